Context: an optimization exercise on an open-source flow, tuned for small area, a short achievable clock period and few clock cycles per item. The choices shown serve that exercise and are no tape-out recipe. At most, simulation tests tie the RTL to the original design; equivalence was not proved. The runs stand in the order in which they began. Some may have run side by side, so a run need not build on the results above it, and the first need not be the original design. Some runs may be left out. An edit can pass the tests and still lose a function that they never use. The RTL of runs 2 to 5, 21, 25, 27, 30, 31, 38, 39, 43, 46, 48, 49, 52 and 53 was laid out without a check of its function. In runs 21 to 55 the design's own scripts or RTL, not TritonCTS, make the clock network. No driver is modelled on the clock port, so clock power and skew are understated where the tree is cut down; a real chip needs a root buffer or a tree.

**flow/design.v**
```verilog
`timescale 1ns/10ps
module LBP ( 
	input  clk,
	input  reset,
	output     [13:0] gray_addr,
	output reg        gray_req,
	input  		  gray_ready,
	input      [7:0]  gray_data,
	output reg        lbp_valid,
	output reg [13:0] lbp_addr,
	output reg [7:0]  lbp_data,
	output reg        finish
);
	localparam frame_width = 3;
	integer i;
	reg [7:0] gray_temp [0:8];
	reg [7:0] valid_pixel;
	reg [7:0] valid_value [7:0];
	reg [6:0] gray_x;
	reg [6:0] gray_y;
	reg [6:0] gray_xb;
	reg [6:0] gray_xb_temp;
	assign gray_addr = {gray_x+gray_xb, gray_y};
	reg gray_done;
	reg gray_valid;
	reg [1:0] shift_con;
	always@(posedge clk, posedge reset)begin
		if(reset)begin
			gray_req  <= 0;
			gray_done <= 0;
			gray_x    <= 0;
			gray_y    <= 0;
			gray_xb   <= 0;
		end else begin
			if(gray_ready & ~gray_done)gray_req <= 1; else gray_req <= 0;
			if(gray_xb==7'd125 && gray_x==7'd1 && gray_y==7'd127)gray_done <= 1;
			if(gray_req)begin
				if(gray_x==2)begin
					gray_x <= 0; 
					gray_y <= gray_y + 1;
					if(gray_y==127)gray_xb <= gray_xb + 1;
				end else begin
					gray_x <= gray_x + 1;
				end
			end
		end
	end
	always@(posedge clk, posedge reset)begin
		if(reset)begin
			for(i=0;i<9;i=i+1)gray_temp[i] <= 0;
			shift_con <= 0;
		end else begin
			if(gray_req)begin
				if(shift_con==2)shift_con <= 0; else shift_con <= shift_con + 1;
				if(shift_con==0)gray_temp[2] <= gray_data;
				if(shift_con==1)gray_temp[5] <= gray_data;
				if(shift_con==2)gray_temp[8] <= gray_data;
				if(shift_con==0)begin
					gray_temp[1] <= gray_temp[2];
					gray_temp[4] <= gray_temp[5];
					gray_temp[7] <= gray_temp[8];
					gray_temp[0] <= gray_temp[1];
					gray_temp[3] <= gray_temp[4];
					gray_temp[6] <= gray_temp[7];
				end
			end
		end
	end
	always@(*)begin
		for(i=0;i<4;i=i+1)if(gray_temp[i] >= gray_temp[4])valid_pixel[i] = 1; else valid_pixel[i] = 0; 
		for(i=5;i<9;i=i+1)if(gray_temp[i] >= gray_temp[4])valid_pixel[i-1] = 1; else valid_pixel[i-1] = 0; 
		for(i=0;i<8;i=i+1)if(valid_pixel[i])valid_value[i] = 8'd1 << i; else valid_value[i] = 0;
	end
	always@(posedge clk, posedge reset)begin
		if(reset)begin
			lbp_data <= 0;
		end else begin
			lbp_data <= valid_value[0] + valid_value[1] + valid_value[2] + valid_value[3] + valid_value[4] + valid_value[5] + valid_value[6] + valid_value[7];
		end
	end
	always@(posedge clk, posedge reset)begin
		if(reset)begin
			lbp_valid <= 0;
			lbp_addr  <= 14'd129;
			gray_xb_temp <= 0;
		end else begin
			if(lbp_valid)begin
				if(lbp_addr[6:0]==7'd126)begin
					lbp_addr[13:7] <= lbp_addr[13:7] + 1;
					lbp_addr[6:0]  <= 1;
				end	else begin
					lbp_addr[6:0] <= lbp_addr[6:0] + 1;
				end
			end
			if(gray_x==0 && gray_y>=3 || gray_xb_temp!=gray_xb)lbp_valid <= 1; else lbp_valid <= 0;
			if(gray_xb_temp!=gray_xb)gray_xb_temp <= gray_xb;
		end
	end
	always@(posedge clk, posedge reset)begin
		if(reset)begin
			finish <= 0;
		end else begin
			if(lbp_addr[13:7]==7'd127 && lbp_addr[6:0]==7'd1)finish <= 1;
		end
	end
endmodule
```
**flow/run.sh**
```bash
#!/bin/bash
# synth_recipe.tcl (not shown) runs the flow's synth.tcl, then flattens the netlist and writes it again
# the make line also repeats each setting of config.mk as NAME=value (left out here)
make -C /OpenROAD-flow-scripts/flow DESIGN_CONFIG=/design/flow/config.mk WORK_HOME=/design/flow/orfs CLKGATE_MAP_FILE= SYNTH_SCRIPT=/design/flow/synth_recipe.tcl finish
```
**flow/constraint.sdc**
```tcl
create_clock -name core_clock -period 4.0 [get_ports {clk}]
set_input_delay 0.8000 -clock core_clock [delete_from_list [all_inputs] [get_ports {clk}]]
set_output_delay 0.8000 -clock core_clock [all_outputs]
set_load 0.01 [all_outputs]
```
**flow/config.mk**
```make
export PLATFORM = sky130hd
export DESIGN_NAME = LBP
export DESIGN_NICKNAME = LBP
export VERILOG_FILES = /design/flow/design.v
export SDC_FILE = /design/flow/constraint.sdc
export NUM_CORES = 4
export LEC_CHECK = 0
export CAP_MARGIN = 20
export CORE_MARGIN = 2
export CORE_UTILIZATION = 40
export SLEW_MARGIN = 20
```
==> flow_summary_export.csv, run 1 <==
group,metric,value,unit
critical_path,crit_start,"gray_xb[0]$_DFFE_PP0P_",
routing,antenna_left,0,
routing,drc_errors,0,
critical_path,required,3.20,ns
run_status,status,"complete, no violations",
grt,gr-total-overflow,0,
critical_path,critical_path.top_delay_family,"simple AND/OR/NAND/NOR gates",
logic_synthesis,synthesis.nets,663,
sta,skew,0.00776,ns
routing,num_vias,4365,
placement,portBuffers,49,
clocking,cts.htree.levels,4,
sta,setup_viol,0,
finish,instances_no_fill,852,
clocking,ctsRootBufferMaster,"clkbuf_16",
logic_synthesis,async_flop_share,100,%
placement,dpl.hpwl,9010,um
critical_path,worst_path_largest_cell_delay,0.48,ns
sta,fin_crit,3.63,ns
routing,drt_iter0_drc,117,
clocking,cts.repair.resized,0,
critical_path,start_kind,"flop",
floorplan,rows,47,
clocking,clkSinkCount,128,
critical_path,path_class,"reg2out",
clocking,cts_hold_buf,0,
clocking,clkLatencyLatePin,0.42,ns
logic_synthesis,syn_inst,570,
logic_synthesis,synth.distinct_cells,42,
grt,grt_first_pass_wirelength,21600,um
sta,timing.fmax,275,MHz
sta,slew_viol_final,0,
critical_path,arrival,2.83,ns
critical_path,crit_cells,8,
floorplan,die_h,133,um
logic_synthesis,ys.flop_type,"dfrtp_1",
critical_path,r2r-start,"gray_req$_DFF_PP0_",
logic_synthesis,synth_area,6660,um2
sta,finalCritPeriodShare,90.9,%
logic_synthesis,avgSynthCellArea,11.7,um2
sta,hold_ws,0.429,ns
finish,diodes,0,
clocking,clockBufferDepth,2,
floorplan,initial_core_util,40.6,%
critical_path,r2r-end,"gray_temp[0][7]$_DFFE_PP0P_",
routing,dr.pass1.iters,4,
routing,routedWlPerCell,15.0,um
floorplan,core,16400,um2
critical_path,crit_end,"gray_addr[13]",
floorplan,die_w,133,um
finish,final_cell_mix,"dfrtp_1, ha_1, mux2_2",
clocking,numCtsBuffers,17,
logic_synthesis,synth_warnings,3,
grt,grt_pass1_vias,4569,
routing,avgViaCountPerCell,5.12,
grt,antenna_found_initial,0,
finish,nets,714,
critical_path,slowest_stage,"dfrtp_1",
routing,finalWirelength,12800,um
clocking,clk_pin_slew,0.06,ns
clocking,cts_tree,"done",
grt,grt_max_degree,129,
sta,setup_tns,0,ns
critical_path,worstSetupEndpointType,"primary output",
placement,dpl_cell_area,7380,um2
floorplan,dieArea,17700,um2
critical_path,reg2reg_depth,4,
grt,grt.total_usage,15.3,%
finish,syn2layout_area_growth,19.8,%
logic_synthesis,synth-seq-area-share,48.1,%
job,maxCapViolCount,0,
clocking,cts_setup_buffers,0,
placement,gp_congestion,0.817,
critical_path,regToRegSetupSlack,1.83,ns
logic_synthesis,synth-seq-cells,128,
sta,slew_headroom,44.6,%
floorplan,boundaryPins,50,
min_path,hp-class,"reg2reg",
sta,final_hold_viol_count,0,
finish,final_common_cell,"dfrtp_1",
placement,place_inst,822,
sta,worst_pin_slew,0.831,ns
critical_path,cp_num_buf_inv,2,
critical_path,critPathMaxFanout,8,
sta,rsz0062_at_grt,"no",
finish,design_area,7980,um2
critical_path,path_cells,"ha_1 -> inv_1 -> fa_1 -> nor2b_1 -> o31a_1 -> or4_1 -> and3_1 -> clkdlybuf4s50_1",
finish,drive_above_1_share,15.8,%
logic_synthesis,synth_enable_flop_cells,0,
-- through the flow --
stage / util, % / worst slack (ns)
floorplan: - / 1.42
global placement: 45.0 / 0.894
detailed placement: 45.0 / 0.830
CTS: 48.6 / 0.360
global route: 48.6 / 0.289
finish: 48.6 / 0.366
-- kinds of logic after synthesis --
logic type      after synthesis  share of synthesized area [%]
simple gates                130                           10.2
fa+ha+maj                    82                           15.5
mux                          60                           10.1
compound gates               90                           8.91
xor+xnor                     33                           4.34
flops                       128                           48.1
buf+inv                      47                           2.76
-- layout make-up --
| class | count | area (um2) |
|---|---|---|
| Inverter | 28 | 109 |
| Fill cell | 1458 | 8430 |
| Sequential cell | 128 | 3210 |
| Multi-Input combinational cell | 395 | 3270 |
| Timing Repair Buffer | 51 | 518 |
| Clock buffer | 24 | 492 |
| Tap cell | 220 | 275 |
| Clock inverter | 6 | 105 |
-- worst min-delay path by stage --
stage               depth (start not counted)  slack (ns)                  to                  start
floorplan                                   1        0.40  gray_req$_DFF_PP0_  gray_done$_DFFE_PP0P_
detailed placement                          1        0.43  gray_req$_DFF_PP0_  gray_done$_DFFE_PP0P_
finish                                      1        0.43  gray_req$_DFF_PP0_  gray_done$_DFFE_PP0P_
CTS                                         1        0.43  gray_req$_DFF_PP0_  gray_done$_DFFE_PP0P_
global route                                1        0.44  gray_req$_DFF_PP0_  gray_done$_DFFE_PP0P_
global placement                            1        0.41  gray_req$_DFF_PP0_  gray_done$_DFFE_PP0P_
-- per-layer routing --
metal  part of all wire (%)  track usage, %  vias to the layer above
li1                       -               -                     2135
met1                     47            19.1                     2163
met2                     49            25.6                       53
met3                    3.0            4.71                       14
met4                    1.0            4.96                        0
met5                      0               0                        -
-- worst reg2reg max path, delay by kind of cell (launching register included) --
family / cells / cell delay, ns
simple gates: 1 / 0.14
mux: 1 / 0.47
flops: 1 / 0.59
buf+inv: 2 / 0.85
-- synth_stat cells, types with 2 or more instances --
cell type  instances  area, um2
xor2_1            16        140
xnor2_1           17        149
o211ai_1           2       15.0
or3_1              2       12.5
a21oi_1           15       75.1
a21o_1            28        210
nor4_1             2       12.5
nor2_1            25       93.8
o2bb2ai_1          2       17.5
inv_1             28        105
dfstp_2            2       52.6
nor3_1            10       50.1
mux2_2            60        676
nand3_1           14       70.1
nand4_1           19        119
clkbuf_1          18       67.6
and3_1             4       25.0
dfrtp_1          126       3150
nand2_1           32        120
nand2b_1           9       56.3
o22ai_1            2       12.5
ha_1              81       1010
o21ai_0           20        100
a211oi_1           8       60.1
o31ai_1            9       67.6
nor2b_1            3       18.8
-- registers in the layout, summed over array words and instances, names as in the netlist --
name	flops
finish	1
gray_temp	72
gray_xb_temp	7
gray_xb	7
lbp_addr	14
gray_y	7
shift_con	2
gray_x	7
gray_req	1
lbp_valid	1
lbp_data	8
gray_done	1
Testbench counts, summed over its fixed seeds: cycles 774,208, images 16.
Power of run 1 is not shown: the default activity estimate is doubtful for this run.
==> inputs of run 2 (changes only) <==
==> flow/design.v (replaced) <==
`timescale 1ns/10ps
module LBP (
	input  clk,
	input  reset,
	output reg [13:0] gray_addr,
	output reg        gray_req,
	input             gray_ready,
	input      [7:0]  gray_data,
	output reg        lbp_valid,
	output reg [13:0] lbp_addr,
	output reg [7:0]  lbp_data,
	output reg        finish
);
	localparam H = 8;            
	wire [6:0] row = gray_addr[13:7];
	wire [6:0] col = gray_addr[6:0];
	reg  [2:0] s;                
	wire       endc = &s;        
	wire       endr = &col;      
	wire [6:0] row_step = {{4{endc}}, {2{endc & endr}}, 1'b1};
	always @(posedge clk) begin
		if (reset) begin
			gray_req  <= 1'b0;
			gray_addr <= 14'd0;
			s         <= 3'd0;
			lbp_valid <= 1'b0;
			finish    <= 1'b0;
		end else begin
			gray_req  <= gray_ready & ~finish & ~(gray_req & endc & endr & (row == 7'd127));
			lbp_valid <= gray_req & (s >= 3'd2) & (col >= 7'd2);
			if (gray_req & endc & endr & (row == 7'd127)) finish <= 1'b1;
			if (gray_req) begin
				{gray_addr[6:0], s} <= {col, s} + 10'd1;
				gray_addr[13:7] <= row + row_step;
			end
		end
	end
	reg [7:0] d [0:H];
	integer i;
	always @(posedge clk) begin
		d[0] <= gray_data;
		for (i = 1; i <= H; i = i + 1) d[i] <= d[i-1];
	end
	function [1:0] tcmp;
		input [7:0] a, b;
		reg [7:0] g, e;
		reg [3:0] g2, e2;
		reg [1:0] g4, e4;
		integer k;
		begin
			g = a & ~b; e = ~(a ^ b);
			for (k = 0; k < 4; k = k + 1) begin
				g2[k] = g[2*k+1] | (e[2*k+1] & g[2*k]);
				e2[k] = e[2*k+1] & e[2*k];
			end
			for (k = 0; k < 2; k = k + 1) begin
				g4[k] = g2[2*k+1] | (e2[2*k+1] & g2[2*k]);
				e4[k] = e2[2*k+1] & e2[2*k];
			end
			tcmp = {g4[1] | (e4[1] & g4[0]), e4[1] & e4[0]};
		end
	endfunction
	wire [7:0] c = d[H];
	wire [1:0] r_dg = tcmp(gray_data, c), r_hz = tcmp(d[0], c);
	wire [1:0] r_ad = tcmp(d[1], c),      r_vt = tcmp(d[H-1], c);
	wire ge_dg = r_dg[1] | r_dg[0],  le_dg = ~r_dg[1];
	wire ge_hz = r_hz[1] | r_hz[0],  le_hz = ~r_hz[1];
	wire ge_ad = r_ad[1] | r_ad[0],  le_ad = ~r_ad[1];
	wire ge_vt = r_vt[1] | r_vt[0],  le_vt = ~r_vt[1];
	reg [H:0]   q_dg;    
	reg [H-1:0] q_hz;
	reg [H-2:0] q_ad;
	reg         q_vt;
	always @(posedge clk) begin
		q_dg <= {q_dg[H-1:0], le_dg};
		q_hz <= {q_hz[H-2:0], le_hz};
		q_ad <= {q_ad[H-3:0], le_ad};
		q_vt <= le_vt;
	end
	always @(posedge clk) begin
		lbp_addr <= {row - 7'd1, col - 7'd1};
		lbp_data <= {ge_dg, ge_vt, q_ad[H-2], ge_hz, q_hz[H-1], ge_ad, q_vt, q_dg[H]};
	end
endmodule
--- a/flow/config.mk
+++ b/flow/config.mk
@@ -10,2 +10,3 @@
 export CORE_UTILIZATION = 40
+export SETUP_SLACK_MARGIN = 0
 export SLEW_MARGIN = 20
==> flow_summary_export.csv, run 2 <==
group,metric,value,unit
clocking,ctsRootBufferMaster,"clkbuf_8",
logic_synthesis,synth-seq-cells,139,
clocking,clkLatencyLatePin,0.51,ns
critical_path,critPathMaxFanout,7,
floorplan,core,10700,um2
floorplan,die_h,108,um
clocking,cts_setup_buffers,0,
clocking,numCtsBuffers,17,
routing,drc_errors,0,
floorplan,rows,38,
routing,drt_iter0_drc,62,
run_status,status,"complete, no violations",
finish,largest_reg_flops,72,
sta,fin_crit,2.67,ns
critical_path,required,4.37,ns
floorplan,initial_core_util,40.6,%
finish,largest-register,"d",
critical_path,arrival,3.04,ns
logic_synthesis,avgSynthCellArea,12.4,um2
sta,setup_tns,0,ns
min_path,hp-class,"reg2reg",
placement,gp_congestion,0.770,
sta,final_hold_viol_count,0,
sta,timing.fmax,374,MHz
clocking,cts_hold_buf,0,
clocking,clockBufferDepth,2,
finish,reg_top3,"d x72, gray_addr x14, lbp_addr x14",
floorplan,dieArea,11800,um2
clocking,cts.htree.levels,4,
finish,num-fill-cells,976,
sta,worst_pin_slew,0.714,ns
critical_path,start_kind,"flop",
placement,portBuffers,49,
finish,design_area,5550,um2
job,maxCapViolCount,0,
logic_synthesis,synth_common_cells,"dfxtp_1, ha_1, nor2_1",
placement,dpl_cell_area,4990,um2
routing,avgViaCountPerCell,4.58,
sta,slew_viol_final,0,
logic_synthesis,synthesis.nets,407,
clocking,cts.repair.resized,0,
routing,dr.pass1.iters,4,
logic_synthesis,async_flop_share,0,%
logic_synthesis,syn_inst,352,
finish,final_common_cell,"dfxtp_1",
logic_synthesis,synth.distinct_cells,33,
clocking,clkSinkCount,139,
logic_synthesis,synth_warnings,2,
sta,finalCritPeriodShare,66.8,%
clocking,cts_tree,"done",
finish,nets,467,
sta,skew,0.00721,ns
grt,gr-total-overflow,0,
logic_synthesis,yosysMostFrequentCell,"dfxtp_1",
finish,syn2layout_area_growth,27.3,%
placement,pre_cts_ws,1.37,ns
logic_synthesis,synth-seq-area-share,63.8,%
grt,grt.total_usage,12.7,%
routing,antenna_left,0,
floorplan,die_w,108,um
routing,routedWlPerCell,11.9,um
critical_path,path_class,"reg2reg",
logic_synthesis,synth_enable_flop_cells,0,
routing,num_vias,2585,
finish,drive_above_1_share,7.55,%
logic_synthesis,synth.area.top_cells,"dfxtp_1, ha_1, a21o_1",
grt,grt_pass1_vias,2502,
sta,setup_viol,0,
logic_synthesis,yosysTopAreaCell,"dfxtp_1",
placement,dpl.hpwl,4670,um
logic_synthesis,synth_area,4360,um2
finish,final_cell_mix,"dfxtp_1, clkdlybuf4s50_1, ha_1",
grt,grt_first_pass_wirelength,11100,um
logic_synthesis,ys.flop_type,"dfxtp_1",
sta,setup_ws,1.33,ns
sta,slew_headroom,52.3,%
routing,finalWirelength,6700,um
floorplan,boundaryPins,50,
grt,grt_max_degree,20,
critical_path,worstSetupEndpointType,"flop",
grt,antenna_found_initial,0,
sta,rsz0062_at_grt,"no",
clocking,clk_pin_slew,0.06,ns
finish,diodes,0,
logic_synthesis,synth_top_area_share,63.8,%
[run 2: worst paths after layout]
check,slack (ns),end,depth (start not counted),startpoint
setup reg to reg,1.33,gray_addr[13]$_SDFFE_PP0P_,11,s[0]$_SDFFE_PP0P_
hold reg to reg,0.32,q_dg[4]$_DFF_P_,0,q_dg[3]$_DFF_P_
setup / recovery,1.33,gray_addr[13]$_SDFFE_PP0P_,11,s[0]$_SDFFE_PP0P_
hold / removal,0.32,q_dg[4]$_DFF_P_,0,q_dg[3]$_DFF_P_
[run 2: through the flow]
stage / instances / hold slack, ns / util [%]
final: 564 / 0.321 / 51.7
after global routing: 564 / 0.331 / 51.7
after CTS: 564 / 0.325 / 51.7
after detailed placement: 533 / 0.312 / 46.4
after global placement: 533 / 0.310 / 46.4
after floorplan: 352 / 0.310 / -
[run 2: critical path, stage by stage (launching register included)]
cell and delay, ns:
dfxtp_1 0.39, ha_1 0.20, ha_1 0.29, nand3_1 0.25, nor2_1 0.23, xnor2_1 0.15
ha_1 0.24, o31ai_1 0.08, o31a_1 0.29, o2111ai_2 0.21, xor2_1 0.16, nor2_1 0.05
[run 2: cell type report]
class | instances | area (um2) | share of cell area (%)
inverters | 17 | 63.8 | 1.15
well taps | 140 | 175 | 3.15
repair buffers | 50 | 498 | 8.97
multi-input cells | 187 | 1470 | 26.5
flip-flops and latches | 139 | 2780 | 50.1
clock inverters | 12 | 141 | 2.55
clock buffers | 19 | 422 | 7.59
[run 2: logic make-up after synthesis]
kind of cell / count (synthesis) / share of synthesized area [%]
and+or+nand+nor: 64 / 7.40
AOI/OAI and AO/OA: 52 / 8.17
adders and majority gates: 44 / 12.6
DFF: 139 / 63.8
xor gates and xnor gates: 24 / 4.82
muxes: 3 / 0.688
buffers and inverters: 26 / 2.52
[run 2: layer usage]
metal	vias up	GRT usage, %	share of wire (%)
met5	-	0	0
met4	0	6.50	1.6
li1	1342	-	-
met2	61	18.8	45
met3	11	6.27	5.8
met1	1171	15.1	48
Power of run 2 is not shown: the default activity estimate is doubtful for this run.
==> inputs of run 3 (changes only) <==
--- a/flow/config.mk
+++ b/flow/config.mk
@@ -10,3 +10,3 @@
 export CORE_UTILIZATION = 40
-export SETUP_SLACK_MARGIN = 0
+export SETUP_SLACK_MARGIN = 2.2
 export SLEW_MARGIN = 20
==> flow_summary_export.csv, run 3 <==
group,metric,value,unit
logic_synthesis,avgSynthCellArea,12.4,um2
job,maxCapViolCount,0,
clocking,clk_pin_slew,0.06,ns
logic_synthesis,synthMuxAreaShare,0.688,%
logic_synthesis,synthSimpleGateAreaFrac,7.40,%
floorplan,core,10700,um2
logic_synthesis,synthAdderAreaFrac,12.6,%
critical_path,r2r-start,"s[0]$_SDFFE_PP0P_",
logic_synthesis,async_flop_share,0,%
finish,syn2layout_area_growth,35.6,%
sta,timing.fmax,476,MHz
clocking,cts_tree,"done",
logic_synthesis,synth-compound-area-share,8.17,%
routing,num_vias,2768,
grt,grt_pass1_vias,2678,
routing,avgViaCountPerCell,4.68,
routing,routedWlPerCell,12.8,um
finish,final_common_cell,"dfxtp_1",
finish,largest_reg_flops,72,
logic_synthesis,ys.flop_type,"dfxtp_1",
clocking,ctsRootBufferMaster,"clkbuf_8",
clocking,numCtsBuffers,17,
sta,setup_tns,0,ns
clocking,cts_hold_buf,0,
logic_synthesis,synth_area,4360,um2
sta,slew_headroom,52.6,%
floorplan,boundaryPins,50,
critical_path,regToRegSetupSlack,1.90,ns
clocking,clkSinkCount,139,
routing,drc_errors,0,
clocking,cts.htree.levels,4,
critical_path,r2r-end,"gray_addr[13]$_SDFFE_PP0P_",
sta,slew_viol_final,0,
min_path,min_to,"lbp_data[1]$_DFF_P_",
grt,antenna_found_initial,0,
grt,gr-total-overflow,0,
logic_synthesis,yosysMostFrequentCell,"dfxtp_1",
logic_synthesis,synth_top_area_share,63.8,%
finish,diodes,0,
clocking,clockBufferDepth,2,
floorplan,initial_core_util,40.6,%
logic_synthesis,synth-xor-area-share,4.82,%
floorplan,rows,38,
min_path,whs_path_depth,0,
placement,portBuffers,49,
critical_path,critPathMaxFanout,3,
routing,drt_iter0_drc,51,
sta,skew,0.00599,ns
logic_synthesis,yosysTopAreaCell,"dfxtp_1",
sta,rsz0062_at_grt,"yes",
critical_path,worstSetupEndpointType,"flop",
logic_synthesis,synth_common_cells,"dfxtp_1, ha_1, nor2_1",
placement,gp_congestion,0.768,
logic_synthesis,synth_enable_flop_cells,0,
logic_synthesis,synth_warnings,2,
sta,fin_crit,2.10,ns
clocking,clkLatencyLatePin,0.51,ns
floorplan,dieArea,11800,um2
critical_path,arrival,2.47,ns
finish,reg_top3,"d x72, gray_addr x14, lbp_addr x14",
placement,dpl.hpwl,4780,um
routing,antenna_left,0,
run_status,status,"complete, no violations",
logic_synthesis,synth-seq-area-share,63.8,%
routing,finalWirelength,7570,um
logic_synthesis,synth_top_family_by_area,"adder cells",
logic_synthesis,synth.area.top_cells,"dfxtp_1, ha_1, a21o_1",
logic_synthesis,synthesis.nets,407,
sta,setup_viol,0,
critical_path,required,4.37,ns
floorplan,die_h,108,um
logic_synthesis,syn_inst,352,
logic_synthesis,synth.distinct_cells,33,
grt,grt.total_usage,14.1,%
min_path,hp-class,"reg2reg",
sta,worst_pin_slew,0.709,ns
floorplan,die_w,108,um
critical_path,start_kind,"flop",
routing,dr.pass1.iters,4,
critical_path,path_class,"reg2reg",
finish,drive_above_1_share,32.2,%
finish,largest-register,"d",
sta,final_hold_viol_count,0,
critical_path,reg2reg_depth,11,
finish,nets,494,
logic_synthesis,synth-seq-cells,139,
grt,grt_max_degree,20,
min_path,hp-start,"q_vt$_DFF_P_",
sta,finalCritPeriodShare,52.5,%
finish,final_cell_mix,"dfxtp_1, ha_1, buf_4",
grt,grt_first_pass_wirelength,12300,um
-- run 3: cell counts after synthesis --
Identical to the previous run, type by type.
-- run 3: final cells by class --
| cell class | count | area, um2 |
|---|---|---|
| tap | 140 | 175 |
| timing repair buffer | 77 | 641 |
| clock inverter | 13 | 141 |
| multi-input combinational | 187 | 1620 |
| sequential | 139 | 2850 |
| clock buffer | 18 | 428 |
| inverter | 17 | 63.8 |
| fill | 935 | 4830 |
-- run 3: stage by stage --
step           hold WS (ns)  std cells  util, %  instance area [um2]  setup WS, ns
6_report              0.322        591     55.1                 5920          1.90
4_1_cts               0.323        586     53.8                 5780          1.92
3_3_place_gp          0.310        533     47.1                 5060          1.68
3_5_place_dp          0.312        533     47.1                 5060          1.63
2_1_floorplan         0.310        352        -                 4430          1.92
5_1_grt               0.326        591     55.1                 5920          1.80
-- run 3: timing repair --
action / in CTS / in global routing
setup buffers: 22 / 5
setup endpoints to repair: 44 / 34
pin swaps: 11 / 3
resized for setup: 197 / 28
-- run 3: critical path, cell delays in order, from the launching register on --
cell and delay (ns):
dfxtp_4 0.35, ha_4 0.14, ha_4 0.14, nand3_4 0.08
nor2_4 0.12, xnor2_2 0.13, ha_2 0.24, a31oi_2 0.12
o21ai_0 0.27, o2111ai_2 0.16, xor2_1 0.16, nor2_1 0.05
-- run 3: how the worst max path moves through the flow --
stage / startpoint / endpoint / slack [ns] / cells past startpoint
global route: s[1]$_SDFFE_PP0P_ / gray_addr[13]$_SDFFE_PP0P_ / 1.80 / 9
global placement: gray_data[1] / lbp_data[7]$_DFF_P_ / 1.68 / 7
detailed placement: gray_data[5] / lbp_data[7]$_DFF_P_ / 1.63 / 7
finish: s[0]$_SDFFE_PP0P_ / gray_addr[13]$_SDFFE_PP0P_ / 1.90 / 11
floorplan: s[1]$_SDFFE_PP0P_ / gray_addr[13]$_SDFFE_PP0P_ / 1.92 / 11
CTS: s[0]$_SDFFE_PP0P_ / gray_addr[13]$_SDFFE_PP0P_ / 1.92 / 11
-- run 3: per-layer routing --
metal,vias up,global-route usage (%),share of wire (%)
met4,0,7.05,2.0
met3,16,5.79,5.8
met5,-,0,0
met1,1283,16.3,44
li1,1396,-,-
met2,73,22.5,48
Power of run 3 is not shown: the default activity estimate is doubtful for this run.
==> inputs of run 4 (changes only) <==
--- a/flow/design.v
+++ b/flow/design.v
@@ -17,5 +17,6 @@
 	reg  [2:0] s;                
-	wire       endc = &s;        
-	wire       endr = &col;      
-	wire [6:0] row_step = {{4{endc}}, {2{endc & endr}}, 1'b1};
+	reg        endc;             
+	reg        ends;             
+	reg        last;             
+	wire [6:0] row_step = {{4{endc}}, {2{ends}}, 1'b1};
 	always @(posedge clk) begin
@@ -25,2 +26,5 @@
 			s         <= 3'd0;
+			endc      <= 1'b0;
+			ends      <= 1'b0;
+			last      <= 1'b0;
 			lbp_valid <= 1'b0;
@@ -28,5 +32,5 @@
 		end else begin
-			gray_req  <= gray_ready & ~finish & ~(gray_req & endc & endr & (row == 7'd127));
+			gray_req  <= gray_ready & ~finish & ~(gray_req & last);
 			lbp_valid <= gray_req & (s >= 3'd2) & (col >= 7'd2);
-			if (gray_req & endc & endr & (row == 7'd127)) finish <= 1'b1;
+			if (gray_req & last) finish <= 1'b1;
 			if (gray_req) begin
@@ -34,2 +38,5 @@
 				gray_addr[13:7] <= row + row_step;
+				endc <= (s == 3'd6);
+				ends <= (s == 3'd6) & (col == 7'd127);
+				last <= (s == 3'd6) & (col == 7'd127) & (row == 7'd126);
 			end
==> flow_summary_export.csv, run 4 <==
group,metric,value,unit
finish,largest-register,"d",
sta,slew_viol_final,0,
clocking,ctsRootBufferMaster,"clkbuf_16",
critical_path,slowest_stage,"dfxtp_4",
finish,syn2layout_area_growth,30.8,%
critical_path,arrival,0.97,ns
floorplan,dieArea,12200,um2
finish,nets,525,
logic_synthesis,async_flop_share,0,%
critical_path,critPathMaxFanout,11,
logic_synthesis,synth.distinct_cells,38,
clocking,clk_pin_slew,0.06,ns
clocking,cts_hold_buf,0,
run_status,status,"complete, no violations",
sta,slew_headroom,63.4,%
logic_synthesis,synth-seq-cells,142,
finish,final_common_cell,"dfxtp_1",
logic_synthesis,synth_top_area_share,62.9,%
critical_path,worst_path_largest_cell_delay,0.41,ns
finish,final_util,54.1,%
finish,num-fill-cells,952,
sta,fin_crit,1.77,ns
finish,diodes,0,
routing,dr.pass1.iters,4,
finish,reg_top3,"d x72, gray_addr x14, lbp_addr x14",
grt,grtUsageMet1,17.2,%
logic_synthesis,avgSynthCellArea,11.6,um2
logic_synthesis,synth_common_cells,"dfxtp_1, ha_1, nor2_1",
placement,dpl.hpwl,4970,um
floorplan,boundaryPins,50,
clocking,clkLatencyLatePin,0.41,ns
logic_synthesis,yosysTopAreaCell,"dfxtp_1",
critical_path,required,3.20,ns
sta,rsz0062_at_grt,"yes",
sta,finalCritPeriodShare,44.3,%
finish,multi_input_area,1600,um2
routing,finalWirelength,7510,um
floorplan,core,10900,um2
logic_synthesis,synth_enable_flop_cells,0,
placement,portBuffers,49,
sta,worst_pin_slew,0.548,ns
grt,grt_max_degree,29,
clocking,cts_tree,"done",
sta,timing.fmax,565,MHz
placement,gp_congestion,0.745,
logic_synthesis,yosysMostFrequentCell,"dfxtp_1",
clocking,clockBufferDepth,2,
sta,final_hold_viol_count,0,
floorplan,rows,38,
clocking,cts.htree.levels,4,
logic_synthesis,synth.area.top_cells,"dfxtp_1, ha_1, a21oi_1",
floorplan,initial_core_util,41.3,%
critical_path,start_kind,"flop",
placement,dpl_cell_area,5150,um2
grt,grt_util_met2,20.4,%
finish,largest_reg_flops,72,
critical_path,path_cells,"clkbuf_2",
logic_synthesis,synth_area,4520,um2
grt,grt_first_pass_wirelength,12400,um
finish,regArea,2900,um2
grt,met3_usage,6.06,%
grt,gr-max-usage-layer,"met2",
finish,final_cell_mix,"dfxtp_1, ha_1, nor2_1",
logic_synthesis,ys.flop_type,"dfxtp_1",
routing,avgViaCountPerCell,4.65,
floorplan,die_w,110,um
logic_synthesis,syn_inst,390,
routing,drt_iter0_drc,78,
routing,drc_errors,0,
floorplan,die_h,110,um
sta,setup_viol,0,
routing,antenna_left,0,
logic_synthesis,synth_warnings,2,
clocking,clkSinkCount,142,
grt,grt.total_usage,13.8,%
grt,antenna_found_initial,0,
finish,drive_above_1_share,21.0,%
grt,gr-total-overflow,0,
logic_synthesis,synthesis.nets,446,
grt,grt_pass1_vias,2720,
routing,num_vias,2891,
critical_path,worstSetupEndpointType,"primary output",
min_path,hp-class,"reg2reg",
clocking,numCtsBuffers,17,
finish,design_area,5910,um2
logic_synthesis,synth-seq-area-share,62.9,%
sta,setup_tns,0,ns
critical_path,path_class,"reg2out",
sta,skew,0.00468,ns
critical_path,critical_path.top_delay_family,"flip-flops",
job,maxCapViolCount,0,
routing,routedWlPerCell,12.1,um
critical_path,cp_num_buf_inv,1,
## run 4: changes by cell type after synthesis, sizes merged, moves of 6 or more
cell | previous run | this run
a21o | 17 | 1
a21oi | 11 | 27
nand2 | 10 | 25
nand4 | 13 | 5
nor2 | 24 | 32
nor3 | 7 | 13
o21ai | 8 | 16
## run 4: final timing paths
path | from | to | slack [ns] | cells past startpoint
worst max register to register | gray_addr[7]$_SDFFE_PP0P_ | gray_addr[11]$_SDFFE_PP0P_ | 2.30 | 6
worst min register to register | q_hz[2]$_DFF_P_ | q_hz[3]$_DFF_P_ | 0.32 | 0
worst min-delay path | q_hz[2]$_DFF_P_ | q_hz[3]$_DFF_P_ | 0.32 | 0
worst max-delay path | gray_addr[2]$_SDFFE_PP0P_ | gray_addr[2] | 2.23 | 1
## run 4: per-stage QoR
step,hold WS [ns],instances,setup slack (ns)
final,0.323,622,2.23
after global placement,0.310,572,1.47
after CTS,0.321,622,2.07
after detailed placement,0.312,572,1.44
after global routing,0.325,622,2.18
after floorplan,0.310,390,2.22
## run 4: repair_timing
item	4_1_cts	5_1_grt
cloned	1	0
pin swaps	1	2
endpoints found under the setup margin	48	37
setup buffers	17	0
resized for setup	110	44
## run 4: cell type report
cell class	count	share of cell area, %
Sequential cell	142	49.0
Tap cell	140	2.96
Inverter	17	1.08
Clock inverter	14	3.05
Multi-Input combinational cell	223	27.0
Clock buffer	18	7.26
Timing Repair Buffer	68	9.69
## run 4: logic make-up after synthesis
kind of cell | after synthesis | share of synthesized area (%)
flops | 142 | 62.9
simple gates | 97 | 10.1
compound gates | 59 | 7.89
fa+ha+maj | 45 | 12.6
buf+inv | 25 | 2.27
xor+xnor | 22 | 4.26
## run 4: per-layer routing
layer / up-vias / wire length, um
met5: - / 0
met4: 0 / 163
met3: 17 / 443
met2: 64 / 3410
met1: 1308 / 3500
li1: 1502 / -
Power of run 4 is not shown: the default activity estimate is doubtful for this run.
==> inputs of run 5 (changes only) <==
--- a/flow/config.mk
+++ b/flow/config.mk
@@ -10,3 +10,3 @@
 export CORE_UTILIZATION = 40
-export SETUP_SLACK_MARGIN = 2.2
+export SETUP_SLACK_MARGIN = 2.5
 export SLEW_MARGIN = 20
==> flow_summary_export.csv, run 5 <==
group,metric,value,unit
sta,slew_viol_final,0,
floorplan,rows,38,
critical_path,r2r-end,"gray_addr[11]$_SDFFE_PP0P_",
sta,rsz0062_at_grt,"yes",
routing,finalWirelength,7900,um
critical_path,worstSetupEndpointType,"primary output",
grt,grt_max_degree,17,
floorplan,boundaryPins,50,
logic_synthesis,yosysTopAreaCell,"dfxtp_1",
floorplan,initial_core_util,41.3,%
finish,largest_reg_flops,72,
sta,slew_headroom,78.4,%
sta,timing.fmax,598,MHz
sta,final_hold_viol_count,0,
logic_synthesis,avgSynthCellArea,11.6,um2
finish,regArea,2920,um2
grt,antenna_found_initial,0,
sta,setup_viol,0,
finish,final_cell_mix,"dfxtp_1, ha_1, buf_6",
finish,num-fill-cells,919,
min_path,whs_path_depth,0,
finish,nets,528,
placement,gp_congestion,0.724,
logic_synthesis,synth_top_area_share,62.9,%
finish,final_util,56.2,%
floorplan,die_w,110,um
critical_path,required,3.20,ns
logic_synthesis,synth.distinct_cells,38,
logic_synthesis,yosysMostFrequentCell,"dfxtp_1",
critical_path,slowest_stage,"dfxtp_4",
finish,drive_above_1_share,33.2,%
grt,grt.total_usage,14.1,%
placement,dpl.hpwl,5040,um
critical_path,critical_path.top_delay_family,"flip-flops",
floorplan,die_h,110,um
clocking,numCtsBuffers,17,
logic_synthesis,synth_area,4520,um2
critical_path,worst_path_largest_cell_delay,0.36,ns
min_path,hp-class,"reg2reg",
clocking,clk_pin_slew,0.06,ns
routing,routedWlPerCell,12.6,um
placement,portBuffers,49,
logic_synthesis,synth-seq-cells,142,
logic_synthesis,synth-seq-area-share,62.9,%
clocking,cts.htree.levels,4,
clocking,clkLatencyLatePin,0.41,ns
routing,drt_iter0_drc,82,
critical_path,arrival,0.87,ns
routing,num_vias,2951,
logic_synthesis,async_flop_share,0,%
critical_path,r2r-start,"ends$_SDFFE_PP0P_",
logic_synthesis,synth_enable_flop_cells,0,
finish,reg_top3,"d x72, gray_addr x14, lbp_addr x14",
sta,skew,0.0102,ns
run_status,status,"complete, no violations",
grt,gr-total-overflow,0,
logic_synthesis,ys.flop_type,"dfxtp_1",
grt,grt_first_pass_wirelength,13000,um
logic_synthesis,synthesis.nets,446,
floorplan,core,10900,um2
finish,final_common_cell,"dfxtp_1",
clocking,clockBufferDepth,2,
sta,worst_pin_slew,0.320,ns
critical_path,start_kind,"flop",
logic_synthesis,synth_warnings,2,
critical_path,reg2reg_depth,6,
sta,fin_crit,1.67,ns
critical_path,cp_num_buf_inv,1,
finish,multi_input_area,1790,um2
finish,syn2layout_area_growth,36.0,%
min_path,min_to,"d[7][4]$_DFF_P_",
logic_synthesis,syn_inst,390,
clocking,ctsRootBufferMaster,"clkbuf_16",
sta,finalCritPeriodShare,41.8,%
critical_path,regToRegSetupSlack,2.35,ns
finish,largest-register,"d",
sta,setup_tns,0,ns
finish,diodes,0,
floorplan,dieArea,12200,um2
logic_synthesis,synth.area.top_cells,"dfxtp_1, ha_1, a21oi_1",
min_path,hp-start,"d[6][4]$_DFF_P_",
routing,drc_errors,0,
clocking,cts_tree,"done",
grt,grt_pass1_vias,2908,
critical_path,path_cells,"buf_6",
logic_synthesis,synth_common_cells,"dfxtp_1, ha_1, nor2_1",
job,maxCapViolCount,0,
clocking,clkSinkCount,142,
routing,antenna_left,0,
critical_path,critPathMaxFanout,2,
routing,dr.pass1.iters,4,
routing,avgViaCountPerCell,4.72,
critical_path,path_class,"reg2out",
[run 5: cell counts after synthesis]
No cell type changed its count.
[run 5: cell type report]
cell class | count | area share, %
Sequential cell | 142 | 47.5
Inverter | 17 | 1.10
Tap cell | 140 | 2.85
Clock buffer | 18 | 6.98
Multi-Input combinational cell | 223 | 29.1
Timing Repair Buffer | 71 | 10.5
Clock inverter | 14 | 2.02
[run 5: cells by family after synthesis]
kind of cell    synth area share [%]
buf+inv                         2.27
flops                           62.9
xor+xnor                        4.26
fa+ha+maj                       12.6
simple gates                    10.1
compound gates                  7.89
[run 5: what timing repair did]
item | in CTS | in global routing
buffers inserted | 17 | 4
setup endpoints to repair | 62 | 47
resized for setup | 227 | 38
pin swaps | 12 | 10
hold buffers | 0 | 0
[run 5: worst max-delay path by stage]
stage | startpoint | to | slack (ns) | cells after the start
after floorplan | gray_data[1] | lbp_data[7]$_DFF_P_ | 2.48 | 4
after global placement | reset | last$_SDFFE_PP0P_ | 1.63 | 5
after detailed placement | reset | last$_SDFFE_PP0P_ | 1.57 | 5
after CTS | gray_addr[10]$_SDFFE_PP0P_ | gray_addr[10] | 2.30 | 1
after global routing | ends$_SDFFE_PP0P_ | gray_addr[11]$_SDFFE_PP0P_ | 2.28 | 6
final | gray_addr[10]$_SDFFE_PP0P_ | gray_addr[10] | 2.33 | 1
[run 5: layer usage]
metal / up-vias / track usage (%) / wire, um
met4: 0 / 6.70 / 101
met5: - / 0 / 0
met2: 62 / 22.1 / 3720
li1: 1505 / - / -
met3: 9 / 4.64 / 384
met1: 1375 / 17.5 / 3700
[run 5: stage by stage]
stage               setup slack (ns)  cells  hold WS, ns  cell area (um2)
floorplan                       2.48    390        0.310             4620
global placement                1.63    572        0.310             5250
detailed placement              1.57    572        0.312             5250
CTS                             2.30    621        0.324             5980
global route                    2.28    625        0.329             6150
finish                          2.33    625        0.323             6150
Power of run 5 is not shown: the default activity estimate is doubtful for this run.
==> inputs of run 6 (changes only) <==
--- a/flow/design.v
+++ b/flow/design.v
@@ -26,5 +26,2 @@
 			s         <= 3'd0;
-			endc      <= 1'b0;
-			ends      <= 1'b0;
-			last      <= 1'b0;
 			lbp_valid <= 1'b0;
@@ -38,7 +35,9 @@
 				gray_addr[13:7] <= row + row_step;
-				endc <= (s == 3'd6);
-				ends <= (s == 3'd6) & (col == 7'd127);
-				last <= (s == 3'd6) & (col == 7'd127) & (row == 7'd126);
 			end
 		end
+	end
+	always @(posedge clk) begin
+		endc <= (s == 3'd6);
+		ends <= (s == 3'd6) & (col == 7'd127);
+		last <= (s == 3'd6) & (col == 7'd127) & (row == 7'd126);
 	end
--- a/flow/config.mk
+++ b/flow/config.mk
@@ -10,2 +10,4 @@
 export CORE_UTILIZATION = 40
+export CTS_BUF_LIST = sky130_fd_sc_hd__clkbuf_4 sky130_fd_sc_hd__clkbuf_8
+export CTS_CLUSTER_SIZE = 30
 export SETUP_SLACK_MARGIN = 2.5
==> flow_summary_export.csv, run 6 <==
group,metric,value,unit
sta,timing.fmax,585,MHz
logic_synthesis,synth-seq-area-share,63.8,%
floorplan,die_h,110,um
logic_synthesis,async_flop_share,0,%
finish,final_cell_mix,"dfxtp_1, ha_1, nor2_1",
routing,routedWlPerCell,12.2,um
sta,fin_crit,1.71,ns
finish,final_common_cell,"dfxtp_1",
routing,dr_wl_met3,434,um
logic_synthesis,synth_top_area_share,63.8,%
floorplan,boundaryPins,50,
critical_path,arrival,0.91,ns
finish,nets,520,
floorplan,core,10800,um2
routing,num_vias,2831,
routing,dr.pass1.iters,4,
sta,rsz0062_at_grt,"yes",
logic_synthesis,syn_inst,378,
critical_path,worstSetupEndpointType,"primary output",
routing,wl_met1,3520,um
clocking,clkSinkCount,142,
grt,grt_first_pass_wirelength,12300,um
routing,highest_layer,"met4",
logic_synthesis,synth_warnings,2,
sta,setup_viol,0,
finish,largest_reg_flops,72,
grt,gr-total-overflow,0,
critical_path,required,3.20,ns
placement,gp_congestion,0.720,
grt,antenna_found_initial,0,
finish,num-fill-cells,937,
placement,portBuffers,49,
sta,slew_viol_final,0,
routing,finalWirelength,7550,um
clocking,cts_tree,"done",
finish,reg_top3,"d x72, gray_addr x14, lbp_addr x14",
clocking,cts.htree.levels,4,
critical_path,path_cells,"buf_6",
logic_synthesis,synth_area,4460,um2
min_path,hp-class,"reg2reg",
floorplan,initial_core_util,41.1,%
logic_synthesis,synthesis.nets,434,
critical_path,critPathMaxFanout,2,
sta,slew_headroom,66.6,%
finish,drive_above_1_share,32.1,%
routing,wl_met2,3440,um
run_status,status,"complete, no violations",
logic_synthesis,synth-seq-cells,142,
clocking,clk_pin_slew,0.09,ns
finish,diodes,0,
grt,grt_max_degree,25,
finish,syn2layout_area_growth,31.6,%
critical_path,path_class,"reg2out",
sta,finalCritPeriodShare,42.8,%
clocking,clockBufferDepth,2,
logic_synthesis,synth_common_cells,"dfxtp_1, ha_1, nor2_1",
routing,drt_iter0_drc,84,
clocking,clkLatencyLatePin,0.44,ns
routing,antenna_left,0,
job,maxCapViolCount,0,
logic_synthesis,yosysTopAreaCell,"dfxtp_1",
sta,hold_ws,0.328,ns
logic_synthesis,synth_enable_flop_cells,0,
placement,dpl.hpwl,4910,um
logic_synthesis,ys.flop_type,"dfxtp_1",
critical_path,cp_num_buf_inv,1,
logic_synthesis,synth.distinct_cells,34,
critical_path,start_kind,"flop",
floorplan,dieArea,12000,um2
clocking,numCtsBuffers,17,
logic_synthesis,yosysMostFrequentCell,"dfxtp_1",
clocking,cts_hold_buf,0,
sta,skew,0.0105,ns
routing,avgViaCountPerCell,4.59,
critical_path,slowest_stage,"dfxtp_4",
logic_synthesis,synth.area.top_cells,"dfxtp_1, ha_1, xor2_1",
finish,final_util,54.1,%
logic_synthesis,avgSynthCellArea,11.8,um2
critical_path,worst_path_largest_cell_delay,0.36,ns
finish,largest-register,"d",
routing,drc_errors,0,
floorplan,die_w,110,um
finish,design_area,5870,um2
sta,setup_tns,0,ns
sta,final_hold_viol_count,0,
placement,dpl_cell_area,5190,um2
sta,worst_pin_slew,0.501,ns
critical_path,critical_path.top_delay_family,"flip-flops",
grt,grt_pass1_vias,2731,
grt,grt.total_usage,13.7,%
floorplan,rows,38,
clocking,ctsRootBufferMaster,"clkbuf_8",
==> run 6: cell count changes in the layout (fill, tap and decap cells not counted), sizes merged, moves of 3 or more <==
cell   delta
xnor2     -3
nor3      -3
nand2     -3
xor2      +4
a21oi     -3
==> run 6: cell families after synthesis <==
| logic type | after synthesis | share of synthesized area (%) |
|---|---|---|
| flops | 142 | 63.8 |
| simple gates | 91 | 9.54 |
| compound gates | 54 | 7.33 |
| fa+ha+maj | 45 | 12.8 |
| xor+xnor | 23 | 4.52 |
| buf+inv | 23 | 2.05 |
==> run 6: path summary, 6_finish.rpt <==
kind	cells past startpoint	to	slack [ns]	start
max reg2reg	7	gray_addr[11]$_SDFFE_PP0P_	2.36	gray_addr[8]$_SDFFE_PP0P_
max	1	gray_addr[1]	2.29	gray_addr[1]$_SDFFE_PP0P_
min reg2reg	0	q_dg[3]$_DFF_P_	0.33	q_dg[2]$_DFF_P_
min	0	q_dg[3]$_DFF_P_	0.33	q_dg[2]$_DFF_P_
==> run 6: area by class of cell <==
cell class              instances  area (um2)  share of cell area, %
flip-flops and latches        142        2910                   49.6
multi-input cells             213        1720                   29.4
repair buffers                 73         614                   10.5
clock buffers                  19         255                   4.35
well taps                     140         175                   2.99
clock inverters                13         116                   1.98
inverters                      17        68.8                   1.17
==> run 6: timing repair <==
item | in CTS | in global routing
resized for setup | 231 | 16
cloned | 0 | 0
endpoints found under the hold margin | 0 | 0
pin swaps | 15 | 6
setup buffers | 22 | 2
endpoints found under the setup margin | 62 | 49
==> run 6: layer usage <==
metal  track usage [%]  up-vias
li1                  -     1473
met1              16.4     1286
met2              21.9       58
met3              4.86       14
met4              6.69        0
met5                 0        -
==> run 6: per-stage QoR <==
stage / instances / worst slack (ns)
CTS: 615 / 2.26
finish: 617 / 2.29
global route: 617 / 2.25
global placement: 561 / 1.58
detailed placement: 561 / 1.51
floorplan: 378 / 2.48
Testbench counts for the RTL of run 6, summed over its fixed seeds: cycles 344,080, images 16.
Power of run 6 is not shown: the default activity estimate is doubtful for this run.
==> inputs of run 7 (changes only) <==
--- a/flow/config.mk
+++ b/flow/config.mk
@@ -10,4 +10,5 @@
 export CORE_UTILIZATION = 40
-export CTS_BUF_LIST = sky130_fd_sc_hd__clkbuf_4 sky130_fd_sc_hd__clkbuf_8
-export CTS_CLUSTER_SIZE = 30
+export CTS_BUF_LIST = sky130_fd_sc_hd__clkbuf_8
+export CTS_CLUSTER_DIAMETER = 100
+export CTS_CLUSTER_SIZE = 50
 export SETUP_SLACK_MARGIN = 2.5
==> flow_summary_export.csv, run 7 <==
group,metric,value,unit
run_status,status,"complete, no violations",
logic_synthesis,synth.area.top_cells,"dfxtp_1, ha_1, xor2_1",
clocking,clkLatencyLatePin,0.44,ns
routing,drc_errors,0,
logic_synthesis,synth_warnings,2,
logic_synthesis,avgSynthCellArea,11.8,um2
critical_path,regToRegSetupSlack,2.36,ns
routing,num_vias,2831,
grt,grt_max_degree,25,
logic_synthesis,synthesis.nets,434,
routing,finalWirelength,7550,um
sta,finalCritPeriodShare,42.8,%
critical_path,critical_path.top_delay_family,"flip-flops",
clocking,clk_pin_slew,0.09,ns
floorplan,rows,38,
logic_synthesis,yosysTopAreaCell,"dfxtp_1",
critical_path,required,3.20,ns
critical_path,cp_num_buf_inv,1,
clocking,numCtsBuffers,17,
sta,setup_tns,0,ns
logic_synthesis,synth_common_cells,"dfxtp_1, ha_1, nor2_1",
finish,drive_above_1_share,31.9,%
grt,grt.total_usage,13.7,%
floorplan,dieArea,12000,um2
job,maxCapViolCount,0,
critical_path,start_kind,"flop",
critical_path,worstSetupEndpointType,"primary output",
placement,gp_congestion,0.720,
sta,setup_viol,0,
grt,antenna_found_initial,0,
clocking,clkSinkCount,142,
sta,slew_viol_final,0,
grt,grt_first_pass_wirelength,12300,um
logic_synthesis,synth-seq-cells,142,
clocking,cts.htree.levels,4,
routing,avgViaCountPerCell,4.59,
sta,skew,0.0105,ns
routing,antenna_left,0,
critical_path,path_class,"reg2out",
critical_path,path_cells,"buf_6",
finish,diodes,0,
logic_synthesis,yosysMostFrequentCell,"dfxtp_1",
logic_synthesis,async_flop_share,0,%
routing,dr.pass1.iters,4,
placement,dpl.hpwl,4910,um
finish,nets,520,
floorplan,initial_core_util,41.1,%
sta,final_hold_viol_count,0,
logic_synthesis,synth_area,4460,um2
logic_synthesis,synth_enable_flop_cells,0,
logic_synthesis,synth_top_area_share,63.8,%
critical_path,worst_path_largest_cell_delay,0.36,ns
floorplan,die_h,110,um
finish,final_cell_mix,"dfxtp_1, ha_1, nor2_1",
floorplan,boundaryPins,50,
finish,largest_reg_flops,72,
floorplan,core,10800,um2
floorplan,die_w,110,um
critical_path,arrival,0.91,ns
sta,rsz0062_at_grt,"yes",
min_path,hp-class,"reg2reg",
finish,syn2layout_area_growth,31.5,%
logic_synthesis,synth-seq-area-share,63.8,%
finish,largest-register,"d",
sta,timing.fmax,585,MHz
placement,portBuffers,49,
logic_synthesis,ys.flop_type,"dfxtp_1",
clocking,ctsRootBufferMaster,"clkbuf_8",
grt,grt_pass1_vias,2731,
grt,gr-total-overflow,0,
logic_synthesis,syn_inst,378,
sta,worst_pin_slew,0.501,ns
sta,fin_crit,1.71,ns
routing,routedWlPerCell,12.2,um
sta,slew_headroom,66.6,%
clocking,clockBufferDepth,2,
critical_path,critPathMaxFanout,2,
clocking,cts_tree,"done",
routing,drt_iter0_drc,84,
critical_path,slowest_stage,"dfxtp_4",
finish,reg_top3,"d x72, gray_addr x14, lbp_addr x14",
clocking,cts_hold_buf,0,
sta,hold_ws,0.328,ns
logic_synthesis,synth.distinct_cells,34,
finish,final_common_cell,"dfxtp_1",
-- run 7: cell counts after synthesis --
No cell type changed its count.
-- run 7: through the flow --
stage | cell area, um2 | worst slack (ns) | cells | util, %
3_3_place_gp | 5190 | 1.58 | 561 | 47.9
3_5_place_dp | 5190 | 1.51 | 561 | 47.9
2_1_floorplan | 4550 | 2.48 | 378 | -
4_1_cts | 5800 | 2.26 | 615 | 53.5
6_report | 5860 | 2.29 | 617 | 54.1
5_1_grt | 5860 | 2.25 | 617 | 54.1
-- run 7: layer usage --
layer / vias to the layer above / part of all wire [%] / wire [um] / track usage, %
met4: 0 / 1.9 / 144 / 6.69
met3: 14 / 5.8 / 434 / 4.86
met5: - / 0 / 0 / 0
li1: 1473 / - / - / -
met1: 1286 / 47 / 3520 / 16.4
met2: 58 / 46 / 3440 / 21.9
-- run 7: final timing paths --
path	start	end	cells after the start
min	q_dg[2]$_DFF_P_	q_dg[3]$_DFF_P_	0
max reg2reg	gray_addr[8]$_SDFFE_PP0P_	gray_addr[11]$_SDFFE_PP0P_	7
min reg2reg	q_dg[2]$_DFF_P_	q_dg[3]$_DFF_P_	0
max	gray_addr[1]$_SDFFE_PP0P_	gray_addr[1]	1
-- run 7: cell type report --
type	count	area (um2)
inverter	17	68.8
clock buffer	18	248
multi-input combinational	213	1720
tap	140	175
timing repair buffer	73	614
sequential	142	2910
clock inverter	14	120
fill	939	4980
-- run 7: timing repair --
item	in CTS	in global routing
endpoints found under the hold margin	0	0
buffers inserted	22	2
endpoints found under the setup margin	62	49
gates cloned	0	0
pin swaps	15	6
resized for setup	231	16
-- run 7: cell families (layout without fill, tap and decap cells) --
family                     after synthesis  in the layout  share of synthesized area, %
AOI/OAI and AO/OA                       54             54                          7.33
and+or+nand+nor                         91             91                          9.54
buffers and inverters                   23            122                          2.05
adders and majority gates               45             45                          12.8
xor gates and xnor gates                23             23                          4.52
DFF                                    142            142                          63.8
Power of run 7 is not shown: the default activity estimate is doubtful for this run.
==> inputs of run 8 (changes only) <==
--- a/flow/design.v
+++ b/flow/design.v
@@ -24,4 +24,2 @@
 			gray_req  <= 1'b0;
-			gray_addr <= 14'd0;
-			s         <= 3'd0;
 			lbp_valid <= 1'b0;
@@ -32,6 +30,10 @@
 			if (gray_req & last) finish <= 1'b1;
-			if (gray_req) begin
-				{gray_addr[6:0], s} <= {col, s} + 10'd1;
-				gray_addr[13:7] <= row + row_step;
-			end
+		end
+	end
+	always @(posedge clk) begin
+		if (gray_req) begin
+			{gray_addr[6:0], s} <= {col, s} + 10'd1;
+			gray_addr[13:7] <= row + row_step;
+		end else begin
+			{gray_addr, s} <= 17'd0;
 		end
--- a/flow/config.mk
+++ b/flow/config.mk
@@ -11,4 +11,2 @@
 export CTS_BUF_LIST = sky130_fd_sc_hd__clkbuf_8
-export CTS_CLUSTER_DIAMETER = 100
-export CTS_CLUSTER_SIZE = 50
 export SETUP_SLACK_MARGIN = 2.5
==> flow_summary_export.csv, run 8 <==
group,metric,value,unit
sta,rsz0062_at_grt,"yes",
logic_synthesis,synth-seq-cells,142,
logic_synthesis,synthMuxAreaShare,0,%
floorplan,die_h,109,um
finish,reg_top3,"d x72, gray_addr x14, lbp_addr x14",
critical_path,arrival,0.97,ns
run_status,status,"complete, no violations",
sta,slew_viol_final,0,
floorplan,dieArea,11900,um2
routing,drc_errors,0,
critical_path,start_kind,"flop",
sta,fin_crit,1.77,ns
sta,finalCritPeriodShare,44.3,%
placement,dpl.hpwl,4890,um
critical_path,critPathMaxFanout,2,
finish,largest-register,"d",
floorplan,die_w,109,um
clocking,cts.htree.levels,4,
routing,finalWirelength,7120,um
critical_path,required,3.20,ns
logic_synthesis,async_flop_share,0,%
logic_synthesis,yosysTopAreaCell,"dfxtp_1",
clocking,clk_pin_slew,0.07,ns
critical_path,worstSetupEndpointType,"primary output",
finish,diodes,0,
critical_path,critical_path.top_delay_family,"flip-flops",
grt,gr-total-overflow,0,
logic_synthesis,synth_enable_flop_cells,0,
clocking,clockBufferDepth,2,
floorplan,initial_core_util,41.0,%
routing,avgViaCountPerCell,4.53,
sta,final_hold_viol_count,0,
sta,skew,0.00897,ns
logic_synthesis,synth_top_family_by_area,"adder cells",
job,maxCapViolCount,0,
placement,gp_congestion,0.726,
finish,drive_above_1_share,30.7,%
finish,final_cell_mix,"dfxtp_1, ha_1, buf_6",
min_path,hp-class,"reg2reg",
logic_synthesis,synth-seq-area-share,64.3,%
logic_synthesis,synth_warnings,2,
logic_synthesis,synth-compound-area-share,7.50,%
routing,antenna_left,0,
sta,setup_tns,0,ns
logic_synthesis,synth.area.top_cells,"dfxtp_1, ha_1, a21oi_1",
logic_synthesis,synth_area,4420,um2
routing,dr.pass1.iters,4,
grt,antenna_found_initial,0,
clocking,clkLatencyLatePin,0.42,ns
sta,slew_headroom,71.7,%
routing,drt_iter0_drc,86,
floorplan,core,10800,um2
finish,largest_reg_flops,72,
routing,num_vias,2702,
grt,grt_first_pass_wirelength,11700,um
critical_path,cp_num_buf_inv,2,
sta,timing.fmax,564,MHz
logic_synthesis,ys.flop_type,"dfxtp_1",
grt,grt_max_degree,17,
finish,syn2layout_area_growth,32.2,%
logic_synthesis,synth.distinct_cells,41,
logic_synthesis,synthSimpleGateAreaFrac,9.59,%
logic_synthesis,synthesis.nets,416,
finish,nets,499,
critical_path,slowest_stage,"dfxtp_2",
clocking,ctsRootBufferMaster,"clkbuf_8",
logic_synthesis,yosysMostFrequentCell,"dfxtp_1",
logic_synthesis,avgSynthCellArea,12.3,um2
critical_path,path_class,"reg2out",
finish,regArea,2910,um2
floorplan,rows,38,
placement,portBuffers,49,
sta,worst_pin_slew,0.419,ns
clocking,cts_tree,"done",
critical_path,worst_path_largest_cell_delay,0.33,ns
finish,multi_input_area,1660,um2
finish,num-fill-cells,919,
clocking,clkSinkCount,142,
finish,final_common_cell,"dfxtp_1",
critical_path,path_cells,"buf_8 -> buf_6",
floorplan,boundaryPins,50,
logic_synthesis,synthAdderAreaFrac,12.9,%
routing,routedWlPerCell,11.9,um
logic_synthesis,synth-xor-area-share,3.57,%
logic_synthesis,synth_top_area_share,64.3,%
grt,grt_pass1_vias,2611,
sta,setup_viol,0,
grt,grt.total_usage,13.3,%
logic_synthesis,syn_inst,360,
logic_synthesis,synth_common_cells,"dfxtp_1, ha_1, a21oi_1",
clocking,numCtsBuffers,17,
-- run 8: cell types whose count changed after synthesis, moves of 4 or more --
cell,previous run,this run
nor2_1,32,12
and2_1,1,8
nand2_1,22,15
xor2_1,14,9
a211oi_1,5,1
buf_2,4,0
nor2b_1,0,4
-- run 8: stage by stage --
step | hold slack (ns) | setup slack (ns) | instances | util (%) | area, um2
global route | 0.333 | 2.16 | 596 | 54.2 | 5850
finish | 0.325 | 2.23 | 596 | 54.2 | 5850
global placement | 0.310 | 1.92 | 546 | 47.7 | 5150
floorplan | 0.310 | 2.48 | 360 | - | 4500
CTS | 0.327 | 2.19 | 595 | 53.6 | 5790
detailed placement | 0.312 | 1.89 | 546 | 47.7 | 5150
-- run 8: area by class of cell --
type	count	area share (%)
Clock buffer	19	4.47
Clock inverter	13	2.80
Inverter	19	1.26
Multi-Input combinational cell	195	28.4
Sequential cell	142	49.7
Tap cell	140	3.00
Timing Repair Buffer	68	10.4
-- run 8: path summary, 6_finish.rpt --
path	start	end	slack, ns	cells after the start
worst max-delay path	gray_req$_SDFF_PP0_	gray_req	2.23	2
worst min-delay path	d[6][4]$_DFF_P_	d[7][4]$_DFF_P_	0.33	0
worst max register to register	gray_addr[7]$_SDFF_PN0_	gray_addr[13]$_SDFF_PN0_	2.46	7
worst min register to register	d[6][4]$_DFF_P_	d[7][4]$_DFF_P_	0.33	0
-- run 8: layer usage --
layer,track usage (%),wire length (um),up-vias
li1,-,-,1401
met1,15.1,3140,1239
met2,21.4,3480,55
met3,5.80,414,7
met4,6.04,91,0
met5,0,0,-
-- run 8: worst register-to-register path, cell delays in order, from the launching register on --
cell and delay [ns]:
dfxtp_4 0.36, buf_6 0.12, inv_4 0.05, fa_2 0.35
nand2b_4 0.17, a21oi_4 0.16, o21ai_1 0.08, and3b_1 0.16
-- run 8: what timing repair did --
item / in CTS / in global routing
endpoints found under the setup margin: 44 / 46
gates resized for setup: 226 / 18
pin swaps: 9 / 9
cloned: 1 / 0
setup buffers: 16 / 1
endpoints found under the hold margin: 0 / 0
hold buffers: 0 / 0
Testbench counts for the RTL of run 8, summed over its fixed seeds: cycles 344,080, images 16.
Power of run 8 is not shown: the default activity estimate is doubtful for this run.
==> inputs of run 9 (changes only) <==
--- a/flow/config.mk
+++ b/flow/config.mk
@@ -9,3 +9,3 @@
 export CORE_MARGIN = 2
-export CORE_UTILIZATION = 40
+export CORE_UTILIZATION = 60
 export CTS_BUF_LIST = sky130_fd_sc_hd__clkbuf_8
==> flow_summary_export.csv, run 9 <==
group,metric,value,unit
critical_path,slowest_stage,"dfxtp_4",
grt,grtUsageMet1,21.4,%
routing,finalWirelength,8350,um
logic_synthesis,avgSynthCellArea,12.3,um2
logic_synthesis,yosysMostFrequentCell,"dfxtp_1",
critical_path,worst_path_largest_cell_delay,0.36,ns
critical_path,path_class,"reg2out",
min_path,min_to,"d[6][0]$_DFF_P_",
logic_synthesis,synth_area,4420,um2
finish,num-fill-cells,415,
finish,final_cell_mix,"dfxtp_1, ha_1, buf_6",
logic_synthesis,synth_common_cells,"dfxtp_1, ha_1, a21oi_1",
critical_path,start_kind,"flop",
routing,drt_iter0_drc,51,
logic_synthesis,ys.flop_type,"dfxtp_1",
placement,dpl.hpwl,4660,um
routing,antenna_left,0,
finish,drive_above_1_share,32.5,%
clocking,numCtsBuffers,17,
clocking,clkSinkCount,142,
logic_synthesis,async_flop_share,0,%
sta,skew,0.00774,ns
finish,reg_top3,"d x72, gray_addr x14, lbp_addr x14",
logic_synthesis,synth.area.top_cells,"dfxtp_1, ha_1, a21oi_1",
floorplan,initial_core_util,61.6,%
logic_synthesis,synth-seq-cells,142,
routing,drc_errors,0,
logic_synthesis,synth_warnings,2,
job,maxCapViolCount,0,
sta,timing.fmax,589,MHz
grt,gr-total-overflow,0,
grt,grt.total_usage,20.4,%
logic_synthesis,synth_top_area_share,64.3,%
finish,largest_reg_flops,72,
run_status,status,"complete, no violations",
placement,gp_congestion,0.765,
grt,grt_util_met2,36.0,%
floorplan,die_w,89.8,um
sta,slew_viol_final,0,
placement,portBuffers,49,
floorplan,core,7180,um2
grt,gr-max-usage-layer,"met2",
critical_path,r2r-end,"gray_addr[10]$_SDFF_PN0_",
critical_path,regToRegSetupSlack,2.38,ns
min_path,hp-start,"d[5][0]$_DFF_P_",
critical_path,worstSetupEndpointType,"primary output",
critical_path,arrival,0.90,ns
min_path,hp-class,"reg2reg",
sta,setup_viol,0,
floorplan,die_h,89.8,um
grt,grt_max_degree,17,
logic_synthesis,syn_inst,360,
finish,nets,502,
sta,final_hold_viol_count,0,
finish,final_util,81.1,%
finish,syn2layout_area_growth,31.6,%
routing,num_vias,2889,
finish,diodes,0,
critical_path,critical_path.top_delay_family,"flip-flops",
grt,grt_pass1_vias,2848,
floorplan,dieArea,8070,um2
critical_path,reg2reg_depth,7,
logic_synthesis,synth.distinct_cells,41,
sta,rsz0062_at_grt,"yes",
grt,antenna_found_initial,0,
clocking,clockBufferDepth,2,
grt,met3_usage,6.29,%
grt,grt_first_pass_wirelength,12800,um
sta,finalCritPeriodShare,42.4,%
sta,worst_pin_slew,0.402,ns
critical_path,cp_num_buf_inv,1,
floorplan,boundaryPins,50,
clocking,ctsRootBufferMaster,"clkbuf_8",
logic_synthesis,synthesis.nets,416,
logic_synthesis,synth-seq-area-share,64.3,%
clocking,clkLatencyLatePin,0.42,ns
critical_path,required,3.20,ns
logic_synthesis,synth_enable_flop_cells,0,
critical_path,path_cells,"buf_6",
clocking,clk_pin_slew,0.08,ns
sta,setup_tns,0,ns
min_path,whs_path_depth,0,
finish,largest-register,"d",
finish,final_common_cell,"dfxtp_1",
sta,fin_crit,1.70,ns
routing,routedWlPerCell,15.0,um
critical_path,critPathMaxFanout,2,
floorplan,rows,31,
routing,avgViaCountPerCell,5.18,
clocking,cts.htree.levels,4,
clocking,cts_tree,"done",
routing,dr.pass1.iters,4,
critical_path,r2r-start,"gray_addr[8]$_SDFF_PN0_",
logic_synthesis,yosysTopAreaCell,"dfxtp_1",
sta,slew_headroom,72.8,%
[run 9: metal layers]
metal  vias up  part of all wire, %
li1       1414                    -
met5         -                    0
met2        77                   52
met1      1367                   40
met3        31                  4.4
met4         0                  4.0
[run 9: through the flow]
stage          cells  hold slack (ns)  worst slack [ns]  area, um2
3_3_place_gp     504            0.310              1.81       5090
4_1_cts          552            0.328              2.29       5640
2_1_floorplan    360            0.310              2.48       4500
3_5_place_dp     504            0.312              1.80       5090
6_report         558            0.327              2.30       5820
5_1_grt          558            0.327              2.26       5820
[run 9: worst max path at each step]
| stage | from | to | cells after the start |
|---|---|---|---|
| global route | gray_addr[6]$_SDFF_PN0_ | gray_addr[6] | 1 |
| finish | gray_addr[5]$_SDFF_PN0_ | gray_addr[5] | 1 |
| CTS | gray_addr[9]$_SDFF_PN0_ | gray_addr[9] | 1 |
| detailed placement | gray_req$_SDFF_PP0_ | gray_req | 1 |
| floorplan | gray_data[1] | lbp_data[7]$_DFF_P_ | 4 |
| global placement | gray_req$_SDFF_PP0_ | gray_req | 1 |
[run 9: repair_timing]
item | in CTS | in global routing
setup buffers | 16 | 6
gates resized for setup | 217 | 38
endpoints found under the setup margin | 44 | 47
hold buffers | 0 | 0
pin swaps | 10 | 14
[run 9: cell type report]
cell class	instances	area (um2)	share of cell area, %
clock inverters	14	168	2.88
flip-flops and latches	142	2910	50.0
inverters	19	76.3	1.31
clock buffers	18	248	4.26
well taps	99	124	2.13
multi-input cells	195	1660	28.6
repair buffers	71	633	10.9
[run 9: kinds of logic after synthesis]
| group | synth area share [%] |
|---|---|
| AOI/OAI and AO/OA | 7.50 |
| buffers and inverters | 2.15 |
| adders and majority gates | 12.9 |
| DFF | 64.3 |
| and+or+nand+nor | 9.59 |
| xor gates and xnor gates | 3.57 |
Power of run 9 is not shown: the default activity estimate is doubtful for this run.
==> inputs of run 10 (changes only) <==
==> flow/flow/run.sh (new file) <==
#!/bin/bash
# Standard layout with custom clock tree synthesis arguments.
set -euo pipefail
bash standard.sh finish "CTS_ARGS=-sink_clustering_enable -repair_clock_nets -root_buf sky130_fd_sc_hd__clkbuf_16 -buf_list sky130_fd_sc_hd__clkbuf_16 -sink_clustering_size 40 -sink_clustering_max_diameter 200 -dont_use_dummy_load" > standard_flow.log 2>&1
==> flow/standard.sh (new file) <==
#!/bin/bash
# synth_recipe.tcl (not shown) runs the flow's synth.tcl, then flattens the netlist and writes it again
# the make line also repeats each setting of config.mk as NAME=value (left out here)
make -C /OpenROAD-flow-scripts/flow DESIGN_CONFIG=/design/flow/config.mk WORK_HOME=/design/flow/orfs CLKGATE_MAP_FILE= SYNTH_SCRIPT=/design/flow/synth_recipe.tcl "${@:-finish}"
--- a/flow/config.mk
+++ b/flow/config.mk
@@ -10,3 +10,2 @@
 export CORE_UTILIZATION = 60
-export CTS_BUF_LIST = sky130_fd_sc_hd__clkbuf_8
 export SETUP_SLACK_MARGIN = 2.5
removed: flow/run.sh
==> flow_summary_export.csv, run 10 <==
group,metric,value,unit
grt,grt_first_pass_wirelength,12400,um
critical_path,path_class,"reg2out",
floorplan,boundaryPins,50,
min_path,whs_path_depth,0,
finish,design_area,5820,um2
sta,slew_viol_final,0,
sta,setup_ws,2.34,ns
routing,drc_errors,0,
critical_path,path_cells,"buf_6",
grt,grt_max_degree,17,
placement,gp_congestion,0.765,
critical_path,cp_num_buf_inv,1,
finish,largest_reg_flops,72,
logic_synthesis,avgSynthCellArea,12.3,um2
critical_path,worst_path_largest_cell_delay,0.35,ns
critical_path,arrival,0.86,ns
job,maxCapViolCount,0,
sta,rsz0062_at_grt,"yes",
critical_path,r2r-end,"gray_addr[12]$_SDFF_PN0_",
routing,drt_iter0_drc,57,
min_path,hp-class,"reg2reg",
sta,slew_headroom,74.1,%
critical_path,crit_end,"gray_addr[9]",
finish,nets,502,
critical_path,crit_cells,1,
sta,final_hold_viol_count,0,
floorplan,initial_core_util,61.6,%
routing,dr.pass1.iters,4,
clocking,clockBufferDepth,2,
sta,skew,0.0164,ns
clocking,cts.htree.levels,4,
sta,timing.fmax,604,MHz
logic_synthesis,syn_inst,360,
finish,diodes,0,
finish,syn2layout_area_growth,31.6,%
routing,num_vias,2828,
placement,pre_cts_ws,1.80,ns
floorplan,rows,31,
logic_synthesis,async_flop_share,0,%
grt,grt.total_usage,19.5,%
min_path,hp-start,"d[5][0]$_DFF_P_",
logic_synthesis,synth-seq-cells,142,
floorplan,core,7180,um2
finish,final_common_cell,"dfxtp_1",
routing,finalWirelength,7800,um
critical_path,r2r-start,"gray_addr[8]$_SDFF_PN0_",
logic_synthesis,synth_common_cells,"dfxtp_1, ha_1, a21oi_1",
clocking,cts_tree,"done",
run_status,status,"complete, no violations",
placement,dpl.hpwl,4660,um
critical_path,critical_path.top_delay_family,"flip-flops",
placement,portBuffers,49,
clocking,clkLatencyLatePin,0.40,ns
routing,avgViaCountPerCell,5.21,
clocking,numCtsBuffers,17,
logic_synthesis,ys.flop_type,"dfxtp_1",
finish,drive_above_1_share,30.4,%
logic_synthesis,synth_area,4420,um2
logic_synthesis,yosysMostFrequentCell,"dfxtp_1",
logic_synthesis,synth.area.top_cells,"dfxtp_1, ha_1, a21oi_1",
critical_path,reg2reg_depth,7,
logic_synthesis,synthesis.nets,416,
finish,largest-register,"d",
critical_path,crit_start,"gray_addr[9]$_SDFF_PN0_",
sta,setup_viol,0,
clocking,cts_hold_buf,0,
critical_path,slowest_stage,"dfxtp_4",
critical_path,required,3.20,ns
logic_synthesis,synth_warnings,2,
critical_path,worstSetupEndpointType,"primary output",
clocking,clkSinkCount,142,
clocking,ctsRootBufferMaster,"clkbuf_16",
placement,dpl_cell_area,5090,um2
floorplan,die_h,89.8,um
sta,worst_pin_slew,0.384,ns
routing,antenna_left,0,
grt,antenna_found_initial,0,
finish,final_util,81.1,%
logic_synthesis,synth_top_area_share,64.3,%
sta,setup_tns,0,ns
critical_path,critPathMaxFanout,2,
grt,gr-total-overflow,0,
finish,final_cell_mix,"dfxtp_1, ha_1, buf_6",
sta,fin_crit,1.66,ns
logic_synthesis,yosysTopAreaCell,"dfxtp_1",
grt,grt_pass1_vias,2784,
critical_path,regToRegSetupSlack,2.47,ns
finish,reg_top3,"d x72, gray_addr x14, lbp_addr x14",
clocking,clk_pin_slew,0.05,ns
logic_synthesis,synth-seq-area-share,64.3,%
floorplan,die_w,89.8,um
logic_synthesis,synth_enable_flop_cells,0,
sta,finalCritPeriodShare,41.4,%
logic_synthesis,synth.distinct_cells,41,
routing,routedWlPerCell,14.4,um
critical_path,start_kind,"flop",
floorplan,dieArea,8070,um2
[run 10: worst min-delay path by stage]
stage	to	slack [ns]
finish	d[6][0]$_DFF_P_	0.31
global route	d[6][0]$_DFF_P_	0.31
CTS	d[6][0]$_DFF_P_	0.32
detailed placement	q_dg[7]$_DFF_P_	0.31
global placement	q_hz[6]$_DFF_P_	0.31
floorplan	d[3][0]$_DFF_P_	0.31
[run 10: routing by layer]
| metal | global-route usage (%) | part of all wire [%] |
|---|---|---|
| met2 | 33.8 | 53 |
| met5 | 0 | 0 |
| met4 | 8.97 | 1.4 |
| met1 | 21.2 | 42 |
| met3 | 7.21 | 3.8 |
[run 10: kinds of logic after synthesis]
| group | Yosys count | synth area share, % |
|---|---|---|
| DFF | 142 | 64.3 |
| and+or+nand+nor | 76 | 9.59 |
| AOI/OAI and AO/OA | 56 | 7.50 |
| adders and majority gates | 45 | 12.9 |
| buffers and inverters | 23 | 2.15 |
| xor gates and xnor gates | 18 | 3.57 |
[run 10: metrics by stage]
| step | hold WS, ns | instances |
|---|---|---|
| final | 0.314 | 543 |
| after global placement | 0.310 | 504 |
| after floorplan | 0.310 | 360 |
| after CTS | 0.315 | 538 |
| after global routing | 0.315 | 543 |
| after detailed placement | 0.312 | 504 |
[run 10: cell type report]
cell class              instances  area, um2
flip-flops and latches        142       2910
multi-input cells             195       1680
fillers                       410       1360
repair buffers                 71        613
clock buffers                  17        425
well taps                      99        124
inverters                      19       73.8
[run 10: what timing repair did]
action	CTS	global route
gates resized for setup	222	27
endpoints found under the hold margin	0	0
pin swaps	15	14
setup endpoints to repair	44	48
setup buffers	17	5
Power of run 10 is not shown: the default activity estimate is doubtful for this run.
==> inputs of run 11 (changes only) <==
==> flow/flow/run.sh (replaced) <==
#!/bin/bash
# Standard layout with custom clock tree synthesis arguments.
set -euo pipefail
bash standard.sh finish "CTS_ARGS=-sink_clustering_enable -repair_clock_nets -root_buf sky130_fd_sc_hd__clkbuf_16 -buf_list sky130_fd_sc_hd__clkbuf_8 -sink_clustering_size 30 -sink_clustering_levels 1 -dont_use_dummy_load" > standard_flow.log 2>&1
==> flow_summary_export.csv, run 11 <==
group,metric,value,unit
logic_synthesis,synth_enable_flop_cells,0,
logic_synthesis,yosysMostFrequentCell,"dfxtp_1",
clocking,ctsRootBufferMaster,"clkbuf_16",
logic_synthesis,synth.area.top_cells,"dfxtp_1, ha_1, a21oi_1",
logic_synthesis,synth_common_cells,"dfxtp_1, ha_1, a21oi_1",
clocking,cts.htree.levels,4,
routing,drc_errors,0,
critical_path,reg2reg_depth,7,
sta,rsz0062_at_grt,"yes",
critical_path,r2r-start,"gray_addr[8]$_SDFF_PN0_",
floorplan,die_w,89.8,um
job,maxCapViolCount,0,
sta,slew_viol_final,0,
critical_path,critical_path.top_delay_family,"flip-flops",
critical_path,required,3.20,ns
logic_synthesis,avgSynthCellArea,12.3,um2
critical_path,slowest_stage,"dfxtp_1",
logic_synthesis,async_flop_share,0,%
logic_synthesis,synth-seq-cells,142,
run_status,status,"complete, no violations",
finish,largest-register,"d",
placement,place_inst,504,
clocking,numCtsBuffers,17,
critical_path,r2r-end,"gray_addr[13]$_SDFF_PN0_",
critical_path,critPathMaxFanout,1,
logic_synthesis,yosysTopAreaCell,"dfxtp_1",
floorplan,die_h,89.8,um
sta,slew_headroom,74.4,%
sta,setup_tns,0,ns
routing,num_vias,2768,
routing,antenna_left,0,
finish,drive_above_1_share,31.0,%
critical_path,worstSetupEndpointType,"primary output",
logic_synthesis,ys.flop_type,"dfxtp_1",
placement,dpl.hpwl,4660,um
critical_path,path_cells,"buf_2",
floorplan,boundaryPins,50,
finish,final_cell_mix,"dfxtp_1, ha_1, buf_6",
floorplan,initial_core_util,61.6,%
critical_path,worst_path_largest_cell_delay,0.34,ns
placement,portBuffers,49,
floorplan,dieArea,8070,um2
finish,syn2layout_area_growth,27.4,%
sta,skew,0.0279,ns
routing,finalWirelength,7700,um
critical_path,cp_num_buf_inv,1,
min_path,whs_path_depth,0,
grt,grt_max_degree,17,
min_path,hp-class,"reg2reg",
floorplan,rows,31,
finish,instances_no_fill,541,
sta,hold_ws,0.309,ns
critical_path,arrival,0.83,ns
grt,grt_pass1_vias,2790,
logic_synthesis,synth.distinct_cells,41,
grt,gr-total-overflow,0,
critical_path,path_class,"reg2out",
clocking,clk_pin_slew,0.07,ns
sta,worst_pin_slew,0.379,ns
placement,gp_congestion,0.765,
critical_path,regToRegSetupSlack,2.49,ns
min_path,min_to,"d[6][0]$_DFF_P_",
grt,antenna_found_initial,0,
sta,fin_crit,1.63,ns
clocking,clkLatencyLatePin,0.35,ns
logic_synthesis,synth_top_area_share,64.3,%
sta,timing.fmax,615,MHz
critical_path,start_kind,"flop",
finish,nets,500,
clocking,clockBufferDepth,2,
clocking,clkSinkCount,142,
finish,num-fill-cells,438,
min_path,hp-start,"d[5][0]$_DFF_P_",
routing,dr.pass1.iters,4,
finish,reg_top3,"d x72, gray_addr x14, lbp_addr x14",
routing,avgViaCountPerCell,5.12,
logic_synthesis,synth_warnings,2,
grt,grt.total_usage,19.4,%
sta,final_hold_viol_count,0,
logic_synthesis,synth-seq-area-share,64.3,%
grt,grt_first_pass_wirelength,12400,um
clocking,cts_tree,"done",
logic_synthesis,synthesis.nets,416,
routing,drt_iter0_drc,66,
logic_synthesis,syn_inst,360,
sta,finalCritPeriodShare,40.6,%
floorplan,core,7180,um2
sta,setup_viol,0,
finish,largest_reg_flops,72,
logic_synthesis,synth_area,4420,um2
finish,final_common_cell,"dfxtp_1",
routing,routedWlPerCell,14.2,um
finish,diodes,0,
run 11: worst max-delay path by stage:
stage,start,end,slack (ns),cells after the start
floorplan,gray_data[1],lbp_data[7]$_DFF_P_,2.48,4
global placement,gray_req$_SDFF_PP0_,gray_req,1.81,1
detailed placement,gray_req$_SDFF_PP0_,gray_req,1.80,1
CTS,gray_addr[11]$_SDFF_PN0_,gray_addr[11],2.38,1
global route,lbp_addr[2]$_DFF_P_,lbp_addr[2],2.33,1
finish,lbp_addr[2]$_DFF_P_,lbp_addr[2],2.37,1
run 11: cells by family (layout without fill, tap and decap cells):
kind of cell / after synthesis / after routing / synth area share, %
and+or+nand+nor: 76 / 76 / 9.59
AOI/OAI and AO/OA: 56 / 56 / 7.50
xor gates and xnor gates: 18 / 18 / 3.57
buffers and inverters: 23 / 105 / 2.15
DFF: 142 / 142 / 64.3
adders and majority gates: 45 / 45 / 12.9
run 11: metrics by stage:
step | instance area (um2) | worst slack [ns] | utilization [%]
2_1_floorplan | 4500 | 2.48 | -
3_3_place_gp | 5090 | 1.81 | 71.0
3_5_place_dp | 5090 | 1.80 | 71.0
4_1_cts | 5480 | 2.38 | 76.4
5_1_grt | 5630 | 2.33 | 78.5
6_report | 5630 | 2.37 | 78.5
run 11: cell type report:
class,instances,area [um2],area share (%)
multi-input cells,195,1690,30.1
flip-flops and latches,142,2910,51.6
repair buffers,69,591,10.5
inverters,19,73.8,1.31
clock buffers,17,245,4.35
well taps,99,124,2.20
run 11: per-layer routing:
metal  up-vias  wire length [um]  track usage [%]
met5         -                 0                0
met1      1303              3280             21.3
met3        12               312             6.79
met4         0               111             10.0
li1       1393                 -                -
met2        60              4000             33.5
run 11: what timing repair did:
action,4_1_cts,5_1_grt
setup buffers,17,3
resized for setup,224,31
endpoints found under the hold margin,0,0
endpoints found under the setup margin,44,47
pin swaps,12,12
hold buffers,0,0
Power of run 11 is not shown: the default activity estimate is doubtful for this run.
==> inputs of run 12 (changes only) <==
--- a/flow/config.mk
+++ b/flow/config.mk
@@ -10,3 +10,3 @@
 export CORE_UTILIZATION = 60
-export SETUP_SLACK_MARGIN = 2.5
+export SETUP_SLACK_MARGIN = 2.2
 export SLEW_MARGIN = 20
==> flow_summary_export.csv, run 12 <==
group,metric,value,unit
run_status,status,"complete, no violations",
critical_path,cp_num_buf_inv,1,
clocking,clkLatencyLatePin,0.35,ns
finish,largest_reg_flops,72,
critical_path,worstSetupEndpointType,"flop",
finish,syn2layout_area_growth,21.5,%
sta,setup_viol,0,
finish,largest-register,"d",
floorplan,initial_core_util,61.6,%
floorplan,boundaryPins,50,
clocking,cts.htree.levels,4,
logic_synthesis,synth.distinct_cells,41,
sta,timing.fmax,563,MHz
finish,reg_top3,"d x72, gray_addr x14, lbp_addr x14",
sta,final_hold_viol_count,0,
logic_synthesis,syn_inst,360,
logic_synthesis,synth_top_area_share,64.3,%
sta,rsz0062_at_grt,"yes",
grt,grt.total_usage,17.9,%
grt,gr-total-overflow,0,
clocking,clockBufferDepth,2,
logic_synthesis,synth-seq-cells,142,
logic_synthesis,synth_enable_flop_cells,0,
grt,grt_first_pass_wirelength,11300,um
logic_synthesis,synth_warnings,2,
sta,finalCritPeriodShare,44.4,%
finish,final_cell_mix,"dfxtp_1, ha_1, dlygate4sd2_1",
routing,avgViaCountPerCell,5.07,
floorplan,dieArea,8070,um2
logic_synthesis,synth.area.top_cells,"dfxtp_1, ha_1, a21oi_1",
clocking,clkSinkCount,142,
logic_synthesis,synth_area,4420,um2
sta,setup_tns,0,ns
logic_synthesis,ys.flop_type,"dfxtp_1",
routing,finalWirelength,6780,um
critical_path,path_cells,"clkdlybuf4s50_1 -> ha_1 -> a41oi_2 -> o21ai_1 -> a21o_1",
clocking,cts_tree,"done",
critical_path,required,4.24,ns
critical_path,critPathMaxFanout,2,
min_path,hp-class,"reg2reg",
logic_synthesis,yosysTopAreaCell,"dfxtp_1",
clocking,cts_hold_buf,0,
routing,num_vias,2693,
finish,final_common_cell,"dfxtp_1",
clocking,ctsRootBufferMaster,"clkbuf_16",
routing,drt_iter0_drc,72,
critical_path,slowest_stage,"clkdlybuf4s50_1",
placement,dpl.hpwl,4670,um
sta,skew,0.0203,ns
logic_synthesis,yosysMostFrequentCell,"dfxtp_1",
routing,antenna_left,0,
placement,gp_congestion,0.758,
finish,num-fill-cells,500,
logic_synthesis,synth-seq-area-share,64.3,%
critical_path,critical_path.top_delay_family,"compound AO/OA/AOI/OAI gates",
finish,nets,490,
finish,diodes,0,
sta,slew_headroom,69.8,%
critical_path,start_kind,"primary input",
floorplan,rows,31,
floorplan,core,7180,um2
clocking,numCtsBuffers,17,
logic_synthesis,synth_common_cells,"dfxtp_1, ha_1, a21oi_1",
logic_synthesis,async_flop_share,0,%
critical_path,worst_path_largest_cell_delay,0.42,ns
critical_path,path_class,"in2reg",
logic_synthesis,synthesis.nets,416,
routing,drc_errors,0,
routing,dr.pass1.iters,4,
floorplan,die_w,89.8,um
job,maxCapViolCount,0,
finish,drive_above_1_share,14.1,%
grt,grt_max_degree,17,
grt,grt_pass1_vias,2552,
grt,antenna_found_initial,0,
critical_path,arrival,2.02,ns
placement,portBuffers,49,
sta,slew_viol_final,0,
sta,fin_crit,1.78,ns
floorplan,die_h,89.8,um
routing,routedWlPerCell,12.8,um
logic_synthesis,avgSynthCellArea,12.3,um2
sta,worst_pin_slew,0.448,ns
clocking,clk_pin_slew,0.07,ns
## run 12: path summary, 6_finish.rpt
kind | startpoint | end | slack (ns) | cells after the start
max | gray_data[2] | lbp_data[7]$_DFF_P_ | 2.22 | 5
min | q_ad[4]$_DFF_P_ | q_ad[5]$_DFF_P_ | 0.31 | 0
max reg2reg | gray_addr[7]$_SDFF_PN0_ | gray_addr[11]$_SDFF_PN0_ | 2.27 | 6
min reg2reg | q_ad[4]$_DFF_P_ | q_ad[5]$_DFF_P_ | 0.31 | 0
## run 12: worst register-to-register path, cell delays in order (launching register included)
cell and delay, ns:
dfxtp_2 0.37, inv_1 0.13, fa_1 0.47, nand2b_1 0.20
a21boi_1 0.19, o21ai_0 0.09, and3b_1 0.16
## run 12: cell type report
cell class / instances / area (um2) / share of cell area [%]
clock buffers: 17 / 245 / 4.56
inverters: 19 / 71.3 / 1.33
multi-input cells: 195 / 1510 / 28.2
flip-flops and latches: 142 / 2880 / 53.6
well taps: 99 / 124 / 2.31
repair buffers: 59 / 538 / 10.0
## run 12: cell families after synthesis
logic type,after synthesis,synth area share [%]
flops,142,64.3
simple gates,76,9.59
compound gates,56,7.50
fa+ha+maj,45,12.9
buf+inv,23,2.15
xor+xnor,18,3.57
## run 12: what timing repair did
action,4_1_cts,5_1_grt
resized for setup,82,19
setup buffers,2,6
cloned,1,0
setup endpoints to repair,42,19
## run 12: stage by stage
step | std cells | hold WS, ns | util [%] | worst slack [ns] | cell area [um2]
after global routing | 531 | 0.318 | 74.9 | 2.15 | 5370
after CTS | 525 | 0.314 | 74.5 | 2.15 | 5340
after global placement | 505 | 0.309 | 70.0 | 1.77 | 5020
final | 531 | 0.309 | 74.9 | 2.22 | 5370
after detailed placement | 505 | 0.312 | 70.0 | 1.75 | 5020
after floorplan | 360 | 0.310 | - | 2.27 | 4420
## run 12: per-layer routing
metal	routed length [um]	vias to the layer above	global-route usage (%)	part of all wire (%)
met5	0	-	0	0
met4	110	0	7.18	1.6
met3	365	10	8.05	5.4
met2	3340	69	29.2	49
met1	2970	1240	20.7	44
li1	-	1374	-	-
Power of run 12 is not shown: the default activity estimate is doubtful for this run.
==> inputs of run 13 (changes only) <==
--- a/flow/config.mk
+++ b/flow/config.mk
@@ -10,3 +10,3 @@
 export CORE_UTILIZATION = 60
-export SETUP_SLACK_MARGIN = 2.2
+export SETUP_SLACK_MARGIN = 2.35
 export SLEW_MARGIN = 20
==> flow_summary_export.csv, run 13 <==
group,metric,value,unit
routing,wl_met2,3550,um
clocking,clk_pin_slew,0.07,ns
sta,worst_pin_slew,0.372,ns
logic_synthesis,synth-seq-cells,142,
finish,final_cell_mix,"dfxtp_1, ha_1, buf_2",
min_path,min_to,"d[4][4]$_DFF_P_",
critical_path,r2r-start,"gray_addr[7]$_SDFF_PN0_",
routing,finalWirelength,7120,um
critical_path,arrival,0.83,ns
clocking,ctsRootBufferMaster,"clkbuf_16",
grt,gr-total-overflow,0,
logic_synthesis,yosysMostFrequentCell,"dfxtp_1",
sta,setup_tns,0,ns
sta,setup_viol,0,
critical_path,slowest_stage,"dfxtp_4",
clocking,cts_tree,"done",
logic_synthesis,synth-seq-area-share,64.3,%
min_path,whs_path_depth,0,
critical_path,critical_path.top_delay_family,"flip-flops",
floorplan,die_w,89.8,um
logic_synthesis,synth_area,4420,um2
critical_path,worst_path_largest_cell_delay,0.37,ns
sta,fin_crit,1.63,ns
grt,grt_first_pass_wirelength,12100,um
logic_synthesis,ys.flop_type,"dfxtp_1",
critical_path,reg2reg_depth,6,
routing,antenna_left,0,
job,maxCapViolCount,0,
finish,largest_reg_flops,72,
logic_synthesis,synthesis.nets,416,
routing,num_vias,2733,
finish,diodes,0,
critical_path,path_class,"reg2out",
run_status,status,"complete, no violations",
grt,grt_max_degree,17,
floorplan,boundaryPins,50,
critical_path,required,3.20,ns
routing,highest_layer,"met4",
sta,final_hold_viol_count,0,
finish,largest-register,"d",
logic_synthesis,yosysTopAreaCell,"dfxtp_1",
grt,grt_pass1_vias,2670,
clocking,cts.htree.levels,4,
finish,drive_above_1_share,23.1,%
critical_path,worstSetupEndpointType,"primary output",
critical_path,cp_num_buf_inv,1,
sta,hold_ws,0.311,ns
sta,skew,0.0369,ns
min_path,hp-class,"reg2reg",
placement,gp_congestion,0.768,
critical_path,start_kind,"flop",
sta,finalCritPeriodShare,40.8,%
finish,reg_top3,"d x72, gray_addr x14, lbp_addr x14",
clocking,numCtsBuffers,17,
grt,grt.total_usage,19.1,%
logic_synthesis,avgSynthCellArea,12.3,um2
finish,multi_input_area,1570,um2
grt,antenna_found_initial,0,
logic_synthesis,synth_enable_flop_cells,0,
critical_path,critPathMaxFanout,6,
logic_synthesis,synth.area.top_cells,"dfxtp_1, ha_1, a21oi_1",
floorplan,rows,31,
floorplan,core,7180,um2
routing,avgViaCountPerCell,5.10,
finish,final_util,74.5,%
routing,drc_errors,0,
routing,wl_met1,3110,um
logic_synthesis,syn_inst,360,
sta,timing.fmax,612,MHz
logic_synthesis,synth_top_area_share,64.3,%
sta,rsz0062_at_grt,"yes",
clocking,clkLatencyLatePin,0.36,ns
sta,slew_headroom,74.9,%
logic_synthesis,async_flop_share,0,%
clocking,clkSinkCount,142,
finish,syn2layout_area_growth,20.9,%
routing,dr.pass1.iters,4,
finish,regArea,2900,um2
logic_synthesis,synth_common_cells,"dfxtp_1, ha_1, a21oi_1",
clocking,clockBufferDepth,2,
critical_path,path_cells,"buf_2",
floorplan,initial_core_util,61.6,%
logic_synthesis,synth.distinct_cells,41,
min_path,hp-start,"d[3][4]$_DFF_P_",
routing,routedWlPerCell,13.3,um
sta,slew_viol_final,0,
floorplan,dieArea,8070,um2
critical_path,r2r-end,"gray_addr[11]$_SDFF_PN0_",
floorplan,die_h,89.8,um
routing,dr_wl_met3,363,um
critical_path,regToRegSetupSlack,2.39,ns
placement,portBuffers,49,
routing,drt_iter0_drc,67,
finish,nets,495,
finish,num-fill-cells,494,
finish,final_common_cell,"dfxtp_1",
placement,dpl.hpwl,4740,um
logic_synthesis,synth_warnings,2,
## run 13: worst max path at each step
| stage | startpoint | end | slack, ns | cells past startpoint |
|---|---|---|---|---|
| after floorplan | gray_data[1] | lbp_data[7]$_DFF_P_ | 2.31 | 4 |
| after global placement | gray_req$_SDFF_PP0_ | gray_req | 1.80 | 1 |
| after detailed placement | gray_data[1] | lbp_data[7]$_DFF_P_ | 1.78 | 5 |
| after CTS | gray_req$_SDFF_PP0_ | gray_req | 2.28 | 1 |
| after global routing | gray_addr[8]$_SDFF_PN0_ | gray_addr[13]$_SDFF_PN0_ | 2.29 | 6 |
| final | gray_addr[7]$_SDFF_PN0_ | gray_addr[7] | 2.37 | 1 |
## run 13: cell type report
cell class / instances / share of cell area (%)
clock buffer: 17 / 4.59
inverter: 19 / 1.33
multi-input combinational: 195 / 29.3
sequential: 142 / 54.2
tap: 99 / 2.32
timing repair buffer: 64 / 8.26
## run 13: timing repair
item | 4_1_cts | 5_1_grt
pin swaps | 4 | 0
endpoints found under the hold margin | 0 | 0
setup buffers | 11 | 4
resized for setup | 201 | 8
setup endpoints to repair | 43 | 13
hold buffers | 0 | 0
## run 13: layer usage
layer	vias up	track usage, %
met4	0	8.85
met5	-	0
met3	12	7.04
met1	1271	21.5
li1	1379	-
met2	71	32.2
## run 13: cell families (layout without fill, tap and decap cells)
kind of cell | after synthesis | after routing | share of synthesized area, %
DFF | 142 | 142 | 64.3
xor gates and xnor gates | 18 | 18 | 3.57
adders and majority gates | 45 | 45 | 12.9
buffers and inverters | 23 | 100 | 2.15
AOI/OAI and AO/OA | 56 | 56 | 7.50
and+or+nand+nor | 76 | 76 | 9.59
## run 13: metrics by stage
step / std cells / area (um2) / setup slack, ns
floorplan: 360 / 4430 / 2.31
global placement: 504 / 5020 / 1.80
detailed placement: 504 / 5020 / 1.78
CTS: 532 / 5280 / 2.28
global route: 536 / 5350 / 2.29
finish: 536 / 5350 / 2.37
Power of run 13 is not shown: the default activity estimate is doubtful for this run.
==> inputs of run 14 (changes only) <==
--- a/flow/config.mk
+++ b/flow/config.mk
@@ -10,3 +10,3 @@
 export CORE_UTILIZATION = 60
-export SETUP_SLACK_MARGIN = 2.35
+export SETUP_SLACK_MARGIN = 2.7
 export SLEW_MARGIN = 20
==> flow_summary_export.csv, run 14 <==
group,metric,value,unit
min_path,hp-class,"reg2reg",
clocking,numCtsBuffers,17,
logic_synthesis,synth_top_area_share,64.3,%
finish,diodes,0,
finish,syn2layout_area_growth,38.9,%
finish,final_cell_mix,"dfxtp_1, buf_6, ha_4",
routing,avgViaCountPerCell,5.41,
routing,antenna_left,0,
grt,grt.total_usage,20.6,%
clocking,cts.htree.levels,4,
clocking,cts_hold_buf,0,
routing,routedWlPerCell,17.4,um
logic_synthesis,yosysTopAreaCell,"dfxtp_1",
min_path,hp-start,"d[6][0]$_DFF_P_",
placement,gp_congestion,0.789,
floorplan,die_h,89.8,um
finish,final_common_cell,"dfxtp_1",
grt,grt_util_met2,36.7,%
floorplan,die_w,89.8,um
min_path,min_to,"d[7][0]$_DFF_P_",
critical_path,worstSetupEndpointType,"primary output",
floorplan,boundaryPins,50,
sta,slew_headroom,72.6,%
clocking,clk_pin_slew,0.07,ns
clocking,cts_tree,"done",
floorplan,rows,31,
run_status,status,"complete, no violations",
critical_path,r2r-end,"gray_addr[13]$_SDFF_PN0_",
logic_synthesis,synth_area,4420,um2
floorplan,initial_core_util,61.6,%
sta,final_hold_viol_count,0,
grt,gr-total-overflow,0,
logic_synthesis,synth_common_cells,"dfxtp_1, ha_1, a21oi_1",
finish,drive_above_1_share,44.8,%
critical_path,required,3.20,ns
critical_path,cp_num_buf_inv,2,
grt,grt_max_degree,17,
logic_synthesis,ys.flop_type,"dfxtp_1",
grt,grtUsageMet1,22.0,%
grt,grt_first_pass_wirelength,13100,um
logic_synthesis,synthesis.nets,416,
finish,largest_reg_flops,72,
logic_synthesis,avgSynthCellArea,12.3,um2
critical_path,crit_start,"gray_req$_SDFF_PP0_",
logic_synthesis,synth_warnings,2,
critical_path,path_cells,"buf_8 -> buf_6",
critical_path,slowest_stage,"dfxtp_2",
finish,multi_input_area,2010,um2
sta,worst_pin_slew,0.405,ns
logic_synthesis,synth.area.top_cells,"dfxtp_1, ha_1, a21oi_1",
clocking,clkLatencyLatePin,0.36,ns
sta,fin_crit,1.69,ns
grt,antenna_found_initial,0,
sta,timing.fmax,593,MHz
finish,final_util,85.6,%
logic_synthesis,synth-seq-area-share,64.3,%
critical_path,path_class,"reg2out",
floorplan,core,7180,um2
critical_path,start_kind,"flop",
placement,portBuffers,49,
clocking,clkSinkCount,142,
finish,design_area,6140,um2
floorplan,dieArea,8070,um2
routing,num_vias,2995,
finish,reg_top3,"d x72, gray_addr x14, lbp_addr x14",
logic_synthesis,yosysMostFrequentCell,"dfxtp_1",
critical_path,regToRegSetupSlack,2.44,ns
logic_synthesis,synth_enable_flop_cells,0,
critical_path,r2r-start,"gray_addr[7]$_SDFF_PN0_",
critical_path,worst_path_largest_cell_delay,0.33,ns
finish,largest-register,"d",
sta,setup_tns,0,ns
clocking,clockBufferDepth,2,
grt,met3_usage,6.87,%
job,maxCapViolCount,0,
routing,finalWirelength,9650,um
critical_path,critPathMaxFanout,2,
sta,slew_viol_final,0,
routing,dr.pass1.iters,5,
finish,regArea,2920,um2
logic_synthesis,async_flop_share,0,%
grt,gr-max-usage-layer,"met2",
critical_path,arrival,0.89,ns
routing,drt_iter0_drc,100,
clocking,ctsRootBufferMaster,"clkbuf_16",
critical_path,reg2reg_depth,7,
logic_synthesis,syn_inst,360,
min_path,whs_path_depth,0,
placement,dpl.hpwl,4820,um
finish,nets,513,
logic_synthesis,synth-seq-cells,142,
grt,grt_pass1_vias,2941,
critical_path,critical_path.top_delay_family,"flip-flops",
finish,num-fill-cells,346,
placement,dpl_cell_area,5160,um2
logic_synthesis,synth.distinct_cells,41,
routing,drc_errors,0,
sta,finalCritPeriodShare,42.2,%
sta,setup_viol,0,
sta,skew,0.0231,ns
sta,rsz0062_at_grt,"yes",
-- run 14: layout make-up --
type	count	share of cell area, %
Clock buffer	17	3.99
Inverter	19	1.51
Multi-Input combinational cell	195	32.7
Sequential cell	142	47.5
Tap cell	99	2.02
Timing Repair Buffer	82	12.3
-- run 14: cell families (layout without fill, tap and decap cells) --
kind of cell	count (synthesis)	count (layout)	share of synthesized area [%]
AO/OA/AOI/OAI	56	56	7.50
XOR/XNOR	18	18	3.57
adder cells (fa/ha/maj)	45	45	12.9
buffers and inverters	23	118	2.15
flip-flops	142	142	64.3
AND/OR/NAND/NOR	76	76	9.59
-- run 14: how the worst max path moves through the flow --
stage                     slack, ns  depth (start not counted)                  end
after floorplan                2.48                          4  lbp_data[7]$_DFF_P_
after global placement         1.92                          5  lbp_data[7]$_DFF_P_
after detailed placement       1.89                          5  lbp_data[7]$_DFF_P_
after CTS                      2.31                          2             gray_req
after global routing           2.29                          2             gray_req
final                          2.31                          2             gray_req
-- run 14: per-layer routing --
metal | up-vias | share of wire (%)
met5 | - | 0
met4 | 0 | 3.0
met3 | 28 | 5.2
met2 | 122 | 54
met1 | 1436 | 38
li1 | 1409 | -
-- run 14: timing repair --
action                                 CTS  global route
resized for setup                      268            76
setup buffers                           22             9
pin swaps                               27            31
endpoints found under the hold margin    0             0
setup endpoints to repair               51            60
cloned                                   1             0
-- run 14: stage by stage --
stage / cells / hold slack, ns / setup WS, ns
finish: 554 / 0.312 / 2.31
global route: 554 / 0.315 / 2.29
CTS: 545 / 0.314 / 2.31
detailed placement: 505 / 0.312 / 1.89
global placement: 505 / 0.310 / 1.92
floorplan: 360 / 0.310 / 2.48
Power of run 14 is not shown: the default activity estimate is doubtful for this run.
==> inputs of run 15 (changes only) <==
--- a/flow/config.mk
+++ b/flow/config.mk
@@ -10,3 +10,3 @@
 export CORE_UTILIZATION = 60
-export SETUP_SLACK_MARGIN = 2.7
+export SETUP_SLACK_MARGIN = 2.0
 export SLEW_MARGIN = 20
==> flow_summary_export.csv, run 15 <==
group,metric,value,unit
finish,final_cell_mix,"dfxtp_1, ha_1, dlygate4sd2_1",
logic_synthesis,synth_enable_flop_cells,0,
critical_path,slowest_stage,"dfxtp_1",
grt,grt_max_degree,25,
floorplan,boundaryPins,50,
grt,gr-total-overflow,0,
critical_path,r2r-start,"gray_addr[7]$_SDFF_PN0_",
finish,largest_reg_flops,72,
logic_synthesis,syn_inst,360,
critical_path,worstSetupEndpointType,"primary output",
placement,dpl.hpwl,4670,um
run_status,status,"complete, no violations",
logic_synthesis,yosysMostFrequentCell,"dfxtp_1",
logic_synthesis,synth-seq-cells,142,
clocking,clkSinkCount,142,
grt,antenna_found_initial,0,
floorplan,dieArea,8070,um2
routing,routedWlPerCell,12.7,um
floorplan,die_w,89.8,um
grt,grt_first_pass_wirelength,11200,um
routing,finalWirelength,6650,um
finish,nets,481,
sta,worst_pin_slew,0.364,ns
finish,largest-register,"d",
critical_path,r2r-end,"gray_addr[11]$_SDFF_PN0_",
min_path,whs_path_depth,0,
clocking,cts.htree.levels,4,
clocking,numCtsBuffers,17,
floorplan,rows,31,
routing,drt_iter0_drc,68,
sta,setup_tns,0,ns
logic_synthesis,synth_top_area_share,64.3,%
finish,drive_above_1_share,7.80,%
min_path,hp-class,"reg2reg",
routing,num_vias,2648,
routing,dr.pass1.iters,4,
floorplan,core,7180,um2
clocking,ctsRootBufferMaster,"clkbuf_16",
logic_synthesis,synth-seq-area-share,64.3,%
clocking,clockBufferDepth,2,
grt,grt_pass1_vias,2556,
logic_synthesis,synth.distinct_cells,41,
finish,diodes,0,
critical_path,critical_path.top_delay_family,"buffers and inverters",
critical_path,worst_path_largest_cell_delay,0.34,ns
job,maxCapViolCount,0,
logic_synthesis,synth.area.top_cells,"dfxtp_1, ha_1, a21oi_1",
logic_synthesis,async_flop_share,0,%
logic_synthesis,synth_area,4420,um2
placement,place_inst,505,
min_path,hp-start,"q_ad[4]$_DFF_P_",
placement,portBuffers,49,
logic_synthesis,synth_warnings,2,
min_path,min_to,"q_ad[5]$_DFF_P_",
critical_path,arrival,1.14,ns
sta,setup_viol,0,
finish,reg_top3,"d x72, gray_addr x14, lbp_addr x14",
critical_path,required,3.20,ns
floorplan,initial_core_util,61.6,%
critical_path,path_cells,"buf_8 -> dlygate4sd2_1",
clocking,cts_tree,"done",
floorplan,die_h,89.8,um
placement,gp_congestion,0.758,
critical_path,critPathMaxFanout,24,
sta,timing.fmax,517,MHz
logic_synthesis,yosysTopAreaCell,"dfxtp_1",
finish,instances_no_fill,522,
critical_path,reg2reg_depth,6,
critical_path,path_class,"reg2out",
sta,final_hold_viol_count,0,
finish,syn2layout_area_growth,19.9,%
sta,slew_headroom,75.4,%
sta,fin_crit,1.94,ns
finish,final_common_cell,"dfxtp_1",
logic_synthesis,ys.flop_type,"dfxtp_1",
critical_path,start_kind,"flop",
clocking,clk_pin_slew,0.06,ns
sta,skew,0.0207,ns
critical_path,cp_num_buf_inv,2,
sta,slew_viol_final,0,
grt,grt.total_usage,17.6,%
routing,avgViaCountPerCell,5.07,
logic_synthesis,synthesis.nets,416,
sta,rsz0062_at_grt,"no",
clocking,clkLatencyLatePin,0.35,ns
logic_synthesis,avgSynthCellArea,12.3,um2
routing,drc_errors,0,
finish,num-fill-cells,502,
sta,finalCritPeriodShare,48.4,%
critical_path,regToRegSetupSlack,2.24,ns
routing,antenna_left,0,
logic_synthesis,synth_common_cells,"dfxtp_1, ha_1, a21oi_1",
[run 15: cell types whose count changed in the layout (fill, tap and decap cells not counted), sizes merged, moves of 2 or more]
cell / change
inv: +2
dlygate4sd2: +23
dlymetal6s2s: +15
clkdlybuf4s50: +9
buf: -76
[run 15: area by class of cell]
cell class                 count  area, um2  share of cell area [%]
clock buffer                  17        245                    4.63
sequential                   142       2860                    53.9
multi-input combinational    195       1480                    28.0
timing repair buffer          50        517                    9.75
tap                           99        124                    2.34
inverter                      19       71.3                    1.35
[run 15: worst max path at each step]
stage                                 start             endpoint  slack, ns  depth (start not counted)
detailed placement             gray_data[1]  lbp_data[7]$_DFF_P_       1.75                          5
finish                  gray_req$_SDFF_PP0_             gray_req       2.06                          2
global route                   gray_data[1]  lbp_data[7]$_DFF_P_       2.00                          5
global placement               gray_data[1]  lbp_data[7]$_DFF_P_       1.77                          5
CTS                 gray_addr[2]$_SDFF_PN0_         gray_addr[2]       1.83                          1
floorplan                      gray_data[1]  lbp_data[7]$_DFF_P_       2.27                          4
[run 15: stage by stage]
stage                     utilization [%]  hold slack (ns)  setup WS (ns)  area [um2]
final                                73.9            0.310           2.06        5300
after global placement               70.0            0.309           1.77        5020
after detailed placement             70.0            0.312           1.75        5020
after floorplan                         -            0.310           2.27        4420
after global routing                 73.9            0.317           2.00        5300
after CTS                            73.3            0.314           1.83        5260
[run 15: logic make-up (layout without fill, tap and decap cells)]
| group | Yosys count | count (layout) | share of synthesized area (%) |
|---|---|---|---|
| fa+ha+maj | 45 | 45 | 12.9 |
| compound gates | 56 | 56 | 7.50 |
| simple gates | 76 | 76 | 9.59 |
| flops | 142 | 142 | 64.3 |
| xor+xnor | 18 | 18 | 3.57 |
| buf+inv | 23 | 86 | 2.15 |
[run 15: timing repair]
action | in CTS | in global routing
setup endpoints to repair | 24 | 16
hold buffers | 0 | 0
resized for setup | 36 | 17
buffers inserted | 0 | 0
[run 15: metal layers]
layer	vias to the layer above	GRT usage (%)	part of all wire, %
met5	-	0	0
met4	0	7.18	1.4
met3	10	8.05	6.2
met2	72	28.8	48
met1	1217	20.2	44
li1	1349	-	-
Power of run 15 is not shown: the default activity estimate is doubtful for this run.
==> inputs of run 16 (changes only) <==
==> flow/flow/run.sh (replaced) <==
#!/bin/bash
# Standard layout, with custom clock tree synthesis arguments and port
# buffer cell.
set -euo pipefail
bash standard.sh finish "CTS_ARGS=-sink_clustering_enable -repair_clock_nets -root_buf sky130_fd_sc_hd__clkbuf_16 -buf_list sky130_fd_sc_hd__clkbuf_8 -sink_clustering_size 30 -sink_clustering_levels 1 -dont_use_dummy_load" "BUFFER_PORTS_ARGS=-buffer_cell sky130_fd_sc_hd__buf_2" > standard_flow.log 2>&1
--- a/flow/config.mk
+++ b/flow/config.mk
@@ -10,3 +10,3 @@
 export CORE_UTILIZATION = 60
-export SETUP_SLACK_MARGIN = 2.0
+export SETUP_SLACK_MARGIN = 2.35
 export SLEW_MARGIN = 20
==> flow_summary_export.csv, run 16 <==
group,metric,value,unit
critical_path,critical_path.top_delay_family,"flip-flops",
critical_path,slowest_stage,"dfxtp_4",
sta,slew_viol_final,0,
placement,dpl.hpwl,4660,um
finish,largest-register,"d",
routing,drc_errors,0,
floorplan,rows,31,
clocking,clkSinkCount,142,
clocking,cts_tree,"done",
critical_path,cp_num_buf_inv,1,
logic_synthesis,yosysMostFrequentCell,"dfxtp_1",
critical_path,start_kind,"flop",
finish,nets,494,
grt,grt_first_pass_wirelength,11500,um
routing,dr.pass1.iters,4,
routing,avgViaCountPerCell,5.05,
routing,drt_iter0_drc,48,
routing,routedWlPerCell,12.4,um
sta,final_hold_viol_count,0,
critical_path,arrival,0.82,ns
min_path,hp-class,"reg2reg",
clocking,clkLatencyLatePin,0.37,ns
sta,fin_crit,1.62,ns
floorplan,core,7180,um2
sta,setup_tns,0,ns
grt,grt.total_usage,18.3,%
grt,grt_pass1_vias,2632,
floorplan,boundaryPins,50,
run_status,status,"complete, no violations",
critical_path,path_class,"reg2out",
critical_path,r2r-start,"gray_addr[7]$_SDFF_PN0_",
logic_synthesis,synth_enable_flop_cells,0,
grt,grt_max_degree,17,
critical_path,worstSetupEndpointType,"primary output",
routing,antenna_left,0,
logic_synthesis,synth.distinct_cells,41,
sta,rsz0062_at_grt,"yes",
sta,skew,0.0347,ns
clocking,cts.htree.levels,4,
logic_synthesis,ys.flop_type,"dfxtp_1",
logic_synthesis,synth_warnings,2,
routing,num_vias,2703,
job,maxCapViolCount,0,
sta,worst_pin_slew,0.391,ns
logic_synthesis,synth_common_cells,"dfxtp_1, ha_1, a21oi_1",
logic_synthesis,synth_top_area_share,64.3,%
finish,reg_top3,"d x72, gray_addr x14, lbp_addr x14",
critical_path,required,3.20,ns
logic_synthesis,synth.area.top_cells,"dfxtp_1, ha_1, a21oi_1",
logic_synthesis,synth_area,4420,um2
floorplan,die_w,89.8,um
finish,syn2layout_area_growth,18.4,%
placement,portBuffers,49,
finish,num-fill-cells,529,
finish,diodes,0,
critical_path,path_cells,"buf_6",
finish,largest_reg_flops,72,
floorplan,initial_core_util,61.6,%
grt,antenna_found_initial,0,
finish,drive_above_1_share,23.9,%
logic_synthesis,synth-seq-cells,142,
min_path,hp-start,"d[6][2]$_DFF_P_",
clocking,ctsRootBufferMaster,"clkbuf_16",
critical_path,crit_start,"gray_addr[12]$_SDFF_PN0_",
logic_synthesis,syn_inst,360,
clocking,clk_pin_slew,0.06,ns
finish,design_area,5240,um2
placement,dpl_cell_area,4770,um2
routing,finalWirelength,6650,um
clocking,numCtsBuffers,17,
logic_synthesis,synthesis.nets,416,
sta,finalCritPeriodShare,40.5,%
placement,gp_congestion,0.770,
sta,setup_viol,0,
logic_synthesis,yosysTopAreaCell,"dfxtp_1",
logic_synthesis,synth-seq-area-share,64.3,%
clocking,clockBufferDepth,2,
floorplan,dieArea,8070,um2
finish,final_cell_mix,"dfxtp_1, ha_1, buf_2",
finish,final_common_cell,"dfxtp_1",
floorplan,die_h,89.8,um
critical_path,critPathMaxFanout,5,
sta,slew_headroom,73.6,%
logic_synthesis,avgSynthCellArea,12.3,um2
sta,timing.fmax,617,MHz
critical_path,worst_path_largest_cell_delay,0.36,ns
logic_synthesis,async_flop_share,0,%
grt,gr-total-overflow,0,
[run 16: cells by family (layout without fill, tap and decap cells)]
group | count (synthesis) | count (layout) | synth area share [%]
buf+inv | 23 | 99 | 2.15
compound gates | 56 | 56 | 7.50
xor+xnor | 18 | 18 | 3.57
flops | 142 | 142 | 64.3
fa+ha+maj | 45 | 45 | 12.9
simple gates | 76 | 76 | 9.59
[run 16: worst paths after layout]
path / slack [ns] / cells after the start / end
setup / recovery: 2.38 / 1 / gray_addr[12]
hold / removal: 0.32 / 0 / d[7][2]$_DFF_P_
setup reg to reg: 2.45 / 6 / gray_addr[11]$_SDFF_PN0_
hold reg to reg: 0.32 / 0 / d[7][2]$_DFF_P_
[run 16: layout make-up]
type	instances	area, um2	share of cell area (%)
flip-flops and latches	142	2900	55.3
well taps	99	124	2.37
clock buffers	17	245	4.68
repair buffers	63	394	7.53
multi-input cells	195	1500	28.7
inverters	19	71.3	1.36
[run 16: repair_timing]
item	CTS	global route
hold buffers	0	0
gates resized for setup	33	7
pin swaps	0	1
setup endpoints to repair	17	10
setup buffers	12	2
[run 16: routing by layer]
metal	part of all wire [%]	GRT usage, %	wire, um	up-vias
met5	0	0	0	-
met1	44	19.9	2920	1247
met3	4.5	6.12	302	17
met2	49	31.3	3280	64
met4	2.2	10.5	147	0
li1	-	-	-	1375
[run 16: worst reg2reg max path, stage by stage, from the launching register on]
cell	delay, ns
dfxtp_4	0.36
inv_2	0.06
fa_1	0.45
nand2b_4	0.17
a21boi_2	0.14
o21ai_0	0.08
and3b_1	0.18
[run 16: stage by stage]
| step | std cells | utilization [%] | worst slack, ns | hold slack, ns |
|---|---|---|---|---|
| finish | 535 | 73.0 | 2.38 | 0.316 |
| CTS | 533 | 72.2 | 2.35 | 0.319 |
| global placement | 504 | 66.5 | 2.14 | 0.310 |
| global route | 535 | 73.0 | 2.35 | 0.325 |
| detailed placement | 504 | 66.5 | 2.11 | 0.312 |
| floorplan | 360 | - | 2.31 | 0.310 |
Power of run 16 is not shown: the default activity estimate is doubtful for this run.
==> inputs of run 17 (changes only) <==
==> flow/flow/run.sh (replaced) <==
#!/bin/bash
# Standard layout, with custom clock tree synthesis arguments and port
# buffer cell.
set -euo pipefail
bash standard.sh finish "CTS_ARGS=-sink_clustering_enable -repair_clock_nets -root_buf sky130_fd_sc_hd__clkbuf_16 -buf_list sky130_fd_sc_hd__clkbuf_8 -sink_clustering_size 30 -sink_clustering_levels 1 -dont_use_dummy_load" "BUFFER_PORTS_ARGS=-buffer_cell sky130_fd_sc_hd__buf_1" > standard_flow.log 2>&1
==> flow_summary_export.csv, run 17 <==
group,metric,value,unit
clocking,clkSinkCount,142,
grt,grt_max_degree,17,
finish,regArea,2900,um2
grt,gr-total-overflow,0,
finish,final_util,72.7,%
sta,final_hold_viol_count,0,
clocking,clk_pin_slew,0.07,ns
floorplan,dieArea,8070,um2
grt,grt_pass1_vias,2606,
sta,rsz0062_at_grt,"yes",
finish,final_common_cell,"dfxtp_1",
logic_synthesis,avgSynthCellArea,12.3,um2
finish,multi_input_area,1510,um2
sta,finalCritPeriodShare,40.4,%
sta,hold_ws,0.311,ns
routing,dr.pass1.iters,4,
critical_path,worst_path_largest_cell_delay,0.38,ns
clocking,ctsRootBufferMaster,"clkbuf_16",
critical_path,reg2reg_depth,6,
critical_path,r2r-end,"gray_addr[11]$_SDFF_PN0_",
critical_path,cp_num_buf_inv,1,
sta,setup_tns,0,ns
sta,setup_viol,0,
logic_synthesis,syn_inst,360,
critical_path,slowest_stage,"dfxtp_4",
min_path,whs_path_depth,0,
routing,drt_iter0_drc,79,
grt,antenna_found_initial,0,
floorplan,core,7180,um2
finish,syn2layout_area_growth,17.9,%
logic_synthesis,synth_common_cells,"dfxtp_1, ha_1, a21oi_1",
sta,timing.fmax,618,MHz
logic_synthesis,ys.flop_type,"dfxtp_1",
min_path,hp-start,"d[3][4]$_DFF_P_",
critical_path,path_class,"reg2out",
job,maxCapViolCount,0,
routing,routedWlPerCell,12.4,um
clocking,cts_hold_buf,0,
critical_path,critPathMaxFanout,5,
logic_synthesis,synth-seq-cells,142,
clocking,clkLatencyLatePin,0.34,ns
logic_synthesis,synth-seq-area-share,64.3,%
routing,avgViaCountPerCell,4.99,
logic_synthesis,synth.area.top_cells,"dfxtp_1, ha_1, a21oi_1",
sta,fin_crit,1.62,ns
finish,final_cell_mix,"dfxtp_1, ha_1, buf_1",
critical_path,path_cells,"buf_6",
floorplan,rows,31,
floorplan,initial_core_util,61.6,%
logic_synthesis,synth_enable_flop_cells,0,
logic_synthesis,synth_warnings,2,
sta,skew,0.0190,ns
placement,portBuffers,49,
finish,drive_above_1_share,18.1,%
logic_synthesis,async_flop_share,0,%
finish,largest_reg_flops,72,
logic_synthesis,synth_top_area_share,64.3,%
logic_synthesis,yosysTopAreaCell,"dfxtp_1",
floorplan,die_h,89.8,um
min_path,hp-class,"reg2reg",
routing,num_vias,2677,
finish,nets,495,
placement,place_inst,504,
critical_path,r2r-start,"gray_addr[7]$_SDFF_PN0_",
floorplan,die_w,89.8,um
finish,instances_no_fill,536,
grt,grt_first_pass_wirelength,11400,um
clocking,clockBufferDepth,2,
floorplan,boundaryPins,50,
critical_path,start_kind,"flop",
finish,diodes,0,
clocking,numCtsBuffers,17,
critical_path,required,3.20,ns
critical_path,arrival,0.82,ns
critical_path,regToRegSetupSlack,2.42,ns
finish,largest-register,"d",
sta,worst_pin_slew,0.408,ns
logic_synthesis,synth_area,4420,um2
finish,num-fill-cells,518,
run_status,status,"complete, no violations",
clocking,cts.htree.levels,4,
placement,gp_congestion,0.780,
sta,slew_headroom,72.4,%
placement,dpl.hpwl,4550,um
routing,antenna_left,0,
clocking,cts_tree,"done",
min_path,min_to,"d[4][4]$_DFF_P_",
logic_synthesis,synthesis.nets,416,
routing,finalWirelength,6660,um
logic_synthesis,synth.distinct_cells,41,
finish,reg_top3,"d x72, gray_addr x14, lbp_addr x14",
critical_path,worstSetupEndpointType,"primary output",
routing,drc_errors,0,
critical_path,critical_path.top_delay_family,"flip-flops",
sta,slew_viol_final,0,
grt,grt.total_usage,17.8,%
logic_synthesis,yosysMostFrequentCell,"dfxtp_1",
[run 17: cell counts after synthesis]
Identical to the previous run, type by type.
[run 17: what timing repair did]
action | in CTS | in global routing
resized for setup | 43 | 20
setup buffers | 11 | 4
endpoints found under the setup margin | 17 | 18
[run 17: how the worst max path moves through the flow]
stage                                          end  slack (ns)  depth (start not counted)                    start
final                                 gray_addr[7]        2.38                          1  gray_addr[7]$_SDFF_PN0_
after global routing      gray_addr[11]$_SDFF_PN0_        2.33                          6  gray_addr[7]$_SDFF_PN0_
after CTS                 gray_addr[13]$_SDFF_PN0_        2.34                          6  gray_addr[7]$_SDFF_PN0_
after detailed placement       lbp_data[7]$_DFF_P_        2.07                          5             gray_data[1]
after global placement         lbp_data[7]$_DFF_P_        2.16                          5             gray_data[1]
after floorplan                lbp_data[7]$_DFF_P_        2.31                          4             gray_data[1]
[run 17: stage by stage]
| step | area, um2 | worst slack (ns) |
|---|---|---|
| 2_1_floorplan | 4430 | 2.31 |
| 3_3_place_gp | 4710 | 2.16 |
| 3_5_place_dp | 4710 | 2.07 |
| 4_1_cts | 5110 | 2.34 |
| 5_1_grt | 5220 | 2.33 |
| 6_report | 5220 | 2.38 |
[run 17: cells by family after synthesis]
kind of cell	count (synthesis)	synth area share, %
adder cells (fa/ha/maj)	45	12.9
XOR/XNOR	18	3.57
AND/OR/NAND/NOR	76	9.59
flip-flops	142	64.3
AO/OA/AOI/OAI	56	7.50
buffers and inverters	23	2.15
[run 17: layout make-up]
class                   count  area share (%)
clock buffers              17            4.70
inverters                  19            1.44
multi-input cells         195            28.9
flip-flops and latches    142            55.5
well taps                  99            2.38
repair buffers             64            7.05
[run 17: metal layers]
metal / share of wire (%) / vias to the layer above / wire [um] / track usage, %
li1: - / 1378 / - / -
met1: 45 / 1235 / 3020 / 20.7
met2: 49 / 59 / 3290 / 30.6
met3: 4.4 / 5 / 295 / 6.29
met4: 0.80 / 0 / 53 / 6.54
met5: 0 / - / 0 / 0
Power of run 17 is not shown: the default activity estimate is doubtful for this run.
==> inputs of run 18 (changes only) <==
--- a/flow/config.mk
+++ b/flow/config.mk
@@ -9,3 +9,3 @@
 export CORE_MARGIN = 2
-export CORE_UTILIZATION = 60
+export CORE_UTILIZATION = 75
 export SETUP_SLACK_MARGIN = 2.35
==> flow_summary_export.csv, run 18 <==
group,metric,value,unit
sta,worst_pin_slew,0.580,ns
placement,dpl_cell_area,4680,um2
logic_synthesis,ys.flop_type,"dfxtp_1",
floorplan,initial_core_util,78.8,%
finish,final_cell_mix,"dfxtp_1, ha_1, buf_1",
run_status,status,"complete, no violations",
sta,final_hold_viol_count,0,
finish,design_area,5220,um2
logic_synthesis,synth-seq-cells,142,
placement,dpl.hpwl,5140,um
finish,num-fill-cells,182,
sta,timing.fmax,607,MHz
sta,finalCritPeriodShare,41.2,%
logic_synthesis,synth.distinct_cells,41,
finish,diodes,0,
sta,fin_crit,1.65,ns
clocking,clockBufferDepth,2,
sta,slew_headroom,61.0,%
grt,antenna_found_initial,0,
logic_synthesis,synth-seq-area-share,64.3,%
routing,wl_met2,5250,um
critical_path,arrival,1.90,ns
placement,pre_cts_ws,2.12,ns
finish,reg_top3,"d x72, gray_addr x14, lbp_addr x14",
logic_synthesis,synth.area.top_cells,"dfxtp_1, ha_1, a21oi_1",
placement,gp_congestion,0.776,
finish,syn2layout_area_growth,17.9,%
critical_path,required,4.25,ns
finish,final_common_cell,"dfxtp_1",
sta,setup_viol,0,
routing,finalWirelength,10200,um
finish,drive_above_1_share,20.8,%
routing,highest_layer,"met4",
routing,num_vias,3027,
routing,wl_met1,3870,um
floorplan,rows,27,
grt,gr-total-overflow,0,
clocking,clkSinkCount,142,
clocking,cts_tree,"done",
logic_synthesis,synth_enable_flop_cells,0,
logic_synthesis,avgSynthCellArea,12.3,um2
grt,grt_max_degree,17,
logic_synthesis,synthesis.nets,416,
sta,setup_tns,0,ns
placement,portBuffers,49,
clocking,numCtsBuffers,17,
routing,dr.pass1.iters,4,
critical_path,crit_start,"gray_addr[0]$_SDFF_PN0_",
clocking,cts.htree.levels,4,
sta,rsz0062_at_grt,"yes",
job,maxCapViolCount,0,
logic_synthesis,synth_common_cells,"dfxtp_1, ha_1, a21oi_1",
logic_synthesis,synth_warnings,2,
finish,largest-register,"d",
sta,setup_ws,2.35,ns
logic_synthesis,async_flop_share,0,%
clocking,cts_hold_buf,0,
finish,largest_reg_flops,72,
floorplan,dieArea,6530,um2
routing,drc_errors,0,
logic_synthesis,syn_inst,360,
critical_path,r2r-start,"gray_addr[0]$_SDFF_PN0_",
critical_path,start_kind,"flop",
logic_synthesis,synth_top_area_share,64.3,%
floorplan,core,5610,um2
clocking,ctsRootBufferMaster,"clkbuf_16",
critical_path,path_class,"reg2reg",
grt,grt_pass1_vias,3097,
critical_path,critPathMaxFanout,6,
critical_path,worstSetupEndpointType,"flop",
routing,dr_wl_met3,653,um
min_path,hp-class,"reg2reg",
logic_synthesis,yosysTopAreaCell,"dfxtp_1",
logic_synthesis,synth_area,4420,um2
min_path,hp-start,"q_ad[4]$_DFF_P_",
sta,skew,0.0202,ns
grt,grt_first_pass_wirelength,14200,um
floorplan,die_h,80.8,um
grt,grt.total_usage,29.8,%
logic_synthesis,yosysMostFrequentCell,"dfxtp_1",
routing,antenna_left,0,
routing,routedWlPerCell,19.9,um
sta,slew_viol_final,0,
routing,drt_iter0_drc,168,
floorplan,boundaryPins,50,
floorplan,die_w,80.8,um
clocking,clkLatencyLatePin,0.36,ns
clocking,clk_pin_slew,0.07,ns
routing,avgViaCountPerCell,5.94,
finish,nets,496,
run 18: cell count changes in the layout (fill, tap and decap cells not counted), sizes merged:
cell	before	now
clkinvlp	1	0
buf	57	54
clkbuf	24	28
inv	18	19
run 18: final timing paths:
check                                  to  slack [ns]  cells after the start
setup / recovery  gray_addr[4]$_SDFF_PN0_        2.35                      5
setup reg to reg  gray_addr[4]$_SDFF_PN0_        2.35                      5
hold reg to reg           q_ad[5]$_DFF_P_        0.31                      0
hold / removal            q_ad[5]$_DFF_P_        0.31                      0
run 18: metal layers:
layer	up-vias	GRT usage [%]
li1	1381	-
met4	0	13.1
met2	147	55.3
met3	41	9.67
met1	1458	30.6
met5	-	0
run 18: worst max-delay path, cell delays in order (launching register included):
cell and delay [ns]:
dfxtp_4 0.35, buf_4 0.15, ha_1 0.22, nand4_1 0.20, or3_1 0.40, a21boi_0 0.22
run 18: timing repair:
item / in CTS / in global routing
buffers inserted: 16 / 0
setup endpoints to repair: 17 / 20
gates resized for setup: 47 / 27
pin swaps: 0 / 1
gates cloned: 0 / 0
run 18: through the flow:
step                      util, %  hold slack (ns)  instances
final                        93.0            0.315        510
after global routing         93.0            0.318        510
after CTS                    91.4            0.317        510
after detailed placement     83.4            0.312        477
after global placement       83.4            0.310        477
after floorplan                 -            0.310        360
run 18: cell families (layout without fill, tap and decap cells):
| family | Yosys count | count (layout) | share of synthesized area, % |
|---|---|---|---|
| AOI/OAI and AO/OA | 56 | 56 | 7.50 |
| xor gates and xnor gates | 18 | 18 | 3.57 |
| adders and majority gates | 45 | 45 | 12.9 |
| buffers and inverters | 23 | 101 | 2.15 |
| DFF | 142 | 142 | 64.3 |
| and+or+nand+nor | 76 | 76 | 9.59 |
run 18: layout make-up:
class / count / area [um2] / area share [%]
flip-flops and latches: 142 / 2900 / 55.6
multi-input cells: 195 / 1550 / 29.7
repair buffers: 65 / 364 / 6.98
clock buffers: 17 / 245 / 4.70
well taps: 72 / 90.1 / 1.73
inverters: 19 / 71.3 / 1.37
Power of run 18 is not shown: the default activity estimate is doubtful for this run.
==> inputs of run 19 (changes only) <==
==> flow/flow/run.sh (replaced) <==
#!/bin/bash
# Standard layout, with custom clock tree synthesis arguments and port
# buffer cell.
set -euo pipefail
bash standard.sh finish "CTS_ARGS=-sink_clustering_enable -repair_clock_nets -root_buf sky130_fd_sc_hd__clkbuf_16 -buf_list sky130_fd_sc_hd__clkbuf_4 -sink_clustering_size 30 -sink_clustering_levels 1 -dont_use_dummy_load" "BUFFER_PORTS_ARGS=-buffer_cell sky130_fd_sc_hd__buf_1" > standard_flow.log 2>&1
--- a/flow/config.mk
+++ b/flow/config.mk
@@ -9,3 +9,3 @@
 export CORE_MARGIN = 2
-export CORE_UTILIZATION = 75
+export CORE_UTILIZATION = 60
 export SETUP_SLACK_MARGIN = 2.35
==> flow_summary_export.csv, run 19 <==
group,metric,value,unit
placement,dpl.hpwl,4550,um
critical_path,cp_num_buf_inv,1,
logic_synthesis,synth.area.top_cells,"dfxtp_1, ha_1, a21oi_1",
sta,skew,0.0321,ns
logic_synthesis,ys.flop_type,"dfxtp_1",
logic_synthesis,synth_common_cells,"dfxtp_1, ha_1, a21oi_1",
logic_synthesis,synth-xor-area-share,3.57,%
critical_path,worstSetupEndpointType,"primary output",
placement,portBuffers,49,
logic_synthesis,synth-seq-cells,142,
finish,syn2layout_area_growth,16.6,%
finish,drive_above_1_share,20.8,%
logic_synthesis,avgSynthCellArea,12.3,um2
routing,avgViaCountPerCell,5.01,
critical_path,start_kind,"flop",
floorplan,rows,31,
sta,setup_tns,0,ns
grt,grt.total_usage,17.9,%
logic_synthesis,yosysMostFrequentCell,"dfxtp_1",
routing,drt_iter0_drc,63,
clocking,clkSinkCount,142,
placement,gp_congestion,0.780,
clocking,clk_pin_slew,0.11,ns
sta,slew_viol_final,0,
critical_path,required,3.20,ns
placement,pre_cts_ws,2.07,ns
finish,nets,496,
critical_path,path_class,"reg2out",
floorplan,die_h,89.8,um
grt,grt_first_pass_wirelength,11400,um
logic_synthesis,synth_enable_flop_cells,0,
floorplan,core,7180,um2
critical_path,critPathMaxFanout,2,
logic_synthesis,yosysTopAreaCell,"dfxtp_1",
routing,dr.pass1.iters,4,
logic_synthesis,async_flop_share,0,%
clocking,ctsRootBufferMaster,"clkbuf_16",
clocking,cts_tree,"done",
critical_path,worst_path_largest_cell_delay,0.37,ns
finish,final_cell_mix,"dfxtp_1, ha_1, a21oi_1",
sta,worst_pin_slew,0.396,ns
finish,final_common_cell,"dfxtp_1",
floorplan,initial_core_util,61.6,%
logic_synthesis,synth.distinct_cells,41,
logic_synthesis,synth-seq-area-share,64.3,%
floorplan,die_w,89.8,um
logic_synthesis,synth_warnings,2,
sta,slew_headroom,73.2,%
clocking,cts_hold_buf,0,
clocking,cts.htree.levels,4,
clocking,clkLatencyLatePin,0.35,ns
logic_synthesis,synth_top_family_by_area,"adder cells",
routing,drc_errors,0,
floorplan,boundaryPins,50,
sta,final_hold_viol_count,0,
critical_path,arrival,0.83,ns
finish,largest-register,"d",
logic_synthesis,synthAdderAreaFrac,12.9,%
sta,rsz0062_at_grt,"yes",
grt,grt_max_degree,17,
routing,antenna_left,0,
critical_path,critical_path.top_delay_family,"flip-flops",
critical_path,slowest_stage,"dfxtp_4",
run_status,status,"complete, no violations",
grt,gr-total-overflow,0,
logic_synthesis,synth_area,4420,um2
finish,largest_reg_flops,72,
clocking,numCtsBuffers,17,
min_path,hp-class,"reg2reg",
finish,reg_top3,"d x72, gray_addr x14, lbp_addr x14",
logic_synthesis,synthesis.nets,416,
sta,finalCritPeriodShare,40.8,%
logic_synthesis,syn_inst,360,
sta,fin_crit,1.63,ns
clocking,clockBufferDepth,2,
routing,num_vias,2691,
routing,finalWirelength,6730,um
critical_path,path_cells,"buf_6",
sta,timing.fmax,613,MHz
logic_synthesis,synthSimpleGateAreaFrac,9.59,%
sta,setup_viol,0,
routing,routedWlPerCell,12.5,um
grt,antenna_found_initial,0,
floorplan,dieArea,8070,um2
logic_synthesis,synth-compound-area-share,7.50,%
job,maxCapViolCount,0,
sta,setup_ws,2.37,ns
logic_synthesis,synthMuxAreaShare,0,%
logic_synthesis,synth_top_area_share,64.3,%
grt,grt_pass1_vias,2608,
finish,diodes,0,
-- run 19: cell counts after synthesis --
Identical to the previous run, type by type.
-- run 19: final timing paths --
kind / from / endpoint / slack (ns) / cells after the start
setup / recovery: gray_addr[2]$_SDFF_PN0_ / gray_addr[2] / 2.37 / 1
setup reg to reg: gray_addr[7]$_SDFF_PN0_ / gray_addr[11]$_SDFF_PN0_ / 2.42 / 6
hold / removal: d[3][4]$_DFF_P_ / d[4][4]$_DFF_P_ / 0.31 / 0
hold reg to reg: d[3][4]$_DFF_P_ / d[4][4]$_DFF_P_ / 0.31 / 0
-- run 19: routing by layer --
metal	GRT usage (%)	wire [um]	vias to the layer above
li1	-	-	1384
met1	20.8	3000	1240
met2	30.1	3380	63
met3	6.29	292	4
met4	8.08	53	0
met5	0	0	-
-- run 19: through the flow --
stage / std cells / area [um2] / hold slack, ns / utilization [%]
after floorplan: 360 / 4430 / 0.310 / -
after global placement: 504 / 4710 / 0.310 / 65.7
after detailed placement: 504 / 4710 / 0.312 / 65.7
after CTS: 534 / 5040 / 0.310 / 70.3
after global routing: 537 / 5150 / 0.313 / 71.8
final: 537 / 5150 / 0.306 / 71.8
-- run 19: logic make-up after synthesis --
kind of cell,after synthesis
compound gates,56
xor+xnor,18
fa+ha+maj,45
flops,142
buf+inv,23
simple gates,76
-- run 19: cell type report --
type | instances | area [um2]
fill | 532 | 2020
timing repair buffer | 65 | 412
multi-input combinational | 195 | 1500
inverter | 19 | 71.3
clock buffer | 17 | 145
tap | 99 | 124
sequential | 142 | 2900
-- run 19: what timing repair did --
action	4_1_cts	5_1_grt
setup endpoints to repair	17	29
resized for setup	46	34
setup buffers	13	3
Power of run 19 is not shown: the default activity estimate is doubtful for this run.
==> inputs of run 20 (changes only) <==
==> flow/flow/run.sh (replaced) <==
#!/bin/bash
# The standard layout, with plain buf_1 port buffers and a one-level clock
# tree: after CTS, flow/mytree.tcl replaces the tree with 4 sky130_fd_sc_hd__clkbuf_16 buffers
# fed from the clock port, one per cluster of flip-flops. Timing repair
# then runs after global routing as usual.
set -euo pipefail
HERE=$(pwd)
bash standard.sh finish \
  "BUFFER_PORTS_ARGS=-buffer_cell sky130_fd_sc_hd__buf_1" \
  "SKIP_CTS_REPAIR_TIMING=1" \
  "POST_CTS_TCL=$HERE/flow/mytree.tcl" \
  "MYTREE_NBUF=4" "MYTREE_CELL=sky130_fd_sc_hd__clkbuf_16"  > standard_flow.log 2>&1
==> flow/flow/mytree.tcl (new file) <==
# Replace the clock tree built by CTS with one level of NBUF buffers fed
# straight from the clock port, each driving one cluster of flip-flops.
set nbuf [expr {[info exists ::env(MYTREE_NBUF)] ? $::env(MYTREE_NBUF) : 4}]
set bufm [expr {[info exists ::env(MYTREE_CELL)] ? $::env(MYTREE_CELL) : "sky130_fd_sc_hd__clkbuf_16"}]
set db [ord::get_db]
set block [ord::get_db_block]
set clk [$block findNet clk]
set master [$db findMaster $bufm]

# sinks: every flip-flop clock pin, found through the existing tree
set sinks {}
set todo [list $clk]
set bufs {}
while {[llength $todo]} {
  set net [lindex $todo 0]; set todo [lrange $todo 1 end]
  foreach it [$net getITerms] {
    if {![$it isInputSignal] && [$it getIoType] ne "INPUT"} { continue }
    set inst [$it getInst]
    set mname [[$inst getMaster] getName]
    if {[string match "sky130_fd_sc_hd__clkbuf*" $mname] || [string match "sky130_fd_sc_hd__clkinv*" $mname] || [string match "sky130_fd_sc_hd__buf*" $mname]} {
      lappend bufs $inst
      foreach o [$inst getITerms] { if {[$o isOutputSignal]} { set n [$o getNet]; if {$n ne "NULL"} { lappend todo $n } } }
    } else {
      lappend sinks $it
    }
  }
}
puts "mytree: [llength $sinks] sinks, removing [llength $bufs] buffers"
foreach inst $bufs {
  foreach o [$inst getITerms] {
    if {[$o isOutputSignal]} { set n [$o getNet]; if {$n ne "NULL" && $n ne $clk} { lappend dead $n } }
  }
}
foreach it $sinks { $it disconnect }
foreach inst $bufs { odb::dbInst_destroy $inst }
foreach n [lsort -unique $dead] { odb::dbNet_destroy $n }

# k-means on sink locations
set pts {}
foreach it $sinks {
  set inst [$it getInst]
  set bb [$inst getBBox]
  lappend pts [list [expr {([$bb xMin]+[$bb xMax])/2}] [expr {([$bb yMin]+[$bb yMax])/2}]]
}
set n [llength $pts]
set sorted [lsort -integer -index 0 $pts]
set cents {}
for {set k 0} {$k < $nbuf} {incr k} {
  lappend cents [lindex $sorted [expr {int(($k + 0.5) * $n / $nbuf)}]]
}
for {set iter 0} {$iter < 30} {incr iter} {
  set assign {}
  foreach p $pts {
    set best 0; set bd 1e30
    for {set k 0} {$k < $nbuf} {incr k} {
      set c [lindex $cents $k]
      set d [expr {abs([lindex $p 0]-[lindex $c 0]) + abs([lindex $p 1]-[lindex $c 1])}]
      if {$d < $bd} { set bd $d; set best $k }
    }
    lappend assign $best
  }
  set newc {}
  for {set k 0} {$k < $nbuf} {incr k} {
    set sx 0; set sy 0; set m 0
    foreach p $pts a $assign { if {$a == $k} { incr sx [lindex $p 0]; incr sy [lindex $p 1]; incr m } }
    if {$m} { lappend newc [list [expr {$sx/$m}] [expr {$sy/$m}]] } else { lappend newc [lindex $cents $k] }
  }
  set cents $newc
}
for {set k 0} {$k < $nbuf} {incr k} {
  set inst [odb::dbInst_create $block $master "clkbuf_leaf_$k"]
  set net [odb::dbNet_create $block "clknet_leaf_$k"]
  $net setSigType CLOCK
  set c [lindex $cents $k]
  $inst setLocation [lindex $c 0] [lindex $c 1]
  $inst setPlacementStatus PLACED
  [$inst findITerm A] connect $clk
  [$inst findITerm X] connect $net
  set m 0
  foreach it $sinks a $assign { if {$a == $k} { $it connect $net; incr m } }
  puts "mytree: buffer $k at $c drives $m sinks"
}
==> flow_summary_export.csv, run 20 <==
group,metric,value,unit
placement,dpl_cell_area,4710,um2
logic_synthesis,syn_inst,360,
floorplan,boundaryPins,50,
logic_synthesis,synth_top_area_share,64.3,%
logic_synthesis,synth_common_cells,"dfxtp_1, ha_1, a21oi_1",
logic_synthesis,synth-seq-cells,142,
logic_synthesis,synth-seq-area-share,64.3,%
logic_synthesis,synth.area.top_cells,"dfxtp_1, ha_1, a21oi_1",
logic_synthesis,avgSynthCellArea,12.3,um2
logic_synthesis,synthesis.nets,416,
logic_synthesis,synth.distinct_cells,41,
run_status,tool.error,"[ERROR DRT-0073] No access point for clkbuf_leaf_0/A (sky130_fd_sc_hd__clkbuf_16).",
logic_synthesis,yosysTopAreaCell,"dfxtp_1",
clocking,clkSinkCount,142,
floorplan,rows,31,
placement,portBuffers,49,
logic_synthesis,synth_area,4420,um2
logic_synthesis,yosysMostFrequentCell,"dfxtp_1",
placement,place_inst,504,
logic_synthesis,ys.flop_type,"dfxtp_1",
run_status,failed_stage,"global routing (5_1_grt)",
placement,dpl.hpwl,4550,um
logic_synthesis,synth_enable_flop_cells,0,
logic_synthesis,synth_warnings,2,
floorplan,die_h,89.8,um
floorplan,initial_core_util,61.6,%
logic_synthesis,async_flop_share,0,%
run_status,status,"aborted with a tool error",
floorplan,die_w,89.8,um
placement,gp_congestion,0.780,
[run 20: cell counts after synthesis]
Identical to the previous run, type by type.
[run 20: how the worst min path moves through the flow]
stage	slack (ns)	start	endpoint
detailed placement	0.31	q_dg[4]$_DFF_P_	q_dg[5]$_DFF_P_
global placement	0.31	d[5][0]$_DFF_P_	d[6][0]$_DFF_P_
floorplan	0.31	d[2][0]$_DFF_P_	d[3][0]$_DFF_P_
[run 20: cells by family after synthesis]
group	after synthesis	synth area share (%)
buf+inv	23	2.15
xor+xnor	18	3.57
compound gates	56	7.50
flops	142	64.3
simple gates	76	9.59
fa+ha+maj	45	12.9
[run 20: per-stage QoR]
| step | worst slack [ns] | utilization (%) |
|---|---|---|
| 3_5_place_dp | 2.07 | 65.7 |
| 2_1_floorplan | 2.31 | - |
| 3_3_place_gp | 2.16 | 65.7 |
==> inputs of run 21 (changes only) <==
--- a/flow/design.v
+++ b/flow/design.v
@@ -51,19 +51,22 @@
 	end
-	function [1:0] tcmp;
+	function [1:0] cmp3;
 		input [7:0] a, b;
-		reg [7:0] g, e;
-		reg [3:0] g2, e2;
-		reg [1:0] g4, e4;
+		reg [7:0] g1, l1;
+		reg [3:0] g2, l2;
+		reg [1:0] g4, l4;
+		reg       g8, l8;
 		integer k;
 		begin
-			g = a & ~b; e = ~(a ^ b);
+			g1 = a & ~b; l1 = ~a & b;
 			for (k = 0; k < 4; k = k + 1) begin
-				g2[k] = g[2*k+1] | (e[2*k+1] & g[2*k]);
-				e2[k] = e[2*k+1] & e[2*k];
+				g2[k] = g1[2*k+1] | (~l1[2*k+1] & g1[2*k]);
+				l2[k] = l1[2*k+1] | (~g1[2*k+1] & l1[2*k]);
 			end
 			for (k = 0; k < 2; k = k + 1) begin
-				g4[k] = g2[2*k+1] | (e2[2*k+1] & g2[2*k]);
-				e4[k] = e2[2*k+1] & e2[2*k];
+				g4[k] = g2[2*k+1] | (~l2[2*k+1] & g2[2*k]);
+				l4[k] = l2[2*k+1] | (~g2[2*k+1] & l2[2*k]);
 			end
-			tcmp = {g4[1] | (e4[1] & g4[0]), e4[1] & e4[0]};
+			g8 = g4[1] | (~l4[1] & g4[0]);
+			l8 = l4[1] | (~g4[1] & l4[0]);
+			cmp3 = {~l8, ~g8};
 		end
@@ -71,8 +74,7 @@
 	wire [7:0] c = d[H];
-	wire [1:0] r_dg = tcmp(gray_data, c), r_hz = tcmp(d[0], c);
-	wire [1:0] r_ad = tcmp(d[1], c),      r_vt = tcmp(d[H-1], c);
-	wire ge_dg = r_dg[1] | r_dg[0],  le_dg = ~r_dg[1];
-	wire ge_hz = r_hz[1] | r_hz[0],  le_hz = ~r_hz[1];
-	wire ge_ad = r_ad[1] | r_ad[0],  le_ad = ~r_ad[1];
-	wire ge_vt = r_vt[1] | r_vt[0],  le_vt = ~r_vt[1];
+	wire ge_dg, le_dg, ge_hz, le_hz, ge_ad, le_ad, ge_vt, le_vt;
+	assign {ge_dg, le_dg} = cmp3(gray_data, c);
+	assign {ge_hz, le_hz} = cmp3(d[0], c);
+	assign {ge_ad, le_ad} = cmp3(d[1], c);
+	assign {ge_vt, le_vt} = cmp3(d[H-1], c);
 	reg [H:0]   q_dg;    
--- a/flow/flow/mytree.tcl
+++ b/flow/flow/mytree.tcl
@@ -13,2 +13,3 @@
 set bufs {}
+set dead {}
 while {[llength $todo]} {
@@ -19,7 +20,8 @@
     set mname [[$inst getMaster] getName]
-    if {[string match "sky130_fd_sc_hd__clkbuf*" $mname] || [string match "sky130_fd_sc_hd__clkinv*" $mname] || [string match "sky130_fd_sc_hd__buf*" $mname]} {
+    if {[string match "sky130_fd_sc_hd__df*" $mname]} {
+      lappend sinks $it
+    } else {
+      # clock buffers and the dummy loads CTS hangs on the tree
       lappend bufs $inst
       foreach o [$inst getITerms] { if {[$o isOutputSignal]} { set n [$o getNet]; if {$n ne "NULL"} { lappend todo $n } } }
-    } else {
-      lappend sinks $it
     }
@@ -50,12 +52,21 @@
 }
+# balanced k-means: each cluster takes at most cap sinks
+set cap [expr {($n + $nbuf - 1) / $nbuf + 1}]
 for {set iter 0} {$iter < 30} {incr iter} {
-  set assign {}
+  set pairs {}
+  set i 0
   foreach p $pts {
-    set best 0; set bd 1e30
     for {set k 0} {$k < $nbuf} {incr k} {
       set c [lindex $cents $k]
-      set d [expr {abs([lindex $p 0]-[lindex $c 0]) + abs([lindex $p 1]-[lindex $c 1])}]
-      if {$d < $bd} { set bd $d; set best $k }
+      lappend pairs [list [expr {abs([lindex $p 0]-[lindex $c 0]) + abs([lindex $p 1]-[lindex $c 1])}] $i $k]
     }
-    lappend assign $best
+    incr i
+  }
+  set assign [lrepeat $n -1]
+  set fill [lrepeat $nbuf 0]
+  foreach pr [lsort -integer -index 0 $pairs] {
+    lassign $pr d i k
+    if {[lindex $assign $i] >= 0 || [lindex $fill $k] >= $cap} { continue }
+    lset assign $i $k
+    lset fill $k [expr {[lindex $fill $k] + 1}]
   }
@@ -82 +93,3 @@
 }
+
+detailed_placement
--- a/flow/config.mk
+++ b/flow/config.mk
@@ -10,3 +10,3 @@
 export CORE_UTILIZATION = 60
-export SETUP_SLACK_MARGIN = 2.35
+export SETUP_SLACK_MARGIN = 2.6
 export SLEW_MARGIN = 20
==> flow_summary_export.csv, run 21 <==
group,metric,value,unit
sta,setup_viol,0,
run_status,status,"complete, no violations",
sta,slew_viol_final,0,
clocking,clkLatencyLatePin,0.18,ns
routing,drc_errors,0,
min_path,hp-start,"q_dg[8]$_DFF_P_",
logic_synthesis,synthesis.nets,405,
logic_synthesis,avgSynthCellArea,11.7,um2
grt,grt.total_usage,17.6,%
logic_synthesis,yosysTopAreaCell,"dfxtp_1",
min_path,min_to,"lbp_data[0]$_DFF_P_",
critical_path,r2r-end,"q_ad[0]$_DFF_P_",
logic_synthesis,ys.flop_type,"dfxtp_1",
logic_synthesis,synth-seq-area-share,63.7,%
floorplan,die_h,90.2,um
critical_path,path_class,"in2reg",
critical_path,arrival,1.96,ns
sta,timing.fmax,532,MHz
logic_synthesis,synth_warnings,2,
finish,final_cell_mix,"dfxtp_1, dfxtp_2, nand2_1",
critical_path,cp_num_buf_inv,1,
critical_path,critical_path.top_delay_family,"adder cells",
critical_path,reg2reg_depth,5,
routing,avgViaCountPerCell,5.20,
finish,drive_above_1_share,30.4,%
logic_synthesis,yosysMostFrequentCell,"dfxtp_1",
routing,antenna_left,0,
min_path,hp-class,"reg2reg",
floorplan,die_w,90.2,um
logic_synthesis,async_flop_share,0,%
logic_synthesis,synth_area,4460,um2
sta,setup_tns,0,ns
logic_synthesis,synth-seq-cells,142,
grt,antenna_found_initial,0,
finish,largest_reg_flops,72,
clocking,clk_pin_slew,0.12,ns
grt,grt_pass1_vias,2633,
finish,instances_no_fill,540,
min_path,whs_path_depth,0,
sta,finalCritPeriodShare,47.0,%
sta,fin_crit,1.88,ns
critical_path,start_kind,"primary input",
routing,drt_iter0_drc,43,
critical_path,path_cells,"buf_6 -> nor2b_4 -> maj3_2 -> maj3_2 -> a221oi_2 -> a21boi_1",
critical_path,regToRegSetupSlack,2.38,ns
finish,syn2layout_area_growth,19.6,%
finish,nets,467,
finish,final_common_cell,"dfxtp_1",
critical_path,required,4.08,ns
critical_path,worstSetupEndpointType,"flop",
grt,gr-total-overflow,0,
critical_path,r2r-start,"d[8][4]$_DFF_P_",
logic_synthesis,synth.distinct_cells,40,
critical_path,critPathMostFrequentCell,"maj3_2",
logic_synthesis,synth.area.top_cells,"dfxtp_1, ha_1, maj3_1",
logic_synthesis,syn_inst,381,
placement,portBuffers,49,
placement,dpl.hpwl,4680,um
critical_path,slowest_stage,"maj3_2",
routing,finalWirelength,7260,um
sta,final_hold_viol_count,0,
finish,largest-register,"d",
sta,rsz0062_at_grt,"yes",
logic_synthesis,synth_enable_flop_cells,0,
grt,grt_max_degree,38,
job,maxCapViolCount,0,
finish,reg_top3,"d x72, gray_addr x14, lbp_addr x14",
sta,worst_pin_slew,0.411,ns
floorplan,initial_core_util,61.8,%
logic_synthesis,synth_top_area_share,63.7,%
sta,skew,0.00812,ns
routing,num_vias,2806,
placement,place_inst,522,
placement,gp_congestion,0.784,
routing,routedWlPerCell,13.4,um
floorplan,boundaryPins,50,
critical_path,critPathMaxFanout,3,
floorplan,core,7210,um2
sta,slew_headroom,72.6,%
critical_path,worst_path_largest_cell_delay,0.33,ns
finish,diodes,0,
grt,grt_first_pass_wirelength,12000,um
logic_synthesis,synth_common_cells,"dfxtp_1, nand2_1, inv_1",
floorplan,dieArea,8140,um2
routing,dr.pass1.iters,4,
clocking,clkSinkCount,142,
floorplan,rows,31,
-- run 21: cell count changes after synthesis, moves of 5 or more --
cell / delta
nor2b_1: +10
nand2_1: +9
maj3_1: +12
nand2b_1: +9
a21oi_1: -13
clkbuf_1: +5
o21ai_0: -8
nand3_1: +5
ha_1: -32
-- run 21: area by class of cell --
| class | instances | area, um2 |
|---|---|---|
| plain buffers | 4 | 100 |
| repair buffers | 63 | 463 |
| fillers | 503 | 1880 |
| flip-flops and latches | 142 | 2910 |
| multi-input cells | 210 | 1640 |
| inverters | 22 | 90.1 |
| well taps | 99 | 124 |
-- run 21: cell families after synthesis --
| kind of cell | Yosys count | synth area share, % |
|---|---|---|
| adder cells (fa/ha/maj) | 29 | 7.52 |
| buffers and inverters | 29 | 2.44 |
| AND/OR/NAND/NOR | 114 | 14.3 |
| AO/OA/AOI/OAI | 49 | 8.50 |
| XOR/XNOR | 18 | 3.54 |
| flip-flops | 142 | 63.7 |
-- run 21: metal layers --
metal / vias to the layer above / share of wire (%) / global-route usage, %
met3: 5 / 3.3 / 3.52
met5: - / 0 / 0
li1: 1423 / - / -
met2: 54 / 51 / 31.3
met1: 1324 / 45 / 22.6
met4: 0 / 0.73 / 3.21
-- run 21: worst max-delay path by stage --
stage | startpoint | endpoint | slack [ns] | cells after the start
floorplan | gray_data[4] | lbp_data[7]$_DFF_P_ | 2.08 | 5
global placement | gray_data[4] | lbp_data[7]$_DFF_P_ | 1.96 | 6
detailed placement | gray_data[4] | lbp_data[7]$_DFF_P_ | 1.92 | 6
global route | gray_data[4] | lbp_data[7]$_DFF_P_ | 2.12 | 6
finish | gray_data[4] | lbp_data[7]$_DFF_P_ | 2.12 | 6
-- run 21: per-stage QoR --
step                cell area, um2  worst slack [ns]  hold WS (ns)  utilization (%)
finish                        5330              2.12         0.336             73.9
floorplan                     4490              2.08         0.310                -
global route                  5330              2.12         0.344             73.9
global placement              4770              1.96         0.310             66.2
detailed placement            4770              1.92         0.312             66.2
Power of run 21 is not shown: the default activity estimate is doubtful for this run.
==> inputs of run 22 (changes only) <==
--- a/flow/design.v
+++ b/flow/design.v
@@ -51,22 +51,19 @@
 	end
-	function [1:0] cmp3;
+	function [1:0] tcmp;
 		input [7:0] a, b;
-		reg [7:0] g1, l1;
-		reg [3:0] g2, l2;
-		reg [1:0] g4, l4;
-		reg       g8, l8;
+		reg [7:0] g, e;
+		reg [3:0] g2, e2;
+		reg [1:0] g4, e4;
 		integer k;
 		begin
-			g1 = a & ~b; l1 = ~a & b;
+			g = a & ~b; e = ~(a ^ b);
 			for (k = 0; k < 4; k = k + 1) begin
-				g2[k] = g1[2*k+1] | (~l1[2*k+1] & g1[2*k]);
-				l2[k] = l1[2*k+1] | (~g1[2*k+1] & l1[2*k]);
+				g2[k] = g[2*k+1] | (e[2*k+1] & g[2*k]);
+				e2[k] = e[2*k+1] & e[2*k];
 			end
 			for (k = 0; k < 2; k = k + 1) begin
-				g4[k] = g2[2*k+1] | (~l2[2*k+1] & g2[2*k]);
-				l4[k] = l2[2*k+1] | (~g2[2*k+1] & l2[2*k]);
+				g4[k] = g2[2*k+1] | (e2[2*k+1] & g2[2*k]);
+				e4[k] = e2[2*k+1] & e2[2*k];
 			end
-			g8 = g4[1] | (~l4[1] & g4[0]);
-			l8 = l4[1] | (~g4[1] & l4[0]);
-			cmp3 = {~l8, ~g8};
+			tcmp = {g4[1] | (e4[1] & g4[0]), e4[1] & e4[0]};
 		end
@@ -74,7 +71,8 @@
 	wire [7:0] c = d[H];
-	wire ge_dg, le_dg, ge_hz, le_hz, ge_ad, le_ad, ge_vt, le_vt;
-	assign {ge_dg, le_dg} = cmp3(gray_data, c);
-	assign {ge_hz, le_hz} = cmp3(d[0], c);
-	assign {ge_ad, le_ad} = cmp3(d[1], c);
-	assign {ge_vt, le_vt} = cmp3(d[H-1], c);
+	wire [1:0] r_dg = tcmp(gray_data, c), r_hz = tcmp(d[0], c);
+	wire [1:0] r_ad = tcmp(d[1], c),      r_vt = tcmp(d[H-1], c);
+	wire ge_dg = r_dg[1] | r_dg[0],  le_dg = ~r_dg[1];
+	wire ge_hz = r_hz[1] | r_hz[0],  le_hz = ~r_hz[1];
+	wire ge_ad = r_ad[1] | r_ad[0],  le_ad = ~r_ad[1];
+	wire ge_vt = r_vt[1] | r_vt[0],  le_vt = ~r_vt[1];
 	reg [H:0]   q_dg;    
--- a/flow/config.mk
+++ b/flow/config.mk
@@ -10,3 +10,3 @@
 export CORE_UTILIZATION = 60
-export SETUP_SLACK_MARGIN = 2.6
+export SETUP_SLACK_MARGIN = 2.55
 export SLEW_MARGIN = 20
==> flow_summary_export.csv, run 22 <==
group,metric,value,unit
finish,final_util,75.5,%
finish,design_area,5420,um2
floorplan,rows,31,
finish,diodes,0,
grt,grt_first_pass_wirelength,10800,um
sta,worst_pin_slew,0.429,ns
critical_path,path_cells,"buf_1",
routing,num_vias,2688,
logic_synthesis,syn_inst,360,
logic_synthesis,yosysTopAreaCell,"dfxtp_1",
logic_synthesis,yosysMostFrequentCell,"dfxtp_1",
finish,final_common_cell,"dfxtp_1",
job,maxCapViolCount,0,
critical_path,worstSetupEndpointType,"primary output",
critical_path,arrival,0.73,ns
logic_synthesis,synth-seq-cells,142,
critical_path,required,3.20,ns
floorplan,boundaryPins,50,
critical_path,critPathMaxFanout,5,
logic_synthesis,synth_enable_flop_cells,0,
logic_synthesis,ys.flop_type,"dfxtp_1",
floorplan,initial_core_util,61.6,%
sta,fin_crit,1.53,ns
routing,dr.pass1.iters,4,
clocking,clkSinkCount,142,
sta,slew_headroom,71.0,%
logic_synthesis,synthesis.nets,416,
finish,nets,489,
critical_path,start_kind,"flop",
grt,grt.total_usage,16.4,%
sta,rsz0062_at_grt,"yes",
critical_path,cp_num_buf_inv,1,
logic_synthesis,synth-seq-area-share,64.3,%
finish,regArea,2920,um2
floorplan,dieArea,8070,um2
placement,portBuffers,49,
finish,largest-register,"d",
clocking,clkLatencyLatePin,0.18,ns
finish,drive_above_1_share,28.8,%
finish,syn2layout_area_growth,22.5,%
grt,antenna_found_initial,0,
finish,multi_input_area,1640,um2
sta,slew_viol_final,0,
routing,drc_errors,0,
placement,gp_congestion,0.771,
routing,antenna_left,0,
grt,gr-total-overflow,0,
run_status,status,"complete, no violations",
logic_synthesis,synth_top_area_share,64.3,%
placement,dpl_cell_area,4790,um2
routing,drt_iter0_drc,33,
critical_path,path_class,"reg2out",
critical_path,worst_path_largest_cell_delay,0.40,ns
finish,reg_top3,"d x72, gray_addr x14, lbp_addr x14",
finish,largest_reg_flops,72,
logic_synthesis,synth.distinct_cells,41,
finish,final_cell_mix,"dfxtp_1, ha_1, buf_6",
sta,timing.fmax,655,MHz
clocking,clk_pin_slew,0.12,ns
floorplan,die_h,89.8,um
min_path,hp-class,"reg2reg",
critical_path,slowest_stage,"dfxtp_4",
critical_path,critical_path.top_delay_family,"flip-flops",
grt,grt_pass1_vias,2430,
logic_synthesis,synth_common_cells,"dfxtp_1, ha_1, a21oi_1",
routing,finalWirelength,7370,um
floorplan,die_w,89.8,um
logic_synthesis,async_flop_share,0,%
sta,skew,0.0193,ns
logic_synthesis,synth_warnings,2,
sta,final_hold_viol_count,0,
finish,num-fill-cells,472,
logic_synthesis,avgSynthCellArea,12.3,um2
sta,setup_viol,0,
logic_synthesis,synth.area.top_cells,"dfxtp_1, ha_1, a21oi_1",
sta,setup_tns,0,ns
floorplan,core,7180,um2
placement,dpl.hpwl,4570,um
sta,finalCritPeriodShare,38.1,%
routing,routedWlPerCell,13.9,um
logic_synthesis,synth_area,4420,um2
routing,avgViaCountPerCell,5.07,
grt,grt_max_degree,38,
[run 22: metal layers]
layer  track usage [%]  part of all wire, %  up-vias
met5                 0                    0        -
met2              29.3                   51       56
met1              20.0                   44     1258
li1                  -                    -     1367
met3              3.86                  3.5        7
met4              4.10                  1.2        0
[run 22: cells by family (layout without fill, tap and decap cells)]
family | after synthesis | in the layout | share of synthesized area (%)
flops | 142 | 142 | 64.3
buf+inv | 23 | 94 | 2.15
fa+ha+maj | 45 | 45 | 12.9
compound gates | 56 | 56 | 7.50
xor+xnor | 18 | 18 | 3.57
simple gates | 76 | 76 | 9.59
[run 22: cell type report]
class	instances	share of cell area [%]
Tap cell	99	2.29
Sequential cell	142	53.9
Inverter	19	1.36
Timing Repair Buffer	71	10.4
Buffer	4	1.85
Multi-Input combinational cell	195	30.2
[run 22: path summary, 6_finish.rpt]
check	start	cells past startpoint	slack (ns)	endpoint
max	gray_req$_SDFF_PP0_	1	2.47	gray_req
min	d[3][2]$_DFF_P_	0	0.32	d[4][2]$_DFF_P_
max reg2reg	gray_addr[7]$_SDFF_PN0_	6	2.50	gray_addr[11]$_SDFF_PN0_
min reg2reg	d[3][2]$_DFF_P_	0	0.32	d[4][2]$_DFF_P_
[run 22: through the flow]
step,worst slack [ns],std cells,hold slack [ns]
floorplan,2.48,360,0.310
global placement,2.25,504,0.309
detailed placement,2.24,504,0.312
global route,2.42,530,0.328
finish,2.47,530,0.320
Testbench counts for the RTL of run 22, summed over its fixed seeds: cycles 344,080, images 16.
Power of run 22 is not shown: the default activity estimate is doubtful for this run.
==> inputs of run 23 (changes only) <==
==> flow/flow/run.sh (replaced) <==
#!/bin/bash
# The standard layout, with plain buf_1 port buffers and a two-level
# inverter clock tree: after CTS, flow/mytree2.tcl replaces the tree with
# N1 first-level inverters fed from the clock port and N2 second-level
# inverters, each driving one cluster of flip-flops. Timing repair then
# runs after global routing as usual.
set -euo pipefail
HERE=$(pwd)
bash standard.sh finish \
  "BUFFER_PORTS_ARGS=-buffer_cell sky130_fd_sc_hd__buf_1" \
  "SKIP_CTS_REPAIR_TIMING=1" \
  "POST_CTS_TCL=$HERE/flow/mytree2.tcl" \
  "MYTREE_N1=4" "MYTREE_N2=8"  > standard_flow.log 2>&1
==> flow/flow/mytree2.tcl (new file) <==
# Replace the clock tree built by CTS with a two-level inverter tree:
# the clock port feeds N1 first-level inverters, each of which feeds
# N2/N1 second-level inverters; each second-level inverter drives one
# cluster of flip-flops. Every flip-flop sees the clock through exactly
# two inverters, so the tree is balanced and keeps the clock's polarity.
set n1 [expr {[info exists ::env(MYTREE_N1)] ? $::env(MYTREE_N1) : 4}]
set n2 [expr {[info exists ::env(MYTREE_N2)] ? $::env(MYTREE_N2) : 8}]
set cell1 [expr {[info exists ::env(MYTREE_CELL1)] ? $::env(MYTREE_CELL1) : "sky130_fd_sc_hd__inv_12"}]
set cell2 [expr {[info exists ::env(MYTREE_CELL2)] ? $::env(MYTREE_CELL2) : "sky130_fd_sc_hd__inv_8"}]
set db [ord::get_db]
set block [ord::get_db_block]
set clk [$block findNet clk]

# sinks: every flip-flop clock pin, found through the existing tree
set sinks {}
set todo [list $clk]
set bufs {}
set dead {}
while {[llength $todo]} {
  set net [lindex $todo 0]; set todo [lrange $todo 1 end]
  foreach it [$net getITerms] {
    if {![$it isInputSignal] && [$it getIoType] ne "INPUT"} { continue }
    set inst [$it getInst]
    set mname [[$inst getMaster] getName]
    if {[string match "sky130_fd_sc_hd__df*" $mname]} {
      lappend sinks $it
    } else {
      # clock buffers and the dummy loads CTS hangs on the tree
      lappend bufs $inst
      foreach o [$inst getITerms] { if {[$o isOutputSignal]} { set n [$o getNet]; if {$n ne "NULL"} { lappend todo $n } } }
    }
  }
}
puts "mytree2: [llength $sinks] sinks, removing [llength $bufs] cells of the old tree"
foreach inst $bufs {
  foreach o [$inst getITerms] {
    if {[$o isOutputSignal]} { set n [$o getNet]; if {$n ne "NULL" && $n ne $clk} { lappend dead $n } }
  }
}
foreach it $sinks { $it disconnect }
foreach inst $bufs { odb::dbInst_destroy $inst }
foreach n [lsort -unique $dead] { odb::dbNet_destroy $n }

# balanced k-means: k clusters of at most ceil(n/k) points each
proc bkmeans {pts k} {
  set n [llength $pts]
  set cap [expr {($n + $k - 1) / $k}]
  set sorted [lsort -integer -index 0 $pts]
  set cents {}
  for {set c 0} {$c < $k} {incr c} {
    lappend cents [lindex $sorted [expr {int(($c + 0.5) * $n / $k)}]]
  }
  set assign {}
  for {set iter 0} {$iter < 40} {incr iter} {
    set pairs {}
    set i 0
    foreach p $pts {
      for {set c 0} {$c < $k} {incr c} {
        set q [lindex $cents $c]
        lappend pairs [list [expr {abs([lindex $p 0]-[lindex $q 0]) + abs([lindex $p 1]-[lindex $q 1])}] $i $c]
      }
      incr i
    }
    set assign [lrepeat $n -1]
    set fill [lrepeat $k 0]
    foreach pr [lsort -integer -index 0 $pairs] {
      lassign $pr d i c
      if {[lindex $assign $i] >= 0 || [lindex $fill $c] >= $cap} { continue }
      lset assign $i $c
      lset fill $c [expr {[lindex $fill $c] + 1}]
    }
    set newc {}
    for {set c 0} {$c < $k} {incr c} {
      set sx 0; set sy 0; set m 0
      foreach p $pts a $assign { if {$a == $c} { incr sx [lindex $p 0]; incr sy [lindex $p 1]; incr m } }
      if {$m} { lappend newc [list [expr {$sx/$m}] [expr {$sy/$m}]] } else { lappend newc [lindex $cents $c] }
    }
    set cents $newc
  }
  return [list $assign $cents]
}

proc add_inv {block master name x y innet} {
  set inst [odb::dbInst_create $block $master $name]
  set net [odb::dbNet_create $block "${name}_net"]
  $net setSigType CLOCK
  $inst setLocation $x $y
  $inst setPlacementStatus PLACED
  [$inst findITerm A] connect $innet
  [$inst findITerm Y] connect $net
  return $net
}

set pts {}
foreach it $sinks {
  set bb [[$it getInst] getBBox]
  lappend pts [list [expr {([$bb xMin]+[$bb xMax])/2}] [expr {([$bb yMin]+[$bb yMax])/2}]]
}
lassign [bkmeans $pts $n2] a2 c2
lassign [bkmeans $c2 $n1] a1 c1

set m1 [$db findMaster $cell1]
set m2 [$db findMaster $cell2]
set l1nets {}
for {set k 0} {$k < $n1} {incr k} {
  set c [lindex $c1 $k]
  lappend l1nets [add_inv $block $m1 "clkinv_l1_$k" [lindex $c 0] [lindex $c 1] $clk]
}
for {set k 0} {$k < $n2} {incr k} {
  set c [lindex $c2 $k]
  set net [add_inv $block $m2 "clkinv_l2_$k" [lindex $c 0] [lindex $c 1] [lindex $l1nets [lindex $a1 $k]]]
  set m 0
  foreach it $sinks a $a2 { if {$a == $k} { $it connect $net; incr m } }
  puts "mytree2: l2 $k under l1 [lindex $a1 $k] at $c drives $m sinks"
}
detailed_placement
--- a/flow/config.mk
+++ b/flow/config.mk
@@ -10,3 +10,3 @@
 export CORE_UTILIZATION = 60
-export SETUP_SLACK_MARGIN = 2.55
+export SETUP_SLACK_MARGIN = 2.6
 export SLEW_MARGIN = 20
removed: flow/flow/mytree.tcl
==> flow_summary_export.csv, run 23 <==
group,metric,value,unit
floorplan,boundaryPins,50,
routing,drt_iter0_drc,52,
finish,final_common_cell,"dfxtp_1",
logic_synthesis,synth_area,4420,um2
critical_path,path_class,"in2reg",
finish,reg_top3,"d x72, gray_addr x14, lbp_addr x14",
clocking,clkSinkCount,142,
run_status,status,"complete, no violations",
logic_synthesis,synth_common_cells,"dfxtp_1, ha_1, a21oi_1",
placement,portBuffers,49,
finish,design_area,5390,um2
finish,nets,493,
job,maxCapViolCount,0,
sta,finalCritPeriodShare,40.1,%
min_path,hp-class,"reg2reg",
finish,largest_reg_flops,72,
floorplan,rows,31,
logic_synthesis,avgSynthCellArea,12.3,um2
critical_path,critPathMaxFanout,2,
placement,gp_congestion,0.771,
logic_synthesis,synth-seq-area-share,64.3,%
logic_synthesis,synth.area.top_cells,"dfxtp_1, ha_1, a21oi_1",
placement,pre_cts_ws,2.22,ns
floorplan,initial_core_util,61.6,%
finish,syn2layout_area_growth,21.9,%
routing,finalWirelength,7060,um
floorplan,dieArea,8070,um2
grt,grt.total_usage,16.5,%
logic_synthesis,async_flop_share,0,%
routing,antenna_left,0,
finish,diodes,0,
finish,drive_above_1_share,24.8,%
logic_synthesis,synth_enable_flop_cells,0,
placement,dpl.hpwl,4470,um
grt,gr-total-overflow,0,
floorplan,die_w,89.8,um
critical_path,worstSetupEndpointType,"flop",
logic_synthesis,syn_inst,360,
logic_synthesis,yosysTopAreaCell,"dfxtp_1",
placement,dpl_cell_area,4800,um2
logic_synthesis,synth_top_area_share,64.3,%
floorplan,core,7180,um2
critical_path,arrival,1.61,ns
sta,worst_pin_slew,0.336,ns
grt,grt_pass1_vias,2429,
logic_synthesis,ys.flop_type,"dfxtp_1",
sta,fin_crit,1.60,ns
sta,skew,0.00658,ns
logic_synthesis,synth_warnings,2,
critical_path,required,4.01,ns
finish,final_cell_mix,"dfxtp_1, ha_1, buf_1",
critical_path,start_kind,"primary input",
logic_synthesis,synth-seq-cells,142,
sta,setup_ws,2.40,ns
routing,avgViaCountPerCell,5.10,
sta,slew_viol_final,0,
sta,timing.fmax,624,MHz
routing,routedWlPerCell,13.2,um
finish,largest-register,"d",
floorplan,die_h,89.8,um
routing,drc_errors,0,
grt,antenna_found_initial,0,
sta,rsz0062_at_grt,"yes",
sta,final_hold_viol_count,0,
logic_synthesis,yosysMostFrequentCell,"dfxtp_1",
routing,dr.pass1.iters,4,
routing,num_vias,2725,
sta,setup_tns,0,ns
grt,grt_first_pass_wirelength,10900,um
logic_synthesis,synthesis.nets,416,
grt,grt_max_degree,25,
sta,setup_viol,0,
sta,slew_headroom,77.3,%
logic_synthesis,synth.distinct_cells,41,
clocking,clkLatencyLatePin,0.11,ns
clocking,clk_pin_slew,0.08,ns
-- run 23: changes by cell type in the layout (fill, tap and decap cells not counted), sizes merged --
cell | previous run | this run
inv | 19 | 31
clkbuf | 8 | 11
buf | 67 | 56
-- run 23: metal layers --
metal	vias to the layer above	part of all wire, %	GRT usage, %
met5	-	0	0
met2	69	50	28.3
met4	0	2.5	6.03
met3	19	4.4	4.27
li1	1383	-	-
met1	1254	43	20.0
-- run 23: final timing paths --
check | start | endpoint | slack [ns] | depth (start not counted)
min | d[3][2]$_DFF_P_ | d[4][2]$_DFF_P_ | 0.33 | 0
min reg2reg | d[3][2]$_DFF_P_ | d[4][2]$_DFF_P_ | 0.33 | 0
max reg2reg | gray_addr[8]$_SDFF_PN0_ | gray_addr[13]$_SDFF_PN0_ | 2.50 | 6
max | gray_data[1] | lbp_data[7]$_DFF_P_ | 2.40 | 5
-- run 23: cell type report --
class | count | area (um2)
Sequential cell | 142 | 2920
Multi-Input combinational cell | 195 | 1690
Tap cell | 99 | 124
Timing Repair Buffer | 67 | 424
Fill cell | 478 | 1790
Inverter | 31 | 234
-- run 23: cells by family after synthesis --
group | after synthesis | synth area share (%)
compound gates | 56 | 7.50
xor+xnor | 18 | 3.57
fa+ha+maj | 45 | 12.9
buf+inv | 23 | 2.15
flops | 142 | 64.3
simple gates | 76 | 9.59
-- run 23: per-stage QoR --
step	cells	util, %	hold WS (ns)
floorplan	360	-	0.310
global route	534	75.1	0.325
detailed placement	504	66.9	0.312
global placement	504	66.9	0.310
finish	534	75.1	0.325
-- run 23: critical path: stages --
cell,delay (ns)
buf_6,0.10
ha_4,0.22
a211oi_4,0.27
o21ai_2,0.07
a21o_1,0.15
Power of run 23 is not shown: the default activity estimate is doubtful for this run.
==> inputs of run 24 (changes only) <==
--- a/flow/config.mk
+++ b/flow/config.mk
@@ -10,3 +10,3 @@
 export CORE_UTILIZATION = 60
-export SETUP_SLACK_MARGIN = 2.6
+export SETUP_SLACK_MARGIN = 2.45
 export SLEW_MARGIN = 20
==> flow_summary_export.csv, run 24 <==
group,metric,value,unit
run_status,status,"complete, no violations",
logic_synthesis,yosysMostFrequentCell,"dfxtp_1",
logic_synthesis,synth_enable_flop_cells,0,
routing,finalWirelength,6740,um
logic_synthesis,avgSynthCellArea,12.3,um2
critical_path,slowest_stage,"ha_4",
logic_synthesis,synth_top_area_share,64.3,%
critical_path,arrival,1.60,ns
logic_synthesis,synth-xor-area-share,3.57,%
finish,final_cell_mix,"dfxtp_1, buf_1, ha_1",
critical_path,path_cells,"buf_1 -> ha_4 -> a41oi_2 -> o21ai_1 -> a21o_1",
routing,routedWlPerCell,13.0,um
critical_path,required,4.02,ns
logic_synthesis,synth-compound-area-share,7.50,%
sta,worst_pin_slew,0.351,ns
logic_synthesis,synth_top_family_by_area,"adder cells",
finish,largest_reg_flops,72,
routing,drt_iter0_drc,72,
logic_synthesis,synthAdderAreaFrac,12.9,%
grt,grt_max_degree,25,
logic_synthesis,synthSimpleGateAreaFrac,9.59,%
sta,setup_viol,0,
routing,drc_errors,0,
logic_synthesis,async_flop_share,0,%
routing,avgViaCountPerCell,5.10,
finish,diodes,0,
placement,portBuffers,49,
critical_path,path_class,"in2reg",
floorplan,initial_core_util,61.6,%
logic_synthesis,ys.flop_type,"dfxtp_1",
finish,final_common_cell,"dfxtp_1",
routing,num_vias,2636,
logic_synthesis,syn_inst,360,
grt,antenna_found_initial,0,
floorplan,core,7180,um2
clocking,clkLatencyLatePin,0.11,ns
floorplan,die_h,89.8,um
sta,finalCritPeriodShare,39.4,%
grt,gr-total-overflow,0,
min_path,hp-class,"reg2reg",
logic_synthesis,synth-seq-cells,142,
finish,reg_top3,"d x72, gray_addr x14, lbp_addr x14",
job,maxCapViolCount,0,
logic_synthesis,synthMuxAreaShare,0,%
clocking,clk_pin_slew,0.09,ns
logic_synthesis,synthesis.nets,416,
finish,largest-register,"d",
logic_synthesis,synth.area.top_cells,"dfxtp_1, ha_1, a21oi_1",
routing,antenna_left,0,
floorplan,dieArea,8070,um2
logic_synthesis,synth-seq-area-share,64.3,%
critical_path,critPathMaxFanout,2,
sta,final_hold_viol_count,0,
sta,slew_headroom,76.4,%
grt,grt_first_pass_wirelength,11100,um
critical_path,worstSetupEndpointType,"flop",
floorplan,boundaryPins,50,
logic_synthesis,synth_area,4420,um2
logic_synthesis,synth_warnings,2,
sta,rsz0062_at_grt,"yes",
floorplan,rows,31,
placement,dpl.hpwl,4630,um
finish,nets,476,
sta,fin_crit,1.58,ns
finish,drive_above_1_share,11.7,%
grt,grt_pass1_vias,2536,
sta,skew,0.0143,ns
sta,setup_tns,0,ns
sta,slew_viol_final,0,
logic_synthesis,yosysTopAreaCell,"dfxtp_1",
floorplan,die_w,89.8,um
routing,dr.pass1.iters,4,
logic_synthesis,synth.distinct_cells,41,
logic_synthesis,synth_common_cells,"dfxtp_1, ha_1, a21oi_1",
placement,gp_congestion,0.788,
clocking,clkSinkCount,142,
critical_path,start_kind,"primary input",
critical_path,worst_path_largest_cell_delay,0.22,ns
finish,syn2layout_area_growth,13.5,%
grt,grt.total_usage,16.9,%
sta,timing.fmax,634,MHz
run 24: changes by cell type in the layout (fill, tap and decap cells not counted), sizes merged:
cell and delta:
clkbuf -9, buf -8
run 24: kinds of logic (layout without fill, tap and decap cells):
kind of cell / Yosys count / after routing
buffers and inverters: 23 / 81
DFF: 142 / 142
and+or+nand+nor: 76 / 76
AOI/OAI and AO/OA: 56 / 56
xor gates and xnor gates: 18 / 18
adders and majority gates: 45 / 45
run 24: layer usage:
layer	wire length [um]	track usage, %	vias up
li1	-	-	1354
met1	3090	20.9	1213
met2	3260	28.9	57
met3	265	4.19	12
met5	0	0	-
met4	124	6.15	0
run 24: worst paths after layout:
kind / slack [ns] / endpoint / cells after the start / from
max reg2reg: 2.52 / gray_addr[13]$_SDFF_PN0_ / 6 / ends$_DFF_P_
min reg2reg: 0.32 / d[4][1]$_DFF_P_ / 0 / d[3][1]$_DFF_P_
max: 2.42 / lbp_data[7]$_DFF_P_ / 5 / gray_data[3]
min: 0.32 / d[4][1]$_DFF_P_ / 0 / d[3][1]$_DFF_P_
run 24: cell type report:
cell class	count	area (um2)
timing repair buffer	50	194
sequential	142	2880
multi-input combinational	195	1600
inverter	31	229
fill	549	2160
tap	99	124
run 24: worst max-delay path, delay by kind of cell:
| kind | cells | cell delay, ns |
|---|---|---|
| AOI/OAI and AO/OA | 3 | 0.45 |
| adders and majority gates | 1 | 0.22 |
| buffers and inverters | 1 | 0.13 |
run 24: per-stage QoR:
stage | instances | utilization [%] | cell area [um2] | worst slack [ns] | hold WS [ns]
after global routing | 517 | 70.0 | 5020 | 2.39 | 0.326
after global placement | 504 | 66.5 | 4770 | 2.25 | 0.310
final | 517 | 70.0 | 5020 | 2.42 | 0.320
after detailed placement | 504 | 66.5 | 4770 | 2.24 | 0.312
after floorplan | 360 | - | 4490 | 2.45 | 0.310
Power of run 24 is not shown: the default activity estimate is doubtful for this run.
==> inputs of run 25 (changes only) <==
--- a/flow/design.v
+++ b/flow/design.v
@@ -51,19 +51,9 @@
 	end
-	function [1:0] tcmp;
+	function [1:0] cmp3;
 		input [7:0] a, b;
-		reg [7:0] g, e;
-		reg [3:0] g2, e2;
-		reg [1:0] g4, e4;
-		integer k;
+		reg gh, lh, gl, ll;
 		begin
-			g = a & ~b; e = ~(a ^ b);
-			for (k = 0; k < 4; k = k + 1) begin
-				g2[k] = g[2*k+1] | (e[2*k+1] & g[2*k]);
-				e2[k] = e[2*k+1] & e[2*k];
-			end
-			for (k = 0; k < 2; k = k + 1) begin
-				g4[k] = g2[2*k+1] | (e2[2*k+1] & g2[2*k]);
-				e4[k] = e2[2*k+1] & e2[2*k];
-			end
-			tcmp = {g4[1] | (e4[1] & g4[0]), e4[1] & e4[0]};
+			gh = a[7:4] > b[7:4]; lh = a[7:4] < b[7:4];
+			gl = a[3:0] > b[3:0]; ll = a[3:0] < b[3:0];
+			cmp3 = {~(lh | (~gh & ll)), ~(gh | (~lh & gl))};
 		end
@@ -71,8 +61,7 @@
 	wire [7:0] c = d[H];
-	wire [1:0] r_dg = tcmp(gray_data, c), r_hz = tcmp(d[0], c);
-	wire [1:0] r_ad = tcmp(d[1], c),      r_vt = tcmp(d[H-1], c);
-	wire ge_dg = r_dg[1] | r_dg[0],  le_dg = ~r_dg[1];
-	wire ge_hz = r_hz[1] | r_hz[0],  le_hz = ~r_hz[1];
-	wire ge_ad = r_ad[1] | r_ad[0],  le_ad = ~r_ad[1];
-	wire ge_vt = r_vt[1] | r_vt[0],  le_vt = ~r_vt[1];
+	wire ge_dg, le_dg, ge_hz, le_hz, ge_ad, le_ad, ge_vt, le_vt;
+	assign {ge_dg, le_dg} = cmp3(gray_data, c);
+	assign {ge_hz, le_hz} = cmp3(d[0], c);
+	assign {ge_ad, le_ad} = cmp3(d[1], c);
+	assign {ge_vt, le_vt} = cmp3(d[H-1], c);
 	reg [H:0]   q_dg;    
==> flow_summary_export.csv, run 25 <==
group,metric,value,unit
job,maxCapViolCount,0,
critical_path,slowest_stage,"o211ai_1",
clocking,clk_pin_slew,0.08,ns
logic_synthesis,synth_top_family_by_area,"adder cells",
grt,antenna_found_initial,0,
finish,largest_reg_flops,72,
sta,final_hold_viol_count,0,
routing,antenna_left,0,
finish,final_common_cell,"dfxtp_1",
floorplan,boundaryPins,50,
floorplan,core,7180,um2
floorplan,dieArea,8020,um2
sta,hold_ws,0.326,ns
logic_synthesis,synthSimpleGateAreaFrac,10.7,%
critical_path,path_cells,"buf_8 -> ha_4 -> nor2b_4 -> o211ai_1 -> nand3_2 -> and2_1",
sta,setup_viol,0,
logic_synthesis,yosysMostFrequentCell,"dfxtp_1",
sta,fin_crit,1.68,ns
critical_path,regToRegSetupSlack,2.36,ns
critical_path,worstSetupEndpointType,"flop",
floorplan,die_h,89.5,um
sta,slew_viol_final,0,
critical_path,critPathMaxFanout,2,
logic_synthesis,synthMuxAreaShare,0,%
critical_path,reg2reg_depth,6,
sta,worst_pin_slew,0.391,ns
critical_path,cp_num_buf_inv,1,
sta,finalCritPeriodShare,42.1,%
finish,multi_input_area,1550,um2
logic_synthesis,async_flop_share,0,%
logic_synthesis,synth-xor-area-share,3.59,%
finish,largest-register,"d",
routing,finalWirelength,6620,um
finish,num-fill-cells,540,
logic_synthesis,synth_common_cells,"dfxtp_1, ha_1, inv_1",
logic_synthesis,synthAdderAreaFrac,13.0,%
critical_path,required,4.01,ns
logic_synthesis,synth-compound-area-share,5.13,%
finish,drive_above_1_share,13.9,%
placement,portBuffers,49,
finish,reg_top3,"d x72, gray_addr x14, lbp_addr x14",
logic_synthesis,yosysTopAreaCell,"dfxtp_1",
min_path,min_to,"lbp_data[0]$_DFF_P_",
finish,diodes,0,
logic_synthesis,avgSynthCellArea,12.0,um2
routing,num_vias,2642,
critical_path,r2r-start,"gray_addr[8]$_SDFF_PN0_",
clocking,clkSinkCount,142,
sta,rsz0062_at_grt,"yes",
sta,skew,0.0100,ns
sta,timing.fmax,594,MHz
routing,avgViaCountPerCell,4.97,
finish,final_cell_mix,"dfxtp_1, buf_1, ha_1",
critical_path,critical_path.top_delay_family,"simple AND/OR/NAND/NOR gates",
routing,dr.pass1.iters,4,
run_status,status,"complete, no violations",
clocking,clkLatencyLatePin,0.11,ns
sta,setup_tns,0,ns
placement,gp_congestion,0.789,
placement,dpl.hpwl,4480,um
floorplan,die_w,89.5,um
routing,drc_errors,0,
critical_path,arrival,1.69,ns
critical_path,r2r-end,"gray_addr[12]$_SDFF_PN0_",
critical_path,start_kind,"primary input",
floorplan,initial_core_util,61.2,%
sta,slew_headroom,73.7,%
logic_synthesis,synth-seq-cells,142,
logic_synthesis,synth_top_area_share,64.7,%
finish,regArea,2880,um2
min_path,whs_path_depth,0,
logic_synthesis,synth-seq-area-share,64.7,%
logic_synthesis,synthesis.nets,423,
logic_synthesis,synth_enable_flop_cells,0,
logic_synthesis,ys.flop_type,"dfxtp_1",
grt,grt_max_degree,19,
finish,nets,491,
routing,drt_iter0_drc,64,
min_path,hp-class,"reg2reg",
critical_path,path_class,"in2reg",
logic_synthesis,synth_warnings,2,
finish,syn2layout_area_growth,16.0,%
grt,grt_first_pass_wirelength,10900,um
grt,grt.total_usage,17.5,%
min_path,hp-start,"q_dg[8]$_DFF_P_",
logic_synthesis,synth_area,4390,um2
logic_synthesis,syn_inst,367,
grt,gr-total-overflow,0,
routing,routedWlPerCell,12.4,um
logic_synthesis,synth.distinct_cells,36,
logic_synthesis,synth.area.top_cells,"dfxtp_1, ha_1, inv_1",
grt,grt_pass1_vias,2513,
critical_path,worst_path_largest_cell_delay,0.21,ns
floorplan,rows,31,
[run 25: cell types whose count changed after synthesis, moves of 3 or more]
cell / previous run / this run
o21ai_0: 17 / 8
nand2b_1: 4 / 1
a21oi_1: 21 / 16
nand2_1: 15 / 20
nand3_1: 6 / 12
inv_1: 19 / 28
nor3_1: 7 / 10
and2_1: 8 / 5
a211o_1: 3 / 0
nor2_1: 12 / 22
[run 25: per-stage QoR]
stage | area (um2) | util, % | instances | worst slack [ns]
floorplan | 4440 | - | 367 | 2.40
global placement | 4740 | 66.0 | 512 | 2.22
detailed placement | 4740 | 66.0 | 512 | 2.21
global route | 5090 | 71.0 | 532 | 2.26
finish | 5090 | 71.0 | 532 | 2.32
[run 25: logic make-up after synthesis]
kind of cell | after synthesis
compound gates | 37
buf+inv | 32
simple gates | 93
fa+ha+maj | 45
flops | 142
xor+xnor | 18
[run 25: area by class of cell]
| cell class | instances | share of cell area [%] |
|---|---|---|
| well taps | 99 | 2.43 |
| inverters | 41 | 5.26 |
| repair buffers | 57 | 5.31 |
| multi-input cells | 193 | 30.5 |
| flip-flops and latches | 142 | 56.5 |
[run 25: worst register-to-register path, stage by stage (launching register included)]
cell      delay (ns)
dfxtp_4         0.38
ha_4            0.27
a211oi_2        0.06
nor2_2          0.15
buf_4           0.13
nor4_1          0.03
or4_1           0.50
[run 25: how the worst max path moves through the flow]
stage | startpoint | to | slack, ns | depth (start not counted)
final | gray_data[1] | lbp_data[7]$_DFF_P_ | 2.32 | 6
after global routing | gray_data[1] | lbp_data[7]$_DFF_P_ | 2.26 | 6
after detailed placement | gray_data[1] | lbp_data[7]$_DFF_P_ | 2.21 | 6
after global placement | gray_data[1] | lbp_data[7]$_DFF_P_ | 2.22 | 6
after floorplan | gray_data[1] | lbp_data[7]$_DFF_P_ | 2.40 | 5
[run 25: routing by layer]
metal	GRT usage, %	vias to the layer above	share of wire (%)
met3	3.42	16	3.7
met1	20.4	1201	44
met4	7.19	0	2.9
li1	-	1360	-
met2	31.3	65	49
met5	0	-	0
Power of run 25 is not shown: the default activity estimate is doubtful for this run.
==> inputs of run 26 (changes only) <==
--- a/flow/design.v
+++ b/flow/design.v
@@ -51,9 +51,19 @@
 	end
-	function [1:0] cmp3;
+	function [1:0] tcmp;
 		input [7:0] a, b;
-		reg gh, lh, gl, ll;
+		reg [7:0] g, e;
+		reg [3:0] g2, e2;
+		reg [1:0] g4, e4;
+		integer k;
 		begin
-			gh = a[7:4] > b[7:4]; lh = a[7:4] < b[7:4];
-			gl = a[3:0] > b[3:0]; ll = a[3:0] < b[3:0];
-			cmp3 = {~(lh | (~gh & ll)), ~(gh | (~lh & gl))};
+			g = a & ~b; e = ~(a ^ b);
+			for (k = 0; k < 4; k = k + 1) begin
+				g2[k] = g[2*k+1] | (e[2*k+1] & g[2*k]);
+				e2[k] = e[2*k+1] & e[2*k];
+			end
+			for (k = 0; k < 2; k = k + 1) begin
+				g4[k] = g2[2*k+1] | (e2[2*k+1] & g2[2*k]);
+				e4[k] = e2[2*k+1] & e2[2*k];
+			end
+			tcmp = {g4[1] | (e4[1] & g4[0]), e4[1] & e4[0]};
 		end
@@ -61,7 +71,8 @@
 	wire [7:0] c = d[H];
-	wire ge_dg, le_dg, ge_hz, le_hz, ge_ad, le_ad, ge_vt, le_vt;
-	assign {ge_dg, le_dg} = cmp3(gray_data, c);
-	assign {ge_hz, le_hz} = cmp3(d[0], c);
-	assign {ge_ad, le_ad} = cmp3(d[1], c);
-	assign {ge_vt, le_vt} = cmp3(d[H-1], c);
+	wire [1:0] r_dg = tcmp(gray_data, c), r_hz = tcmp(d[0], c);
+	wire [1:0] r_ad = tcmp(d[1], c),      r_vt = tcmp(d[H-1], c);
+	wire ge_dg = r_dg[1] | r_dg[0],  le_dg = ~r_dg[1];
+	wire ge_hz = r_hz[1] | r_hz[0],  le_hz = ~r_hz[1];
+	wire ge_ad = r_ad[1] | r_ad[0],  le_ad = ~r_ad[1];
+	wire ge_vt = r_vt[1] | r_vt[0],  le_vt = ~r_vt[1];
 	reg [H:0]   q_dg;    
--- a/flow/config.mk
+++ b/flow/config.mk
@@ -10,3 +10,4 @@
 export CORE_UTILIZATION = 60
-export SETUP_SLACK_MARGIN = 2.45
+export SETUP_SLACK_MARGIN = 2.55
 export SLEW_MARGIN = 20
+export TNS_END_PERCENT = 20
==> flow_summary_export.csv, run 26 <==
group,metric,value,unit
grt,grt.total_usage,17.2,%
finish,largest-register,"d",
sta,hold_ws,0.327,ns
floorplan,die_h,89.8,um
logic_synthesis,synth_top_area_share,64.3,%
logic_synthesis,avgSynthCellArea,12.3,um2
finish,final_cell_mix,"dfxtp_1, buf_1, ha_1",
finish,design_area,5060,um2
finish,final_common_cell,"dfxtp_1",
critical_path,critPathMaxFanout,24,
critical_path,required,3.20,ns
sta,worst_pin_slew,0.361,ns
logic_synthesis,synthesis.nets,416,
placement,dpl.hpwl,4600,um
sta,timing.fmax,640,MHz
logic_synthesis,synth-seq-area-share,64.3,%
min_path,hp-start,"q_ad[3]$_DFF_P_",
routing,routedWlPerCell,13.2,um
floorplan,dieArea,8070,um2
finish,diodes,0,
routing,antenna_left,0,
placement,dpl_cell_area,4780,um2
placement,portBuffers,49,
finish,nets,481,
logic_synthesis,synth.distinct_cells,41,
grt,gr-max-usage-layer,"met2",
sta,rsz0062_at_grt,"yes",
critical_path,path_class,"reg2out",
floorplan,rows,31,
min_path,whs_path_depth,0,
floorplan,boundaryPins,50,
sta,final_hold_viol_count,0,
critical_path,worst_path_largest_cell_delay,0.48,ns
logic_synthesis,synth.area.top_cells,"dfxtp_1, ha_1, a21oi_1",
critical_path,slowest_stage,"dfxtp_4",
routing,dr.pass1.iters,4,
critical_path,critical_path.top_delay_family,"flip-flops",
routing,avgViaCountPerCell,5.07,
grt,grtUsageMet1,19.8,%
sta,finalCritPeriodShare,39.1,%
logic_synthesis,yosysMostFrequentCell,"dfxtp_1",
sta,setup_tns,0,ns
critical_path,start_kind,"flop",
clocking,clkLatencyLatePin,0.11,ns
sta,fin_crit,1.56,ns
run_status,status,"complete, no violations",
floorplan,core,7180,um2
grt,gr-total-overflow,0,
logic_synthesis,yosysTopAreaCell,"dfxtp_1",
finish,drive_above_1_share,12.1,%
min_path,hp-class,"reg2reg",
critical_path,arrival,0.76,ns
grt,grt_first_pass_wirelength,11300,um
finish,largest_reg_flops,72,
sta,slew_headroom,75.7,%
finish,final_util,70.5,%
finish,reg_top3,"d x72, gray_addr x14, lbp_addr x14",
critical_path,r2r-start,"d[8][3]$_DFF_P_",
logic_synthesis,synth_common_cells,"dfxtp_1, ha_1, a21oi_1",
logic_synthesis,synth_area,4420,um2
routing,num_vias,2648,
grt,grt_pass1_vias,2633,
critical_path,path_cells,"buf_1",
grt,grt_util_met2,30.3,%
logic_synthesis,synth_enable_flop_cells,0,
grt,met3_usage,4.95,%
sta,setup_viol,0,
critical_path,regToRegSetupSlack,2.47,ns
logic_synthesis,syn_inst,360,
grt,antenna_found_initial,0,
placement,gp_congestion,0.794,
logic_synthesis,async_flop_share,0,%
clocking,clk_pin_slew,0.09,ns
logic_synthesis,synth-seq-cells,142,
min_path,min_to,"q_ad[4]$_DFF_P_",
floorplan,initial_core_util,61.6,%
critical_path,reg2reg_depth,5,
logic_synthesis,synth_warnings,2,
routing,finalWirelength,6870,um
routing,drt_iter0_drc,34,
grt,grt_max_degree,25,
routing,drc_errors,0,
logic_synthesis,ys.flop_type,"dfxtp_1",
critical_path,crit_cells,1,
sta,slew_viol_final,0,
sta,skew,0.0108,ns
floorplan,die_w,89.8,um
critical_path,cp_num_buf_inv,1,
critical_path,r2r-end,"lbp_data[2]$_DFF_P_",
clocking,clkSinkCount,142,
finish,syn2layout_area_growth,14.5,%
job,maxCapViolCount,0,
critical_path,worstSetupEndpointType,"primary output",
==> run 26: cell type report <==
class                   count  area [um2]
repair buffers             55         239
well taps                  99         124
inverters                  31         229
fillers                   521        2110
multi-input cells         195        1600
flip-flops and latches    142        2870
==> run 26: metrics by stage <==
stage               instances  worst slack (ns)
finish                    522              2.44
floorplan                 360              2.48
global route              522              2.38
detailed placement        504              2.23
global placement          504              2.23
==> run 26: worst max path at each step <==
stage / from / to / slack [ns]
after detailed placement: gray_req$_SDFF_PP0_ / gray_req / 2.23
after global placement: gray_req$_SDFF_PP0_ / gray_req / 2.23
final: gray_req$_SDFF_PP0_ / gray_req / 2.44
after floorplan: gray_data[1] / lbp_data[7]$_DFF_P_ / 2.48
after global routing: gray_addr[0]$_SDFF_PN0_ / gray_addr[0] / 2.38
==> run 26: cells by family after synthesis <==
family          count (synthesis)  synth area share, %
buf+inv                        23                 2.15
xor+xnor                       18                 3.57
flops                         142                 64.3
compound gates                 56                 7.50
fa+ha+maj                      45                 12.9
simple gates                   76                 9.59
==> run 26: metal layers <==
| metal | routed length, um | vias up |
|---|---|---|
| met4 | 148 | 0 |
| li1 | - | 1355 |
| met5 | 0 | - |
| met2 | 3360 | 57 |
| met3 | 301 | 14 |
| met1 | 3060 | 1222 |
Testbench counts for the RTL of run 26, summed over its fixed seeds: cycles 344,080, images 16.
Power of run 26 is not shown: the default activity estimate is doubtful for this run.
==> inputs of run 27 (changes only) <==
--- a/flow/design.v
+++ b/flow/design.v
@@ -51,28 +51,12 @@
 	end
-	function [1:0] tcmp;
+	function [1:0] cmp3;   
 		input [7:0] a, b;
-		reg [7:0] g, e;
-		reg [3:0] g2, e2;
-		reg [1:0] g4, e4;
-		integer k;
-		begin
-			g = a & ~b; e = ~(a ^ b);
-			for (k = 0; k < 4; k = k + 1) begin
-				g2[k] = g[2*k+1] | (e[2*k+1] & g[2*k]);
-				e2[k] = e[2*k+1] & e[2*k];
-			end
-			for (k = 0; k < 2; k = k + 1) begin
-				g4[k] = g2[2*k+1] | (e2[2*k+1] & g2[2*k]);
-				e4[k] = e2[2*k+1] & e2[2*k];
-			end
-			tcmp = {g4[1] | (e4[1] & g4[0]), e4[1] & e4[0]};
-		end
+		cmp3 = {a >= b, a <= b};
 	endfunction
 	wire [7:0] c = d[H];
-	wire [1:0] r_dg = tcmp(gray_data, c), r_hz = tcmp(d[0], c);
-	wire [1:0] r_ad = tcmp(d[1], c),      r_vt = tcmp(d[H-1], c);
-	wire ge_dg = r_dg[1] | r_dg[0],  le_dg = ~r_dg[1];
-	wire ge_hz = r_hz[1] | r_hz[0],  le_hz = ~r_hz[1];
-	wire ge_ad = r_ad[1] | r_ad[0],  le_ad = ~r_ad[1];
-	wire ge_vt = r_vt[1] | r_vt[0],  le_vt = ~r_vt[1];
+	wire ge_dg, le_dg, ge_hz, le_hz, ge_ad, le_ad, ge_vt, le_vt;
+	assign {ge_dg, le_dg} = cmp3(gray_data, c);
+	assign {ge_hz, le_hz} = cmp3(d[0], c);
+	assign {ge_ad, le_ad} = cmp3(d[1], c);
+	assign {ge_vt, le_vt} = cmp3(d[H-1], c);
 	reg [H:0]   q_dg;    
--- a/flow/config.mk
+++ b/flow/config.mk
@@ -10,4 +10,3 @@
 export CORE_UTILIZATION = 60
-export SETUP_SLACK_MARGIN = 2.55
+export SETUP_SLACK_MARGIN = 2.45
 export SLEW_MARGIN = 20
-export TNS_END_PERCENT = 20
==> flow_summary_export.csv, run 27 <==
group,metric,value,unit
logic_synthesis,synth_area,4460,um2
finish,largest_reg_flops,72,
routing,drc_errors,0,
routing,num_vias,2744,
routing,avgViaCountPerCell,5.20,
floorplan,core,7210,um2
critical_path,required,4.00,ns
placement,portBuffers,49,
logic_synthesis,yosysTopAreaCell,"dfxtp_1",
placement,dpl.hpwl,4770,um
logic_synthesis,synthesis.nets,426,
floorplan,dieArea,8140,um2
sta,skew,0.00886,ns
finish,reg_top3,"d x72, gray_addr x14, lbp_addr x14",
floorplan,die_w,90.2,um
critical_path,worst_path_largest_cell_delay,0.25,ns
placement,gp_congestion,0.763,
logic_synthesis,synth_warnings,2,
floorplan,rows,31,
finish,multi_input_area,1710,um2
finish,final_util,71.8,%
critical_path,regToRegSetupSlack,2.47,ns
clocking,clk_pin_slew,0.08,ns
grt,grt.total_usage,17.8,%
finish,instances_no_fill,528,
sta,slew_viol_final,0,
finish,num-fill-cells,520,
clocking,clkLatencyLatePin,0.11,ns
logic_synthesis,synth.area.top_cells,"dfxtp_1, ha_1, nor2_1",
grt,grt_pass1_vias,2613,
floorplan,boundaryPins,50,
sta,finalCritPeriodShare,41.9,%
floorplan,die_h,90.2,um
logic_synthesis,synth_common_cells,"dfxtp_1, ha_1, nor2_1",
logic_synthesis,yosysMostFrequentCell,"dfxtp_1",
job,maxCapViolCount,0,
finish,drive_above_1_share,15.6,%
critical_path,path_cells,"buf_6 -> ha_4 -> nand4_1 -> o21bai_4 -> a22o_1",
critical_path,worstSetupEndpointType,"flop",
finish,regArea,2880,um2
grt,gr-total-overflow,0,
sta,hold_ws,0.319,ns
grt,grt_first_pass_wirelength,11700,um
min_path,min_to,"q_ad[4]$_DFF_P_",
finish,syn2layout_area_growth,16.2,%
critical_path,arrival,1.68,ns
min_path,whs_path_depth,0,
floorplan,initial_core_util,61.8,%
critical_path,reg2reg_depth,6,
sta,slew_headroom,72.8,%
logic_synthesis,synth_top_area_share,63.8,%
run_status,status,"complete, no violations",
sta,setup_viol,0,
finish,diodes,0,
logic_synthesis,async_flop_share,0,%
sta,fin_crit,1.68,ns
routing,finalWirelength,7280,um
critical_path,slowest_stage,"ha_4",
logic_synthesis,synth-seq-area-share,63.8,%
critical_path,critPathMaxFanout,3,
placement,place_inst,514,
critical_path,r2r-end,"gray_addr[13]$_SDFF_PN0_",
logic_synthesis,synth.distinct_cells,45,
min_path,hp-class,"reg2reg",
grt,antenna_found_initial,0,
sta,rsz0062_at_grt,"yes",
logic_synthesis,synth_enable_flop_cells,0,
finish,largest-register,"d",
sta,timing.fmax,596,MHz
grt,grt_max_degree,20,
routing,routedWlPerCell,13.8,um
finish,final_common_cell,"dfxtp_1",
sta,setup_tns,0,ns
routing,dr.pass1.iters,4,
finish,final_cell_mix,"dfxtp_1, buf_1, ha_1",
logic_synthesis,synth-seq-cells,142,
critical_path,r2r-start,"gray_addr[8]$_SDFF_PN0_",
finish,nets,487,
critical_path,path_class,"in2reg",
routing,antenna_left,0,
logic_synthesis,ys.flop_type,"dfxtp_1",
sta,worst_pin_slew,0.405,ns
critical_path,start_kind,"primary input",
clocking,clkSinkCount,142,
logic_synthesis,avgSynthCellArea,12.0,um2
logic_synthesis,syn_inst,370,
sta,final_hold_viol_count,0,
min_path,hp-start,"q_ad[3]$_DFF_P_",
routing,drt_iter0_drc,60,
[run 27: cell count changes after synthesis, sizes merged, moves of 3 or more]
cell and change:
nor2 +16, o21ai -5, and2 -7, nand4 +7, a21oi -7, clkbuf -3, a211oi +3, buf +3
nor3 -3
[run 27: cell families after synthesis]
logic type                 after synthesis  synth area share, %
and+or+nand+nor                         94                 11.1
buffers and inverters                   25                 2.25
adders and majority gates               45                 12.8
DFF                                    142                 63.8
xor gates and xnor gates                17                 3.34
AOI/OAI and AO/OA                       46                 6.54
muxes                                    1                0.225
[run 27: area by class of cell]
class | count | area share [%]
Tap cell | 99 | 2.39
Timing Repair Buffer | 51 | 4.54
Multi-Input combinational cell | 203 | 32.9
Sequential cell | 142 | 55.6
Inverter | 33 | 4.52
[run 27: metal layers]
| layer | vias up | global-route usage (%) | routed length, um |
|---|---|---|---|
| met4 | 0 | 6.67 | 198 |
| li1 | 1391 | - | - |
| met5 | - | 0 | 0 |
| met3 | 20 | 4.36 | 270 |
| met1 | 1272 | 21.4 | 3170 |
| met2 | 61 | 30.8 | 3640 |
[run 27: worst max-delay path: cells and delay by family]
family / cells / cell delay (ns)
AND/OR/NAND/NOR: 1 / 0.14
buffers and inverters: 1 / 0.10
AO/OA/AOI/OAI: 2 / 0.40
adder cells (fa/ha/maj): 1 / 0.25
[run 27: worst max-delay path by stage]
stage | from | to | slack, ns | cells past startpoint
2_1_floorplan | gray_data[7] | q_dg[0]$_DFF_P_ | 2.39 | 4
3_3_place_gp | gray_data[7] | q_dg[0]$_DFF_P_ | 2.21 | 5
3_5_place_dp | gray_data[5] | lbp_data[7]$_DFF_P_ | 2.16 | 6
5_1_grt | gray_data[3] | q_dg[0]$_DFF_P_ | 2.28 | 6
6_report | gray_data[6] | q_dg[0]$_DFF_P_ | 2.32 | 5
[run 27: stage by stage]
| step | setup slack (ns) | area [um2] |
|---|---|---|
| 3_3_place_gp | 2.21 | 4790 |
| 5_1_grt | 2.28 | 5180 |
| 6_report | 2.32 | 5180 |
| 3_5_place_dp | 2.16 | 4790 |
| 2_1_floorplan | 2.39 | 4510 |
Power of run 27 is not shown: the default activity estimate is doubtful for this run.
==> inputs of run 28 (changes only) <==
--- a/flow/design.v
+++ b/flow/design.v
@@ -51,12 +51,28 @@
 	end
-	function [1:0] cmp3;   
+	function [1:0] tcmp;
 		input [7:0] a, b;
-		cmp3 = {a >= b, a <= b};
+		reg [7:0] g, e;
+		reg [3:0] g2, e2;
+		reg [1:0] g4, e4;
+		integer k;
+		begin
+			g = a & ~b; e = ~(a ^ b);
+			for (k = 0; k < 4; k = k + 1) begin
+				g2[k] = g[2*k+1] | (e[2*k+1] & g[2*k]);
+				e2[k] = e[2*k+1] & e[2*k];
+			end
+			for (k = 0; k < 2; k = k + 1) begin
+				g4[k] = g2[2*k+1] | (e2[2*k+1] & g2[2*k]);
+				e4[k] = e2[2*k+1] & e2[2*k];
+			end
+			tcmp = {g4[1] | (e4[1] & g4[0]), e4[1] & e4[0]};
+		end
 	endfunction
 	wire [7:0] c = d[H];
-	wire ge_dg, le_dg, ge_hz, le_hz, ge_ad, le_ad, ge_vt, le_vt;
-	assign {ge_dg, le_dg} = cmp3(gray_data, c);
-	assign {ge_hz, le_hz} = cmp3(d[0], c);
-	assign {ge_ad, le_ad} = cmp3(d[1], c);
-	assign {ge_vt, le_vt} = cmp3(d[H-1], c);
+	wire [1:0] r_dg = tcmp(gray_data, c), r_hz = tcmp(d[0], c);
+	wire [1:0] r_ad = tcmp(d[1], c),      r_vt = tcmp(d[H-1], c);
+	wire ge_dg = r_dg[1] | r_dg[0],  le_dg = ~r_dg[1];
+	wire ge_hz = r_hz[1] | r_hz[0],  le_hz = ~r_hz[1];
+	wire ge_ad = r_ad[1] | r_ad[0],  le_ad = ~r_ad[1];
+	wire ge_vt = r_vt[1] | r_vt[0],  le_vt = ~r_vt[1];
 	reg [H:0]   q_dg;    
--- a/flow/config.mk
+++ b/flow/config.mk
@@ -12 +12,2 @@
 export SLEW_MARGIN = 20
+export TNS_END_PERCENT = 20
==> flow_summary_export.csv, run 28 <==
group,metric,value,unit
critical_path,path_class,"in2reg",
critical_path,regToRegSetupSlack,2.48,ns
sta,slew_viol_final,0,
routing,finalWirelength,6950,um
critical_path,r2r-start,"gray_addr[12]$_SDFF_PN0_",
routing,drc_errors,0,
critical_path,path_cells,"buf_1 -> ha_4 -> a41oi_2 -> o21ai_1 -> a21o_1",
logic_synthesis,yosysTopAreaCell,"dfxtp_1",
min_path,hp-start,"q_hz[6]$_DFF_P_",
finish,largest_reg_flops,72,
clocking,clkSinkCount,142,
placement,dpl.hpwl,4690,um
critical_path,critical_path.top_delay_family,"compound AO/OA/AOI/OAI gates",
clocking,clk_pin_slew,0.09,ns
critical_path,r2r-end,"gray_addr[12]$_SDFF_PN0_",
critical_path,slowest_stage,"ha_4",
logic_synthesis,synth-seq-area-share,64.3,%
floorplan,rows,31,
logic_synthesis,avgSynthCellArea,12.3,um2
sta,skew,0.0159,ns
sta,fin_crit,1.61,ns
logic_synthesis,synth_warnings,2,
grt,grt_first_pass_wirelength,11300,um
routing,routedWlPerCell,13.4,um
sta,rsz0062_at_grt,"yes",
critical_path,critPathMaxFanout,2,
routing,drt_iter0_drc,40,
critical_path,required,4.01,ns
finish,drive_above_1_share,9.55,%
grt,grt_max_degree,25,
logic_synthesis,ys.flop_type,"dfxtp_1",
routing,num_vias,2687,
logic_synthesis,synthesis.nets,416,
critical_path,cp_num_buf_inv,1,
finish,final_cell_mix,"dfxtp_1, buf_1, ha_1",
sta,finalCritPeriodShare,40.2,%
logic_synthesis,async_flop_share,0,%
grt,grt_pass1_vias,2641,
floorplan,boundaryPins,50,
grt,grtUsageMet1,19.1,%
logic_synthesis,synth_area,4420,um2
grt,grt.total_usage,17.4,%
sta,final_hold_viol_count,0,
critical_path,worstSetupEndpointType,"flop",
finish,syn2layout_area_growth,13.0,%
finish,diodes,0,
placement,gp_congestion,0.797,
finish,final_common_cell,"dfxtp_1",
sta,slew_headroom,75.8,%
logic_synthesis,synth-seq-cells,142,
grt,gr-total-overflow,0,
grt,met3_usage,4.27,%
logic_synthesis,synth_common_cells,"dfxtp_1, ha_1, a21oi_1",
min_path,hp-class,"reg2reg",
logic_synthesis,syn_inst,360,
min_path,min_to,"q_hz[7]$_DFF_P_",
clocking,clkLatencyLatePin,0.11,ns
finish,reg_top3,"d x72, gray_addr x14, lbp_addr x14",
sta,worst_pin_slew,0.359,ns
routing,avgViaCountPerCell,5.19,
sta,timing.fmax,622,MHz
logic_synthesis,synth.distinct_cells,41,
min_path,whs_path_depth,0,
logic_synthesis,synth_top_area_share,64.3,%
critical_path,arrival,1.62,ns
critical_path,reg2reg_depth,5,
floorplan,core,7180,um2
critical_path,worst_path_largest_cell_delay,0.22,ns
routing,antenna_left,0,
sta,setup_viol,0,
floorplan,initial_core_util,61.6,%
logic_synthesis,synth_enable_flop_cells,0,
sta,setup_tns,0,ns
grt,gr-max-usage-layer,"met2",
finish,nets,477,
job,maxCapViolCount,0,
run_status,status,"complete, no violations",
logic_synthesis,synth.area.top_cells,"dfxtp_1, ha_1, a21oi_1",
critical_path,start_kind,"primary input",
floorplan,die_h,89.8,um
routing,dr.pass1.iters,4,
floorplan,dieArea,8070,um2
floorplan,die_w,89.8,um
grt,antenna_found_initial,0,
placement,portBuffers,49,
logic_synthesis,yosysMostFrequentCell,"dfxtp_1",
finish,largest-register,"d",
grt,grt_util_met2,31.8,%
sta,hold_ws,0.317,ns
[run 28: cell count changes in the layout (fill, tap and decap cells not counted), sizes merged, moves of 3 or more]
cell and change:
nor2 -16, a211oi -3, o21ai +5, a21oi +7
nor3 +3, and2 +7, nand4 -7
[run 28: worst max path at each step]
stage	slack (ns)	from	depth (start not counted)	to
3_3_place_gp	2.25	gray_req$_SDFF_PP0_	1	gray_req
2_1_floorplan	2.44	gray_addr[7]$_SDFF_PN0_	6	gray_addr[13]$_SDFF_PN0_
3_5_place_dp	2.24	gray_data[1]	5	lbp_data[7]$_DFF_P_
6_report	2.39	gray_data[3]	5	lbp_data[7]$_DFF_P_
5_1_grt	2.33	gray_data[5]	5	lbp_data[7]$_DFF_P_
[run 28: worst reg2reg max path, stage by stage (launching register included)]
cell      delay, ns
dfxtp_1        0.43
ha_1           0.32
nor4bb_1       0.16
a41o_1         0.22
a31oi_1        0.15
o211ai_1       0.11
[run 28: layer usage]
metal | wire (um) | vias to the layer above
li1 | - | 1347
met1 | 2920 | 1265
met3 | 271 | 18
met2 | 3570 | 57
met4 | 200 | 0
met5 | 0 | -
[run 28: cells by family after synthesis]
| family | after synthesis | synth area share, % |
|---|---|---|
| compound gates | 56 | 7.50 |
| xor+xnor | 18 | 3.57 |
| fa+ha+maj | 45 | 12.9 |
| buf+inv | 23 | 2.15 |
| flops | 142 | 64.3 |
| simple gates | 76 | 9.59 |
[run 28: layout make-up]
type,count,area (um2)
fill,523,2180
tap,99,124
sequential,142,2860
inverter,31,226
multi-input combinational,195,1590
timing repair buffer,51,200
[run 28: per-stage QoR]
step / worst slack, ns / util, % / instances / instance area, um2
after floorplan: 2.44 / - / 360 / 4490
after global placement: 2.25 / 66.5 / 504 / 4770
after detailed placement: 2.24 / 66.5 / 504 / 4770
after global routing: 2.33 / 69.6 / 518 / 5000
final: 2.39 / 69.6 / 518 / 5000
Testbench counts for the RTL of run 28, summed over its fixed seeds: cycles 344,080, images 16.
Power of run 28 is not shown: the default activity estimate is doubtful for this run.
==> inputs of run 29 (changes only) <==
--- a/flow/config.mk
+++ b/flow/config.mk
@@ -9,5 +9,4 @@
 export CORE_MARGIN = 2
-export CORE_UTILIZATION = 60
+export CORE_UTILIZATION = 50
 export SETUP_SLACK_MARGIN = 2.45
 export SLEW_MARGIN = 20
-export TNS_END_PERCENT = 20
==> flow_summary_export.csv, run 29 <==
group,metric,value,unit
sta,slew_headroom,73.9,%
grt,grt.total_usage,14.3,%
floorplan,die_h,98.0,um
logic_synthesis,ys.flop_type,"dfxtp_1",
sta,setup_viol,0,
logic_synthesis,synth_enable_flop_cells,0,
routing,dr.pass1.iters,4,
logic_synthesis,synth.area.top_cells,"dfxtp_1, ha_1, a21oi_1",
critical_path,path_class,"in2reg",
finish,largest-register,"d",
placement,dpl.hpwl,4700,um
routing,avgViaCountPerCell,4.93,
logic_synthesis,synth.distinct_cells,41,
finish,largest_reg_flops,72,
grt,gr-total-overflow,0,
critical_path,critPathMaxFanout,2,
finish,drive_above_1_share,11.5,%
logic_synthesis,async_flop_share,0,%
sta,skew,0.0107,ns
min_path,hp-class,"reg2reg",
finish,reg_top3,"d x72, gray_addr x14, lbp_addr x14",
job,maxCapViolCount,0,
logic_synthesis,synth_top_area_share,64.3,%
floorplan,core,8640,um2
grt,grt_max_degree,25,
critical_path,cp_num_buf_inv,1,
logic_synthesis,synth_warnings,2,
placement,gp_congestion,0.744,
routing,drc_errors,0,
sta,final_hold_viol_count,0,
routing,antenna_left,0,
clocking,clkLatencyLatePin,0.11,ns
routing,drt_iter0_drc,43,
finish,design_area,5020,um2
finish,num-fill-cells,719,
sta,slew_viol_final,0,
finish,diodes,0,
run_status,status,"complete, no violations",
sta,finalCritPeriodShare,39.9,%
logic_synthesis,synthesis.nets,416,
floorplan,rows,34,
logic_synthesis,synth_area,4420,um2
finish,nets,476,
logic_synthesis,synth-seq-area-share,64.3,%
logic_synthesis,synth-seq-cells,142,
routing,num_vias,2595,
finish,syn2layout_area_growth,13.5,%
logic_synthesis,avgSynthCellArea,12.3,um2
grt,grt_first_pass_wirelength,11200,um
grt,antenna_found_initial,0,
finish,final_common_cell,"dfxtp_1",
critical_path,slowest_stage,"a211oi_4",
sta,setup_tns,0,ns
finish,final_cell_mix,"dfxtp_1, buf_1, ha_1",
sta,fin_crit,1.59,ns
critical_path,critical_path.top_delay_family,"compound AO/OA/AOI/OAI gates",
routing,finalWirelength,6440,um
floorplan,dieArea,9610,um2
sta,timing.fmax,627,MHz
floorplan,boundaryPins,50,
logic_synthesis,yosysMostFrequentCell,"dfxtp_1",
floorplan,initial_core_util,51.2,%
logic_synthesis,yosysTopAreaCell,"dfxtp_1",
floorplan,die_w,98.0,um
routing,routedWlPerCell,12.2,um
critical_path,path_cells,"buf_6 -> ha_4 -> a211oi_4 -> o21ai_1 -> a21o_1",
sta,worst_pin_slew,0.387,ns
critical_path,start_kind,"primary input",
critical_path,worstSetupEndpointType,"flop",
critical_path,required,4.01,ns
clocking,clk_pin_slew,0.09,ns
critical_path,worst_path_largest_cell_delay,0.23,ns
clocking,clkSinkCount,142,
placement,dpl_cell_area,4780,um2
logic_synthesis,syn_inst,360,
placement,portBuffers,49,
critical_path,arrival,1.60,ns
sta,rsz0062_at_grt,"yes",
grt,grt_pass1_vias,2543,
logic_synthesis,synth_common_cells,"dfxtp_1, ha_1, a21oi_1",
run 29: cell types whose count changed in the layout (fill, tap and decap cells not counted), sizes merged:
| cell | previous run | this run |
|---|---|---|
| clkbuf | 1 | 0 |
run 29: final cells by class:
type | instances | area (um2) | share of cell area (%)
timing repair buffer | 50 | 199 | 3.97
tap | 108 | 135 | 2.69
multi-input combinational | 195 | 1590 | 31.6
sequential | 142 | 2870 | 57.2
inverter | 31 | 226 | 4.51
run 29: metal layers:
layer	track usage (%)	routed length, um	vias to the layer above
met2	24.8	3090	51
met1	17.3	2900	1181
met3	3.65	274	16
met4	5.24	172	0
li1	-	-	1347
met5	0	0	-
run 29: stage by stage:
step | instances | worst slack [ns] | utilization [%] | hold WS (ns)
finish | 526 | 2.41 | 58.1 | 0.323
floorplan | 360 | 2.45 | - | 0.310
global placement | 513 | 2.26 | 55.4 | 0.310
global route | 526 | 2.38 | 58.1 | 0.336
detailed placement | 513 | 2.23 | 55.4 | 0.312
run 29: kinds of logic after synthesis:
family	Yosys count	synth area share (%)
compound gates	56	7.50
xor+xnor	18	3.57
fa+ha+maj	45	12.9
buf+inv	23	2.15
flops	142	64.3
simple gates	76	9.59
run 29: path summary, 6_finish.rpt:
check,slack [ns],cells past startpoint,to,startpoint
max,2.41,5,lbp_data[7]$_DFF_P_,gray_data[1]
min,0.32,0,d[7][4]$_DFF_P_,d[6][4]$_DFF_P_
max reg2reg,2.50,6,gray_addr[11]$_SDFF_PN0_,ends$_DFF_P_
min reg2reg,0.32,0,d[7][4]$_DFF_P_,d[6][4]$_DFF_P_
Power of run 29 is not shown: the default activity estimate is doubtful for this run.
==> inputs of run 30 (changes only) <==
--- a/flow/design.v
+++ b/flow/design.v
@@ -21,2 +21,3 @@
 	wire [6:0] row_step = {{4{endc}}, {2{ends}}, 1'b1};
+	reg run;
 	always @(posedge clk) begin
@@ -24,2 +25,3 @@
 			gray_req  <= 1'b0;
+			run       <= 1'b0;
 			lbp_valid <= 1'b0;
@@ -28,4 +30,5 @@
 			gray_req  <= gray_ready & ~finish & ~(gray_req & last);
-			lbp_valid <= gray_req & (s >= 3'd2) & (col >= 7'd2);
-			if (gray_req & last) finish <= 1'b1;
+			run       <= gray_ready & ~finish & ~(run & last);
+			lbp_valid <= run & (s >= 3'd2) & (col >= 7'd2);
+			if (run & last) finish <= 1'b1;
 		end
@@ -33,3 +36,3 @@
 	always @(posedge clk) begin
-		if (gray_req) begin
+		if (run) begin
 			{gray_addr[6:0], s} <= {col, s} + 10'd1;
--- a/flow/config.mk
+++ b/flow/config.mk
@@ -9,3 +9,3 @@
 export CORE_MARGIN = 2
-export CORE_UTILIZATION = 50
+export CORE_UTILIZATION = 60
 export SETUP_SLACK_MARGIN = 2.45
==> flow_summary_export.csv, run 30 <==
group,metric,value,unit
run_status,status,"complete, no violations",
critical_path,critical_path.top_delay_family,"compound AO/OA/AOI/OAI gates",
sta,slew_headroom,74.0,%
finish,instances_no_fill,520,
finish,diodes,0,
placement,place_inst,507,
sta,setup_tns,0,ns
floorplan,boundaryPins,50,
routing,dr.pass1.iters,4,
critical_path,arrival,1.60,ns
critical_path,r2r-start,"ends$_DFF_P_",
critical_path,reg2reg_depth,6,
logic_synthesis,synth_warnings,2,
routing,antenna_left,0,
logic_synthesis,synth-seq-cells,143,
placement,gp_congestion,0.767,
critical_path,crit_end,"lbp_data[7]$_DFF_P_",
logic_synthesis,synth_common_cells,"dfxtp_1, ha_1, a21oi_1",
grt,grt.total_usage,17.1,%
critical_path,worst_path_largest_cell_delay,0.28,ns
logic_synthesis,yosysMostFrequentCell,"dfxtp_1",
logic_synthesis,synthSimpleGateAreaFrac,9.55,%
sta,setup_ws,2.41,ns
critical_path,start_kind,"primary input",
floorplan,initial_core_util,61.7,%
finish,nets,479,
finish,reg_top3,"d x72, gray_addr x14, lbp_addr x14",
sta,final_hold_viol_count,0,
logic_synthesis,synth.distinct_cells,41,
finish,final_cell_mix,"dfxtp_1, buf_1, ha_1",
clocking,clk_pin_slew,0.09,ns
critical_path,crit_start,"gray_data[5]",
critical_path,critPathMaxFanout,2,
logic_synthesis,synth-xor-area-share,3.54,%
logic_synthesis,avgSynthCellArea,12.3,um2
sta,setup_viol,0,
critical_path,crit_cells,5,
logic_synthesis,synth_enable_flop_cells,0,
finish,largest-register,"d",
finish,final_common_cell,"dfxtp_1",
finish,regArea,2890,um2
logic_synthesis,synthesis.nets,419,
routing,drc_errors,0,
logic_synthesis,synth_area,4450,um2
logic_synthesis,ys.flop_type,"dfxtp_1",
logic_synthesis,synth_top_area_share,64.3,%
grt,grt_first_pass_wirelength,11300,um
critical_path,regToRegSetupSlack,2.54,ns
grt,grt_max_degree,25,
clocking,clkLatencyLatePin,0.11,ns
job,maxCapViolCount,0,
logic_synthesis,synth_top_family_by_area,"adder cells",
critical_path,path_class,"in2reg",
floorplan,die_w,90.2,um
min_path,hp-class,"reg2reg",
routing,routedWlPerCell,13.0,um
logic_synthesis,synthAdderAreaFrac,12.8,%
critical_path,required,4.00,ns
floorplan,core,7210,um2
logic_synthesis,synth.area.top_cells,"dfxtp_1, ha_1, a21oi_1",
finish,final_util,69.9,%
sta,rsz0062_at_grt,"yes",
critical_path,slowest_stage,"ha_1",
finish,num-fill-cells,531,
sta,worst_pin_slew,0.385,ns
floorplan,die_h,90.2,um
routing,finalWirelength,6750,um
critical_path,worstSetupEndpointType,"flop",
sta,timing.fmax,627,MHz
sta,slew_viol_final,0,
logic_synthesis,async_flop_share,0,%
routing,avgViaCountPerCell,5.12,
floorplan,rows,31,
grt,gr-total-overflow,0,
critical_path,path_cells,"buf_1 -> ha_1 -> a21oi_1 -> o21ai_2 -> a21o_1",
grt,grt_pass1_vias,2528,
logic_synthesis,syn_inst,363,
grt,antenna_found_initial,0,
critical_path,r2r-end,"gray_addr[11]$_SDFF_PN0_",
logic_synthesis,synthMuxAreaShare,0,%
clocking,clkSinkCount,143,
finish,drive_above_1_share,12.8,%
finish,largest_reg_flops,72,
critical_path,cp_num_buf_inv,1,
finish,multi_input_area,1610,um2
sta,finalCritPeriodShare,39.9,%
finish,syn2layout_area_growth,13.3,%
sta,skew,0.00945,ns
logic_synthesis,synth-seq-area-share,64.3,%
routing,num_vias,2661,
placement,pre_cts_ws,2.25,ns
logic_synthesis,synth-compound-area-share,7.67,%
placement,portBuffers,49,
sta,fin_crit,1.59,ns
logic_synthesis,yosysTopAreaCell,"dfxtp_1",
routing,drt_iter0_drc,41,
placement,dpl.hpwl,4590,um
floorplan,dieArea,8130,um2
-- run 30: changes by cell type after synthesis --
| cell | delta |
|---|---|
| a21oi_1 | +2 |
| and3_1 | -1 |
| dfxtp_1 | +1 |
| nand3b_1 | +1 |
-- run 30: layer usage --
metal / GRT usage [%] / part of all wire (%)
met1: 20.0 / 44
met3: 4.61 / 4.1
met4: 5.90 / 1.9
met5: 0 / 0
met2: 30.2 / 50
-- run 30: metrics by stage --
step	instance area, um2	hold slack [ns]
6_report	5050	0.321
5_1_grt	5050	0.326
3_5_place_dp	4800	0.312
3_3_place_gp	4800	0.309
2_1_floorplan	4520	0.310
-- run 30: cell type report --
type	count	area share, %
Multi-Input combinational cell	197	31.9
Tap cell	99	2.45
Inverter	31	4.49
Timing Repair Buffer	50	3.87
Sequential cell	143	57.3
-- run 30: cells by family after synthesis --
group                    after synthesis
flip-flops                           143
AND/OR/NAND/NOR                       76
AO/OA/AOI/OAI                         58
adder cells (fa/ha/maj)               45
buffers and inverters                 23
XOR/XNOR                              18
-- run 30: worst min-delay path by stage --
| stage | cells past startpoint | slack, ns | from | to |
|---|---|---|---|---|
| finish | 0 | 0.32 | d[6][6]$_DFF_P_ | d[7][6]$_DFF_P_ |
| global placement | 0 | 0.31 | q_hz[6]$_DFF_P_ | q_hz[7]$_DFF_P_ |
| floorplan | 0 | 0.31 | d[2][0]$_DFF_P_ | d[3][0]$_DFF_P_ |
| global route | 0 | 0.33 | d[6][6]$_DFF_P_ | d[7][6]$_DFF_P_ |
| detailed placement | 0 | 0.31 | d[4][1]$_DFF_P_ | d[5][1]$_DFF_P_ |
Power of run 30 is not shown: the default activity estimate is doubtful for this run.
==> inputs of run 31 (changes only) <==
--- a/flow/config.mk
+++ b/flow/config.mk
@@ -10,3 +10,4 @@
 export CORE_UTILIZATION = 60
-export SETUP_SLACK_MARGIN = 2.45
+export SETUP_SLACK_MARGIN = 2.55
 export SLEW_MARGIN = 20
+export TNS_END_PERCENT = 20
==> flow_summary_export.csv, run 31 <==
group,metric,value,unit
finish,syn2layout_area_growth,14.4,%
logic_synthesis,synth.distinct_cells,41,
floorplan,core,7210,um2
critical_path,slowest_stage,"ha_4",
critical_path,critPathMaxFanout,2,
logic_synthesis,synth-seq-area-share,64.3,%
finish,final_common_cell,"dfxtp_1",
grt,gr-total-overflow,0,
logic_synthesis,avgSynthCellArea,12.3,um2
floorplan,dieArea,8130,um2
logic_synthesis,synth_enable_flop_cells,0,
critical_path,path_class,"in2reg",
sta,setup_viol,0,
critical_path,cp_num_buf_inv,1,
floorplan,boundaryPins,50,
finish,final_cell_mix,"dfxtp_1, buf_1, ha_1",
logic_synthesis,yosysTopAreaCell,"dfxtp_1",
sta,slew_viol_final,0,
sta,finalCritPeriodShare,39.4,%
finish,nets,486,
grt,antenna_found_initial,0,
routing,drt_iter0_drc,47,
finish,instances_no_fill,527,
critical_path,critical_path.top_delay_family,"compound AO/OA/AOI/OAI gates",
logic_synthesis,synthesis.nets,419,
critical_path,reg2reg_depth,6,
floorplan,rows,31,
sta,rsz0062_at_grt,"yes",
clocking,clkSinkCount,143,
critical_path,crit_cells,5,
logic_synthesis,ys.flop_type,"dfxtp_1",
placement,dpl.hpwl,4650,um
logic_synthesis,synth.area.top_cells,"dfxtp_1, ha_1, a21oi_1",
logic_synthesis,synth_warnings,2,
finish,reg_top3,"d x72, gray_addr x14, lbp_addr x14",
sta,timing.fmax,635,MHz
critical_path,required,4.02,ns
clocking,clkLatencyLatePin,0.11,ns
logic_synthesis,synth-seq-cells,143,
floorplan,die_h,90.2,um
grt,grt_max_degree,25,
finish,diodes,0,
min_path,whs_path_depth,0,
clocking,clk_pin_slew,0.09,ns
sta,skew,0.0120,ns
grt,grt_pass1_vias,2520,
logic_synthesis,yosysMostFrequentCell,"dfxtp_1",
floorplan,initial_core_util,61.7,%
routing,antenna_left,0,
grt,grt.total_usage,16.9,%
critical_path,worstSetupEndpointType,"flop",
logic_synthesis,synth_top_area_share,64.3,%
routing,dr.pass1.iters,4,
sta,setup_tns,0,ns
critical_path,worst_path_largest_cell_delay,0.22,ns
critical_path,path_cells,"buf_1 -> ha_4 -> a211oi_2 -> o21ai_1 -> a21o_1",
logic_synthesis,synth_area,4450,um2
finish,largest_reg_flops,72,
sta,slew_headroom,74.0,%
routing,avgViaCountPerCell,5.05,
placement,portBuffers,49,
floorplan,die_w,90.2,um
routing,num_vias,2661,
placement,gp_congestion,0.748,
run_status,status,"complete, no violations",
grt,grt_first_pass_wirelength,11000,um
logic_synthesis,synth_common_cells,"dfxtp_1, ha_1, a21oi_1",
sta,fin_crit,1.57,ns
finish,drive_above_1_share,13.1,%
critical_path,start_kind,"primary input",
finish,largest-register,"d",
routing,drc_errors,0,
routing,finalWirelength,6750,um
logic_synthesis,async_flop_share,0,%
min_path,hp-class,"reg2reg",
critical_path,arrival,1.59,ns
placement,place_inst,507,
job,maxCapViolCount,0,
routing,routedWlPerCell,12.8,um
logic_synthesis,syn_inst,363,
sta,final_hold_viol_count,0,
sta,worst_pin_slew,0.385,ns
==> run 31: cell counts after synthesis <==
Identical to the previous run, type by type.
==> run 31: logic make-up (layout without fill, tap and decap cells) <==
family                     count (synthesis)  count (layout)  synth area share [%]
DFF                                      143             143                  64.3
and+or+nand+nor                           76              76                  9.55
AOI/OAI and AO/OA                         58              58                  7.67
adders and majority gates                 45              45                  12.8
buffers and inverters                     23              88                  2.14
xor gates and xnor gates                  18              18                  3.54
==> run 31: stage by stage <==
| stage | setup slack, ns | area (um2) | utilization, % | hold slack (ns) |
|---|---|---|---|---|
| floorplan | 2.48 | 4520 | - | 0.310 |
| global placement | 2.30 | 4810 | 66.6 | 0.309 |
| detailed placement | 2.26 | 4810 | 66.6 | 0.312 |
| global route | 2.40 | 5090 | 70.6 | 0.334 |
| finish | 2.43 | 5090 | 70.6 | 0.327 |
==> run 31: layout make-up <==
class | count | area [um2]
Timing Repair Buffer | 57 | 254
Inverter | 31 | 231
Multi-Input combinational cell | 197 | 1600
Sequential cell | 143 | 2890
Fill cell | 556 | 2120
Tap cell | 99 | 124
==> run 31: metal layers <==
layer | wire length (um) | vias to the layer above | track usage, % | part of all wire [%]
met4 | 227 | 0 | 6.92 | 3.4
met5 | 0 | - | 0 | 0
met1 | 2950 | 1206 | 19.2 | 44
met2 | 3280 | 65 | 29.9 | 49
met3 | 292 | 19 | 4.95 | 4.3
li1 | - | 1371 | - | -
==> run 31: path summary, 6_finish.rpt <==
| kind | start | endpoint | slack, ns |
|---|---|---|---|
| worst max-delay path | gray_data[1] | lbp_data[7]$_DFF_P_ | 2.43 |
| worst min-delay path | q_hz[4]$_DFF_P_ | q_hz[5]$_DFF_P_ | 0.33 |
| worst max register to register | gray_addr[7]$_SDFF_PN0_ | gray_addr[13]$_SDFF_PN0_ | 2.53 |
| worst min register to register | q_hz[4]$_DFF_P_ | q_hz[5]$_DFF_P_ | 0.33 |
==> run 31: worst reg2reg max path: stages (launching register included) <==
cell and delay (ns):
dfxtp_4 0.38, inv_6 0.05, fa_2 0.38, nand2b_4 0.16, a21oi_2 0.16, o21ai_1 0.07, and3b_1 0.17
Power of run 31 is not shown: the default activity estimate is doubtful for this run.
==> inputs of run 32 (changes only) <==
--- a/flow/design.v
+++ b/flow/design.v
@@ -54,19 +54,22 @@
 	end
-	function [1:0] tcmp;
+	function [1:0] cmp3;
 		input [7:0] a, b;
-		reg [7:0] g, e;
-		reg [3:0] g2, e2;
-		reg [1:0] g4, e4;
+		reg [7:0] g1, p1;
+		reg [3:0] g2, p2;
+		reg [1:0] g4, p4;
+		reg       g8, p8;
 		integer k;
 		begin
-			g = a & ~b; e = ~(a ^ b);
+			g1 = a & ~b; p1 = a | ~b;
 			for (k = 0; k < 4; k = k + 1) begin
-				g2[k] = g[2*k+1] | (e[2*k+1] & g[2*k]);
-				e2[k] = e[2*k+1] & e[2*k];
+				g2[k] = g1[2*k+1] | (p1[2*k+1] & g1[2*k]);
+				p2[k] = p1[2*k+1] & p1[2*k];
 			end
 			for (k = 0; k < 2; k = k + 1) begin
-				g4[k] = g2[2*k+1] | (e2[2*k+1] & g2[2*k]);
-				e4[k] = e2[2*k+1] & e2[2*k];
+				g4[k] = g2[2*k+1] | (p2[2*k+1] & g2[2*k]);
+				p4[k] = p2[2*k+1] & p2[2*k];
 			end
-			tcmp = {g4[1] | (e4[1] & g4[0]), e4[1] & e4[0]};
+			g8 = g4[1] | (p4[1] & g4[0]);
+			p8 = p4[1] & p4[0];
+			cmp3 = {g8 | p8, ~g8};
 		end
@@ -74,8 +77,7 @@
 	wire [7:0] c = d[H];
-	wire [1:0] r_dg = tcmp(gray_data, c), r_hz = tcmp(d[0], c);
-	wire [1:0] r_ad = tcmp(d[1], c),      r_vt = tcmp(d[H-1], c);
-	wire ge_dg = r_dg[1] | r_dg[0],  le_dg = ~r_dg[1];
-	wire ge_hz = r_hz[1] | r_hz[0],  le_hz = ~r_hz[1];
-	wire ge_ad = r_ad[1] | r_ad[0],  le_ad = ~r_ad[1];
-	wire ge_vt = r_vt[1] | r_vt[0],  le_vt = ~r_vt[1];
+	wire ge_dg, le_dg, ge_hz, le_hz, ge_ad, le_ad, ge_vt, le_vt;
+	assign {ge_dg, le_dg} = cmp3(gray_data, c);
+	assign {ge_hz, le_hz} = cmp3(d[0], c);
+	assign {ge_ad, le_ad} = cmp3(d[1], c);
+	assign {ge_vt, le_vt} = cmp3(d[H-1], c);
 	reg [H:0]   q_dg;    
==> flow_summary_export.csv, run 32 <==
group,metric,value,unit
grt,grt_pass1_vias,2538,
critical_path,start_kind,"flop",
clocking,clkSinkCount,143,
routing,antenna_left,0,
floorplan,die_h,88.7,um
grt,gr-total-overflow,0,
finish,nets,448,
routing,avgViaCountPerCell,5.29,
min_path,min_to,"d[3][2]$_DFF_P_",
grt,grt_first_pass_wirelength,11500,um
logic_synthesis,synth-seq-area-share,66.5,%
critical_path,reg2reg_depth,4,
finish,num-fill-cells,496,
floorplan,core,6870,um2
sta,slew_headroom,71.0,%
logic_synthesis,synth_warnings,2,
min_path,hp-start,"d[2][2]$_DFF_P_",
critical_path,arrival,0.82,ns
placement,dpl.hpwl,4680,um
sta,final_hold_viol_count,0,
sta,setup_tns,0,ns
floorplan,die_w,88.7,um
grt,antenna_found_initial,0,
placement,gp_congestion,0.783,
critical_path,critPathMaxFanout,8,
logic_synthesis,yosysMostFrequentCell,"dfxtp_1",
routing,drt_iter0_drc,94,
finish,final_common_cell,"dfxtp_1",
routing,finalWirelength,7400,um
clocking,clk_pin_slew,0.09,ns
logic_synthesis,synth_enable_flop_cells,0,
finish,reg_top3,"d x72, gray_addr x14, lbp_addr x14",
sta,hold_ws,0.320,ns
finish,multi_input_area,1450,um2
min_path,whs_path_depth,0,
logic_synthesis,yosysTopAreaCell,"dfxtp_1",
finish,syn2layout_area_growth,14.1,%
logic_synthesis,synth-seq-cells,143,
critical_path,r2r-end,"gray_addr[6]$_SDFF_PN0_",
job,maxCapViolCount,0,
floorplan,initial_core_util,62.7,%
critical_path,critical_path.top_delay_family,"flip-flops",
finish,regArea,2890,um2
sta,timing.fmax,616,MHz
logic_synthesis,async_flop_share,0,%
critical_path,cp_num_buf_inv,1,
finish,diodes,0,
critical_path,path_class,"reg2out",
sta,slew_viol_final,0,
sta,skew,0.0146,ns
logic_synthesis,synth.distinct_cells,44,
finish,largest-register,"d",
run_status,status,"complete, no violations",
critical_path,required,3.20,ns
sta,setup_ws,2.38,ns
logic_synthesis,syn_inst,364,
logic_synthesis,synth_common_cells,"dfxtp_1, nor2b_1, inv_1",
sta,finalCritPeriodShare,40.6,%
critical_path,worstSetupEndpointType,"primary output",
sta,setup_viol,0,
critical_path,r2r-start,"gray_addr[1]$_SDFF_PN0_",
critical_path,path_cells,"buf_1",
critical_path,regToRegSetupSlack,2.45,ns
placement,portBuffers,49,
routing,drc_errors,0,
logic_synthesis,synth_area,4310,um2
logic_synthesis,avgSynthCellArea,11.8,um2
placement,pre_cts_ws,2.26,ns
critical_path,worst_path_largest_cell_delay,0.51,ns
min_path,hp-class,"reg2reg",
sta,rsz0062_at_grt,"yes",
logic_synthesis,synthesis.nets,388,
critical_path,slowest_stage,"dfxtp_1",
floorplan,boundaryPins,50,
finish,final_cell_mix,"dfxtp_1, buf_1, inv_1",
grt,grt.total_usage,18.9,%
routing,dr.pass1.iters,4,
clocking,clkLatencyLatePin,0.12,ns
routing,routedWlPerCell,14.3,um
logic_synthesis,synth_top_area_share,66.5,%
finish,final_util,71.5,%
sta,fin_crit,1.62,ns
floorplan,rows,30,
finish,largest_reg_flops,72,
floorplan,dieArea,7870,um2
routing,num_vias,2738,
logic_synthesis,ys.flop_type,"dfxtp_1",
finish,drive_above_1_share,9.48,%
logic_synthesis,synth.area.top_cells,"dfxtp_1, ha_1, nor2b_1",
sta,worst_pin_slew,0.435,ns
grt,grt_max_degree,28,
-- run 32: changes by cell type in the layout (fill, tap and decap cells not counted), sizes merged, moves of 3 or more --
cell,change
or3,+4
a21oi,-9
and2b,+4
or4,+3
nor3,-4
o2111ai,+3
ha,-32
o221ai,+9
a22oi,+8
nor2b,+18
o21ai,-9
buf,-6
-- run 32: metal layers --
metal	global-route usage [%]	vias up	part of all wire (%)
met5	0	-	0
met2	32.2	71	49
met4	7.02	0	2.5
li1	-	1375	-
met3	4.66	13	4.8
met1	23.2	1279	43
-- run 32: worst max path at each step --
| stage | slack [ns] | cells past startpoint | endpoint | from |
|---|---|---|---|---|
| after floorplan | 2.44 | 4 | lbp_data[7]$_DFF_P_ | gray_data[2] |
| after global placement | 2.30 | 5 | lbp_data[7]$_DFF_P_ | gray_data[7] |
| after detailed placement | 2.26 | 5 | lbp_data[7]$_DFF_P_ | gray_data[7] |
| after global routing | 2.33 | 5 | lbp_data[7]$_DFF_P_ | gray_data[2] |
| final | 2.38 | 1 | gray_addr[1] | gray_addr[1]$_SDFF_PN0_ |
-- run 32: cell type report --
cell class | count | share of cell area (%)
sequential | 143 | 58.7
inverter | 33 | 4.76
tap | 96 | 2.44
multi-input combinational | 195 | 29.5
timing repair buffer | 51 | 4.51
-- run 32: stage by stage --
step / cells / instance area, um2
3_5_place_dp: 504 / 4600
5_1_grt: 518 / 4910
3_3_place_gp: 504 / 4600
2_1_floorplan: 364 / 4320
6_report: 518 / 4910
-- run 32: kinds of logic (layout without fill, tap and decap cells) --
kind of cell / after synthesis / count (layout) / synth area share (%)
flops: 143 / 143 / 66.5
fa+ha+maj: 13 / 13 / 3.95
compound gates: 61 / 61 / 9.85
simple gates: 104 / 104 / 13.9
xor+xnor: 17 / 17 / 3.46
buf+inv: 26 / 84 / 2.38
Testbench counts for the RTL of run 32, summed over its fixed seeds: cycles 344,080, images 16.
Power of run 32 is not shown: the default activity estimate is doubtful for this run.
==> inputs of run 33 (changes only) <==
--- a/flow/flow/run.sh
+++ b/flow/flow/run.sh
@@ -12,2 +12,2 @@
   "POST_CTS_TCL=$HERE/flow/mytree2.tcl" \
-  "MYTREE_N1=4" "MYTREE_N2=8"  > standard_flow.log 2>&1
+  "MYTREE_N1=4" "MYTREE_N2=8" "POST_GLOBAL_ROUTE_TCL=$HERE/flow/morerepair.tcl"  > standard_flow.log 2>&1
==> flow/flow/morerepair.tcl (new file) <==
# Extra setup repair passes after global routing, with the same margin as
# the flow's own pass.
set margin $::env(SETUP_SLACK_MARGIN)
for {set pass 0} {$pass < 2} {incr pass} {
  estimate_parasitics -global_routing
  global_route -start_incremental
  repair_timing -setup -setup_margin $margin -repair_tns 100 -verbose
  detailed_placement
  global_route -end_incremental
}
estimate_parasitics -global_routing
--- a/flow/config.mk
+++ b/flow/config.mk
@@ -10,4 +10,3 @@
 export CORE_UTILIZATION = 60
-export SETUP_SLACK_MARGIN = 2.55
+export SETUP_SLACK_MARGIN = 2.45
 export SLEW_MARGIN = 20
-export TNS_END_PERCENT = 20
==> flow_summary_export.csv, run 33 <==
group,metric,value,unit
routing,drt_iter0_drc,84,
routing,wl_met1,3150,um
logic_synthesis,synth-compound-area-share,9.85,%
finish,reg_top3,"d x72, gray_addr x14, lbp_addr x14",
critical_path,critPathMaxFanout,3,
sta,finalCritPeriodShare,40.4,%
finish,largest_reg_flops,72,
logic_synthesis,async_flop_share,0,%
finish,final_cell_mix,"dfxtp_1, buf_1, nor2b_1",
clocking,clk_pin_slew,0.08,ns
finish,drive_above_1_share,11.4,%
floorplan,boundaryPins,50,
finish,largest-register,"d",
critical_path,required,4.00,ns
run_status,status,"complete, no violations",
logic_synthesis,synthMuxAreaShare,0,%
sta,fin_crit,1.62,ns
logic_synthesis,synthesis.nets,388,
routing,highest_layer,"met4",
sta,timing.fmax,618,MHz
job,maxCapViolCount,0,
logic_synthesis,synth_top_family_by_area,"simple AND/OR/NAND/NOR gates",
logic_synthesis,synth_top_area_share,66.5,%
logic_synthesis,synth_enable_flop_cells,0,
clocking,clkLatencyLatePin,0.11,ns
critical_path,worstSetupEndpointType,"flop",
logic_synthesis,ys.flop_type,"dfxtp_1",
grt,grt_max_degree,28,
critical_path,critical_path.top_delay_family,"compound AO/OA/AOI/OAI gates",
routing,finalWirelength,7330,um
critical_path,path_class,"in2reg",
logic_synthesis,synthSimpleGateAreaFrac,13.9,%
sta,slew_headroom,70.8,%
routing,num_vias,2747,
logic_synthesis,synth-seq-cells,143,
placement,dpl.hpwl,4680,um
critical_path,path_cells,"buf_6 -> or2b_1 -> o221ai_2 -> o211ai_1 -> a211o_1",
logic_synthesis,syn_inst,364,
logic_synthesis,avgSynthCellArea,11.8,um2
logic_synthesis,synth-xor-area-share,3.46,%
logic_synthesis,synth.area.top_cells,"dfxtp_1, ha_1, nor2b_1",
grt,grt.total_usage,18.9,%
floorplan,die_h,88.7,um
critical_path,slowest_stage,"a211o_1",
critical_path,start_kind,"primary input",
sta,hold_ws,0.325,ns
logic_synthesis,synth_common_cells,"dfxtp_1, nor2b_1, inv_1",
finish,diodes,0,
clocking,clkSinkCount,143,
placement,portBuffers,49,
sta,final_hold_viol_count,0,
critical_path,cp_num_buf_inv,1,
logic_synthesis,synth-seq-area-share,66.5,%
routing,drc_errors,0,
routing,dr_wl_met3,388,um
sta,skew,0.0110,ns
floorplan,initial_core_util,62.7,%
routing,wl_met2,3620,um
finish,syn2layout_area_growth,13.7,%
sta,setup_viol,0,
logic_synthesis,synth.distinct_cells,44,
sta,setup_tns,0,ns
logic_synthesis,synth_area,4310,um2
finish,instances_no_fill,518,
placement,place_inst,504,
grt,grt_pass1_vias,2538,
critical_path,arrival,1.62,ns
logic_synthesis,synth_warnings,2,
routing,dr.pass1.iters,4,
grt,grt_first_pass_wirelength,11500,um
floorplan,dieArea,7870,um2
min_path,hp-class,"reg2reg",
grt,gr-total-overflow,0,
routing,avgViaCountPerCell,5.30,
sta,slew_viol_final,0,
grt,antenna_found_initial,0,
logic_synthesis,synthAdderAreaFrac,3.95,%
routing,antenna_left,0,
logic_synthesis,yosysMostFrequentCell,"dfxtp_1",
routing,routedWlPerCell,14.1,um
floorplan,die_w,88.7,um
logic_synthesis,yosysTopAreaCell,"dfxtp_1",
floorplan,core,6870,um2
floorplan,rows,30,
critical_path,worst_path_largest_cell_delay,0.27,ns
finish,final_common_cell,"dfxtp_1",
finish,nets,448,
sta,worst_pin_slew,0.439,ns
placement,gp_congestion,0.783,
-- run 33: layout make-up --
cell class / instances / area (um2)
multi-input combinational: 195 / 1440
inverter: 33 / 234
tap: 96 / 120
sequential: 143 / 2900
timing repair buffer: 51 / 208
fill: 499 / 1970
-- run 33: layer usage --
layer | vias up | GRT usage (%)
met1 | 1285 | 23.2
met2 | 76 | 32.2
met3 | 15 | 4.66
met5 | - | 0
met4 | 0 | 7.02
li1 | 1371 | -
-- run 33: worst register-to-register path, cell delays in order (launching register included) --
cell and delay (ns):
dfxtp_4 0.39, inv_1 0.08, fa_2 0.43, nor2b_4 0.17
o31ai_4 0.08, a21o_1 0.19, o311ai_1 0.08
-- run 33: path summary, 6_finish.rpt --
kind / endpoint / from / cells after the start / slack (ns)
worst max-delay path: lbp_data[7]$_DFF_P_ / gray_data[2] / 5 / 2.38
worst min register to register: d[3][2]$_DFF_P_ / d[2][2]$_DFF_P_ / 0 / 0.32
worst max register to register: gray_addr[13]$_SDFF_PN0_ / ends$_DFF_P_ / 6 / 2.49
worst min-delay path: d[3][2]$_DFF_P_ / d[2][2]$_DFF_P_ / 0 / 0.32
-- run 33: through the flow --
stage	util (%)	setup slack [ns]	cell area, um2
floorplan	-	2.44	4320
global placement	66.9	2.30	4600
detailed placement	66.9	2.26	4600
finish	71.3	2.38	4900
-- run 33: cells by family (layout without fill, tap and decap cells) --
kind of cell               Yosys count  after routing
adders and majority gates           13             13
xor gates and xnor gates            17             17
buffers and inverters               26             84
AOI/OAI and AO/OA                   61             61
and+or+nand+nor                    104            104
DFF                                143            143
Power of run 33 is not shown: the default activity estimate is doubtful for this run.
==> inputs of run 34 (changes only) <==
--- a/flow/config.mk
+++ b/flow/config.mk
@@ -10,3 +10,3 @@
 export CORE_UTILIZATION = 60
-export SETUP_SLACK_MARGIN = 2.45
+export SETUP_SLACK_MARGIN = 2.55
 export SLEW_MARGIN = 20
==> flow_summary_export.csv, run 34 <==
group,metric,value,unit
clocking,clk_pin_slew,0.08,ns
logic_synthesis,synth.area.top_cells,"dfxtp_1, ha_1, nor2b_1",
logic_synthesis,synthAdderAreaFrac,3.95,%
floorplan,boundaryPins,50,
placement,portBuffers,49,
routing,antenna_left,0,
logic_synthesis,synth_top_family_by_area,"simple AND/OR/NAND/NOR gates",
critical_path,r2r-end,"gray_addr[13]$_SDFF_PN0_",
finish,drive_above_1_share,20.9,%
job,maxCapViolCount,0,
critical_path,regToRegSetupSlack,2.59,ns
finish,diodes,0,
logic_synthesis,synthesis.nets,388,
sta,worst_pin_slew,0.430,ns
floorplan,initial_core_util,62.7,%
grt,grt_max_degree,28,
min_path,hp-start,"d[2][2]$_DFF_P_",
critical_path,worst_path_largest_cell_delay,0.27,ns
logic_synthesis,synth_common_cells,"dfxtp_1, nor2b_1, inv_1",
logic_synthesis,synthMuxAreaShare,0,%
finish,nets,461,
logic_synthesis,synth.distinct_cells,44,
logic_synthesis,yosysTopAreaCell,"dfxtp_1",
routing,finalWirelength,7450,um
critical_path,start_kind,"primary input",
min_path,whs_path_depth,0,
critical_path,arrival,1.61,ns
routing,num_vias,2799,
routing,drt_iter0_drc,54,
logic_synthesis,yosysMostFrequentCell,"dfxtp_1",
clocking,clkSinkCount,143,
sta,setup_viol,0,
finish,final_common_cell,"dfxtp_1",
grt,grt_first_pass_wirelength,11500,um
logic_synthesis,ys.flop_type,"dfxtp_1",
finish,syn2layout_area_growth,19.7,%
sta,slew_headroom,71.3,%
logic_synthesis,synthSimpleGateAreaFrac,13.9,%
min_path,min_to,"d[3][2]$_DFF_P_",
logic_synthesis,async_flop_share,0,%
critical_path,r2r-start,"gray_addr[8]$_SDFF_PN0_",
finish,reg_top3,"d x72, gray_addr x14, lbp_addr x14",
logic_synthesis,syn_inst,364,
critical_path,path_class,"in2reg",
critical_path,path_cells,"buf_6 -> or2b_1 -> o221ai_2 -> o211ai_1 -> a211o_1",
run_status,status,"complete, no violations",
sta,finalCritPeriodShare,40.1,%
critical_path,critPathMaxFanout,3,
logic_synthesis,synth-seq-area-share,66.5,%
logic_synthesis,synth_warnings,2,
grt,antenna_found_initial,0,
logic_synthesis,synth_enable_flop_cells,0,
finish,largest-register,"d",
placement,dpl.hpwl,4530,um
logic_synthesis,synth-xor-area-share,3.46,%
grt,grt.total_usage,19.0,%
grt,gr-total-overflow,0,
routing,avgViaCountPerCell,5.27,
sta,final_hold_viol_count,0,
floorplan,die_w,88.7,um
finish,largest_reg_flops,72,
critical_path,required,4.01,ns
critical_path,reg2reg_depth,6,
sta,slew_viol_final,0,
logic_synthesis,synth-seq-cells,143,
placement,gp_congestion,0.816,
min_path,hp-class,"reg2reg",
floorplan,rows,30,
logic_synthesis,synth_top_area_share,66.5,%
clocking,clkLatencyLatePin,0.11,ns
floorplan,die_h,88.7,um
critical_path,slowest_stage,"a211o_1",
grt,grt_pass1_vias,2504,
logic_synthesis,avgSynthCellArea,11.8,um2
critical_path,worstSetupEndpointType,"flop",
sta,timing.fmax,624,MHz
logic_synthesis,synth_area,4310,um2
routing,drc_errors,0,
routing,routedWlPerCell,14.0,um
logic_synthesis,synth-compound-area-share,9.85,%
sta,fin_crit,1.60,ns
sta,setup_tns,0,ns
finish,final_cell_mix,"dfxtp_1, buf_1, nor2b_1",
routing,dr.pass1.iters,4,
floorplan,core,6870,um2
floorplan,dieArea,7870,um2
sta,skew,0.00971,ns
[run 34: changes by cell type in the layout (fill, tap and decap cells not counted), sizes merged]
cell and change:
buf +3, clkbuf +10
[run 34: layout make-up]
cell class                      count  area [um2]
Sequential cell                   143        2930
Fill cell                         471        1720
Multi-Input combinational cell    195        1490
Timing Repair Buffer               64         372
Inverter                           33         241
Tap cell                           96         120
[run 34: worst max path at each step]
| stage | slack (ns) | start | to |
|---|---|---|---|
| 6_report | 2.40 | gray_data[2] | lbp_data[7]$_DFF_P_ |
| 3_5_place_dp | 2.18 | gray_data[7] | lbp_data[7]$_DFF_P_ |
| 3_3_place_gp | 2.30 | gray_data[7] | lbp_data[7]$_DFF_P_ |
| 2_1_floorplan | 2.44 | gray_data[2] | lbp_data[7]$_DFF_P_ |
[run 34: kinds of logic (layout without fill, tap and decap cells)]
logic type,count (synthesis),count (layout)
compound gates,61,61
buf+inv,26,97
flops,143,143
xor+xnor,17,17
simple gates,104,104
fa+ha+maj,13,13
[run 34: layer usage]
layer,wire length (um),global-route usage (%),vias to the layer above
met2,3790,32.0,67
met4,99,7.99,0
li1,-,-,1402
met1,3240,23.6,1321
met5,0,0,-
met3,320,4.01,9
[run 34: stage by stage]
step | hold slack (ns) | util [%] | worst slack, ns | cell area (um2) | cells
2_1_floorplan | 0.310 | - | 2.44 | 4320 | 364
3_5_place_dp | 0.312 | 67.0 | 2.18 | 4600 | 504
6_report | 0.319 | 75.0 | 2.40 | 5150 | 531
3_3_place_gp | 0.310 | 67.0 | 2.30 | 4600 | 504
[run 34: critical path, delay by kind of cell]
| kind | cells | cell delay, ns |
|---|---|---|
| buf+inv | 1 | 0.09 |
| compound gates | 3 | 0.49 |
| simple gates | 1 | 0.22 |
Power of run 34 is not shown: the default activity estimate is doubtful for this run.
==> inputs of run 35 (changes only) <==
--- a/flow/flow/run.sh
+++ b/flow/flow/run.sh
@@ -12,2 +12,2 @@
   "POST_CTS_TCL=$HERE/flow/mytree2.tcl" \
-  "MYTREE_N1=4" "MYTREE_N2=8" "POST_GLOBAL_ROUTE_TCL=$HERE/flow/morerepair.tcl"  > standard_flow.log 2>&1
+  "MYTREE_N1=4" "MYTREE_N2=8"  > standard_flow.log 2>&1
--- a/flow/config.mk
+++ b/flow/config.mk
@@ -10,3 +10,3 @@
 export CORE_UTILIZATION = 60
-export SETUP_SLACK_MARGIN = 2.55
+export SETUP_SLACK_MARGIN = 2.45
 export SLEW_MARGIN = 20
removed: flow/flow/morerepair.tcl
==> flow_summary_export.csv, run 35 <==
group,metric,value,unit
finish,syn2layout_area_growth,12.4,%
critical_path,path_cells,"buf_6 -> or2b_1 -> o221ai_2 -> o211ai_1 -> a211o_1",
critical_path,required,4.00,ns
clocking,clk_pin_slew,0.08,ns
logic_synthesis,yosysMostFrequentCell,"dfxtp_1",
sta,setup_tns,0,ns
grt,grt_max_degree,28,
routing,antenna_left,0,
logic_synthesis,yosysTopAreaCell,"dfxtp_1",
critical_path,arrival,1.62,ns
sta,worst_pin_slew,0.435,ns
logic_synthesis,synth.area.top_cells,"dfxtp_1, ha_1, nor2b_1",
sta,finalCritPeriodShare,40.4,%
logic_synthesis,synthSimpleGateAreaFrac,13.9,%
logic_synthesis,synth_top_family_by_area,"simple AND/OR/NAND/NOR gates",
logic_synthesis,synth-xor-area-share,3.46,%
floorplan,initial_core_util,62.7,%
finish,final_cell_mix,"dfxtp_1, buf_1, inv_1, nor2b_1, nand2_1",
clocking,clkSinkCount,143,
placement,dpl.hpwl,4680,um
logic_synthesis,synth.distinct_cells,44,
logic_synthesis,syn_inst,364,
clocking,clkLatencyLatePin,0.11,ns
placement,gp_congestion,0.783,
routing,drc_errors,0,
sta,slew_viol_final,0,
floorplan,rows,30,
logic_synthesis,synth-compound-area-share,9.85,%
finish,diodes,0,
logic_synthesis,avgSynthCellArea,11.8,um2
critical_path,critical_path.top_delay_family,"compound AO/OA/AOI/OAI gates",
finish,largest-register,"d",
critical_path,path_class,"in2reg",
floorplan,dieArea,7870,um2
run_status,status,"complete, no violations",
grt,grt.total_usage,18.9,%
logic_synthesis,synth_area,4310,um2
routing,dr.pass1.iters,4,
grt,grt_first_pass_wirelength,11500,um
routing,drt_iter0_drc,91,
sta,setup_viol,0,
logic_synthesis,synth_warnings,2,
routing,finalWirelength,7270,um
sta,final_hold_viol_count,0,
logic_synthesis,synthAdderAreaFrac,3.95,%
floorplan,die_w,88.7,um
finish,reg_top3,"d x72, gray_addr x14, lbp_addr x14",
critical_path,start_kind,"primary input",
sta,fin_crit,1.62,ns
grt,antenna_found_initial,0,
critical_path,slowest_stage,"a211o_1",
floorplan,die_h,88.7,um
min_path,hp-class,"reg2reg",
job,maxCapViolCount,0,
critical_path,cp_num_buf_inv,1,
logic_synthesis,synthesis.nets,388,
logic_synthesis,ys.flop_type,"dfxtp_1",
logic_synthesis,synth-seq-cells,143,
logic_synthesis,synthMuxAreaShare,0,%
critical_path,worst_path_largest_cell_delay,0.27,ns
sta,skew,0.0127,ns
sta,timing.fmax,618,MHz
logic_synthesis,synth_common_cells,"dfxtp_1, nor2b_1, inv_1",
logic_synthesis,async_flop_share,0,%
logic_synthesis,synth_top_area_share,66.5,%
sta,slew_headroom,71.0,%
logic_synthesis,synth-seq-area-share,66.5,%
finish,final_util,70.5,%
floorplan,boundaryPins,50,
floorplan,core,6870,um2
finish,drive_above_1_share,9.29,%
grt,grt_pass1_vias,2538,
sta,setup_ws,2.38,ns
placement,portBuffers,49,
critical_path,worstSetupEndpointType,"flop",
finish,nets,446,
routing,avgViaCountPerCell,5.29,
grt,gr-total-overflow,0,
placement,pre_cts_ws,2.26,ns
finish,largest_reg_flops,72,
routing,routedWlPerCell,14.1,um
finish,final_common_cell,"dfxtp_1",
sta,rsz0062_at_grt,"yes",
routing,num_vias,2729,
logic_synthesis,synth_enable_flop_cells,0,
critical_path,critPathMaxFanout,3,
[run 35: logic make-up after synthesis]
logic type / after synthesis
fa+ha+maj: 13
compound gates: 61
xor+xnor: 17
buf+inv: 26
simple gates: 104
flops: 143
[run 35: routing by layer]
| metal | share of wire [%] | routed length (um) | track usage, % | vias to the layer above |
|---|---|---|---|---|
| met3 | 5.3 | 385 | 4.66 | 14 |
| met5 | 0 | 0 | 0 | - |
| li1 | - | - | - | 1363 |
| met2 | 49 | 3530 | 32.2 | 75 |
| met1 | 44 | 3160 | 23.2 | 1277 |
| met4 | 2.6 | 187 | 7.02 | 0 |
[run 35: path summary, 6_finish.rpt]
path / to / slack (ns) / cells past startpoint / from
worst max-delay path: lbp_data[7]$_DFF_P_ / 2.38 / 5 / gray_data[2]
worst min-delay path: d[3][2]$_DFF_P_ / 0.32 / 0 / d[2][2]$_DFF_P_
worst max register to register: gray_addr[13]$_SDFF_PN0_ / 2.45 / 6 / gray_addr[7]$_SDFF_PN0_
worst min register to register: d[3][2]$_DFF_P_ / 0.32 / 0 / d[2][2]$_DFF_P_
[run 35: cell type report]
class | instances | area [um2]
fillers | 513 | 2030
inverters | 33 | 234
multi-input cells | 195 | 1410
flip-flops and latches | 143 | 2890
repair buffers | 49 | 193
well taps | 96 | 120
[run 35: per-stage QoR]
step	cells	cell area, um2	hold WS, ns
2_1_floorplan	364	4320	0.310
3_3_place_gp	504	4600	0.310
3_5_place_dp	504	4600	0.312
5_1_grt	516	4840	0.333
6_report	516	4840	0.325
[run 35: worst reg2reg max path: stages (launching register included)]
cell,delay (ns)
dfxtp_2,0.38
inv_1,0.12
fa_2,0.44
nor2b_4,0.17
o31ai_4,0.08
a21o_1,0.20
o311ai_1,0.08
Power of run 35 is not shown: the default activity estimate is doubtful for this run.
==> inputs of run 36 (changes only) <==
--- a/flow/flow/run.sh
+++ b/flow/flow/run.sh
@@ -12,2 +12,2 @@
   "POST_CTS_TCL=$HERE/flow/mytree2.tcl" \
-  "MYTREE_N1=4" "MYTREE_N2=8"  > standard_flow.log 2>&1
+  "MYTREE_N1=3" "MYTREE_N2=6" MYTREE_CELL1=sky130_fd_sc_hd__inv_8 > standard_flow.log 2>&1
==> flow_summary_export.csv, run 36 <==
group,metric,value,unit
sta,setup_tns,0,ns
logic_synthesis,yosysTopAreaCell,"dfxtp_1",
grt,grt_pass1_vias,2532,
floorplan,core,6870,um2
floorplan,initial_core_util,62.7,%
critical_path,start_kind,"flop",
logic_synthesis,synth_warnings,2,
routing,routedWlPerCell,14.2,um
critical_path,r2r-end,"gray_addr[12]$_SDFF_PN0_",
routing,drt_iter0_drc,76,
finish,nets,445,
critical_path,critPathMaxFanout,3,
logic_synthesis,synthesis.nets,388,
job,maxCapViolCount,0,
critical_path,reg2reg_depth,5,
finish,reg_top3,"d x72, gray_addr x14, lbp_addr x14",
sta,timing.fmax,626,MHz
critical_path,path_class,"reg2reg",
min_path,whs_path_depth,0,
grt,antenna_found_initial,0,
logic_synthesis,synth.distinct_cells,44,
finish,final_common_cell,"dfxtp_1",
floorplan,dieArea,7870,um2
floorplan,die_h,88.7,um
clocking,clkLatencyLatePin,0.14,ns
finish,regArea,2900,um2
finish,final_cell_mix,"dfxtp_1, buf_1, inv_1, nor2b_1, nand2_1",
clocking,clk_pin_slew,0.13,ns
logic_synthesis,synth_top_area_share,66.5,%
finish,largest_reg_flops,72,
logic_synthesis,synth-seq-area-share,66.5,%
logic_synthesis,synth_area,4310,um2
logic_synthesis,synth_common_cells,"dfxtp_1, nor2b_1, inv_1",
critical_path,worstSetupEndpointType,"flop",
routing,num_vias,2724,
critical_path,regToRegSetupSlack,2.40,ns
finish,syn2layout_area_growth,11.9,%
clocking,clkSinkCount,143,
logic_synthesis,synth.area.top_cells,"dfxtp_1, ha_1, nor2b_1",
min_path,hp-start,"q_hz[7]$_DFF_P_",
routing,antenna_left,0,
sta,skew,0.0143,ns
routing,avgViaCountPerCell,5.29,
routing,dr.pass1.iters,4,
min_path,min_to,"lbp_data[3]$_DFF_P_",
floorplan,die_w,88.7,um
placement,dpl.hpwl,4680,um
sta,worst_pin_slew,0.805,ns
logic_synthesis,synth-seq-cells,143,
logic_synthesis,synth_enable_flop_cells,0,
grt,grt_first_pass_wirelength,11500,um
sta,slew_viol_final,0,
sta,setup_viol,0,
floorplan,rows,30,
critical_path,r2r-start,"ends$_DFF_P_",
finish,diodes,0,
placement,gp_congestion,0.783,
finish,num-fill-cells,512,
sta,rsz0062_at_grt,"yes",
sta,final_hold_viol_count,0,
min_path,hp-class,"reg2reg",
critical_path,arrival,1.62,ns
sta,slew_headroom,46.3,%
logic_synthesis,syn_inst,364,
grt,grt.total_usage,18.6,%
routing,finalWirelength,7310,um
floorplan,boundaryPins,50,
sta,fin_crit,1.60,ns
finish,final_util,70.1,%
finish,drive_above_1_share,9.31,%
logic_synthesis,yosysMostFrequentCell,"dfxtp_1",
critical_path,required,4.03,ns
sta,finalCritPeriodShare,39.9,%
grt,grt_max_degree,28,
logic_synthesis,avgSynthCellArea,11.8,um2
run_status,status,"complete, no violations",
finish,multi_input_area,1420,um2
routing,drc_errors,0,
finish,largest-register,"d",
logic_synthesis,ys.flop_type,"dfxtp_1",
grt,gr-total-overflow,0,
logic_synthesis,async_flop_share,0,%
placement,portBuffers,49,
==> run 36: cell counts after synthesis <==
Identical to the previous run, type by type.
==> run 36: worst max-delay path by stage <==
| stage | depth (start not counted) | startpoint | to | slack (ns) |
|---|---|---|---|---|
| 2_1_floorplan | 4 | gray_data[2] | lbp_data[7]$_DFF_P_ | 2.44 |
| 3_3_place_gp | 5 | gray_data[7] | lbp_data[7]$_DFF_P_ | 2.30 |
| 3_5_place_dp | 5 | gray_data[7] | lbp_data[7]$_DFF_P_ | 2.26 |
| 5_1_grt | 5 | ends$_DFF_P_ | gray_addr[12]$_SDFF_PN0_ | 2.34 |
| 6_report | 5 | ends$_DFF_P_ | gray_addr[12]$_SDFF_PN0_ | 2.40 |
==> run 36: cells by family (layout without fill, tap and decap cells) <==
family                   Yosys count  after routing  share of synthesized area [%]
flip-flops                       143            143                           66.5
AND/OR/NAND/NOR                  104            104                           13.9
AO/OA/AOI/OAI                     61             61                           9.85
buffers and inverters             26             81                           2.38
XOR/XNOR                          17             17                           3.46
adder cells (fa/ha/maj)           13             13                           3.95
==> run 36: critical path, stage by stage (launching register included) <==
cell and delay [ns]:
dfxtp_1 0.41, ha_1 0.25, a21oi_1 0.27, a2bb2oi_2 0.23, nor2_1 0.07, a211o_1 0.26
==> run 36: routing by layer <==
layer / wire length [um] / global-route usage [%] / vias to the layer above
li1: - / - / 1361
met1: 3190 / 23.3 / 1271
met2: 3590 / 32.4 / 81
met3: 394 / 3.54 / 11
met4: 137 / 5.65 / 0
met5: 0 / 0 / -
==> run 36: final cells by class <==
type | count | share of cell area, %
flip-flops and latches | 143 | 60.1
multi-input cells | 195 | 29.4
repair buffers | 51 | 4.23
inverters | 30 | 3.74
well taps | 96 | 2.49
==> run 36: stage by stage <==
| stage | setup slack, ns | std cells | cell area (um2) | hold WS (ns) |
|---|---|---|---|---|
| floorplan | 2.44 | 364 | 4320 | 0.310 |
| global placement | 2.30 | 504 | 4600 | 0.310 |
| detailed placement | 2.26 | 504 | 4600 | 0.312 |
| global route | 2.34 | 515 | 4820 | 0.330 |
| finish | 2.40 | 515 | 4820 | 0.332 |
Power of run 36 is not shown: the default activity estimate is doubtful for this run.
==> inputs of run 37 (changes only) <==
--- a/flow/design.v
+++ b/flow/design.v
@@ -76,5 +76,23 @@
 	endfunction
+	function [1:0] cmp3f;
+		input [7:0] a, b;
+		reg [7:0] g1, p1;
+		reg [1:0] g4, p4;
+		reg       g8, p8;
+		integer k;
+		begin
+			g1 = a & ~b; p1 = a | ~b;
+			for (k = 0; k < 2; k = k + 1) begin
+				g4[k] = g1[4*k+3] | (p1[4*k+3] & g1[4*k+2]) | (p1[4*k+3] & p1[4*k+2] & g1[4*k+1])
+				      | (p1[4*k+3] & p1[4*k+2] & p1[4*k+1] & g1[4*k]);
+				p4[k] = &p1[4*k+3 -: 4];
+			end
+			g8 = g4[1] | (p4[1] & g4[0]);
+			p8 = p4[1] & p4[0];
+			cmp3f = {g8 | p8, ~g8};
+		end
+	endfunction
 	wire [7:0] c = d[H];
 	wire ge_dg, le_dg, ge_hz, le_hz, ge_ad, le_ad, ge_vt, le_vt;
-	assign {ge_dg, le_dg} = cmp3(gray_data, c);
+	assign {ge_dg, le_dg} = cmp3f(gray_data, c);
 	assign {ge_hz, le_hz} = cmp3(d[0], c);
--- a/flow/flow/run.sh
+++ b/flow/flow/run.sh
@@ -12,2 +12,2 @@
   "POST_CTS_TCL=$HERE/flow/mytree2.tcl" \
-  "MYTREE_N1=3" "MYTREE_N2=6" MYTREE_CELL1=sky130_fd_sc_hd__inv_8 > standard_flow.log 2>&1
+  "MYTREE_N1=4" "MYTREE_N2=8"  > standard_flow.log 2>&1
--- a/flow/config.mk
+++ b/flow/config.mk
@@ -10,3 +10,3 @@
 export CORE_UTILIZATION = 60
-export SETUP_SLACK_MARGIN = 2.45
+export SETUP_SLACK_MARGIN = 2.5
 export SLEW_MARGIN = 20
==> flow_summary_export.csv, run 37 <==
group,metric,value,unit
logic_synthesis,synthesis.nets,378,
grt,grt_pass1_vias,2426,
run_status,status,"complete, no violations",
critical_path,critPathMaxFanout,3,
routing,drc_errors,0,
sta,finalCritPeriodShare,40.7,%
routing,finalWirelength,6980,um
finish,largest-register,"d",
logic_synthesis,synth_warnings,2,
grt,antenna_found_initial,0,
job,maxCapViolCount,0,
routing,routedWlPerCell,14.1,um
clocking,clk_pin_slew,0.09,ns
floorplan,die_h,87.5,um
critical_path,path_class,"in2reg",
placement,portBuffers,49,
min_path,hp-class,"reg2reg",
sta,setup_tns,0,ns
routing,num_vias,2609,
logic_synthesis,synth_top_area_share,68.4,%
grt,grt_first_pass_wirelength,11100,um
floorplan,die_w,87.5,um
floorplan,boundaryPins,50,
sta,timing.fmax,615,MHz
logic_synthesis,synth.distinct_cells,44,
sta,skew,0.00994,ns
floorplan,dieArea,7660,um2
logic_synthesis,synth_common_cells,"dfxtp_1, nor2_1, a21oi_1, inv_1, nand2_1",
clocking,clkSinkCount,143,
critical_path,start_kind,"primary input",
routing,drt_iter0_drc,95,
sta,slew_headroom,76.4,%
logic_synthesis,yosysMostFrequentCell,"dfxtp_1",
logic_synthesis,avgSynthCellArea,11.8,um2
sta,final_hold_viol_count,0,
sta,rsz0062_at_grt,"yes",
logic_synthesis,async_flop_share,0,%
logic_synthesis,synth-seq-cells,143,
clocking,clkLatencyLatePin,0.11,ns
floorplan,initial_core_util,62.0,%
critical_path,worstSetupEndpointType,"flop",
logic_synthesis,synth_enable_flop_cells,0,
critical_path,required,4.01,ns
placement,dpl.hpwl,4310,um
finish,nets,440,
logic_synthesis,synth.area.top_cells,"dfxtp_1, ha_1, xor2_1",
grt,grt_max_degree,19,
logic_synthesis,synth_area,4190,um2
logic_synthesis,yosysTopAreaCell,"dfxtp_1",
floorplan,rows,30,
logic_synthesis,synth-seq-area-share,68.4,%
routing,dr.pass1.iters,4,
sta,slew_viol_final,0,
routing,antenna_left,0,
finish,diodes,0,
grt,grt.total_usage,18.6,%
placement,gp_congestion,0.816,
finish,syn2layout_area_growth,14.5,%
sta,worst_pin_slew,0.354,ns
finish,drive_above_1_share,16.9,%
grt,gr-total-overflow,0,
sta,setup_viol,0,
logic_synthesis,ys.flop_type,"dfxtp_1",
finish,largest_reg_flops,72,
finish,final_cell_mix,"dfxtp_1, buf_1, nor2_1",
critical_path,arrival,1.64,ns
floorplan,core,6760,um2
routing,avgViaCountPerCell,5.28,
finish,final_common_cell,"dfxtp_1",
finish,reg_top3,"d x72, gray_addr x14, lbp_addr x14",
sta,fin_crit,1.63,ns
logic_synthesis,syn_inst,354,
## run 37: cell count changes after synthesis, moves of 4 or more
cell      delta
xor2_1       +5
nor2_1      +15
xnor2_1      -4
a21o_1       -4
inv_2        +7
o21ai_1      +5
a21oi_1      +4
nor2b_1     -14
nand2b_1     +7
and2_1       -6
## run 37: final timing paths
path,startpoint,cells past startpoint,to,slack [ns]
hold reg to reg,d[5][2]$_DFF_P_,0,d[6][2]$_DFF_P_,0.32
setup / recovery,gray_data[3],5,lbp_data[7]$_DFF_P_,2.37
hold / removal,d[5][2]$_DFF_P_,0,d[6][2]$_DFF_P_,0.32
setup reg to reg,ends$_DFF_P_,7,gray_addr[13]$_SDFF_PN0_,2.45
## run 37: logic make-up (layout without fill, tap and decap cells)
| kind of cell | after synthesis | count (layout) | synth area share (%) |
|---|---|---|---|
| xor gates and xnor gates | 18 | 18 | 3.76 |
| AOI/OAI and AO/OA | 59 | 59 | 9.20 |
| DFF | 143 | 143 | 68.4 |
| adders and majority gates | 16 | 16 | 4.84 |
| and+or+nand+nor | 90 | 90 | 11.3 |
| buffers and inverters | 28 | 88 | 2.57 |
## run 37: critical path: stages
cell,delay [ns]
buf_1,0.10
nand2b_4,0.15
maj3_2,0.34
a31oi_4,0.19
o21ai_2,0.06
## run 37: layer usage
metal  track usage [%]  routed length (um)  up-vias
li1                  -                   -     1315
met1              23.4                3160     1209
met2              31.0                3370       71
met3              5.09                 304       14
met4              6.57                 149        0
met5                 0                   0        -
## run 37: layout make-up
type | count | area [um2]
flip-flops and latches | 143 | 2910
fillers | 490 | 1960
well taps | 80 | 100
repair buffers | 51 | 226
inverters | 37 | 249
multi-input cells | 183 | 1310
## run 37: stage by stage
stage               util (%)  instances  setup slack, ns  area [um2]  hold slack (ns)
floorplan                  -        354             2.43        4200            0.310
global placement        66.1        480             2.25        4470            0.310
detailed placement      66.1        480             2.23        4470            0.312
global route            71.0        494             2.33        4790            0.328
finish                  71.0        494             2.37        4790            0.324
Testbench counts for the RTL of run 37, summed over its fixed seeds: cycles 344,080, images 16.
Power of run 37 is not shown: the default activity estimate is doubtful for this run.
==> inputs of run 38 (changes only) <==
--- a/flow/design.v
+++ b/flow/design.v
@@ -21,3 +21,2 @@
 	wire [6:0] row_step = {{4{endc}}, {2{ends}}, 1'b1};
-	reg run;
 	always @(posedge clk) begin
@@ -25,3 +24,2 @@
 			gray_req  <= 1'b0;
-			run       <= 1'b0;
 			lbp_valid <= 1'b0;
@@ -30,5 +28,4 @@
 			gray_req  <= gray_ready & ~finish & ~(gray_req & last);
-			run       <= gray_ready & ~finish & ~(run & last);
-			lbp_valid <= run & (s >= 3'd2) & (col >= 7'd2);
-			if (run & last) finish <= 1'b1;
+			lbp_valid <= gray_req & (s >= 3'd2) & (col >= 7'd2);
+			if (gray_req & last) finish <= 1'b1;
 		end
@@ -36,3 +33,3 @@
 	always @(posedge clk) begin
-		if (run) begin
+		if (gray_req) begin
 			{gray_addr[6:0], s} <= {col, s} + 10'd1;
--- a/flow/config.mk
+++ b/flow/config.mk
@@ -10,3 +10,3 @@
 export CORE_UTILIZATION = 60
-export SETUP_SLACK_MARGIN = 2.5
+export SETUP_SLACK_MARGIN = 2.45
 export SLEW_MARGIN = 20
==> flow_summary_export.csv, run 38 <==
group,metric,value,unit
finish,reg_top3,"d x72, gray_addr x14, lbp_addr x14",
routing,num_vias,2545,
sta,finalCritPeriodShare,41.9,%
grt,antenna_found_initial,0,
sta,rsz0062_at_grt,"yes",
sta,timing.fmax,597,MHz
sta,final_hold_viol_count,0,
critical_path,r2r-end,"gray_addr[13]$_SDFF_PN0_",
logic_synthesis,synth_top_area_share,68.3,%
sta,worst_pin_slew,0.401,ns
logic_synthesis,synth.distinct_cells,43,
critical_path,regToRegSetupSlack,2.45,ns
logic_synthesis,synth_area,4160,um2
placement,portBuffers,49,
critical_path,r2r-start,"gray_addr[7]$_SDFF_PN0_",
sta,slew_headroom,73.3,%
finish,drive_above_1_share,13.1,%
logic_synthesis,synth.area.top_cells,"dfxtp_1, ha_1, nor2_1",
floorplan,dieArea,7620,um2
routing,routedWlPerCell,13.6,um
finish,num-fill-cells,555,
logic_synthesis,synthesis.nets,376,
critical_path,start_kind,"primary input",
grt,grt.total_usage,18.7,%
logic_synthesis,synth-seq-cells,142,
critical_path,worstSetupEndpointType,"flop",
logic_synthesis,synth_enable_flop_cells,0,
critical_path,critPathMaxFanout,3,
routing,dr.pass1.iters,4,
finish,largest_reg_flops,72,
floorplan,rows,30,
critical_path,path_class,"in2reg",
floorplan,core,6760,um2
logic_synthesis,ys.flop_type,"dfxtp_1",
critical_path,arrival,1.67,ns
run_status,status,"complete, no violations",
finish,multi_input_area,1240,um2
sta,hold_ws,0.314,ns
clocking,clkSinkCount,142,
logic_synthesis,syn_inst,352,
finish,diodes,0,
logic_synthesis,avgSynthCellArea,11.8,um2
critical_path,cp_num_buf_inv,1,
logic_synthesis,synth_common_cells,"dfxtp_1, nor2_1, inv_1",
critical_path,reg2reg_depth,7,
finish,regArea,2870,um2
finish,syn2layout_area_growth,12.1,%
grt,gr-total-overflow,0,
critical_path,path_cells,"buf_8 -> a222oi_1 -> o21ai_2 -> a31oi_2 -> o21ai_2",
placement,dpl.hpwl,4430,um
critical_path,crit_end,"lbp_data[7]$_DFF_P_",
critical_path,critPathMostFrequentCell,"o21ai_2",
sta,slew_viol_final,0,
finish,largest-register,"d",
finish,final_cell_mix,"dfxtp_1, buf_1, nor2_1",
min_path,hp-start,"d[6][2]$_DFF_P_",
routing,antenna_left,0,
critical_path,required,4.00,ns
routing,finalWirelength,6690,um
logic_synthesis,synth-seq-area-share,68.3,%
min_path,hp-class,"reg2reg",
routing,drt_iter0_drc,67,
logic_synthesis,yosysTopAreaCell,"dfxtp_1",
sta,setup_viol,0,
logic_synthesis,async_flop_share,0,%
grt,grt_pass1_vias,2372,
placement,gp_congestion,0.818,
logic_synthesis,synth_warnings,2,
floorplan,boundaryPins,50,
grt,grt_first_pass_wirelength,11000,um
clocking,clkLatencyLatePin,0.12,ns
grt,grt_max_degree,19,
floorplan,die_h,87.3,um
critical_path,critical_path.top_delay_family,"compound AO/OA/AOI/OAI gates",
sta,setup_tns,0,ns
floorplan,initial_core_util,61.6,%
critical_path,crit_cells,5,
finish,final_common_cell,"dfxtp_1",
finish,nets,438,
routing,drc_errors,0,
critical_path,worst_path_largest_cell_delay,0.42,ns
sta,skew,0.0151,ns
critical_path,slowest_stage,"a222oi_1",
sta,fin_crit,1.68,ns
logic_synthesis,yosysMostFrequentCell,"dfxtp_1",
routing,avgViaCountPerCell,5.17,
floorplan,die_w,87.3,um
critical_path,crit_start,"gray_data[4]",
clocking,clk_pin_slew,0.09,ns
job,maxCapViolCount,0,
==> run 38: logic make-up (layout without fill, tap and decap cells) <==
| kind of cell | count (synthesis) | count (layout) | share of synthesized area (%) |
|---|---|---|---|
| AOI/OAI and AO/OA | 57 | 57 | 9.02 |
| adders and majority gates | 16 | 16 | 4.87 |
| buffers and inverters | 28 | 88 | 2.58 |
| and+or+nand+nor | 91 | 91 | 11.5 |
| DFF | 142 | 142 | 68.3 |
| xor gates and xnor gates | 18 | 18 | 3.79 |
==> run 38: how the worst min path moves through the flow <==
stage	slack [ns]	cells past startpoint	endpoint
2_1_floorplan	0.31	0	d[3][0]$_DFF_P_
3_3_place_gp	0.31	0	q_ad[3]$_DFF_P_
3_5_place_dp	0.31	0	lbp_data[1]$_DFF_P_
5_1_grt	0.32	0	d[6][0]$_DFF_P_
6_report	0.31	0	d[7][2]$_DFF_P_
==> run 38: metrics by stage <==
stage               setup WS (ns)  instance area, um2  cells  util, %
finish                       2.32                4670    492     69.1
global route                 2.24                4670    492     69.1
global placement             2.26                4440    478     65.6
detailed placement           2.17                4440    478     65.6
floorplan                    2.43                4170    352        -
==> run 38: worst register-to-register path, stage by stage (launching register included) <==
cell and delay, ns:
dfxtp_2 0.38, inv_2 0.08, fa_2 0.39, nor2b_2 0.17, o21ai_2 0.08, a21boi_2 0.19, o21ai_0 0.10, o311ai_1 0.08
==> run 38: area by class of cell <==
type                    count  share of cell area, %
flip-flops and latches    142                   61.5
multi-input cells         182                   26.5
inverters                  37                   5.34
repair buffers             51                   4.56
well taps                  80                   2.14
==> run 38: metal layers <==
metal,global-route usage [%],vias up,part of all wire (%)
met3,4.64,11,4.0
met2,31.5,60,48
met1,23.6,1165,46
met5,0,-,0
li1,-,1309,-
met4,5.73,0,1.5
Power of run 38 is not shown: the default activity estimate is doubtful for this run.
==> inputs of run 39 (changes only) <==
--- a/flow/config.mk
+++ b/flow/config.mk
@@ -10,3 +10,3 @@
 export CORE_UTILIZATION = 60
-export SETUP_SLACK_MARGIN = 2.45
+export SETUP_SLACK_MARGIN = 2.5
 export SLEW_MARGIN = 20
==> flow_summary_export.csv, run 39 <==
group,metric,value,unit
run_status,status,"complete, no violations",
placement,pre_cts_ws,2.17,ns
finish,diodes,0,
placement,gp_congestion,0.801,
logic_synthesis,ys.flop_type,"dfxtp_1",
logic_synthesis,synthSimpleGateAreaFrac,11.5,%
sta,finalCritPeriodShare,41.2,%
finish,syn2layout_area_growth,15.4,%
grt,grt.total_usage,18.4,%
logic_synthesis,synth_area,4160,um2
critical_path,critPathMaxFanout,4,
logic_synthesis,synth-compound-area-share,9.02,%
critical_path,arrival,1.65,ns
logic_synthesis,synth-seq-area-share,68.3,%
sta,setup_ws,2.35,ns
logic_synthesis,yosysTopAreaCell,"dfxtp_1",
sta,final_hold_viol_count,0,
routing,drc_errors,0,
grt,grt_first_pass_wirelength,11100,um
finish,nets,442,
floorplan,initial_core_util,61.6,%
floorplan,dieArea,7620,um2
logic_synthesis,synth_enable_flop_cells,0,
sta,worst_pin_slew,0.369,ns
logic_synthesis,yosysMostFrequentCell,"dfxtp_1",
routing,drt_iter0_drc,68,
grt,grt_pass1_vias,2450,
min_path,hp-class,"reg2reg",
clocking,clkSinkCount,142,
min_path,hp-start,"q_dg[6]$_DFF_P_",
critical_path,required,4.00,ns
grt,grt_max_degree,19,
sta,skew,0.00798,ns
critical_path,start_kind,"primary input",
placement,portBuffers,49,
logic_synthesis,synth-seq-cells,142,
floorplan,die_w,87.3,um
grt,gr-total-overflow,0,
logic_synthesis,avgSynthCellArea,11.8,um2
finish,num-fill-cells,481,
logic_synthesis,synth_top_family_by_area,"simple AND/OR/NAND/NOR gates",
routing,dr.pass1.iters,4,
sta,rsz0062_at_grt,"yes",
logic_synthesis,synthMuxAreaShare,0,%
critical_path,slowest_stage,"a222oi_1",
critical_path,critical_path.top_delay_family,"compound AO/OA/AOI/OAI gates",
logic_synthesis,synth.area.top_cells,"dfxtp_1, ha_1, nor2_1",
sta,slew_viol_final,0,
routing,routedWlPerCell,14.0,um
critical_path,r2r-start,"gray_addr[7]$_SDFF_PN0_",
critical_path,worstSetupEndpointType,"flop",
sta,timing.fmax,607,MHz
job,maxCapViolCount,0,
sta,slew_headroom,75.4,%
logic_synthesis,synthAdderAreaFrac,4.87,%
grt,antenna_found_initial,0,
critical_path,crit_start,"gray_data[4]",
logic_synthesis,synthesis.nets,376,
logic_synthesis,synth-xor-area-share,3.79,%
logic_synthesis,synth.distinct_cells,43,
finish,regArea,2890,um2
logic_synthesis,async_flop_share,0,%
floorplan,rows,30,
finish,largest-register,"d",
logic_synthesis,synth_warnings,2,
floorplan,core,6760,um2
sta,setup_tns,0,ns
finish,drive_above_1_share,18.5,%
critical_path,critPathMostFrequentCell,"o21ai_2",
critical_path,path_class,"in2reg",
sta,setup_viol,0,
logic_synthesis,synth_top_area_share,68.3,%
finish,final_cell_mix,"dfxtp_1, buf_1, nor2_1",
routing,avgViaCountPerCell,5.14,
placement,dpl.hpwl,4410,um
logic_synthesis,syn_inst,352,
floorplan,die_h,87.3,um
sta,fin_crit,1.65,ns
routing,finalWirelength,6950,um
critical_path,path_cells,"buf_8 -> a222oi_1 -> o21ai_2 -> a31oi_4 -> o21ai_2",
clocking,clkLatencyLatePin,0.11,ns
floorplan,boundaryPins,50,
finish,final_common_cell,"dfxtp_1",
finish,largest_reg_flops,72,
critical_path,cp_num_buf_inv,1,
routing,num_vias,2551,
clocking,clk_pin_slew,0.08,ns
finish,reg_top3,"d x72, gray_addr x14, lbp_addr x14",
finish,multi_input_area,1300,um2
critical_path,worst_path_largest_cell_delay,0.40,ns
routing,antenna_left,0,
logic_synthesis,synth_common_cells,"dfxtp_1, nor2_1, inv_1",
-- run 39: cell count changes in the layout (fill, tap and decap cells not counted), sizes merged --
cell    previous run  this run
clkbuf             2        11
buf               49        44
-- run 39: worst paths after layout --
path                                    to  slack [ns]  depth (start not counted)
setup / recovery       lbp_data[7]$_DFF_P_        2.35                          5
hold / removal             q_dg[7]$_DFF_P_        0.33                          0
setup reg to reg  gray_addr[13]$_SDFF_PN0_        2.45                          7
hold reg to reg            q_dg[7]$_DFF_P_        0.33                          0
-- run 39: cell type report --
class,instances,share of cell area [%]
Inverter,37,5.18
Multi-Input combinational cell,182,27.1
Sequential cell,142,60.2
Tap cell,80,2.08
Timing Repair Buffer,55,5.44
-- run 39: metal layers --
metal | up-vias | track usage, % | share of wire [%]
met3 | 12 | 3.41 | 3.4
met2 | 53 | 31.1 | 49
met4 | 0 | 7.69 | 2.5
met1 | 1167 | 23.2 | 45
met5 | - | 0 | 0
li1 | 1319 | - | -
-- run 39: cells by family after synthesis --
kind of cell / count (synthesis)
XOR/XNOR: 18
adder cells (fa/ha/maj): 16
AO/OA/AOI/OAI: 57
AND/OR/NAND/NOR: 91
buffers and inverters: 28
flip-flops: 142
-- run 39: metrics by stage --
stage	area (um2)	hold WS, ns	util, %	cells
finish	4810	0.328	71.1	496
detailed placement	4440	0.312	65.7	478
global placement	4440	0.310	65.7	478
global route	4810	0.335	71.1	496
floorplan	4170	0.310	-	352
Power of run 39 is not shown: the default activity estimate is doubtful for this run.
==> inputs of run 40 (changes only) <==
--- a/flow/design.v
+++ b/flow/design.v
@@ -21,2 +21,3 @@
 	wire [6:0] row_step = {{4{endc}}, {2{ends}}, 1'b1};
+	reg run;
 	always @(posedge clk) begin
@@ -24,2 +25,3 @@
 			gray_req  <= 1'b0;
+			run       <= 1'b0;
 			lbp_valid <= 1'b0;
@@ -28,4 +30,5 @@
 			gray_req  <= gray_ready & ~finish & ~(gray_req & last);
-			lbp_valid <= gray_req & (s >= 3'd2) & (col >= 7'd2);
-			if (gray_req & last) finish <= 1'b1;
+			run       <= gray_ready & ~finish & ~(run & last);
+			lbp_valid <= run & (s >= 3'd2) & (col >= 7'd2);
+			if (run & last) finish <= 1'b1;
 		end
@@ -33,3 +36,3 @@
 	always @(posedge clk) begin
-		if (gray_req) begin
+		if (run) begin
 			{gray_addr[6:0], s} <= {col, s} + 10'd1;
--- a/flow/config.mk
+++ b/flow/config.mk
@@ -10,3 +10,3 @@
 export CORE_UTILIZATION = 60
-export SETUP_SLACK_MARGIN = 2.5
+export SETUP_SLACK_MARGIN = 2.45
 export SLEW_MARGIN = 20
==> flow_summary_export.csv, run 40 <==
group,metric,value,unit
critical_path,arrival,1.63,ns
floorplan,rows,30,
logic_synthesis,ys.flop_type,"dfxtp_1",
finish,reg_top3,"d x72, gray_addr x14, lbp_addr x14",
clocking,clkLatencyLatePin,0.11,ns
critical_path,critPathMostFrequentCell,"o21ai_2",
floorplan,boundaryPins,50,
logic_synthesis,avgSynthCellArea,11.8,um2
critical_path,critical_path.top_delay_family,"compound AO/OA/AOI/OAI gates",
floorplan,die_h,87.5,um
logic_synthesis,yosysMostFrequentCell,"dfxtp_1",
sta,rsz0062_at_grt,"yes",
logic_synthesis,synth_warnings,2,
logic_synthesis,synth_enable_flop_cells,0,
critical_path,critPathMaxFanout,3,
sta,finalCritPeriodShare,40.7,%
critical_path,required,4.00,ns
grt,grt.total_usage,18.5,%
routing,drc_errors,0,
sta,worst_pin_slew,0.338,ns
critical_path,path_class,"in2reg",
sta,slew_headroom,77.5,%
min_path,hp-start,"d[6][2]$_DFF_P_",
sta,setup_tns,0,ns
finish,largest_reg_flops,72,
logic_synthesis,async_flop_share,0,%
floorplan,initial_core_util,62.0,%
routing,num_vias,2556,
logic_synthesis,synth_top_area_share,68.4,%
logic_synthesis,synth_common_cells,"dfxtp_1, nor2_1, a21oi_1, inv_1, nand2_1",
finish,num-fill-cells,484,
finish,drive_above_1_share,14.5,%
critical_path,reg2reg_depth,7,
placement,gp_congestion,0.828,
placement,dpl.hpwl,4520,um
critical_path,cp_num_buf_inv,1,
floorplan,core,6760,um2
finish,diodes,0,
logic_synthesis,synthesis.nets,378,
routing,dr.pass1.iters,4,
routing,avgViaCountPerCell,5.16,
run_status,status,"complete, no violations",
logic_synthesis,synth.area.top_cells,"dfxtp_1, ha_1, xor2_1",
logic_synthesis,syn_inst,354,
finish,final_cell_mix,"dfxtp_1, buf_1, nor2_1",
critical_path,crit_start,"gray_data[4]",
critical_path,r2r-start,"gray_addr[8]$_SDFF_PN0_",
finish,syn2layout_area_growth,13.4,%
job,maxCapViolCount,0,
finish,final_util,70.3,%
routing,finalWirelength,6980,um
grt,antenna_found_initial,0,
finish,largest-register,"d",
sta,final_hold_viol_count,0,
sta,skew,0.0106,ns
floorplan,die_w,87.5,um
grt,gr-total-overflow,0,
floorplan,dieArea,7660,um2
finish,nets,441,
sta,setup_viol,0,
placement,portBuffers,49,
logic_synthesis,synth-seq-cells,143,
grt,grt_first_pass_wirelength,10900,um
routing,antenna_left,0,
logic_synthesis,synth_area,4190,um2
grt,grt_max_degree,19,
sta,timing.fmax,614,MHz
critical_path,worst_path_largest_cell_delay,0.37,ns
critical_path,worstSetupEndpointType,"flop",
min_path,hp-class,"reg2reg",
clocking,clk_pin_slew,0.08,ns
critical_path,start_kind,"primary input",
critical_path,crit_cells,5,
grt,grt_pass1_vias,2428,
critical_path,slowest_stage,"a222oi_1",
routing,drt_iter0_drc,77,
critical_path,path_cells,"buf_8 -> a222oi_1 -> o21ai_2 -> a31oi_4 -> o21ai_2",
sta,fin_crit,1.63,ns
clocking,clkSinkCount,143,
sta,slew_viol_final,0,
logic_synthesis,synth.distinct_cells,44,
finish,final_common_cell,"dfxtp_1",
min_path,whs_path_depth,0,
routing,routedWlPerCell,14.1,um
logic_synthesis,yosysTopAreaCell,"dfxtp_1",
logic_synthesis,synth-seq-area-share,68.4,%
-- run 40: final cells by class --
| class | count | area [um2] | area share [%] |
|---|---|---|---|
| multi-input combinational | 183 | 1270 | 26.7 |
| tap | 80 | 100 | 2.11 |
| sequential | 143 | 2890 | 60.8 |
| timing repair buffer | 52 | 243 | 5.11 |
| inverter | 37 | 249 | 5.24 |
-- run 40: worst reg2reg max path: stages, from the launching register on --
cell and delay (ns):
dfxtp_4 0.39, inv_1 0.09, fa_1 0.42, nor2b_2 0.16, o21ai_2 0.08, a21boi_2 0.17, o21ai_0 0.09, o311ai_1 0.08
-- run 40: final timing paths --
kind	to	slack (ns)
worst max-delay path	lbp_data[7]$_DFF_P_	2.37
worst min-delay path	d[7][2]$_DFF_P_	0.32
worst max register to register	gray_addr[13]$_SDFF_PN0_	2.43
worst min register to register	d[7][2]$_DFF_P_	0.32
-- run 40: logic make-up (layout without fill, tap and decap cells) --
logic type               count (synthesis)  after routing  share of synthesized area [%]
XOR/XNOR                                18             18                           3.76
AO/OA/AOI/OAI                           59             59                           9.20
AND/OR/NAND/NOR                         90             90                           11.3
flip-flops                             143            143                           68.4
buffers and inverters                   28             89                           2.57
adder cells (fa/ha/maj)                 16             16                           4.84
-- run 40: routing by layer --
| metal | up-vias | GRT usage (%) | wire, um |
|---|---|---|---|
| met5 | - | 0 | 0 |
| met4 | 0 | 6.15 | 111 |
| met3 | 13 | 5.56 | 359 |
| met2 | 63 | 32.2 | 3470 |
| met1 | 1164 | 21.9 | 3030 |
| li1 | 1316 | - | - |
-- run 40: through the flow --
step / hold WS [ns] / cell area (um2) / std cells / setup slack [ns]
2_1_floorplan: 0.310 / 4190 / 354 / 2.43
3_3_place_gp: 0.310 / 4460 / 480 / 2.26
3_5_place_dp: 0.312 / 4460 / 480 / 2.21
5_1_grt: 0.335 / 4750 / 495 / 2.33
6_report: 0.325 / 4750 / 495 / 2.37
Testbench counts for the RTL of run 40, summed over its fixed seeds: cycles 344,080, images 16.
Power of run 40 is not shown: the default activity estimate is doubtful for this run.
==> inputs of run 41 (changes only) <==
--- a/flow/config.mk
+++ b/flow/config.mk
@@ -7,2 +7,3 @@
 export LEC_CHECK = 0
+export ABC_AREA = 1
 export CAP_MARGIN = 20
@@ -10,3 +11,3 @@
 export CORE_UTILIZATION = 60
-export SETUP_SLACK_MARGIN = 2.45
+export SETUP_SLACK_MARGIN = 2.55
 export SLEW_MARGIN = 20
==> flow_summary_export.csv, run 41 <==
group,metric,value,unit
critical_path,critical_path.top_delay_family,"flip-flops",
sta,final_hold_viol_count,0,
floorplan,dieArea,8180,um2
critical_path,slowest_stage,"dfxtp_4",
critical_path,start_kind,"flop",
sta,slew_viol_final,0,
logic_synthesis,ys.flop_type,"dfxtp_1",
sta,fin_crit,1.43,ns
placement,portBuffers,49,
finish,final_cell_mix,"dfxtp_1, nand2_1, inv_1",
critical_path,path_cells,"buf_6",
sta,setup_ws,2.57,ns
logic_synthesis,synth-seq-area-share,63.9,%
critical_path,cp_num_buf_inv,1,
finish,instances_no_fill,642,
sta,finalCritPeriodShare,35.8,%
critical_path,path_class,"reg2out",
floorplan,boundaryPins,50,
logic_synthesis,yosysTopAreaCell,"dfxtp_1",
routing,finalWirelength,7300,um
sta,timing.fmax,698,MHz
logic_synthesis,synthesis.nets,501,
sta,skew,0.0153,ns
placement,pre_cts_ws,2.40,ns
routing,drt_iter0_drc,76,
routing,wl_met1,3250,um
logic_synthesis,synth_warnings,2,
finish,syn2layout_area_growth,14.7,%
grt,grt_pass1_vias,2738,
grt,grt_first_pass_wirelength,11800,um
finish,final_common_cell,"dfxtp_1",
logic_synthesis,syn_inst,477,
grt,grt_max_degree,19,
logic_synthesis,synth_top_area_share,63.9,%
logic_synthesis,synth-seq-cells,143,
sta,rsz0062_at_grt,"yes",
critical_path,critPathMaxFanout,7,
logic_synthesis,synth.area.top_cells,"dfxtp_1, nand2_1, inv_1",
floorplan,core,7250,um2
floorplan,die_h,90.4,um
finish,nets,569,
finish,drive_above_1_share,16.2,%
routing,wl_met2,3630,um
finish,diodes,0,
placement,dpl.hpwl,4820,um
critical_path,worstSetupEndpointType,"primary output",
sta,setup_viol,0,
floorplan,rows,31,
logic_synthesis,synth_common_cells,"dfxtp_1, nand2_1, inv_1",
logic_synthesis,yosysMostFrequentCell,"dfxtp_1",
finish,largest_reg_flops,72,
placement,place_inst,621,
grt,antenna_found_initial,0,
sta,slew_headroom,65.9,%
min_path,hp-class,"reg2reg",
critical_path,worst_path_largest_cell_delay,0.41,ns
logic_synthesis,synth_enable_flop_cells,0,
sta,worst_pin_slew,0.512,ns
logic_synthesis,synth_area,4480,um2
floorplan,die_w,90.4,um
sta,setup_tns,0,ns
job,maxCapViolCount,0,
grt,gr-total-overflow,0,
logic_synthesis,async_flop_share,0,%
critical_path,required,3.20,ns
clocking,clkLatencyLatePin,0.12,ns
routing,highest_layer,"met4",
placement,gp_congestion,0.835,
logic_synthesis,avgSynthCellArea,9.40,um2
run_status,status,"complete, no violations",
routing,dr.pass1.iters,4,
routing,dr_wl_met3,311,um
finish,reg_top3,"d x72, gray_addr x14, lbp_addr x14",
routing,drc_errors,0,
grt,grt.total_usage,17.5,%
routing,antenna_left,0,
routing,num_vias,3089,
clocking,clk_pin_slew,0.09,ns
floorplan,initial_core_util,61.8,%
routing,avgViaCountPerCell,4.81,
clocking,clkSinkCount,143,
logic_synthesis,synth.distinct_cells,29,
finish,num-fill-cells,565,
routing,routedWlPerCell,11.4,um
finish,largest-register,"d",
critical_path,arrival,0.63,ns
## run 41: changes by cell type in the layout (fill, tap and decap cells not counted), sizes merged, moves of 5 or more
cell | before | now
nand2 | 15 | 99
inv | 37 | 81
nor2 | 27 | 59
nand3 | 5 | 23
nand2b | 13 | 0
clkbuf | 2 | 13
o221ai | 9 | 0
nor2b | 8 | 0
a22oi | 6 | 0
buf | 50 | 45
## run 41: kinds of logic after synthesis
family,synth area share [%]
AND/OR/NAND/NOR,19.5
flip-flops,63.9
buffers and inverters,6.34
AO/OA/AOI/OAI,4.33
adder cells (fa/ha/maj),3.80
XOR/XNOR,2.15
## run 41: layout make-up
class                   instances  area (um2)  area share [%]
multi-input cells             261        1390            27.0
repair buffers                 58         298            5.79
flip-flops and latches        143        2910            56.7
inverters                      81         417            8.10
well taps                      99         124            2.41
## run 41: worst paths after layout
kind / from / slack [ns] / cells past startpoint / end
max reg2reg: gray_addr[8]$_SDFF_PN0_ / 2.61 / 8 / gray_addr[13]$_SDFF_PN0_
max: gray_addr[5]$_SDFF_PN0_ / 2.57 / 1 / gray_addr[5]
min: d[5][5]$_DFF_P_ / 0.32 / 0 / d[6][5]$_DFF_P_
min reg2reg: d[5][5]$_DFF_P_ / 0.32 / 0 / d[6][5]$_DFF_P_
## run 41: stage by stage
stage               util (%)  hold WS (ns)  area, um2
floorplan                  -         0.310       4480
global placement        65.7         0.310       4770
detailed placement      65.7         0.312       4770
global route            70.9         0.330       5140
finish                  70.9         0.322       5140
## run 41: per-layer routing
metal / track usage, % / vias to the layer above
li1: - / 1607
met1: 22.0 / 1391
met2: 30.1 / 80
met3: 4.09 / 11
met4: 5.38 / 0
met5: 0 / -
Power of run 41 is not shown: the default activity estimate is doubtful for this run.
==> inputs of run 42 (changes only) <==
--- a/flow/config.mk
+++ b/flow/config.mk
@@ -11,3 +11,3 @@
 export CORE_UTILIZATION = 60
-export SETUP_SLACK_MARGIN = 2.55
+export SETUP_SLACK_MARGIN = 2.65
 export SLEW_MARGIN = 20
==> flow_summary_export.csv, run 42 <==
group,metric,value,unit
critical_path,r2r-end,"gray_addr[13]$_SDFF_PN0_",
sta,timing.fmax,698,MHz
floorplan,rows,31,
placement,gp_congestion,0.840,
logic_synthesis,yosysTopAreaCell,"dfxtp_1",
grt,grt.total_usage,18.3,%
routing,dr_wl_met3,278,um
critical_path,critPathMaxFanout,4,
critical_path,crit_end,"gray_addr[13]$_SDFF_PN0_",
floorplan,die_w,90.4,um
routing,num_vias,3170,
logic_synthesis,synth-seq-area-share,63.9,%
critical_path,crit_start,"gray_addr[7]$_SDFF_PN0_",
critical_path,r2r-start,"gray_addr[7]$_SDFF_PN0_",
logic_synthesis,synth_enable_flop_cells,0,
finish,final_common_cell,"dfxtp_1",
sta,slew_headroom,64.7,%
sta,worst_pin_slew,0.528,ns
logic_synthesis,synth_warnings,2,
logic_synthesis,yosysMostFrequentCell,"dfxtp_1",
logic_synthesis,synth_top_area_share,63.9,%
grt,grt_first_pass_wirelength,12200,um
routing,wl_met1,3550,um
finish,diodes,0,
routing,antenna_left,0,
critical_path,required,4.05,ns
logic_synthesis,synth-seq-cells,143,
finish,syn2layout_area_growth,21.2,%
floorplan,die_h,90.4,um
sta,rsz0062_at_grt,"yes",
min_path,whs_path_depth,0,
routing,highest_layer,"met4",
routing,finalWirelength,8080,um
logic_synthesis,synth.distinct_cells,29,
finish,drive_above_1_share,27.5,%
routing,wl_met2,4130,um
routing,routedWlPerCell,12.4,um
sta,setup_viol,0,
critical_path,path_class,"reg2reg",
sta,setup_tns,0,ns
clocking,clkLatencyLatePin,0.13,ns
grt,grt_pass1_vias,2783,
critical_path,start_kind,"flop",
clocking,clkSinkCount,143,
finish,reg_top3,"d x72, gray_addr x14, lbp_addr x14",
floorplan,initial_core_util,61.8,%
sta,fin_crit,1.43,ns
logic_synthesis,syn_inst,477,
routing,avgViaCountPerCell,4.87,
grt,grt_max_degree,19,
finish,largest_reg_flops,72,
sta,finalCritPeriodShare,35.8,%
logic_synthesis,synth.area.top_cells,"dfxtp_1, nand2_1, inv_1",
logic_synthesis,ys.flop_type,"dfxtp_1",
min_path,hp-class,"reg2reg",
run_status,status,"complete, no violations",
logic_synthesis,avgSynthCellArea,9.40,um2
finish,final_cell_mix,"dfxtp_1, nand2_1, inv_1",
logic_synthesis,synthesis.nets,501,
finish,largest-register,"d",
job,maxCapViolCount,0,
finish,nets,578,
logic_synthesis,synth_common_cells,"dfxtp_1, nand2_1, inv_1",
sta,slew_viol_final,0,
floorplan,boundaryPins,50,
routing,dr.pass1.iters,4,
placement,dpl.hpwl,4980,um
floorplan,dieArea,8180,um2
logic_synthesis,synth_area,4480,um2
critical_path,regToRegSetupSlack,2.57,ns
sta,final_hold_viol_count,0,
routing,drc_errors,0,
grt,antenna_found_initial,0,
floorplan,core,7250,um2
grt,gr-total-overflow,0,
critical_path,reg2reg_depth,9,
critical_path,worstSetupEndpointType,"flop",
clocking,clk_pin_slew,0.10,ns
sta,skew,0.0205,ns
critical_path,arrival,1.48,ns
logic_synthesis,async_flop_share,0,%
routing,drt_iter0_drc,107,
placement,portBuffers,49,
==> run 42: critical path, cell delays in order, from the launching register on <==
cell and delay, ns:
dfxtp_4 0.38, inv_4 0.05, fa_2 0.37, inv_2 0.06
nand2_2 0.06, nand2_2 0.07, nand3b_1 0.10, nand3_1 0.09
nand2_1 0.06, nor2_1 0.12
==> run 42: how the worst min path moves through the flow <==
| stage | from | endpoint | slack (ns) |
|---|---|---|---|
| 2_1_floorplan | d[2][0]$_DFF_P_ | d[3][0]$_DFF_P_ | 0.31 |
| 3_3_place_gp | q_dg[6]$_DFF_P_ | q_dg[7]$_DFF_P_ | 0.31 |
| 3_5_place_dp | d[4][7]$_DFF_P_ | d[5][7]$_DFF_P_ | 0.31 |
| 5_1_grt | q_hz[3]$_DFF_P_ | q_hz[4]$_DFF_P_ | 0.33 |
| 6_report | q_ad[3]$_DFF_P_ | q_ad[4]$_DFF_P_ | 0.31 |
==> run 42: logic make-up after synthesis <==
group / after synthesis / share of synthesized area, %
AND/OR/NAND/NOR: 200 / 19.5
flip-flops: 143 / 63.9
buffers and inverters: 73 / 6.34
AO/OA/AOI/OAI: 37 / 4.33
adder cells (fa/ha/maj): 13 / 3.80
XOR/XNOR: 11 / 2.15
==> run 42: per-stage QoR <==
stage / hold WS [ns] / setup WS [ns] / instances / instance area, um2 / util [%]
2_1_floorplan: 0.310 / 2.65 / 477 / 4490 / -
3_3_place_gp: 0.310 / 2.47 / 621 / 4780 / 65.9
3_5_place_dp: 0.312 / 2.43 / 621 / 4780 / 65.9
5_1_grt: 0.332 / 2.45 / 651 / 5430 / 74.9
6_report: 0.309 / 2.57 / 651 / 5430 / 74.9
==> run 42: per-layer routing <==
layer | vias to the layer above | GRT usage, %
met3 | 12 | 4.34
met1 | 1450 | 22.3
met5 | - | 0
met2 | 80 | 31.9
li1 | 1628 | -
met4 | 0 | 5.77
==> run 42: area by class of cell <==
class                   instances  area, um2
multi-input cells             261       1420
fillers                       504       1820
repair buffers                 67        537
inverters                      81        419
well taps                      99        124
flip-flops and latches        143       2930
Power of run 42 is not shown: the default activity estimate is doubtful for this run.
==> inputs of run 43 (changes only) <==
--- a/flow/design.v
+++ b/flow/design.v
@@ -21,3 +21,2 @@
 	wire [6:0] row_step = {{4{endc}}, {2{ends}}, 1'b1};
-	reg run;
 	always @(posedge clk) begin
@@ -25,3 +24,2 @@
 			gray_req  <= 1'b0;
-			run       <= 1'b0;
 			lbp_valid <= 1'b0;
@@ -30,5 +28,4 @@
 			gray_req  <= gray_ready & ~finish & ~(gray_req & last);
-			run       <= gray_ready & ~finish & ~(run & last);
-			lbp_valid <= run & (s >= 3'd2) & (col >= 7'd2);
-			if (run & last) finish <= 1'b1;
+			lbp_valid <= gray_req & (s >= 3'd2) & (col >= 7'd2);
+			if (gray_req & last) finish <= 1'b1;
 		end
@@ -36,3 +33,3 @@
 	always @(posedge clk) begin
-		if (run) begin
+		if (gray_req) begin
 			{gray_addr[6:0], s} <= {col, s} + 10'd1;
--- a/flow/config.mk
+++ b/flow/config.mk
@@ -11,3 +11,3 @@
 export CORE_UTILIZATION = 60
-export SETUP_SLACK_MARGIN = 2.65
+export SETUP_SLACK_MARGIN = 2.55
 export SLEW_MARGIN = 20
==> flow_summary_export.csv, run 43 <==
group,metric,value,unit
routing,drt_iter0_drc,85,
run_status,status,"complete, no violations",
sta,fin_crit,1.43,ns
sta,final_hold_viol_count,0,
finish,reg_top3,"d x72, gray_addr x14, lbp_addr x14",
logic_synthesis,synth_area,4450,um2
clocking,clkSinkCount,142,
critical_path,worstSetupEndpointType,"primary output",
routing,routedWlPerCell,11.5,um
logic_synthesis,ys.flop_type,"dfxtp_1",
clocking,clk_pin_slew,0.09,ns
sta,timing.fmax,699,MHz
floorplan,die_w,90.1,um
finish,final_cell_mix,"dfxtp_1, nand2_1, inv_1",
critical_path,worst_path_largest_cell_delay,0.39,ns
finish,final_common_cell,"dfxtp_1",
floorplan,initial_core_util,61.7,%
logic_synthesis,yosysTopAreaCell,"dfxtp_1",
placement,dpl.hpwl,4880,um
floorplan,boundaryPins,50,
logic_synthesis,synth_warnings,2,
grt,gr-total-overflow,0,
routing,num_vias,3047,
logic_synthesis,syn_inst,475,
clocking,clkLatencyLatePin,0.11,ns
sta,worst_pin_slew,0.432,ns
finish,design_area,5120,um2
logic_synthesis,synth-seq-cells,142,
sta,slew_headroom,71.2,%
critical_path,critPathMaxFanout,5,
logic_synthesis,avgSynthCellArea,9.37,um2
logic_synthesis,synth-seq-area-share,63.9,%
finish,instances_no_fill,640,
logic_synthesis,async_flop_share,0,%
critical_path,regToRegSetupSlack,2.61,ns
critical_path,arrival,0.63,ns
grt,grt_first_pass_wirelength,12200,um
grt,grt.total_usage,18.2,%
job,maxCapViolCount,0,
critical_path,required,3.20,ns
logic_synthesis,synth_common_cells,"dfxtp_1, nand2_1, inv_1",
logic_synthesis,synth_top_area_share,63.9,%
routing,avgViaCountPerCell,4.76,
critical_path,cp_num_buf_inv,1,
floorplan,rows,31,
placement,dpl_cell_area,4740,um2
floorplan,die_h,90.1,um
sta,hold_ws,0.324,ns
logic_synthesis,synth_enable_flop_cells,0,
logic_synthesis,synth.area.top_cells,"dfxtp_1, nand2_1, inv_1",
sta,finalCritPeriodShare,35.8,%
sta,setup_tns,0,ns
floorplan,dieArea,8120,um2
grt,antenna_found_initial,0,
grt,grt_pass1_vias,2878,
critical_path,slowest_stage,"dfxtp_4",
logic_synthesis,synthesis.nets,499,
critical_path,critical_path.top_delay_family,"flip-flops",
min_path,hp-class,"reg2reg",
placement,gp_congestion,0.812,
finish,diodes,0,
logic_synthesis,synth.distinct_cells,27,
finish,drive_above_1_share,17.0,%
critical_path,path_cells,"clkbuf_2",
finish,syn2layout_area_growth,15.1,%
finish,nets,567,
sta,setup_viol,0,
sta,rsz0062_at_grt,"yes",
logic_synthesis,yosysMostFrequentCell,"dfxtp_1",
critical_path,start_kind,"flop",
grt,grt_max_degree,19,
routing,antenna_left,0,
routing,dr.pass1.iters,5,
finish,largest_reg_flops,72,
critical_path,path_class,"reg2out",
sta,skew,0.0113,ns
sta,slew_viol_final,0,
routing,finalWirelength,7340,um
placement,place_inst,619,
floorplan,core,7210,um2
finish,largest-register,"d",
placement,portBuffers,49,
routing,drc_errors,0,
run 43: cell count changes in the layout (fill, tap and decap cells not counted), moves of 5 or more:
cell,previous run,this run
buf_4,19,9
dfxtp_1,115,125
buf_6,24,2
buf_2,14,0
buf_1,5,33
clkbuf_2,4,14
inv_1,56,61
dfxtp_2,15,3
run 43: path summary, 6_finish.rpt:
kind | cells after the start | endpoint | from
worst max register to register | 8 | gray_addr[13]$_SDFF_PN0_ | gray_addr[8]$_SDFF_PN0_
worst max-delay path | 1 | gray_addr[11] | gray_addr[11]$_SDFF_PN0_
worst min-delay path | 0 | q_hz[2]$_DFF_P_ | q_hz[1]$_DFF_P_
worst min register to register | 0 | q_hz[2]$_DFF_P_ | q_hz[1]$_DFF_P_
run 43: through the flow:
stage / setup WS (ns) / util (%)
global route: 2.51 / 71.0
finish: 2.57 / 71.0
floorplan: 2.56 / -
global placement: 2.37 / 65.6
detailed placement: 2.37 / 65.6
run 43: per-layer routing:
metal / global-route usage [%] / routed length, um / part of all wire, % / vias to the layer above
li1: - / - / - / 1605
met1: 21.4 / 3240 / 44 / 1353
met2: 31.9 / 3600 / 49 / 74
met3: 4.44 / 298 / 4.1 / 15
met4: 7.69 / 194 / 2.6 / 0
met5: 0 / 0 / 0 / -
run 43: cell type report:
type                            count  area, um2
Tap cell                           99        124
Inverter                           81        417
Timing Repair Buffer               58        284
Sequential cell                   142       2900
Fill cell                         547       2090
Multi-Input combinational cell    260       1400
run 43: cell families (layout without fill, tap and decap cells):
group	after synthesis	in the layout	share of synthesized area, %
flip-flops	142	142	63.9
buffers and inverters	73	139	6.38
XOR/XNOR	11	11	2.16
AO/OA/AOI/OAI	36	36	4.19
adder cells (fa/ha/maj)	13	13	3.82
AND/OR/NAND/NOR	200	200	19.6
Power of run 43 is not shown: the default activity estimate is doubtful for this run.
==> inputs of run 44 (changes only) <==
--- a/flow/design.v
+++ b/flow/design.v
@@ -21,2 +21,3 @@
 	wire [6:0] row_step = {{4{endc}}, {2{ends}}, 1'b1};
+	reg run;
 	always @(posedge clk) begin
@@ -24,2 +25,3 @@
 			gray_req  <= 1'b0;
+			run       <= 1'b0;
 			lbp_valid <= 1'b0;
@@ -28,4 +30,5 @@
 			gray_req  <= gray_ready & ~finish & ~(gray_req & last);
-			lbp_valid <= gray_req & (s >= 3'd2) & (col >= 7'd2);
-			if (gray_req & last) finish <= 1'b1;
+			run       <= gray_ready & ~finish & ~(run & last);
+			lbp_valid <= run & (s >= 3'd2) & (col >= 7'd2);
+			if (run & last) finish <= 1'b1;
 		end
@@ -33,3 +36,3 @@
 	always @(posedge clk) begin
-		if (gray_req) begin
+		if (run) begin
 			{gray_addr[6:0], s} <= {col, s} + 10'd1;
--- a/flow/config.mk
+++ b/flow/config.mk
@@ -11,3 +11,3 @@
 export CORE_UTILIZATION = 60
-export SETUP_SLACK_MARGIN = 2.55
+export SETUP_SLACK_MARGIN = 2.5
 export SLEW_MARGIN = 20
==> flow_summary_export.csv, run 44 <==
group,metric,value,unit
finish,syn2layout_area_growth,11.8,%
routing,dr.pass1.iters,4,
sta,worst_pin_slew,0.483,ns
sta,rsz0062_at_grt,"yes",
finish,reg_top3,"d x72, gray_addr x14, lbp_addr x14",
routing,finalWirelength,7340,um
sta,setup_tns,0,ns
critical_path,r2r-start,"endc$_DFF_P_",
critical_path,slowest_stage,"dfxtp_2",
critical_path,required,3.20,ns
finish,nets,561,
critical_path,critical_path.top_delay_family,"flip-flops",
grt,met3_usage,3.51,%
clocking,clk_pin_slew,0.09,ns
floorplan,boundaryPins,50,
grt,grt_first_pass_wirelength,12300,um
sta,slew_headroom,67.8,%
floorplan,die_w,90.4,um
grt,gr-total-overflow,0,
finish,largest-register,"d",
critical_path,path_cells,"buf_1",
clocking,clkSinkCount,143,
logic_synthesis,yosysMostFrequentCell,"dfxtp_1",
floorplan,initial_core_util,61.8,%
critical_path,reg2reg_depth,6,
routing,avgViaCountPerCell,4.84,
critical_path,cp_num_buf_inv,1,
logic_synthesis,async_flop_share,0,%
floorplan,die_h,90.4,um
critical_path,critPathMaxFanout,6,
routing,drc_errors,0,
finish,largest_reg_flops,72,
logic_synthesis,synth_area,4480,um2
routing,drt_iter0_drc,110,
critical_path,path_class,"reg2out",
routing,antenna_left,0,
routing,num_vias,3071,
clocking,clkLatencyLatePin,0.11,ns
sta,finalCritPeriodShare,36.6,%
placement,portBuffers,49,
grt,grt_util_met2,32.6,%
placement,gp_congestion,0.807,
min_path,hp-start,"d[4][6]$_DFF_P_",
logic_synthesis,synth.distinct_cells,29,
finish,num-fill-cells,595,
critical_path,worst_path_largest_cell_delay,0.39,ns
sta,skew,0.00820,ns
finish,final_common_cell,"dfxtp_1",
sta,fin_crit,1.46,ns
grt,grt_pass1_vias,2926,
logic_synthesis,avgSynthCellArea,9.40,um2
routing,routedWlPerCell,11.6,um
logic_synthesis,synthesis.nets,501,
grt,gr-max-usage-layer,"met2",
finish,regArea,2890,um2
logic_synthesis,synth_enable_flop_cells,0,
placement,dpl_cell_area,4760,um2
finish,drive_above_1_share,12.7,%
finish,design_area,5010,um2
floorplan,dieArea,8180,um2
placement,dpl.hpwl,4860,um
critical_path,regToRegSetupSlack,2.61,ns
grt,grtUsageMet1,21.4,%
logic_synthesis,synth_common_cells,"dfxtp_1, nand2_1, inv_1",
job,maxCapViolCount,0,
floorplan,rows,31,
grt,grt_max_degree,19,
floorplan,core,7250,um2
logic_synthesis,synth-seq-area-share,63.9,%
run_status,status,"complete, no violations",
min_path,whs_path_depth,0,
critical_path,arrival,0.66,ns
logic_synthesis,yosysTopAreaCell,"dfxtp_1",
logic_synthesis,synth_warnings,2,
critical_path,worstSetupEndpointType,"primary output",
sta,setup_viol,0,
critical_path,r2r-end,"gray_addr[11]$_SDFF_PN0_",
sta,final_hold_viol_count,0,
logic_synthesis,ys.flop_type,"dfxtp_1",
finish,diodes,0,
min_path,min_to,"d[5][6]$_DFF_P_",
grt,antenna_found_initial,0,
logic_synthesis,synth.area.top_cells,"dfxtp_1, nand2_1, inv_1",
grt,grt.total_usage,18.3,%
sta,timing.fmax,684,MHz
finish,final_cell_mix,"dfxtp_1, nand2_1, inv_1",
logic_synthesis,synth_top_area_share,63.9,%
logic_synthesis,syn_inst,477,
finish,multi_input_area,1380,um2
logic_synthesis,synth-seq-cells,143,
sta,slew_viol_final,0,
min_path,hp-class,"reg2reg",
critical_path,start_kind,"flop",
-- run 44: cell types whose count changed after synthesis --
cell / before / now
nand3_1: 24 / 23
nor3b_1: 0 / 1
nand2_1: 92 / 93
dfxtp_1: 142 / 143
nor2_1: 54 / 53
a211oi_1: 0 / 1
-- run 44: logic make-up after synthesis --
group | count (synthesis) | synth area share, %
buffers and inverters | 73 | 6.34
DFF | 143 | 63.9
and+or+nand+nor | 200 | 19.5
AOI/OAI and AO/OA | 37 | 4.33
adders and majority gates | 13 | 3.80
xor gates and xnor gates | 11 | 2.15
-- run 44: layer usage --
layer  vias up  share of wire [%]  wire length (um)
li1       1589                  -                 -
met1      1412                 45              3280
met2        57                 50              3670
met3        13                3.1               228
met4         0                2.1               153
met5         -                  0                 0
-- run 44: worst max path at each step --
| stage | from | end | slack, ns | depth (start not counted) |
|---|---|---|---|---|
| 2_1_floorplan | gray_addr[7]$_SDFF_PN0_ | gray_addr[13]$_SDFF_PN0_ | 2.50 | 8 |
| 3_3_place_gp | gray_data[7] | q_dg[0]$_DFF_P_ | 2.48 | 8 |
| 3_5_place_dp | gray_data[7] | q_dg[0]$_DFF_P_ | 2.40 | 8 |
| 5_1_grt | endc$_DFF_P_ | gray_addr[11]$_SDFF_PN0_ | 2.48 | 6 |
| 6_report | gray_addr[2]$_SDFF_PN0_ | gray_addr[2] | 2.54 | 1 |
-- run 44: metrics by stage --
stage               util, %  hold WS [ns]  std cells  setup WS [ns]
floorplan                 -         0.310        477           2.50
global placement       65.7         0.310        621           2.48
detailed placement     65.7         0.312        621           2.40
global route           69.1         0.331        634           2.48
finish                 69.1         0.323        634           2.54
-- run 44: area by class of cell --
class / count / share of cell area (%)
timing repair buffer: 50 / 4.00
sequential: 143 / 57.8
inverter: 81 / 8.27
tap: 99 / 2.47
multi-input combinational: 261 / 27.5
Testbench counts for the RTL of run 44, summed over its fixed seeds: cycles 344,080, images 16.
Power of run 44 is not shown: the default activity estimate is doubtful for this run.
==> inputs of run 45 (changes only) <==
--- a/flow/design.v
+++ b/flow/design.v
@@ -76,23 +76,5 @@
 	endfunction
-	function [1:0] cmp3f;
-		input [7:0] a, b;
-		reg [7:0] g1, p1;
-		reg [1:0] g4, p4;
-		reg       g8, p8;
-		integer k;
-		begin
-			g1 = a & ~b; p1 = a | ~b;
-			for (k = 0; k < 2; k = k + 1) begin
-				g4[k] = g1[4*k+3] | (p1[4*k+3] & g1[4*k+2]) | (p1[4*k+3] & p1[4*k+2] & g1[4*k+1])
-				      | (p1[4*k+3] & p1[4*k+2] & p1[4*k+1] & g1[4*k]);
-				p4[k] = &p1[4*k+3 -: 4];
-			end
-			g8 = g4[1] | (p4[1] & g4[0]);
-			p8 = p4[1] & p4[0];
-			cmp3f = {g8 | p8, ~g8};
-		end
-	endfunction
 	wire [7:0] c = d[H];
 	wire ge_dg, le_dg, ge_hz, le_hz, ge_ad, le_ad, ge_vt, le_vt;
-	assign {ge_dg, le_dg} = cmp3f(gray_data, c);
+	assign {ge_dg, le_dg} = cmp3(gray_data, c);
 	assign {ge_hz, le_hz} = cmp3(d[0], c);
==> flow_summary_export.csv, run 45 <==
group,metric,value,unit
clocking,clkLatencyLatePin,0.12,ns
logic_synthesis,synth_enable_flop_cells,0,
logic_synthesis,yosysTopAreaCell,"dfxtp_1",
sta,slew_viol_final,0,
logic_synthesis,syn_inst,480,
critical_path,worst_path_largest_cell_delay,0.41,ns
critical_path,slowest_stage,"dfxtp_1",
grt,gr-total-overflow,0,
finish,num-fill-cells,589,
floorplan,rows,31,
logic_synthesis,async_flop_share,0,%
sta,fin_crit,1.49,ns
sta,final_hold_viol_count,0,
finish,syn2layout_area_growth,11.0,%
placement,portBuffers,49,
logic_synthesis,synthesis.nets,504,
sta,setup_viol,0,
finish,largest-register,"d",
logic_synthesis,synth_top_area_share,64.0,%
finish,largest_reg_flops,72,
critical_path,r2r-start,"ends$_DFF_P_",
critical_path,r2r-end,"gray_addr[13]$_SDFF_PN0_",
critical_path,path_class,"reg2out",
floorplan,dieArea,8160,um2
finish,drive_above_1_share,7.99,%
grt,antenna_found_initial,0,
critical_path,crit_cells,1,
critical_path,path_cells,"buf_1",
critical_path,critPathMaxFanout,4,
critical_path,arrival,0.69,ns
logic_synthesis,yosysMostFrequentCell,"dfxtp_1",
routing,drt_iter0_drc,99,
sta,rsz0062_at_grt,"yes",
routing,num_vias,3065,
sta,skew,0.0191,ns
critical_path,cp_num_buf_inv,1,
finish,regArea,2890,um2
sta,setup_tns,0,ns
grt,grt_pass1_vias,2798,
grt,grt_first_pass_wirelength,12100,um
routing,routedWlPerCell,11.6,um
min_path,hp-class,"reg2reg",
routing,drc_errors,0,
floorplan,core,7250,um2
sta,slew_headroom,65.4,%
routing,avgViaCountPerCell,4.81,
logic_synthesis,synth.distinct_cells,27,
floorplan,die_w,90.3,um
finish,nets,564,
job,maxCapViolCount,0,
logic_synthesis,synth_common_cells,"dfxtp_1, nand2_1, inv_1",
critical_path,critical_path.top_delay_family,"flip-flops",
grt,grt_max_degree,19,
placement,gp_congestion,0.842,
placement,dpl.hpwl,4950,um
finish,multi_input_area,1360,um2
grt,grt.total_usage,18.1,%
routing,finalWirelength,7410,um
logic_synthesis,ys.flop_type,"dfxtp_1",
routing,antenna_left,0,
finish,diodes,0,
logic_synthesis,avgSynthCellArea,9.32,um2
finish,final_cell_mix,"dfxtp_1, nand2_1, inv_1, nor2_1, buf_1",
critical_path,crit_end,"gray_addr[13]",
floorplan,boundaryPins,50,
logic_synthesis,synth-seq-area-share,64.0,%
critical_path,regToRegSetupSlack,2.54,ns
finish,reg_top3,"d x72, gray_addr x14, lbp_addr x14",
critical_path,start_kind,"flop",
floorplan,initial_core_util,61.7,%
sta,hold_ws,0.316,ns
clocking,clkSinkCount,143,
logic_synthesis,synth_warnings,2,
clocking,clk_pin_slew,0.10,ns
critical_path,required,3.20,ns
critical_path,crit_start,"gray_addr[13]$_SDFF_PN0_",
routing,dr.pass1.iters,4,
logic_synthesis,synth.area.top_cells,"dfxtp_1, nand2_1, inv_1",
sta,worst_pin_slew,0.518,ns
sta,timing.fmax,672,MHz
critical_path,worstSetupEndpointType,"primary output",
logic_synthesis,synth_area,4470,um2
floorplan,die_h,90.3,um
sta,finalCritPeriodShare,37.2,%
critical_path,reg2reg_depth,9,
finish,final_common_cell,"dfxtp_1",
run_status,status,"complete, no violations",
logic_synthesis,synth-seq-cells,143,
-- run 45: metal layers --
metal | global-route usage [%] | vias to the layer above | share of wire [%]
met5 | 0 | - | 0
li1 | - | 1602 | -
met3 | 4.26 | 12 | 4.6
met4 | 6.03 | 0 | 1.6
met2 | 31.6 | 72 | 49
met1 | 22.2 | 1379 | 44
-- run 45: cell families (layout without fill, tap and decap cells) --
group	Yosys count	count (layout)	share of synthesized area [%]
flip-flops	143	143	64.0
AND/OR/NAND/NOR	205	205	19.4
XOR/XNOR	12	12	2.35
buffers and inverters	69	127	6.04
adder cells (fa/ha/maj)	13	13	3.80
AO/OA/AOI/OAI	38	38	4.42
-- run 45: area by class of cell --
| type | count | share of cell area, % |
|---|---|---|
| Sequential cell | 143 | 58.3 |
| Multi-Input combinational cell | 268 | 27.4 |
| Inverter | 77 | 8.04 |
| Timing Repair Buffer | 50 | 3.85 |
| Tap cell | 99 | 2.49 |
-- run 45: how the worst min path moves through the flow --
stage | startpoint | endpoint | slack (ns) | depth (start not counted)
5_1_grt | q_hz[7]$_DFF_P_ | lbp_data[3]$_DFF_P_ | 0.32 | 0
3_5_place_dp | d[3][6]$_DFF_P_ | d[4][6]$_DFF_P_ | 0.31 | 0
3_3_place_gp | q_ad[5]$_DFF_P_ | q_ad[6]$_DFF_P_ | 0.31 | 0
2_1_floorplan | d[2][0]$_DFF_P_ | d[3][0]$_DFF_P_ | 0.31 | 0
6_report | q_ad[5]$_DFF_P_ | q_ad[6]$_DFF_P_ | 0.32 | 0
-- run 45: worst reg2reg max path, stage by stage (launching register included) --
cell,delay (ns)
dfxtp_2,0.36
inv_1,0.06
fa_2,0.38
inv_2,0.07
nand2_1,0.07
nand2_2,0.08
nand3b_1,0.11
nand3_1,0.09
nand2_1,0.05
nor2_1,0.12
-- run 45: metrics by stage --
| stage | utilization, % | setup slack, ns | area, um2 | instances |
|---|---|---|---|---|
| finish | 68.5 | 2.51 | 4970 | 637 |
| global route | 68.5 | 2.46 | 4970 | 637 |
| detailed placement | 65.6 | 2.39 | 4750 | 624 |
| global placement | 65.6 | 2.50 | 4750 | 624 |
| floorplan | - | 2.50 | 4470 | 480 |
Testbench counts for the RTL of run 45, summed over its fixed seeds: cycles 344,080, images 16.
Power of run 45 is not shown: the default activity estimate is doubtful for this run.
==> inputs of run 46 (changes only) <==
--- a/flow/design.v
+++ b/flow/design.v
@@ -21,3 +21,2 @@
 	wire [6:0] row_step = {{4{endc}}, {2{ends}}, 1'b1};
-	reg run;
 	always @(posedge clk) begin
@@ -25,3 +24,2 @@
 			gray_req  <= 1'b0;
-			run       <= 1'b0;
 			lbp_valid <= 1'b0;
@@ -30,5 +28,4 @@
 			gray_req  <= gray_ready & ~finish & ~(gray_req & last);
-			run       <= gray_ready & ~finish & ~(run & last);
-			lbp_valid <= run & (s >= 3'd2) & (col >= 7'd2);
-			if (run & last) finish <= 1'b1;
+			lbp_valid <= gray_req & (s >= 3'd2) & (col >= 7'd2);
+			if (gray_req & last) finish <= 1'b1;
 		end
@@ -36,3 +33,3 @@
 	always @(posedge clk) begin
-		if (run) begin
+		if (gray_req) begin
 			{gray_addr[6:0], s} <= {col, s} + 10'd1;
@@ -76,5 +73,23 @@
 	endfunction
+	function [1:0] cmp3f;
+		input [7:0] a, b;
+		reg [7:0] g1, p1;
+		reg [1:0] g4, p4;
+		reg       g8, p8;
+		integer k;
+		begin
+			g1 = a & ~b; p1 = a | ~b;
+			for (k = 0; k < 2; k = k + 1) begin
+				g4[k] = g1[4*k+3] | (p1[4*k+3] & g1[4*k+2]) | (p1[4*k+3] & p1[4*k+2] & g1[4*k+1])
+				      | (p1[4*k+3] & p1[4*k+2] & p1[4*k+1] & g1[4*k]);
+				p4[k] = &p1[4*k+3 -: 4];
+			end
+			g8 = g4[1] | (p4[1] & g4[0]);
+			p8 = p4[1] & p4[0];
+			cmp3f = {g8 | p8, ~g8};
+		end
+	endfunction
 	wire [7:0] c = d[H];
 	wire ge_dg, le_dg, ge_hz, le_hz, ge_ad, le_ad, ge_vt, le_vt;
-	assign {ge_dg, le_dg} = cmp3(gray_data, c);
+	assign {ge_dg, le_dg} = cmp3f(gray_data, c);
 	assign {ge_hz, le_hz} = cmp3(d[0], c);
==> flow_summary_export.csv, run 46 <==
group,metric,value,unit
run_status,status,"complete, no violations",
sta,hold_ws,0.318,ns
sta,setup_tns,0,ns
sta,setup_viol,0,
sta,finalCritPeriodShare,38.6,%
floorplan,rows,31,
routing,routedWlPerCell,11.5,um
grt,grt.total_usage,18.5,%
finish,nets,562,
logic_synthesis,syn_inst,475,
logic_synthesis,async_flop_share,0,%
grt,grt_pass1_vias,2911,
floorplan,boundaryPins,50,
clocking,clkLatencyLatePin,0.12,ns
critical_path,worst_path_largest_cell_delay,0.45,ns
finish,num-fill-cells,560,
logic_synthesis,synth_enable_flop_cells,0,
logic_synthesis,synth_area,4450,um2
grt,grt_max_degree,19,
critical_path,critical_path.top_delay_family,"flip-flops",
critical_path,critPathMaxFanout,15,
floorplan,die_h,90.1,um
finish,diodes,0,
floorplan,core,7210,um2
finish,reg_top3,"d x72, gray_addr x14, lbp_addr x14",
critical_path,required,3.20,ns
logic_synthesis,synth.distinct_cells,27,
clocking,clkSinkCount,142,
min_path,hp-class,"reg2reg",
logic_synthesis,synth-seq-cells,142,
critical_path,start_kind,"flop",
critical_path,slowest_stage,"dfxtp_4",
floorplan,dieArea,8120,um2
sta,fin_crit,1.54,ns
critical_path,path_class,"reg2out",
critical_path,crit_end,"gray_req",
grt,grt_first_pass_wirelength,12300,um
finish,drive_above_1_share,12.3,%
placement,portBuffers,49,
routing,avgViaCountPerCell,4.82,
grt,gr-total-overflow,0,
sta,skew,0.0140,ns
logic_synthesis,synth_common_cells,"dfxtp_1, nand2_1, inv_1",
critical_path,reg2reg_depth,8,
logic_synthesis,yosysTopAreaCell,"dfxtp_1",
logic_synthesis,avgSynthCellArea,9.37,um2
finish,largest_reg_flops,72,
critical_path,r2r-end,"gray_addr[13]$_SDFF_PN0_",
job,maxCapViolCount,0,
sta,slew_viol_final,0,
routing,finalWirelength,7300,um
routing,drc_errors,0,
critical_path,crit_start,"gray_req$_SDFF_PP0_",
sta,worst_pin_slew,0.432,ns
grt,antenna_found_initial,0,
floorplan,initial_core_util,61.7,%
sta,final_hold_viol_count,0,
routing,num_vias,3061,
logic_synthesis,synth.area.top_cells,"dfxtp_1, nand2_1, inv_1",
logic_synthesis,synth_warnings,2,
finish,largest-register,"d",
finish,syn2layout_area_growth,12.2,%
finish,final_util,69.3,%
critical_path,crit_cells,1,
sta,slew_headroom,71.2,%
finish,final_cell_mix,"dfxtp_1, nand2_1, inv_1",
routing,drt_iter0_drc,70,
routing,dr.pass1.iters,4,
logic_synthesis,synth_top_area_share,63.9,%
floorplan,die_w,90.1,um
critical_path,regToRegSetupSlack,2.64,ns
clocking,clk_pin_slew,0.09,ns
critical_path,path_cells,"buf_1",
sta,timing.fmax,648,MHz
critical_path,worstSetupEndpointType,"primary output",
critical_path,cp_num_buf_inv,1,
logic_synthesis,synth-seq-area-share,63.9,%
finish,final_common_cell,"dfxtp_1",
placement,dpl.hpwl,4790,um
logic_synthesis,ys.flop_type,"dfxtp_1",
placement,gp_congestion,0.809,
critical_path,arrival,0.74,ns
critical_path,r2r-start,"gray_addr[8]$_SDFF_PN0_",
sta,rsz0062_at_grt,"yes",
logic_synthesis,synthesis.nets,499,
routing,antenna_left,0,
logic_synthesis,yosysMostFrequentCell,"dfxtp_1",
## run 46: worst min path at each step
stage	cells after the start	to	start	slack [ns]
2_1_floorplan	0	d[3][0]$_DFF_P_	d[2][0]$_DFF_P_	0.31
3_3_place_gp	0	lbp_data[0]$_DFF_P_	q_dg[8]$_DFF_P_	0.31
3_5_place_dp	0	d[5][5]$_DFF_P_	d[4][5]$_DFF_P_	0.31
5_1_grt	0	d[6][6]$_DFF_P_	d[5][6]$_DFF_P_	0.33
6_report	0	d[6][5]$_DFF_P_	d[5][5]$_DFF_P_	0.32
## run 46: layout make-up
cell class	count	area, um2	area share [%]
timing repair buffer	53	216	4.33
sequential	142	2880	57.6
tap	99	124	2.48
multi-input combinational	260	1360	27.2
inverter	81	417	8.34
## run 46: routing by layer
layer,share of wire [%],vias up,GRT usage (%)
met5,0,-,0
met4,2.6,0,6.41
met3,4.1,21,4.27
met2,51,77,34.3
met1,42,1364,20.7
li1,-,1599,-
## run 46: cells by family after synthesis
kind of cell	Yosys count	synth area share, %
xor gates and xnor gates	11	2.16
buffers and inverters	73	6.38
and+or+nand+nor	200	19.6
adders and majority gates	13	3.82
AOI/OAI and AO/OA	36	4.19
DFF	142	63.9
## run 46: worst register-to-register path, cell delays in order, from the launching register on
cell      delay, ns
dfxtp_4        0.39
inv_4          0.04
fa_2           0.35
inv_2          0.07
nand2_2        0.05
nand2_2        0.06
nand3b_1       0.11
a21oi_2        0.15
nor2_1         0.04
## run 46: per-stage QoR
| stage | setup WS [ns] | instance area [um2] | instances |
|---|---|---|---|
| after floorplan | 2.50 | 4450 | 475 |
| after global placement | 2.37 | 4730 | 619 |
| after detailed placement | 2.36 | 4730 | 619 |
| after global routing | 2.43 | 5000 | 635 |
| final | 2.46 | 5000 | 635 |
Power of run 46 is not shown: the default activity estimate is doubtful for this run.
==> inputs of run 47 (changes only) <==
--- a/flow/design.v
+++ b/flow/design.v
@@ -21,2 +21,3 @@
 	wire [6:0] row_step = {{4{endc}}, {2{ends}}, 1'b1};
+	reg run;
 	always @(posedge clk) begin
@@ -24,2 +25,3 @@
 			gray_req  <= 1'b0;
+			run       <= 1'b0;
 			lbp_valid <= 1'b0;
@@ -28,4 +30,5 @@
 			gray_req  <= gray_ready & ~finish & ~(gray_req & last);
-			lbp_valid <= gray_req & (s >= 3'd2) & (col >= 7'd2);
-			if (gray_req & last) finish <= 1'b1;
+			run       <= gray_ready & ~finish & ~(run & last);
+			lbp_valid <= run & (s >= 3'd2) & (col >= 7'd2);
+			if (run & last) finish <= 1'b1;
 		end
@@ -33,3 +36,3 @@
 	always @(posedge clk) begin
-		if (gray_req) begin
+		if (run) begin
 			{gray_addr[6:0], s} <= {col, s} + 10'd1;
--- a/flow/flow/run.sh
+++ b/flow/flow/run.sh
@@ -12,2 +12,2 @@
   "POST_CTS_TCL=$HERE/flow/mytree2.tcl" \
-  "MYTREE_N1=4" "MYTREE_N2=8"  > standard_flow.log 2>&1
+  "MYTREE_N1=4" "MYTREE_N2=8" MYTREE_CELL1=sky130_fd_sc_hd__inv_16 MYTREE_CELL2=sky130_fd_sc_hd__inv_12 > standard_flow.log 2>&1
--- a/flow/config.mk
+++ b/flow/config.mk
@@ -11,3 +11,3 @@
 export CORE_UTILIZATION = 60
-export SETUP_SLACK_MARGIN = 2.5
+export SETUP_SLACK_MARGIN = 2.55
 export SLEW_MARGIN = 20
==> flow_summary_export.csv, run 47 <==
group,metric,value,unit
run_status,status,"complete, no violations",
logic_synthesis,synth-seq-area-share,63.9,%
floorplan,dieArea,8180,um2
logic_synthesis,yosysMostFrequentCell,"dfxtp_1",
sta,setup_viol,0,
sta,fin_crit,1.43,ns
critical_path,critPathMaxFanout,7,
critical_path,cp_num_buf_inv,1,
min_path,whs_path_depth,0,
min_path,hp-start,"d[5][5]$_DFF_P_",
sta,worst_pin_slew,0.520,ns
clocking,clk_pin_slew,0.07,ns
critical_path,reg2reg_depth,8,
logic_synthesis,synth_area,4480,um2
finish,multi_input_area,1400,um2
grt,gr-max-usage-layer,"met2",
critical_path,path_class,"reg2out",
grt,grt.total_usage,17.5,%
routing,drt_iter0_drc,90,
finish,syn2layout_area_growth,15.0,%
placement,gp_congestion,0.835,
logic_synthesis,synth.area.top_cells,"dfxtp_1, nand2_1, inv_1",
min_path,hp-class,"reg2reg",
logic_synthesis,yosysTopAreaCell,"dfxtp_1",
logic_synthesis,avgSynthCellArea,9.40,um2
logic_synthesis,synth-seq-cells,143,
critical_path,required,3.20,ns
critical_path,r2r-end,"gray_addr[13]$_SDFF_PN0_",
finish,diodes,0,
clocking,clkSinkCount,143,
logic_synthesis,synth_top_area_share,63.9,%
grt,antenna_found_initial,0,
routing,num_vias,3043,
floorplan,boundaryPins,50,
logic_synthesis,synth_warnings,2,
logic_synthesis,synth_common_cells,"dfxtp_1, nand2_1, inv_1",
finish,final_common_cell,"dfxtp_1",
finish,largest-register,"d",
critical_path,slowest_stage,"dfxtp_4",
critical_path,critical_path.top_delay_family,"flip-flops",
routing,dr.pass1.iters,4,
job,maxCapViolCount,0,
sta,skew,0.00902,ns
placement,portBuffers,49,
grt,gr-total-overflow,0,
min_path,min_to,"d[6][5]$_DFF_P_",
critical_path,worstSetupEndpointType,"primary output",
floorplan,rows,31,
routing,avgViaCountPerCell,4.76,
finish,drive_above_1_share,16.3,%
grt,met3_usage,4.09,%
sta,finalCritPeriodShare,35.8,%
logic_synthesis,async_flop_share,0,%
sta,timing.fmax,699,MHz
sta,setup_tns,0,ns
critical_path,regToRegSetupSlack,2.63,ns
floorplan,initial_core_util,61.8,%
critical_path,worst_path_largest_cell_delay,0.39,ns
finish,reg_top3,"d x72, gray_addr x14, lbp_addr x14",
placement,dpl.hpwl,4820,um
routing,antenna_left,0,
finish,nets,566,
sta,rsz0062_at_grt,"yes",
logic_synthesis,synth_enable_flop_cells,0,
routing,finalWirelength,7140,um
critical_path,r2r-start,"gray_addr[7]$_SDFF_PN0_",
logic_synthesis,syn_inst,477,
sta,slew_viol_final,0,
grt,grt_first_pass_wirelength,11800,um
floorplan,core,7250,um2
finish,final_cell_mix,"dfxtp_1, nand2_1, inv_1",
finish,largest_reg_flops,72,
routing,routedWlPerCell,11.2,um
grt,grtUsageMet1,22.0,%
grt,grt_max_degree,19,
finish,num-fill-cells,565,
logic_synthesis,synthesis.nets,501,
clocking,clkLatencyLatePin,0.11,ns
sta,final_hold_viol_count,0,
floorplan,die_w,90.4,um
logic_synthesis,ys.flop_type,"dfxtp_1",
grt,grt_util_met2,30.1,%
logic_synthesis,synth.distinct_cells,29,
routing,drc_errors,0,
critical_path,arrival,0.63,ns
finish,regArea,2910,um2
critical_path,path_cells,"clkbuf_2",
critical_path,start_kind,"flop",
grt,grt_pass1_vias,2735,
floorplan,die_h,90.4,um
sta,slew_headroom,65.3,%
[run 47: cell count changes after synthesis, sizes merged]
| cell | change |
|---|---|
| nand3 | -1 |
| dfxtp | +1 |
| a211oi | +1 |
| nor2 | -1 |
| nor3b | +1 |
| nand2 | +1 |
[run 47: routing by layer]
| metal | vias to the layer above | share of wire (%) |
|---|---|---|
| met2 | 71 | 48 |
| met5 | - | 0 |
| met1 | 1366 | 45 |
| met4 | 0 | 1.5 |
| li1 | 1596 | - |
| met3 | 10 | 4.7 |
[run 47: stage by stage]
step | hold WS (ns) | setup slack [ns] | utilization, % | instance area [um2] | instances
finish | 0.323 | 2.57 | 71.1 | 5160 | 639
global route | 0.327 | 2.48 | 71.1 | 5160 | 639
detailed placement | 0.312 | 2.40 | 65.7 | 4770 | 621
global placement | 0.310 | 2.48 | 65.7 | 4770 | 621
floorplan | 0.310 | 2.56 | - | 4480 | 477
[run 47: how the worst max path moves through the flow]
stage | from | endpoint | slack [ns] | cells past startpoint
6_report | gray_addr[5]$_SDFF_PN0_ | gray_addr[5] | 2.57 | 1
5_1_grt | gray_data[1] | q_dg[0]$_DFF_P_ | 2.48 | 8
3_5_place_dp | gray_data[7] | q_dg[0]$_DFF_P_ | 2.40 | 8
3_3_place_gp | gray_data[7] | q_dg[0]$_DFF_P_ | 2.48 | 8
2_1_floorplan | gray_addr[8]$_SDFF_PN0_ | gray_addr[13]$_SDFF_PN0_ | 2.56 | 8
[run 47: final cells by class]
class	instances	area share, %
multi-input combinational	261	27.2
sequential	143	56.4
timing repair buffer	55	4.85
inverter	81	9.15
tap	99	2.40
[run 47: cell families (layout without fill, tap and decap cells)]
kind of cell | count (synthesis) | after routing | synth area share, %
xor gates and xnor gates | 11 | 11 | 2.15
AOI/OAI and AO/OA | 37 | 37 | 4.33
DFF | 143 | 143 | 63.9
adders and majority gates | 13 | 13 | 3.80
buffers and inverters | 73 | 136 | 6.34
and+or+nand+nor | 200 | 200 | 19.5
Testbench counts for the RTL of run 47, summed over its fixed seeds: cycles 344,080, images 16.
Power of run 47 is not shown: the default activity estimate is doubtful for this run.
==> inputs of run 48 (changes only) <==
--- a/flow/design.v
+++ b/flow/design.v
@@ -97,5 +97,5 @@
 	assign {ge_dg, le_dg} = cmp3f(gray_data, c);
-	assign {ge_hz, le_hz} = cmp3(d[0], c);
-	assign {ge_ad, le_ad} = cmp3(d[1], c);
-	assign {ge_vt, le_vt} = cmp3(d[H-1], c);
+	assign {ge_hz, le_hz} = cmp3f(d[0], c);
+	assign {ge_ad, le_ad} = cmp3f(d[1], c);
+	assign {ge_vt, le_vt} = cmp3f(d[H-1], c);
 	reg [H:0]   q_dg;    
--- a/flow/flow/run.sh
+++ b/flow/flow/run.sh
@@ -12,2 +12,2 @@
   "POST_CTS_TCL=$HERE/flow/mytree2.tcl" \
-  "MYTREE_N1=4" "MYTREE_N2=8" MYTREE_CELL1=sky130_fd_sc_hd__inv_16 MYTREE_CELL2=sky130_fd_sc_hd__inv_12 > standard_flow.log 2>&1
+  "MYTREE_N1=4" "MYTREE_N2=8"  > standard_flow.log 2>&1
--- a/flow/config.mk
+++ b/flow/config.mk
@@ -11,3 +11,3 @@
 export CORE_UTILIZATION = 60
-export SETUP_SLACK_MARGIN = 2.55
+export SETUP_SLACK_MARGIN = 2.5
 export SLEW_MARGIN = 20
==> flow_summary_export.csv, run 48 <==
group,metric,value,unit
critical_path,regToRegSetupSlack,2.58,ns
critical_path,path_cells,"buf_1",
finish,drive_above_1_share,9.60,%
routing,avgViaCountPerCell,4.66,
routing,routedWlPerCell,10.9,um
sta,finalCritPeriodShare,37.2,%
floorplan,initial_core_util,61.5,%
clocking,clkSinkCount,143,
placement,dpl.hpwl,4800,um
critical_path,start_kind,"flop",
routing,antenna_left,0,
logic_synthesis,synth.area.top_cells,"dfxtp_1, nand2_1, inv_1",
critical_path,required,3.20,ns
finish,final_util,68.6,%
sta,fin_crit,1.49,ns
grt,grtUsageMet1,20.7,%
logic_synthesis,synth_warnings,2,
critical_path,reg2reg_depth,3,
logic_synthesis,yosysTopAreaCell,"dfxtp_1",
floorplan,die_h,90.0,um
critical_path,critical_path.top_delay_family,"flip-flops",
routing,finalWirelength,6890,um
routing,drt_iter0_drc,61,
floorplan,rows,31,
floorplan,boundaryPins,50,
logic_synthesis,synth_common_cells,"dfxtp_1, nand2_1, inv_1",
sta,slew_headroom,66.8,%
min_path,whs_path_depth,0,
min_path,min_to,"q_dg[4]$_DFF_P_",
finish,largest_reg_flops,72,
grt,antenna_found_initial,0,
clocking,clk_pin_slew,0.09,ns
grt,grt_first_pass_wirelength,11900,um
sta,worst_pin_slew,0.497,ns
grt,gr-max-usage-layer,"met2",
grt,grt_max_degree,19,
routing,drc_errors,0,
finish,nets,557,
finish,largest-register,"d",
clocking,clkLatencyLatePin,0.11,ns
grt,grt_util_met2,32.4,%
logic_synthesis,async_flop_share,0,%
logic_synthesis,synth_area,4440,um2
logic_synthesis,ys.flop_type,"dfxtp_1",
grt,grt_pass1_vias,2860,
floorplan,dieArea,8100,um2
logic_synthesis,synth-seq-area-share,64.5,%
logic_synthesis,synth.distinct_cells,26,
logic_synthesis,synth_top_area_share,64.5,%
critical_path,r2r-end,"lbp_valid$_SDFF_PP0_",
floorplan,core,7210,um2
logic_synthesis,syn_inst,474,
logic_synthesis,yosysMostFrequentCell,"dfxtp_1",
logic_synthesis,synth-seq-cells,143,
sta,setup_viol,0,
critical_path,critPathMaxFanout,4,
critical_path,slowest_stage,"dfxtp_1",
finish,final_cell_mix,"dfxtp_1, nand2_1, inv_1",
run_status,status,"complete, no violations",
min_path,hp-class,"reg2reg",
finish,reg_top3,"d x72, gray_addr x14, lbp_addr x14",
logic_synthesis,synth_enable_flop_cells,0,
min_path,hp-start,"q_dg[3]$_DFF_P_",
grt,grt.total_usage,17.8,%
routing,dr.pass1.iters,4,
grt,met3_usage,4.69,%
finish,diodes,0,
finish,syn2layout_area_growth,11.4,%
sta,skew,0.0102,ns
critical_path,path_class,"reg2out",
floorplan,die_w,90.0,um
routing,num_vias,2938,
placement,portBuffers,49,
critical_path,r2r-start,"run$_SDFF_PP0_",
critical_path,worst_path_largest_cell_delay,0.41,ns
sta,rsz0062_at_grt,"yes",
sta,setup_tns,0,ns
sta,timing.fmax,671,MHz
grt,gr-total-overflow,0,
critical_path,cp_num_buf_inv,1,
sta,slew_viol_final,0,
job,maxCapViolCount,0,
critical_path,arrival,0.69,ns
sta,final_hold_viol_count,0,
logic_synthesis,avgSynthCellArea,9.37,um2
critical_path,worstSetupEndpointType,"primary output",
logic_synthesis,synthesis.nets,498,
placement,gp_congestion,0.819,
finish,final_common_cell,"dfxtp_1",
==> run 48: cell types whose count changed after synthesis, moves of 2 or more <==
cell | before | now
nand2_2 | 6 | 2
or2_1 | 2 | 0
a31oi_1 | 3 | 0
o21ai_1 | 5 | 2
nand3_1 | 23 | 27
nor3_1 | 7 | 5
a21oi_1 | 15 | 18
nand2_1 | 93 | 106
o21ai_0 | 12 | 8
nor2_1 | 53 | 59
nor2_2 | 4 | 0
inv_1 | 64 | 62
nand4_1 | 4 | 1
==> run 48: worst max-delay path by stage <==
stage                     cells past startpoint                     start                       end  slack, ns
final                                         1  gray_addr[13]$_SDFF_PN0_             gray_addr[13]       2.51
after global routing                          1  gray_addr[13]$_SDFF_PN0_             gray_addr[13]       2.48
after detailed placement                      7              gray_data[7]       lbp_data[7]$_DFF_P_       2.43
after global placement                        8              gray_data[3]           q_dg[0]$_DFF_P_       2.47
after floorplan                               8   gray_addr[7]$_SDFF_PN0_  gray_addr[13]$_SDFF_PN0_       2.51
==> run 48: cells by family (layout without fill, tap and decap cells) <==
group	count (synthesis)	after routing	synth area share (%)
AOI/OAI and AO/OA	30	30	3.50
xor gates and xnor gates	11	11	2.17
adders and majority gates	13	13	3.83
buffers and inverters	70	127	6.12
DFF	143	143	64.5
and+or+nand+nor	207	207	19.9
==> run 48: final cells by class <==
cell class	instances	area, um2
multi-input cells	261	1330
repair buffers	49	189
well taps	99	124
fillers	573	2270
inverters	78	403
flip-flops and latches	143	2900
==> run 48: stage by stage <==
step | setup slack (ns) | cell area, um2 | instances | hold WS, ns
2_1_floorplan | 2.51 | 4440 | 474 | 0.310
3_3_place_gp | 2.47 | 4720 | 618 | 0.310
6_report | 2.51 | 4950 | 630 | 0.329
5_1_grt | 2.48 | 4950 | 630 | 0.333
3_5_place_dp | 2.43 | 4720 | 618 | 0.312
==> run 48: routing by layer <==
| layer | up-vias | routed length, um |
|---|---|---|
| met5 | - | 0 |
| met4 | 0 | 72 |
| met3 | 6 | 273 |
| met2 | 48 | 3420 |
| met1 | 1319 | 3120 |
| li1 | 1565 | - |
Power of run 48 is not shown: the default activity estimate is doubtful for this run.
==> inputs of run 49 (changes only) <==
--- a/flow/config.mk
+++ b/flow/config.mk
@@ -11,3 +11,3 @@
 export CORE_UTILIZATION = 60
-export SETUP_SLACK_MARGIN = 2.5
+export SETUP_SLACK_MARGIN = 2.55
 export SLEW_MARGIN = 20
==> flow_summary_export.csv, run 49 <==
group,metric,value,unit
min_path,hp-class,"reg2reg",
logic_synthesis,yosysTopAreaCell,"dfxtp_1",
finish,final_common_cell,"dfxtp_1",
floorplan,rows,31,
logic_synthesis,synth-seq-area-share,64.5,%
logic_synthesis,synth.distinct_cells,26,
placement,portBuffers,49,
logic_synthesis,syn_inst,474,
grt,gr-total-overflow,0,
finish,largest_reg_flops,72,
routing,num_vias,3056,
sta,final_hold_viol_count,0,
run_status,status,"complete, no violations",
critical_path,r2r-start,"ends$_DFF_P_",
sta,finalCritPeriodShare,35.6,%
logic_synthesis,async_flop_share,0,%
floorplan,initial_core_util,61.5,%
routing,drc_errors,0,
grt,grt_first_pass_wirelength,12400,um
job,maxCapViolCount,0,
finish,final_cell_mix,"dfxtp_1, nand2_1, inv_1",
logic_synthesis,synth.area.top_cells,"dfxtp_1, nand2_1, inv_1",
routing,dr_wl_met3,308,um
logic_synthesis,avgSynthCellArea,9.37,um2
finish,largest-register,"d",
grt,antenna_found_initial,0,
sta,worst_pin_slew,0.345,ns
placement,dpl.hpwl,4920,um
logic_synthesis,synthesis.nets,498,
routing,dr.pass1.iters,4,
floorplan,boundaryPins,50,
clocking,clk_pin_slew,0.09,ns
sta,slew_headroom,77.0,%
logic_synthesis,ys.flop_type,"dfxtp_1",
logic_synthesis,synth-seq-cells,143,
critical_path,worstSetupEndpointType,"primary output",
logic_synthesis,synth_top_area_share,64.5,%
routing,wl_met1,3300,um
critical_path,path_cells,"clkbuf_2",
critical_path,crit_start,"gray_addr[4]$_SDFF_PN0_",
routing,finalWirelength,7510,um
routing,avgViaCountPerCell,4.73,
sta,rsz0062_at_grt,"yes",
sta,fin_crit,1.42,ns
finish,nets,573,
finish,diodes,0,
grt,grt_max_degree,19,
critical_path,arrival,0.62,ns
logic_synthesis,synth_warnings,2,
routing,drt_iter0_drc,91,
grt,grt.total_usage,18.5,%
critical_path,slowest_stage,"dfxtp_4",
sta,setup_viol,0,
critical_path,critical_path.top_delay_family,"flip-flops",
clocking,clkSinkCount,143,
critical_path,critPathMaxFanout,5,
sta,setup_tns,0,ns
routing,antenna_left,0,
clocking,clkLatencyLatePin,0.11,ns
routing,highest_layer,"met4",
floorplan,core,7210,um2
sta,slew_viol_final,0,
floorplan,die_w,90.0,um
logic_synthesis,synth_common_cells,"dfxtp_1, nand2_1, inv_1",
finish,syn2layout_area_growth,16.9,%
routing,wl_met2,3820,um
critical_path,required,3.20,ns
finish,reg_top3,"d x72, gray_addr x14, lbp_addr x14",
sta,skew,0.0134,ns
finish,drive_above_1_share,19.7,%
critical_path,start_kind,"flop",
placement,gp_congestion,0.814,
logic_synthesis,synth_enable_flop_cells,0,
logic_synthesis,yosysMostFrequentCell,"dfxtp_1",
critical_path,cp_num_buf_inv,1,
sta,timing.fmax,702,MHz
critical_path,worst_path_largest_cell_delay,0.38,ns
grt,grt_pass1_vias,2909,
finish,num-fill-cells,547,
critical_path,path_class,"reg2out",
floorplan,die_h,90.0,um
routing,routedWlPerCell,11.6,um
min_path,hp-start,"q_ad[4]$_DFF_P_",
floorplan,dieArea,8100,um2
logic_synthesis,synth_area,4440,um2
-- run 49: cell types whose count changed in the layout (fill, tap and decap cells not counted), sizes merged --
cell    previous run  this run
buf               45        49
clkbuf             4        16
-- run 49: logic make-up after synthesis --
family,after synthesis,synth area share (%)
buf+inv,70,6.12
fa+ha+maj,13,3.83
xor+xnor,11,2.17
flops,143,64.5
simple gates,207,19.9
compound gates,30,3.50
-- run 49: metrics by stage --
| stage | area [um2] | util [%] | hold WS [ns] | cells | setup slack, ns |
|---|---|---|---|---|---|
| 2_1_floorplan | 4440 | - | 0.310 | 474 | 2.60 |
| 3_3_place_gp | 4730 | 65.5 | 0.310 | 618 | 2.47 |
| 3_5_place_dp | 4730 | 65.5 | 0.312 | 618 | 2.40 |
| 5_1_grt | 5190 | 71.9 | 0.337 | 646 | 2.55 |
| 6_report | 5190 | 71.9 | 0.327 | 646 | 2.58 |
-- run 49: metal layers --
metal  track usage [%]  vias up
li1                  -     1598
met1              21.5     1391
met2              33.8       62
met3              4.86        5
met4              4.74        0
met5                 0        -
-- run 49: final timing paths --
kind	slack [ns]	endpoint	cells past startpoint
min reg2reg	0.33	q_ad[5]$_DFF_P_	0
max reg2reg	2.63	gray_addr[13]$_SDFF_PN0_	8
max	2.58	gray_addr[4]	1
min	0.33	q_ad[5]$_DFF_P_	0
-- run 49: cell type report --
cell class	instances	area [um2]	area share (%)
tap	99	124	2.39
sequential	143	2920	56.2
timing repair buffer	65	339	6.53
multi-input combinational	261	1410	27.1
inverter	78	403	7.76
Power of run 49 is not shown: the default activity estimate is doubtful for this run.
==> inputs of run 50 (changes only) <==
--- a/flow/design.v
+++ b/flow/design.v
@@ -22,3 +22,3 @@
 	reg run;
-	always @(posedge clk) begin
+	always @(posedge clk, posedge reset) begin
 		if (reset) begin
@@ -97,5 +97,5 @@
 	assign {ge_dg, le_dg} = cmp3f(gray_data, c);
-	assign {ge_hz, le_hz} = cmp3f(d[0], c);
-	assign {ge_ad, le_ad} = cmp3f(d[1], c);
-	assign {ge_vt, le_vt} = cmp3f(d[H-1], c);
+	assign {ge_hz, le_hz} = cmp3(d[0], c);
+	assign {ge_ad, le_ad} = cmp3(d[1], c);
+	assign {ge_vt, le_vt} = cmp3(d[H-1], c);
 	reg [H:0]   q_dg;    
==> flow_summary_export.csv, run 50 <==
group,metric,value,unit
grt,grtUsageMet1,23.8,%
sta,finalCritPeriodShare,36.9,%
critical_path,critPathMaxFanout,2,
placement,portBuffers,49,
floorplan,core,7180,um2
logic_synthesis,synth_common_cells,"dfxtp_1, nand2_1, inv_1",
logic_synthesis,synth-seq-area-share,65.7,%
finish,nets,555,
routing,dr.pass1.iters,4,
floorplan,dieArea,8010,um2
critical_path,start_kind,"flop",
grt,antenna_found_initial,0,
critical_path,arrival,0.68,ns
sta,timing.fmax,678,MHz
routing,routedWlPerCell,11.8,um
finish,largest-register,"d",
floorplan,initial_core_util,61.2,%
sta,setup_viol,0,
critical_path,crit_cells,1,
critical_path,path_cells,"clkbuf_2",
floorplan,rows,31,
critical_path,cp_num_buf_inv,1,
grt,grt_pass1_vias,2687,
sta,fin_crit,1.48,ns
critical_path,slowest_stage,"dfrtp_1",
grt,grt_util_met2,33.0,%
logic_synthesis,synth-seq-cells,143,
grt,grt_max_degree,19,
finish,final_cell_mix,"dfxtp_1, nand2_1, inv_1",
sta,rsz0062_at_grt,"yes",
critical_path,r2r-end,"gray_addr[11]$_SDFF_PN0_",
floorplan,die_h,89.5,um
critical_path,worst_path_largest_cell_delay,0.42,ns
routing,finalWirelength,7380,um
logic_synthesis,synth_top_area_share,63.4,%
critical_path,regToRegSetupSlack,2.60,ns
finish,drive_above_1_share,17.2,%
logic_synthesis,async_flop_share,2.80,%
logic_synthesis,synth.area.top_cells,"dfxtp_1, nand2_1, inv_1",
critical_path,crit_end,"gray_req",
critical_path,required,3.20,ns
logic_synthesis,avgSynthCellArea,9.58,um2
finish,largest_reg_flops,72,
placement,dpl.hpwl,5060,um
routing,drc_errors,0,
logic_synthesis,synth_area,4390,um2
clocking,clk_pin_slew,0.09,ns
logic_synthesis,synth_enable_flop_cells,0,
logic_synthesis,synth_warnings,2,
min_path,whs_path_depth,0,
job,maxCapViolCount,0,
clocking,clkLatencyLatePin,0.11,ns
routing,drt_iter0_drc,79,
grt,grt.total_usage,18.8,%
sta,slew_viol_final,0,
critical_path,path_class,"reg2out",
placement,gp_congestion,0.794,
logic_synthesis,synthesis.nets,482,
logic_synthesis,yosysTopAreaCell,"dfxtp_1",
sta,skew,0.00818,ns
logic_synthesis,ys.flop_type,"dfxtp_1",
grt,met3_usage,3.42,%
floorplan,boundaryPins,50,
critical_path,r2r-start,"ends$_DFF_P_",
finish,reg_top3,"d x72, gray_addr x14, lbp_addr x14",
logic_synthesis,syn_inst,458,
grt,grt_first_pass_wirelength,11700,um
run_status,status,"complete, no violations",
sta,setup_tns,0,ns
finish,diodes,0,
critical_path,critical_path.top_delay_family,"flip-flops",
critical_path,reg2reg_depth,9,
routing,antenna_left,0,
floorplan,die_w,89.5,um
finish,final_common_cell,"dfxtp_1",
sta,slew_headroom,73.3,%
sta,worst_pin_slew,0.400,ns
grt,gr-max-usage-layer,"met2",
routing,num_vias,2960,
clocking,clkSinkCount,143,
grt,gr-total-overflow,0,
finish,syn2layout_area_growth,16.3,%
critical_path,worstSetupEndpointType,"primary output",
routing,avgViaCountPerCell,4.71,
sta,final_hold_viol_count,0,
min_path,hp-class,"reg2reg",
logic_synthesis,synth.distinct_cells,27,
critical_path,crit_start,"gray_req$_DFF_PP0_",
logic_synthesis,yosysMostFrequentCell,"dfxtp_1",
run 50: logic make-up after synthesis:
family	Yosys count	share of synthesized area, %
AOI/OAI and AO/OA	43	5.08
and+or+nand+nor	176	17.1
adders and majority gates	13	3.88
DFF	143	65.7
xor gates and xnor gates	10	2.00
buffers and inverters	73	6.24
run 50: how the worst min path moves through the flow:
stage	startpoint	end	slack (ns)
3_3_place_gp	q_dg[8]$_DFF_P_	lbp_data[0]$_DFF_P_	0.31
2_1_floorplan	d[2][0]$_DFF_P_	d[3][0]$_DFF_P_	0.31
3_5_place_dp	d[2][1]$_DFF_P_	d[3][1]$_DFF_P_	0.31
6_report	d[2][5]$_DFF_P_	d[3][5]$_DFF_P_	0.33
5_1_grt	q_hz[1]$_DFF_P_	q_hz[2]$_DFF_P_	0.34
run 50: layer usage:
| layer | share of wire [%] | routed length [um] | vias up |
|---|---|---|---|
| li1 | - | - | 1556 |
| met1 | 44 | 3260 | 1338 |
| met2 | 51 | 3740 | 57 |
| met3 | 3.7 | 270 | 9 |
| met4 | 1.6 | 115 | 0 |
| met5 | 0 | 0 | - |
run 50: through the flow:
step | util [%] | worst slack (ns) | std cells | area (um2) | hold slack [ns]
after detailed placement | 65.4 | 2.36 | 605 | 4700 | 0.312
final | 71.1 | 2.52 | 628 | 5100 | 0.325
after floorplan | - | 2.55 | 458 | 4390 | 0.310
after global routing | 71.1 | 2.50 | 628 | 5100 | 0.337
after global placement | 65.4 | 2.43 | 605 | 4700 | 0.310
run 50: final cells by class:
type,count,area (um2)
multi-input combinational,242,1310
sequential,143,2940
inverter,84,425
timing repair buffer,60,309
fill,554,2070
tap,99,124
Testbench counts for the RTL of run 50, summed over its fixed seeds: cycles 344,080, images 16.
Power of run 50 is not shown: the default activity estimate is doubtful for this run.
==> inputs of run 51 (changes only) <==
--- a/flow/config.mk
+++ b/flow/config.mk
@@ -11,3 +11,3 @@
 export CORE_UTILIZATION = 60
-export SETUP_SLACK_MARGIN = 2.55
+export SETUP_SLACK_MARGIN = 2.5
 export SLEW_MARGIN = 20
==> flow_summary_export.csv, run 51 <==
group,metric,value,unit
logic_synthesis,synth-seq-area-share,65.7,%
finish,syn2layout_area_growth,13.1,%
clocking,clkLatencyLatePin,0.11,ns
logic_synthesis,ys.flop_type,"dfxtp_1",
routing,avgViaCountPerCell,4.63,
sta,fin_crit,1.47,ns
finish,diodes,0,
logic_synthesis,synth_top_area_share,63.4,%
job,maxCapViolCount,0,
logic_synthesis,yosysTopAreaCell,"dfxtp_1",
floorplan,die_h,89.5,um
logic_synthesis,synth_warnings,2,
run_status,status,"complete, no violations",
routing,routedWlPerCell,11.1,um
grt,grt_pass1_vias,2582,
critical_path,worstSetupEndpointType,"flop",
critical_path,path_class,"reg2reg",
logic_synthesis,syn_inst,458,
routing,antenna_left,0,
min_path,hp-start,"q_dg[4]$_DFF_P_",
critical_path,regToRegSetupSlack,2.53,ns
sta,setup_viol,0,
finish,largest-register,"d",
floorplan,initial_core_util,61.2,%
floorplan,boundaryPins,50,
sta,setup_tns,0,ns
finish,drive_above_1_share,9.83,%
routing,num_vias,2862,
sta,worst_pin_slew,0.391,ns
finish,instances_no_fill,618,
sta,timing.fmax,681,MHz
logic_synthesis,synthesis.nets,482,
logic_synthesis,synth.area.top_cells,"dfxtp_1, nand2_1, inv_1",
critical_path,path_cells,"inv_4 -> fa_1 -> inv_1 -> nand2_1 -> nand3_2 -> and2_4 -> nand2_1 -> nand2_1 -> nor2_1",
placement,place_inst,605,
placement,portBuffers,49,
critical_path,worst_path_largest_cell_delay,0.41,ns
grt,antenna_found_initial,0,
finish,final_common_cell,"dfxtp_1",
critical_path,r2r-end,"gray_addr[11]$_SDFF_PN0_",
logic_synthesis,synth_common_cells,"dfxtp_1, nand2_1, inv_1",
sta,final_hold_viol_count,0,
sta,slew_viol_final,0,
finish,num-fill-cells,546,
min_path,min_to,"q_dg[5]$_DFF_P_",
logic_synthesis,synth_enable_flop_cells,0,
routing,finalWirelength,6860,um
critical_path,arrival,1.48,ns
placement,gp_congestion,0.810,
floorplan,core,7180,um2
critical_path,reg2reg_depth,9,
placement,dpl.hpwl,4660,um
finish,final_cell_mix,"dfxtp_1, nand2_1, inv_1",
finish,reg_top3,"d x72, gray_addr x14, lbp_addr x14",
logic_synthesis,synth-seq-cells,143,
floorplan,dieArea,8010,um2
sta,skew,0.00795,ns
floorplan,die_w,89.5,um
sta,rsz0062_at_grt,"yes",
clocking,clk_pin_slew,0.08,ns
routing,dr.pass1.iters,4,
critical_path,slowest_stage,"fa_1",
critical_path,r2r-start,"gray_addr[7]$_SDFF_PN0_",
grt,grt.total_usage,17.9,%
logic_synthesis,async_flop_share,2.80,%
min_path,hp-class,"reg2reg",
critical_path,critPathMaxFanout,6,
sta,slew_headroom,73.9,%
logic_synthesis,synth_area,4390,um2
logic_synthesis,synth.distinct_cells,27,
logic_synthesis,yosysMostFrequentCell,"dfxtp_1",
critical_path,start_kind,"flop",
logic_synthesis,avgSynthCellArea,9.58,um2
grt,grt_first_pass_wirelength,11100,um
routing,drc_errors,0,
finish,nets,545,
floorplan,rows,31,
grt,grt_max_degree,19,
finish,largest_reg_flops,72,
clocking,clkSinkCount,143,
critical_path,critPathMostFrequentCell,"nand2_1",
routing,drt_iter0_drc,70,
critical_path,required,4.01,ns
sta,finalCritPeriodShare,36.7,%
grt,gr-total-overflow,0,
min_path,whs_path_depth,0,
[run 51: layout make-up]
type	instances	area [um2]	share of cell area, %
tap	99	124	2.50
timing repair buffer	50	196	3.96
sequential	143	2910	58.7
inverter	84	428	8.62
multi-input combinational	242	1300	26.2
[run 51: how the worst max path moves through the flow]
stage / startpoint / to / slack (ns) / cells past startpoint
finish: gray_addr[7]$_SDFF_PN0_ / gray_addr[11]$_SDFF_PN0_ / 2.53 / 9
global placement: gray_data[4] / q_dg[0]$_DFF_P_ / 2.42 / 7
global route: gray_addr[7]$_SDFF_PN0_ / gray_addr[11]$_SDFF_PN0_ / 2.43 / 9
detailed placement: gray_data[4] / q_dg[0]$_DFF_P_ / 2.38 / 7
floorplan: gray_addr[7]$_SDFF_PN0_ / gray_addr[11]$_SDFF_PN0_ / 2.54 / 9
[run 51: logic make-up after synthesis]
kind of cell / share of synthesized area, %
XOR/XNOR: 2.00
buffers and inverters: 6.24
adder cells (fa/ha/maj): 3.88
flip-flops: 65.7
AND/OR/NAND/NOR: 17.1
AO/OA/AOI/OAI: 5.08
[run 51: stage by stage]
step	setup WS, ns	hold slack (ns)	util [%]	instance area (um2)
after floorplan	2.54	0.310	-	4390
final	2.53	0.325	69.2	4960
after global routing	2.43	0.335	69.2	4960
after global placement	2.42	0.310	65.4	4690
after detailed placement	2.38	0.312	65.4	4690
[run 51: routing by layer]
layer	part of all wire, %	track usage [%]	vias up	routed length (um)
met4	2.2	7.60	0	153
met5	0	0	-	0
met1	46	22.4	1255	3180
met3	3.3	3.32	13	229
met2	48	30.4	59	3300
li1	-	-	1535	-
[run 51: worst max-delay path: cells and delay by family (launching register included)]
family / cells / cell delay [ns]
adder cells (fa/ha/maj): 1 / 0.41
flip-flops: 1 / 0.38
AND/OR/NAND/NOR: 6 / 0.43
buffers and inverters: 2 / 0.15
Power of run 51 is not shown: the default activity estimate is doubtful for this run.
==> inputs of run 52 (changes only) <==
--- a/flow/design.v
+++ b/flow/design.v
@@ -20,3 +20,3 @@
 	reg        last;             
-	wire [6:0] row_step = {{4{endc}}, {2{ends}}, 1'b1};
+	wire [6:0] row_nxt = endc ? (ends ? row - 7'd1 : row - 7'd7) : row + 7'd1;
 	reg run;
@@ -38,3 +38,3 @@
 			{gray_addr[6:0], s} <= {col, s} + 10'd1;
-			gray_addr[13:7] <= row + row_step;
+			gray_addr[13:7] <= row_nxt;
 		end else begin
--- a/flow/config.mk
+++ b/flow/config.mk
@@ -11,3 +11,3 @@
 export CORE_UTILIZATION = 60
-export SETUP_SLACK_MARGIN = 2.5
+export SETUP_SLACK_MARGIN = 2.55
 export SLEW_MARGIN = 20
==> flow_summary_export.csv, run 52 <==
group,metric,value,unit
routing,drt_iter0_drc,92,
clocking,clk_pin_slew,0.09,ns
routing,finalWirelength,7280,um
critical_path,path_cells,"buf_1",
sta,slew_viol_final,0,
floorplan,die_h,89.1,um
routing,drc_errors,0,
floorplan,core,7140,um2
floorplan,initial_core_util,60.9,%
grt,grt_max_degree,19,
clocking,clkLatencyLatePin,0.11,ns
logic_synthesis,syn_inst,442,
finish,largest-register,"d",
grt,met3_usage,3.51,%
grt,grtUsageMet1,25.1,%
critical_path,critical_path.top_delay_family,"flip-flops",
routing,num_vias,2955,
logic_synthesis,synth.distinct_cells,32,
critical_path,worstSetupEndpointType,"primary output",
logic_synthesis,synth-seq-area-share,66.3,%
floorplan,die_w,89.1,um
logic_synthesis,ys.flop_type,"dfxtp_1",
finish,multi_input_area,1260,um2
critical_path,start_kind,"flop",
clocking,clkSinkCount,143,
finish,regArea,2930,um2
logic_synthesis,synthesis.nets,461,
grt,grt.total_usage,18.0,%
routing,avgViaCountPerCell,4.86,
sta,timing.fmax,666,MHz
critical_path,slowest_stage,"dfxtp_4",
min_path,hp-class,"reg2reg",
sta,slew_headroom,69.6,%
critical_path,path_class,"reg2out",
routing,routedWlPerCell,12.0,um
logic_synthesis,yosysTopAreaCell,"dfxtp_1",
sta,final_hold_viol_count,0,
placement,dpl.hpwl,4710,um
logic_synthesis,synth_warnings,2,
placement,gp_congestion,0.851,
logic_synthesis,synth.area.top_cells,"dfxtp_1, nand2_1, inv_1",
finish,syn2layout_area_growth,15.1,%
logic_synthesis,avgSynthCellArea,9.83,um2
run_status,status,"complete, no violations",
critical_path,arrival,0.70,ns
sta,setup_tns,0,ns
sta,fin_crit,1.50,ns
critical_path,cp_num_buf_inv,1,
logic_synthesis,synth-seq-cells,143,
finish,diodes,0,
sta,finalCritPeriodShare,37.6,%
finish,reg_top3,"d x72, gray_addr x14, lbp_addr x14",
routing,dr.pass1.iters,4,
sta,setup_viol,0,
routing,antenna_left,0,
critical_path,critPathMaxFanout,8,
logic_synthesis,async_flop_share,2.80,%
grt,antenna_found_initial,0,
floorplan,boundaryPins,50,
grt,gr-total-overflow,0,
finish,final_cell_mix,"dfxtp_1, nand2_1, inv_1",
logic_synthesis,synth_area,4350,um2
finish,drive_above_1_share,15.3,%
logic_synthesis,synth_common_cells,"dfxtp_1, nand2_1, inv_1",
finish,largest_reg_flops,72,
sta,worst_pin_slew,0.457,ns
sta,skew,0.0135,ns
logic_synthesis,synth_top_area_share,64.0,%
grt,grt_first_pass_wirelength,11300,um
finish,num-fill-cells,559,
job,maxCapViolCount,0,
critical_path,worst_path_largest_cell_delay,0.42,ns
grt,grt_pass1_vias,2610,
critical_path,required,3.20,ns
logic_synthesis,yosysMostFrequentCell,"dfxtp_1",
sta,rsz0062_at_grt,"yes",
placement,portBuffers,49,
floorplan,rows,31,
grt,gr-max-usage-layer,"met2",
finish,final_common_cell,"dfxtp_1",
grt,grt_util_met2,28.6,%
logic_synthesis,synth_enable_flop_cells,0,
finish,nets,530,
floorplan,dieArea,7940,um2
## run 52: changes by cell type in the layout (fill, tap and decap cells not counted), moves of 9 or more
cell      delta
nand3_1     +12
dfxtp_2      -9
clkbuf_2    +10
nand2_1     -22
buf_4       +12
inv_1       -18
buf_1       -13
## run 52: final timing paths
kind	start	endpoint	slack, ns	cells past startpoint
worst max register to register	d[8][2]$_DFF_P_	q_vt$_DFF_P_	2.69	5
max in group asynchronous	reset	lbp_valid$_DFF_PP0_	3.34	2
worst max-delay path	gray_addr[11]$_SDFF_PN0_	gray_addr[11]	2.50	1
worst min-delay path	q_hz[7]$_DFF_P_	lbp_data[3]$_DFF_P_	0.32	0
min in group asynchronous	reset	finish$_DFFE_PP0P_	0.52	2
worst min register to register	q_hz[7]$_DFF_P_	lbp_data[3]$_DFF_P_	0.32	0
## run 52: cell type report
cell class / count / share of cell area [%]
well taps: 99 / 2.48
flip-flops and latches: 143 / 58.6
repair buffers: 62 / 6.43
multi-input cells: 236 / 25.1
inverters: 68 / 7.35
## run 52: cells by family (layout without fill, tap and decap cells)
kind of cell | Yosys count | count (layout) | synth area share [%]
and+or+nand+nor | 160 | 160 | 15.9
DFF | 143 | 143 | 66.3
buffers and inverters | 63 | 130 | 5.96
AOI/OAI and AO/OA | 56 | 56 | 7.08
xor gates and xnor gates | 12 | 12 | 2.42
adders and majority gates | 8 | 8 | 2.30
## run 52: through the flow
stage | hold WS, ns | util (%) | cell area (um2) | std cells | setup slack (ns)
floorplan | 0.310 | - | 4350 | 442 | 2.56
finish | 0.315 | 70.1 | 5000 | 608 | 2.50
global route | 0.328 | 70.1 | 5000 | 608 | 2.45
detailed placement | 0.312 | 64.5 | 4610 | 583 | 2.33
global placement | 0.310 | 64.5 | 4610 | 583 | 2.39
## run 52: layer usage
layer	share of wire [%]	up-vias	wire, um
li1	-	1532	-
met1	47	1357	3390
met2	49	56	3570
met3	3.2	10	235
met4	1.1	0	82
met5	0	-	0
Power of run 52 is not shown: the default activity estimate is doubtful for this run.
==> inputs of run 53 (changes only) <==
--- a/flow/config.mk
+++ b/flow/config.mk
@@ -11,3 +11,3 @@
 export CORE_UTILIZATION = 60
-export SETUP_SLACK_MARGIN = 2.55
+export SETUP_SLACK_MARGIN = 2.5
 export SLEW_MARGIN = 20
==> flow_summary_export.csv, run 53 <==
group,metric,value,unit
placement,gp_congestion,0.885,
logic_synthesis,async_flop_share,2.80,%
routing,finalWirelength,7460,um
grt,grt_first_pass_wirelength,11800,um
logic_synthesis,ys.flop_type,"dfxtp_1",
logic_synthesis,synth_top_area_share,64.0,%
grt,grt.total_usage,19.1,%
logic_synthesis,syn_inst,442,
logic_synthesis,synth.distinct_cells,32,
logic_synthesis,synth_enable_flop_cells,0,
run_status,status,"complete, no violations",
routing,drc_errors,0,
finish,num-fill-cells,591,
logic_synthesis,yosysTopAreaCell,"dfxtp_1",
routing,dr.pass1.iters,4,
sta,fin_crit,1.52,ns
critical_path,critPathMaxFanout,8,
min_path,hp-start,"d[6][1]$_DFF_P_",
finish,largest-register,"d",
sta,setup_tns,0,ns
routing,num_vias,2950,
finish,reg_top3,"d x72, gray_addr x14, lbp_addr x14",
floorplan,boundaryPins,50,
logic_synthesis,yosysMostFrequentCell,"dfxtp_1",
logic_synthesis,synth_area,4350,um2
routing,avgViaCountPerCell,4.94,
logic_synthesis,synthesis.nets,461,
placement,portBuffers,49,
finish,multi_input_area,1270,um2
grt,antenna_found_initial,0,
placement,dpl.hpwl,4880,um
grt,gr-total-overflow,0,
critical_path,slowest_stage,"dfxtp_4",
clocking,clkLatencyLatePin,0.12,ns
critical_path,cp_num_buf_inv,1,
finish,largest_reg_flops,72,
critical_path,arrival,0.72,ns
sta,slew_headroom,70.5,%
critical_path,worst_path_largest_cell_delay,0.43,ns
floorplan,rows,31,
grt,grt_max_degree,19,
logic_synthesis,synth.area.top_cells,"dfxtp_1, nand2_1, inv_1",
critical_path,r2r-start,"gray_addr[7]$_SDFF_PN0_",
job,maxCapViolCount,0,
sta,final_hold_viol_count,0,
finish,syn2layout_area_growth,12.9,%
clocking,clkSinkCount,143,
critical_path,worstSetupEndpointType,"primary output",
floorplan,initial_core_util,60.9,%
critical_path,path_cells,"buf_1",
routing,antenna_left,0,
min_path,hp-class,"reg2reg",
sta,timing.fmax,660,MHz
critical_path,start_kind,"flop",
floorplan,die_w,89.1,um
critical_path,crit_start,"gray_addr[11]$_SDFF_PN0_",
finish,final_common_cell,"dfxtp_1",
finish,regArea,2920,um2
logic_synthesis,synth-seq-area-share,66.3,%
critical_path,critical_path.top_delay_family,"flip-flops",
floorplan,die_h,89.1,um
sta,setup_viol,0,
grt,grt_pass1_vias,2718,
sta,skew,0.0179,ns
floorplan,core,7140,um2
routing,routedWlPerCell,12.5,um
floorplan,dieArea,7940,um2
sta,worst_pin_slew,0.442,ns
finish,drive_above_1_share,12.7,%
sta,finalCritPeriodShare,37.9,%
logic_synthesis,avgSynthCellArea,9.83,um2
logic_synthesis,synth_common_cells,"dfxtp_1, nand2_1, inv_1",
critical_path,path_class,"reg2out",
clocking,clk_pin_slew,0.09,ns
critical_path,required,3.20,ns
logic_synthesis,synth_warnings,2,
sta,slew_viol_final,0,
logic_synthesis,synth-seq-cells,143,
finish,final_cell_mix,"dfxtp_1, nand2_1, inv_1",
finish,diodes,0,
sta,rsz0062_at_grt,"yes",
routing,drt_iter0_drc,48,
finish,nets,519,
[run 53: cell counts after synthesis]
Identical to the previous run, type by type.
[run 53: cells by family after synthesis]
family	after synthesis	share of synthesized area, %
AOI/OAI and AO/OA	56	7.08
buffers and inverters	63	5.96
DFF	143	66.3
and+or+nand+nor	160	15.9
xor gates and xnor gates	12	2.42
adders and majority gates	8	2.30
[run 53: worst paths after layout]
path                                       endpoint  cells past startpoint  slack (ns)
min                                 d[7][1]$_DFF_P_                      0        0.31
min reg2reg                         d[7][1]$_DFF_P_                      0        0.31
max in group asynchronous       lbp_valid$_DFF_PP0_                      2        3.33
max                                   gray_addr[11]                      1        2.48
min in group asynchronous        gray_req$_DFF_PP0_                      2        0.52
max reg2reg                gray_addr[13]$_SDFF_PN0_                      9        2.65
[run 53: final cells by class]
cell class              instances  area share [%]
multi-input cells             236            25.9
repair buffers                 51            4.59
inverters                      68            7.55
flip-flops and latches        143            59.4
well taps                      99            2.52
[run 53: metal layers]
layer	share of wire, %	GRT usage [%]	wire (um)
met1	42	22.1	3120
met2	52	34.5	3910
met3	4.4	4.62	325
met4	1.4	5.97	105
met5	0	0	0
[run 53: metrics by stage]
step	area, um2	hold WS, ns	setup WS, ns	utilization (%)	instances
6_report	4910	0.312	2.48	68.8	597
5_1_grt	4910	0.328	2.46	68.8	597
3_5_place_dp	4610	0.312	2.30	64.5	583
3_3_place_gp	4610	0.310	2.37	64.5	583
2_1_floorplan	4350	0.310	2.53	-	442
Power of run 53 is not shown: the default activity estimate is doubtful for this run.
==> inputs of run 54 (changes only) <==
--- a/flow/design.v
+++ b/flow/design.v
@@ -20,3 +20,3 @@
 	reg        last;             
-	wire [6:0] row_nxt = endc ? (ends ? row - 7'd1 : row - 7'd7) : row + 7'd1;
+	wire [6:0] row_step = {{4{endc}}, {2{ends}}, 1'b1};
 	reg run;
@@ -38,3 +38,3 @@
 			{gray_addr[6:0], s} <= {col, s} + 10'd1;
-			gray_addr[13:7] <= row_nxt;
+			gray_addr[13:7] <= row + row_step;
 		end else begin
--- a/flow/config.mk
+++ b/flow/config.mk
@@ -11,3 +11,3 @@
 export CORE_UTILIZATION = 60
-export SETUP_SLACK_MARGIN = 2.5
+export SETUP_SLACK_MARGIN = 2.45
 export SLEW_MARGIN = 20
==> flow_summary_export.csv, run 54 <==
group,metric,value,unit
floorplan,rows,31,
sta,slew_viol_final,0,
critical_path,path_cells,"buf_1",
critical_path,worst_path_largest_cell_delay,0.44,ns
critical_path,reg2reg_depth,9,
finish,num-fill-cells,577,
sta,setup_viol,0,
sta,timing.fmax,656,MHz
floorplan,dieArea,8010,um2
routing,num_vias,2890,
finish,drive_above_1_share,6.74,%
min_path,whs_path_depth,0,
logic_synthesis,synth_enable_flop_cells,0,
sta,fin_crit,1.52,ns
critical_path,r2r-start,"gray_addr[7]$_SDFF_PN0_",
logic_synthesis,synth_top_area_share,63.4,%
logic_synthesis,synth_area,4390,um2
finish,final_cell_mix,"dfxtp_1, nand2_1, inv_1",
logic_synthesis,async_flop_share,2.80,%
sta,rsz0062_at_grt,"yes",
floorplan,core,7180,um2
routing,finalWirelength,6780,um
logic_synthesis,synth-seq-area-share,65.7,%
routing,avgViaCountPerCell,4.68,
floorplan,boundaryPins,50,
routing,antenna_left,0,
finish,diodes,0,
critical_path,slowest_stage,"dfxtp_1",
grt,grt_first_pass_wirelength,11500,um
grt,grt_max_degree,19,
placement,gp_congestion,0.782,
finish,syn2layout_area_growth,11.3,%
critical_path,regToRegSetupSlack,2.54,ns
critical_path,critical_path.top_delay_family,"flip-flops",
grt,grt.total_usage,18.4,%
finish,final_common_cell,"dfxtp_1",
min_path,min_to,"d[3][2]$_DFF_P_",
logic_synthesis,avgSynthCellArea,9.58,um2
logic_synthesis,yosysMostFrequentCell,"dfxtp_1",
logic_synthesis,ys.flop_type,"dfxtp_1",
clocking,clkLatencyLatePin,0.12,ns
sta,worst_pin_slew,0.426,ns
routing,drt_iter0_drc,56,
floorplan,die_w,89.5,um
critical_path,worstSetupEndpointType,"primary output",
critical_path,critPathMaxFanout,6,
sta,skew,0.0159,ns
critical_path,arrival,0.72,ns
routing,drc_errors,0,
logic_synthesis,yosysTopAreaCell,"dfxtp_1",
logic_synthesis,synth_common_cells,"dfxtp_1, nand2_1, inv_1",
finish,reg_top3,"d x72, gray_addr x14, lbp_addr x14",
critical_path,r2r-end,"gray_addr[11]$_SDFF_PN0_",
logic_synthesis,synth_warnings,2,
logic_synthesis,synth.distinct_cells,27,
logic_synthesis,synth.area.top_cells,"dfxtp_1, nand2_1, inv_1",
critical_path,cp_num_buf_inv,1,
clocking,clk_pin_slew,0.10,ns
floorplan,die_h,89.5,um
critical_path,path_class,"reg2out",
floorplan,initial_core_util,61.2,%
finish,nets,545,
grt,antenna_found_initial,0,
finish,largest_reg_flops,72,
sta,setup_tns,0,ns
grt,grt_pass1_vias,2728,
critical_path,required,3.20,ns
sta,slew_headroom,71.6,%
grt,gr-total-overflow,0,
min_path,hp-class,"reg2reg",
placement,dpl.hpwl,4660,um
clocking,clkSinkCount,143,
critical_path,start_kind,"flop",
routing,routedWlPerCell,11.0,um
critical_path,crit_cells,1,
logic_synthesis,synth-seq-cells,143,
routing,dr.pass1.iters,4,
placement,portBuffers,49,
logic_synthesis,syn_inst,458,
finish,largest-register,"d",
min_path,hp-start,"d[2][2]$_DFF_P_",
run_status,status,"complete, no violations",
sta,final_hold_viol_count,0,
job,maxCapViolCount,0,
sta,finalCritPeriodShare,38.1,%
logic_synthesis,synthesis.nets,482,
-- run 54: area by class of cell --
cell class / instances / area (um2) / area share, %
Sequential cell: 143 / 2900 / 59.3
Multi-Input combinational cell: 242 / 1250 / 25.5
Timing Repair Buffer: 50 / 193 / 3.94
Inverter: 84 / 425 / 8.71
Tap cell: 99 / 124 / 2.54
-- run 54: how the worst max path moves through the flow --
stage | startpoint | slack, ns | endpoint
finish | gray_addr[11]$_SDFF_PN0_ | 2.48 | gray_addr[11]
detailed placement | gray_data[4] | 2.39 | q_dg[0]$_DFF_P_
floorplan | gray_addr[7]$_SDFF_PN0_ | 2.50 | gray_addr[11]$_SDFF_PN0_
global placement | gray_data[4] | 2.43 | q_dg[0]$_DFF_P_
global route | gray_addr[7]$_SDFF_PN0_ | 2.38 | gray_addr[11]$_SDFF_PN0_
-- run 54: kinds of logic (layout without fill, tap and decap cells) --
kind of cell             Yosys count  after routing  share of synthesized area, %
flip-flops                       143            143                          65.7
AND/OR/NAND/NOR                  176            176                          17.1
adder cells (fa/ha/maj)           13             13                          3.88
XOR/XNOR                          10             10                          2.00
AO/OA/AOI/OAI                     43             43                          5.08
buffers and inverters             73            134                          6.24
-- run 54: metrics by stage --
stage	cells	hold slack [ns]	utilization [%]	worst slack [ns]	cell area, um2
after global placement	605	0.309	65.4	2.43	4690
final	618	0.320	68.1	2.48	4890
after floorplan	458	0.310	-	2.50	4390
after detailed placement	605	0.312	65.4	2.39	4690
after global routing	618	0.334	68.1	2.38	4890
-- run 54: routing by layer --
metal  wire length, um  track usage, %  vias up
li1                  -               -     1528
met1              3140            22.2     1280
met2              3200            32.5       68
met3               312            4.71       14
met4               133            5.43        0
met5                 0               0        -
Testbench counts for the RTL of run 54, summed over its fixed seeds: cycles 344,080, images 16.
Power of run 54 is not shown: the default activity estimate is doubtful for this run.
==> inputs of run 55 (changes only) <==
--- a/flow/config.mk
+++ b/flow/config.mk
@@ -10,4 +10,4 @@
 export CORE_MARGIN = 2
-export CORE_UTILIZATION = 60
-export SETUP_SLACK_MARGIN = 2.45
+export CORE_UTILIZATION = 70
+export SETUP_SLACK_MARGIN = 2.5
 export SLEW_MARGIN = 20
==> flow_summary_export.csv, run 55 <==
group,metric,value,unit
sta,timing.fmax,661,MHz
finish,design_area,4920,um2
sta,fin_crit,1.51,ns
logic_synthesis,synth_area,4390,um2
critical_path,worst_path_largest_cell_delay,0.40,ns
placement,portBuffers,49,
floorplan,core,5990,um2
sta,slew_viol_final,0,
sta,slew_headroom,70.7,%
routing,wl_met2,4480,um
clocking,clkSinkCount,143,
critical_path,crit_start,"gray_addr[9]$_SDFF_PN0_",
critical_path,path_cells,"ha_2 -> nand2_1 -> nand2_1 -> nand2_1 -> nand2_1 -> nor2_2 -> nand2_1 -> nand2_1 -> nor2_1",
sta,rsz0062_at_grt,"yes",
routing,finalWirelength,8570,um
grt,grt_max_degree,19,
floorplan,initial_core_util,73.2,%
finish,final_common_cell,"dfxtp_1",
critical_path,required,4.01,ns
finish,largest-register,"d",
logic_synthesis,synthesis.nets,482,
critical_path,worstSetupEndpointType,"flop",
critical_path,arrival,1.52,ns
logic_synthesis,syn_inst,458,
placement,dpl.hpwl,4970,um
logic_synthesis,async_flop_share,2.80,%
routing,wl_met1,3430,um
routing,routedWlPerCell,14.4,um
critical_path,critPathMostFrequentCell,"nand2_1",
logic_synthesis,yosysTopAreaCell,"dfxtp_1",
sta,final_hold_viol_count,0,
placement,dpl_cell_area,4660,um2
routing,drt_iter0_drc,110,
critical_path,start_kind,"flop",
finish,reg_top3,"d x72, gray_addr x14, lbp_addr x14",
critical_path,crit_cells,9,
critical_path,path_class,"reg2reg",
sta,setup_viol,0,
finish,largest_reg_flops,72,
min_path,hp-start,"q_ad[3]$_DFF_P_",
routing,antenna_left,0,
logic_synthesis,synth.area.top_cells,"dfxtp_1, nand2_1, inv_1",
clocking,clkLatencyLatePin,0.12,ns
critical_path,r2r-start,"gray_addr[9]$_SDFF_PN0_",
sta,setup_tns,0,ns
critical_path,slowest_stage,"dfxtp_4",
logic_synthesis,synth-seq-cells,143,
critical_path,cp_num_buf_inv,0,
floorplan,dieArea,6920,um2
sta,hold_ws,0.328,ns
logic_synthesis,avgSynthCellArea,9.58,um2
routing,num_vias,3074,
floorplan,rows,28,
routing,drc_errors,0,
min_path,hp-class,"reg2reg",
sta,worst_pin_slew,0.439,ns
finish,drive_above_1_share,10.2,%
logic_synthesis,synth_enable_flop_cells,0,
clocking,clk_pin_slew,0.08,ns
grt,grt_pass1_vias,3029,
logic_synthesis,ys.flop_type,"dfxtp_1",
floorplan,die_w,83.2,um
min_path,whs_path_depth,0,
finish,nets,545,
routing,highest_layer,"met4",
run_status,status,"complete, no violations",
job,maxCapViolCount,0,
critical_path,critPathMaxFanout,6,
grt,gr-total-overflow,0,
logic_synthesis,synth_warnings,2,
sta,skew,0.0141,ns
logic_synthesis,yosysMostFrequentCell,"dfxtp_1",
routing,dr.pass1.iters,4,
floorplan,boundaryPins,50,
finish,final_cell_mix,"dfxtp_1, nand2_1, inv_1",
placement,gp_congestion,0.845,
routing,dr_wl_met3,361,um
finish,diodes,0,
logic_synthesis,synth_common_cells,"dfxtp_1, nand2_1, inv_1",
finish,syn2layout_area_growth,12.1,%
logic_synthesis,synth.distinct_cells,27,
critical_path,reg2reg_depth,9,
logic_synthesis,synth-seq-area-share,65.7,%
floorplan,die_h,83.2,um
logic_synthesis,synth_top_area_share,63.4,%
routing,avgViaCountPerCell,5.18,
grt,antenna_found_initial,0,
grt,grt_first_pass_wirelength,13800,um
grt,grt.total_usage,24.8,%
critical_path,critical_path.top_delay_family,"simple AND/OR/NAND/NOR gates",
sta,finalCritPeriodShare,37.8,%
## run 55: cell counts after synthesis
No cell type changed its count.
## run 55: kinds of logic (layout without fill, tap and decap cells)
family	Yosys count	count (layout)	synth area share, %
buffers and inverters	73	134	6.24
and+or+nand+nor	176	176	17.1
xor gates and xnor gates	10	10	2.00
AOI/OAI and AO/OA	43	43	5.08
DFF	143	143	65.7
adders and majority gates	13	13	3.88
## run 55: path summary, 6_finish.rpt
path                                            end  slack, ns
setup / recovery           gray_addr[12]$_SDFF_PN0_       2.49
min in group asynchronous        finish$_DFFE_PP0P_       0.52
max in group asynchronous       lbp_valid$_DFF_PP0_       3.34
hold / removal                      q_ad[4]$_DFF_P_       0.33
hold reg to reg                     q_ad[4]$_DFF_P_       0.33
setup reg to reg           gray_addr[12]$_SDFF_PN0_       2.49
## run 55: through the flow
step	setup slack, ns	utilization, %	cells
final	2.49	82.1	594
after global routing	2.44	82.1	594
after detailed placement	2.35	77.8	581
after global placement	2.43	77.8	581
after floorplan	2.54	-	458
## run 55: final cells by class
cell class / instances / area [um2]
Tap cell: 75 / 93.8
Fill cell: 360 / 1070
Timing Repair Buffer: 50 / 200
Sequential cell: 143 / 2910
Inverter: 84 / 425
Multi-Input combinational cell: 242 / 1290
## run 55: per-layer routing
metal | up-vias | track usage (%)
li1 | 1534 | -
met1 | 1409 | 27.9
met2 | 99 | 45.9
met3 | 32 | 4.97
met4 | 0 | 9.84
met5 | - | 0
Power of run 55 is not shown: the default activity estimate is doubtful for this run.

re-timing with driven ports:
In the flow no input, the clock included, has a driving cell. The finished layouts below were timed again as built, in two steps. Step 1 (the two cells are an assumption about what drives the block):
set clk [get_ports {clk}]
set_driving_cell -lib_cell sky130_fd_sc_hd__clkbuf_16 $clk
set_driving_cell -lib_cell sky130_fd_sc_hd__buf_2 [delete_from_list [all_inputs] $clk]
Step 2 moves the port delays by t, midway between the first and last clock arrival at a register: inputs arrive t later, outputs are due t later. That takes back most of the time a late clock gives input paths. Slacks: ideal / step 1 / step 2; pairs: ideal / step 1.
| run | shift t [ns] | slack for setup (ns) | hold slack, ns | cell pins on the clock port's net |
|---|---|---|---|---|
| run 1 | 0.456 | 0.366 / 0.324 / 0.780 | 0.429 / 0.429 / 0.429 | 1 |
| run 2 | 0.540 | 1.329 / 1.329 / 1.329 | 0.321 / 0.321 / 0.321 | 1 |
| run 3 | 0.541 | 1.900 / 1.900 / 1.750 | 0.322 / 0.322 / 0.322 | 1 |
| run 4 | 0.442 | 2.229 / 2.192 / 1.819 | 0.323 / 0.323 / 0.323 | 1 |
| run 5 | 0.443 | 2.327 / 2.285 / 2.107 | 0.323 / 0.323 / 0.323 | 1 |
| run 6 | 0.464 | 2.290 / 2.256 / 2.030 | 0.328 / 0.328 / 0.328 | 1 |
| run 7 | 0.464 | 2.290 / 2.256 / 2.030 | 0.328 / 0.328 / 0.328 | 1 |
| run 8 | 0.451 | 2.228 / 2.196 / 2.070 | 0.325 / 0.325 / 0.325 | 1 |
| run 9 | 0.449 | 2.302 / 2.273 / 2.080 | 0.327 / 0.327 / 0.327 | 1 |
| run 10 | 0.424 | 2.343 / 2.308 / 2.133 | 0.314 / 0.314 / 0.314 | 1 |
| run 11 | 0.375 | 2.374 / 2.341 / 2.143 | 0.309 / 0.309 / 0.309 | 1 |
| run 12 | 0.376 | 2.225 / 2.215 / 1.862 | 0.309 / 0.309 / 0.309 | 1 |
| run 13 | 0.380 | 2.366 / 2.332 / 2.063 | 0.311 / 0.311 / 0.311 | 1 |
| run 14 | 0.382 | 2.313 / 2.279 / 2.278 | 0.312 / 0.312 / 0.312 | 1 |
| run 15 | 0.377 | 2.065 / 2.031 / 1.746 | 0.310 / 0.310 / 0.310 | 1 |
| run 16 | 0.385 | 2.380 / 2.346 / 2.100 | 0.316 / 0.316 / 0.316 | 1 |
| run 17 | 0.372 | 2.383 / 2.347 / 2.079 | 0.311 / 0.311 / 0.311 | 1 |
| run 18 | 0.385 | 2.352 / 2.328 / 2.120 | 0.315 / 0.315 / 0.315 | 1 |
| run 19 | 0.364 | 2.368 / 2.334 / 2.084 | 0.306 / 0.306 / 0.306 | 1 |
| run 21 | 0.248 | 2.121 / 2.140 / 1.913 | 0.336 / 0.336 / 0.336 | 4 |
| run 22 | 0.250 | 2.474 / 2.397 / 2.315 | 0.320 / 0.320 / 0.320 | 4 |
| run 23 | 0.246 | 2.398 / 2.274 / 2.262 | 0.325 / 0.325 / 0.325 | 4 |
| run 24 | 0.247 | 2.422 / 2.290 / 2.291 | 0.320 / 0.320 / 0.320 | 4 |
| run 25 | 0.248 | 2.318 / 2.357 / 2.173 | 0.326 / 0.325 / 0.325 | 4 |
| run 26 | 0.253 | 2.437 / 2.289 / 2.305 | 0.327 / 0.326 / 0.326 | 4 |
| run 27 | 0.249 | 2.323 / 2.353 / 2.180 | 0.319 / 0.319 / 0.319 | 4 |
| run 28 | 0.253 | 2.393 / 2.258 / 2.265 | 0.317 / 0.316 / 0.316 | 4 |
| run 29 | 0.251 | 2.406 / 2.285 / 2.270 | 0.323 / 0.323 / 0.323 | 4 |
| run 30 | 0.251 | 2.405 / 2.353 / 2.278 | 0.321 / 0.321 / 0.321 | 4 |
| run 31 | 0.253 | 2.426 / 2.307 / 2.296 | 0.327 / 0.328 / 0.328 | 4 |
| run 32 | 0.257 | 2.376 / 2.234 / 2.243 | 0.320 / 0.321 / 0.321 | 4 |
| run 33 | 0.252 | 2.383 / 2.345 / 2.246 | 0.325 / 0.325 / 0.325 | 4 |
| run 34 | 0.250 | 2.398 / 2.424 / 2.258 | 0.319 / 0.319 / 0.319 | 4 |
| run 35 | 0.256 | 2.383 / 2.340 / 2.245 | 0.325 / 0.325 / 0.325 | 4 |
| run 36 | 0.228 | 2.403 / 2.367 / 2.299 | 0.332 / 0.332 / 0.332 | 3 |
| run 37 | 0.249 | 2.373 / 2.390 / 2.236 | 0.324 / 0.326 / 0.326 | 4 |
| run 38 | 0.253 | 2.325 / 2.344 / 2.179 | 0.314 / 0.313 / 0.313 | 4 |
| run 39 | 0.250 | 2.351 / 2.325 / 2.207 | 0.328 / 0.327 / 0.327 | 4 |
| run 40 | 0.252 | 2.372 / 2.311 / 2.231 | 0.325 / 0.325 / 0.325 | 4 |
| run 41 | 0.253 | 2.567 / 2.425 / 2.482 | 0.322 / 0.323 / 0.323 | 4 |
| run 42 | 0.251 | 2.567 / 2.433 / 2.412 | 0.309 / 0.309 / 0.309 | 4 |
| run 43 | 0.251 | 2.569 / 2.423 / 2.490 | 0.324 / 0.324 / 0.324 | 4 |
| run 44 | 0.249 | 2.538 / 2.391 / 2.442 | 0.323 / 0.323 / 0.323 | 4 |
| run 45 | 0.256 | 2.512 / 2.366 / 2.482 | 0.316 / 0.316 / 0.316 | 4 |
| run 46 | 0.247 | 2.457 / 2.318 / 2.469 | 0.318 / 0.318 / 0.318 | 4 |
| run 47 | 0.272 | 2.569 / 2.399 / 2.470 | 0.323 / 0.324 / 0.324 | 4 |
| run 48 | 0.251 | 2.511 / 2.365 / 2.458 | 0.329 / 0.328 / 0.328 | 4 |
| run 49 | 0.254 | 2.576 / 2.429 / 2.460 | 0.327 / 0.327 / 0.327 | 4 |
| run 50 | 0.248 | 2.524 / 2.381 / 2.425 | 0.325 / 0.325 / 0.325 | 4 |
| run 51 | 0.247 | 2.532 / 2.391 / 2.447 | 0.325 / 0.325 / 0.325 | 4 |
| run 52 | 0.249 | 2.498 / 2.355 / 2.384 | 0.315 / 0.314 / 0.314 | 4 |
| run 53 | 0.253 | 2.485 / 2.344 / 2.420 | 0.312 / 0.311 / 0.311 | 4 |
| run 54 | 0.252 | 2.476 / 2.333 / 2.404 | 0.320 / 0.320 / 0.320 | 4 |
| run 55 | 0.256 | 2.488 / 2.352 / 2.407 | 0.328 / 0.327 / 0.327 | 4 |
After both steps setup and hold are still met in every run listed. The setup slack of run 4, which loses most, moves by -0.037 ns with the drivers and by -0.410 ns with both steps.
